What follows belongs to an exercise in optimizing a design on an open flow for small area; a production flow would make more cautious choices. RTL that was checked went through simulation tests only; none was proved equivalent to the original. The runs stand in the order in which they began. Some may have run side by side, so a run need not build on the results above it, and the first need not be the original design. Not every run is shown, and edits may drop behaviour that the tests do not exercise. Only the layout flow was run in runs 3 to 6 and 14 to 16; the RTL was not checked for function there.

==> flow/design.v <==
module CC(
    clk,
    rst_n,
	in_valid,
	mode,
    xi,
    yi,
    out_valid,
	xo,
	yo
    );
input               clk, rst_n, in_valid;
input       [1:0]   mode;
input       [7:0]   xi, yi;  
output reg          out_valid;
output reg  [7:0]   xo, yo;
parameter IDLE  = 3'd0; 
parameter INPUT = 3'd1;
parameter MODE0 = 3'd2;
parameter CAL0 = 3'd3;
parameter MODE1 = 3'd4;
parameter MODE2 = 3'd5;
parameter OUTPUT = 3'd6;
parameter CAL2 = 3'd7;
integer i;
reg [2:0] current_state, next_state;
reg signed [7:0] in_x [0:3] ;
reg signed [7:0] in_y [0:3] ;
reg [1:0] cnt;
reg o_flag;  
reg signed [7:0] xcnt, ycnt;
reg signed [7:0] cur_lb, cur_rb, next_lb, next_rb;
wire signed [7:0] next_lb_c, next_rb_c;  
wire signed [31:0] c1, c2;
wire signed [7:0] t_lb, t_rb;
wire signed [6:0] circle_a, circle_b;  
wire signed [12:0] circle_c;
wire signed [24:0] distance;
wire signed [24:0] radius;
wire signed [6:0] new_ax, new_ay;
wire signed [6:0] new_bx, new_by;
wire signed [6:0] new_cx, new_cy;
wire signed [6:0] new_dx, new_dy;
wire signed [15:0] area0, area1, area2, area3;
wire signed [16:0] tmp_add1, tmp_add2;
wire signed [16:0] total;
wire signed [15:0] total_area;
always @(posedge clk, negedge rst_n) begin
    if(!rst_n)
        current_state <= IDLE;
    else
        current_state <= next_state;
end
always @(*)begin
    case(current_state)
    IDLE: if(in_valid) next_state = INPUT;
            else next_state = IDLE;
    INPUT: if(cnt == 3'd3 && mode == 2'd0) next_state = MODE0;
            else if(cnt == 3'd3 && mode == 2'd1) next_state = MODE1;
            else if(cnt == 3'd3 && mode == 2'd2) next_state = MODE2;
            else next_state = current_state;
    MODE0: next_state = CAL0;
    CAL0: if (o_flag) next_state = IDLE;
            else next_state = current_state;
    MODE1: next_state = OUTPUT;
    OUTPUT: if (!out_valid) next_state = IDLE;
        else next_state = current_state;
    MODE2: next_state = CAL2;
    CAL2: if (!out_valid) next_state = IDLE;
        else next_state = current_state;
    default next_state = current_state;
    endcase
end
always @(posedge clk, negedge rst_n) begin
    if(!rst_n) cnt <= 0;
    else begin
        case(current_state)
        IDLE: if(in_valid) cnt <= cnt + 1;
            else cnt <= cnt;
        INPUT: if(in_valid) cnt <= cnt + 1;
            else cnt <= cnt;
        default: cnt <= 0;
        endcase
    end
end
always @(posedge clk, negedge rst_n) begin
    if(!rst_n)
        for (i=0;i<4;i=i+1)begin
            in_x[i] <= 8'd0;
        end
    else
        case(current_state)
        IDLE: if(in_valid) in_x[cnt] <= xi;
            else in_x[cnt] <= in_x[cnt];
        INPUT: if(in_valid) in_x[cnt] <= xi;
            else in_x[cnt] <= in_x[cnt];
        default: in_x[cnt] <= in_x[cnt];
        endcase
end
always @(posedge clk, negedge rst_n) begin
    if(!rst_n)
        for (i=0;i<4;i=i+1)begin
            in_y[i] <= 8'd0;
        end
    else
        case(current_state)
        IDLE: if(in_valid) in_y[cnt] <= yi;
            else in_y[cnt] <= in_y[cnt];
        INPUT: if(in_valid) in_y[cnt] <= yi;
            else in_y[cnt] <= in_y[cnt];
        default: in_y[cnt] <= in_y[cnt];
        endcase
end
always @(posedge clk, negedge rst_n)begin
    if (!rst_n) begin
        cur_lb<=0;
        cur_rb<=0;
    end
    else begin
        case(current_state)
        IDLE:begin
            cur_lb<=0;
            cur_rb<=0;
        end
        INPUT:
            if(cnt == 3) begin
                cur_lb <= in_x[2];
                cur_rb <= xi;
            end
            else begin
                cur_lb <= cur_lb;
                cur_rb <= cur_rb;
            end
        MODE0:begin 
            cur_lb <= in_x[2];
            cur_rb <= in_x[3];
        end
        CAL0: begin
           if(xcnt == cur_rb)begin
                cur_lb <= next_lb_c;
                cur_rb <= next_rb_c;
           end
           else begin
                cur_lb <= cur_lb;
                cur_rb <= cur_rb;
           end
        end
        default: begin
            cur_lb <= cur_lb;
            cur_rb <= cur_rb;
            end
        endcase
    end
end
wire signed [8:0] delta_y;
assign delta_y = in_y[0]-in_y[2];
assign c1 = delta_y*in_x[2]-(in_x[0]-in_x[2])*in_y[2];
assign c2 = delta_y*in_x[3]+(in_x[3]-in_x[1])*in_y[2];
assign t_lb = ((delta_y*in_x[2]-(in_x[0]-in_x[2])*in_y[2]) + (in_x[0]-in_x[2])*(ycnt+1))/delta_y;
assign t_rb = ((delta_y*in_x[3]+(in_x[3]-in_x[1])*in_y[2]) - (in_x[3]-in_x[1])*(ycnt+1))/delta_y;
always @(posedge clk, negedge rst_n)begin
    if (!rst_n) begin
        next_lb<=0;
        next_rb<=0;
    end
    else begin
        case(current_state)
        IDLE:begin
            next_lb<=0;
            next_rb<=0;
        end
        MODE0: begin
            if ( (in_y[0]-in_y[2])*(t_lb-1)-(in_x[0]-in_x[2])*(ycnt+1) < c1 && (in_y[0]-in_y[2])*(t_lb)-(in_x[0]-in_x[2])*(ycnt+1) > c1  ) begin
                next_lb <= (t_lb-1);
            end
            else begin
                next_lb <= t_lb;
            end
            if ( (in_y[0]-in_y[2])*(t_rb-1)+(in_x[3]-in_x[1])*(ycnt+1) < c2 && (in_y[0]-in_y[2])*(t_rb)+(in_x[3]-in_x[1])*(ycnt+1) > c2 )begin
                next_rb <= t_rb-1;
            end
            else begin
                next_rb <= t_rb;
            end
        end
        CAL0: begin
            if ( (in_y[0]-in_y[2])*(t_lb-1)-(in_x[0]-in_x[2])*(ycnt+1) < c1 && (in_y[0]-in_y[2])*(t_lb)-(in_x[0]-in_x[2])*(ycnt+1) > c1  ) begin
                next_lb <= (t_lb-1);
            end
            else begin
                next_lb <= t_lb;
            end
            if ( (in_y[0]-in_y[2])*(t_rb-1)+(in_x[3]-in_x[1])*(ycnt+1) < c2 && (in_y[0]-in_y[2])*(t_rb)+(in_x[3]-in_x[1])*(ycnt+1) > c2 )begin
                next_rb <= t_rb-1;
            end
            else begin
                next_rb <= t_rb;
            end
        end
        default: begin
            next_lb <= next_lb;
            next_rb <= next_rb;
            end
        endcase
    end
end
assign next_lb_c = ( (in_y[0]-in_y[2])*(t_lb-1)-(in_x[0]-in_x[2])*(ycnt+1) < c1 && (in_y[0]-in_y[2])*(t_lb)-(in_x[0]-in_x[2])*(ycnt+1) > c1 ) ? (t_lb-1) : t_lb;
assign next_rb_c = ( (in_y[0]-in_y[2])*(t_rb-1)+(in_x[3]-in_x[1])*(ycnt+1) < c2 && (in_y[0]-in_y[2])*(t_rb)+(in_x[3]-in_x[1])*(ycnt+1) > c2 ) ? (t_rb-1) : t_rb;
always @(posedge clk, negedge rst_n)begin
    if(!rst_n) xcnt <= 0;
    else begin
        case(current_state)
        IDLE: xcnt<=0;
        INPUT: xcnt <= in_x[2];
        MODE0: xcnt <= xcnt+1;
        CAL0: begin
            if(xcnt < cur_rb) xcnt <= xcnt +1;
            else if (xcnt == cur_rb) xcnt <= next_lb_c;
            else xcnt <= xcnt;
        end
        endcase
    end
end
always @(posedge clk, negedge rst_n)begin
    if(!rst_n) ycnt <= 0;
    else begin
        case(current_state)
        IDLE:ycnt<=0;
        INPUT: ycnt <= in_y[2];
        MODE0: ycnt <= in_y[2];
        CAL0: begin
            if (xcnt == cur_rb) ycnt <= ycnt + 1;
            else ycnt <= ycnt;
        end
        endcase
    end
end
always @(posedge clk , negedge rst_n)begin
    if(!rst_n) o_flag<=1'b0;
    else begin
        case(current_state)
        IDLE: o_flag <=0;
        CAL0: if(xcnt == in_x[1] && ycnt == in_y[1]) o_flag <= 1'b1;
            else o_flag <= o_flag;
        default: o_flag <= o_flag;
        endcase
    end
end
assign new_ax = in_x[0]-in_x[2];
assign new_ay = in_y[0]-in_y[2];
assign new_bx = in_x[1]-in_x[2];
assign new_by = in_y[1]-in_y[2];
assign new_cx = 0;
assign new_cy = 0;
assign new_dx = in_x[3]-in_x[2];
assign new_dy = in_y[3]-in_y[2];
assign circle_a = new_ay-new_by;
assign circle_b = new_bx-new_ax;
assign circle_c = (new_ax-new_bx)*new_by+(new_by-new_ay)*new_bx;
assign distance = circle_c*circle_c;
assign radius = ((new_dx*new_dx)+(new_dy*new_dy))*(circle_a*circle_a+circle_b*circle_b);
assign area0 = in_x[0]*in_y[1] - in_x[1]*in_y[0];
assign area1 = in_x[1]*in_y[2] - in_x[2]*in_y[1];
assign area2 = in_x[2]*in_y[3] - in_x[3]*in_y[2];
assign area3 = in_x[3]*in_y[0] - in_x[0]*in_y[3];
assign tmp_add1 = area0 + area1;
assign tmp_add2 = area2 + area3;
assign total = ((tmp_add1+tmp_add2) > 0)?(tmp_add1+tmp_add2):(tmp_add1+tmp_add2)*(-1);
assign total_area = total/2;
always @(posedge clk , negedge rst_n)begin
    if(!rst_n)begin
        xo<=8'd0;
    end
    else begin
        case(current_state)
        IDLE: xo<=0;
        MODE0: xo <= in_x[2];
        CAL0: begin
            xo <= xcnt;
        end
        MODE2: xo <= total_area[15:8];
        default: xo<=xo;
        endcase
    end
end
always @(posedge clk , negedge rst_n)begin
    if(!rst_n)begin
        yo<=8'd0;
    end
    else begin
       case(current_state)
       IDLE: yo<=0;
        MODE0: yo<=in_y[2];
        CAL0:  yo <= ycnt;
        MODE1: if(distance > radius) yo <= 0;
            else if (distance == radius) yo <= 2;
            else yo <= 1; 
        MODE2: yo <= total_area[7:0];    
        default: yo <= yo;
        endcase
    end
end
always @(posedge clk , negedge rst_n)begin
    if(!rst_n) out_valid<=1'b0;
    else begin
        case(current_state)
        MODE0: out_valid<=1;
        CAL0: begin
                if(xo == in_x[1] && yo == in_y[1]) out_valid <=1'b0;
                else if(o_flag ==1 && ycnt != in_y[1]) out_valid <= 1'b0;
                else out_valid <= 1;
            end
        MODE2: out_valid <= 1'b1;
        MODE1: out_valid<=1'b1;
        OUTPUT: out_valid<=1'b0;
        CAL2: out_valid <= 1'b0;
        default: out_valid <= 0;
        endcase
    end
end
endmodule 
==> flow/run.sh <==
#!/bin/bash
# synth_recipe.tcl (not shown) runs the flow's synth.tcl, then flattens the netlist and writes it again
# the make line also repeats each setting of config.mk as NAME=value (left out here)
make -C /OpenROAD-flow-scripts/flow DESIGN_CONFIG=/design/flow/config.mk WORK_HOME=/design/flow/orfs CLKGATE_MAP_FILE= SYNTH_SCRIPT=/design/flow/synth_recipe.tcl finish
==> flow/config.mk <==
export PLATFORM = sky130hd
export DESIGN_NAME = CC
export DESIGN_NICKNAME = CC
export VERILOG_FILES = /design/flow/design.v
export SDC_FILE = /design/flow/constraint.sdc
export NUM_CORES = 8
export LEC_CHECK = 0
export CAP_MARGIN = 20
export CORE_MARGIN = 2
export CORE_UTILIZATION = 50
export SLEW_MARGIN = 20
==> flow/constraint.sdc <==
create_clock -name core_clock -period 100.0 [get_ports {clk}]
set_input_delay 20.0000 -clock core_clock [delete_from_list [all_inputs] [get_ports {clk}]]
set_output_delay 20.0000 -clock core_clock [all_outputs]
set_load 0.01 [all_outputs]
==> run notes, run 1 <==
yosys warns 3; maximum buffer depth of the clock tree 2; initial antenna violation count 11; met1 usage 41.7%; synth unique cells 122; kind of critical path flop to flop; Main synth FF type dfrtp_1; Total Routed Length 458,000 microns; Critical Path Start in_x[2][2]; worst reg-to-reg setup slack 6.62 ns; drt first pass iters 9; Top Ports 38; worst-path maximum fanout 31; post-synthesis xor/xnor area fraction between 7 and 8%; Worst Reg-to-Reg Cells 386; register area share after synthesis 1.90%; CP most frequent cell ha_1; Final Critical Period 93.38 ns; GR peak layer met2; outcome no timing/DRC/antenna violations; syn_area_per_cell about 8 sq um; Crit path max-delay family compound AO/OA/AOI/OAI gates; Final Hold Vio Count 0; CTS Hold Bufs 0; CTS sink count 111; met3 Track Usage GR 3.40%; pin count of the biggest net entering global routing 67; Area growth syn-to-layout 6.11%; period utilisation layout 93.4%; FF+latch area approximately 2800 sq um; IO Port Bufs 37; CTS buffer count 9; unrepaired setup endpoints after global routing false; source of the worst hold timing path cur_rb[3]; Post-synth EDFFs 0; final setup fails 0; max-slew violations 0; Remaining Overflow, GRT 0; die height 545 microns; achievable clock frequency 0.0107 GHz; setup TNS 0 ns; most numerous cell in the Yosys netlist inv_1; Least-Margin Pin Slew between 1 and 1.5 ns; multi-input logic area 134,000 sq um; Final nets ~23,000; starting density of the core 50.2%; adder-cell share of the synthesized area 45.1%; mux share of post-synthesis cell area between 1.5 and 2%; hold slack 0.492 ns; H-Tree Depth 3; share of layout cells above drive strength 1 4.62%; slowest CP cell or4_1; worst hold path type flop to flop; Core Util, Final 53.3%; first-pass GRT wire length 727,000 microns; global-route met2 utilization 52.5%; Synth Area in Simple Gates about 18%; die area ~300,000 sq um; skew final 0.0212 ns; Post-Syn Area roughly 150,000 sq um; post-DR wirelength/cell just over 20 microns; Synth top area share 26.2%; CORE AREA just under 300,000 sq um; WP buf/inv 37; Crit. End Element flop; Critical R2R Launch in_x[2][2]; vias post-DR 128,317; Worst Path Arrival 93.65 ns; total global-route track usage 31.0%; #FFs+latches synth approximately 110; Startpoint Class flop; max incr delay on CP 0.60 ns; compound-gate portion of the synthesized area 17.3%; DP HPWL 378,000 microns; Crit path depth just under 400; Max-Slew Margin vs Limit 20.2%; largest area contributor in the netlist fa_1; Root Buffer clkbuf_16; Setup crit end xcnt[6]; gpl congestion ~0.99; cells after synthesis 18,401; FP Rows about 200; drt drc 0; Filler cells 28,555; top cells by area, synth fa_1 26%, ha_1 19%, inv_1 6.8%; vias per cell 5.66; vias in the first global route 127,725; Clock Latency Late Sink 0.40 ns; RR Endpoint xcnt[6]; Critical Path RT between 100 and 150 ns; most common library cells after synthesis 2,645 x inv_1, 2,200 x ha_1, 1,912 x fa_1; Max Cap Viol 0; largest family of logic cells by synthesized area adder cells; Routed Antenna Nets 0; CTS clock-pin slew for the worst setup and hold paths roughly 0.090 ns; Die Wd approximately 540 microns; DRT iter0 DRCs approximately 9,400; CTS tree built; Async SR Flop Fraction 100%
## how the worst min path moves through the flow
stage                      endpoint  slack, ns  cells after the start
after detailed placement  cur_rb[1]       0.47                      2
after CTS                 cur_rb[3]       0.49                      2
after global routing      cur_rb[1]       0.53                      2
after floorplan           cur_rb[1]       0.45                      2
final                     cur_rb[3]       0.49                      2
after global placement    cur_rb[3]       0.47                      2
## registers in the layout (all words and copies together), names as in the netlist
name           cells
cur_rb             8
in_x              32
out_valid          1
xo                 8
cnt                2
current_state      3
in_y              32
o_flag             1
yo                 8
xcnt               8
ycnt               8
## stage by stage
| step | instances | setup slack [ns] | instance area (sq um) |
|---|---|---|---|
| finish | 22687 | 6.62 | 155000 |
| global placement | 22641 | 3.51 | 154000 |
| global route | 22682 | 0.000298 | 155000 |
| detailed placement | 22641 | 2.36 | 154000 |
| floorplan | 18971 | 10.96 | 148000 |
| CTS | 22657 | 1.96 | 154000 |
## cell usage in the layout, fill, tap and decap left out, types with 247 or more instances in the layout
master    netlist  routed
nor2_1       1640    1628
xor2_1        437     429
o21ai_0       653     645
nand2b_1      249     247
fa_1         1912    1911
nor3_1        359     353
inv_1        2645    2643
xnor2_1       873     846
a21oi_1      1028    1021
nand2_1      1727    1723
buf_4           2     323
a21o_1        488     484
and2_1        470     467
ha_1         2200    2198
conb_1          2     572
nand3_1       252     252
o21a_1        328     327
## area by class of cell
class                           count  area share (%)
Clock buffer                        9           0.145
Sequential cell                   111            1.79
Multi-Input combinational cell  15627            86.6
Tap cell                         3900            3.15
Inverter                         2666            6.46
Clock inverter                      7          0.0557
Antenna cell                        6         0.00968
Timing Repair Buffer              361            1.82
## worst register-to-register path: cells and delay by family (launching register included)
kind            cells  cell delay (ns)
simple gates       94            18.99
fa+ha+maj          49            17.47
mux                 5             1.60
compound gates    195            45.65
xor+xnor            6             1.63
buf+inv            37             7.60
flops               1             0.33
## per-layer routing
metal | wire length (microns) | share of wire, %
met2 | 213000 | 47
met5 | 183 | 0.040
met3 | 29300 | 6.4
met4 | 16000 | 3.5
met1 | 199000 | 44
## kinds of logic after synthesis
family / after synthesis
simple gates: 5597
fa+ha+maj: 4122
compound gates: 3807
buf+inv: 3235
xor+xnor: 1312
mux: 215
flops: 111
other cells: 2
## repair_timing
item / CTS / global route
gates resized for setup: 0 / 85
buffers inserted: 0 / 22
endpoints found under the setup margin: 0 / 16
Power of run 1 is not shown: default switching activity piles up to over one toggle a cycle in this logic, so the estimate is an artifact.
==> run 2: changes to the inputs <==
==> flow/design.v (replaced) <==
module CC(
    clk,
    rst_n,
    in_valid,
    mode,
    xi,
    yi,
    out_valid,
    xo,
    yo
);
input               clk, rst_n, in_valid;
input       [1:0]   mode;
input       [7:0]   xi, yi;
output reg          out_valid;
output      [7:0]   xo, yo;
function [9:0] add10;
    input [9:0] a, b;
    input ci;
    integer k;
    reg c;
    begin
        c = ci;
        for (k = 0; k < 10; k = k + 1) begin
            add10[k] = a[k] ^ b[k] ^ c;
            c = (a[k] & b[k]) | (a[k] & c) | (b[k] & c);
        end
    end
endfunction
function [25:0] add26;
    input [25:0] a, b;
    input ci;
    integer k;
    reg c;
    begin
        c = ci;
        for (k = 0; k < 26; k = k + 1) begin
            add26[k] = a[k] ^ b[k] ^ c;
            c = (a[k] & b[k]) | (a[k] & c) | (b[k] & c);
        end
    end
endfunction
function [15:0] udiv8;
    input [7:0] n;
    input [7:0] d1;
    integer k;
    reg [8:0] pr;
    reg [9:0] t;
    reg [7:0] q;
    begin
        pr = 9'd0;
        for (k = 7; k >= 0; k = k - 1) begin
            pr = {pr[7:0], n[k]};
            t  = add10({1'b0, pr}, {2'b11, ~d1}, 1'b0);    
            q[k] = ~t[9];
            if (~t[9]) pr = t[8:0];
        end
        udiv8 = {pr[7:0], q};
    end
endfunction
function [14:0] sp7;
    input [6:0] a1, b1, a2, b2;
    integer i, j;
    reg [14:0] s, c, pp, ns;
    reg cy;
    begin
        s = 15'h4100; c = 15'd0;    
        for (i = 0; i < 14; i = i + 1) begin
            pp = 15'd0;
            for (j = 0; j < 7; j = j + 1) begin
                if (i < 7)
                    pp[i+j] = ((i == 6) ^ (j == 6)) ? ~(a1[j] & b1[i]) : (a1[j] & b1[i]);
                else
                    pp[i-7+j] = ((i == 13) ^ (j == 6)) ? ~(a2[j] & b2[i-7]) : (a2[j] & b2[i-7]);
            end
            ns = s ^ c ^ pp;
            c  = ((s & c) | (s & pp) | (c & pp)) << 1;
            s  = ns;
        end
        cy = 1'b0;
        for (i = 0; i < 15; i = i + 1) begin
            sp7[i] = s[i] ^ c[i] ^ cy;
            cy = (s[i] & c[i]) | (s[i] & cy) | (c[i] & cy);
        end
    end
endfunction
function [24:0] mul14x12;
    input [13:0] a;
    input [11:0] b;
    integer i, j;
    reg [24:0] s, c, pp, ns;
    reg cy;
    begin
        s = 25'h0002800; c = 25'd0;    
        for (i = 0; i < 12; i = i + 1) begin
            pp = 25'd0;
            for (j = 0; j < 14; j = j + 1)
                pp[i+j] = ((i == 11) ^ (j == 13)) ? ~(a[j] & b[i]) : (a[j] & b[i]);
            ns = s ^ c ^ pp;
            c  = ((s & c) | (s & pp) | (c & pp)) << 1;
            s  = ns;
        end
        cy = 1'b0;
        for (i = 0; i < 25; i = i + 1) begin
            mul14x12[i] = s[i] ^ c[i] ^ cy;
            cy = (s[i] & c[i]) | (s[i] & cy) | (c[i] & cy);
        end
    end
endfunction
reg  [1:0] cnt;      
reg        t1;       
reg  [1:0] md;       
wire       last;     
wire in0 = in_valid & (cnt == 2'd0);
wire in1 = in_valid & (cnt == 2'd1);
wire in2 = in_valid & (cnt == 2'd2);
wire in3 = in_valid & (cnt == 2'd3);
wire m0  = (md == 2'd0);
wire m1  = (md == 2'd1);
wire m2  = (md == 2'd2);
wire run = out_valid & m0;           
always @(posedge clk or negedge rst_n) begin
    if (!rst_n) begin
        cnt       <= 2'd0;
        t1        <= 1'b0;
        out_valid <= 1'b0;
    end
    else begin
        if (in_valid) cnt <= cnt + 2'd1;
        t1        <= in3;
        out_valid <= t1 | (run & ~last);
    end
end
always @(posedge clk) if (in0) md <= mode;
reg  [7:0]  RX0, RY0, RX1, RY1;      
reg  [7:0]  RL, RR;                  
reg  [7:0]  X, Y;                    
reg  [8:0]  QL, QR;                  
reg  [7:0]  RQL, RQR;                
reg  [7:0]  EL, ER;                  
reg  [7:0]  D1R;                     
reg  [12:0] SREG;                    
reg  [24:0] AREG;                    
assign xo = X;
assign yo = Y;
wire [7:0] dA = t1 ? RX1 : RX0;
wire [7:0] dB = t1 ? RR  : RL;
wire [9:0] dlt = add10({dA[7], dA[7], dA}, ~{dB[7], dB[7], dB}, 1'b1);
wire       sg  = dlt[8];
wire [9:0] d1w = add10({RY0[7], RY0[7], RY0}, ~{Y[7], Y[7], Y}, 1'b0);    
wire [7:0] D1  = d1w[7:0];
wire [15:0] dv = udiv8(dlt[7:0] ^ {8{sg}}, D1);
wire [7:0] sx  = in3 ? RL : RX0;
wire [7:0] sy  = in3 ? Y  : RY0;
wire [9:0] s1w = add10({2'b00, xi}, ~{2'b00, sx}, 1'b1);
wire [9:0] s2w = add10({2'b00, yi}, ~{2'b00, sy}, 1'b1);
wire [9:0] wxw = add10({2'b00, RX1}, ~{2'b00, RX0}, 1'b1);
wire [9:0] nyw = add10({2'b00, RY0}, ~{2'b00, RY1}, 1'b1);
wire [6:0] s1 = s1w[6:0];
wire [6:0] s2 = s2w[6:0];
wire [14:0] spo = sp7(in2 ? nyw[6:0] : s1, s1, in2 ? wxw[6:0] : s2, s2);
wire [9:0]  zw = add10({yi[7], yi[7], yi}, ~{RY1[7], RY1[7], RY1}, 1'b1);   
wire [13:0] ma = in2 ? spo[13:0] : ((in3 & m1) ? {1'b0, SREG} : {{5{dlt[8]}}, dlt[8:0]});
wire [11:0] mb = (in2 | (in3 & m1)) ? spo[11:0] : (in3 ? {{3{zw[8]}}, zw[8:0]} : {{3{~d1w[8]}}, ~d1w[8:0]});
wire [24:0] mp = mul14x12(ma, mb);
wire [25:0] dfw = add26({1'b0, mp}, ~{1'b0, AREG}, 1'b1);
wire [24:0] df  = dfw[24:0];         
wire [1:0] res = (df == 25'd0) ? 2'd2 : (df[24] ? 2'd0 : 2'd1);
wire        ns = df[24];
wire [15:0] ha = df[16:1] ^ {16{ns}};
wire [25:0] arw = add26({10'd0, ha}, 26'd0, ns & ~df[0]);
wire [15:0] area = arw[15:0];
wire       sgL = QL[8];
wire       sgR = QR[8];
wire [9:0] tL  = add10({2'b00, EL}, {2'b00, RQL}, sgL);
wire [9:0] uL  = add10(tL, {2'b11, ~D1R}, 1'b0);
wire       wL  = ~uL[9];
wire [9:0] tR  = add10({2'b00, ER}, {2'b00, RQR}, sgR);
wire [9:0] uR  = add10(tR, {2'b11, ~D1R}, 1'b0);
wire       wR  = ~uR[9];
wire [9:0] nLw = add10({2'b00, RL}, {2'b00, QL[7:0] ^ {8{sgL}}}, wL ^ sgL);
wire [9:0] nRw = add10({2'b00, RR}, {2'b00, QR[7:0] ^ {8{sgR}}}, wR ^ sgR);
wire [9:0] xiw = add10({2'b00, X}, 10'd0, 1'b1);
wire [9:0] yiw = add10({2'b00, Y}, 10'd0, 1'b1);
wire       rowend = (X == RR);
assign     last   = rowend & (Y == RY0);
wire       step   = run & rowend;
always @(posedge clk) begin
    if (in0) begin
        RX0 <= xi;
        RY0 <= yi;
    end
    if (in1) begin
        RX1 <= xi;
        RY1 <= yi;
    end
    if (in1 & m1) SREG <= spo[12:0];
    AREG <= mp;
    if (in2)       RL <= xi;
    else if (step) RL <= nLw[7:0];
    if (in3)       RR <= xi;
    else if (step) RR <= nRw[7:0];
    if (in3 & m0) begin
        QL  <= {sg, dv[7:0]};
        RQL <= dv[15:8];
    end
    if (t1 & m0) begin
        QR  <= {sg, dv[7:0]};
        RQR <= dv[15:8];
        D1R <= D1;
        EL  <= QL[8] ? D1 : 8'd0;
        ER  <= sg    ? D1 : 8'd0;
    end
    else if (step) begin
        EL <= wL ? uL[7:0] : tL[7:0];
        ER <= wR ? uR[7:0] : tR[7:0];
    end
    if (in3 & m1)       X <= 8'd0;
    else if (t1 & m0)   X <= RL;
    else if (t1 & m2)   X <= area[15:8];
    else if (step)      X <= nLw[7:0];
    else if (run)       X <= xiw[7:0];
    if (in2)            Y <= yi;
    else if (in3 & m1)  Y <= {6'd0, res};
    else if (t1 & m2)   Y <= area[7:0];
    else if (step)      Y <= yiw[7:0];
end
endmodule
==> run 2 against run 1 <==
Compared with the run above:
- wire length fell by 90%
- die area fell by 86%
- non-clock buffer count fell by 299
- first-iteration DRC count fell by 92%
- clock skew fell by 0.0053 ns
- via count fell by 90%
- critical endpoint is now X[6]
- highest routed layer is now met4
==> run notes, run 2 <==
CP most frequent cell fa_1; Max Cap Viol 0 (unchanged); register area share after synthesis 22.6% (+21 points); FF+latch area 4630 sq um (+67%); WP buf/inv 12 (-68%); met1 usage 33.1% (-8.6 points); worst hold path type flop to flop; largest family of logic cells by synthesized area adder cells; number of cells on the worst hold path 1 (-1); max-slew violations 0 (unchanged); Final Hold Vio Count 0 (unchanged); CTS Hold Bufs 0 (unchanged); compound-gate portion of the synthesized area 6.21% (-11 points); global-route met2 utilization 40.0% (-12 points); die height 206 microns (-62%); most frequent cells in the layout 377 x fa_1, 339 x inv_1, 230 x nand2_1; gpl congestion 0.899 (-8.9%); largest registers AREG (25), SREG (13); RR Endpoint RQR[0]; Post-Syn Area 20,500 sq um (-86%); Die Wd 206 microns (-62%); skew final 0.0160 ns (-0.00526 ns); worst hold endpoint cnt[0]; Least-Margin Pin Slew 0.960 ns (-0.236 ns); Final Critical Period 49.81 ns (-43.57 ns); initial antenna violation count 0 (-11); vias in the first global route 13,678 (-89%); filler-free cell count of the finished design 2,493 (-89%); kind of critical path input port to flop; Top Ports 38 (unchanged); Main synth FF type edfxtp_1; Clock Latency Late Sink 0.47 ns (+0.07 ns); slowest CP cell xnor2_1; post-DR wirelength/cell 19.1 microns (-5.2%); adder-cell share of the synthesized area 44.5% (-0.63 points); CTS clock-pin slew for the worst setup and hold paths 0.08 ns (about the same); syn_area_per_cell 10.5 sq um (+33%); max incr delay on CP 0.77 ns (+0.17 ns); Remaining Overflow, GRT 0 (unchanged); DP HPWL 39,500 microns (-90%); unrepaired setup endpoints after global routing false; CTS buffer count 17 (+8); slack of the critical path 50.19 ns (+43.57 ns); post-synthesis xor/xnor area fraction 3.45% (-4.4 points); postcts setup bufs 0 (unchanged); Placement Setup Slack 49.77 ns (+47.40 ns); Critical Path RT 100.38 ns (+0.11 ns); H-Tree Depth 4 (+1); Area growth syn-to-layout 7.53%; CORE AREA 40,600 sq um (-86%); Max-Slew Margin vs Limit 35.8% (+16 points); Synth top area share 36.9% (+11 points); DRT iter0 DRCs 761 (-92%); achievable clock frequency 0.0201 GHz (+87%); commonest non-fill, non-tap cell in the layout fa_1; cells after synthesis 1,942 (-89%); multi-input logic area 14,200 sq um (-89%); Ant. Diodes 0 (-6); worst reg-to-reg setup slack 67.27 ns (+60.65 ns); worst-path maximum fanout 32 (+3.2%); drt first pass iters 6 (-3); Root Buffer clkbuf_16; most common library cells after synthesis 377 x fa_1, 339 x inv_1, 231 x nand2_1; Crit path max-delay family adder cells; Final nets 2,470 (-89%); die area 42,600 sq um (-86%); Startpoint Class input port; final setup fails 0 (unchanged); first-pass GRT wire length 76,600 microns (-89%); GR peak layer met2; Worst Path Arrival 50.19 ns (-43.46 ns); Crit. End Element flop; vias post-DR 13,157 (-90%); vias per cell 5.28 (-6.7%); total global-route track usage 24.1% (-6.9 points); met3 Track Usage GR 3.42% (+0.023 points); CTS tree built; share of layout cells above drive strength 1 5.51% (+0.89 points); most numerous cell in the Yosys netlist fa_1; Synth Area in Simple Gates 11.3% (-6.6 points); drt drc 0 (unchanged); Async SR Flop Fraction 2.41% (-98 points); pin count of the biggest net entering global routing 64 (-4.5%); starting density of the core 50.3% (+0.10 points); synth unique cells 77 (-37%); DP Cell Count 2,461 (-89%); Critical R2R Launch t1; Post-synth EDFFs 129 (+129); maximum buffer depth of the clock tree 2 (unchanged); register bank with the most flops AREG; outcome no timing/DRC/antenna violations; Routed Antenna Nets 0 (unchanged); Worst Reg-to-Reg Cells 103 (-73%); Crit path depth 91 (-76%); Filler cells 3,609 (-87%); post-cts resize count 0 (unchanged); setup TNS 0 ns (unchanged); yosys warns 1 (-2); CTS sink count 166 (+50%); FP Rows 74 (-63%); Total Routed Length 47,700 microns (-90%); mux share of post-synthesis cell area 4.05% (+2.5 points); #FFs+latches synth 166 (+50%); IO Port Bufs 37 (unchanged); source of the worst hold timing path cnt[0]; top cells by area, synth fa_1 37%, edfxtp_1 19%, ha_1 7.6%; Largest register FFs 25; period utilisation layout 49.8% (-44 points); largest area contributor in the netlist fa_1
[run 2: worst reg2reg max path: cells and delay by family, from the launching register on]
family | cells | cell delay, ns
multiplexers | 8 | 2.37
XOR/XNOR | 1 | 0.30
AND/OR/NAND/NOR | 5 | 1.75
flip-flops | 1 | 0.47
adder cells (fa/ha/maj) | 65 | 24.09
buffers and inverters | 14 | 1.20
AO/OA/AOI/OAI | 10 | 2.37
[run 2: worst max-delay path by stage]
stage	slack (ns)	start	to
2_1_floorplan	52.59	in_valid	X[6]
3_3_place_gp	50.28	in_valid	X[6]
3_5_place_dp	49.77	in_valid	X[6]
4_1_cts	50.22	in_valid	X[6]
5_1_grt	48.69	in_valid	X[6]
6_report	50.19	in_valid	X[6]
[run 2: stage by stage]
| stage | utilization, % | hold slack (ns) | area (sq um) |
|---|---|---|---|
| floorplan | - | 0.494 | 20500 |
| global placement | 52.6 | 0.523 | 21400 |
| detailed placement | 52.6 | 0.531 | 21400 |
| CTS | 54.1 | 0.546 | 22000 |
| global route | 54.1 | 0.572 | 22000 |
| finish | 54.1 | 0.541 | 22000 |
[run 2: cell families (layout without fill, tap and decap cells)]
group	Yosys count	count (layout)
xor+xnor	79	79
mux	79	79
flops	166	166
fa+ha+maj	501	501
simple gates	499	499
compound gates	199	199
buf+inv	419	438
[run 2: layout make-up]
type | count | share of cell area (%)
multi-input combinational | 1357 | 64.7
sequential | 166 | 21.1
inverter | 344 | 5.87
tap | 532 | 3.02
timing repair buffer | 62 | 2.54
clock buffer | 17 | 1.93
clock inverter | 15 | 0.904
[run 2: routing by layer]
metal | vias to the layer above | share of wire, %
met4 | 0 | 2.3
met5 | - | 0
li1 | 6112 | -
met2 | 227 | 50
met3 | 50 | 4.0
met1 | 6768 | 44
Power of run 2 is left out for the same reason.
==> run 3: changes to the inputs <==
==> flow/design.v (replaced) <==
module CC(
    clk,
    rst_n,
    in_valid,
    mode,
    xi,
    yi,
    out_valid,
    xo,
    yo
);
input               clk, rst_n, in_valid;
input       [1:0]   mode;
input       [7:0]   xi, yi;
output reg          out_valid;
output      [7:0]   xo, yo;
reg  [1:0] cnt;      
reg        t1;       
reg  [1:0] md;       
wire       last;     
wire in0 = in_valid & (cnt == 2'd0);
wire in1 = in_valid & (cnt == 2'd1);
wire in2 = in_valid & (cnt == 2'd2);
wire in3 = in_valid & (cnt == 2'd3);
wire m0  = (md == 2'd0);
wire m1  = (md == 2'd1);
wire m2  = (md == 2'd2);
wire run = out_valid & m0;           
always @(posedge clk or negedge rst_n) begin
    if (!rst_n) begin
        cnt       <= 2'd0;
        t1        <= 1'b0;
        out_valid <= 1'b0;
    end
    else begin
        if (in_valid) cnt <= cnt + 2'd1;
        t1        <= in3;
        out_valid <= t1 | (run & ~last);
    end
end
always @(posedge clk) if (in0) md <= mode;
reg  [7:0]  RX0, RY0;        
reg  [7:0]  RX1, RY1;        
reg  [7:0]  RL, RR;          
reg  [7:0]  X, Y;            
reg  [16:0] QA, QB;          
reg  [21:0] AREG;            
assign xo = X;
assign yo = Y;
wire n0, n1, n2, n3, n4, n5, n6, n7, n8, n9, n10, n11;
wire n12, n13, n14, n15, n16, n17, n18, n19, n20, n21, n22, n23;
wire n24, n25, n26, n27, n28, n29, n30, n31, n32, n33, n34, n35;
wire n36, n37, n38, n39, n40, n41, n42, n43, n44, n45, n46, n47;
wire n48, n49, n50, n51, n52, n53, n54, n55, n56, n57, n58, n59;
wire n60, n61, n62, n63, n64, n65, n66, n67, n68, n69, n70, n71;
wire n72, n73, n74, n75, n76, n77, n78, n79, n80, n81, n82, n83;
wire n84, n85, n86, n87, n88, n89, n90, n91, n92, n93, n94, n95;
wire n96, n97, n98, n99, n100, n101, n102, n103, n104, n105, n106, n107;
wire n108, n109, n110, n111, n112, n113, n114, n115, n116, n117, n118, n119;
wire n120, n121, n122, n123, n124, n125, n126, n127, n128, n129, n130, n131;
wire n132, n133, n134, n135, n136, n137, n138, n139, n140, n141, n142, n143;
wire n144, n145, n146, n147, n148, n149, n150, n151, n152, n153, n154, n155;
wire n156, n157, n158, n159, n160, n161, n162, n163, n164, n165, n166, n167;
wire n168, n169, n170, n171, n172, n173, n174, n175, n176, n177, n178, n179;
wire n180, n181, n182, n183, n184, n185, n186, n187, n188, n189, n190, n191;
wire n192, n193, n194, n195, n196, n197, n198, n199, n200, n201, n202, n203;
wire n204, n205, n206, n207, n208, n209, n210, n211, n212, n213, n214, n215;
wire n216, n217, n218, n219, n220, n221, n222, n223, n224, n225, n226, n227;
wire n228, n229, n230, n231, n232, n233, n234, n235, n236, n237, n238, n239;
wire n240, n241, n242, n243, n244, n245, n246, n247, n248, n249, n250, n251;
wire n252, n253, n254, n255, n256, n257, n258, n259, n260, n261, n262, n263;
wire n264, n265, n266, n267, n268, n269, n270, n271, n272, n273, n274, n275;
wire n276, n277, n278, n279, n280, n281, n282, n283, n284, n285, n286, n287;
wire n288, n289, n290, n291, n292, n293, n294, n295, n296, n297, n298, n299;
wire n300, n301, n302, n303, n304, n305, n306, n307, n308, n309, n310, n311;
wire n312, n313, n314, n315, n316, n317, n318, n319, n320, n321, n322, n323;
wire n324, n325, n326, n327, n328, n329, n330, n331, n332, n333, n334, n335;
wire n336, n337, n338, n339, n340, n341, n342, n343, n344, n345, n346, n347;
wire n348, n349, n350, n351, n352, n353, n354, n355, n356, n357, n358, n359;
wire n360, n361, n362, n363, n364, n365, n366, n367, n368, n369, n370, n371;
wire n372, n373, n374, n375, n376, n377, n378, n379, n380, n381, n382, n383;
wire n384, n385, n386, n387, n388, n389, n390, n391, n392, n393, n394, n395;
wire n396, n397, n398, n399, n400, n401, n402, n403, n404, n405, n406, n407;
wire n408, n409, n410, n411, n412, n413, n414, n415, n416, n417, n418, n419;
wire n420, n421, n422, n423, n424, n425, n426, n427, n428, n429, n430, n431;
wire n432, n433, n434, n435, n436, n437, n438, n439, n440, n441, n442, n443;
wire n444, n445, n446, n447, n448, n449, n450, n451, n452, n453, n454, n455;
wire n456, n457, n458, n459, n460, n461, n462, n463, n464, n465, n466, n467;
wire n468, n469, n470, n471, n472, n473, n474, n475, n476, n477, n478, n479;
wire n480, n481, n482, n483, n484, n485, n486, n487, n488, n489, n490, n491;
wire n492, n493, n494, n495, n496, n497, n498, n499, n500, n501, n502, n503;
wire n504, n505, n506, n507, n508, n509, n510, n511, n512, n513, n514, n515;
wire n516, n517, n518, n519, n520, n521, n522, n523, n524, n525, n526, n527;
wire n528, n529, n530, n531, n532, n533, n534, n535, n536, n537, n538, n539;
wire n540, n541, n542, n543, n544, n545, n546, n547, n548, n549, n550, n551;
wire n552, n553, n554, n555, n556, n557, n558, n559, n560, n561, n562, n563;
wire n564, n565, n566, n567, n568, n569, n570, n571, n572, n573, n574, n575;
wire n576, n577, n578, n579, n580, n581, n582, n583, n584, n585, n586, n587;
wire n588, n589, n590, n591, n592, n593, n594, n595, n596, n597, n598, n599;
wire n600, n601, n602, n603, n604, n605, n606, n607, n608, n609, n610, n611;
wire n612, n613, n614, n615, n616, n617, n618, n619, n620, n621, n622, n623;
wire n624, n625, n626, n627, n628, n629, n630, n631, n632, n633, n634, n635;
wire n636, n637, n638, n639, n640, n641, n642, n643, n644, n645, n646, n647;
wire n648, n649, n650, n651, n652, n653, n654, n655, n656, n657, n658, n659;
wire n660, n661, n662, n663, n664, n665, n666, n667, n668, n669, n670, n671;
wire n672, n673, n674, n675, n676, n677, n678, n679, n680, n681, n682, n683;
wire n684, n685, n686, n687, n688, n689, n690, n691, n692, n693, n694, n695;
wire n696, n697, n698, n699, n700, n701, n702, n703, n704, n705, n706, n707;
wire n708, n709, n710, n711, n712, n713, n714, n715, n716, n717, n718, n719;
wire n720, n721, n722, n723, n724, n725, n726, n727, n728, n729, n730, n731;
wire n732, n733, n734, n735, n736, n737, n738, n739, n740, n741, n742, n743;
wire n744, n745, n746, n747, n748, n749, n750, n751, n752, n753, n754, n755;
wire n756, n757, n758, n759, n760, n761, n762, n763, n764, n765, n766, n767;
wire n768, n769, n770, n771, n772, n773, n774, n775, n776, n777, n778, n779;
wire n780, n781, n782, n783, n784, n785, n786, n787, n788, n789, n790, n791;
wire n792, n793, n794, n795, n796, n797, n798, n799, n800, n801, n802, n803;
wire n804, n805, n806, n807, n808, n809, n810, n811, n812, n813, n814, n815;
wire n816, n817, n818, n819, n820, n821, n822, n823, n824, n825, n826, n827;
wire n828, n829, n830, n831, n832, n833, n834, n835, n836, n837, n838, n839;
wire n840, n841, n842, n843, n844, n845, n846, n847, n848, n849, n850, n851;
wire n852, n853, n854, n855, n856, n857, n858, n859, n860, n861, n862, n863;
wire n864, n865, n866, n867, n868, n869, n870, n871, n872, n873, n874, n875;
wire n876, n877, n878, n879, n880, n881, n882, n883, n884, n885, n886, n887;
wire n888, n889, n890, n891, n892, n893, n894, n895, n896, n897, n898, n899;
wire n900, n901, n902, n903, n904, n905, n906, n907, n908, n909, n910, n911;
wire n912, n913, n914, n915, n916, n917, n918, n919, n920, n921, n922, n923;
wire n924, n925, n926, n927, n928, n929, n930, n931, n932, n933, n934, n935;
wire n936, n937, n938, n939, n940, n941, n942, n943, n944, n945, n946, n947;
wire n948, n949, n950, n951, n952, n953, n954, n955, n956, n957, n958, n959;
wire n960, n961, n962, n963, n964, n965, n966, n967, n968, n969, n970, n971;
wire n972, n973, n974, n975, n976, n977, n978, n979, n980, n981, n982, n983;
wire n984, n985, n986, n987, n988, n989, n990, n991, n992, n993, n994, n995;
wire n996, n997, n998, n999, n1000, n1001, n1002, n1003, n1004, n1005, n1006, n1007;
wire n1008, n1009, n1010, n1011, n1012, n1013, n1014, n1015, n1016, n1017, n1018, n1019;
wire n1020, n1021, n1022, n1023, n1024, n1025, n1026, n1027, n1028, n1029, n1030, n1031;
wire n1032, n1033, n1034, n1035, n1036, n1037, n1038, n1039, n1040, n1041, n1042, n1043;
wire n1044, n1045, n1046, n1047, n1048, n1049, n1050, n1051, n1052, n1053, n1054, n1055;
wire n1056, n1057, n1058, n1059, n1060, n1061, n1062, n1063, n1064, n1065, n1066, n1067;
wire n1068, n1069, n1070, n1071, n1072, n1073, n1074, n1075, n1076, n1077, n1078, n1079;
wire n1080, n1081, n1082, n1083, n1084, n1085, n1086, n1087, n1088, n1089, n1090, n1091;
wire n1092, n1093, n1094, n1095, n1096, n1097, n1098, n1099, n1100, n1101, n1102, n1103;
wire n1104, n1105, n1106, n1107, n1108, n1109, n1110, n1111, n1112, n1113, n1114, n1115;
wire n1116, n1117, n1118, n1119, n1120, n1121, n1122, n1123, n1124, n1125, n1126, n1127;
wire n1128, n1129, n1130, n1131, n1132, n1133, n1134, n1135, n1136, n1137, n1138, n1139;
wire n1140, n1141, n1142, n1143, n1144, n1145, n1146, n1147, n1148, n1149, n1150, n1151;
wire n1152, n1153, n1154, n1155, n1156, n1157, n1158, n1159, n1160, n1161, n1162, n1163;
wire n1164, n1165, n1166, n1167, n1168, n1169, n1170, n1171, n1172, n1173, n1174, n1175;
wire n1176, n1177, n1178, n1179, n1180, n1181, n1182, n1183, n1184, n1185, n1186, n1187;
wire n1188, n1189, n1190, n1191, n1192, n1193, n1194, n1195, n1196, n1197, n1198, n1199;
wire n1200, n1201, n1202, n1203, n1204, n1205, n1206, n1207, n1208, n1209, n1210, n1211;
wire n1212, n1213, n1214, n1215, n1216, n1217, n1218, n1219, n1220, n1221, n1222, n1223;
wire n1224, n1225, n1226, n1227, n1228, n1229, n1230, n1231, n1232, n1233, n1234, n1235;
wire n1236, n1237, n1238, n1239, n1240, n1241, n1242, n1243, n1244, n1245, n1246, n1247;
wire n1248, n1249, n1250, n1251, n1252, n1253, n1254, n1255, n1256, n1257, n1258, n1259;
wire n1260, n1261, n1262, n1263, n1264, n1265, n1266, n1267, n1268, n1269, n1270, n1271;
wire n1272, n1273, n1274, n1275, n1276, n1277, n1278, n1279, n1280, n1281, n1282, n1283;
wire n1284, n1285, n1286, n1287, n1288, n1289, n1290, n1291, n1292, n1293, n1294, n1295;
wire n1296, n1297, n1298, n1299, n1300, n1301, n1302, n1303, n1304, n1305, n1306, n1307;
wire n1308, n1309, n1310, n1311, n1312, n1313, n1314, n1315, n1316, n1317, n1318, n1319;
wire n1320, n1321, n1322, n1323, n1324, n1325, n1326, n1327, n1328, n1329, n1330, n1331;
wire n1332, n1333, n1334, n1335, n1336, n1337, n1338, n1339, n1340, n1341, n1342, n1343;
wire n1344, n1345, n1346, n1347, n1348, n1349, n1350, n1351, n1352, n1353, n1354, n1355;
wire n1356, n1357, n1358, n1359, n1360, n1361, n1362, n1363, n1364, n1365, n1366, n1367;
wire n1368, n1369, n1370, n1371, n1372, n1373, n1374, n1375, n1376, n1377, n1378, n1379;
wire n1380, n1381, n1382, n1383, n1384, n1385, n1386, n1387, n1388, n1389, n1390, n1391;
wire n1392, n1393, n1394, n1395, n1396, n1397, n1398, n1399, n1400, n1401, n1402, n1403;
wire n1404, n1405, n1406, n1407, n1408, n1409, n1410, n1411, n1412, n1413, n1414, n1415;
wire n1416, n1417, n1418, n1419, n1420, n1421, n1422, n1423, n1424, n1425, n1426, n1427;
wire n1428, n1429, n1430, n1431, n1432, n1433, n1434, n1435, n1436, n1437, n1438, n1439;
wire n1440, n1441, n1442, n1443, n1444, n1445, n1446, n1447, n1448, n1449, n1450, n1451;
wire n1452, n1453, n1454, n1455, n1456, n1457, n1458, n1459, n1460, n1461, n1462, n1463;
wire n1464, n1465, n1466, n1467, n1468, n1469, n1470, n1471, n1472, n1473, n1474, n1475;
wire n1476, n1477, n1478, n1479, n1480, n1481, n1482, n1483, n1484, n1485, n1486, n1487;
wire n1488, n1489, n1490, n1491, n1492, n1493, n1494, n1495, n1496, n1497, n1498, n1499;
wire n1500, n1501, n1502, n1503, n1504, n1505, n1506, n1507, n1508, n1509, n1510, n1511;
wire n1512, n1513, n1514, n1515, n1516, n1517, n1518, n1519, n1520, n1521, n1522, n1523;
wire n1524, n1525, n1526, n1527, n1528, n1529, n1530, n1531, n1532, n1533, n1534, n1535;
wire n1536, n1537, n1538, n1539, n1540, n1541, n1542, n1543, n1544, n1545, n1546, n1547;
wire n1548, n1549, n1550, n1551, n1552, n1553, n1554, n1555, n1556, n1557, n1558, n1559;
wire n1560, n1561, n1562, n1563, n1564, n1565, n1566, n1567, n1568, n1569, n1570, n1571;
wire n1572, n1573, n1574, n1575, n1576, n1577, n1578, n1579, n1580, n1581, n1582, n1583;
wire n1584, n1585, n1586, n1587, n1588, n1589, n1590, n1591, n1592, n1593, n1594, n1595;
wire n1596, n1597, n1598, n1599, n1600, n1601, n1602, n1603, n1604, n1605, n1606, n1607;
wire n1608, n1609, n1610, n1611, n1612, n1613, n1614, n1615, n1616, n1617, n1618, n1619;
wire n1620, n1621, n1622, n1623, n1624, n1625;
assign n0 = t1 ? RX1[0] : RX0[0];
assign n1 = t1 ? RX1[1] : RX0[1];
assign n2 = t1 ? RX1[2] : RX0[2];
assign n3 = t1 ? RX1[3] : RX0[3];
assign n4 = t1 ? RX1[4] : RX0[4];
assign n5 = t1 ? RX1[5] : RX0[5];
assign n6 = t1 ? RX1[6] : RX0[6];
assign n7 = t1 ? RX1[7] : RX0[7];
assign n8 = t1 ? RR[0] : RL[0];
assign n9 = t1 ? RR[1] : RL[1];
assign n10 = t1 ? RR[2] : RL[2];
assign n11 = t1 ? RR[3] : RL[3];
assign n12 = t1 ? RR[4] : RL[4];
assign n13 = t1 ? RR[5] : RL[5];
assign n14 = t1 ? RR[6] : RL[6];
assign n15 = t1 ? RR[7] : RL[7];
assign n16 = n1 ^ n9;
assign n17 = n1 & ~n9;
assign n18 = n2 ^ n10;
assign n19 = n2 & ~n10;
assign n20 = n3 ^ n11;
assign n21 = n3 & ~n11;
assign n22 = n4 ^ n12;
assign n23 = n4 & ~n12;
assign n24 = n5 ^ n13;
assign n25 = n5 & ~n13;
assign n26 = n6 ^ n14;
assign n27 = n6 & ~n14;
assign n28 = n7 ^ n15;
assign n29 = n7 & ~n15;
assign n30 = n7 ^ n15;
assign n31 = ~n7 & n15;
assign n32 = n8 ^ n0;
assign n33 = ~(n8 | n0);
assign n34 = ~n16;
cc_fa u_n35 (.a(n34), .b(n0), .c(n33), .s(n35), .co(n36));
assign n37 = ~n18;
cc_fa u_n38 (.a(n37), .b(n17), .c(n36), .s(n38), .co(n39));
assign n40 = ~n20;
cc_fa u_n41 (.a(n40), .b(n19), .c(n39), .s(n41), .co(n42));
assign n43 = ~n22;
cc_fa u_n44 (.a(n43), .b(n21), .c(n42), .s(n44), .co(n45));
assign n46 = ~n24;
cc_fa u_n47 (.a(n46), .b(n23), .c(n45), .s(n47), .co(n48));
assign n49 = ~n26;
cc_fa u_n50 (.a(n49), .b(n25), .c(n48), .s(n50), .co(n51));
assign n52 = ~n28;
cc_fa u_n53 (.a(n52), .b(n27), .c(n51), .s(n53), .co(n54));
assign n55 = n30 ^ n29;
assign n56 = n55 ^ n54;
assign n57 = Y[1] ^ RY0[1];
assign n58 = Y[1] & ~RY0[1];
assign n59 = Y[2] ^ RY0[2];
assign n60 = Y[2] & ~RY0[2];
assign n61 = Y[3] ^ RY0[3];
assign n62 = Y[3] & ~RY0[3];
assign n63 = Y[4] ^ RY0[4];
assign n64 = Y[4] & ~RY0[4];
assign n65 = Y[5] ^ RY0[5];
assign n66 = Y[5] & ~RY0[5];
assign n67 = Y[6] ^ RY0[6];
assign n68 = Y[6] & ~RY0[6];
assign n69 = Y[7] ^ RY0[7];
assign n70 = Y[7] & ~RY0[7];
assign n71 = Y[7] ^ RY0[7];
assign n72 = ~Y[7] & RY0[7];
assign n73 = RY0[0] ^ Y[0];
assign n74 = ~(RY0[0] | Y[0]);
assign n75 = ~n57;
cc_fa u_n76 (.a(n75), .b(Y[0]), .c(n74), .s(n76), .co(n77));
assign n78 = ~n59;
cc_fa u_n79 (.a(n78), .b(n58), .c(n77), .s(n79), .co(n80));
assign n81 = ~n61;
cc_fa u_n82 (.a(n81), .b(n60), .c(n80), .s(n82), .co(n83));
assign n84 = ~n63;
cc_fa u_n85 (.a(n84), .b(n62), .c(n83), .s(n85), .co(n86));
assign n87 = ~n65;
cc_fa u_n88 (.a(n87), .b(n64), .c(n86), .s(n88), .co(n89));
assign n90 = ~n67;
cc_fa u_n91 (.a(n90), .b(n66), .c(n89), .s(n91), .co(n92));
assign n93 = ~n69;
cc_fa u_n94 (.a(n93), .b(n68), .c(n92), .s(n94), .co(n95));
assign n96 = n71 ^ n70;
assign n97 = n96 ^ n95;
assign n98 = n32 ^ n56;
assign n99 = n35 ^ n56;
assign n100 = n38 ^ n56;
assign n101 = n41 ^ n56;
assign n102 = n44 ^ n56;
assign n103 = n47 ^ n56;
assign n104 = n50 ^ n56;
assign n105 = n53 ^ n56;
assign n106 = n105 ^ n73;
assign n107 = ~n105 & n73;
assign n108 = n76 & n79 & n82 & n85 & n88 & n91 & n94;
assign n109 = n107 & n108;
assign n110 = n109 ? ~n106 : ~n105;
assign n111 = n104 ^ n73;
assign n112 = ~n104 & n73;
cc_fa u_n113 (.a(n110), .b(n76), .c(n112), .s(n113), .co(n114));
assign n115 = n79 & n82 & n85 & n88 & n91 & n94;
assign n116 = n114 & n115;
assign n117 = n116 ? ~n111 : ~n104;
assign n118 = n116 ? n113 : n110;
assign n119 = n103 ^ n73;
assign n120 = ~n103 & n73;
cc_fa u_n121 (.a(n117), .b(n76), .c(n120), .s(n121), .co(n122));
cc_fa u_n123 (.a(n118), .b(n79), .c(n122), .s(n123), .co(n124));
assign n125 = n82 & n85 & n88 & n91 & n94;
assign n126 = n124 & n125;
assign n127 = n126 ? ~n119 : ~n103;
assign n128 = n126 ? n121 : n117;
assign n129 = n126 ? n123 : n118;
assign n130 = n102 ^ n73;
assign n131 = ~n102 & n73;
cc_fa u_n132 (.a(n127), .b(n76), .c(n131), .s(n132), .co(n133));
cc_fa u_n134 (.a(n128), .b(n79), .c(n133), .s(n134), .co(n135));
cc_fa u_n136 (.a(n129), .b(n82), .c(n135), .s(n136), .co(n137));
assign n138 = n85 & n88 & n91 & n94;
assign n139 = n137 & n138;
assign n140 = n139 ? ~n130 : ~n102;
assign n141 = n139 ? n132 : n127;
assign n142 = n139 ? n134 : n128;
assign n143 = n139 ? n136 : n129;
assign n144 = n101 ^ n73;
assign n145 = ~n101 & n73;
cc_fa u_n146 (.a(n140), .b(n76), .c(n145), .s(n146), .co(n147));
cc_fa u_n148 (.a(n141), .b(n79), .c(n147), .s(n148), .co(n149));
cc_fa u_n150 (.a(n142), .b(n82), .c(n149), .s(n150), .co(n151));
cc_fa u_n152 (.a(n143), .b(n85), .c(n151), .s(n152), .co(n153));
assign n154 = n88 & n91 & n94;
assign n155 = n153 & n154;
assign n156 = n155 ? ~n144 : ~n101;
assign n157 = n155 ? n146 : n140;
assign n158 = n155 ? n148 : n141;
assign n159 = n155 ? n150 : n142;
assign n160 = n155 ? n152 : n143;
assign n161 = n100 ^ n73;
assign n162 = ~n100 & n73;
cc_fa u_n163 (.a(n156), .b(n76), .c(n162), .s(n163), .co(n164));
cc_fa u_n165 (.a(n157), .b(n79), .c(n164), .s(n165), .co(n166));
cc_fa u_n167 (.a(n158), .b(n82), .c(n166), .s(n167), .co(n168));
cc_fa u_n169 (.a(n159), .b(n85), .c(n168), .s(n169), .co(n170));
cc_fa u_n171 (.a(n160), .b(n88), .c(n170), .s(n171), .co(n172));
assign n173 = n91 & n94;
assign n174 = n172 & n173;
assign n175 = n174 ? ~n161 : ~n100;
assign n176 = n174 ? n163 : n156;
assign n177 = n174 ? n165 : n157;
assign n178 = n174 ? n167 : n158;
assign n179 = n174 ? n169 : n159;
assign n180 = n174 ? n171 : n160;
assign n181 = n99 ^ n73;
assign n182 = ~n99 & n73;
cc_fa u_n183 (.a(n175), .b(n76), .c(n182), .s(n183), .co(n184));
cc_fa u_n185 (.a(n176), .b(n79), .c(n184), .s(n185), .co(n186));
cc_fa u_n187 (.a(n177), .b(n82), .c(n186), .s(n187), .co(n188));
cc_fa u_n189 (.a(n178), .b(n85), .c(n188), .s(n189), .co(n190));
cc_fa u_n191 (.a(n179), .b(n88), .c(n190), .s(n191), .co(n192));
cc_fa u_n193 (.a(n180), .b(n91), .c(n192), .s(n193), .co(n194));
assign n195 = n94;
assign n196 = n194 & n195;
assign n197 = n196 ? ~n181 : ~n99;
assign n198 = n196 ? n183 : n175;
assign n199 = n196 ? n185 : n176;
assign n200 = n196 ? n187 : n177;
assign n201 = n196 ? n189 : n178;
assign n202 = n196 ? n191 : n179;
assign n203 = n196 ? n193 : n180;
assign n204 = n98 ^ n73;
assign n205 = ~n98 & n73;
cc_fa u_n206 (.a(n197), .b(n76), .c(n205), .s(n206), .co(n207));
cc_fa u_n208 (.a(n198), .b(n79), .c(n207), .s(n208), .co(n209));
cc_fa u_n210 (.a(n199), .b(n82), .c(n209), .s(n210), .co(n211));
cc_fa u_n212 (.a(n200), .b(n85), .c(n211), .s(n212), .co(n213));
cc_fa u_n214 (.a(n201), .b(n88), .c(n213), .s(n214), .co(n215));
cc_fa u_n216 (.a(n202), .b(n91), .c(n215), .s(n216), .co(n217));
cc_fa u_n218 (.a(n203), .b(n94), .c(n217), .s(n218), .co(n219));
assign n220 = n219 ? ~n204 : ~n98;
assign n221 = n219 ? n206 : n197;
assign n222 = n219 ? n208 : n198;
assign n223 = n219 ? n210 : n199;
assign n224 = n219 ? n212 : n200;
assign n225 = n219 ? n214 : n201;
assign n226 = n219 ? n216 : n202;
assign n227 = n219 ? n218 : n203;
assign n228 = n219 ^ n56;
assign n229 = n196 ^ n56;
assign n230 = n174 ^ n56;
assign n231 = n155 ^ n56;
assign n232 = n139 ^ n56;
assign n233 = n126 ^ n56;
assign n234 = n116 ^ n56;
assign n235 = n109 ^ n56;
cc_ha u_n236 (.a(RY1[0]), .b(QA[0]), .s(n236), .co(n237));
cc_ha u_n238 (.a(RY1[1]), .b(QA[1]), .s(n238), .co(n239));
cc_ha u_n240 (.a(RY1[2]), .b(QA[2]), .s(n240), .co(n241));
cc_ha u_n242 (.a(RY1[3]), .b(QA[3]), .s(n242), .co(n243));
cc_ha u_n244 (.a(RY1[4]), .b(QA[4]), .s(n244), .co(n245));
cc_ha u_n246 (.a(RY1[5]), .b(QA[5]), .s(n246), .co(n247));
cc_ha u_n248 (.a(RY1[6]), .b(QA[6]), .s(n248), .co(n249));
cc_ha u_n250 (.a(RY1[7]), .b(QA[7]), .s(n250), .co(n251));
cc_ha u_n252 (.a(QA[16]), .b(n236), .s(n252), .co(n253));
cc_fa u_n254 (.a(n238), .b(n237), .c(n253), .s(n254), .co(n255));
cc_fa u_n256 (.a(n240), .b(n239), .c(n255), .s(n256), .co(n257));
cc_fa u_n258 (.a(n242), .b(n241), .c(n257), .s(n258), .co(n259));
cc_fa u_n260 (.a(n244), .b(n243), .c(n259), .s(n260), .co(n261));
cc_fa u_n262 (.a(n246), .b(n245), .c(n261), .s(n262), .co(n263));
cc_fa u_n264 (.a(n248), .b(n247), .c(n263), .s(n264), .co(n265));
cc_fa u_n266 (.a(n250), .b(n249), .c(n265), .s(n266), .co(n267));
assign n268 = n251 ^ n267;
cc_ha u_n269 (.a(n252), .b(RX0[0]), .s(n269), .co(n270));
cc_fa u_n271 (.a(n254), .b(RX0[1]), .c(n270), .s(n271), .co(n272));
cc_fa u_n273 (.a(n256), .b(RX0[2]), .c(n272), .s(n273), .co(n274));
cc_fa u_n275 (.a(n258), .b(RX0[3]), .c(n274), .s(n275), .co(n276));
cc_fa u_n277 (.a(n260), .b(RX0[4]), .c(n276), .s(n277), .co(n278));
cc_fa u_n279 (.a(n262), .b(RX0[5]), .c(n278), .s(n279), .co(n280));
cc_fa u_n281 (.a(n264), .b(RX0[6]), .c(n280), .s(n281), .co(n282));
cc_fa u_n283 (.a(n266), .b(RX0[7]), .c(n282), .s(n283), .co(n284));
assign n285 = n268 ^ n284;
assign n286 = n268 | n284;
assign n287 = n286 ? n269 : n252;
assign n288 = n286 ? n271 : n254;
assign n289 = n286 ? n273 : n256;
assign n290 = n286 ? n275 : n258;
assign n291 = n286 ? n277 : n260;
assign n292 = n286 ? n279 : n262;
assign n293 = n286 ? n281 : n264;
assign n294 = n286 ? n283 : n266;
assign n295 = n286 ^ QA[16];
cc_ha u_n296 (.a(RL[0]), .b(QA[8]), .s(n296), .co(n297));
cc_ha u_n298 (.a(RL[1]), .b(QA[9]), .s(n298), .co(n299));
cc_ha u_n300 (.a(RL[2]), .b(QA[10]), .s(n300), .co(n301));
cc_ha u_n302 (.a(RL[3]), .b(QA[11]), .s(n302), .co(n303));
cc_ha u_n304 (.a(RL[4]), .b(QA[12]), .s(n304), .co(n305));
cc_ha u_n306 (.a(RL[5]), .b(QA[13]), .s(n306), .co(n307));
cc_ha u_n308 (.a(RL[6]), .b(QA[14]), .s(n308), .co(n309));
cc_ha u_n310 (.a(RL[7]), .b(QA[15]), .s(n310), .co(n311));
cc_ha u_n312 (.a(n295), .b(n296), .s(n312), .co(n313));
cc_fa u_n314 (.a(n298), .b(n297), .c(n313), .s(n314), .co(n315));
cc_fa u_n316 (.a(n300), .b(n299), .c(n315), .s(n316), .co(n317));
cc_fa u_n318 (.a(n302), .b(n301), .c(n317), .s(n318), .co(n319));
cc_fa u_n320 (.a(n304), .b(n303), .c(n319), .s(n320), .co(n321));
cc_fa u_n322 (.a(n306), .b(n305), .c(n321), .s(n322), .co(n323));
cc_fa u_n324 (.a(n308), .b(n307), .c(n323), .s(n324), .co(n325));
assign n326 = n310 ^ n309;
assign n327 = n326 ^ n325;
cc_ha u_n328 (.a(RX1[0]), .b(QB[0]), .s(n328), .co(n329));
cc_ha u_n330 (.a(RX1[1]), .b(QB[1]), .s(n330), .co(n331));
cc_ha u_n332 (.a(RX1[2]), .b(QB[2]), .s(n332), .co(n333));
cc_ha u_n334 (.a(RX1[3]), .b(QB[3]), .s(n334), .co(n335));
cc_ha u_n336 (.a(RX1[4]), .b(QB[4]), .s(n336), .co(n337));
cc_ha u_n338 (.a(RX1[5]), .b(QB[5]), .s(n338), .co(n339));
cc_ha u_n340 (.a(RX1[6]), .b(QB[6]), .s(n340), .co(n341));
cc_ha u_n342 (.a(RX1[7]), .b(QB[7]), .s(n342), .co(n343));
cc_ha u_n344 (.a(QB[16]), .b(n328), .s(n344), .co(n345));
cc_fa u_n346 (.a(n330), .b(n329), .c(n345), .s(n346), .co(n347));
cc_fa u_n348 (.a(n332), .b(n331), .c(n347), .s(n348), .co(n349));
cc_fa u_n350 (.a(n334), .b(n333), .c(n349), .s(n350), .co(n351));
cc_fa u_n352 (.a(n336), .b(n335), .c(n351), .s(n352), .co(n353));
cc_fa u_n354 (.a(n338), .b(n337), .c(n353), .s(n354), .co(n355));
cc_fa u_n356 (.a(n340), .b(n339), .c(n355), .s(n356), .co(n357));
cc_fa u_n358 (.a(n342), .b(n341), .c(n357), .s(n358), .co(n359));
assign n360 = n343 ^ n359;
cc_ha u_n361 (.a(n344), .b(RX0[0]), .s(n361), .co(n362));
cc_fa u_n363 (.a(n346), .b(RX0[1]), .c(n362), .s(n363), .co(n364));
cc_fa u_n365 (.a(n348), .b(RX0[2]), .c(n364), .s(n365), .co(n366));
cc_fa u_n367 (.a(n350), .b(RX0[3]), .c(n366), .s(n367), .co(n368));
cc_fa u_n369 (.a(n352), .b(RX0[4]), .c(n368), .s(n369), .co(n370));
cc_fa u_n371 (.a(n354), .b(RX0[5]), .c(n370), .s(n371), .co(n372));
cc_fa u_n373 (.a(n356), .b(RX0[6]), .c(n372), .s(n373), .co(n374));
cc_fa u_n375 (.a(n358), .b(RX0[7]), .c(n374), .s(n375), .co(n376));
assign n377 = n360 ^ n376;
assign n378 = n360 | n376;
assign n379 = n378 ? n361 : n344;
assign n380 = n378 ? n363 : n346;
assign n381 = n378 ? n365 : n348;
assign n382 = n378 ? n367 : n350;
assign n383 = n378 ? n369 : n352;
assign n384 = n378 ? n371 : n354;
assign n385 = n378 ? n373 : n356;
assign n386 = n378 ? n375 : n358;
assign n387 = n378 ^ QB[16];
cc_ha u_n388 (.a(RR[0]), .b(QB[8]), .s(n388), .co(n389));
cc_ha u_n390 (.a(RR[1]), .b(QB[9]), .s(n390), .co(n391));
cc_ha u_n392 (.a(RR[2]), .b(QB[10]), .s(n392), .co(n393));
cc_ha u_n394 (.a(RR[3]), .b(QB[11]), .s(n394), .co(n395));
cc_ha u_n396 (.a(RR[4]), .b(QB[12]), .s(n396), .co(n397));
cc_ha u_n398 (.a(RR[5]), .b(QB[13]), .s(n398), .co(n399));
cc_ha u_n400 (.a(RR[6]), .b(QB[14]), .s(n400), .co(n401));
cc_ha u_n402 (.a(RR[7]), .b(QB[15]), .s(n402), .co(n403));
cc_ha u_n404 (.a(n387), .b(n388), .s(n404), .co(n405));
cc_fa u_n406 (.a(n390), .b(n389), .c(n405), .s(n406), .co(n407));
cc_fa u_n408 (.a(n392), .b(n391), .c(n407), .s(n408), .co(n409));
cc_fa u_n410 (.a(n394), .b(n393), .c(n409), .s(n410), .co(n411));
cc_fa u_n412 (.a(n396), .b(n395), .c(n411), .s(n412), .co(n413));
cc_fa u_n414 (.a(n398), .b(n397), .c(n413), .s(n414), .co(n415));
cc_fa u_n416 (.a(n400), .b(n399), .c(n415), .s(n416), .co(n417));
assign n418 = n402 ^ n401;
assign n419 = n418 ^ n417;
cc_ha u_n420 (.a(X[1]), .b(X[0]), .s(n420), .co(n421));
cc_ha u_n422 (.a(X[2]), .b(n421), .s(n422), .co(n423));
cc_ha u_n424 (.a(X[3]), .b(n423), .s(n424), .co(n425));
cc_ha u_n426 (.a(X[4]), .b(n425), .s(n426), .co(n427));
cc_ha u_n428 (.a(X[5]), .b(n427), .s(n428), .co(n429));
cc_ha u_n430 (.a(X[6]), .b(n429), .s(n430), .co(n431));
assign n432 = X[7] ^ n431;
cc_ha u_n433 (.a(Y[1]), .b(Y[0]), .s(n433), .co(n434));
cc_ha u_n435 (.a(Y[2]), .b(n434), .s(n435), .co(n436));
cc_ha u_n437 (.a(Y[3]), .b(n436), .s(n437), .co(n438));
cc_ha u_n439 (.a(Y[4]), .b(n438), .s(n439), .co(n440));
cc_ha u_n441 (.a(Y[5]), .b(n440), .s(n441), .co(n442));
cc_ha u_n443 (.a(Y[6]), .b(n442), .s(n443), .co(n444));
assign n445 = Y[7] ^ n444;
assign n446 = in3 ? RL[0] : RX0[0];
assign n447 = in3 ? RL[1] : RX0[1];
assign n448 = in3 ? RL[2] : RX0[2];
assign n449 = in3 ? RL[3] : RX0[3];
assign n450 = in3 ? RL[4] : RX0[4];
assign n451 = in3 ? RL[5] : RX0[5];
assign n452 = in3 ? RL[6] : RX0[6];
assign n453 = in3 ? RL[7] : RX0[7];
assign n454 = in3 ? Y[0] : RY0[0];
assign n455 = in3 ? Y[1] : RY0[1];
assign n456 = in3 ? Y[2] : RY0[2];
assign n457 = in3 ? Y[3] : RY0[3];
assign n458 = in3 ? Y[4] : RY0[4];
assign n459 = in3 ? Y[5] : RY0[5];
assign n460 = in3 ? Y[6] : RY0[6];
assign n461 = in3 ? Y[7] : RY0[7];
assign n462 = xi[1] ^ n447;
assign n463 = xi[1] & ~n447;
assign n464 = xi[2] ^ n448;
assign n465 = xi[2] & ~n448;
assign n466 = xi[3] ^ n449;
assign n467 = xi[3] & ~n449;
assign n468 = xi[4] ^ n450;
assign n469 = xi[4] & ~n450;
assign n470 = xi[5] ^ n451;
assign n471 = xi[5] & ~n451;
assign n472 = xi[6] ^ n452;
assign n473 = xi[6] & ~n452;
assign n474 = n446 ^ xi[0];
assign n475 = ~(n446 | xi[0]);
assign n476 = ~n462;
cc_fa u_n477 (.a(n476), .b(xi[0]), .c(n475), .s(n477), .co(n478));
assign n479 = ~n464;
cc_fa u_n480 (.a(n479), .b(n463), .c(n478), .s(n480), .co(n481));
assign n482 = ~n466;
cc_fa u_n483 (.a(n482), .b(n465), .c(n481), .s(n483), .co(n484));
assign n485 = ~n468;
cc_fa u_n486 (.a(n485), .b(n467), .c(n484), .s(n486), .co(n487));
assign n488 = ~n470;
cc_fa u_n489 (.a(n488), .b(n469), .c(n487), .s(n489), .co(n490));
assign n491 = n472 ^ n471;
assign n492 = n491 ^ n490;
assign n493 = yi[1] ^ n455;
assign n494 = yi[1] & ~n455;
assign n495 = yi[2] ^ n456;
assign n496 = yi[2] & ~n456;
assign n497 = yi[3] ^ n457;
assign n498 = yi[3] & ~n457;
assign n499 = yi[4] ^ n458;
assign n500 = yi[4] & ~n458;
assign n501 = yi[5] ^ n459;
assign n502 = yi[5] & ~n459;
assign n503 = yi[6] ^ n460;
assign n504 = yi[6] & ~n460;
assign n505 = n454 ^ yi[0];
assign n506 = ~(n454 | yi[0]);
assign n507 = ~n493;
cc_fa u_n508 (.a(n507), .b(yi[0]), .c(n506), .s(n508), .co(n509));
assign n510 = ~n495;
cc_fa u_n511 (.a(n510), .b(n494), .c(n509), .s(n511), .co(n512));
assign n513 = ~n497;
cc_fa u_n514 (.a(n513), .b(n496), .c(n512), .s(n514), .co(n515));
assign n516 = ~n499;
cc_fa u_n517 (.a(n516), .b(n498), .c(n515), .s(n517), .co(n518));
assign n519 = ~n501;
cc_fa u_n520 (.a(n519), .b(n500), .c(n518), .s(n520), .co(n521));
assign n522 = n503 ^ n502;
assign n523 = n522 ^ n521;
assign n524 = RX1[1] ^ RX0[1];
assign n525 = RX1[1] & ~RX0[1];
assign n526 = RX1[2] ^ RX0[2];
assign n527 = RX1[2] & ~RX0[2];
assign n528 = RX1[3] ^ RX0[3];
assign n529 = RX1[3] & ~RX0[3];
assign n530 = RX1[4] ^ RX0[4];
assign n531 = RX1[4] & ~RX0[4];
assign n532 = RX1[5] ^ RX0[5];
assign n533 = RX1[5] & ~RX0[5];
assign n534 = RX1[6] ^ RX0[6];
assign n535 = RX1[6] & ~RX0[6];
assign n536 = RX0[0] ^ RX1[0];
assign n537 = ~(RX0[0] | RX1[0]);
assign n538 = ~n524;
cc_fa u_n539 (.a(n538), .b(RX1[0]), .c(n537), .s(n539), .co(n540));
assign n541 = ~n526;
cc_fa u_n542 (.a(n541), .b(n525), .c(n540), .s(n542), .co(n543));
assign n544 = ~n528;
cc_fa u_n545 (.a(n544), .b(n527), .c(n543), .s(n545), .co(n546));
assign n547 = ~n530;
cc_fa u_n548 (.a(n547), .b(n529), .c(n546), .s(n548), .co(n549));
assign n550 = ~n532;
cc_fa u_n551 (.a(n550), .b(n531), .c(n549), .s(n551), .co(n552));
assign n553 = n534 ^ n533;
assign n554 = n553 ^ n552;
assign n555 = RY0[1] ^ RY1[1];
assign n556 = RY0[1] & ~RY1[1];
assign n557 = RY0[2] ^ RY1[2];
assign n558 = RY0[2] & ~RY1[2];
assign n559 = RY0[3] ^ RY1[3];
assign n560 = RY0[3] & ~RY1[3];
assign n561 = RY0[4] ^ RY1[4];
assign n562 = RY0[4] & ~RY1[4];
assign n563 = RY0[5] ^ RY1[5];
assign n564 = RY0[5] & ~RY1[5];
assign n565 = RY0[6] ^ RY1[6];
assign n566 = RY0[6] & ~RY1[6];
assign n567 = RY1[0] ^ RY0[0];
assign n568 = ~(RY1[0] | RY0[0]);
assign n569 = ~n555;
cc_fa u_n570 (.a(n569), .b(RY0[0]), .c(n568), .s(n570), .co(n571));
assign n572 = ~n557;
cc_fa u_n573 (.a(n572), .b(n556), .c(n571), .s(n573), .co(n574));
assign n575 = ~n559;
cc_fa u_n576 (.a(n575), .b(n558), .c(n574), .s(n576), .co(n577));
assign n578 = ~n561;
cc_fa u_n579 (.a(n578), .b(n560), .c(n577), .s(n579), .co(n580));
assign n581 = ~n563;
cc_fa u_n582 (.a(n581), .b(n562), .c(n580), .s(n582), .co(n583));
assign n584 = n565 ^ n564;
assign n585 = n584 ^ n583;
assign n586 = in2 ? n567 : n474;
assign n587 = in2 ? n570 : n477;
assign n588 = in2 ? n573 : n480;
assign n589 = in2 ? n576 : n483;
assign n590 = in2 ? n579 : n486;
assign n591 = in2 ? n582 : n489;
assign n592 = in2 ? ~n585 : ~n492;
assign n593 = in2 ? n536 : n505;
assign n594 = in2 ? n539 : n508;
assign n595 = in2 ? n542 : n511;
assign n596 = in2 ? n545 : n514;
assign n597 = in2 ? n548 : n517;
assign n598 = in2 ? n551 : n520;
assign n599 = in2 ? ~n554 : ~n523;
assign n600 = ~(n586 & n474);
assign n601 = ~(n587 & n474);
assign n602 = ~(n588 & n474);
assign n603 = ~(n589 & n474);
assign n604 = ~(n590 & n474);
assign n605 = ~(n591 & n474);
assign n606 = n592 & n474;
assign n607 = ~(n586 & n477);
assign n608 = ~(n587 & n477);
assign n609 = ~(n588 & n477);
assign n610 = ~(n589 & n477);
assign n611 = ~(n590 & n477);
assign n612 = ~(n591 & n477);
assign n613 = n592 & n477;
assign n614 = ~(n586 & n480);
assign n615 = ~(n587 & n480);
assign n616 = ~(n588 & n480);
assign n617 = ~(n589 & n480);
assign n618 = ~(n590 & n480);
assign n619 = ~(n591 & n480);
assign n620 = n592 & n480;
assign n621 = ~(n586 & n483);
assign n622 = ~(n587 & n483);
assign n623 = ~(n588 & n483);
assign n624 = ~(n589 & n483);
assign n625 = ~(n590 & n483);
assign n626 = ~(n591 & n483);
assign n627 = n592 & n483;
assign n628 = ~(n586 & n486);
assign n629 = ~(n587 & n486);
assign n630 = ~(n588 & n486);
assign n631 = ~(n589 & n486);
assign n632 = ~(n590 & n486);
assign n633 = ~(n591 & n486);
assign n634 = n592 & n486;
assign n635 = ~(n586 & n489);
assign n636 = ~(n587 & n489);
assign n637 = ~(n588 & n489);
assign n638 = ~(n589 & n489);
assign n639 = ~(n590 & n489);
assign n640 = ~(n591 & n489);
assign n641 = n592 & n489;
assign n642 = n586 & ~n492;
assign n643 = n587 & ~n492;
assign n644 = n588 & ~n492;
assign n645 = n589 & ~n492;
assign n646 = n590 & ~n492;
assign n647 = n591 & ~n492;
assign n648 = ~(n592 & ~n492);
assign n649 = ~(n593 & n505);
assign n650 = ~(n594 & n505);
assign n651 = ~(n595 & n505);
assign n652 = ~(n596 & n505);
assign n653 = ~(n597 & n505);
assign n654 = ~(n598 & n505);
assign n655 = n599 & n505;
assign n656 = ~(n593 & n508);
assign n657 = ~(n594 & n508);
assign n658 = ~(n595 & n508);
assign n659 = ~(n596 & n508);
assign n660 = ~(n597 & n508);
assign n661 = ~(n598 & n508);
assign n662 = n599 & n508;
assign n663 = ~(n593 & n511);
assign n664 = ~(n594 & n511);
assign n665 = ~(n595 & n511);
assign n666 = ~(n596 & n511);
assign n667 = ~(n597 & n511);
assign n668 = ~(n598 & n511);
assign n669 = n599 & n511;
assign n670 = ~(n593 & n514);
assign n671 = ~(n594 & n514);
assign n672 = ~(n595 & n514);
assign n673 = ~(n596 & n514);
assign n674 = ~(n597 & n514);
assign n675 = ~(n598 & n514);
assign n676 = n599 & n514;
assign n677 = ~(n593 & n517);
assign n678 = ~(n594 & n517);
assign n679 = ~(n595 & n517);
assign n680 = ~(n596 & n517);
assign n681 = ~(n597 & n517);
assign n682 = ~(n598 & n517);
assign n683 = n599 & n517;
assign n684 = ~(n593 & n520);
assign n685 = ~(n594 & n520);
assign n686 = ~(n595 & n520);
assign n687 = ~(n596 & n520);
assign n688 = ~(n597 & n520);
assign n689 = ~(n598 & n520);
assign n690 = n599 & n520;
assign n691 = n593 & ~n523;
assign n692 = n594 & ~n523;
assign n693 = n595 & ~n523;
assign n694 = n596 & ~n523;
assign n695 = n597 & ~n523;
assign n696 = n598 & ~n523;
assign n697 = ~(n599 & ~n523);
assign n698 = n606 ^ n612;
assign n699 = ~(n606 | n612);
assign n700 = n604 ^ n610;
assign n701 = ~(n604 | n610);
cc_fa u_n702 (.a(n605), .b(n611), .c(n617), .s(n702), .co(n703));
cc_fa u_n704 (.a(n623), .b(n629), .c(n635), .s(n704), .co(n705));
cc_fa u_n706 (.a(n618), .b(n624), .c(n630), .s(n706), .co(n707));
cc_fa u_n708 (.a(n636), .b(n642), .c(n655), .s(n708), .co(n709));
cc_fa u_n710 (.a(n661), .b(n667), .c(n673), .s(n710), .co(n711));
cc_fa u_n712 (.a(n613), .b(n619), .c(n625), .s(n712), .co(n713));
cc_fa u_n714 (.a(n631), .b(n637), .c(n643), .s(n714), .co(n715));
cc_fa u_n716 (.a(n662), .b(n668), .c(n674), .s(n716), .co(n717));
assign n718 = n680 ^ n686;
assign n719 = ~(n680 | n686);
cc_fa u_n720 (.a(n620), .b(n626), .c(n632), .s(n720), .co(n721));
cc_fa u_n722 (.a(n638), .b(n644), .c(n669), .s(n722), .co(n723));
cc_fa u_n724 (.a(n675), .b(n681), .c(n687), .s(n724), .co(n725));
cc_fa u_n726 (.a(n627), .b(n633), .c(n639), .s(n726), .co(n727));
cc_fa u_n728 (.a(n603), .b(n609), .c(n615), .s(n728), .co(n729));
cc_fa u_n730 (.a(n616), .b(n622), .c(n628), .s(n730), .co(n731));
cc_fa u_n732 (.a(n653), .b(n659), .c(n665), .s(n732), .co(n733));
cc_fa u_n734 (.a(n702), .b(n704), .c(n654), .s(n734), .co(n735));
cc_fa u_n736 (.a(n660), .b(n666), .c(n672), .s(n736), .co(n737));
assign n738 = n678 ^ n684;
assign n739 = ~(n678 | n684);
cc_fa u_n740 (.a(n706), .b(n708), .c(n710), .s(n740), .co(n741));
cc_fa u_n742 (.a(n703), .b(n705), .c(n679), .s(n742), .co(n743));
assign n744 = ~n698;
cc_fa u_n745 (.a(n685), .b(n691), .c(n744), .s(n745), .co(n746));
cc_fa u_n747 (.a(n712), .b(n714), .c(n716), .s(n747), .co(n748));
cc_fa u_n749 (.a(n707), .b(n709), .c(n711), .s(n749), .co(n750));
assign n751 = ~n692;
cc_fa u_n752 (.a(n699), .b(n718), .c(n751), .s(n752), .co(n753));
cc_fa u_n754 (.a(n720), .b(n722), .c(n724), .s(n754), .co(n755));
cc_fa u_n756 (.a(n713), .b(n715), .c(n717), .s(n756), .co(n757));
assign n758 = n719 ^ n693;
assign n759 = n719 | ~n693;
cc_fa u_n760 (.a(n726), .b(n721), .c(n723), .s(n760), .co(n761));
cc_fa u_n762 (.a(n725), .b(n645), .c(n676), .s(n762), .co(n763));
cc_fa u_n764 (.a(n682), .b(n688), .c(n694), .s(n764), .co(n765));
cc_fa u_n766 (.a(n727), .b(n634), .c(n640), .s(n766), .co(n767));
cc_fa u_n768 (.a(n646), .b(n683), .c(n689), .s(n768), .co(n769));
cc_fa u_n770 (.a(n602), .b(n608), .c(n614), .s(n770), .co(n771));
cc_fa u_n772 (.a(n728), .b(n621), .c(n652), .s(n772), .co(n773));
assign n774 = n658 ^ n664;
assign n775 = ~(n658 | n664);
cc_fa u_n776 (.a(n730), .b(n732), .c(n729), .s(n776), .co(n777));
assign n778 = ~n700;
cc_fa u_n779 (.a(n671), .b(n677), .c(n778), .s(n779), .co(n780));
cc_fa u_n781 (.a(n734), .b(n736), .c(n731), .s(n781), .co(n782));
assign n783 = ~n733;
cc_fa u_n784 (.a(n701), .b(n738), .c(n783), .s(n784), .co(n785));
cc_fa u_n786 (.a(n740), .b(n742), .c(n745), .s(n786), .co(n787));
assign n788 = ~n739;
cc_fa u_n789 (.a(n735), .b(n737), .c(n788), .s(n789), .co(n790));
cc_fa u_n791 (.a(n747), .b(n749), .c(n741), .s(n791), .co(n792));
assign n793 = ~n752;
cc_fa u_n794 (.a(n793), .b(n743), .c(n746), .s(n794), .co(n795));
cc_fa u_n796 (.a(n754), .b(n756), .c(n748), .s(n796), .co(n797));
assign n798 = ~n750;
cc_fa u_n799 (.a(n758), .b(n798), .c(n753), .s(n799), .co(n800));
cc_fa u_n801 (.a(n760), .b(n762), .c(n764), .s(n801), .co(n802));
assign n803 = ~n759;
cc_fa u_n804 (.a(n755), .b(n757), .c(n803), .s(n804), .co(n805));
cc_fa u_n806 (.a(n766), .b(n768), .c(n761), .s(n806), .co(n807));
cc_fa u_n808 (.a(n763), .b(n765), .c(n695), .s(n808), .co(n809));
cc_fa u_n810 (.a(n767), .b(n769), .c(n641), .s(n810), .co(n811));
cc_fa u_n812 (.a(n647), .b(n690), .c(n696), .s(n812), .co(n813));
assign n814 = n601 ^ n607;
assign n815 = ~(n601 | n607);
cc_fa u_n816 (.a(n770), .b(n651), .c(n657), .s(n816), .co(n817));
cc_fa u_n818 (.a(n772), .b(n771), .c(n670), .s(n818), .co(n819));
cc_fa u_n820 (.a(n776), .b(n779), .c(n773), .s(n820), .co(n821));
cc_fa u_n822 (.a(n781), .b(n777), .c(n780), .s(n822), .co(n823));
cc_fa u_n824 (.a(n786), .b(n789), .c(n782), .s(n824), .co(n825));
cc_fa u_n826 (.a(n791), .b(n794), .c(n787), .s(n826), .co(n827));
cc_fa u_n828 (.a(n796), .b(n792), .c(n795), .s(n828), .co(n829));
cc_fa u_n830 (.a(n801), .b(n804), .c(n797), .s(n830), .co(n831));
cc_fa u_n832 (.a(n806), .b(n808), .c(n802), .s(n832), .co(n833));
cc_fa u_n834 (.a(n810), .b(n812), .c(n807), .s(n834), .co(n835));
cc_fa u_n836 (.a(n811), .b(n813), .c(n648), .s(n836), .co(n837));
assign n838 = n650 ^ n656;
assign n839 = ~(n650 | n656);
assign n840 = ~n815;
cc_fa u_n841 (.a(n663), .b(n816), .c(n840), .s(n841), .co(n842));
assign n843 = ~n774;
cc_fa u_n844 (.a(n818), .b(n817), .c(n843), .s(n844), .co(n845));
assign n846 = ~n775;
cc_fa u_n847 (.a(n820), .b(n819), .c(n846), .s(n847), .co(n848));
assign n849 = ~n784;
cc_fa u_n850 (.a(n849), .b(n822), .c(n821), .s(n850), .co(n851));
assign n852 = ~n785;
cc_fa u_n853 (.a(n852), .b(n824), .c(n823), .s(n853), .co(n854));
cc_fa u_n855 (.a(n790), .b(n826), .c(n825), .s(n855), .co(n856));
assign n857 = ~n799;
cc_fa u_n858 (.a(n857), .b(n828), .c(n827), .s(n858), .co(n859));
assign n860 = ~n800;
cc_fa u_n861 (.a(n860), .b(n830), .c(n829), .s(n861), .co(n862));
cc_fa u_n863 (.a(n805), .b(n832), .c(n831), .s(n863), .co(n864));
cc_fa u_n865 (.a(n809), .b(n834), .c(n833), .s(n865), .co(n866));
cc_fa u_n867 (.a(n836), .b(n835), .c(n697), .s(n867), .co(n868));
assign n869 = n600 ^ n649;
assign n870 = ~(n600 | n649);
cc_fa u_n871 (.a(n814), .b(n838), .c(n870), .s(n871), .co(n872));
assign n873 = ~n841;
cc_fa u_n874 (.a(n873), .b(n839), .c(n872), .s(n874), .co(n875));
assign n876 = ~n875;
cc_fa u_n877 (.a(n844), .b(n842), .c(n876), .s(n877), .co(n878));
cc_fa u_n879 (.a(n847), .b(n845), .c(n878), .s(n879), .co(n880));
cc_fa u_n881 (.a(n850), .b(n848), .c(n880), .s(n881), .co(n882));
cc_fa u_n883 (.a(n853), .b(n851), .c(n882), .s(n883), .co(n884));
cc_fa u_n885 (.a(n855), .b(n854), .c(n884), .s(n885), .co(n886));
cc_fa u_n887 (.a(n858), .b(n856), .c(n886), .s(n887), .co(n888));
cc_fa u_n889 (.a(n861), .b(n859), .c(n888), .s(n889), .co(n890));
cc_fa u_n891 (.a(n863), .b(n862), .c(n890), .s(n891), .co(n892));
cc_fa u_n893 (.a(n865), .b(n864), .c(n892), .s(n893), .co(n894));
cc_fa u_n895 (.a(n867), .b(n866), .c(n894), .s(n895), .co(n896));
cc_fa u_n897 (.a(n837), .b(n868), .c(n896), .s(n897), .co(n898));
assign n899 = yi[1] ^ RY1[1];
assign n900 = yi[1] & ~RY1[1];
assign n901 = yi[2] ^ RY1[2];
assign n902 = yi[2] & ~RY1[2];
assign n903 = yi[3] ^ RY1[3];
assign n904 = yi[3] & ~RY1[3];
assign n905 = yi[4] ^ RY1[4];
assign n906 = yi[4] & ~RY1[4];
assign n907 = yi[5] ^ RY1[5];
assign n908 = yi[5] & ~RY1[5];
assign n909 = yi[6] ^ RY1[6];
assign n910 = yi[6] & ~RY1[6];
assign n911 = yi[7] ^ RY1[7];
assign n912 = yi[7] & ~RY1[7];
assign n913 = yi[7] ^ RY1[7];
assign n914 = ~yi[7] & RY1[7];
assign n915 = RY1[0] ^ yi[0];
assign n916 = ~(RY1[0] | yi[0]);
assign n917 = ~n899;
cc_fa u_n918 (.a(n917), .b(yi[0]), .c(n916), .s(n918), .co(n919));
assign n920 = ~n901;
cc_fa u_n921 (.a(n920), .b(n900), .c(n919), .s(n921), .co(n922));
assign n923 = ~n903;
cc_fa u_n924 (.a(n923), .b(n902), .c(n922), .s(n924), .co(n925));
assign n926 = ~n905;
cc_fa u_n927 (.a(n926), .b(n904), .c(n925), .s(n927), .co(n928));
assign n929 = ~n907;
cc_fa u_n930 (.a(n929), .b(n906), .c(n928), .s(n930), .co(n931));
assign n932 = ~n909;
cc_fa u_n933 (.a(n932), .b(n908), .c(n931), .s(n933), .co(n934));
assign n935 = ~n911;
cc_fa u_n936 (.a(n935), .b(n910), .c(n934), .s(n936), .co(n937));
assign n938 = n913 ^ n912;
assign n939 = n938 ^ n937;
assign n940 = in2 ? n869 : ((in3 & m1) ? QA[0] : n32);
assign n941 = in2 ? n871 : ((in3 & m1) ? QA[1] : n35);
assign n942 = in2 ? n874 : ((in3 & m1) ? QA[2] : n38);
assign n943 = in2 ? ~n877 : ((in3 & m1) ? QA[3] : n41);
assign n944 = in2 ? ~n879 : ((in3 & m1) ? QA[4] : n44);
assign n945 = in2 ? ~n881 : ((in3 & m1) ? QA[5] : n47);
assign n946 = in2 ? ~n883 : ((in3 & m1) ? QA[6] : n50);
assign n947 = in2 ? ~n885 : ((in3 & m1) ? QA[7] : n53);
assign n948 = in2 ? ~n887 : ((in3 & m1) ? QA[8] : ~n56);
assign n949 = in2 ? ~n889 : ((in3 & m1) ? QA[9] : ~n56);
assign n950 = in2 ? ~n891 : ((in3 & m1) ? QA[10] : ~n56);
assign n951 = in2 ? ~n893 : ((in3 & m1) ? QA[11] : ~n56);
assign n952 = in2 ? ~n893 : ((in3 & m1) ? QA[12] : ~n56);
assign n953 = in2 ? ~n893 : ((in3 & m1) ? 1'b0 : ~n56);
assign n954 = (in2 | (in3 & m1)) ? n869 : (in3 ? n915 : n73);
assign n955 = (in2 | (in3 & m1)) ? n871 : (in3 ? n918 : n76);
assign n956 = (in2 | (in3 & m1)) ? n874 : (in3 ? n921 : n79);
assign n957 = (in2 | (in3 & m1)) ? ~n877 : (in3 ? n924 : n82);
assign n958 = (in2 | (in3 & m1)) ? ~n879 : (in3 ? n927 : n85);
assign n959 = (in2 | (in3 & m1)) ? ~n881 : (in3 ? n930 : n88);
assign n960 = (in2 | (in3 & m1)) ? ~n883 : (in3 ? n933 : n91);
assign n961 = (in2 | (in3 & m1)) ? ~n885 : (in3 ? n936 : n94);
assign n962 = (in2 | (in3 & m1)) ? ~n887 : (in3 ? ~n939 : ~n97);
assign n963 = (in2 | (in3 & m1)) ? ~n889 : (in3 ? ~n939 : ~n97);
assign n964 = (in2 | (in3 & m1)) ? ~n891 : (in3 ? ~n939 : ~n97);
assign n965 = (in2 | (in3 & m1)) ? ~n893 : (in3 ? ~n939 : ~n97);
assign n966 = ~(n940 & n954);
assign n967 = ~(n941 & n954);
assign n968 = ~(n942 & n954);
assign n969 = ~(n943 & n954);
assign n970 = ~(n944 & n954);
assign n971 = ~(n945 & n954);
assign n972 = ~(n946 & n954);
assign n973 = ~(n947 & n954);
assign n974 = ~(n948 & n954);
assign n975 = ~(n949 & n954);
assign n976 = ~(n950 & n954);
assign n977 = ~(n951 & n954);
assign n978 = ~(n952 & n954);
assign n979 = n953 & n954;
assign n980 = ~(n940 & n955);
assign n981 = ~(n941 & n955);
assign n982 = ~(n942 & n955);
assign n983 = ~(n943 & n955);
assign n984 = ~(n944 & n955);
assign n985 = ~(n945 & n955);
assign n986 = ~(n946 & n955);
assign n987 = ~(n947 & n955);
assign n988 = ~(n948 & n955);
assign n989 = ~(n949 & n955);
assign n990 = ~(n950 & n955);
assign n991 = ~(n951 & n955);
assign n992 = ~(n952 & n955);
assign n993 = n953 & n955;
assign n994 = ~(n940 & n956);
assign n995 = ~(n941 & n956);
assign n996 = ~(n942 & n956);
assign n997 = ~(n943 & n956);
assign n998 = ~(n944 & n956);
assign n999 = ~(n945 & n956);
assign n1000 = ~(n946 & n956);
assign n1001 = ~(n947 & n956);
assign n1002 = ~(n948 & n956);
assign n1003 = ~(n949 & n956);
assign n1004 = ~(n950 & n956);
assign n1005 = ~(n951 & n956);
assign n1006 = ~(n952 & n956);
assign n1007 = n953 & n956;
assign n1008 = ~(n940 & n957);
assign n1009 = ~(n941 & n957);
assign n1010 = ~(n942 & n957);
assign n1011 = ~(n943 & n957);
assign n1012 = ~(n944 & n957);
assign n1013 = ~(n945 & n957);
assign n1014 = ~(n946 & n957);
assign n1015 = ~(n947 & n957);
assign n1016 = ~(n948 & n957);
assign n1017 = ~(n949 & n957);
assign n1018 = ~(n950 & n957);
assign n1019 = ~(n951 & n957);
assign n1020 = ~(n952 & n957);
assign n1021 = n953 & n957;
assign n1022 = ~(n940 & n958);
assign n1023 = ~(n941 & n958);
assign n1024 = ~(n942 & n958);
assign n1025 = ~(n943 & n958);
assign n1026 = ~(n944 & n958);
assign n1027 = ~(n945 & n958);
assign n1028 = ~(n946 & n958);
assign n1029 = ~(n947 & n958);
assign n1030 = ~(n948 & n958);
assign n1031 = ~(n949 & n958);
assign n1032 = ~(n950 & n958);
assign n1033 = ~(n951 & n958);
assign n1034 = ~(n952 & n958);
assign n1035 = n953 & n958;
assign n1036 = ~(n940 & n959);
assign n1037 = ~(n941 & n959);
assign n1038 = ~(n942 & n959);
assign n1039 = ~(n943 & n959);
assign n1040 = ~(n944 & n959);
assign n1041 = ~(n945 & n959);
assign n1042 = ~(n946 & n959);
assign n1043 = ~(n947 & n959);
assign n1044 = ~(n948 & n959);
assign n1045 = ~(n949 & n959);
assign n1046 = ~(n950 & n959);
assign n1047 = ~(n951 & n959);
assign n1048 = ~(n952 & n959);
assign n1049 = n953 & n959;
assign n1050 = ~(n940 & n960);
assign n1051 = ~(n941 & n960);
assign n1052 = ~(n942 & n960);
assign n1053 = ~(n943 & n960);
assign n1054 = ~(n944 & n960);
assign n1055 = ~(n945 & n960);
assign n1056 = ~(n946 & n960);
assign n1057 = ~(n947 & n960);
assign n1058 = ~(n948 & n960);
assign n1059 = ~(n949 & n960);
assign n1060 = ~(n950 & n960);
assign n1061 = ~(n951 & n960);
assign n1062 = ~(n952 & n960);
assign n1063 = n953 & n960;
assign n1064 = ~(n940 & n961);
assign n1065 = ~(n941 & n961);
assign n1066 = ~(n942 & n961);
assign n1067 = ~(n943 & n961);
assign n1068 = ~(n944 & n961);
assign n1069 = ~(n945 & n961);
assign n1070 = ~(n946 & n961);
assign n1071 = ~(n947 & n961);
assign n1072 = ~(n948 & n961);
assign n1073 = ~(n949 & n961);
assign n1074 = ~(n950 & n961);
assign n1075 = ~(n951 & n961);
assign n1076 = ~(n952 & n961);
assign n1077 = n953 & n961;
assign n1078 = ~(n940 & n962);
assign n1079 = ~(n941 & n962);
assign n1080 = ~(n942 & n962);
assign n1081 = ~(n943 & n962);
assign n1082 = ~(n944 & n962);
assign n1083 = ~(n945 & n962);
assign n1084 = ~(n946 & n962);
assign n1085 = ~(n947 & n962);
assign n1086 = ~(n948 & n962);
assign n1087 = ~(n949 & n962);
assign n1088 = ~(n950 & n962);
assign n1089 = ~(n951 & n962);
assign n1090 = ~(n952 & n962);
assign n1091 = n953 & n962;
assign n1092 = ~(n940 & n963);
assign n1093 = ~(n941 & n963);
assign n1094 = ~(n942 & n963);
assign n1095 = ~(n943 & n963);
assign n1096 = ~(n944 & n963);
assign n1097 = ~(n945 & n963);
assign n1098 = ~(n946 & n963);
assign n1099 = ~(n947 & n963);
assign n1100 = ~(n948 & n963);
assign n1101 = ~(n949 & n963);
assign n1102 = ~(n950 & n963);
assign n1103 = ~(n951 & n963);
assign n1104 = ~(n952 & n963);
assign n1105 = n953 & n963;
assign n1106 = ~(n940 & n964);
assign n1107 = ~(n941 & n964);
assign n1108 = ~(n942 & n964);
assign n1109 = ~(n943 & n964);
assign n1110 = ~(n944 & n964);
assign n1111 = ~(n945 & n964);
assign n1112 = ~(n946 & n964);
assign n1113 = ~(n947 & n964);
assign n1114 = ~(n948 & n964);
assign n1115 = ~(n949 & n964);
assign n1116 = ~(n950 & n964);
assign n1117 = ~(n951 & n964);
assign n1118 = ~(n952 & n964);
assign n1119 = n953 & n964;
assign n1120 = n940 & n965;
assign n1121 = n941 & n965;
assign n1122 = n942 & n965;
assign n1123 = n943 & n965;
assign n1124 = n944 & n965;
assign n1125 = n945 & n965;
assign n1126 = n946 & n965;
assign n1127 = n947 & n965;
assign n1128 = n948 & n965;
assign n1129 = n949 & n965;
assign n1130 = n950 & n965;
assign n1131 = n951 & n965;
assign n1132 = n952 & n965;
assign n1133 = ~(n953 & n965);
assign n1134 = n975 ^ n988;
assign n1135 = ~(n975 | n988);
cc_fa u_n1136 (.a(n976), .b(n989), .c(n1002), .s(n1136), .co(n1137));
assign n1138 = n1015 ^ n1028;
assign n1139 = ~(n1015 | n1028);
cc_fa u_n1140 (.a(n977), .b(n990), .c(n1003), .s(n1140), .co(n1141));
cc_fa u_n1142 (.a(n1016), .b(n1029), .c(n1042), .s(n1142), .co(n1143));
cc_fa u_n1144 (.a(n1055), .b(n1068), .c(n1081), .s(n1144), .co(n1145));
cc_fa u_n1146 (.a(n978), .b(n991), .c(n1004), .s(n1146), .co(n1147));
cc_fa u_n1148 (.a(n1017), .b(n1030), .c(n1043), .s(n1148), .co(n1149));
cc_fa u_n1150 (.a(n1056), .b(n1069), .c(n1082), .s(n1150), .co(n1151));
cc_fa u_n1152 (.a(n979), .b(n992), .c(n1005), .s(n1152), .co(n1153));
cc_fa u_n1154 (.a(n1018), .b(n1031), .c(n1044), .s(n1154), .co(n1155));
cc_fa u_n1156 (.a(n1057), .b(n1070), .c(n1083), .s(n1156), .co(n1157));
assign n1158 = n1096 ^ n1109;
assign n1159 = ~(n1096 | n1109);
cc_fa u_n1160 (.a(n993), .b(n1006), .c(n1019), .s(n1160), .co(n1161));
cc_fa u_n1162 (.a(n1032), .b(n1045), .c(n1058), .s(n1162), .co(n1163));
cc_fa u_n1164 (.a(n1071), .b(n1084), .c(n1097), .s(n1164), .co(n1165));
cc_fa u_n1166 (.a(n1007), .b(n1020), .c(n1033), .s(n1166), .co(n1167));
cc_fa u_n1168 (.a(n1046), .b(n1059), .c(n1072), .s(n1168), .co(n1169));
cc_fa u_n1170 (.a(n1021), .b(n1034), .c(n1047), .s(n1170), .co(n1171));
assign n1172 = n972 ^ n985;
assign n1173 = ~(n972 | n985);
cc_fa u_n1174 (.a(n973), .b(n986), .c(n999), .s(n1174), .co(n1175));
assign n1176 = n1012 ^ n1025;
assign n1177 = ~(n1012 | n1025);
cc_fa u_n1178 (.a(n974), .b(n987), .c(n1000), .s(n1178), .co(n1179));
cc_fa u_n1180 (.a(n1013), .b(n1026), .c(n1039), .s(n1180), .co(n1181));
assign n1182 = n1052 ^ n1065;
assign n1183 = ~(n1052 | n1065);
cc_fa u_n1184 (.a(n1001), .b(n1014), .c(n1027), .s(n1184), .co(n1185));
cc_fa u_n1186 (.a(n1040), .b(n1053), .c(n1066), .s(n1186), .co(n1187));
assign n1188 = ~n1134;
cc_fa u_n1189 (.a(n1079), .b(n1092), .c(n1188), .s(n1189), .co(n1190));
cc_fa u_n1191 (.a(n1136), .b(n1041), .c(n1054), .s(n1191), .co(n1192));
cc_fa u_n1193 (.a(n1067), .b(n1080), .c(n1093), .s(n1193), .co(n1194));
assign n1195 = ~n1106;
cc_fa u_n1196 (.a(n1138), .b(n1135), .c(n1195), .s(n1196), .co(n1197));
cc_fa u_n1198 (.a(n1140), .b(n1142), .c(n1144), .s(n1198), .co(n1199));
cc_fa u_n1200 (.a(n1137), .b(n1094), .c(n1107), .s(n1200), .co(n1201));
assign n1202 = n1139 ^ n1120;
assign n1203 = n1139 | ~n1120;
cc_fa u_n1204 (.a(n1146), .b(n1148), .c(n1150), .s(n1204), .co(n1205));
cc_fa u_n1206 (.a(n1141), .b(n1143), .c(n1145), .s(n1206), .co(n1207));
cc_fa u_n1208 (.a(n1095), .b(n1108), .c(n1121), .s(n1208), .co(n1209));
cc_fa u_n1210 (.a(n1152), .b(n1154), .c(n1156), .s(n1210), .co(n1211));
cc_fa u_n1212 (.a(n1147), .b(n1149), .c(n1151), .s(n1212), .co(n1213));
assign n1214 = n1158 ^ n1122;
assign n1215 = n1158 | ~n1122;
cc_fa u_n1216 (.a(n1160), .b(n1162), .c(n1164), .s(n1216), .co(n1217));
cc_fa u_n1218 (.a(n1153), .b(n1155), .c(n1157), .s(n1218), .co(n1219));
assign n1220 = ~n1159;
cc_fa u_n1221 (.a(n1110), .b(n1123), .c(n1220), .s(n1221), .co(n1222));
cc_fa u_n1223 (.a(n1166), .b(n1168), .c(n1161), .s(n1223), .co(n1224));
cc_fa u_n1225 (.a(n1163), .b(n1165), .c(n1085), .s(n1225), .co(n1226));
cc_fa u_n1227 (.a(n1098), .b(n1111), .c(n1124), .s(n1227), .co(n1228));
cc_fa u_n1229 (.a(n1170), .b(n1167), .c(n1169), .s(n1229), .co(n1230));
cc_fa u_n1231 (.a(n1060), .b(n1073), .c(n1086), .s(n1231), .co(n1232));
cc_fa u_n1233 (.a(n1099), .b(n1112), .c(n1125), .s(n1233), .co(n1234));
cc_fa u_n1235 (.a(n1171), .b(n1035), .c(n1048), .s(n1235), .co(n1236));
cc_fa u_n1237 (.a(n1061), .b(n1074), .c(n1087), .s(n1237), .co(n1238));
cc_fa u_n1239 (.a(n1100), .b(n1113), .c(n1126), .s(n1239), .co(n1240));
cc_fa u_n1241 (.a(n1049), .b(n1062), .c(n1075), .s(n1241), .co(n1242));
cc_fa u_n1243 (.a(n1088), .b(n1101), .c(n1114), .s(n1243), .co(n1244));
cc_fa u_n1245 (.a(n1063), .b(n1076), .c(n1089), .s(n1245), .co(n1246));
assign n1247 = n970 ^ n983;
assign n1248 = ~(n970 | n983);
cc_fa u_n1249 (.a(n971), .b(n984), .c(n997), .s(n1249), .co(n1250));
assign n1251 = n1010 ^ n1023;
assign n1252 = ~(n1010 | n1023);
cc_fa u_n1253 (.a(n998), .b(n1011), .c(n1024), .s(n1253), .co(n1254));
assign n1255 = ~n1172;
cc_fa u_n1256 (.a(n1037), .b(n1050), .c(n1255), .s(n1256), .co(n1257));
cc_fa u_n1258 (.a(n1174), .b(n1038), .c(n1051), .s(n1258), .co(n1259));
assign n1260 = ~n1064;
cc_fa u_n1261 (.a(n1176), .b(n1173), .c(n1260), .s(n1261), .co(n1262));
cc_fa u_n1263 (.a(n1178), .b(n1180), .c(n1175), .s(n1263), .co(n1264));
assign n1265 = ~n1078;
cc_fa u_n1266 (.a(n1182), .b(n1177), .c(n1265), .s(n1266), .co(n1267));
cc_fa u_n1268 (.a(n1184), .b(n1186), .c(n1189), .s(n1268), .co(n1269));
assign n1270 = ~n1183;
cc_fa u_n1271 (.a(n1179), .b(n1181), .c(n1270), .s(n1271), .co(n1272));
cc_fa u_n1273 (.a(n1191), .b(n1193), .c(n1185), .s(n1273), .co(n1274));
assign n1275 = ~n1196;
cc_fa u_n1276 (.a(n1275), .b(n1187), .c(n1190), .s(n1276), .co(n1277));
cc_fa u_n1278 (.a(n1198), .b(n1200), .c(n1192), .s(n1278), .co(n1279));
assign n1280 = ~n1194;
cc_fa u_n1281 (.a(n1202), .b(n1280), .c(n1197), .s(n1281), .co(n1282));
cc_fa u_n1283 (.a(n1204), .b(n1206), .c(n1208), .s(n1283), .co(n1284));
assign n1285 = ~n1203;
cc_fa u_n1286 (.a(n1199), .b(n1201), .c(n1285), .s(n1286), .co(n1287));
cc_fa u_n1288 (.a(n1210), .b(n1212), .c(n1205), .s(n1288), .co(n1289));
assign n1290 = ~n1214;
cc_fa u_n1291 (.a(n1207), .b(n1209), .c(n1290), .s(n1291), .co(n1292));
cc_fa u_n1293 (.a(n1216), .b(n1218), .c(n1221), .s(n1293), .co(n1294));
assign n1295 = ~n1215;
cc_fa u_n1296 (.a(n1211), .b(n1213), .c(n1295), .s(n1296), .co(n1297));
cc_fa u_n1298 (.a(n1223), .b(n1225), .c(n1227), .s(n1298), .co(n1299));
cc_fa u_n1300 (.a(n1217), .b(n1219), .c(n1222), .s(n1300), .co(n1301));
cc_fa u_n1302 (.a(n1229), .b(n1231), .c(n1233), .s(n1302), .co(n1303));
cc_fa u_n1304 (.a(n1224), .b(n1226), .c(n1228), .s(n1304), .co(n1305));
cc_fa u_n1306 (.a(n1235), .b(n1237), .c(n1239), .s(n1306), .co(n1307));
cc_fa u_n1308 (.a(n1230), .b(n1232), .c(n1234), .s(n1308), .co(n1309));
cc_fa u_n1310 (.a(n1241), .b(n1243), .c(n1236), .s(n1310), .co(n1311));
cc_fa u_n1312 (.a(n1238), .b(n1240), .c(n1127), .s(n1312), .co(n1313));
cc_fa u_n1314 (.a(n1245), .b(n1242), .c(n1244), .s(n1314), .co(n1315));
cc_fa u_n1316 (.a(n1102), .b(n1115), .c(n1128), .s(n1316), .co(n1317));
cc_fa u_n1318 (.a(n1246), .b(n1077), .c(n1090), .s(n1318), .co(n1319));
cc_fa u_n1320 (.a(n1103), .b(n1116), .c(n1129), .s(n1320), .co(n1321));
cc_fa u_n1322 (.a(n1091), .b(n1104), .c(n1117), .s(n1322), .co(n1323));
assign n1324 = n969 ^ n982;
assign n1325 = ~(n969 | n982);
cc_fa u_n1326 (.a(n996), .b(n1009), .c(n1022), .s(n1326), .co(n1327));
assign n1328 = ~n1251;
cc_fa u_n1329 (.a(n1036), .b(n1249), .c(n1328), .s(n1329), .co(n1330));
cc_fa u_n1331 (.a(n1253), .b(n1256), .c(n1250), .s(n1331), .co(n1332));
cc_fa u_n1333 (.a(n1258), .b(n1254), .c(n1257), .s(n1333), .co(n1334));
assign n1335 = ~n1266;
cc_fa u_n1336 (.a(n1263), .b(n1335), .c(n1259), .s(n1336), .co(n1337));
cc_fa u_n1338 (.a(n1268), .b(n1271), .c(n1264), .s(n1338), .co(n1339));
cc_fa u_n1340 (.a(n1273), .b(n1276), .c(n1269), .s(n1340), .co(n1341));
cc_fa u_n1342 (.a(n1278), .b(n1274), .c(n1277), .s(n1342), .co(n1343));
cc_fa u_n1344 (.a(n1283), .b(n1286), .c(n1279), .s(n1344), .co(n1345));
cc_fa u_n1346 (.a(n1288), .b(n1291), .c(n1284), .s(n1346), .co(n1347));
cc_fa u_n1348 (.a(n1293), .b(n1296), .c(n1289), .s(n1348), .co(n1349));
cc_fa u_n1350 (.a(n1298), .b(n1300), .c(n1294), .s(n1350), .co(n1351));
cc_fa u_n1352 (.a(n1302), .b(n1304), .c(n1299), .s(n1352), .co(n1353));
cc_fa u_n1354 (.a(n1306), .b(n1308), .c(n1303), .s(n1354), .co(n1355));
cc_fa u_n1356 (.a(n1310), .b(n1312), .c(n1307), .s(n1356), .co(n1357));
cc_fa u_n1358 (.a(n1314), .b(n1316), .c(n1311), .s(n1358), .co(n1359));
cc_fa u_n1360 (.a(n1318), .b(n1320), .c(n1315), .s(n1360), .co(n1361));
cc_fa u_n1362 (.a(n1322), .b(n1319), .c(n1321), .s(n1362), .co(n1363));
cc_fa u_n1364 (.a(n1323), .b(n1105), .c(n1118), .s(n1364), .co(n1365));
assign n1366 = n968 ^ n981;
assign n1367 = ~(n968 | n981);
assign n1368 = ~n1324;
cc_fa u_n1369 (.a(n995), .b(n1008), .c(n1368), .s(n1369), .co(n1370));
assign n1371 = ~n1326;
cc_fa u_n1372 (.a(n1247), .b(n1371), .c(n1325), .s(n1372), .co(n1373));
assign n1374 = ~n1248;
cc_fa u_n1375 (.a(n1329), .b(n1327), .c(n1374), .s(n1375), .co(n1376));
assign n1377 = ~n1252;
cc_fa u_n1378 (.a(n1331), .b(n1330), .c(n1377), .s(n1378), .co(n1379));
assign n1380 = ~n1261;
cc_fa u_n1381 (.a(n1380), .b(n1333), .c(n1332), .s(n1381), .co(n1382));
assign n1383 = ~n1262;
cc_fa u_n1384 (.a(n1383), .b(n1336), .c(n1334), .s(n1384), .co(n1385));
assign n1386 = ~n1267;
cc_fa u_n1387 (.a(n1386), .b(n1338), .c(n1337), .s(n1387), .co(n1388));
cc_fa u_n1389 (.a(n1272), .b(n1340), .c(n1339), .s(n1389), .co(n1390));
assign n1391 = ~n1281;
cc_fa u_n1392 (.a(n1391), .b(n1342), .c(n1341), .s(n1392), .co(n1393));
assign n1394 = ~n1282;
cc_fa u_n1395 (.a(n1394), .b(n1344), .c(n1343), .s(n1395), .co(n1396));
cc_fa u_n1397 (.a(n1287), .b(n1346), .c(n1345), .s(n1397), .co(n1398));
cc_fa u_n1399 (.a(n1292), .b(n1348), .c(n1347), .s(n1399), .co(n1400));
cc_fa u_n1401 (.a(n1297), .b(n1350), .c(n1349), .s(n1401), .co(n1402));
cc_fa u_n1403 (.a(n1301), .b(n1352), .c(n1351), .s(n1403), .co(n1404));
cc_fa u_n1405 (.a(n1305), .b(n1354), .c(n1353), .s(n1405), .co(n1406));
cc_fa u_n1407 (.a(n1309), .b(n1356), .c(n1355), .s(n1407), .co(n1408));
cc_fa u_n1409 (.a(n1313), .b(n1358), .c(n1357), .s(n1409), .co(n1410));
cc_fa u_n1411 (.a(n1317), .b(n1360), .c(n1359), .s(n1411), .co(n1412));
cc_fa u_n1413 (.a(n1362), .b(n1361), .c(n1130), .s(n1413), .co(n1414));
cc_fa u_n1415 (.a(n1364), .b(n1363), .c(n1131), .s(n1415), .co(n1416));
cc_fa u_n1417 (.a(n1365), .b(n1119), .c(n1132), .s(n1417), .co(n1418));
assign n1419 = n967 ^ n980;
assign n1420 = ~(n967 | n980);
assign n1421 = ~n994;
cc_fa u_n1422 (.a(n1421), .b(n1366), .c(n1420), .s(n1422), .co(n1423));
assign n1424 = ~n1369;
cc_fa u_n1425 (.a(n1424), .b(n1367), .c(n1423), .s(n1425), .co(n1426));
assign n1427 = ~n1370;
cc_fa u_n1428 (.a(n1372), .b(n1427), .c(n1426), .s(n1428), .co(n1429));
assign n1430 = ~n1375;
cc_fa u_n1431 (.a(n1430), .b(n1373), .c(n1429), .s(n1431), .co(n1432));
assign n1433 = ~n1432;
cc_fa u_n1434 (.a(n1378), .b(n1376), .c(n1433), .s(n1434), .co(n1435));
cc_fa u_n1436 (.a(n1381), .b(n1379), .c(n1435), .s(n1436), .co(n1437));
cc_fa u_n1438 (.a(n1384), .b(n1382), .c(n1437), .s(n1438), .co(n1439));
cc_fa u_n1440 (.a(n1387), .b(n1385), .c(n1439), .s(n1440), .co(n1441));
cc_fa u_n1442 (.a(n1389), .b(n1388), .c(n1441), .s(n1442), .co(n1443));
cc_fa u_n1444 (.a(n1392), .b(n1390), .c(n1443), .s(n1444), .co(n1445));
cc_fa u_n1446 (.a(n1395), .b(n1393), .c(n1445), .s(n1446), .co(n1447));
cc_fa u_n1448 (.a(n1397), .b(n1396), .c(n1447), .s(n1448), .co(n1449));
cc_fa u_n1450 (.a(n1399), .b(n1398), .c(n1449), .s(n1450), .co(n1451));
cc_fa u_n1452 (.a(n1401), .b(n1400), .c(n1451), .s(n1452), .co(n1453));
cc_fa u_n1454 (.a(n1403), .b(n1402), .c(n1453), .s(n1454), .co(n1455));
cc_fa u_n1456 (.a(n1405), .b(n1404), .c(n1455), .s(n1456), .co(n1457));
cc_fa u_n1458 (.a(n1407), .b(n1406), .c(n1457), .s(n1458), .co(n1459));
cc_fa u_n1460 (.a(n1409), .b(n1408), .c(n1459), .s(n1460), .co(n1461));
cc_fa u_n1462 (.a(n1411), .b(n1410), .c(n1461), .s(n1462), .co(n1463));
cc_fa u_n1464 (.a(n1413), .b(n1412), .c(n1463), .s(n1464), .co(n1465));
cc_fa u_n1466 (.a(n1415), .b(n1414), .c(n1465), .s(n1466), .co(n1467));
cc_fa u_n1468 (.a(n1417), .b(n1416), .c(n1467), .s(n1468), .co(n1469));
assign n1470 = n1133 ^ n1418;
assign n1471 = n1470 ^ n1469;
assign n1472 = m2 & AREG[21];
assign n1473 = n966 ^ AREG[0];
assign n1474 = ~(n966 | AREG[0]);
assign n1475 = n1419 ^ AREG[1];
assign n1476 = n1419 & ~AREG[1];
assign n1477 = n1422 ^ AREG[2];
assign n1478 = n1422 & ~AREG[2];
assign n1479 = n1425 ^ AREG[3];
assign n1480 = n1425 & ~AREG[3];
assign n1481 = n1428 ^ AREG[4];
assign n1482 = n1428 & ~AREG[4];
assign n1483 = n1431 ^ AREG[5];
assign n1484 = n1431 & ~AREG[5];
assign n1485 = n1434 ^ AREG[6];
assign n1486 = ~(n1434 | AREG[6]);
assign n1487 = n1436 ^ AREG[7];
assign n1488 = ~(n1436 | AREG[7]);
assign n1489 = n1438 ^ AREG[8];
assign n1490 = ~(n1438 | AREG[8]);
assign n1491 = n1440 ^ AREG[9];
assign n1492 = ~(n1440 | AREG[9]);
assign n1493 = n1442 ^ AREG[10];
assign n1494 = ~(n1442 | AREG[10]);
assign n1495 = n1444 ^ AREG[11];
assign n1496 = ~(n1444 | AREG[11]);
assign n1497 = n1446 ^ AREG[12];
assign n1498 = ~(n1446 | AREG[12]);
assign n1499 = n1448 ^ AREG[13];
assign n1500 = ~(n1448 | AREG[13]);
assign n1501 = n1450 ^ AREG[14];
assign n1502 = ~(n1450 | AREG[14]);
assign n1503 = n1452 ^ AREG[15];
assign n1504 = ~(n1452 | AREG[15]);
assign n1505 = n1454 ^ AREG[16];
assign n1506 = ~(n1454 | AREG[16]);
assign n1507 = n1456 ^ AREG[17];
assign n1508 = ~(n1456 | AREG[17]);
assign n1509 = n1458 ^ AREG[18];
assign n1510 = ~(n1458 | AREG[18]);
assign n1511 = n1460 ^ AREG[19];
assign n1512 = ~(n1460 | AREG[19]);
assign n1513 = n1462 ^ AREG[20];
assign n1514 = ~(n1462 | AREG[20]);
assign n1515 = n1464 ^ AREG[21];
assign n1516 = ~(n1464 | AREG[21]);
assign n1517 = n1466 ^ n1472;
assign n1518 = ~(n1466 | n1472);
assign n1519 = n1468 ^ n1472;
assign n1520 = ~(n1468 | n1472);
assign n1521 = n1471 ^ n1472;
assign n1522 = ~(n1471 | n1472);
assign n1523 = ~n1475;
cc_fa u_n1524 (.a(n1523), .b(n1474), .c(n1473), .s(n1524), .co(n1525));
assign n1526 = ~n1477;
cc_fa u_n1527 (.a(n1526), .b(n1476), .c(n1525), .s(n1527), .co(n1528));
assign n1529 = ~n1479;
cc_fa u_n1530 (.a(n1529), .b(n1478), .c(n1528), .s(n1530), .co(n1531));
assign n1532 = ~n1481;
cc_fa u_n1533 (.a(n1532), .b(n1480), .c(n1531), .s(n1533), .co(n1534));
assign n1535 = ~n1483;
cc_fa u_n1536 (.a(n1535), .b(n1482), .c(n1534), .s(n1536), .co(n1537));
cc_fa u_n1538 (.a(n1485), .b(n1484), .c(n1537), .s(n1538), .co(n1539));
cc_fa u_n1540 (.a(n1487), .b(n1486), .c(n1539), .s(n1540), .co(n1541));
cc_fa u_n1542 (.a(n1489), .b(n1488), .c(n1541), .s(n1542), .co(n1543));
cc_fa u_n1544 (.a(n1491), .b(n1490), .c(n1543), .s(n1544), .co(n1545));
cc_fa u_n1546 (.a(n1493), .b(n1492), .c(n1545), .s(n1546), .co(n1547));
cc_fa u_n1548 (.a(n1495), .b(n1494), .c(n1547), .s(n1548), .co(n1549));
cc_fa u_n1550 (.a(n1497), .b(n1496), .c(n1549), .s(n1550), .co(n1551));
cc_fa u_n1552 (.a(n1499), .b(n1498), .c(n1551), .s(n1552), .co(n1553));
cc_fa u_n1554 (.a(n1501), .b(n1500), .c(n1553), .s(n1554), .co(n1555));
cc_fa u_n1556 (.a(n1503), .b(n1502), .c(n1555), .s(n1556), .co(n1557));
cc_fa u_n1558 (.a(n1505), .b(n1504), .c(n1557), .s(n1558), .co(n1559));
cc_fa u_n1560 (.a(n1507), .b(n1506), .c(n1559), .s(n1560), .co(n1561));
cc_fa u_n1562 (.a(n1509), .b(n1508), .c(n1561), .s(n1562), .co(n1563));
cc_fa u_n1564 (.a(n1511), .b(n1510), .c(n1563), .s(n1564), .co(n1565));
cc_fa u_n1566 (.a(n1513), .b(n1512), .c(n1565), .s(n1566), .co(n1567));
cc_fa u_n1568 (.a(n1515), .b(n1514), .c(n1567), .s(n1568), .co(n1569));
cc_fa u_n1570 (.a(n1517), .b(n1516), .c(n1569), .s(n1570), .co(n1571));
cc_fa u_n1572 (.a(n1519), .b(n1518), .c(n1571), .s(n1572), .co(n1573));
assign n1574 = n1521 ^ n1520;
assign n1575 = n1574 ^ n1573;
assign n1576 = ~(~n1473 | n1524 | n1527 | n1530 | n1533 | n1536 | n1538 | n1540 | n1542 | n1544 | n1546 | n1548 | n1550 | n1552 | n1554 | n1556 | n1558 | n1560 | n1562 | n1564 | n1566 | n1568 | n1570 | n1572 | n1575);
assign n1577 = ~n1576 & ~n1575;
assign n1578 = n1524 ^ n1575;
assign n1579 = n1527 ^ n1575;
assign n1580 = n1530 ^ n1575;
assign n1581 = n1533 ^ n1575;
assign n1582 = n1536 ^ n1575;
assign n1583 = n1538 ^ n1575;
assign n1584 = n1540 ^ n1575;
assign n1585 = n1542 ^ n1575;
assign n1586 = n1544 ^ n1575;
assign n1587 = n1546 ^ n1575;
assign n1588 = n1548 ^ n1575;
assign n1589 = n1550 ^ n1575;
assign n1590 = n1552 ^ n1575;
assign n1591 = n1554 ^ n1575;
assign n1592 = n1556 ^ n1575;
assign n1593 = n1558 ^ n1575;
assign n1594 = n1575 & n1473;
cc_ha u_n1595 (.a(n1578), .b(n1594), .s(n1595), .co(n1596));
cc_ha u_n1597 (.a(n1579), .b(n1596), .s(n1597), .co(n1598));
cc_ha u_n1599 (.a(n1580), .b(n1598), .s(n1599), .co(n1600));
cc_ha u_n1601 (.a(n1581), .b(n1600), .s(n1601), .co(n1602));
cc_ha u_n1603 (.a(n1582), .b(n1602), .s(n1603), .co(n1604));
cc_ha u_n1605 (.a(n1583), .b(n1604), .s(n1605), .co(n1606));
cc_ha u_n1607 (.a(n1584), .b(n1606), .s(n1607), .co(n1608));
cc_ha u_n1609 (.a(n1585), .b(n1608), .s(n1609), .co(n1610));
cc_ha u_n1611 (.a(n1586), .b(n1610), .s(n1611), .co(n1612));
cc_ha u_n1613 (.a(n1587), .b(n1612), .s(n1613), .co(n1614));
cc_ha u_n1615 (.a(n1588), .b(n1614), .s(n1615), .co(n1616));
cc_ha u_n1617 (.a(n1589), .b(n1616), .s(n1617), .co(n1618));
cc_ha u_n1619 (.a(n1590), .b(n1618), .s(n1619), .co(n1620));
cc_ha u_n1621 (.a(n1591), .b(n1620), .s(n1621), .co(n1622));
cc_ha u_n1623 (.a(n1592), .b(n1622), .s(n1623), .co(n1624));
assign n1625 = n1593 ^ n1624;
wire       rowend = (X == RR);
assign     last   = rowend & (Y == RY0);
wire       step   = run & rowend;
always @(posedge clk) begin
    if (in0) begin
        RX0 <= xi;
        RY0 <= yi;
    end
    else if (t1 & m0)
        RX0 <= {n94, n91, n88, n85, n82, n79, n76, n73};
    if (in1) begin
        RX1 <= xi;
        RY1 <= yi;
    end
    else if (t1 & m0) begin
        RY1 <= QA[16] ? {~n94, ~n91, ~n88, ~n85, ~n82, ~n79, ~n76, ~n73} : 8'd0;
        RX1 <= {~n56} ? {~n94, ~n91, ~n88, ~n85, ~n82, ~n79, ~n76, ~n73} : 8'd0;
    end
    else if (step) begin
        RY1 <= {n294, n293, n292, n291, n290, n289, n288, n287};
        RX1 <= {n386, n385, n384, n383, n382, n381, n380, n379};
    end
    if (in1 & m1)      QA[12:0] <= {~n895, ~n893, ~n891, ~n889, ~n887, ~n885, ~n883, ~n881, ~n879, ~n877, n874, n871, n869};
    else if (in3 & m0) QA[12:0] <= {{~n232, ~n231, ~n230, ~n229, ~n228}, {n227, n226, n225, n224, n223, n222, n221, n220}};
    if (in3 & m0)      QA[16:13] <= {{~n56}, {~n235, ~n234, ~n233}};
    if (t1 & m0)       QB <= {{~n56}, {~n235, ~n234, ~n233, ~n232, ~n231, ~n230, ~n229, ~n228}, {n227, n226, n225, n224, n223, n222, n221, n220}};
    AREG <= {~n1464, ~n1462, ~n1460, ~n1458, ~n1456, ~n1454, ~n1452, ~n1450, ~n1448, ~n1446, ~n1444, ~n1442, ~n1440, ~n1438, ~n1436, ~n1434, n1431, n1428, n1425, n1422, n1419, ~n966};
    if (in2)       RL <= xi;
    else if (step) RL <= {n327, n324, n322, n320, n318, n316, n314, n312};
    if (in3)       RR <= xi;
    else if (step) RR <= {n419, n416, n414, n412, n410, n408, n406, n404};
    if (in3 & m1)       X <= 8'd0;
    else if (t1 & m0)   X <= RL;
    else if (t1 & m2)   X <= {n1625, n1623, n1621, n1619, n1617, n1615, n1613, n1611};
    else if (step)      X <= {n327, n324, n322, n320, n318, n316, n314, n312};
    else if (run)       X <= {n432, n430, n428, n426, n424, n422, n420, ~X[0]};
    if (in2)            Y <= yi;
    else if (in3 & m1)  Y <= {6'd0, {n1576}, {n1577}};
    else if (t1 & m2)   Y <= {n1609, n1607, n1605, n1603, n1601, n1599, n1597, n1595};
    else if (step)      Y <= {n445, n443, n441, n439, n437, n435, n433, ~Y[0]};
end
endmodule
module cc_fa(a, b, c, s, co);
input a, b, c;
output s, co;
assign s  = a ^ b ^ c;
assign co = (a & b) | (a & c) | (b & c);
endmodule
module cc_ha(a, b, s, co);
input a, b;
output s, co;
assign s  = a ^ b;
assign co = a & b;
endmodule
--- a/flow/config.mk
+++ b/flow/config.mk
@@ -10,2 +10,4 @@
 export CORE_UTILIZATION = 50
 export SLEW_MARGIN = 20
+export SYNTH_HIERARCHICAL = 1
+export SYNTH_MINIMUM_KEEP_SIZE = 0
==> run 3 against run 2 <==
Compared with the run above:
- critical endpoint unchanged
- wire length is 11% higher
- area after synthesis fell by 9.4%
- critical path depth is 19 lower
- utilization increased by 0.96 points
==> run notes, run 3 <==
die area 38,600 sq um (-9.3%); worst reg-to-reg setup slack 74.77 ns (+7.50 ns); #FFs+latches synth 126 (-24%); unrepaired setup endpoints after global routing false; worst hold path type flop to flop; Top Ports 38 (unchanged); gpl congestion 0.902 (+0.26%); Remaining Overflow, GRT 0 (unchanged); Final Hold Vio Count 0 (unchanged); Max-Slew Margin vs Limit 24.4% (-11 points); Worst Reg-to-Reg Cells 72 (-30%); CTS Hold Bufs 0 (unchanged); Final Critical Period 44.88 ns (-4.93 ns); Worst Path Arrival 45.26 ns (-4.93 ns); vias per cell 5.88 (+11%); vias in the first global route 13,971 (+2.1%); CTS clock-pin slew for the worst setup and hold paths 0.07 ns (about the same); synth unique cells 63 (-18%); largest registers AREG (22), QA (17), QB (17); initial antenna violation count 1 (+1); starting density of the core 50.7% (+0.40 points); skew final 0.0160 ns (+0.00000770 ns); CTS sink count 126 (-24%); CP most frequent cell fa_1; max incr delay on CP 0.88 ns (+0.11 ns); register bank with the most flops AREG; Post-synth EDFFs 92 (-29%); kind of critical path input port to flop; Area growth syn-to-layout 8.58%; yosys warns 7 (+6); commonest non-fill, non-tap cell in the layout fa_1; Main synth FF type edfxtp_1; die height 197 microns (-4.7%); Root Buffer clkbuf_16; most frequent cells in the layout 355 x fa_1, 293 x nand2_1, 171 x ha_1; most numerous cell in the Yosys netlist fa_1; drt drc 0 (unchanged); postcts setup bufs 0 (unchanged); CTS tree built; achievable clock frequency 0.0223 GHz (+11%); first-pass GRT wire length 82,900 microns (+8.2%); H-Tree Depth 4 (unchanged); total global-route track usage 29.4% (+5.4 points); post-cts resize count 0 (unchanged); Clock Latency Late Sink 0.45 ns (-0.02 ns); final setup fails 0 (unchanged); Crit path depth 72 (-21%); largest area contributor in the netlist fa_1; Post-Syn Area 18,500 sq um (-9.4%); post-DR wirelength/cell 24.1 microns (+26%); top cells by area, synth fa_1 38%, edfxtp_1 15%, ha_1 12%; most common library cells after synthesis 355 x fa_1, 293 x nand2_1, 171 x ha_1; Least-Margin Pin Slew 1.12 ns (+0.162 ns); Crit path max-delay family adder cells; worst hold endpoint cnt[0]; Synth top area share 38.3% (+1.5 points); Async SR Flop Fraction 3.17% (+0.76 points); IO Port Bufs 37 (unchanged); source of the worst hold timing path cnt[0]; FP Rows 70 (-5.4%); worst-path maximum fanout 16 (-50%); Routed Antenna Nets 0 (unchanged); Critical Path RT 100.38 ns (about the same); max-slew violations 0 (unchanged); Final nets 2,269 (-8.1%); RR Endpoint X[6]; DRT iter0 DRCs 858 (+13%); drt first pass iters 5 (-1); Total Routed Length 53,200 microns (+11%); DP HPWL 43,400 microns (+9.7%); register area share after synthesis 18.7% (-4.0 points); pin count of the biggest net entering global routing 41 (-36%); CTS buffer count 17 (unchanged); share of layout cells above drive strength 1 6.63% (+1.1 points); slowest CP cell a21oi_1; Largest register FFs 22 (-12%); Die Wd 197 microns (-4.7%); WP buf/inv 3 (-9); number of cells on the worst hold path 1 (unchanged); cells after synthesis 1,698 (-13%); CORE AREA 36,500 sq um (-10%); period utilisation layout 44.9% (-4.9 points); hold slack 0.536 ns (-0.00475 ns); Max Cap Viol 0 (unchanged); setup TNS 0 ns (unchanged); vias post-DR 12,961 (-1.5%); Critical R2R Launch cnt[0]; Startpoint Class input port; Crit. End Element flop; maximum buffer depth of the clock tree 2 (unchanged); syn_area_per_cell 10.9 sq um (+3.6%); outcome no timing/DRC/antenna violations
[run 3: per-layer routing]
layer	wire [microns]	global-route usage, %	vias up
met1	22700	41.2	6701
met5	0	0	-
met4	1700	8.75	0
met3	4250	6.57	98
met2	24500	46.2	502
li1	-	-	5660
[run 3: Yosys stat by module, one instance, submodules excluded]
module	copies in the design	flops+latches	cells inside	area [sq um]
cc_ha	65	0	1	12.5
cc_fa	355	0	1	20.0
CC	1	126	1278	10600
[run 3: kinds of logic (layout without fill, tap and decap cells)]
| family | Yosys count | after routing | share of synthesized area [%] |
|---|---|---|---|
| buffers and inverters | 200 | 237 | 4.12 |
| xor gates and xnor gates | 73 | 73 | 3.76 |
| and+or+nand+nor | 500 | 500 | 12.2 |
| adders and majority gates | 526 | 526 | 49.9 |
| other | 0 | 1 | 0 |
| DFF | 126 | 126 | 18.7 |
| AOI/OAI and AO/OA | 178 | 178 | 5.97 |
| muxes | 95 | 95 | 5.34 |
[run 3: area by class of cell]
cell class | count | area, sq um
antenna | 1 | 2.50
clock buffer | 17 | 425
clock inverter | 15 | 195
fill | 3183 | 16400
inverter | 131 | 492
multi-input combinational | 1372 | 14300
sequential | 126 | 3460
tap | 468 | 586
timing repair buffer | 74 | 648
[run 3: how the worst max path moves through the flow]
stage / from / to / slack, ns
finish: in_valid / X[6] / 55.12
global placement: in_valid / X[6] / 55.30
detailed placement: in_valid / X[6] / 54.65
CTS: in_valid / X[6] / 55.15
floorplan: in_valid / X[6] / 57.62
global route: in_valid / X[6] / 53.89
[run 3: metrics by stage]
stage	std cells	worst slack, ns	utilization (%)	instance area (sq um)
global placement	2171	55.30	53.4	19500
floorplan	1698	57.62	-	18500
CTS	2203	55.15	55.1	20100
global route	2204	53.89	55.1	20100
detailed placement	2171	54.65	53.4	19500
finish	2204	55.12	55.1	20100
Power of run 3 is left out for the same reason.
## Run 4: large edit since run 3, in outline
flow/design.v: 1444 -> 1284 lines; modules unchanged: 2
  CC: edited, 1432 -> 1272 lines, shown in part
==> module CC as of run 4, first 58 of 1272 lines <==
module CC(
    clk,
    rst_n,
    in_valid,
    mode,
    xi,
    yi,
    out_valid,
    xo,
    yo
);
input               clk, rst_n, in_valid;
input       [1:0]   mode;
input       [7:0]   xi, yi;
output reg          out_valid;
output      [7:0]   xo, yo;
reg  [1:0] cnt;      
reg        t1;       
reg  [1:0] md;       
wire       last;     
wire in0 = in_valid & (cnt == 2'd0);
wire in1 = in_valid & (cnt == 2'd1);
wire in2 = in_valid & (cnt == 2'd2);
wire in3 = in_valid & (cnt == 2'd3);
wire m0  = (md == 2'd0);
wire m1  = (md == 2'd1);
wire m2  = (md == 2'd2);
wire run = out_valid & m0;           
always @(posedge clk or negedge rst_n) begin
    if (!rst_n) begin
        cnt       <= 2'd0;
        t1        <= 1'b0;
        out_valid <= 1'b0;
    end
    else begin
        if (in_valid) cnt <= cnt + 2'd1;
        t1        <= in3;
        out_valid <= t1 | (run & ~last);
    end
end
always @(posedge clk) if (in0) md <= mode;
reg  [7:0]  RX0, RY0;        
reg  [7:0]  RX1, RY1;        
reg  [7:0]  RL, RR;          
reg  [7:0]  X, Y;            
reg  [16:0] QA, QB;          
reg  [21:0] AREG;            
assign xo = X;
assign yo = Y;
wire n0, n1, n2, n3, n4, n5, n6, n7, n8, n9, n10, n11;
wire n12, n13, n14, n15, n16, n17, n18, n19, n20, n21, n22, n23;
wire n24, n25, n26, n27, n28, n29, n30, n31, n32, n33, n34, n35;
wire n36, n37, n38, n39, n40, n41, n42, n43, n44, n45, n46, n47;
wire n48, n49, n50, n51, n52, n53, n54, n55, n56, n57, n58, n59;
wire n60, n61, n62, n63, n64, n65, n66, n67, n68, n69, n70, n71;
wire n72, n73, n74, n75, n76, n77, n78, n79, n80, n81, n82, n83;
wire n84, n85, n86, n87, n88, n89, n90, n91, n92, n93, n94, n95;
wire n96, n97, n98, n99, n100, n101, n102, n103, n104, n105, n106, n107;
--- a/flow/config.mk
+++ b/flow/config.mk
@@ -8,5 +8,6 @@
 export CAP_MARGIN = 20
 export CORE_MARGIN = 2
-export CORE_UTILIZATION = 50
+export CORE_UTILIZATION = 80
+export CTS_BUF_LIST = sky130_fd_sc_hd__clkbuf_4 sky130_fd_sc_hd__clkbuf_8
 export SLEW_MARGIN = 20
 export SYNTH_HIERARCHICAL = 1
==> run 4 against run 3 <==
Compared with the run above:
- synthesized cell count is 1.5% lower
- non-clock buffer count is 5 lower
- count of clock-buffer cells in the layout is 1 higher
- clock skew is 0.0015 ns higher
- final area is 7.0% lower
- critical path depth is 1 higher
- utilization is 31 points higher
- wire length is 0.62% lower
- largest cell class unchanged
- highest routed layer is now met5
==> run notes, run 4 <==
yosys warns 7 (unchanged); CTS Hold Bufs 0 (unchanged); FP Rows 54 (-23%); drt first pass iters 7 (+2); Final Critical Period 43.96 ns (-0.924 ns); Synth top area share 40.6% (+2.3 points); Final Hold Vio Count 0 (unchanged); Total Routed Length 52,900 microns (-0.62%); vias post-DR 13,669 (+5.5%); post-DR wirelength/cell 26.8 microns (+11%); worst reg-to-reg setup slack 75.52 ns (+0.75 ns); Critical Path RT 100.38 ns (about the same); share of layout cells above drive strength 1 5.91% (-0.72 points); period utilisation layout 44.0% (-0.92 points); Main synth FF type edfxtp_1; worst hold path type flop to flop; postcts setup bufs 0 (unchanged); setup TNS 0 ns (unchanged); CTS clock-pin slew for the worst setup and hold paths 0.09 ns (+0.02 ns); initial antenna violation count 0 (-1); most common library cells after synthesis 359 x fa_1, 303 x nand2_1, 121 x inv_1; Routed Antenna Nets 0 (unchanged); H-Tree Depth 4 (unchanged); Die Wd 153 microns (-22%); total global-route track usage 47.7% (+18 points); filler-free cell count of the finished design 1,974 (-10%); Max-Slew Margin vs Limit 29.2% (+4.8 points); post-cts resize count 0 (unchanged); die height 153 microns (-22%); outcome no timing/DRC/antenna violations; largest registers AREG (22), QA (17), QB (17); Worst Reg-to-Reg Cells 72 (unchanged); worst hold endpoint cnt[0]; first-pass GRT wire length 82,900 microns (about the same); achievable clock frequency 0.0227 GHz (+2.1%); max-slew violations 0 (unchanged); largest area contributor in the netlist fa_1; DP Cell Count 1,941 (-11%); drt drc 0 (unchanged); skew final 0.0175 ns (+0.00153 ns); RR Endpoint X[7]; DP HPWL 41,300 microns (-4.6%); Final nets 2,131 (-6.1%); Root Buffer clkbuf_8; Largest register FFs 22 (unchanged); maximum buffer depth of the clock tree 2 (unchanged); Area growth syn-to-layout 5.77%; top cells by area, synth fa_1 41%, edfxtp_1 16%, nand2_1 6.4%; final setup fails 0 (unchanged); register area share after synthesis 19.6% (+0.88 points); CTS sink count 126 (unchanged); syn_area_per_cell 10.6 sq um (-3.1%); vias per cell 6.92 (+18%); vias in the first global route 14,621 (+4.7%); Crit. End Element flop; Max Cap Viol 0 (unchanged); unrepaired setup endpoints after global routing false; DRT iter0 DRCs 1,865 (+120%); CTS buffer count 17 (unchanged); gpl congestion 1.05 (+16%); worst-path maximum fanout 22 (+6); most numerous cell in the Yosys netlist fa_1; register bank with the most flops AREG; CP most frequent cell fa_1; Async SR Flop Fraction 3.17% (unchanged); die area 23,300 sq um (-40%); cells after synthesis 1,673 (-1.5%); max incr delay on CP 0.71 ns (-0.17 ns); Post-Syn Area 17,700 sq um (-4.5%); most frequent cells in the layout 359 x fa_1, 303 x nand2_1, 121 x inv_1; #FFs+latches synth 126 (unchanged); source of the worst hold timing path cnt[0]; starting density of the core 81.4% (+31 points); Critical R2R Launch cnt[0]; Remaining Overflow, GRT 0 (unchanged); CORE AREA 21,800 sq um (-40%); Least-Margin Pin Slew 1.06 ns (-0.0614 ns); Post-synth EDFFs 92 (unchanged); Startpoint Class input port; commonest non-fill, non-tap cell in the layout fa_1; pin count of the biggest net entering global routing 58 (+41%); slowest CP cell xnor2_1; kind of critical path input port to flop; number of cells on the worst hold path 1 (unchanged); synth unique cells 71 (+13%); Clock Latency Late Sink 0.47 ns (+0.02 ns); IO Port Bufs 37 (unchanged); Worst Path Arrival 44.33 ns (-0.93 ns); CTS tree built; Top Ports 38 (unchanged)
run 4: cell types whose count changed after synthesis, moves of 10 or more:
cell,delta
xor2_1,+11
xnor2_1,-18
ha_1,-100
nor2_1,+15
o21ai_0,+36
mux2_2,-10
nand2b_1,+15
a21oi_1,+23
nand2_1,+10
a31oi_1,+17
o21ai_1,-17
clkbuf_1,+11
mux2i_1,-10
run 4: critical path: cells and delay by family:
family | cells | cell delay (ns)
AOI/OAI and AO/OA | 4 | 0.78
buffers and inverters | 5 | 1.61
adders and majority gates | 51 | 18.54
and+or+nand+nor | 4 | 0.52
xor gates and xnor gates | 9 | 2.83
run 4: cell families after synthesis:
family                     Yosys count  share of synthesized area [%]
AOI/OAI and AO/OA                  229                           7.68
xor gates and xnor gates            73                           4.50
adders and majority gates          430                           45.6
buffers and inverters              206                           4.59
DFF                                126                           19.6
muxes                               75                           4.39
and+or+nand+nor                    534                           13.7
run 4: cell type report:
cell class	instances	area, sq um
Multi-Input combinational cell	1341	13400
Sequential cell	126	3460
Fill cell	1177	3030
Timing Repair Buffer	69	611
Inverter	125	472
Tap cell	280	350
Clock buffer	18	241
Clock inverter	14	156
Antenna cell	1	2.50
run 4: stage by stage:
step	util, %	hold WS (ns)	worst slack, ns	instance area (sq um)
4_1_cts	86.0	0.549	56.33	18700
3_5_place_dp	84.2	0.536	55.86	18300
5_1_grt	86.0	0.568	55.37	18700
3_3_place_gp	84.2	0.516	56.56	18300
2_1_floorplan	-	0.491	57.99	17700
6_report	86.1	0.550	56.04	18700
run 4: per-module statistics from Yosys, one instance, submodules excluded:
module / cell area, sq um / times used / cells / flops+latches
CC: 9810 / 1 / 1258 / 126
cc_ha: 12.5 / 56 / 1 / 0
cc_fa: 20.0 / 359 / 1 / 0
run 4: worst max path at each step:
| stage | start | end | slack, ns |
|---|---|---|---|
| after global routing | in_valid | X[7] | 55.37 |
| after global placement | in_valid | X[7] | 56.56 |
| after CTS | in_valid | X[7] | 56.33 |
| final | in_valid | X[7] | 56.04 |
| after detailed placement | in_valid | X[7] | 55.86 |
| after floorplan | in_valid | X[6] | 57.99 |
run 4: layer usage:
metal  part of all wire (%)  global-route usage (%)  wire length [microns]  vias up
met5                   0.11                    2.28                     58        -
met4                    6.9                    24.6                   3640        2
met3                     14                    15.6                   7530      317
met2                     46                    72.2                  24200     1156
met1                     33                    62.7                  17400     6702
li1                       -                       -                      -     5492
Power of run 4 is left out for the same reason.
==> run 5: changes to the inputs <==
--- a/flow/config.mk
+++ b/flow/config.mk
@@ -6,9 +6,9 @@
 export NUM_CORES = 8
 export LEC_CHECK = 0
-export CAP_MARGIN = 20
+export CAP_MARGIN = 0
 export CORE_MARGIN = 2
 export CORE_UTILIZATION = 80
 export CTS_BUF_LIST = sky130_fd_sc_hd__clkbuf_4 sky130_fd_sc_hd__clkbuf_8
-export SLEW_MARGIN = 20
+export SLEW_MARGIN = 0
 export SYNTH_HIERARCHICAL = 1
 export SYNTH_MINIMUM_KEEP_SIZE = 0
==> run 5 against run 4 <==
Compared with the run above:
- final area unchanged
- clock skew unchanged
- hold slack unchanged
- still clean on timing, DRC and antenna
- die area unchanged
- critical path type unchanged
- wire length unchanged
- area after synthesis unchanged
==> run notes, run 5 <==
Startpoint Class input port; DRT iter0 DRCs 1,865 (unchanged); worst hold path type flop to flop; vias per cell 6.92 (unchanged); cells after synthesis 1,673 (unchanged); Critical Path RT 100.38 ns (about the same); Post-Syn Area 17,700 sq um (unchanged); CP most frequent cell fa_1; drt first pass iters 7 (unchanged); most common library cells after synthesis 359 x fa_1, 303 x nand2_1, 121 x inv_1; drt drc 0 (unchanged); kind of critical path input port to flop; outcome no timing/DRC/antenna violations; Synth top area share 40.6% (unchanged); CTS sink count 126 (unchanged); die area 23,300 sq um (unchanged); FP Rows 54 (unchanged); slowest CP cell xnor2_1; Filler cells 1,177 (unchanged); pin count of the biggest net entering global routing 58 (unchanged); initial antenna violation count 0 (unchanged); Async SR Flop Fraction 3.17% (unchanged); CTS Hold Bufs 0 (unchanged); CTS buffer count 17 (unchanged); Die Wd 153 microns (unchanged); largest registers AREG (22), QA (17), QB (17); Post-synth EDFFs 92 (unchanged); DP HPWL 41,300 microns (unchanged); die height 153 microns (unchanged); Final Hold Vio Count 0 (unchanged); Routed Antenna Nets 0 (unchanged); most numerous cell in the Yosys netlist fa_1; CTS tree built; Top Ports 38 (unchanged); #FFs+latches synth 126 (unchanged); setup TNS 0 ns (unchanged); starting density of the core 81.4% (unchanged); largest area contributor in the netlist fa_1; Area growth syn-to-layout 5.77% (unchanged); Largest register FFs 22 (unchanged); max incr delay on CP 0.71 ns (about the same); Least-Margin Pin Slew 1.06 ns (unchanged); hold slack 0.550 ns (unchanged); unrepaired setup endpoints after global routing false; multi-input logic area 13,400 sq um (unchanged); gpl congestion 1.05 (unchanged); Final nets 2,131 (unchanged); commonest non-fill, non-tap cell in the layout fa_1; Root Buffer clkbuf_8; FF+latch area 3460 sq um (unchanged); vias post-DR 13,669 (unchanged); maximum buffer depth of the clock tree 2 (unchanged); IO Port Bufs 37 (unchanged); Crit. End Element flop; syn_area_per_cell 10.6 sq um (unchanged); share of layout cells above drive strength 1 5.91% (unchanged); most frequent cells in the layout 359 x fa_1, 303 x nand2_1, 121 x inv_1; Final Critical Period 43.96 ns (unchanged); achievable clock frequency 0.0227 GHz (unchanged); post-DR wirelength/cell 26.8 microns (unchanged); Max-Slew Margin vs Limit 29.2% (unchanged); first-pass GRT wire length 82,900 microns (unchanged); yosys warns 7 (unchanged); H-Tree Depth 4 (unchanged); worst reg-to-reg setup slack 75.52 ns (about the same); total global-route track usage 47.7% (unchanged); synth unique cells 71 (unchanged); top cells by area, synth fa_1 41%, edfxtp_1 16%, nand2_1 6.4%; worst-path maximum fanout 22 (unchanged); CTS clock-pin slew for the worst setup and hold paths 0.09 ns (about the same); Remaining Overflow, GRT 0 (unchanged); Clock Latency Late Sink 0.47 ns (about the same); skew final 0.0175 ns (unchanged); Total Routed Length 52,900 microns (unchanged); CORE AREA 21,800 sq um (unchanged); Worst Path Arrival 44.33 ns (about the same); period utilisation layout 44.0% (unchanged); register bank with the most flops AREG; max-slew violations 0 (unchanged); Main synth FF type edfxtp_1; register area share after synthesis 19.6% (unchanged); post-cts resize count 0 (unchanged); Max Cap Viol 0 (unchanged); final setup fails 0 (unchanged); postcts setup bufs 0 (unchanged); vias in the first global route 14,621 (unchanged)
run 5: cell counts after synthesis:
No cell type changed its count.
run 5: critical path, delay by kind of cell:
family / cells / cell delay, ns
fa+ha+maj: 51 / 18.54
xor+xnor: 9 / 2.83
buf+inv: 5 / 1.61
compound gates: 4 / 0.78
simple gates: 4 / 0.52
run 5: cells by family (layout without fill, tap and decap cells):
| kind of cell | count (synthesis) | after routing | share of synthesized area [%] |
|---|---|---|---|
| and+or+nand+nor | 534 | 534 | 13.7 |
| buffers and inverters | 206 | 226 | 4.59 |
| xor gates and xnor gates | 73 | 73 | 4.50 |
| DFF | 126 | 126 | 19.6 |
| AOI/OAI and AO/OA | 229 | 229 | 7.68 |
| muxes | 75 | 75 | 4.39 |
| other | 0 | 1 | 0 |
| adders and majority gates | 430 | 430 | 45.6 |
run 5: Yosys stat by module, one instance, submodules excluded:
module / times used / cell area (sq um) / cells inside / flip-flops and latches
cc_fa: 359 / 20.0 / 1 / 0
CC: 1 / 9810 / 1258 / 126
cc_ha: 56 / 12.5 / 1 / 0
run 5: final cells by class:
class / instances / area share (%)
diodes: 1 / 0.0134
clock buffers: 18 / 1.29
clock inverters: 14 / 0.835
inverters: 125 / 2.52
multi-input cells: 1341 / 71.7
flip-flops and latches: 126 / 18.5
well taps: 280 / 1.87
repair buffers: 69 / 3.26
run 5: per-layer routing:
layer  GRT usage, %  wire length, microns  up-vias
met4           24.6                  3640        2
li1               -                     -     5492
met2           72.2                 24200     1156
met5           2.28                    58        -
met1           62.7                 17400     6702
met3           15.6                  7530      317
run 5: worst paths after layout:
kind,start,end,depth (start not counted)
max in group asynchronous,rst_n,cnt[0],1
setup / recovery,in_valid,X[7],73
setup reg to reg,cnt[0],X[7],72
min in group asynchronous,rst_n,out_valid,1
hold / removal,cnt[0],cnt[0],1
hold reg to reg,cnt[0],cnt[0],1
run 5: metrics by stage:
step / util, % / setup WS, ns / std cells / cell area [sq um]
floorplan: - / 57.99 / 1673 / 17700
global placement: 84.2 / 56.56 / 1941 / 18300
detailed placement: 84.2 / 55.86 / 1941 / 18300
CTS: 86.0 / 56.33 / 1973 / 18700
global route: 86.0 / 55.37 / 1973 / 18700
finish: 86.1 / 56.04 / 1974 / 18700
Power of run 5 is left out for the same reason.
## Run 6: large edit since run 5, in outline
flow/design.v: 1284 -> 1238 lines; modules unchanged: 2
  CC: edited, 1272 -> 1221 lines, shown in part
  cc_bth: new, 5 lines
==> module CC, changes in run 6, first 33 of 2102 lines <==
@@ -165,26 +165,21 @@
 wire n1380, n1381, n1382, n1383, n1384, n1385, n1386, n1387, n1388, n1389, n1390, n1391;
 wire n1392, n1393, n1394, n1395, n1396, n1397, n1398, n1399, n1400, n1401, n1402, n1403;
-wire n1404, n1405, n1406, n1407, n1408, n1409, n1410, n1411, n1412, n1413, n1414, n1415;
-wire n1416, n1417, n1418, n1419, n1420, n1421, n1422, n1423, n1424, n1425, n1426, n1427;
-wire n1428, n1429, n1430, n1431, n1432, n1433, n1434, n1435, n1436, n1437, n1438, n1439;
-wire n1440, n1441, n1442, n1443, n1444, n1445, n1446, n1447, n1448, n1449, n1450, n1451;
-wire n1452, n1453, n1454, n1455, n1456, n1457, n1458, n1459, n1460, n1461, n1462, n1463;
-wire n1464, n1465, n1466, n1467, n1468, n1469, n1470, n1471, n1472, n1473;
-assign n0 = t1 ? RX1[0] : RX0[0];
-assign n1 = t1 ? RX1[1] : RX0[1];
-assign n2 = t1 ? RX1[2] : RX0[2];
-assign n3 = t1 ? RX1[3] : RX0[3];
-assign n4 = t1 ? RX1[4] : RX0[4];
-assign n5 = t1 ? RX1[5] : RX0[5];
-assign n6 = t1 ? RX1[6] : RX0[6];
-assign n7 = t1 ? RX1[7] : RX0[7];
-assign n8 = t1 ? RR[0] : RL[0];
-assign n9 = t1 ? RR[1] : RL[1];
-assign n10 = t1 ? RR[2] : RL[2];
-assign n11 = t1 ? RR[3] : RL[3];
-assign n12 = t1 ? RR[4] : RL[4];
-assign n13 = t1 ? RR[5] : RL[5];
-assign n14 = t1 ? RR[6] : RL[6];
-assign n15 = t1 ? RR[7] : RL[7];
+wire n1404, n1405, n1406, n1407, n1408, n1409, n1410;
+assign n0 = t1 ? RX1[0] : ((in3 & ~m1) ? RX0[0] : xi[0]);
+assign n1 = t1 ? RX1[1] : ((in3 & ~m1) ? RX0[1] : xi[1]);
+assign n2 = t1 ? RX1[2] : ((in3 & ~m1) ? RX0[2] : xi[2]);
+assign n3 = t1 ? RX1[3] : ((in3 & ~m1) ? RX0[3] : xi[3]);
+assign n4 = t1 ? RX1[4] : ((in3 & ~m1) ? RX0[4] : xi[4]);
+assign n5 = t1 ? RX1[5] : ((in3 & ~m1) ? RX0[5] : xi[5]);
+assign n6 = t1 ? RX1[6] : ((in3 & ~m1) ? RX0[6] : xi[6]);
==> module cc_bth as of run 6 <==
module cc_bth(one, two, neg, a, am, p);
input one, two, neg, a, am;
output p;
assign p = ((one & a) | (two & am)) ^ neg;
endmodule
removed: flow/run.sh
==> flow/flow/run.sh (new file) <==
#!/bin/bash
# Own layout flow: the standard synthesis and layout, with port buffers of the smallest
# buffer and power recovery (downsizing of cells off the critical paths) after global routing.
set -euo pipefail
bash standard.sh synth > synth.log 2>&1
bash standard.sh RECOVER_POWER=100 "BUFFER_PORTS_ARGS=-buffer_cell sky130_fd_sc_hd__buf_1" finish > finish.log 2>&1
==> flow/standard.sh (new file) <==
#!/bin/bash
# synth_recipe.tcl (not shown) runs the flow's synth.tcl, then flattens the netlist and writes it again
# the make line also repeats each setting of config.mk as NAME=value (left out here)
make -C /OpenROAD-flow-scripts/flow DESIGN_CONFIG=/design/flow/config.mk WORK_HOME=/design/flow/orfs CLKGATE_MAP_FILE= SYNTH_SCRIPT=/design/flow/synth_recipe.tcl "${@:-finish}"
--- a/flow/config.mk
+++ b/flow/config.mk
@@ -6,9 +6,9 @@
 export NUM_CORES = 8
 export LEC_CHECK = 0
-export CAP_MARGIN = 0
+export CAP_MARGIN = 20
 export CORE_MARGIN = 2
 export CORE_UTILIZATION = 80
 export CTS_BUF_LIST = sky130_fd_sc_hd__clkbuf_4 sky130_fd_sc_hd__clkbuf_8
-export SLEW_MARGIN = 0
+export SLEW_MARGIN = 20
 export SYNTH_HIERARCHICAL = 1
 export SYNTH_MINIMUM_KEEP_SIZE = 0
==> run 6 against run 5 <==
Compared with the run above:
- the layout now fails its checks (max-capacitance violations, max-slew violations)
- critical path type unchanged
- first-iteration DRC count down 1.0%
- wire length down 0.88%
- global-route usage down 0.091 points
- register-to-register slack worse by 3.4 ns
- critical endpoint is now X[6]
- synthesized cell count up 4.2%
- die area down 1.1%
- largest cell class unchanged
- fmax down 6.6%
- utilization down 2.1 points
- count of clock-buffer cells in the layout down 1
- clock skew up 0.0030 ns
- cell count up 2.6%
- critical path depth down 1
==> run notes, run 6 <==
Final Hold Vio Count 0 (unchanged); multi-input logic area 13,200 sq um (-1.9%); #FFs+latches synth 126 (unchanged); Root Buffer clkbuf_8; Area growth syn-to-layout 3.78%; initial antenna violation count 0 (unchanged); register bank with the most flops AREG; CTS sink count 126 (unchanged); register area share after synthesis 19.8% (+0.23 points); CTS Hold Bufs 0 (unchanged); synth unique cells 66 (-7.0%); vias in the first global route 14,888 (+1.8%); Top Ports 38 (unchanged); Final nets 2,163 (+1.5%); slowest CP cell xnor2_1; commonest non-fill, non-tap cell in the layout nand2_1; Post-synth EDFFs 92 (unchanged); yosys warns 7 (unchanged); CTS buffer count 17 (unchanged); postcts setup bufs 0 (unchanged); SO Faults max-capacitance violations, max-slew violations; Filler cells 1,257 (+6.8%); Least-Margin Pin Slew 2.41 ns (+1.35 ns); Routed Antenna Nets 0 (unchanged); worst-path maximum fanout 32 (+45%); Ant. Diodes 0 (-1); share of layout cells above drive strength 1 4.64% (-1.3 points); syn_area_per_cell 10.0 sq um (-5.1%); maximum buffer depth of the clock tree 2 (unchanged); max-slew violations 131 (+131); Max Cap Viol 3 (+3); drt first pass iters 9 (+2); gpl congestion 1.01 (-3.2%); Post-Syn Area 17,500 sq um (-1.2%); setup TNS 0 ns (unchanged); largest area contributor in the netlist fa_1; Crit path max-delay family adder cells; unrepaired setup endpoints after global routing false; H-Tree Depth 4 (unchanged); hold slack 0.572 ns (+0.0219 ns); vias per cell 6.99 (+0.95%); most numerous cell in the Yosys netlist nand2_1; IO Port Bufs 37 (unchanged); Worst Path Arrival 47.38 ns (+3.05 ns); total global-route track usage 47.6% (-0.091 points); CP most frequent cell fa_1; most common library cells after synthesis 350 x nand2_1, 342 x fa_1, 106 x inv_1; DRT iter0 DRCs 1,846 (-1.0%); outcome failed layout checks; Remaining Overflow, GRT 0 (unchanged); DP HPWL 40,800 microns (-1.3%); first-pass GRT wire length 82,900 microns (-0.11%); top cells by area, synth fa_1 39%, edfxtp_1 16%, nand2_1 7.5%; max incr delay on CP 1.51 ns (+0.80 ns); Die Wd 152 microns (-0.56%); Critical Path RT 100.32 ns (-0.06 ns); Startpoint Class input port; Largest register FFs 22 (unchanged); FP Rows 54 (unchanged); largest registers AREG (22), QA (17), QB (17); WP buf/inv 4 (-1); final setup fails 0 (unchanged); period utilisation layout 47.1% (+3.1 points); Crit. End Element flop; starting density of the core 80.9% (-0.43 points); post-cts resize count 0 (unchanged); achievable clock frequency 0.0212 GHz (-6.6%); cells after synthesis 1,743 (+4.2%); worst hold path type flop to flop; kind of critical path input port to flop; die height 152 microns (-0.56%); Async SR Flop Fraction 3.17% (unchanged); most frequent cells in the layout 351 x nand2_1, 342 x fa_1, 105 x inv_1; Total Routed Length 52,400 microns (-0.88%); Main synth FF type edfxtp_1; skew final 0.0206 ns (+0.00303 ns); drt drc 0 (unchanged); Clock Latency Late Sink 0.48 ns (about the same); post-DR wirelength/cell 25.9 microns (-3.4%); die area 23,100 sq um (-1.1%); vias post-DR 14,155 (+3.6%); CTS clock-pin slew for the worst setup and hold paths 0.10 ns (about the same); Max-Slew Margin vs Limit -61.7% (-91 points); CORE AREA 21,600 sq um (-0.62%); Final Critical Period 47.07 ns (+3.11 ns); CTS tree built; pin count of the biggest net entering global routing 66 (+14%); Synth top area share 39.1% (-1.5 points); FF+latch area 3460 sq um (unchanged)
## run 6: Yosys stat by module, one instance, submodules excluded
module,flops+latches,copies in the design,cells
CC,126,1,1345
cc_fa,0,342,1
cc_ha,0,56,1
## run 6: worst paths after layout
path / start / end / slack [ns] / cells past startpoint
max: in_valid / X[6] / 52.94 / 72
min: cnt[0] / cnt[0] / 0.57 / 1
max reg2reg: cnt[0] / X[6] / 72.10 / 72
min reg2reg: cnt[0] / cnt[0] / 0.57 / 1
max in group asynchronous: rst_n / cnt[1] / 80.33 / 1
min in group asynchronous: rst_n / cnt[0] / 19.40 / 1
## run 6: cell type report
cell class              count  area share, %
clock buffers              17           1.29
clock inverters            15           1.07
inverters                 109           2.27
multi-input cells        1411           72.5
flip-flops and latches    126           19.1
well taps                 280           1.93
repair buffers             67           1.82
## run 6: per-stage QoR
| stage | utilization (%) | instance area (sq um) | instances | setup slack (ns) |
|---|---|---|---|---|
| after floorplan | - | 17500 | 1743 | 57.42 |
| after global placement | 82.4 | 17800 | 1993 | 55.98 |
| after detailed placement | 82.4 | 17800 | 1993 | 55.27 |
| after CTS | 84.4 | 18200 | 2025 | 55.76 |
| after global routing | 84.0 | 18200 | 2025 | 51.77 |
| final | 84.0 | 18200 | 2025 | 52.94 |
## run 6: cells by family after synthesis
group	share of synthesized area [%]
AND/OR/NAND/NOR	15.1
adder cells (fa/ha/maj)	44.0
AO/OA/AOI/OAI	9.08
buffers and inverters	4.67
flip-flops	19.8
XOR/XNOR	4.23
multiplexers	3.17
## run 6: layer usage
metal / global-route usage, % / part of all wire (%) / up-vias
met1: 63.1 / 33 / 6843
met4: 30.0 / 8.0 / 0
li1: - / - / 5691
met2: 69.7 / 43 / 1273
met3: 14.7 / 15 / 348
met5: 0 / 0 / -
Power of run 6 is left out for the same reason.
--- run 7: outline of the changes from run 6 ---
flow/design.v: 1238 -> 1126 lines; modules unchanged: 3
  CC: edited, 1221 -> 1104 lines, shown in part
  cc_s3: new, 5 lines
==> module CC as of run 7, first 58 of 1104 lines <==
module CC(
    clk,
    rst_n,
    in_valid,
    mode,
    xi,
    yi,
    out_valid,
    xo,
    yo
);
input               clk, rst_n, in_valid;
input       [1:0]   mode;
input       [7:0]   xi, yi;
output reg          out_valid;
output      [7:0]   xo, yo;
reg  [1:0] cnt;      
reg        t1;       
reg  [1:0] md;       
wire       last;     
wire in0 = in_valid & (cnt == 2'd0);
wire in1 = in_valid & (cnt == 2'd1);
wire in2 = in_valid & (cnt == 2'd2);
wire in3 = in_valid & (cnt == 2'd3);
wire m0  = (md == 2'd0);
wire m1  = (md == 2'd1);
wire m2  = (md == 2'd2);
wire run = out_valid & m0;           
always @(posedge clk or negedge rst_n) begin
    if (!rst_n) begin
        cnt       <= 2'd0;
        t1        <= 1'b0;
        out_valid <= 1'b0;
    end
    else begin
        if (in_valid) cnt <= cnt + 2'd1;
        t1        <= in3;
        out_valid <= t1 | (run & ~last);
    end
end
always @(posedge clk) if (in0) md <= mode;
reg  [7:0]  RX0, RY0;        
reg  [7:0]  RX1, RY1;        
reg  [7:0]  RL, RR;          
reg  [7:0]  X, Y;            
reg  [16:0] QA, QB;          
reg  [21:0] AREG;            
assign xo = X;
assign yo = Y;
wire n0, n1, n2, n3, n4, n5, n6, n7, n8, n9, n10, n11;
wire n12, n13, n14, n15, n16, n17, n18, n19, n20, n21, n22, n23;
wire n24, n25, n26, n27, n28, n29, n30, n31, n32, n33, n34, n35;
wire n36, n37, n38, n39, n40, n41, n42, n43, n44, n45, n46, n47;
wire n48, n49, n50, n51, n52, n53, n54, n55, n56, n57, n58, n59;
wire n60, n61, n62, n63, n64, n65, n66, n67, n68, n69, n70, n71;
wire n72, n73, n74, n75, n76, n77, n78, n79, n80, n81, n82, n83;
wire n84, n85, n86, n87, n88, n89, n90, n91, n92, n93, n94, n95;
wire n96, n97, n98, n99, n100, n101, n102, n103, n104, n105, n106, n107;
==> module cc_s3 as of run 7 <==
module cc_s3(a, b, c, s1, s2, s3, y);
input a, b, c, s1, s2, s3;
output y;
assign y = ~((a & s1) | (b & s2) | (c & s3));
endmodule
removed: flow/flow/run.sh
removed: flow/standard.sh
==> flow/run.sh (new file) <==
#!/bin/bash
# synth_recipe.tcl (not shown) runs the flow's synth.tcl, then flattens the netlist and writes it again
# the make line also repeats each setting of config.mk as NAME=value (left out here)
make -C /OpenROAD-flow-scripts/flow DESIGN_CONFIG=/design/flow/config.mk WORK_HOME=/design/flow/orfs CLKGATE_MAP_FILE= SYNTH_SCRIPT=/design/flow/synth_recipe.tcl finish
==> run 7 against run 6 <==
Compared with the run above:
- the run now finishes clean
- utilization rose by 2.4 points
- critical path depth rose by 1
- first-iteration DRC count rose by 67%
- die area fell by 2.3%
- wire length rose by 3.6%
- count of clock-buffer cells in the layout rose by 1
- critical endpoint is now X[7]
- largest cell class unchanged
==> run notes, run 7 <==
outcome no timing/DRC/antenna violations; max incr delay on CP 0.90 ns (-0.61 ns); Final Hold Vio Count 0 (unchanged); post-DR wirelength/cell 28.5 microns (+10%); register area share after synthesis 20.3% (+0.48 points); metal3 WL 8910 microns (+13%); Metal-1 WL 16,900 microns (-3.6%); Synth Area in Simple Gates 13.2% (-1.9 points); Critical Path RT 100.36 ns (+0.04 ns); most frequent cells in the layout 297 x fa_1, 236 x nand2_1, 92 x edfxtp_1; Startpoint Class input port; CTS buffer count 17 (unchanged); max-slew violations 0 (-100%); Clock Latency Late Sink 0.49 ns (about the same); Total Routed Length 54,300 microns (+3.6%); DRT iter0 DRCs 3,078 (+67%); CP most frequent cell fa_1; vias in the first global route 15,038 (+1.0%); mux share of post-synthesis cell area 4.31% (+1.1 points); Root Buffer clkbuf_8; yosys warns 7 (unchanged); worst-path maximum fanout 33 (+3.1%); Post-synth EDFFs 92 (unchanged); Max Cap Viol 0 (-3); syn_area_per_cell 10.7 sq um (+6.8%); commonest non-fill, non-tap cell in the layout fa_1; drt drc 0 (unchanged); most numerous cell in the Yosys netlist fa_1; H-Tree Depth 4 (unchanged); total global-route track usage 51.0% (+3.4 points); postcts setup bufs 0 (unchanged); Async SR Flop Fraction 3.17% (unchanged); vias per cell 7.67 (+9.7%); CTS Hold Bufs 0 (unchanged); period utilisation layout 45.0% (-2.1 points); highest metal used met5; pin count of the biggest net entering global routing 49 (-26%); starting density of the core 81.3% (+0.33 points); Main synth FF type edfxtp_1; Routed Antenna Nets 0 (unchanged); cells after synthesis 1,593 (-8.6%); post-cts resize count 0 (unchanged); worst reg-to-reg setup slack 74.60 ns (+2.50 ns); CTS tree built; Die Wd 150 microns (-1.2%); CORE AREA 21,000 sq um (-2.8%); most common library cells after synthesis 297 x fa_1, 236 x nand2_1, 92 x edfxtp_1; compound-gate portion of the synthesized area 13.6% (+4.5 points); Final Critical Period 45.01 ns (-2.06 ns); initial antenna violation count 6 (+6); Crit. End Element flop; IO Port Bufs 37 (unchanged); final setup fails 0 (unchanged); DP HPWL 39,600 microns (-3.0%); share of layout cells above drive strength 1 9.30% (+4.7 points); gpl congestion 0.995 (-1.8%); skew final 0.0244 ns (+0.00388 ns); CTS clock-pin slew for the worst setup and hold paths 0.09 ns (about the same); adder-cell share of the synthesized area 39.8% (-4.2 points); largest area contributor in the netlist fa_1; worst hold path type flop to flop; DR WL met2 24,000 microns (+5.3%); slowest CP cell fa_1; first-pass GRT wire length 84,300 microns (+1.7%); synth unique cells 86 (+30%); top cells by area, synth fa_1 35%, edfxtp_1 16%, nand2_1 5.2%; kind of critical path input port to flop; Final nets 1,997 (-7.7%); Remaining Overflow, GRT 0 (unchanged); post-synthesis xor/xnor area fraction 4.73% (+0.50 points); Largest register FFs 22 (unchanged); die area 22,500 sq um (-2.3%); Top Ports 38 (unchanged); #FFs+latches synth 126 (unchanged); drt first pass iters 28 (+19); CTS sink count 126 (unchanged); achievable clock frequency 0.0222 GHz (+4.6%); setup TNS 0 ns (unchanged); Post-Syn Area 17,100 sq um (-2.4%); FP Rows 53 (-1.9%); largest registers AREG (22), QA (17), QB (17); Worst Path Arrival 45.37 ns (-2.01 ns); Least-Margin Pin Slew 1.31 ns (-1.10 ns); Synth top area share 34.8% (-4.3 points); register bank with the most flops AREG; Area growth syn-to-layout 6.35%; vias post-DR 14,587 (+3.1%); unrepaired setup endpoints after global routing false; die height 150 microns (-1.2%); maximum buffer depth of the clock tree 2 (unchanged); Max-Slew Margin vs Limit 12.1% (+74 points); largest family of logic cells by synthesized area adder cells
## run 7: cell count changes in the layout (fill, tap and decap cells not counted), moves of 14 or more
cell / before / now
o21ai_0: 103 / 63
inv_1: 105 / 88
nor2b_1: 31 / 16
mux2_2: 15 / 34
nand3b_1: 0 / 14
fa_1: 342 / 297
clkbuf_1: 19 / 0
buf_1: 27 / 0
nor2_1: 93 / 61
nand2_1: 351 / 236
a31oi_1: 31 / 12
a222oi_1: 0 / 80
clkdlybuf4s50_1: 0 / 37
a21oi_1: 90 / 62
## run 7: kinds of logic (layout without fill, tap and decap cells)
group                    after synthesis  count (layout)
other                                  1               8
XOR/XNOR                              79              79
AO/OA/AOI/OAI                        312             312
buffers and inverters                168             195
multiplexers                          68              68
adder cells (fa/ha/maj)              365             365
AND/OR/NAND/NOR                      474             474
flip-flops                           126             126
## run 7: cell type report
| cell class | count | area [sq um] |
|---|---|---|
| clock inverter | 14 | 153 |
| sequential | 126 | 3460 |
| timing repair buffer | 71 | 626 |
| tap | 275 | 344 |
| multi-input combinational | 1303 | 13000 |
| clock buffer | 18 | 241 |
| inverter | 92 | 353 |
| antenna | 3 | 7.51 |
| fill | 1083 | 2860 |
## run 7: critical path, delay by kind of cell
| kind | cells | cell delay, ns |
|---|---|---|
| simple gates | 6 | 1.51 |
| buf+inv | 3 | 1.41 |
| fa+ha+maj | 51 | 19.50 |
| xor+xnor | 6 | 1.02 |
| compound gates | 6 | 1.56 |
| mux | 1 | 0.32 |
## run 7: path summary, 6_finish.rpt
path,to,start,depth (start not counted)
worst min register to register,cnt[0],cnt[0],1
worst min-delay path,cnt[0],cnt[0],1
worst max register to register,X[7],cnt[0],73
min in group asynchronous,out_valid,rst_n,1
max in group asynchronous,cnt[1],rst_n,1
worst max-delay path,X[7],in_valid,73
## run 7: metal layers
layer | global-route usage, % | vias up
met5 | 0 | -
met4 | 31.0 | 2
met3 | 22.5 | 446
met2 | 76.3 | 1496
met1 | 61.4 | 6971
li1 | - | 5672
## run 7: metrics by stage
stage | worst slack (ns) | hold WS (ns) | instance area [sq um] | util [%] | std cells
final | 54.99 | 0.585 | 18200 | 86.4 | 1902
after global routing | 54.25 | 0.608 | 18200 | 86.4 | 1899
after global placement | 56.06 | 0.519 | 17700 | 84.4 | 1867
after CTS | 55.24 | 0.576 | 18100 | 86.3 | 1899
after floorplan | 56.76 | 0.491 | 17100 | - | 1597
after detailed placement | 54.91 | 0.558 | 17700 | 84.4 | 1867
## run 7: per-module statistics from Yosys (local to each module, per instance)
module / flops+latches / times used
cc_ha: 0 / 54
cc_fa: 0 / 297
cc_s3: 0 / 80
CC: 126 / 1
Power of run 7 is left out for the same reason.
==> run 8: changes to the inputs <==
==> flow/flow/run.sh (new file) <==
#!/bin/bash
# Own layout flow: the standard synthesis and layout, with port buffers of the smallest buffer.
set -euo pipefail
bash standard.sh synth > synth.log 2>&1
bash standard.sh "BUFFER_PORTS_ARGS=-buffer_cell sky130_fd_sc_hd__buf_1" finish > finish.log 2>&1
==> flow/standard.sh (new file) <==
#!/bin/bash
# synth_recipe.tcl (not shown) runs the flow's synth.tcl, then flattens the netlist and writes it again
# the make line also repeats each setting of config.mk as NAME=value (left out here)
make -C /OpenROAD-flow-scripts/flow DESIGN_CONFIG=/design/flow/config.mk WORK_HOME=/design/flow/orfs CLKGATE_MAP_FILE= SYNTH_SCRIPT=/design/flow/synth_recipe.tcl "${@:-finish}"
removed: flow/run.sh
==> run 8 against run 7 <==
Compared with the run above:
- hold slack got worse by 0.021 ns
- count of clock-buffer cells in the layout did not move
- area after synthesis did not move
- sequential cell count did not move
- fmax rose by 1.9%
- first-iteration DRC count rose by 0.84%
- register-to-register slack improved by 0.58 ns
- utilization fell by 0.85 points
- wire length fell by 2.1%
- highest routed layer unchanged
==> run notes, run 8 <==
outcome no timing/DRC/antenna violations; total global-route track usage 50.5% (-0.56 points); final setup fails 0 (unchanged); postcts setup bufs 0 (unchanged); unrepaired setup endpoints after global routing false; Final Critical Period 44.16 ns (-0.845 ns); top cells by area, synth fa_1 35%, edfxtp_1 16%, nand2_1 5.2%; worst-path maximum fanout 33 (unchanged); post-cts resize count 0 (unchanged); CORE AREA 21,000 sq um (unchanged); DP HPWL 38,900 microns (-1.6%); Root Buffer clkbuf_8; Die Wd 150 microns (unchanged); CTS tree built; initial antenna violation count 1 (-5); starting density of the core 81.3% (unchanged); Largest register FFs 22 (unchanged); Total Routed Length 53,200 microns (-2.1%); largest area contributor in the netlist fa_1; Main synth FF type edfxtp_1; vias post-DR 14,403 (-1.3%); Max Cap Viol 0 (unchanged); #FFs+latches synth 126 (unchanged); Max-Slew Margin vs Limit 24.4% (+12 points); die area 22,500 sq um (unchanged); maximum buffer depth of the clock tree 2 (unchanged); register area share after synthesis 20.3% (unchanged); Final nets 2,000 (+0.15%); vias in the first global route 15,003 (-0.23%); period utilisation layout 44.2% (-0.85 points); most common library cells after synthesis 297 x fa_1, 236 x nand2_1, 92 x edfxtp_1; hold slack 0.564 ns (-0.0214 ns); Async SR Flop Fraction 3.17% (unchanged); drt drc 0 (unchanged); most frequent cells in the layout 297 x fa_1, 236 x nand2_1, 92 x edfxtp_1; Startpoint Class input port; achievable clock frequency 0.0226 GHz (+1.9%); drt first pass iters 22 (-21%); setup TNS 0 ns (unchanged); FP Rows 53 (unchanged); Area growth syn-to-layout 5.30%; slowest CP cell fa_1; Routed Antenna Nets 0 (unchanged); IO Port Bufs 37 (unchanged); CTS clock-pin slew for the worst setup and hold paths 0.10 ns (about the same); Post-Syn Area 17,100 sq um (unchanged); Cell Area, Placed 17,500 sq um (-1.2%); Metal-1 WL 16,600 microns (-1.8%); highest metal used met5; max incr delay on CP 0.89 ns (about the same); Top Ports 38 (unchanged); CTS sink count 126 (unchanged); CTS buffer count 17 (unchanged); share of layout cells above drive strength 1 9.34% (+0.044 points); CTS Hold Bufs 0 (unchanged); Post-synth EDFFs 92 (unchanged); first-pass GRT wire length 83,400 microns (-1.0%); Remaining Overflow, GRT 0 (unchanged); DR WL met2 23,500 microns (-2.1%); register bank with the most flops AREG; fin area 18,000 sq um (-0.98%); Final Hold Vio Count 0 (unchanged); die height 150 microns (unchanged); commonest non-fill, non-tap cell in the layout fa_1; DRT iter0 DRCs 3,104 (+0.84%); vias per cell 7.57 (-1.3%); Synth top area share 34.8% (unchanged); Worst Path Arrival 44.52 ns (-0.85 ns); Crit. End Element flop; gpl congestion 0.989 (-0.65%); largest registers AREG (22), QA (17), QB (17); post-DR wirelength/cell 27.9 microns (-2.1%); Least-Margin Pin Slew 1.13 ns (-0.183 ns); CP most frequent cell fa_1; yosys warns 7 (unchanged); Clock Latency Late Sink 0.48 ns (about the same); cells after synthesis 1,593 (unchanged); worst hold path type flop to flop; pin count of the biggest net entering global routing 49 (unchanged); Filler cells 1,136 (+4.9%); skew final 0.0282 ns (+0.00377 ns); syn_area_per_cell 10.7 sq um (unchanged); kind of critical path input port to flop; metal3 WL 8750 microns (-1.8%); synth unique cells 86 (unchanged); max-slew violations 0 (unchanged); H-Tree Depth 4 (unchanged); Critical Path RT 100.36 ns (about the same); most numerous cell in the Yosys netlist fa_1
==> run 8: worst paths after layout <==
kind | from | endpoint | slack, ns | cells past startpoint
min in group asynchronous | rst_n | cnt[1] | 19.36 | 1
max reg2reg | md[0] | X[7] | 75.18 | 72
max | in_valid | X[7] | 55.84 | 73
min reg2reg | cnt[0] | cnt[0] | 0.56 | 1
min | cnt[0] | cnt[0] | 0.56 | 1
max in group asynchronous | rst_n | t1 | 80.42 | 1
==> run 8: per-module statistics from Yosys (local to each module, per instance) <==
| module | copies in the design | cells inside |
|---|---|---|
| cc_fa | 297 | 1 |
| cc_ha | 54 | 1 |
| CC | 1 | 1162 |
| cc_s3 | 80 | 1 |
==> run 8: metrics by stage <==
stage          utilization (%)  instances  worst slack, ns
2_1_floorplan                -       1597            56.76
3_3_place_gp              83.4       1870            56.38
3_5_place_dp              83.4       1870            55.49
4_1_cts                   85.5       1902            55.95
5_1_grt                   85.6       1903            54.88
6_report                  85.6       1903            55.84
==> run 8: cell type report <==
type                       count  area [sq um]  area share (%)
clock inverter                14           204            1.13
timing repair buffer          74           417            2.32
clock buffer                  18           241            1.34
multi-input combinational   1303         13000            72.1
tap                          275           344            1.91
sequential                   126          3460            19.3
inverter                      92           353            1.96
antenna                        1          2.50          0.0139
==> run 8: critical path, delay by kind of cell <==
family                   cells  cell delay (ns)
adder cells (fa/ha/maj)     51            19.10
AND/OR/NAND/NOR              6             1.56
AO/OA/AOI/OAI                6             1.45
buffers and inverters        3             1.07
XOR/XNOR                     6             1.00
multiplexers                 1             0.28
==> run 8: cell families (layout without fill, tap and decap cells) <==
group	after synthesis	in the layout	synth area share (%)
adder cells (fa/ha/maj)	365	365	39.8
XOR/XNOR	79	79	4.73
multiplexers	68	68	4.31
buffers and inverters	168	198	4.13
AND/OR/NAND/NOR	474	474	13.2
flip-flops	126	126	20.3
other	1	6	0.0220
AO/OA/AOI/OAI	312	312	13.6
==> run 8: layer usage <==
layer	track usage, %	vias to the layer above
li1	-	5689
met1	61.3	6854
met2	74.0	1427
met3	22.6	429
met4	30.5	4
met5	6.36	-
Power of run 8 is left out for the same reason.
==> run 9: changes to the inputs <==
--- a/flow/design.v
+++ b/flow/design.v
@@ -45,5 +45,4 @@
 reg  [7:0]  X, Y;            
 reg  [16:0] QA, QB;          
-reg  [21:0] AREG;            
 assign xo = X;
 assign yo = Y;
@@ -153,4 +152,5 @@
 wire n1236, n1237, n1238, n1239, n1240, n1241, n1242, n1243, n1244, n1245, n1246, n1247;
 wire n1248, n1249, n1250, n1251, n1252, n1253, n1254, n1255, n1256, n1257, n1258, n1259;
+wire n1260, n1261, n1262, n1263, n1264;
 assign n0 = t1 ? RX1[0] : ((in3 & ~m1) ? RX0[0] : xi[0]);
 assign n1 = t1 ? RX1[1] : ((in3 & ~m1) ? RX0[1] : xi[1]);
@@ -981,84 +981,89 @@
 assign n1140 = n1089 ^ n1088;
 assign n1141 = n1140 ^ n1139;
-assign n1142 = m2 & AREG[21];
-assign n1143 = n796 ^ AREG[0];
-assign n1144 = ~n796 | ~AREG[0];
-assign n1145 = ~n1144;
-cc_fa u_n1146 (.a(n797), .b(AREG[1]), .c(n1145), .s(n1146), .co(n1147));
-assign n1148 = ~n1091;
-cc_fa u_n1149 (.a(n1148), .b(AREG[2]), .c(n1147), .s(n1149), .co(n1150));
-cc_fa u_n1151 (.a(n1095), .b(AREG[3]), .c(n1150), .s(n1151), .co(n1152));
-cc_fa u_n1153 (.a(n1098), .b(AREG[4]), .c(n1152), .s(n1153), .co(n1154));
-cc_fa u_n1155 (.a(n1101), .b(AREG[5]), .c(n1154), .s(n1155), .co(n1156));
-cc_fa u_n1157 (.a(n1103), .b(AREG[6]), .c(n1156), .s(n1157), .co(n1158));
-cc_fa u_n1159 (.a(n1105), .b(AREG[7]), .c(n1158), .s(n1159), .co(n1160));
-cc_fa u_n1161 (.a(n1107), .b(AREG[8]), .c(n1160), .s(n1161), .co(n1162));
-cc_fa u_n1163 (.a(n1109), .b(AREG[9]), .c(n1162), .s(n1163), .co(n1164));
-cc_fa u_n1165 (.a(n1111), .b(AREG[10]), .c(n1164), .s(n1165), .co(n1166));
-cc_fa u_n1167 (.a(n1113), .b(AREG[11]), .c(n1166), .s(n1167), .co(n1168));
-cc_fa u_n1169 (.a(n1115), .b(AREG[12]), .c(n1168), .s(n1169), .co(n1170));
-cc_fa u_n1171 (.a(n1117), .b(AREG[13]), .c(n1170), .s(n1171), .co(n1172));
-cc_fa u_n1173 (.a(n1119), .b(AREG[14]), .c(n1172), .s(n1173), .co(n1174));
-cc_fa u_n1175 (.a(n1121), .b(AREG[15]), .c(n1174), .s(n1175), .co(n1176));
-cc_fa u_n1177 (.a(n1123), .b(AREG[16]), .c(n1176), .s(n1177), .co(n1178));
-cc_fa u_n1179 (.a(n1125), .b(AREG[17]), .c(n1178), .s(n1179), .co(n1180));
-cc_fa u_n1181 (.a(n1127), .b(AREG[18]), .c(n1180), .s(n1181), .co(n1182));
-cc_fa u_n1183 (.a(n1129), .b(AREG[19]), .c(n1182), .s(n1183), .co(n1184));
-cc_fa u_n1185 (.a(n1131), .b(AREG[20]), .c(n1184), .s(n1185), .co(n1186));
-cc_fa u_n1187 (.a(n1133), .b(AREG[21]), .c(n1186), .s(n1187), .co(n1188));
-cc_fa u_n1189 (.a(n1135), .b(n1142), .c(n1188), .s(n1189), .co(n1190));
-cc_fa u_n1191 (.a(n1138), .b(n1142), .c(n1190), .s(n1191), .co(n1192));
-assign n1193 = n1141 ^ n1142;
-assign n1194 = n1193 ^ n1192;
-assign n1195 = ~(~n1143 | ~n1146 | ~n1149 | ~n1151 | ~n1153 | ~n1155 | ~n1157 | ~n1159 | ~n1161 | ~n1163 | ~n1165 | ~n1167 | ~n1169 | ~n1171 | ~n1173 | ~n1175 | ~n1177 | ~n1179 | ~n1181 | ~n1183 | ~n1185 | ~n1187 | ~n1189 | ~n1191 | n1194);
-assign n1196 = ~n1195 & ~n1194;
-assign n1197 = n1146 ^ n1194;
-assign n1198 = n1149 ^ n1194;
-assign n1199 = n1151 ^ n1194;
-assign n1200 = n1153 ^ n1194;
-assign n1201 = n1155 ^ n1194;
-assign n1202 = n1157 ^ n1194;
-assign n1203 = n1159 ^ n1194;
-assign n1204 = n1161 ^ n1194;
-assign n1205 = n1163 ^ n1194;
-assign n1206 = n1165 ^ n1194;
-assign n1207 = n1167 ^ n1194;
-assign n1208 = n1169 ^ n1194;
-assign n1209 = n1171 ^ n1194;
-assign n1210 = n1173 ^ n1194;
-assign n1211 = n1175 ^ n1194;
-assign n1212 = n1177 ^ n1194;
-assign n1213 = n1194 & n1143;
-assign n1214 = ~n1197;
-cc_ha u_n1215 (.a(n1214), .b(n1213), .s(n1215), .co(n1216));
-assign n1217 = ~n1198;
-cc_ha u_n1218 (.a(n1217), .b(n1216), .s(n1218), .co(n1219));
-assign n1220 = ~n1199;
-cc_ha u_n1221 (.a(n1220), .b(n1219), .s(n1221), .co(n1222));
-assign n1223 = ~n1200;
-cc_ha u_n1224 (.a(n1223), .b(n1222), .s(n1224), .co(n1225));
-assign n1226 = ~n1201;
-cc_ha u_n1227 (.a(n1226), .b(n1225), .s(n1227), .co(n1228));
-assign n1229 = ~n1202;
-cc_ha u_n1230 (.a(n1229), .b(n1228), .s(n1230), .co(n1231));
-assign n1232 = ~n1203;
-cc_ha u_n1233 (.a(n1232), .b(n1231), .s(n1233), .co(n1234));
-assign n1235 = ~n1204;
-cc_ha u_n1236 (.a(n1235), .b(n1234), .s(n1236), .co(n1237));
-assign n1238 = ~n1205;
-cc_ha u_n1239 (.a(n1238), .b(n1237), .s(n1239), .co(n1240));
-assign n1241 = ~n1206;
-cc_ha u_n1242 (.a(n1241), .b(n1240), .s(n1242), .co(n1243));
-assign n1244 = ~n1207;
-cc_ha u_n1245 (.a(n1244), .b(n1243), .s(n1245), .co(n1246));
-assign n1247 = ~n1208;
-cc_ha u_n1248 (.a(n1247), .b(n1246), .s(n1248), .co(n1249));
-assign n1250 = ~n1209;
-cc_ha u_n1251 (.a(n1250), .b(n1249), .s(n1251), .co(n1252));
-assign n1253 = ~n1210;
-cc_ha u_n1254 (.a(n1253), .b(n1252), .s(n1254), .co(n1255));
-assign n1256 = ~n1211;
-cc_ha u_n1257 (.a(n1256), .b(n1255), .s(n1257), .co(n1258));
-assign n1259 = n1212 ^ n1258;
+assign n1142 = m2 & QB[16];
+assign n1143 = m1 ? X[0] : n1142;
+assign n1144 = m1 ? X[1] : n1142;
+assign n1145 = m1 ? X[2] : n1142;
+assign n1146 = m1 ? X[3] : n1142;
+assign n1147 = m1 ? X[4] : n1142;
+assign n1148 = n796 ^ QB[0];
+assign n1149 = ~n796 | ~QB[0];
+assign n1150 = ~n1149;
+cc_fa u_n1151 (.a(n797), .b(QB[1]), .c(n1150), .s(n1151), .co(n1152));
+assign n1153 = ~n1091;
+cc_fa u_n1154 (.a(n1153), .b(QB[2]), .c(n1152), .s(n1154), .co(n1155));
+cc_fa u_n1156 (.a(n1095), .b(QB[3]), .c(n1155), .s(n1156), .co(n1157));
+cc_fa u_n1158 (.a(n1098), .b(QB[4]), .c(n1157), .s(n1158), .co(n1159));
+cc_fa u_n1160 (.a(n1101), .b(QB[5]), .c(n1159), .s(n1160), .co(n1161));
+cc_fa u_n1162 (.a(n1103), .b(QB[6]), .c(n1161), .s(n1162), .co(n1163));
+cc_fa u_n1164 (.a(n1105), .b(QB[7]), .c(n1163), .s(n1164), .co(n1165));
+cc_fa u_n1166 (.a(n1107), .b(QB[8]), .c(n1165), .s(n1166), .co(n1167));
+cc_fa u_n1168 (.a(n1109), .b(QB[9]), .c(n1167), .s(n1168), .co(n1169));
+cc_fa u_n1170 (.a(n1111), .b(QB[10]), .c(n1169), .s(n1170), .co(n1171));
+cc_fa u_n1172 (.a(n1113), .b(QB[11]), .c(n1171), .s(n1172), .co(n1173));
+cc_fa u_n1174 (.a(n1115), .b(QB[12]), .c(n1173), .s(n1174), .co(n1175));
+cc_fa u_n1176 (.a(n1117), .b(QB[13]), .c(n1175), .s(n1176), .co(n1177));
+cc_fa u_n1178 (.a(n1119), .b(QB[14]), .c(n1177), .s(n1178), .co(n1179));
+cc_fa u_n1180 (.a(n1121), .b(QB[15]), .c(n1179), .s(n1180), .co(n1181));
+cc_fa u_n1182 (.a(n1123), .b(QB[16]), .c(n1181), .s(n1182), .co(n1183));
+cc_fa u_n1184 (.a(n1125), .b(n1143), .c(n1183), .s(n1184), .co(n1185));
+cc_fa u_n1186 (.a(n1127), .b(n1144), .c(n1185), .s(n1186), .co(n1187));
+cc_fa u_n1188 (.a(n1129), .b(n1145), .c(n1187), .s(n1188), .co(n1189));
+cc_fa u_n1190 (.a(n1131), .b(n1146), .c(n1189), .s(n1190), .co(n1191));
+cc_fa u_n1192 (.a(n1133), .b(n1147), .c(n1191), .s(n1192), .co(n1193));
+cc_fa u_n1194 (.a(n1135), .b(n1142), .c(n1193), .s(n1194), .co(n1195));
+cc_fa u_n1196 (.a(n1138), .b(n1142), .c(n1195), .s(n1196), .co(n1197));
+assign n1198 = n1141 ^ n1142;
+assign n1199 = n1198 ^ n1197;
+assign n1200 = ~(~n1148 | ~n1151 | ~n1154 | ~n1156 | ~n1158 | ~n1160 | ~n1162 | ~n1164 | ~n1166 | ~n1168 | ~n1170 | ~n1172 | ~n1174 | ~n1176 | ~n1178 | ~n1180 | ~n1182 | ~n1184 | ~n1186 | ~n1188 | ~n1190 | ~n1192 | ~n1194 | ~n1196 | n1199);
+assign n1201 = ~n1200 & ~n1199;
+assign n1202 = n1151 ^ n1199;
+assign n1203 = n1154 ^ n1199;
+assign n1204 = n1156 ^ n1199;
+assign n1205 = n1158 ^ n1199;
+assign n1206 = n1160 ^ n1199;
+assign n1207 = n1162 ^ n1199;
+assign n1208 = n1164 ^ n1199;
+assign n1209 = n1166 ^ n1199;
+assign n1210 = n1168 ^ n1199;
+assign n1211 = n1170 ^ n1199;
+assign n1212 = n1172 ^ n1199;
+assign n1213 = n1174 ^ n1199;
+assign n1214 = n1176 ^ n1199;
+assign n1215 = n1178 ^ n1199;
+assign n1216 = n1180 ^ n1199;
+assign n1217 = n1182 ^ n1199;
+assign n1218 = n1199 & n1148;
+assign n1219 = ~n1202;
+cc_ha u_n1220 (.a(n1219), .b(n1218), .s(n1220), .co(n1221));
+assign n1222 = ~n1203;
+cc_ha u_n1223 (.a(n1222), .b(n1221), .s(n1223), .co(n1224));
+assign n1225 = ~n1204;
+cc_ha u_n1226 (.a(n1225), .b(n1224), .s(n1226), .co(n1227));
+assign n1228 = ~n1205;
+cc_ha u_n1229 (.a(n1228), .b(n1227), .s(n1229), .co(n1230));
+assign n1231 = ~n1206;
+cc_ha u_n1232 (.a(n1231), .b(n1230), .s(n1232), .co(n1233));
+assign n1234 = ~n1207;
+cc_ha u_n1235 (.a(n1234), .b(n1233), .s(n1235), .co(n1236));
+assign n1237 = ~n1208;
+cc_ha u_n1238 (.a(n1237), .b(n1236), .s(n1238), .co(n1239));
+assign n1240 = ~n1209;
+cc_ha u_n1241 (.a(n1240), .b(n1239), .s(n1241), .co(n1242));
+assign n1243 = ~n1210;
+cc_ha u_n1244 (.a(n1243), .b(n1242), .s(n1244), .co(n1245));
+assign n1246 = ~n1211;
+cc_ha u_n1247 (.a(n1246), .b(n1245), .s(n1247), .co(n1248));
+assign n1249 = ~n1212;
+cc_ha u_n1250 (.a(n1249), .b(n1248), .s(n1250), .co(n1251));
+assign n1252 = ~n1213;
+cc_ha u_n1253 (.a(n1252), .b(n1251), .s(n1253), .co(n1254));
+assign n1255 = ~n1214;
+cc_ha u_n1256 (.a(n1255), .b(n1254), .s(n1256), .co(n1257));
+assign n1258 = ~n1215;
+cc_ha u_n1259 (.a(n1258), .b(n1257), .s(n1259), .co(n1260));
+assign n1261 = ~n1216;
+cc_ha u_n1262 (.a(n1261), .b(n1260), .s(n1262), .co(n1263));
+assign n1264 = n1217 ^ n1263;
 wire       rowend = (X == RR);
 assign     last   = rowend & (Y == RY0);
@@ -1087,17 +1092,18 @@
     if (in3 & m0)      QA[16:13] <= {{~n40}, {~n227, ~n226, ~n225}};
     if (t1 & m0)       QB <= {{~n40}, {~n227, ~n226, ~n225, ~n224, ~n223, ~n222, ~n221, ~n220}, {n219, n218, n217, n216, n215, n214, n213, n212}};
-    AREG <= {~n1133, ~n1131, ~n1129, ~n1127, ~n1125, ~n1123, ~n1121, ~n1119, ~n1117, ~n1115, ~n1113, ~n1111, ~n1109, ~n1107, ~n1105, ~n1103, ~n1101, ~n1098, ~n1095, n1091, ~n797, ~n796};
+    else if ((in2 & m1) | (in3 & m2)) QB <= {~n1123, ~n1121, ~n1119, ~n1117, ~n1115, ~n1113, ~n1111, ~n1109, ~n1107, ~n1105, ~n1103, ~n1101, ~n1098, ~n1095, n1091, ~n797, ~n796};
     if (in2)       RL <= xi;
     else if (step) RL <= {n285, n282, n280, n278, n276, n274, n272, n270};
     if (in3)       RR <= xi;
     else if (step) RR <= {n343, n340, n338, n336, n334, n332, n330, n328};
-    if (in3 & m1)       X <= 8'd0;
+    if (in2 & m1)       X <= {n1141, ~n1138, ~n1135, ~n1133, ~n1131, ~n1129, ~n1127, ~n1125};
+    else if (t1 & m1)   X <= 8'd0;
     else if (t1 & m0)   X <= RL;
-    else if (t1 & m2)   X <= {~n1259, n1257, n1254, n1251, n1248, n1245, n1242, n1239};
+    else if (t1 & m2)   X <= {~n1264, n1262, n1259, n1256, n1253, n1250, n1247, n1244};
     else if (step)      X <= {n285, n282, n280, n278, n276, n274, n272, n270};
-    else if (run)       X <= {n356, n354, n352, n350, n348, n346, n344, ~X[0]};
+    else                X <= {n356, n354, n352, n350, n348, n346, n344, ~X[0]};
     if (in2)            Y <= yi;
-    else if (in3 & m1)  Y <= {6'd0, {n1195}, {n1196}};
-    else if (t1 & m2)   Y <= {n1236, n1233, n1230, n1227, n1224, n1221, n1218, n1215};
+    else if (in3 & m1)  Y <= {6'd0, {n1200}, {n1201}};
+    else if (t1 & m2)   Y <= {n1241, n1238, n1235, n1232, n1229, n1226, n1223, n1220};
     else if (step)      Y <= {n369, n367, n365, n363, n361, n359, n357, ~Y[0]};
 end
==> flow/run.sh (new file) <==
#!/bin/bash
# synth_recipe.tcl (not shown) runs the flow's synth.tcl, then flattens the netlist and writes it again
# the make line also repeats each setting of config.mk as NAME=value (left out here)
make -C /OpenROAD-flow-scripts/flow DESIGN_CONFIG=/design/flow/config.mk WORK_HOME=/design/flow/orfs CLKGATE_MAP_FILE= SYNTH_SCRIPT=/design/flow/synth_recipe.tcl finish
--- a/flow/config.mk
+++ b/flow/config.mk
@@ -8,5 +8,5 @@
 export CAP_MARGIN = 20
 export CORE_MARGIN = 2
-export CORE_UTILIZATION = 80
+export CORE_UTILIZATION = 65
 export CTS_BUF_LIST = sky130_fd_sc_hd__clkbuf_4 sky130_fd_sc_hd__clkbuf_8
 export SLEW_MARGIN = 20
removed: flow/flow/run.sh
removed: flow/standard.sh
==> run 9 against run 8 <==
Compared with the run above:
- first-iteration DRC count fell by 20%
- critical path depth rose by 2
- die area rose by 18%
- wire length fell by 0.24%
- count of clock-buffer cells in the layout fell by 9
- hold slack got worse by 0.0080 ns
- final area fell by 2.7%
- utilization fell by 16 points
- register-to-register slack improved by 0.07 ns
- fmax fell by 0.58%
- clock skew fell by 0.0043 ns
- area after synthesis fell by 3.6%
==> run notes, run 9 <==
outcome no timing/DRC/antenna violations; number of cells on the worst hold path 1 (unchanged); source of the worst hold timing path cnt[0]; largest registers QA (17), QB (17); Die Wd 163 microns (+8.7%); Final Hold Vio Count 0 (unchanged); synth unique cells 69 (-20%); post-cts resize count 0 (unchanged); maximum buffer depth of the clock tree 2 (unchanged); Post-synth EDFFs 92 (unchanged); CTS clock-pin slew for the worst setup and hold paths 0.11 ns (about the same); cells after synthesis 1,589 (-0.25%); commonest non-fill, non-tap cell in the layout fa_1; filler-free cell count of the finished design 1,934 (+1.6%); top cells by area, synth fa_1 36%, edfxtp_1 17%, nand2_1 5.7%; share of layout cells above drive strength 1 7.04% (-2.3 points); Critical Path Start in_valid; CTS tree built; Max-Slew Margin vs Limit 26.8% (+2.4 points); unrepaired setup endpoints after global routing false; post-DR wirelength/cell 27.4 microns (-1.8%); final setup fails 0 (unchanged); Critical R2R Launch cnt[0]; postcts setup bufs 0 (unchanged); Remaining Overflow, GRT 0 (unchanged); H-Tree Depth 3 (-1); DRT iter0 DRCs 2,489 (-20%); Area growth syn-to-layout 6.28%; most frequent cells in the layout 297 x fa_1, 248 x nand2_1, 92 x edfxtp_1; max-slew violations 0 (unchanged); yosys warns 7 (unchanged); slowest CP cell nor3_1; initial antenna violation count 1 (unchanged); period utilisation layout 44.4% (+0.26 points); achievable clock frequency 0.0225 GHz (-0.58%); vias per cell 7.04 (-7.0%); die area 26,600 sq um (+18%); Post-Syn Area 16,500 sq um (-3.6%); CTS buffer count 9 (-8); Critical Path RT 100.33 ns (-0.03 ns); Clock Latency Late Sink 0.41 ns (-0.07 ns); Ant. Diodes 0 (-1); drt first pass iters 19 (-14%); Main synth FF type edfxtp_1; starting density of the core 65.8% (-15 points); register area share after synthesis 18.4% (-1.9 points); most common library cells after synthesis 297 x fa_1, 249 x nand2_1, 92 x edfxtp_1; Worst Path Arrival 44.75 ns (+0.23 ns); Synth top area share 36.1% (+1.3 points); max incr delay on CP 0.82 ns (-0.07 ns); Placement Setup Slack 55.29 ns (-0.203 ns); Routed Antenna Nets 0 (unchanged); worst-path maximum fanout 37 (+12%); pin count of the biggest net entering global routing 50 (+2.0%); CTS Hold Bufs 0 (unchanged); largest area contributor in the netlist fa_1; die height 163 microns (+8.7%); CP most frequent cell fa_1; kind of critical path input port to flop; DP HPWL 40,600 microns (+4.2%); Startpoint Class input port; Worst Reg-to-Reg Cells 75 (+4.2%); CORE AREA 25,000 sq um (+19%); Total Routed Length 53,000 microns (-0.24%); Async SR Flop Fraction 3.85% (+0.67 points); gpl congestion 0.949 (-4.0%); FP Rows 58 (+9.4%); skew final 0.0239 ns (-0.00433 ns); Crit path depth 75 (+2.7%); IO Port Bufs 37 (unchanged); Crit path max-delay family adder cells; Final Critical Period 44.42 ns (+0.256 ns); setup TNS 0 ns (unchanged); slack of the critical path 55.58 ns (-0.256 ns); #FFs+latches synth 104 (-17%); Max Cap Viol 0 (unchanged); Top Ports 38 (unchanged); worst hold path type flop to flop; WP buf/inv 5 (+2); CTS sink count 104 (-17%); total global-route track usage 41.9% (-8.6 points); vias post-DR 13,614 (-5.5%); drt drc 0 (unchanged); most numerous cell in the Yosys netlist fa_1; DP Cell Count 1,918 (+2.6%); Root Buffer clkbuf_8; vias in the first global route 13,767 (-8.2%); first-pass GRT wire length 82,800 microns (-0.80%); Crit. End Element flop; Least-Margin Pin Slew 1.10 ns (-0.0310 ns); syn_area_per_cell 10.4 sq um (-3.4%); Final nets 1,985 (-0.75%)
run 9: modules after synthesis, one instance, submodules excluded:
module / times used / flip-flops and latches / area (sq um)
CC: 1 / 104 / 9040
cc_fa: 297 / 0 / 20.0
cc_ha: 54 / 0 / 12.5
cc_s3: 80 / 0 / 10.0
run 9: worst paths after layout:
path,to,slack [ns]
min,cnt[0],0.56
max reg2reg,X[7],75.25
max,X[7],55.58
min in group asynchronous,cnt[0],19.80
max in group asynchronous,t1,80.03
min reg2reg,cnt[0],0.56
run 9: stage by stage:
stage                     cell area, sq um  utilization, %  hold slack [ns]
after CTS                            17500            69.9            0.557
after detailed placement             17300            69.0            0.539
after floorplan                      16500               -            0.491
after global placement               17300            69.0            0.525
after global routing                 17500            69.9            0.594
final                                17500            69.9            0.556
run 9: metal layers:
| layer | wire, microns | up-vias | track usage (%) |
|---|---|---|---|
| met5 | 0 | - | 0 |
| met4 | 2380 | 0 | 15.4 |
| met3 | 7410 | 162 | 8.56 |
| met2 | 22600 | 1084 | 61.4 |
| met1 | 20600 | 6690 | 62.3 |
| li1 | - | 5678 | - |
run 9: layout make-up:
type,count,area (sq um)
fill,1936,7540
multi-input combinational,1341,12900
clock buffer,9,124
tap,330,413
timing repair buffer,77,671
sequential,104,3020
inverter,66,248
clock inverter,7,103
run 9: cells by family (layout without fill, tap and decap cells):
family	Yosys count	in the layout	synth area share, %
simple gates	522	522	14.8
fa+ha+maj	365	365	41.3
compound gates	302	302	13.3
buf+inv	148	159	3.47
flops	104	104	18.4
mux	78	78	4.95
xor+xnor	69	69	3.81
other cells	1	5	0.0228
Power of run 9 is left out for the same reason.
==> run 10: changes to the inputs <==
--- a/flow/config.mk
+++ b/flow/config.mk
@@ -10,4 +10,5 @@
 export CORE_UTILIZATION = 65
 export CTS_BUF_LIST = sky130_fd_sc_hd__clkbuf_4 sky130_fd_sc_hd__clkbuf_8
+export GPL_TIMING_DRIVEN = 0
 export SLEW_MARGIN = 20
 export SYNTH_HIERARCHICAL = 1
==> run 10 against run 9 <==
Compared with the run above:
- still clean on timing, DRC and antenna
- synthesized cell count is the same
- register-to-register slack lost 1.5 ns
- sequential share of layout area shrank 0.16 points
- critical path type unchanged
- largest cell class unchanged
==> run notes, run 10 <==
skew final 0.0161 ns (-0.00776 ns); Die Wd 163 microns (unchanged); worst hold path type flop to flop; kind of critical path input port to flop; unrepaired setup endpoints after global routing false; top cells by area, synth fa_1 36%, edfxtp_1 17%, nand2_1 5.7%; most frequent cells in the layout 297 x fa_1, 249 x nand2_1, 92 x edfxtp_1; syn_area_per_cell 10.4 sq um (unchanged); period utilisation layout 45.6% (+1.2 points); Max Cap Viol 0 (unchanged); Main synth FF type edfxtp_1; IO Port Bufs 37 (unchanged); setup TNS 0 ns (unchanged); Metal-1 WL 21,000 microns (+1.9%); postcts setup bufs 0 (unchanged); Placement Setup Slack 54.32 ns (-0.970 ns); Startpoint Class input port; pin count of the biggest net entering global routing 33 (-34%); Top Ports 38 (unchanged); yosys warns 7 (unchanged); Post-Syn Area 16,500 sq um (unchanged); FP Rows 58 (unchanged); drt first pass iters 14 (-5); largest registers QA (17), QB (17); max incr delay on CP 0.78 ns (-0.04 ns); vias per cell 7.04 (about the same); FF+latch area 3020 sq um (unchanged); most common library cells after synthesis 297 x fa_1, 249 x nand2_1, 92 x edfxtp_1; largest area contributor in the netlist fa_1; WP buf/inv 8 (+3); post-cts resize count 0 (unchanged); commonest non-fill, non-tap cell in the layout fa_1; CTS sink count 104 (unchanged); Filler cells 1,890 (-2.4%); achievable clock frequency 0.0219 GHz (-2.6%); CTS Hold Bufs 0 (unchanged); number of cells on the worst hold path 1 (unchanged); die area 26,600 sq um (unchanged); Routed Antenna Nets 0 (unchanged); Area growth syn-to-layout 7.25%; Worst Path Arrival 45.95 ns (+1.20 ns); vias post-DR 13,968 (+2.6%); metal3 WL 7410 microns (unchanged); most numerous cell in the Yosys netlist fa_1; cells after synthesis 1,589 (unchanged); Final nets 2,033 (+2.4%); Total Routed Length 55,900 microns (+5.3%); Root Buffer clkbuf_8; register area share after synthesis 18.4% (unchanged); DR WL met2 24,300 microns (+7.7%); worst-path maximum fanout 32 (-14%); Remaining Overflow, GRT 0 (unchanged); highest metal used met5; slowest CP cell fa_1; starting density of the core 65.8% (unchanged); H-Tree Depth 3 (unchanged); slack of the critical path 54.37 ns (-1.21 ns); Crit. End Element flop; die height 163 microns (unchanged); Max-Slew Margin vs Limit 22.7% (-4.1 points); maximum buffer depth of the clock tree 2 (unchanged); Critical Path RT 100.32 ns (about the same); outcome no timing/DRC/antenna violations; DRT iter0 DRCs 2,333 (-6.3%); Post-synth EDFFs 92 (unchanged); multi-input logic area 13,000 sq um (+0.76%); CTS buffer count 9 (unchanged); final setup fails 0 (unchanged); vias in the first global route 13,963 (+1.4%); DP HPWL 43,900 microns (+8.2%); #FFs+latches synth 104 (unchanged); CTS clock-pin slew for the worst setup and hold paths 0.11 ns (about the same); Crit path max-delay family adder cells; synth unique cells 69 (unchanged); CP most frequent cell fa_1; CORE AREA 25,000 sq um (unchanged); total global-route track usage 43.9% (+2.0 points); Clock Latency Late Sink 0.40 ns (about the same); share of layout cells above drive strength 1 6.17% (-0.87 points); Synth top area share 36.1% (unchanged); post-DR wirelength/cell 28.2 microns (+2.7%); Least-Margin Pin Slew 1.16 ns (+0.0638 ns); CTS tree built; first-pass GRT wire length 85,400 microns (+3.2%); Async SR Flop Fraction 3.85% (unchanged); Final Critical Period 45.63 ns (+1.21 ns); Crit path depth 76 (+1.3%); Final Hold Vio Count 0 (unchanged); max-slew violations 0 (unchanged); drt drc 0 (unchanged); Worst Reg-to-Reg Cells 76 (+1.3%); initial antenna violation count 3 (+2); gpl congestion 1.05 (+11%)
-- run 10: cell counts after synthesis --
No cell type changed its count.
-- run 10: cells by family after synthesis --
logic type | after synthesis | synth area share [%]
buffers and inverters | 148 | 3.47
adder cells (fa/ha/maj) | 365 | 41.3
XOR/XNOR | 69 | 3.81
multiplexers | 78 | 4.95
AO/OA/AOI/OAI | 302 | 13.3
AND/OR/NAND/NOR | 522 | 14.8
other | 1 | 0.0228
flip-flops | 104 | 18.4
-- run 10: area by class of cell --
cell class,instances,area share [%]
Multi-Input combinational cell,1341,73.7
Timing Repair Buffer,43,2.51
Antenna cell,2,0.0283
Inverter,66,1.40
Clock buffer,10,0.779
Clock inverter,6,0.283
Buffer,82,1.84
Tap cell,330,2.34
Sequential cell,104,17.1
-- run 10: per-module statistics from Yosys, one instance, submodules excluded --
| module | flip-flops and latches | copies in the design | cell area (sq um) | cells |
|---|---|---|---|---|
| CC | 104 | 1 | 9040 | 1158 |
| cc_fa | 0 | 297 | 20.0 | 1 |
| cc_ha | 0 | 54 | 12.5 | 1 |
| cc_s3 | 0 | 80 | 10.0 | 1 |
-- run 10: worst paths after layout --
kind                       startpoint   endpoint  slack (ns)
hold / removal                 cnt[0]     cnt[0]        0.57
setup / recovery             in_valid       X[7]       54.37
setup reg to reg                md[0]       X[7]       73.73
min in group asynchronous       rst_n     cnt[0]       19.80
hold reg to reg                cnt[0]     cnt[0]        0.57
max in group asynchronous       rst_n  out_valid       80.02
-- run 10: through the flow --
step / instance area (sq um) / hold slack [ns] / instances / util, %
after floorplan: 16500 / 0.491 / 1593 / -
after global routing: 17700 / 0.592 / 1982 / 70.5
final: 17700 / 0.570 / 1984 / 70.5
after global placement: 17300 / 0.516 / 1960 / 69.0
after detailed placement: 17500 / 0.554 / 1966 / 69.7
after CTS: 17600 / 0.568 / 1982 / 70.5
-- run 10: per-layer routing --
layer / track usage (%) / vias up
li1: - / 5763
met1: 62.3 / 6856
met2: 65.1 / 1130
met3: 10.0 / 217
met4: 19.7 / 2
met5: 0 / -
Power of run 10 is left out for the same reason.
==> run 11: changes to the inputs <==
--- a/flow/config.mk
+++ b/flow/config.mk
@@ -8,7 +8,6 @@
 export CAP_MARGIN = 20
 export CORE_MARGIN = 2
-export CORE_UTILIZATION = 65
+export CORE_UTILIZATION = 50
 export CTS_BUF_LIST = sky130_fd_sc_hd__clkbuf_4 sky130_fd_sc_hd__clkbuf_8
-export GPL_TIMING_DRIVEN = 0
 export SLEW_MARGIN = 20
 export SYNTH_HIERARCHICAL = 1
==> run 11 against run 10 <==
Compared with the run above:
- register-to-register slack improved by 1.4 ns
- cell count increased by 3.3%
- first-iteration DRC count decreased by 7.5%
- worst setup slack improved by 1.2 ns
- clock skew increased by 0.0018 ns
- die area increased by 29%
- sequential share of layout area about the same
- global-route usage decreased by 10 points
==> run notes, run 11 <==
CTS Hold Bufs 0 (unchanged); drt first pass iters 13 (-1); Main synth FF type edfxtp_1; H-Tree Depth 3 (unchanged); worst hold path type flop to flop; initial antenna violation count 0 (-3); kind of critical path input port to flop; Startpoint Class input port; Post-synth EDFFs 92 (unchanged); Total Routed Length 55,100 microns (-1.3%); period utilisation layout 44.5% (-1.2 points); post-cts resize count 0 (unchanged); Post-Syn Area 16,500 sq um (unchanged); hold slack 0.550 ns (-0.0204 ns); top cells by area, synth fa_1 36%, edfxtp_1 17%, nand2_1 5.7%; most frequent cells in the layout 297 x fa_1, 248 x nand2_1, 92 x edfxtp_1; Final Hold Vio Count 0 (unchanged); Crit. End Element flop; Filler cells 2,895 (+53%); largest registers QA (17), QB (17); Async SR Flop Fraction 3.85% (unchanged); number of cells on the worst hold path 1 (unchanged); outcome no timing/DRC/antenna violations; Synth top area share 36.1% (unchanged); DRT iter0 DRCs 2,158 (-7.5%); pin count of the biggest net entering global routing 50 (+52%); syn_area_per_cell 10.4 sq um (unchanged); Area growth syn-to-layout 7.07%; synth unique cells 69 (unchanged); Critical Path RT 100.27 ns (-0.05 ns); most numerous cell in the Yosys netlist fa_1; CTS sink count 104 (unchanged); starting density of the core 50.7% (-15 points); Remaining Overflow, GRT 0 (unchanged); Core Util, Final 54.3% (-16 points); yosys warns 7 (unchanged); Final nets 1,987 (-2.3%); total global-route track usage 33.5% (-10 points); Die Wd 185 microns (+14%); setup TNS 0 ns (unchanged); Least-Margin Pin Slew 1.04 ns (-0.116 ns); cells after synthesis 1,589 (unchanged); vias post-DR 13,317 (-4.7%); Top Ports 38 (unchanged); maximum buffer depth of the clock tree 2 (unchanged); CTS tree built; CP most frequent cell fa_1; CTS buffer count 9 (unchanged); Worst Reg-to-Reg Cells 75 (-1.3%); worst-path maximum fanout 37 (+16%); commonest non-fill, non-tap cell in the layout fa_1; Max Cap Viol 0 (unchanged); FP Rows 66 (+14%); post-DR wirelength/cell 26.9 microns (-4.4%); Max-Slew Margin vs Limit 30.3% (+7.6 points); slowest CP cell nor3_1; IO Port Bufs 37 (unchanged); DP HPWL 42,300 microns (-3.7%); Routed Antenna Nets 0 (unchanged); Clock Latency Late Sink 0.42 ns (+0.02 ns); Worst Path Arrival 44.74 ns (-1.21 ns); final setup fails 0 (unchanged); Final Critical Period 44.47 ns (-1.16 ns); vias in the first global route 13,165 (-5.7%); CTS clock-pin slew for the worst setup and hold paths 0.11 ns (about the same); unrepaired setup endpoints after global routing false; skew final 0.0179 ns (+0.00175 ns); max incr delay on CP 0.82 ns (+0.04 ns); die height 185 microns (+14%); max-slew violations 0 (unchanged); Root Buffer clkbuf_8; postcts setup bufs 0 (unchanged); drt drc 0 (unchanged); first-pass GRT wire length 84,400 microns (-1.3%); vias per cell 6.50 (-7.7%); die area 34,400 sq um (+29%); largest area contributor in the netlist fa_1; CORE AREA 32,500 sq um (+30%); gpl congestion 0.925 (-12%); register area share after synthesis 18.4% (unchanged); share of layout cells above drive strength 1 7.16% (+0.99 points); #FFs+latches synth 104 (unchanged); achievable clock frequency 0.0225 GHz (+2.6%); most common library cells after synthesis 297 x fa_1, 249 x nand2_1, 92 x edfxtp_1
==> run 11: worst paths after layout <==
check / startpoint / end / slack, ns
max: in_valid / X[7] / 55.53
min: cnt[0] / cnt[0] / 0.55
max reg2reg: cnt[0] / X[7] / 75.17
min reg2reg: cnt[0] / cnt[0] / 0.55
max in group asynchronous: rst_n / out_valid / 80.06
min in group asynchronous: rst_n / t1 / 19.77
==> run 11: kinds of logic (layout without fill, tap and decap cells) <==
family | after synthesis | in the layout | synth area share, %
other | 1 | 6 | 0.0228
adders and majority gates | 365 | 365 | 41.3
DFF | 104 | 104 | 18.4
muxes | 78 | 78 | 4.95
xor gates and xnor gates | 69 | 69 | 3.81
AOI/OAI and AO/OA | 302 | 302 | 13.3
buffers and inverters | 148 | 161 | 3.47
and+or+nand+nor | 522 | 522 | 14.8
==> run 11: modules after synthesis (local to each module, per instance) <==
module | cell area, sq um | cells inside
cc_s3 | 10.0 | 1
CC | 9040 | 1158
cc_ha | 12.5 | 1
cc_fa | 20.0 | 1
==> run 11: cell type report <==
class / instances / area (sq um) / share of cell area, %
clock inverters: 6 / 68.8 / 0.390
multi-input cells: 1341 / 12900 / 73.3
well taps: 442 / 553 / 3.14
diodes: 1 / 2.50 / 0.0142
repair buffers: 79 / 686 / 3.89
inverters: 66 / 248 / 1.41
clock buffers: 10 / 131 / 0.745
flip-flops and latches: 104 / 3020 / 17.1
==> run 11: per-layer routing <==
layer  global-route usage (%)  up-vias  wire [microns]
met5                        0        -               0
met4                     10.1        0            1570
met3                     5.36       88            5320
met2                     51.5      806           24800
met1                     49.0     6754           23400
li1                         -     5669               -
==> run 11: critical path: cells and delay by family <==
family | cells | cell delay (ns)
buf+inv | 5 | 1.66
xor+xnor | 7 | 1.25
compound gates | 7 | 1.57
fa+ha+maj | 51 | 18.29
simple gates | 4 | 1.65
mux | 1 | 0.25
==> run 11: stage by stage <==
stage	cell area (sq um)	cells	worst slack, ns
6_report	17600	2049	55.53
5_1_grt	17600	2048	54.61
2_1_floorplan	16500	1593	55.73
3_5_place_dp	17400	2032	55.35
3_3_place_gp	17400	2032	55.68
4_1_cts	17600	2048	55.71
Power of run 11 is left out for the same reason.
==> run 12: changes to the inputs <==
--- a/flow/design.v
+++ b/flow/design.v
@@ -1098,7 +1098,6 @@
     else if (step) RR <= {n343, n340, n338, n336, n334, n332, n330, n328};
     if (in2 & m1)       X <= {n1141, ~n1138, ~n1135, ~n1133, ~n1131, ~n1129, ~n1127, ~n1125};
-    else if (t1 & m1)   X <= 8'd0;
     else if (t1 & m0)   X <= RL;
-    else if (t1 & m2)   X <= {~n1264, n1262, n1259, n1256, n1253, n1250, n1247, n1244};
+    else if (t1)        X <= {~n1264, n1262, n1259, n1256, n1253, n1250, n1247, n1244} & {8{m2}};
     else if (step)      X <= {n285, n282, n280, n278, n276, n274, n272, n270};
     else                X <= {n356, n354, n352, n350, n348, n346, n344, ~X[0]};
==> run 12 against run 11 <==
Compared with the run above:
- still clean on timing, DRC and antenna
- die area hardly changed
- synthesized cell count up 0.25%
- sequential share of layout area barely moved
==> run notes, run 12 <==
vias per cell 6.43 (-1.1%); achievable clock frequency 0.0226 GHz (+0.50%); final setup fails 0 (unchanged); register area share after synthesis 18.4% (about the same); yosys warns 7 (unchanged); Crit path max-delay family adder cells; Post-synth EDFFs 92 (unchanged); cells after synthesis 1,593 (+0.25%); total global-route track usage 33.6% (+0.093 points); initial antenna violation count 0 (unchanged); RR Endpoint X[7]; Main synth FF type edfxtp_1; slowest CP cell nor3_1; postcts setup bufs 0 (unchanged); first-pass GRT wire length 84,800 microns (+0.47%); FP Rows 66 (unchanged); share of layout cells above drive strength 1 7.07% (-0.089 points); CORE AREA 32,500 sq um (unchanged); most common library cells after synthesis 297 x fa_1, 251 x nand2_1, 92 x edfxtp_1; syn_area_per_cell 10.3 sq um (-0.28%); Post-Syn Area 16,500 sq um (about the same); period utilisation layout 44.2% (-0.22 points); commonest non-fill, non-tap cell in the layout fa_1; Max Cap Viol 0 (unchanged); Crit. End Element flop; Worst Reg-to-Reg Cells 73 (-2.7%); H-Tree Depth 3 (unchanged); Max-Slew Margin vs Limit 31.2% (+0.93 points); largest registers QA (17), QB (17); Least-Margin Pin Slew 1.03 ns (-0.0148 ns); fin area 17,600 sq um (about the same); setup TNS 0 ns (unchanged); Area growth syn-to-layout 7.15% (about the same); CTS buffer count 9 (unchanged); DP Cell Count 2,038 (+0.30%); drt drc 0 (unchanged); Final Hold Vio Count 0 (unchanged); most frequent cells in the layout 297 x fa_1, 251 x nand2_1, 92 x edfxtp_1; Critical Path RT 100.25 ns (-0.02 ns); Root Buffer clkbuf_8; Remaining Overflow, GRT 0 (unchanged); outcome no timing/DRC/antenna violations; Top Ports 38 (unchanged); Critical R2R Launch cnt[0]; CTS sink count 104 (unchanged); gpl congestion 0.926 (about the same); hold slack 0.571 ns (+0.0218 ns); worst reg-to-reg setup slack 75.43 ns (+0.26 ns); post-cts resize count 0 (unchanged); WP buf/inv 5 (unchanged); post-DR wirelength/cell 26.7 microns (-0.61%); Final Critical Period 44.25 ns (-0.221 ns); Ant. Diodes 0 (-1); kind of critical path input port to flop; #FFs+latches synth 104 (unchanged); largest area contributor in the netlist fa_1; CTS tree built; worst hold endpoint cnt[0]; Async SR Flop Fraction 3.85% (unchanged); max incr delay on CP 0.84 ns (+0.02 ns); synth unique cells 69 (unchanged); most numerous cell in the Yosys netlist fa_1; unrepaired setup endpoints after global routing false; source of the worst hold timing path cnt[0]; drt first pass iters 9 (-4); pin count of the biggest net entering global routing 54 (+8.0%); vias post-DR 13,199 (-0.89%); Synth top area share 36.1% (about the same); Final nets 1,993 (+0.30%); CTS clock-pin slew for the worst setup and hold paths 0.11 ns (about the same); Startpoint Class input port; DP HPWL 42,400 microns (+0.29%); Cell Area, Placed 17,400 sq um (about the same); CP most frequent cell fa_1; worst-path maximum fanout 37 (unchanged); top cells by area, synth fa_1 36%, edfxtp_1 17%, nand2_1 5.7%; die height 185 microns (about the same); Routed Antenna Nets 0 (unchanged); Clock Latency Late Sink 0.41 ns (about the same); die area 34,400 sq um (about the same); vias in the first global route 13,386 (+1.7%); worst hold path type flop to flop; skew final 0.0250 ns (+0.00716 ns); number of cells on the worst hold path 1 (unchanged); maximum buffer depth of the clock tree 2 (unchanged); max-slew violations 0 (unchanged); IO Port Bufs 37 (unchanged); filler-free cell count of the finished design 2,054 (+0.24%); Total Routed Length 54,900 microns (-0.37%); Worst Path Arrival 44.49 ns (-0.25 ns); DRT iter0 DRCs 1,916 (-11%); starting density of the core 50.7% (about the same); CTS Hold Bufs 0 (unchanged); Die Wd 185 microns (about the same)
run 12: per-stage QoR:
step	setup WS, ns	utilization [%]
floorplan	56.66	-
global placement	55.61	53.7
detailed placement	55.40	53.7
CTS	55.84	54.3
global route	54.65	54.3
finish	55.75	54.3
run 12: cell families after synthesis:
group           count (synthesis)  share of synthesized area [%]
simple gates                  527                           15.0
fa+ha+maj                     365                           41.3
compound gates                302                           13.2
buf+inv                       149                           3.51
flops                         104                           18.4
mux                            76                           4.83
xor+xnor                       69                           3.81
other cells                     1                         0.0228
run 12: layout make-up:
type,instances,area [sq um]
fillers,2930,14800
multi-input cells,1344,12900
flip-flops and latches,104,3020
repair buffers,82,708
well taps,442,553
inverters,66,248
clock buffers,13,160
clock inverters,3,42.5
run 12: metal layers:
metal  track usage (%)  wire length [microns]
met5                 0                      0
met4              10.1                   1640
met3              4.86                   4950
met2              52.0                  24900
met1              49.1                  23500
run 12: worst max-delay path by stage:
stage	endpoint	slack (ns)	startpoint	cells after the start
after global routing	X[7]	54.65	in_valid	73
final	X[7]	55.75	in_valid	73
after global placement	X[7]	55.61	in_valid	73
after CTS	X[7]	55.84	in_valid	73
after floorplan	X[7]	56.66	in_valid	70
after detailed placement	X[7]	55.40	in_valid	73
run 12: per-module statistics from Yosys (local to each module, per instance):
module	times used	cells	area (sq um)
CC	1	1162	9040
cc_fa	297	1	20.0
cc_ha	54	1	12.5
cc_s3	80	1	10.0
Power of run 12 is left out for the same reason.
==> run 13: changes to the inputs <==
==> flow/flow/run.sh (new file) <==
#!/bin/bash
# Own layout flow: the standard synthesis and layout, with port buffers of the smallest buffer.
set -euo pipefail
bash standard.sh synth > synth.log 2>&1
bash standard.sh "BUFFER_PORTS_ARGS=-buffer_cell sky130_fd_sc_hd__buf_1" finish > finish.log 2>&1
==> flow/standard.sh (new file) <==
#!/bin/bash
# synth_recipe.tcl (not shown) runs the flow's synth.tcl, then flattens the netlist and writes it again
# the make line also repeats each setting of config.mk as NAME=value (left out here)
make -C /OpenROAD-flow-scripts/flow DESIGN_CONFIG=/design/flow/config.mk WORK_HOME=/design/flow/orfs CLKGATE_MAP_FILE= SYNTH_SCRIPT=/design/flow/synth_recipe.tcl "${@:-finish}"
removed: flow/run.sh
==> run 13 against run 12 <==
Compared with the run above:
- still clean on timing, DRC and antenna
- area after synthesis unchanged
- non-clock buffer count decreased by 1
- count of clock-buffer cells in the layout unchanged
- utilization decreased by 0.71 points
- sequential cell count unchanged
- critical path depth decreased by 2
- worst setup slack improved by 0.27 ns
- global-route usage decreased by 0.38 points
- register-to-register slack got worse by 0.06 ns
- die area unchanged
- first-iteration DRC count increased by 18%
- critical endpoint unchanged
==> run notes, run 13 <==
Crit. End Element flop; Synth top area share 36.1% (unchanged); Total Routed Length 54,500 microns (-0.72%); CTS Hold Bufs 0 (unchanged); die area 34,400 sq um (unchanged); vias post-DR 13,266 (+0.51%); most numerous cell in the Yosys netlist fa_1; register area share after synthesis 18.4% (unchanged); synth unique cells 69 (unchanged); drt drc 0 (unchanged); Worst Path Arrival 44.25 ns (-0.24 ns); Max-Slew Margin vs Limit 31.4% (+0.20 points); CTS tree built; commonest non-fill, non-tap cell in the layout fa_1; largest registers QA (17), QB (17); CTS buffer count 9 (unchanged); postcts setup bufs 0 (unchanged); worst hold path type flop to flop; pin count of the biggest net entering global routing 54 (unchanged); setup TNS 0 ns (unchanged); multi-input logic area 12,900 sq um (about the same); period utilisation layout 44.0% (-0.27 points); worst-path maximum fanout 37 (unchanged); outcome no timing/DRC/antenna violations; Ant. Diodes 0 (unchanged); maximum buffer depth of the clock tree 2 (unchanged); vias per cell 6.46 (+0.56%); post-cts resize count 0 (unchanged); most common library cells after synthesis 297 x fa_1, 251 x nand2_1, 92 x edfxtp_1; Root Buffer clkbuf_8; Final Critical Period 43.98 ns (-0.265 ns); unrepaired setup endpoints after global routing false; Final nets 1,992 (-0.050%); CORE AREA 32,500 sq um (unchanged); max incr delay on CP 0.86 ns (+0.02 ns); post-DR wirelength/cell 26.6 microns (-0.68%); vias in the first global route 13,210 (-1.3%); CTS clock-pin slew for the worst setup and hold paths 0.10 ns (about the same); Clock Latency Late Sink 0.41 ns (about the same); achievable clock frequency 0.0227 GHz (+0.60%); most frequent cells in the layout 297 x fa_1, 251 x nand2_1, 92 x edfxtp_1; Filler cells 2,939 (+0.31%); IO Port Bufs 37 (unchanged); total global-route track usage 33.2% (-0.38 points); Routed Antenna Nets 0 (unchanged); FP Rows 66 (unchanged); Async SR Flop Fraction 3.85% (unchanged); syn_area_per_cell 10.3 sq um (unchanged); die height 185 microns (unchanged); kind of critical path input port to flop; yosys warns 7 (unchanged); Remaining Overflow, GRT 0 (unchanged); CTS sink count 104 (unchanged); cells after synthesis 1,593 (unchanged); skew final 0.0217 ns (-0.00336 ns); Final Hold Vio Count 0 (unchanged); drt first pass iters 17 (+8); Post-Syn Area 16,500 sq um (unchanged); top cells by area, synth fa_1 36%, edfxtp_1 17%, nand2_1 5.7%; gpl congestion 0.921 (-0.52%); Main synth FF type edfxtp_1; first-pass GRT wire length 83,700 microns (-1.2%); FF+latch area 3020 sq um (unchanged); Max Cap Viol 0 (unchanged); DRT iter0 DRCs 2,255 (+18%); Top Ports 38 (unchanged); Die Wd 185 microns (unchanged); #FFs+latches synth 104 (unchanged); final setup fails 0 (unchanged); Startpoint Class input port; Area growth syn-to-layout 5.75%; Least-Margin Pin Slew 1.03 ns (-0.00205 ns); Post-synth EDFFs 92 (unchanged); DP HPWL 42,000 microns (-1.1%); share of layout cells above drive strength 1 7.08% (about the same); starting density of the core 50.7% (unchanged); largest area contributor in the netlist fa_1; initial antenna violation count 1 (+1); CP most frequent cell fa_1; Critical Path RT 100.27 ns (+0.02 ns); slowest CP cell nor3_1; H-Tree Depth 3 (unchanged); max-slew violations 0 (unchanged)
## run 13: layer usage
layer	GRT usage (%)	wire, microns	part of all wire (%)
met4	10.9	1840	3.4
met2	49.7	24100	44
met1	49.0	23200	42
met3	5.84	5440	10
met5	0	0	0
## run 13: cells by family after synthesis
kind of cell / Yosys count / share of synthesized area [%]
AO/OA/AOI/OAI: 302 / 13.2
XOR/XNOR: 69 / 3.81
adder cells (fa/ha/maj): 365 / 41.3
buffers and inverters: 149 / 3.51
flip-flops: 104 / 18.4
multiplexers: 76 / 4.83
other: 1 / 0.0228
AND/OR/NAND/NOR: 527 / 15.0
## run 13: critical path, delay by kind of cell
family | cells | cell delay (ns)
xor+xnor | 4 | 0.60
buf+inv | 4 | 1.19
simple gates | 4 | 1.72
fa+ha+maj | 51 | 18.86
compound gates | 7 | 1.49
mux | 1 | 0.37
## run 13: layout make-up
cell class	instances	share of cell area, %
well taps	442	3.18
clock inverters	3	0.244
flip-flops and latches	104	17.4
inverters	66	1.42
multi-input cells	1344	74.1
clock buffers	13	0.956
repair buffers	81	2.70
## run 13: worst paths after layout
kind                       slack [ns]  cells past startpoint      from     end
hold / removal                   0.54                      1    cnt[0]  cnt[0]
hold reg to reg                  0.54                      1    cnt[0]  cnt[0]
setup / recovery                56.02                     71  in_valid    X[7]
min in group asynchronous       19.41                      1     rst_n      t1
max in group asynchronous       80.41                      1     rst_n  cnt[1]
setup reg to reg                75.37                     71    cnt[0]    X[7]
## run 13: modules after synthesis, one instance, submodules excluded
module / flip-flops and latches / cells inside
CC: 104 / 1162
cc_fa: 0 / 1
cc_ha: 0 / 1
cc_s3: 0 / 1
## run 13: per-stage QoR
step	instances	utilization, %	hold slack [ns]	setup WS (ns)	instance area [sq um]
floorplan	1597	-	0.491	56.66	16500
global placement	2037	53.0	0.538	56.00	17200
detailed placement	2037	53.0	0.527	55.70	17200
CTS	2053	53.6	0.541	56.16	17400
global route	2053	53.6	0.558	54.82	17400
finish	2053	53.6	0.541	56.02	17400
Power of run 13 is left out for the same reason.
==> run 14: changes to the inputs <==
==> flow/design.v (replaced) <==
module CC(
    clk,
    rst_n,
    in_valid,
    mode,
    xi,
    yi,
    out_valid,
    xo,
    yo
);
input               clk, rst_n, in_valid;
input       [1:0]   mode;
input       [7:0]   xi, yi;
output reg          out_valid;
output      [7:0]   xo, yo;
reg  [1:0] cnt;      
reg        t1;       
reg  [1:0] md;       
wire       last;     
wire in0 = in_valid & (cnt == 2'd0);
wire in1 = in_valid & (cnt == 2'd1);
wire in2 = in_valid & (cnt == 2'd2);
wire in3 = in_valid & (cnt == 2'd3);
wire m0  = (md == 2'd0);
wire m1  = (md == 2'd1);
wire m2  = (md == 2'd2);
wire run = out_valid & m0;           
always @(posedge clk or negedge rst_n) begin
    if (!rst_n) begin
        cnt       <= 2'd0;
        t1        <= 1'b0;
        out_valid <= 1'b0;
    end
    else begin
        if (in_valid) cnt <= cnt + 2'd1;
        t1        <= in3;
        out_valid <= t1 | (run & ~last);
    end
end
always @(posedge clk) if (in0) md <= mode;
reg  [7:0]  RX0, RY0;        
reg  [7:0]  RX1, RY1;        
reg  [7:0]  RL, RR;          
reg  [7:0]  X, Y;            
reg  [16:0] QA, QB;          
assign xo = X;
assign yo = Y;
wire n0, n1, n2, n3, n4, n5, n6, n7, n8, n9, n10, n11;
wire n12, n13, n14, n15, n16, n17, n18, n19, n20, n21, n22, n23;
wire n24, n25, n26, n27, n28, n29, n30, n31, n32, n33, n34, n35;
wire n36, n37, n38, n39, n40, n41, n42, n43, n44, n45, n46, n47;
wire n48, n49, n50, n51, n52, n53, n54, n55, n56, n57, n58, n59;
wire n60, n61, n62, n63, n64, n65, n66, n67, n68, n69, n70, n71;
wire n72, n73, n74, n75, n76, n77, n78, n79, n80, n81, n82, n83;
wire n84, n85, n86, n87, n88, n89, n90, n91, n92, n93, n94, n95;
wire n96, n97, n98, n99, n100, n101, n102, n103, n104, n105, n106, n107;
wire n108, n109, n110, n111, n112, n113, n114, n115, n116, n117, n118, n119;
wire n120, n121, n122, n123, n124, n125, n126, n127, n128, n129, n130, n131;
wire n132, n133, n134, n135, n136, n137, n138, n139, n140, n141, n142, n143;
wire n144, n145, n146, n147, n148, n149, n150, n151, n152, n153, n154, n155;
wire n156, n157, n158, n159, n160, n161, n162, n163, n164, n165, n166, n167;
wire n168, n169, n170, n171, n172, n173, n174, n175, n176, n177, n178, n179;
wire n180, n181, n182, n183, n184, n185, n186, n187, n188, n189, n190, n191;
wire n192, n193, n194, n195, n196, n197, n198, n199, n200, n201, n202, n203;
wire n204, n205, n206, n207, n208, n209, n210, n211, n212, n213, n214, n215;
wire n216, n217, n218, n219, n220, n221, n222, n223, n224, n225, n226, n227;
wire n228, n229, n230, n231, n232, n233, n234, n235, n236, n237, n238, n239;
wire n240, n241, n242, n243, n244, n245, n246, n247, n248, n249, n250, n251;
wire n252, n253, n254, n255, n256, n257, n258, n259, n260, n261, n262, n263;
wire n264, n265, n266, n267, n268, n269, n270, n271, n272, n273, n274, n275;
wire n276, n277, n278, n279, n280, n281, n282, n283, n284, n285, n286, n287;
wire n288, n289, n290, n291, n292, n293, n294, n295, n296, n297, n298, n299;
wire n300, n301, n302, n303, n304, n305, n306, n307, n308, n309, n310, n311;
wire n312, n313, n314, n315, n316, n317, n318, n319, n320, n321, n322, n323;
wire n324, n325, n326, n327, n328, n329, n330, n331, n332, n333, n334, n335;
wire n336, n337, n338, n339, n340, n341, n342, n343, n344, n345, n346, n347;
wire n348, n349, n350, n351, n352, n353, n354, n355, n356, n357, n358, n359;
wire n360, n361, n362, n363, n364, n365, n366, n367, n368, n369, n370, n371;
wire n372, n373, n374, n375, n376, n377, n378, n379, n380, n381, n382, n383;
wire n384, n385, n386, n387, n388, n389, n390, n391, n392, n393, n394, n395;
wire n396, n397, n398, n399, n400, n401, n402, n403, n404, n405, n406, n407;
wire n408, n409, n410, n411, n412, n413, n414, n415, n416, n417, n418, n419;
wire n420, n421, n422, n423, n424, n425, n426, n427, n428, n429, n430, n431;
wire n432, n433, n434, n435, n436, n437, n438, n439, n440, n441, n442, n443;
wire n444, n445, n446, n447, n448, n449, n450, n451, n452, n453, n454, n455;
wire n456, n457, n458, n459, n460, n461, n462, n463, n464, n465, n466, n467;
wire n468, n469, n470, n471, n472, n473, n474, n475, n476, n477, n478, n479;
wire n480, n481, n482, n483, n484, n485, n486, n487, n488, n489, n490, n491;
wire n492, n493, n494, n495, n496, n497, n498, n499, n500, n501, n502, n503;
wire n504, n505, n506, n507, n508, n509, n510, n511, n512, n513, n514, n515;
wire n516, n517, n518, n519, n520, n521, n522, n523, n524, n525, n526, n527;
wire n528, n529, n530, n531, n532, n533, n534, n535, n536, n537, n538, n539;
wire n540, n541, n542, n543, n544, n545, n546, n547, n548, n549, n550, n551;
wire n552, n553, n554, n555, n556, n557, n558, n559, n560, n561, n562, n563;
wire n564, n565, n566, n567, n568, n569, n570, n571, n572, n573, n574, n575;
wire n576, n577, n578, n579, n580, n581, n582, n583, n584, n585, n586, n587;
wire n588, n589, n590, n591, n592, n593, n594, n595, n596, n597, n598, n599;
wire n600, n601, n602, n603, n604, n605, n606, n607, n608, n609, n610, n611;
wire n612, n613, n614, n615, n616, n617, n618, n619, n620, n621, n622, n623;
wire n624, n625, n626, n627, n628, n629, n630, n631, n632, n633, n634, n635;
wire n636, n637, n638, n639, n640, n641, n642, n643, n644, n645, n646, n647;
wire n648, n649, n650, n651, n652, n653, n654, n655, n656, n657, n658, n659;
wire n660, n661, n662, n663, n664, n665, n666, n667, n668, n669, n670, n671;
wire n672, n673, n674, n675, n676, n677, n678, n679, n680, n681, n682, n683;
wire n684, n685, n686, n687, n688, n689, n690, n691, n692, n693, n694, n695;
wire n696, n697, n698, n699, n700, n701, n702, n703, n704, n705, n706, n707;
wire n708, n709, n710, n711, n712, n713, n714, n715, n716, n717, n718, n719;
wire n720, n721, n722, n723, n724, n725, n726, n727, n728, n729, n730, n731;
wire n732, n733, n734, n735, n736, n737, n738, n739, n740, n741, n742, n743;
wire n744, n745, n746, n747, n748, n749, n750, n751, n752, n753, n754, n755;
wire n756, n757, n758, n759, n760, n761, n762, n763, n764, n765, n766, n767;
wire n768, n769, n770, n771, n772, n773, n774, n775, n776, n777, n778, n779;
wire n780, n781, n782, n783, n784, n785, n786, n787, n788, n789, n790, n791;
wire n792, n793, n794, n795, n796, n797, n798, n799, n800, n801, n802, n803;
wire n804, n805, n806, n807, n808, n809, n810, n811, n812, n813, n814, n815;
wire n816, n817, n818, n819, n820, n821, n822, n823, n824, n825, n826, n827;
wire n828, n829, n830, n831, n832, n833, n834, n835, n836, n837, n838, n839;
wire n840, n841, n842, n843, n844, n845, n846, n847, n848, n849, n850, n851;
wire n852, n853, n854, n855, n856, n857, n858, n859, n860, n861, n862, n863;
wire n864, n865, n866, n867, n868, n869, n870, n871, n872, n873, n874, n875;
wire n876, n877, n878, n879, n880, n881, n882, n883, n884, n885, n886, n887;
wire n888, n889, n890, n891, n892, n893, n894, n895, n896, n897, n898, n899;
wire n900, n901, n902, n903, n904, n905, n906, n907, n908, n909, n910, n911;
wire n912, n913, n914, n915, n916, n917, n918, n919, n920, n921, n922, n923;
wire n924, n925, n926, n927, n928, n929, n930, n931, n932, n933, n934, n935;
wire n936, n937, n938, n939, n940, n941, n942, n943, n944, n945, n946, n947;
wire n948, n949, n950, n951, n952, n953, n954, n955, n956, n957, n958, n959;
wire n960, n961, n962, n963, n964, n965, n966, n967, n968, n969, n970, n971;
wire n972, n973, n974, n975, n976, n977, n978, n979, n980, n981, n982, n983;
wire n984, n985, n986, n987, n988, n989, n990, n991, n992, n993, n994, n995;
wire n996, n997, n998, n999, n1000, n1001, n1002, n1003, n1004, n1005, n1006, n1007;
wire n1008, n1009, n1010, n1011, n1012, n1013, n1014, n1015, n1016, n1017, n1018, n1019;
wire n1020, n1021, n1022, n1023, n1024, n1025, n1026, n1027, n1028, n1029, n1030, n1031;
wire n1032, n1033, n1034, n1035, n1036, n1037, n1038, n1039, n1040, n1041, n1042, n1043;
wire n1044, n1045, n1046, n1047, n1048, n1049, n1050, n1051, n1052, n1053, n1054, n1055;
wire n1056, n1057, n1058, n1059, n1060, n1061, n1062, n1063, n1064, n1065, n1066, n1067;
wire n1068, n1069, n1070, n1071, n1072, n1073, n1074, n1075, n1076, n1077, n1078, n1079;
wire n1080, n1081, n1082, n1083, n1084, n1085, n1086, n1087, n1088, n1089, n1090, n1091;
wire n1092, n1093, n1094, n1095, n1096, n1097, n1098, n1099, n1100, n1101, n1102, n1103;
wire n1104, n1105, n1106, n1107, n1108, n1109, n1110, n1111, n1112, n1113, n1114, n1115;
wire n1116, n1117, n1118, n1119, n1120, n1121, n1122, n1123, n1124, n1125, n1126, n1127;
wire n1128, n1129, n1130, n1131, n1132, n1133, n1134, n1135, n1136, n1137, n1138, n1139;
wire n1140, n1141, n1142, n1143, n1144, n1145, n1146, n1147, n1148, n1149, n1150, n1151;
wire n1152, n1153, n1154, n1155, n1156, n1157, n1158, n1159, n1160, n1161, n1162, n1163;
wire n1164, n1165, n1166, n1167, n1168, n1169, n1170, n1171, n1172, n1173, n1174, n1175;
wire n1176, n1177, n1178, n1179, n1180, n1181, n1182, n1183, n1184, n1185, n1186, n1187;
wire n1188, n1189, n1190, n1191, n1192, n1193, n1194, n1195, n1196, n1197, n1198, n1199;
wire n1200, n1201, n1202, n1203, n1204, n1205, n1206, n1207, n1208, n1209, n1210, n1211;
wire n1212, n1213, n1214, n1215, n1216, n1217, n1218, n1219, n1220, n1221, n1222;
assign n0 = t1 ? RX1[0] : ((in3 & ~m1) ? ~RX0[0] : xi[0]);
assign n1 = t1 ? RX1[1] : ((in3 & ~m1) ? ~RX0[1] : xi[1]);
assign n2 = t1 ? RX1[2] : ((in3 & ~m1) ? ~RX0[2] : xi[2]);
assign n3 = t1 ? RX1[3] : ((in3 & ~m1) ? ~RX0[3] : xi[3]);
assign n4 = t1 ? RX1[4] : ((in3 & ~m1) ? ~RX0[4] : xi[4]);
assign n5 = t1 ? RX1[5] : ((in3 & ~m1) ? ~RX0[5] : xi[5]);
assign n6 = t1 ? RX1[6] : ((in3 & ~m1) ? ~RX0[6] : xi[6]);
assign n7 = t1 ? RX1[7] : ((in3 & ~m1) ? ~RX0[7] : xi[7]);
assign n8 = t1 ? RR[0] : (in3 ? RL[0] : ~RX0[0]);
assign n9 = t1 ? RR[1] : (in3 ? RL[1] : ~RX0[1]);
assign n10 = t1 ? RR[2] : (in3 ? RL[2] : ~RX0[2]);
assign n11 = t1 ? RR[3] : (in3 ? RL[3] : ~RX0[3]);
assign n12 = t1 ? RR[4] : (in3 ? RL[4] : ~RX0[4]);
assign n13 = t1 ? RR[5] : (in3 ? RL[5] : ~RX0[5]);
assign n14 = t1 ? RR[6] : (in3 ? RL[6] : ~RX0[6]);
assign n15 = t1 ? RR[7] : (in3 ? RL[7] : ~RX0[7]);
assign n16 = n0 ^ n8;
assign n17 = n0 | ~n8;
assign n18 = ~n9;
cc_fa u_n19 (.a(n1), .b(n18), .c(n17), .s(n19), .co(n20));
assign n21 = ~n10;
cc_fa u_n22 (.a(n2), .b(n21), .c(n20), .s(n22), .co(n23));
assign n24 = ~n11;
cc_fa u_n25 (.a(n3), .b(n24), .c(n23), .s(n25), .co(n26));
assign n27 = ~n12;
cc_fa u_n28 (.a(n4), .b(n27), .c(n26), .s(n28), .co(n29));
assign n30 = ~n13;
cc_fa u_n31 (.a(n5), .b(n30), .c(n29), .s(n31), .co(n32));
assign n33 = ~n14;
cc_fa u_n34 (.a(n6), .b(n33), .c(n32), .s(n34), .co(n35));
assign n36 = ~n15;
cc_fa u_n37 (.a(n7), .b(n36), .c(n35), .s(n37), .co(n38));
assign n39 = n7 ^ n15;
assign n40 = n39 ^ n38;
assign n41 = (t1 | (in3 & m0)) ? Y[0] : yi[0];
assign n42 = (t1 | (in3 & m0)) ? Y[1] : yi[1];
assign n43 = (t1 | (in3 & m0)) ? Y[2] : yi[2];
assign n44 = (t1 | (in3 & m0)) ? Y[3] : yi[3];
assign n45 = (t1 | (in3 & m0)) ? Y[4] : yi[4];
assign n46 = (t1 | (in3 & m0)) ? Y[5] : yi[5];
assign n47 = (t1 | (in3 & m0)) ? Y[6] : yi[6];
assign n48 = (t1 | (in3 & m0)) ? Y[7] : yi[7];
assign n49 = in3 ? (m1 ? Y[0] : (m2 ? ~RY1[0] : RY0[0])) : RY0[0];
assign n50 = in3 ? (m1 ? Y[1] : (m2 ? ~RY1[1] : RY0[1])) : RY0[1];
assign n51 = in3 ? (m1 ? Y[2] : (m2 ? ~RY1[2] : RY0[2])) : RY0[2];
assign n52 = in3 ? (m1 ? Y[3] : (m2 ? ~RY1[3] : RY0[3])) : RY0[3];
assign n53 = in3 ? (m1 ? Y[4] : (m2 ? ~RY1[4] : RY0[4])) : RY0[4];
assign n54 = in3 ? (m1 ? Y[5] : (m2 ? ~RY1[5] : RY0[5])) : RY0[5];
assign n55 = in3 ? (m1 ? Y[6] : (m2 ? ~RY1[6] : RY0[6])) : RY0[6];
assign n56 = in3 ? (m1 ? Y[7] : (m2 ? ~RY1[7] : RY0[7])) : RY0[7];
assign n57 = n41 ^ n49;
assign n58 = n41 | ~n49;
assign n59 = ~n50;
cc_fa u_n60 (.a(n42), .b(n59), .c(n58), .s(n60), .co(n61));
assign n62 = ~n51;
cc_fa u_n63 (.a(n43), .b(n62), .c(n61), .s(n63), .co(n64));
assign n65 = ~n52;
cc_fa u_n66 (.a(n44), .b(n65), .c(n64), .s(n66), .co(n67));
assign n68 = ~n53;
cc_fa u_n69 (.a(n45), .b(n68), .c(n67), .s(n69), .co(n70));
assign n71 = ~n54;
cc_fa u_n72 (.a(n46), .b(n71), .c(n70), .s(n72), .co(n73));
assign n74 = ~n55;
cc_fa u_n75 (.a(n47), .b(n74), .c(n73), .s(n75), .co(n76));
assign n77 = ~n56;
cc_fa u_n78 (.a(n48), .b(n77), .c(n76), .s(n78), .co(n79));
assign n80 = n48 ^ n56;
assign n81 = n80 ^ n79;
assign n82 = n16 ^ n40;
assign n83 = n19 ^ n40;
assign n84 = n22 ^ n40;
assign n85 = n25 ^ n40;
assign n86 = n28 ^ n40;
assign n87 = n31 ^ n40;
assign n88 = n34 ^ n40;
assign n89 = n37 ^ n40;
assign n90 = ~n89;
cc_ha u_n91 (.a(n90), .b(n57), .s(n91), .co(n92));
assign n93 = n60 & n63 & n66 & n69 & n72 & n75 & n78;
assign n94 = n92 & n93;
assign n95 = n94 ? n91 : ~n89;
assign n96 = ~n88;
cc_ha u_n97 (.a(n96), .b(n57), .s(n97), .co(n98));
cc_fa u_n99 (.a(n95), .b(n60), .c(n98), .s(n99), .co(n100));
assign n101 = n63 & n66 & n69 & n72 & n75 & n78;
assign n102 = n100 & n101;
assign n103 = n102 ? n97 : ~n88;
assign n104 = n102 ? n99 : n95;
assign n105 = ~n87;
cc_ha u_n106 (.a(n105), .b(n57), .s(n106), .co(n107));
cc_fa u_n108 (.a(n103), .b(n60), .c(n107), .s(n108), .co(n109));
cc_fa u_n110 (.a(n104), .b(n63), .c(n109), .s(n110), .co(n111));
assign n112 = n66 & n69 & n72 & n75 & n78;
assign n113 = n111 & n112;
assign n114 = n113 ? n106 : ~n87;
assign n115 = n113 ? n108 : n103;
assign n116 = n113 ? n110 : n104;
assign n117 = ~n86;
cc_ha u_n118 (.a(n117), .b(n57), .s(n118), .co(n119));
cc_fa u_n120 (.a(n114), .b(n60), .c(n119), .s(n120), .co(n121));
cc_fa u_n122 (.a(n115), .b(n63), .c(n121), .s(n122), .co(n123));
cc_fa u_n124 (.a(n116), .b(n66), .c(n123), .s(n124), .co(n125));
assign n126 = n69 & n72 & n75 & n78;
assign n127 = n125 & n126;
assign n128 = n127 ? n118 : ~n86;
assign n129 = n127 ? n120 : n114;
assign n130 = n127 ? n122 : n115;
assign n131 = n127 ? n124 : n116;
assign n132 = ~n85;
cc_ha u_n133 (.a(n132), .b(n57), .s(n133), .co(n134));
cc_fa u_n135 (.a(n128), .b(n60), .c(n134), .s(n135), .co(n136));
cc_fa u_n137 (.a(n129), .b(n63), .c(n136), .s(n137), .co(n138));
cc_fa u_n139 (.a(n130), .b(n66), .c(n138), .s(n139), .co(n140));
cc_fa u_n141 (.a(n131), .b(n69), .c(n140), .s(n141), .co(n142));
assign n143 = n72 & n75 & n78;
assign n144 = n142 & n143;
assign n145 = n144 ? n133 : ~n85;
assign n146 = n144 ? n135 : n128;
assign n147 = n144 ? n137 : n129;
assign n148 = n144 ? n139 : n130;
assign n149 = n144 ? n141 : n131;
assign n150 = ~n84;
cc_ha u_n151 (.a(n150), .b(n57), .s(n151), .co(n152));
cc_fa u_n153 (.a(n145), .b(n60), .c(n152), .s(n153), .co(n154));
cc_fa u_n155 (.a(n146), .b(n63), .c(n154), .s(n155), .co(n156));
cc_fa u_n157 (.a(n147), .b(n66), .c(n156), .s(n157), .co(n158));
cc_fa u_n159 (.a(n148), .b(n69), .c(n158), .s(n159), .co(n160));
cc_fa u_n161 (.a(n149), .b(n72), .c(n160), .s(n161), .co(n162));
assign n163 = n75 & n78;
assign n164 = n162 & n163;
assign n165 = n164 ? n151 : ~n84;
assign n166 = n164 ? n153 : n145;
assign n167 = n164 ? n155 : n146;
assign n168 = n164 ? n157 : n147;
assign n169 = n164 ? n159 : n148;
assign n170 = n164 ? n161 : n149;
assign n171 = ~n83;
cc_ha u_n172 (.a(n171), .b(n57), .s(n172), .co(n173));
cc_fa u_n174 (.a(n165), .b(n60), .c(n173), .s(n174), .co(n175));
cc_fa u_n176 (.a(n166), .b(n63), .c(n175), .s(n176), .co(n177));
cc_fa u_n178 (.a(n167), .b(n66), .c(n177), .s(n178), .co(n179));
cc_fa u_n180 (.a(n168), .b(n69), .c(n179), .s(n180), .co(n181));
cc_fa u_n182 (.a(n169), .b(n72), .c(n181), .s(n182), .co(n183));
cc_fa u_n184 (.a(n170), .b(n75), .c(n183), .s(n184), .co(n185));
assign n186 = n78;
assign n187 = n185 & n186;
assign n188 = n187 ? n172 : ~n83;
assign n189 = n187 ? n174 : n165;
assign n190 = n187 ? n176 : n166;
assign n191 = n187 ? n178 : n167;
assign n192 = n187 ? n180 : n168;
assign n193 = n187 ? n182 : n169;
assign n194 = n187 ? n184 : n170;
assign n195 = ~n82;
cc_ha u_n196 (.a(n195), .b(n57), .s(n196), .co(n197));
cc_fa u_n198 (.a(n188), .b(n60), .c(n197), .s(n198), .co(n199));
cc_fa u_n200 (.a(n189), .b(n63), .c(n199), .s(n200), .co(n201));
cc_fa u_n202 (.a(n190), .b(n66), .c(n201), .s(n202), .co(n203));
cc_fa u_n204 (.a(n191), .b(n69), .c(n203), .s(n204), .co(n205));
cc_fa u_n206 (.a(n192), .b(n72), .c(n205), .s(n206), .co(n207));
cc_fa u_n208 (.a(n193), .b(n75), .c(n207), .s(n208), .co(n209));
cc_fa u_n210 (.a(n194), .b(n78), .c(n209), .s(n210), .co(n211));
assign n212 = n211 ? n196 : ~n82;
assign n213 = n211 ? n198 : n188;
assign n214 = n211 ? n200 : n189;
assign n215 = n211 ? n202 : n190;
assign n216 = n211 ? n204 : n191;
assign n217 = n211 ? n206 : n192;
assign n218 = n211 ? n208 : n193;
assign n219 = n211 ? n210 : n194;
assign n220 = n211 ^ n40;
assign n221 = n187 ^ n40;
assign n222 = n164 ^ n40;
assign n223 = n144 ^ n40;
assign n224 = n127 ^ n40;
assign n225 = n113 ^ n40;
assign n226 = n102 ^ n40;
assign n227 = n94 ^ n40;
cc_fa u_n228 (.a(RY1[0]), .b(QA[0]), .c(QA[16]), .s(n228), .co(n229));
cc_fa u_n230 (.a(RY1[1]), .b(QA[1]), .c(n229), .s(n230), .co(n231));
cc_fa u_n232 (.a(RY1[2]), .b(QA[2]), .c(n231), .s(n232), .co(n233));
cc_fa u_n234 (.a(RY1[3]), .b(QA[3]), .c(n233), .s(n234), .co(n235));
cc_fa u_n236 (.a(RY1[4]), .b(QA[4]), .c(n235), .s(n236), .co(n237));
cc_fa u_n238 (.a(RY1[5]), .b(QA[5]), .c(n237), .s(n238), .co(n239));
cc_fa u_n240 (.a(RY1[6]), .b(QA[6]), .c(n239), .s(n240), .co(n241));
cc_fa u_n242 (.a(RY1[7]), .b(QA[7]), .c(n241), .s(n242), .co(n243));
cc_ha u_n244 (.a(n228), .b(RX0[0]), .s(n244), .co(n245));
cc_fa u_n246 (.a(n230), .b(RX0[1]), .c(n245), .s(n246), .co(n247));
cc_fa u_n248 (.a(n232), .b(RX0[2]), .c(n247), .s(n248), .co(n249));
cc_fa u_n250 (.a(n234), .b(RX0[3]), .c(n249), .s(n250), .co(n251));
cc_fa u_n252 (.a(n236), .b(RX0[4]), .c(n251), .s(n252), .co(n253));
cc_fa u_n254 (.a(n238), .b(RX0[5]), .c(n253), .s(n254), .co(n255));
cc_fa u_n256 (.a(n240), .b(RX0[6]), .c(n255), .s(n256), .co(n257));
cc_fa u_n258 (.a(n242), .b(RX0[7]), .c(n257), .s(n258), .co(n259));
assign n260 = n243 ^ n259;
assign n261 = n260 ? n244 : n228;
assign n262 = n260 ? n246 : n230;
assign n263 = n260 ? n248 : n232;
assign n264 = n260 ? n250 : n234;
assign n265 = n260 ? n252 : n236;
assign n266 = n260 ? n254 : n238;
assign n267 = n260 ? n256 : n240;
assign n268 = n260 ? n258 : n242;
assign n269 = n260 ^ QA[16];
cc_fa u_n270 (.a(RL[0]), .b(QA[8]), .c(n269), .s(n270), .co(n271));
cc_fa u_n272 (.a(RL[1]), .b(QA[9]), .c(n271), .s(n272), .co(n273));
cc_fa u_n274 (.a(RL[2]), .b(QA[10]), .c(n273), .s(n274), .co(n275));
cc_fa u_n276 (.a(RL[3]), .b(QA[11]), .c(n275), .s(n276), .co(n277));
cc_fa u_n278 (.a(RL[4]), .b(QA[12]), .c(n277), .s(n278), .co(n279));
cc_fa u_n280 (.a(RL[5]), .b(QA[13]), .c(n279), .s(n280), .co(n281));
cc_fa u_n282 (.a(RL[6]), .b(QA[14]), .c(n281), .s(n282), .co(n283));
assign n284 = RL[7] ^ QA[15];
assign n285 = n284 ^ n283;
cc_fa u_n286 (.a(RX1[0]), .b(QB[0]), .c(QB[16]), .s(n286), .co(n287));
cc_fa u_n288 (.a(RX1[1]), .b(QB[1]), .c(n287), .s(n288), .co(n289));
cc_fa u_n290 (.a(RX1[2]), .b(QB[2]), .c(n289), .s(n290), .co(n291));
cc_fa u_n292 (.a(RX1[3]), .b(QB[3]), .c(n291), .s(n292), .co(n293));
cc_fa u_n294 (.a(RX1[4]), .b(QB[4]), .c(n293), .s(n294), .co(n295));
cc_fa u_n296 (.a(RX1[5]), .b(QB[5]), .c(n295), .s(n296), .co(n297));
cc_fa u_n298 (.a(RX1[6]), .b(QB[6]), .c(n297), .s(n298), .co(n299));
cc_fa u_n300 (.a(RX1[7]), .b(QB[7]), .c(n299), .s(n300), .co(n301));
cc_ha u_n302 (.a(n286), .b(RX0[0]), .s(n302), .co(n303));
cc_fa u_n304 (.a(n288), .b(RX0[1]), .c(n303), .s(n304), .co(n305));
cc_fa u_n306 (.a(n290), .b(RX0[2]), .c(n305), .s(n306), .co(n307));
cc_fa u_n308 (.a(n292), .b(RX0[3]), .c(n307), .s(n308), .co(n309));
cc_fa u_n310 (.a(n294), .b(RX0[4]), .c(n309), .s(n310), .co(n311));
cc_fa u_n312 (.a(n296), .b(RX0[5]), .c(n311), .s(n312), .co(n313));
cc_fa u_n314 (.a(n298), .b(RX0[6]), .c(n313), .s(n314), .co(n315));
cc_fa u_n316 (.a(n300), .b(RX0[7]), .c(n315), .s(n316), .co(n317));
assign n318 = n301 ^ n317;
assign n319 = n318 ? n302 : n286;
assign n320 = n318 ? n304 : n288;
assign n321 = n318 ? n306 : n290;
assign n322 = n318 ? n308 : n292;
assign n323 = n318 ? n310 : n294;
assign n324 = n318 ? n312 : n296;
assign n325 = n318 ? n314 : n298;
assign n326 = n318 ? n316 : n300;
assign n327 = n318 ^ QB[16];
cc_fa u_n328 (.a(RR[0]), .b(QB[8]), .c(n327), .s(n328), .co(n329));
cc_fa u_n330 (.a(RR[1]), .b(QB[9]), .c(n329), .s(n330), .co(n331));
cc_fa u_n332 (.a(RR[2]), .b(QB[10]), .c(n331), .s(n332), .co(n333));
cc_fa u_n334 (.a(RR[3]), .b(QB[11]), .c(n333), .s(n334), .co(n335));
cc_fa u_n336 (.a(RR[4]), .b(QB[12]), .c(n335), .s(n336), .co(n337));
cc_fa u_n338 (.a(RR[5]), .b(QB[13]), .c(n337), .s(n338), .co(n339));
cc_fa u_n340 (.a(RR[6]), .b(QB[14]), .c(n339), .s(n340), .co(n341));
assign n342 = RR[7] ^ QB[15];
assign n343 = n342 ^ n341;
cc_ha u_n344 (.a(X[1]), .b(X[0]), .s(n344), .co(n345));
cc_ha u_n346 (.a(X[2]), .b(n345), .s(n346), .co(n347));
cc_ha u_n348 (.a(X[3]), .b(n347), .s(n348), .co(n349));
cc_ha u_n350 (.a(X[4]), .b(n349), .s(n350), .co(n351));
cc_ha u_n352 (.a(X[5]), .b(n351), .s(n352), .co(n353));
cc_ha u_n354 (.a(X[6]), .b(n353), .s(n354), .co(n355));
assign n356 = X[7] ^ n355;
cc_ha u_n357 (.a(Y[1]), .b(Y[0]), .s(n357), .co(n358));
cc_ha u_n359 (.a(Y[2]), .b(n358), .s(n359), .co(n360));
cc_ha u_n361 (.a(Y[3]), .b(n360), .s(n361), .co(n362));
cc_ha u_n363 (.a(Y[4]), .b(n362), .s(n363), .co(n364));
cc_ha u_n365 (.a(Y[5]), .b(n364), .s(n365), .co(n366));
cc_ha u_n367 (.a(Y[6]), .b(n366), .s(n367), .co(n368));
assign n369 = Y[7] ^ n368;
assign n370 = RX1[0] ^ RX0[0];
assign n371 = RX1[0] | RX0[0];
cc_fa u_n372 (.a(RX1[1]), .b(RX0[1]), .c(n371), .s(n372), .co(n373));
cc_fa u_n374 (.a(RX1[2]), .b(RX0[2]), .c(n373), .s(n374), .co(n375));
cc_fa u_n376 (.a(RX1[3]), .b(RX0[3]), .c(n375), .s(n376), .co(n377));
cc_fa u_n378 (.a(RX1[4]), .b(RX0[4]), .c(n377), .s(n378), .co(n379));
cc_fa u_n380 (.a(RX1[5]), .b(RX0[5]), .c(n379), .s(n380), .co(n381));
assign n382 = RX1[6] ^ RX0[6];
assign n383 = n382 ^ n381;
assign n384 = RY0[0] ^ RY1[0];
assign n385 = RY0[0] | RY1[0];
cc_fa u_n386 (.a(RY0[1]), .b(RY1[1]), .c(n385), .s(n386), .co(n387));
cc_fa u_n388 (.a(RY0[2]), .b(RY1[2]), .c(n387), .s(n388), .co(n389));
cc_fa u_n390 (.a(RY0[3]), .b(RY1[3]), .c(n389), .s(n390), .co(n391));
cc_fa u_n392 (.a(RY0[4]), .b(RY1[4]), .c(n391), .s(n392), .co(n393));
cc_fa u_n394 (.a(RY0[5]), .b(RY1[5]), .c(n393), .s(n394), .co(n395));
assign n396 = RY0[6] ^ RY1[6];
assign n397 = n396 ^ n395;
assign n398 = in2 ? ~n384 : n16;
assign n399 = in2 ? n386 : n19;
assign n400 = in2 ? n388 : n22;
assign n401 = in2 ? n390 : n25;
assign n402 = in2 ? n392 : n28;
assign n403 = in2 ? n394 : n31;
assign n404 = in2 ? n397 : n34;
assign n405 = in2 ? ~n370 : n57;
assign n406 = in2 ? n372 : n60;
assign n407 = in2 ? n374 : n63;
assign n408 = in2 ? n376 : n66;
assign n409 = in2 ? n378 : n69;
assign n410 = in2 ? n380 : n72;
assign n411 = in2 ? n383 : n75;
assign n412 = n398 & n16;
assign n413 = n399 & n16;
assign n414 = n400 & n16;
assign n415 = n401 & n16;
assign n416 = n402 & n16;
assign n417 = n403 & n16;
assign n418 = ~(n404 & n16);
assign n419 = n398 & n19;
assign n420 = n399 & n19;
assign n421 = n400 & n19;
assign n422 = n401 & n19;
assign n423 = n402 & n19;
assign n424 = n403 & n19;
assign n425 = ~(n404 & n19);
assign n426 = n398 & n22;
assign n427 = n399 & n22;
assign n428 = n400 & n22;
assign n429 = n401 & n22;
assign n430 = n402 & n22;
assign n431 = n403 & n22;
assign n432 = ~(n404 & n22);
assign n433 = n398 & n25;
assign n434 = n399 & n25;
assign n435 = n400 & n25;
assign n436 = n401 & n25;
assign n437 = n402 & n25;
assign n438 = n403 & n25;
assign n439 = ~(n404 & n25);
assign n440 = n398 & n28;
assign n441 = n399 & n28;
assign n442 = n400 & n28;
assign n443 = n401 & n28;
assign n444 = n402 & n28;
assign n445 = n403 & n28;
assign n446 = ~(n404 & n28);
assign n447 = n398 & n31;
assign n448 = n399 & n31;
assign n449 = n400 & n31;
assign n450 = n401 & n31;
assign n451 = n402 & n31;
assign n452 = n403 & n31;
assign n453 = ~(n404 & n31);
assign n454 = ~(n398 & n34);
assign n455 = ~(n399 & n34);
assign n456 = ~(n400 & n34);
assign n457 = ~(n401 & n34);
assign n458 = ~(n402 & n34);
assign n459 = ~(n403 & n34);
assign n460 = n404 & n34;
assign n461 = n405 & n57;
assign n462 = n406 & n57;
assign n463 = n407 & n57;
assign n464 = n408 & n57;
assign n465 = n409 & n57;
assign n466 = n410 & n57;
assign n467 = ~(n411 & n57);
assign n468 = n405 & n60;
assign n469 = n406 & n60;
assign n470 = n407 & n60;
assign n471 = n408 & n60;
assign n472 = n409 & n60;
assign n473 = n410 & n60;
assign n474 = ~(n411 & n60);
assign n475 = n405 & n63;
assign n476 = n406 & n63;
assign n477 = n407 & n63;
assign n478 = n408 & n63;
assign n479 = n409 & n63;
assign n480 = n410 & n63;
assign n481 = ~(n411 & n63);
assign n482 = n405 & n66;
assign n483 = n406 & n66;
assign n484 = n407 & n66;
assign n485 = n408 & n66;
assign n486 = n409 & n66;
assign n487 = n410 & n66;
assign n488 = ~(n411 & n66);
assign n489 = n405 & n69;
assign n490 = n406 & n69;
assign n491 = n407 & n69;
assign n492 = n408 & n69;
assign n493 = n409 & n69;
assign n494 = n410 & n69;
assign n495 = ~(n411 & n69);
assign n496 = n405 & n72;
assign n497 = n406 & n72;
assign n498 = n407 & n72;
assign n499 = n408 & n72;
assign n500 = n409 & n72;
assign n501 = n410 & n72;
assign n502 = ~(n411 & n72);
assign n503 = ~(n405 & n75);
assign n504 = ~(n406 & n75);
assign n505 = ~(n407 & n75);
assign n506 = ~(n408 & n75);
assign n507 = ~(n409 & n75);
assign n508 = ~(n410 & n75);
assign n509 = n411 & n75;
cc_ha u_n510 (.a(n418), .b(n424), .s(n510), .co(n511));
cc_ha u_n512 (.a(n416), .b(n422), .s(n512), .co(n513));
cc_fa u_n514 (.a(n417), .b(n423), .c(n429), .s(n514), .co(n515));
cc_fa u_n516 (.a(n435), .b(n441), .c(n447), .s(n516), .co(n517));
cc_fa u_n518 (.a(n510), .b(n430), .c(n436), .s(n518), .co(n519));
cc_fa u_n520 (.a(n442), .b(n448), .c(n454), .s(n520), .co(n521));
cc_fa u_n522 (.a(n467), .b(n473), .c(n479), .s(n522), .co(n523));
cc_fa u_n524 (.a(n511), .b(n425), .c(n431), .s(n524), .co(n525));
cc_fa u_n526 (.a(n437), .b(n443), .c(n449), .s(n526), .co(n527));
cc_fa u_n528 (.a(n455), .b(n474), .c(n480), .s(n528), .co(n529));
cc_ha u_n530 (.a(n486), .b(n492), .s(n530), .co(n531));
cc_fa u_n532 (.a(n432), .b(n438), .c(n444), .s(n532), .co(n533));
cc_fa u_n534 (.a(n450), .b(n456), .c(n481), .s(n534), .co(n535));
cc_fa u_n536 (.a(n487), .b(n493), .c(n499), .s(n536), .co(n537));
cc_fa u_n538 (.a(n439), .b(n445), .c(n451), .s(n538), .co(n539));
cc_fa u_n540 (.a(n415), .b(n421), .c(n427), .s(n540), .co(n541));
cc_fa u_n542 (.a(n512), .b(n428), .c(n434), .s(n542), .co(n543));
cc_fa u_n544 (.a(n440), .b(n465), .c(n471), .s(n544), .co(n545));
cc_fa u_n546 (.a(n514), .b(n516), .c(n513), .s(n546), .co(n547));
cc_fa u_n548 (.a(n466), .b(n472), .c(n478), .s(n548), .co(n549));
cc_ha u_n550 (.a(n484), .b(n490), .s(n550), .co(n551));
cc_fa u_n552 (.a(n518), .b(n520), .c(n522), .s(n552), .co(n553));
cc_fa u_n554 (.a(n515), .b(n517), .c(n485), .s(n554), .co(n555));
cc_fa u_n556 (.a(n491), .b(n497), .c(n503), .s(n556), .co(n557));
cc_fa u_n558 (.a(n524), .b(n526), .c(n528), .s(n558), .co(n559));
cc_fa u_n560 (.a(n530), .b(n519), .c(n521), .s(n560), .co(n561));
cc_fa u_n562 (.a(n523), .b(n498), .c(n504), .s(n562), .co(n563));
cc_fa u_n564 (.a(n532), .b(n534), .c(n536), .s(n564), .co(n565));
cc_fa u_n566 (.a(n525), .b(n527), .c(n529), .s(n566), .co(n567));
assign n568 = n531 ^ n505;
assign n569 = n531 | n505;
cc_fa u_n570 (.a(n538), .b(n533), .c(n535), .s(n570), .co(n571));
cc_fa u_n572 (.a(n537), .b(n457), .c(n488), .s(n572), .co(n573));
cc_fa u_n574 (.a(n494), .b(n500), .c(n506), .s(n574), .co(n575));
cc_fa u_n576 (.a(n539), .b(n446), .c(n452), .s(n576), .co(n577));
cc_fa u_n578 (.a(n458), .b(n495), .c(n501), .s(n578), .co(n579));
cc_fa u_n580 (.a(n414), .b(n420), .c(n426), .s(n580), .co(n581));
cc_fa u_n582 (.a(n540), .b(n433), .c(n464), .s(n582), .co(n583));
cc_ha u_n584 (.a(n470), .b(n476), .s(n584), .co(n585));
cc_fa u_n586 (.a(n542), .b(n544), .c(n541), .s(n586), .co(n587));
cc_fa u_n588 (.a(n477), .b(n483), .c(n489), .s(n588), .co(n589));
cc_fa u_n590 (.a(n546), .b(n548), .c(n550), .s(n590), .co(n591));
cc_fa u_n592 (.a(n543), .b(n545), .c(n496), .s(n592), .co(n593));
cc_fa u_n594 (.a(n552), .b(n554), .c(n556), .s(n594), .co(n595));
cc_fa u_n596 (.a(n547), .b(n549), .c(n551), .s(n596), .co(n597));
cc_fa u_n598 (.a(n558), .b(n560), .c(n562), .s(n598), .co(n599));
cc_fa u_n600 (.a(n553), .b(n555), .c(n557), .s(n600), .co(n601));
cc_fa u_n602 (.a(n564), .b(n566), .c(n559), .s(n602), .co(n603));
assign n604 = ~n568;
cc_fa u_n605 (.a(n561), .b(n563), .c(n604), .s(n605), .co(n606));
cc_fa u_n607 (.a(n570), .b(n572), .c(n574), .s(n607), .co(n608));
cc_fa u_n609 (.a(n565), .b(n567), .c(n569), .s(n609), .co(n610));
cc_fa u_n611 (.a(n576), .b(n578), .c(n571), .s(n611), .co(n612));
cc_fa u_n613 (.a(n573), .b(n575), .c(n507), .s(n613), .co(n614));
cc_fa u_n615 (.a(n577), .b(n579), .c(n453), .s(n615), .co(n616));
cc_fa u_n617 (.a(n459), .b(n502), .c(n508), .s(n617), .co(n618));
cc_ha u_n619 (.a(n413), .b(n419), .s(n619), .co(n620));
cc_fa u_n621 (.a(n580), .b(n463), .c(n469), .s(n621), .co(n622));
cc_fa u_n623 (.a(n582), .b(n584), .c(n581), .s(n623), .co(n624));
cc_fa u_n625 (.a(n586), .b(n588), .c(n583), .s(n625), .co(n626));
cc_fa u_n627 (.a(n590), .b(n592), .c(n587), .s(n627), .co(n628));
cc_fa u_n629 (.a(n594), .b(n596), .c(n591), .s(n629), .co(n630));
cc_fa u_n631 (.a(n598), .b(n600), .c(n595), .s(n631), .co(n632));
cc_fa u_n633 (.a(n602), .b(n605), .c(n599), .s(n633), .co(n634));
cc_fa u_n635 (.a(n607), .b(n609), .c(n603), .s(n635), .co(n636));
cc_fa u_n637 (.a(n611), .b(n613), .c(n608), .s(n637), .co(n638));
cc_fa u_n639 (.a(n615), .b(n617), .c(n612), .s(n639), .co(n640));
cc_fa u_n641 (.a(n616), .b(n618), .c(n460), .s(n641), .co(n642));
cc_ha u_n643 (.a(n462), .b(n468), .s(n643), .co(n644));
cc_fa u_n645 (.a(n621), .b(n620), .c(n475), .s(n645), .co(n646));
cc_fa u_n647 (.a(n623), .b(n622), .c(n482), .s(n647), .co(n648));
cc_fa u_n649 (.a(n585), .b(n625), .c(n624), .s(n649), .co(n650));
cc_fa u_n651 (.a(n589), .b(n627), .c(n626), .s(n651), .co(n652));
cc_fa u_n653 (.a(n593), .b(n629), .c(n628), .s(n653), .co(n654));
cc_fa u_n655 (.a(n597), .b(n631), .c(n630), .s(n655), .co(n656));
cc_fa u_n657 (.a(n601), .b(n633), .c(n632), .s(n657), .co(n658));
cc_fa u_n659 (.a(n606), .b(n635), .c(n634), .s(n659), .co(n660));
cc_fa u_n661 (.a(n610), .b(n637), .c(n636), .s(n661), .co(n662));
cc_fa u_n663 (.a(n614), .b(n639), .c(n638), .s(n663), .co(n664));
cc_fa u_n665 (.a(n641), .b(n640), .c(n509), .s(n665), .co(n666));
cc_ha u_n667 (.a(n412), .b(n461), .s(n667), .co(n668));
cc_fa u_n669 (.a(n619), .b(n643), .c(n668), .s(n669), .co(n670));
cc_fa u_n671 (.a(n645), .b(n644), .c(n670), .s(n671), .co(n672));
cc_fa u_n673 (.a(n647), .b(n646), .c(n672), .s(n673), .co(n674));
cc_fa u_n675 (.a(n649), .b(n648), .c(n674), .s(n675), .co(n676));
cc_fa u_n677 (.a(n651), .b(n650), .c(n676), .s(n677), .co(n678));
cc_fa u_n679 (.a(n653), .b(n652), .c(n678), .s(n679), .co(n680));
cc_fa u_n681 (.a(n655), .b(n654), .c(n680), .s(n681), .co(n682));
cc_fa u_n683 (.a(n657), .b(n656), .c(n682), .s(n683), .co(n684));
cc_fa u_n685 (.a(n659), .b(n658), .c(n684), .s(n685), .co(n686));
cc_fa u_n687 (.a(n661), .b(n660), .c(n686), .s(n687), .co(n688));
cc_fa u_n689 (.a(n663), .b(n662), .c(n688), .s(n689), .co(n690));
cc_fa u_n691 (.a(n665), .b(n664), .c(n690), .s(n691), .co(n692));
cc_fa u_n693 (.a(n642), .b(n666), .c(n692), .s(n693), .co(n694));
assign n695 = in2 ? n667 : ((in3 & m1) ? QA[0] : n16);
assign n696 = in2 ? n669 : ((in3 & m1) ? QA[1] : n19);
assign n697 = in2 ? n671 : ((in3 & m1) ? QA[2] : n22);
assign n698 = in2 ? n673 : ((in3 & m1) ? QA[3] : n25);
assign n699 = in2 ? n675 : ((in3 & m1) ? QA[4] : n28);
assign n700 = in2 ? n677 : ((in3 & m1) ? QA[5] : n31);
assign n701 = in2 ? n679 : ((in3 & m1) ? QA[6] : n34);
assign n702 = in2 ? n681 : ((in3 & m1) ? QA[7] : n37);
assign n703 = in2 ? n683 : ((in3 & m1) ? QA[8] : ~n40);
assign n704 = in2 ? n685 : ((in3 & m1) ? QA[9] : ~n40);
assign n705 = in2 ? n687 : ((in3 & m1) ? QA[10] : ~n40);
assign n706 = in2 ? n689 : ((in3 & m1) ? QA[11] : ~n40);
assign n707 = in2 ? n689 : ((in3 & m1) ? QA[12] : ~n40);
assign n708 = in2 ? n689 : ((in3 & m1) ? 1'b0 : ~n40);
assign n709 = (in2 | (in3 & m1)) ? n667 : n57;
assign n710 = (in2 | (in3 & m1)) ? n669 : n60;
assign n711 = (in2 | (in3 & m1)) ? n671 : n63;
assign n712 = (in2 | (in3 & m1)) ? n673 : n66;
assign n713 = (in2 | (in3 & m1)) ? n675 : n69;
assign n714 = (in2 | (in3 & m1)) ? n677 : n72;
assign n715 = (in2 | (in3 & m1)) ? n679 : n75;
assign n716 = (in2 | (in3 & m1)) ? n681 : n78;
assign n717 = (in2 | (in3 & m1)) ? n683 : ~n81;
assign n718 = (in2 | (in3 & m1)) ? n685 : ~n81;
assign n719 = (in2 | (in3 & m1)) ? n687 : ~n81;
assign n720 = (in2 | (in3 & m1)) ? n689 : ~n81;
cc_ha u_n721 (.a(n696), .b(n695), .s(n721), .co(n722));
cc_fa u_n723 (.a(n697), .b(n696), .c(n722), .s(n723), .co(n724));
cc_fa u_n725 (.a(n698), .b(n697), .c(n724), .s(n725), .co(n726));
cc_fa u_n727 (.a(n699), .b(n698), .c(n726), .s(n727), .co(n728));
cc_fa u_n729 (.a(n700), .b(n699), .c(n728), .s(n729), .co(n730));
cc_fa u_n731 (.a(n701), .b(n700), .c(n730), .s(n731), .co(n732));
cc_fa u_n733 (.a(n702), .b(n701), .c(n732), .s(n733), .co(n734));
cc_fa u_n735 (.a(n703), .b(n702), .c(n734), .s(n735), .co(n736));
cc_fa u_n737 (.a(n704), .b(n703), .c(n736), .s(n737), .co(n738));
cc_fa u_n739 (.a(n705), .b(n704), .c(n738), .s(n739), .co(n740));
cc_fa u_n741 (.a(n706), .b(n705), .c(n740), .s(n741), .co(n742));
cc_fa u_n743 (.a(n707), .b(n706), .c(n742), .s(n743), .co(n744));
cc_fa u_n745 (.a(n708), .b(n707), .c(n744), .s(n745), .co(n746));
cc_fa u_n747 (.a(n708), .b(n708), .c(n746), .s(n747), .co(n748));
assign n749 = n708 ^ n708;
assign n750 = n749 ^ n748;
assign n751 = n709 & ~n710;
assign n752 = ~n709 & n710;
assign n753 = n709 & n710;
cc_s3 u_n754 (.a(n695), .b(1'b0), .c(n695), .s1(n751), .s2(n752), .s3(n753), .y(n754));
cc_s3 u_n755 (.a(n696), .b(n695), .c(n721), .s1(n751), .s2(n752), .s3(n753), .y(n755));
cc_s3 u_n756 (.a(n697), .b(n696), .c(n723), .s1(n751), .s2(n752), .s3(n753), .y(n756));
cc_s3 u_n757 (.a(n698), .b(n697), .c(n725), .s1(n751), .s2(n752), .s3(n753), .y(n757));
cc_s3 u_n758 (.a(n699), .b(n698), .c(n727), .s1(n751), .s2(n752), .s3(n753), .y(n758));
cc_s3 u_n759 (.a(n700), .b(n699), .c(n729), .s1(n751), .s2(n752), .s3(n753), .y(n759));
cc_s3 u_n760 (.a(n701), .b(n700), .c(n731), .s1(n751), .s2(n752), .s3(n753), .y(n760));
cc_s3 u_n761 (.a(n702), .b(n701), .c(n733), .s1(n751), .s2(n752), .s3(n753), .y(n761));
cc_s3 u_n762 (.a(n703), .b(n702), .c(n735), .s1(n751), .s2(n752), .s3(n753), .y(n762));
cc_s3 u_n763 (.a(n704), .b(n703), .c(n737), .s1(n751), .s2(n752), .s3(n753), .y(n763));
cc_s3 u_n764 (.a(n705), .b(n704), .c(n739), .s1(n751), .s2(n752), .s3(n753), .y(n764));
cc_s3 u_n765 (.a(n706), .b(n705), .c(n741), .s1(n751), .s2(n752), .s3(n753), .y(n765));
cc_s3 u_n766 (.a(n707), .b(n706), .c(n743), .s1(n751), .s2(n752), .s3(n753), .y(n766));
cc_s3 u_n767 (.a(n708), .b(n707), .c(n745), .s1(n751), .s2(n752), .s3(n753), .y(n767));
cc_s3 u_n768 (.a(n708), .b(n708), .c(n747), .s1(n751), .s2(n752), .s3(n753), .y(n768));
cc_s3 u_n769 (.a(n708), .b(n708), .c(n750), .s1(n751), .s2(n752), .s3(n753), .y(n769));
assign n770 = n711 & ~n712;
assign n771 = ~n711 & n712;
assign n772 = n711 & n712;
cc_s3 u_n773 (.a(n695), .b(1'b0), .c(n695), .s1(n770), .s2(n771), .s3(n772), .y(n773));
cc_s3 u_n774 (.a(n696), .b(n695), .c(n721), .s1(n770), .s2(n771), .s3(n772), .y(n774));
cc_s3 u_n775 (.a(n697), .b(n696), .c(n723), .s1(n770), .s2(n771), .s3(n772), .y(n775));
cc_s3 u_n776 (.a(n698), .b(n697), .c(n725), .s1(n770), .s2(n771), .s3(n772), .y(n776));
cc_s3 u_n777 (.a(n699), .b(n698), .c(n727), .s1(n770), .s2(n771), .s3(n772), .y(n777));
cc_s3 u_n778 (.a(n700), .b(n699), .c(n729), .s1(n770), .s2(n771), .s3(n772), .y(n778));
cc_s3 u_n779 (.a(n701), .b(n700), .c(n731), .s1(n770), .s2(n771), .s3(n772), .y(n779));
cc_s3 u_n780 (.a(n702), .b(n701), .c(n733), .s1(n770), .s2(n771), .s3(n772), .y(n780));
cc_s3 u_n781 (.a(n703), .b(n702), .c(n735), .s1(n770), .s2(n771), .s3(n772), .y(n781));
cc_s3 u_n782 (.a(n704), .b(n703), .c(n737), .s1(n770), .s2(n771), .s3(n772), .y(n782));
cc_s3 u_n783 (.a(n705), .b(n704), .c(n739), .s1(n770), .s2(n771), .s3(n772), .y(n783));
cc_s3 u_n784 (.a(n706), .b(n705), .c(n741), .s1(n770), .s2(n771), .s3(n772), .y(n784));
cc_s3 u_n785 (.a(n707), .b(n706), .c(n743), .s1(n770), .s2(n771), .s3(n772), .y(n785));
cc_s3 u_n786 (.a(n708), .b(n707), .c(n745), .s1(n770), .s2(n771), .s3(n772), .y(n786));
cc_s3 u_n787 (.a(n708), .b(n708), .c(n747), .s1(n770), .s2(n771), .s3(n772), .y(n787));
cc_s3 u_n788 (.a(n708), .b(n708), .c(n750), .s1(n770), .s2(n771), .s3(n772), .y(n788));
assign n789 = n713 & ~n714;
assign n790 = ~n713 & n714;
assign n791 = n713 & n714;
cc_s3 u_n792 (.a(n695), .b(1'b0), .c(n695), .s1(n789), .s2(n790), .s3(n791), .y(n792));
cc_s3 u_n793 (.a(n696), .b(n695), .c(n721), .s1(n789), .s2(n790), .s3(n791), .y(n793));
cc_s3 u_n794 (.a(n697), .b(n696), .c(n723), .s1(n789), .s2(n790), .s3(n791), .y(n794));
cc_s3 u_n795 (.a(n698), .b(n697), .c(n725), .s1(n789), .s2(n790), .s3(n791), .y(n795));
cc_s3 u_n796 (.a(n699), .b(n698), .c(n727), .s1(n789), .s2(n790), .s3(n791), .y(n796));
cc_s3 u_n797 (.a(n700), .b(n699), .c(n729), .s1(n789), .s2(n790), .s3(n791), .y(n797));
cc_s3 u_n798 (.a(n701), .b(n700), .c(n731), .s1(n789), .s2(n790), .s3(n791), .y(n798));
cc_s3 u_n799 (.a(n702), .b(n701), .c(n733), .s1(n789), .s2(n790), .s3(n791), .y(n799));
cc_s3 u_n800 (.a(n703), .b(n702), .c(n735), .s1(n789), .s2(n790), .s3(n791), .y(n800));
cc_s3 u_n801 (.a(n704), .b(n703), .c(n737), .s1(n789), .s2(n790), .s3(n791), .y(n801));
cc_s3 u_n802 (.a(n705), .b(n704), .c(n739), .s1(n789), .s2(n790), .s3(n791), .y(n802));
cc_s3 u_n803 (.a(n706), .b(n705), .c(n741), .s1(n789), .s2(n790), .s3(n791), .y(n803));
cc_s3 u_n804 (.a(n707), .b(n706), .c(n743), .s1(n789), .s2(n790), .s3(n791), .y(n804));
cc_s3 u_n805 (.a(n708), .b(n707), .c(n745), .s1(n789), .s2(n790), .s3(n791), .y(n805));
cc_s3 u_n806 (.a(n708), .b(n708), .c(n747), .s1(n789), .s2(n790), .s3(n791), .y(n806));
cc_s3 u_n807 (.a(n708), .b(n708), .c(n750), .s1(n789), .s2(n790), .s3(n791), .y(n807));
assign n808 = n715 & ~n716;
assign n809 = ~n715 & n716;
assign n810 = n715 & n716;
cc_s3 u_n811 (.a(n695), .b(1'b0), .c(n695), .s1(n808), .s2(n809), .s3(n810), .y(n811));
cc_s3 u_n812 (.a(n696), .b(n695), .c(n721), .s1(n808), .s2(n809), .s3(n810), .y(n812));
cc_s3 u_n813 (.a(n697), .b(n696), .c(n723), .s1(n808), .s2(n809), .s3(n810), .y(n813));
cc_s3 u_n814 (.a(n698), .b(n697), .c(n725), .s1(n808), .s2(n809), .s3(n810), .y(n814));
cc_s3 u_n815 (.a(n699), .b(n698), .c(n727), .s1(n808), .s2(n809), .s3(n810), .y(n815));
cc_s3 u_n816 (.a(n700), .b(n699), .c(n729), .s1(n808), .s2(n809), .s3(n810), .y(n816));
cc_s3 u_n817 (.a(n701), .b(n700), .c(n731), .s1(n808), .s2(n809), .s3(n810), .y(n817));
cc_s3 u_n818 (.a(n702), .b(n701), .c(n733), .s1(n808), .s2(n809), .s3(n810), .y(n818));
cc_s3 u_n819 (.a(n703), .b(n702), .c(n735), .s1(n808), .s2(n809), .s3(n810), .y(n819));
cc_s3 u_n820 (.a(n704), .b(n703), .c(n737), .s1(n808), .s2(n809), .s3(n810), .y(n820));
cc_s3 u_n821 (.a(n705), .b(n704), .c(n739), .s1(n808), .s2(n809), .s3(n810), .y(n821));
cc_s3 u_n822 (.a(n706), .b(n705), .c(n741), .s1(n808), .s2(n809), .s3(n810), .y(n822));
cc_s3 u_n823 (.a(n707), .b(n706), .c(n743), .s1(n808), .s2(n809), .s3(n810), .y(n823));
cc_s3 u_n824 (.a(n708), .b(n707), .c(n745), .s1(n808), .s2(n809), .s3(n810), .y(n824));
cc_s3 u_n825 (.a(n708), .b(n708), .c(n747), .s1(n808), .s2(n809), .s3(n810), .y(n825));
cc_s3 u_n826 (.a(n708), .b(n708), .c(n750), .s1(n808), .s2(n809), .s3(n810), .y(n826));
assign n827 = n717 & ~n718;
assign n828 = ~n717 & n718;
assign n829 = n717 & n718;
cc_s3 u_n830 (.a(n695), .b(1'b0), .c(n695), .s1(n827), .s2(n828), .s3(n829), .y(n830));
cc_s3 u_n831 (.a(n696), .b(n695), .c(n721), .s1(n827), .s2(n828), .s3(n829), .y(n831));
cc_s3 u_n832 (.a(n697), .b(n696), .c(n723), .s1(n827), .s2(n828), .s3(n829), .y(n832));
cc_s3 u_n833 (.a(n698), .b(n697), .c(n725), .s1(n827), .s2(n828), .s3(n829), .y(n833));
cc_s3 u_n834 (.a(n699), .b(n698), .c(n727), .s1(n827), .s2(n828), .s3(n829), .y(n834));
cc_s3 u_n835 (.a(n700), .b(n699), .c(n729), .s1(n827), .s2(n828), .s3(n829), .y(n835));
cc_s3 u_n836 (.a(n701), .b(n700), .c(n731), .s1(n827), .s2(n828), .s3(n829), .y(n836));
cc_s3 u_n837 (.a(n702), .b(n701), .c(n733), .s1(n827), .s2(n828), .s3(n829), .y(n837));
cc_s3 u_n838 (.a(n703), .b(n702), .c(n735), .s1(n827), .s2(n828), .s3(n829), .y(n838));
cc_s3 u_n839 (.a(n704), .b(n703), .c(n737), .s1(n827), .s2(n828), .s3(n829), .y(n839));
cc_s3 u_n840 (.a(n705), .b(n704), .c(n739), .s1(n827), .s2(n828), .s3(n829), .y(n840));
cc_s3 u_n841 (.a(n706), .b(n705), .c(n741), .s1(n827), .s2(n828), .s3(n829), .y(n841));
cc_s3 u_n842 (.a(n707), .b(n706), .c(n743), .s1(n827), .s2(n828), .s3(n829), .y(n842));
cc_s3 u_n843 (.a(n708), .b(n707), .c(n745), .s1(n827), .s2(n828), .s3(n829), .y(n843));
cc_s3 u_n844 (.a(n708), .b(n708), .c(n747), .s1(n827), .s2(n828), .s3(n829), .y(n844));
cc_s3 u_n845 (.a(n708), .b(n708), .c(n750), .s1(n827), .s2(n828), .s3(n829), .y(n845));
assign n846 = ~(n695 & n719);
assign n847 = ~(n696 & n719);
assign n848 = ~(n697 & n719);
assign n849 = ~(n698 & n719);
assign n850 = ~(n699 & n719);
assign n851 = ~(n700 & n719);
assign n852 = ~(n701 & n719);
assign n853 = ~(n702 & n719);
assign n854 = ~(n703 & n719);
assign n855 = ~(n704 & n719);
assign n856 = ~(n705 & n719);
assign n857 = ~(n706 & n719);
assign n858 = ~(n707 & n719);
assign n859 = n708 & n719;
assign n860 = n695 & n720;
assign n861 = n696 & n720;
assign n862 = n697 & n720;
assign n863 = n698 & n720;
assign n864 = n699 & n720;
assign n865 = n700 & n720;
assign n866 = n701 & n720;
assign n867 = n702 & n720;
assign n868 = n703 & n720;
assign n869 = n704 & n720;
assign n870 = n705 & n720;
assign n871 = n706 & n720;
assign n872 = n707 & n720;
assign n873 = ~(n708 & n720);
cc_fa u_n874 (.a(n765), .b(n782), .c(n799), .s(n874), .co(n875));
cc_fa u_n876 (.a(n766), .b(n783), .c(n800), .s(n876), .co(n877));
cc_fa u_n878 (.a(n767), .b(n784), .c(n801), .s(n878), .co(n879));
cc_fa u_n880 (.a(n768), .b(n785), .c(n802), .s(n880), .co(n881));
cc_fa u_n882 (.a(n786), .b(n803), .c(n820), .s(n882), .co(n883));
cc_fa u_n884 (.a(n787), .b(n804), .c(n821), .s(n884), .co(n885));
assign n886 = ~n852;
assign n887 = ~n838;
cc_ha u_n888 (.a(n887), .b(n886), .s(n888), .co(n889));
cc_fa u_n890 (.a(n805), .b(n822), .c(n839), .s(n890), .co(n891));
cc_ha u_n892 (.a(n806), .b(n823), .s(n892), .co(n893));
assign n894 = ~(n892 | n893);
cc_ha u_n895 (.a(n762), .b(n779), .s(n895), .co(n896));
assign n897 = ~(n895 | n896);
cc_fa u_n898 (.a(n763), .b(n780), .c(n797), .s(n898), .co(n899));
cc_fa u_n900 (.a(n764), .b(n781), .c(n798), .s(n900), .co(n901));
cc_ha u_n902 (.a(n815), .b(n832), .s(n902), .co(n903));
assign n904 = ~(n902 | n903);
cc_fa u_n905 (.a(n816), .b(n833), .c(n874), .s(n905), .co(n906));
assign n907 = n847 ^ n860;
assign n908 = ~n847 | ~n860;
cc_fa u_n909 (.a(n817), .b(n834), .c(n876), .s(n909), .co(n910));
cc_fa u_n911 (.a(n875), .b(n848), .c(n861), .s(n911), .co(n912));
cc_fa u_n913 (.a(n818), .b(n835), .c(n878), .s(n913), .co(n914));
cc_fa u_n915 (.a(n877), .b(n849), .c(n862), .s(n915), .co(n916));
cc_fa u_n917 (.a(n819), .b(n836), .c(n880), .s(n917), .co(n918));
cc_fa u_n919 (.a(n879), .b(n850), .c(n863), .s(n919), .co(n920));
cc_fa u_n921 (.a(n837), .b(n882), .c(n769), .s(n921), .co(n922));
cc_fa u_n923 (.a(n881), .b(n851), .c(n864), .s(n923), .co(n924));
cc_fa u_n925 (.a(n884), .b(n883), .c(n865), .s(n925), .co(n926));
assign n927 = n888 ^ n769;
assign n928 = n888 | n769;
cc_fa u_n929 (.a(n890), .b(n885), .c(n853), .s(n929), .co(n930));
assign n931 = ~n866;
cc_fa u_n932 (.a(n788), .b(n889), .c(n931), .s(n932), .co(n933));
cc_fa u_n934 (.a(n840), .b(n891), .c(n854), .s(n934), .co(n935));
assign n936 = n892 ^ n867;
assign n937 = n892 | ~n867;
cc_fa u_n938 (.a(n824), .b(n841), .c(n855), .s(n938), .co(n939));
assign n940 = ~n868;
cc_fa u_n941 (.a(n807), .b(n894), .c(n940), .s(n941), .co(n942));
cc_fa u_n943 (.a(n825), .b(n842), .c(n856), .s(n943), .co(n944));
cc_fa u_n945 (.a(n843), .b(n857), .c(n870), .s(n945), .co(n946));
assign n947 = ~n858;
assign n948 = ~n844;
cc_ha u_n949 (.a(n948), .b(n947), .s(n949), .co(n950));
cc_ha u_n951 (.a(n760), .b(n777), .s(n951), .co(n952));
assign n953 = ~(n951 | n952);
cc_fa u_n954 (.a(n761), .b(n778), .c(n795), .s(n954), .co(n955));
cc_fa u_n956 (.a(n796), .b(n813), .c(n830), .s(n956), .co(n957));
cc_fa u_n958 (.a(n814), .b(n831), .c(n898), .s(n958), .co(n959));
cc_fa u_n960 (.a(n900), .b(n899), .c(n846), .s(n960), .co(n961));
cc_fa u_n962 (.a(n905), .b(n901), .c(n907), .s(n962), .co(n963));
cc_fa u_n964 (.a(n909), .b(n911), .c(n906), .s(n964), .co(n965));
cc_fa u_n966 (.a(n913), .b(n915), .c(n910), .s(n966), .co(n967));
cc_fa u_n968 (.a(n917), .b(n919), .c(n914), .s(n968), .co(n969));
cc_fa u_n970 (.a(n921), .b(n923), .c(n918), .s(n970), .co(n971));
cc_fa u_n972 (.a(n925), .b(n922), .c(n924), .s(n972), .co(n973));
assign n974 = ~n928;
cc_fa u_n975 (.a(n929), .b(n926), .c(n974), .s(n975), .co(n976));
assign n977 = ~n936;
cc_fa u_n978 (.a(n934), .b(n930), .c(n977), .s(n978), .co(n979));
assign n980 = ~n937;
cc_fa u_n981 (.a(n938), .b(n935), .c(n980), .s(n981), .co(n982));
assign n983 = ~n869;
cc_fa u_n984 (.a(n943), .b(n939), .c(n983), .s(n984), .co(n985));
cc_fa u_n986 (.a(n945), .b(n944), .c(n869), .s(n986), .co(n987));
assign n988 = n871 ^ n946;
assign n989 = ~n871 | ~n946;
cc_fa u_n990 (.a(n845), .b(n859), .c(n872), .s(n990), .co(n991));
cc_ha u_n992 (.a(n758), .b(n775), .s(n992), .co(n993));
assign n994 = ~(n992 | n993);
cc_fa u_n995 (.a(n759), .b(n776), .c(n793), .s(n995), .co(n996));
assign n997 = ~n951;
cc_fa u_n998 (.a(n794), .b(n811), .c(n997), .s(n998), .co(n999));
assign n1000 = ~n953;
cc_fa u_n1001 (.a(n812), .b(n954), .c(n1000), .s(n1001), .co(n1002));
assign n1003 = ~n895;
cc_fa u_n1004 (.a(n1003), .b(n956), .c(n955), .s(n1004), .co(n1005));
assign n1006 = ~n897;
cc_fa u_n1007 (.a(n958), .b(n957), .c(n1006), .s(n1007), .co(n1008));
assign n1009 = ~n902;
cc_fa u_n1010 (.a(n1009), .b(n960), .c(n959), .s(n1010), .co(n1011));
assign n1012 = ~n904;
cc_fa u_n1013 (.a(n962), .b(n961), .c(n1012), .s(n1013), .co(n1014));
assign n1015 = ~n908;
cc_fa u_n1016 (.a(n964), .b(n963), .c(n1015), .s(n1016), .co(n1017));
cc_fa u_n1018 (.a(n912), .b(n966), .c(n965), .s(n1018), .co(n1019));
cc_fa u_n1020 (.a(n916), .b(n968), .c(n967), .s(n1020), .co(n1021));
cc_fa u_n1022 (.a(n920), .b(n970), .c(n969), .s(n1022), .co(n1023));
cc_fa u_n1024 (.a(n972), .b(n971), .c(n927), .s(n1024), .co(n1025));
assign n1026 = ~n932;
cc_fa u_n1027 (.a(n1026), .b(n975), .c(n973), .s(n1027), .co(n1028));
assign n1029 = ~n933;
cc_fa u_n1030 (.a(n1029), .b(n978), .c(n976), .s(n1030), .co(n1031));
assign n1032 = ~n941;
cc_fa u_n1033 (.a(n1032), .b(n981), .c(n979), .s(n1033), .co(n1034));
assign n1035 = ~n942;
cc_fa u_n1036 (.a(n1035), .b(n984), .c(n982), .s(n1036), .co(n1037));
assign n1038 = ~n826;
cc_fa u_n1039 (.a(n1038), .b(n986), .c(n985), .s(n1039), .co(n1040));
assign n1041 = ~n949;
cc_fa u_n1042 (.a(n1041), .b(n988), .c(n987), .s(n1042), .co(n1043));
assign n1044 = ~n990;
cc_fa u_n1045 (.a(n950), .b(n1044), .c(n989), .s(n1045), .co(n1046));
cc_fa u_n1047 (.a(n845), .b(n991), .c(n873), .s(n1047), .co(n1048));
cc_ha u_n1049 (.a(n756), .b(n773), .s(n1049), .co(n1050));
assign n1051 = ~(n1049 | n1050);
assign n1052 = ~n1051;
cc_fa u_n1053 (.a(n757), .b(n774), .c(n1052), .s(n1053), .co(n1054));
assign n1055 = ~n992;
cc_fa u_n1056 (.a(n792), .b(n1055), .c(n1054), .s(n1056), .co(n1057));
assign n1058 = ~n994;
cc_fa u_n1059 (.a(n995), .b(n1058), .c(n1057), .s(n1059), .co(n1060));
cc_fa u_n1061 (.a(n998), .b(n996), .c(n1060), .s(n1061), .co(n1062));
cc_fa u_n1063 (.a(n1001), .b(n999), .c(n1062), .s(n1063), .co(n1064));
cc_fa u_n1065 (.a(n1004), .b(n1002), .c(n1064), .s(n1065), .co(n1066));
cc_fa u_n1067 (.a(n1007), .b(n1005), .c(n1066), .s(n1067), .co(n1068));
cc_fa u_n1069 (.a(n1010), .b(n1008), .c(n1068), .s(n1069), .co(n1070));
cc_fa u_n1071 (.a(n1013), .b(n1011), .c(n1070), .s(n1071), .co(n1072));
cc_fa u_n1073 (.a(n1016), .b(n1014), .c(n1072), .s(n1073), .co(n1074));
cc_fa u_n1075 (.a(n1018), .b(n1017), .c(n1074), .s(n1075), .co(n1076));
cc_fa u_n1077 (.a(n1020), .b(n1019), .c(n1076), .s(n1077), .co(n1078));
cc_fa u_n1079 (.a(n1022), .b(n1021), .c(n1078), .s(n1079), .co(n1080));
cc_fa u_n1081 (.a(n1024), .b(n1023), .c(n1080), .s(n1081), .co(n1082));
cc_fa u_n1083 (.a(n1027), .b(n1025), .c(n1082), .s(n1083), .co(n1084));
cc_fa u_n1085 (.a(n1030), .b(n1028), .c(n1084), .s(n1085), .co(n1086));
cc_fa u_n1087 (.a(n1033), .b(n1031), .c(n1086), .s(n1087), .co(n1088));
cc_fa u_n1089 (.a(n1036), .b(n1034), .c(n1088), .s(n1089), .co(n1090));
cc_fa u_n1091 (.a(n1039), .b(n1037), .c(n1090), .s(n1091), .co(n1092));
cc_fa u_n1093 (.a(n1042), .b(n1040), .c(n1092), .s(n1093), .co(n1094));
assign n1095 = ~n1045;
cc_fa u_n1096 (.a(n1095), .b(n1043), .c(n1094), .s(n1096), .co(n1097));
assign n1098 = n1047 ^ n1046;
assign n1099 = n1098 ^ n1097;
assign n1100 = m2 & QB[16];
assign n1101 = m1 ? X[0] : n1100;
assign n1102 = m1 ? X[1] : n1100;
assign n1103 = m1 ? X[2] : n1100;
assign n1104 = m1 ? X[3] : n1100;
assign n1105 = m1 ? X[4] : n1100;
assign n1106 = n754 ^ QB[0];
assign n1107 = ~n754 | ~QB[0];
assign n1108 = ~n1107;
cc_fa u_n1109 (.a(n755), .b(QB[1]), .c(n1108), .s(n1109), .co(n1110));
assign n1111 = ~n1049;
cc_fa u_n1112 (.a(n1111), .b(QB[2]), .c(n1110), .s(n1112), .co(n1113));
cc_fa u_n1114 (.a(n1053), .b(QB[3]), .c(n1113), .s(n1114), .co(n1115));
cc_fa u_n1116 (.a(n1056), .b(QB[4]), .c(n1115), .s(n1116), .co(n1117));
cc_fa u_n1118 (.a(n1059), .b(QB[5]), .c(n1117), .s(n1118), .co(n1119));
cc_fa u_n1120 (.a(n1061), .b(QB[6]), .c(n1119), .s(n1120), .co(n1121));
cc_fa u_n1122 (.a(n1063), .b(QB[7]), .c(n1121), .s(n1122), .co(n1123));
cc_fa u_n1124 (.a(n1065), .b(QB[8]), .c(n1123), .s(n1124), .co(n1125));
cc_fa u_n1126 (.a(n1067), .b(QB[9]), .c(n1125), .s(n1126), .co(n1127));
cc_fa u_n1128 (.a(n1069), .b(QB[10]), .c(n1127), .s(n1128), .co(n1129));
cc_fa u_n1130 (.a(n1071), .b(QB[11]), .c(n1129), .s(n1130), .co(n1131));
cc_fa u_n1132 (.a(n1073), .b(QB[12]), .c(n1131), .s(n1132), .co(n1133));
cc_fa u_n1134 (.a(n1075), .b(QB[13]), .c(n1133), .s(n1134), .co(n1135));
cc_fa u_n1136 (.a(n1077), .b(QB[14]), .c(n1135), .s(n1136), .co(n1137));
cc_fa u_n1138 (.a(n1079), .b(QB[15]), .c(n1137), .s(n1138), .co(n1139));
cc_fa u_n1140 (.a(n1081), .b(QB[16]), .c(n1139), .s(n1140), .co(n1141));
cc_fa u_n1142 (.a(n1083), .b(n1101), .c(n1141), .s(n1142), .co(n1143));
cc_fa u_n1144 (.a(n1085), .b(n1102), .c(n1143), .s(n1144), .co(n1145));
cc_fa u_n1146 (.a(n1087), .b(n1103), .c(n1145), .s(n1146), .co(n1147));
cc_fa u_n1148 (.a(n1089), .b(n1104), .c(n1147), .s(n1148), .co(n1149));
cc_fa u_n1150 (.a(n1091), .b(n1105), .c(n1149), .s(n1150), .co(n1151));
cc_fa u_n1152 (.a(n1093), .b(n1100), .c(n1151), .s(n1152), .co(n1153));
cc_fa u_n1154 (.a(n1096), .b(n1100), .c(n1153), .s(n1154), .co(n1155));
assign n1156 = n1099 ^ n1100;
assign n1157 = n1156 ^ n1155;
assign n1158 = ~(~n1106 | ~n1109 | ~n1112 | ~n1114 | ~n1116 | ~n1118 | ~n1120 | ~n1122 | ~n1124 | ~n1126 | ~n1128 | ~n1130 | ~n1132 | ~n1134 | ~n1136 | ~n1138 | ~n1140 | ~n1142 | ~n1144 | ~n1146 | ~n1148 | ~n1150 | ~n1152 | ~n1154 | n1157);
assign n1159 = ~n1158 & ~n1157;
assign n1160 = n1109 ^ n1157;
assign n1161 = n1112 ^ n1157;
assign n1162 = n1114 ^ n1157;
assign n1163 = n1116 ^ n1157;
assign n1164 = n1118 ^ n1157;
assign n1165 = n1120 ^ n1157;
assign n1166 = n1122 ^ n1157;
assign n1167 = n1124 ^ n1157;
assign n1168 = n1126 ^ n1157;
assign n1169 = n1128 ^ n1157;
assign n1170 = n1130 ^ n1157;
assign n1171 = n1132 ^ n1157;
assign n1172 = n1134 ^ n1157;
assign n1173 = n1136 ^ n1157;
assign n1174 = n1138 ^ n1157;
assign n1175 = n1140 ^ n1157;
assign n1176 = n1157 & n1106;
assign n1177 = ~n1160;
cc_ha u_n1178 (.a(n1177), .b(n1176), .s(n1178), .co(n1179));
assign n1180 = ~n1161;
cc_ha u_n1181 (.a(n1180), .b(n1179), .s(n1181), .co(n1182));
assign n1183 = ~n1162;
cc_ha u_n1184 (.a(n1183), .b(n1182), .s(n1184), .co(n1185));
assign n1186 = ~n1163;
cc_ha u_n1187 (.a(n1186), .b(n1185), .s(n1187), .co(n1188));
assign n1189 = ~n1164;
cc_ha u_n1190 (.a(n1189), .b(n1188), .s(n1190), .co(n1191));
assign n1192 = ~n1165;
cc_ha u_n1193 (.a(n1192), .b(n1191), .s(n1193), .co(n1194));
assign n1195 = ~n1166;
cc_ha u_n1196 (.a(n1195), .b(n1194), .s(n1196), .co(n1197));
assign n1198 = ~n1167;
cc_ha u_n1199 (.a(n1198), .b(n1197), .s(n1199), .co(n1200));
assign n1201 = ~n1168;
cc_ha u_n1202 (.a(n1201), .b(n1200), .s(n1202), .co(n1203));
assign n1204 = ~n1169;
cc_ha u_n1205 (.a(n1204), .b(n1203), .s(n1205), .co(n1206));
assign n1207 = ~n1170;
cc_ha u_n1208 (.a(n1207), .b(n1206), .s(n1208), .co(n1209));
assign n1210 = ~n1171;
cc_ha u_n1211 (.a(n1210), .b(n1209), .s(n1211), .co(n1212));
assign n1213 = ~n1172;
cc_ha u_n1214 (.a(n1213), .b(n1212), .s(n1214), .co(n1215));
assign n1216 = ~n1173;
cc_ha u_n1217 (.a(n1216), .b(n1215), .s(n1217), .co(n1218));
assign n1219 = ~n1174;
cc_ha u_n1220 (.a(n1219), .b(n1218), .s(n1220), .co(n1221));
assign n1222 = n1175 ^ n1221;
wire       rowend = (X == RR);
assign     last   = rowend & (Y == RY0);
wire       step   = run & rowend;
always @(posedge clk) begin
    if (in0) begin
        RX0 <= ~xi;
        RY0 <= yi;
    end
    else if (t1 & m0)
        RX0 <= {n78, n75, n72, n69, n66, n63, n60, n57};
    if (in1) begin
        RX1 <= xi;
        RY1 <= ~yi;
    end
    else if (t1 & m0) begin
        RY1 <= QA[16] ? {~n78, ~n75, ~n72, ~n69, ~n66, ~n63, ~n60, ~n57} : 8'd0;
        RX1 <= {~n40} ? {~n78, ~n75, ~n72, ~n69, ~n66, ~n63, ~n60, ~n57} : 8'd0;
    end
    else if (step) begin
        RY1 <= {n268, n267, n266, n265, n264, n263, n262, n261};
        RX1 <= {n326, n325, n324, n323, n322, n321, n320, n319};
    end
    if (in1 & m1)      QA[12:0] <= {n691, n689, n687, n685, n683, n681, n679, n677, n675, n673, n671, n669, n667};
    else if (in3 & m0) QA[12:0] <= {{~n224, ~n223, ~n222, ~n221, ~n220}, {n219, n218, n217, n216, n215, n214, n213, n212}};
    if (in3 & m0)      QA[16:13] <= {{~n40}, {~n227, ~n226, ~n225}};
    if (t1 & m0)       QB <= {{~n40}, {~n227, ~n226, ~n225, ~n224, ~n223, ~n222, ~n221, ~n220}, {n219, n218, n217, n216, n215, n214, n213, n212}};
    else if ((in2 & m1) | (in3 & m2)) QB <= {~n1081, ~n1079, ~n1077, ~n1075, ~n1073, ~n1071, ~n1069, ~n1067, ~n1065, ~n1063, ~n1061, ~n1059, ~n1056, ~n1053, n1049, ~n755, ~n754};
    if (in2)       RL <= xi;
    else if (step) RL <= {n285, n282, n280, n278, n276, n274, n272, n270};
    if (in3)       RR <= xi;
    else if (step) RR <= {n343, n340, n338, n336, n334, n332, n330, n328};
    if (in2 & m1)       X <= {n1099, ~n1096, ~n1093, ~n1091, ~n1089, ~n1087, ~n1085, ~n1083};
    else if (t1 & m0)   X <= RL;
    else if (t1)        X <= {~n1222, n1220, n1217, n1214, n1211, n1208, n1205, n1202} & {8{m2}};
    else if (step)      X <= {n285, n282, n280, n278, n276, n274, n272, n270};
    else                X <= {n356, n354, n352, n350, n348, n346, n344, ~X[0]};
    if (in2)            Y <= yi;
    else if (in3 & m1)  Y <= {6'd0, {n1158}, {n1159}};
    else if (t1 & m2)   Y <= {n1199, n1196, n1193, n1190, n1187, n1184, n1181, n1178};
    else if (step)      Y <= {n369, n367, n365, n363, n361, n359, n357, ~Y[0]};
end
endmodule
module cc_fa(a, b, c, s, co);
input a, b, c;
output s, co;
assign s  = a ^ b ^ c;
assign co = (a & b) | (a & c) | (b & c);
endmodule
module cc_bth(one, two, neg, a, am, p);
input one, two, neg, a, am;
output p;
assign p = ((one & a) | (two & am)) ^ neg;
endmodule
module cc_s3(a, b, c, s1, s2, s3, y);
input a, b, c, s1, s2, s3;
output y;
assign y = ~((a & s1) | (b & s2) | (c & s3));
endmodule
module cc_ha(a, b, s, co);
input a, b;
output s, co;
assign s  = a ^ b;
assign co = a & b;
endmodule
--- a/flow/config.mk
+++ b/flow/config.mk
@@ -10,4 +10,5 @@
 export CORE_UTILIZATION = 50
 export CTS_BUF_LIST = sky130_fd_sc_hd__clkbuf_4 sky130_fd_sc_hd__clkbuf_8
+export PLACE_DENSITY = 0.45
 export SLEW_MARGIN = 20
 export SYNTH_HIERARCHICAL = 1
==> run 14 against run 13 <==
Compared with the run above:
- first-iteration DRC count is 3.3% lower
- non-clock buffer count down 1
- global-route usage up 0.82 points
- register-to-register slack got worse by 0.54 ns
- via count down 1.5%
- sequential cell count did not move
- critical path depth grew 8
- utilization fell by 0.21 points
- largest cell class unchanged
- clock skew hardly changed
- count of clock-buffer cells in the layout rose by 1
- die area decreased by 0.39%
==> run notes, run 14 <==
Max Cap Viol 0 (unchanged); achievable clock frequency 0.0225 GHz (-1.1%); hold slack 0.564 ns (+0.0231 ns); vias in the first global route 12,962 (-1.9%); CTS tree built; CTS buffer count 9 (unchanged); Total Routed Length 55,800 microns (+2.3%); Metal-1 WL 24,400 microns (+5.3%); total global-route track usage 34.0% (+0.82 points); register area share after synthesis 18.4% (+0.073 points); FP Rows 66 (unchanged); Final nets 1,980 (-0.60%); CTS clock-pin slew for the worst setup and hold paths 0.11 ns (about the same); DRT iter0 DRCs 2,180 (-3.3%); Post-synth EDFFs 92 (unchanged); Crit. End Element flop; highest metal used met4; commonest non-fill, non-tap cell in the layout fa_1; initial antenna violation count 0 (-1); metal3 WL 5560 microns (+2.2%); Synth top area share 36.3% (+0.14 points); Least-Margin Pin Slew 1.04 ns (+0.0160 ns); syn_area_per_cell 10.4 sq um (+0.42%); most numerous cell in the Yosys netlist fa_1; Area growth syn-to-layout 5.49%; H-Tree Depth 3 (unchanged); die height 185 microns (-0.19%); vias per cell 6.40 (-0.89%); worst hold path type flop to flop; starting density of the core 50.6% (-0.072 points); most frequent cells in the layout 297 x fa_1, 195 x nand2_1, 123 x nor2_1; gpl congestion 0.930 (+1.0%); Critical Path RT 100.27 ns (about the same); postcts setup bufs 0 (unchanged); drt drc 0 (unchanged); filler-free cell count of the finished design 2,041 (-0.58%); die area 34,300 sq um (-0.39%); Remaining Overflow, GRT 0 (unchanged); WP buf/inv 7 (+3); Worst Path Arrival 44.74 ns (+0.49 ns); Top Ports 38 (unchanged); fin area 17,300 sq um (-0.65%); cells after synthesis 1,580 (-0.82%); Cell Area, Placed 17,100 sq um (-0.49%); DP Cell Count 2,025 (-0.59%); first-pass GRT wire length 84,500 microns (+0.90%); skew final 0.0221 ns (+0.000422 ns); pin count of the biggest net entering global routing 54 (unchanged); Final Hold Vio Count 0 (unchanged); Final Critical Period 44.47 ns (+0.484 ns); largest registers QA (17), QB (17); Root Buffer clkbuf_8; CORE AREA 32,400 sq um (-0.25%); DR WL met2 24,700 microns (+2.6%); CTS sink count 104 (unchanged); post-cts resize count 0 (unchanged); Die Wd 185 microns (-0.19%); DP HPWL 43,300 microns (+3.3%); setup TNS 0 ns (unchanged); share of layout cells above drive strength 1 6.50% (-0.57 points); Clock Latency Late Sink 0.42 ns (about the same); CTS Hold Bufs 0 (unchanged); IO Port Bufs 37 (unchanged); unrepaired setup endpoints after global routing false; vias post-DR 13,071 (-1.5%); drt first pass iters 17 (unchanged); Max-Slew Margin vs Limit 30.3% (-1.1 points); max-slew violations 0 (unchanged); synth unique cells 69 (unchanged); max incr delay on CP 0.65 ns (-0.21 ns); post-DR wirelength/cell 27.3 microns (+2.9%); largest area contributor in the netlist fa_1; slowest CP cell inv_1; maximum buffer depth of the clock tree 2 (unchanged); Async SR Flop Fraction 3.85% (unchanged); Ant. Diodes 0 (unchanged); worst-path maximum fanout 41 (+11%); yosys warns 7 (unchanged); top cells by area, synth fa_1 36%, edfxtp_1 17%, ha_1 5.2%; most common library cells after synthesis 297 x fa_1, 196 x nand2_1, 124 x nor2_1; outcome no timing/DRC/antenna violations; period utilisation layout 44.5% (+0.48 points); final setup fails 0 (unchanged); Startpoint Class input port; Crit path max-delay family adder cells; CP most frequent cell fa_1; Routed Antenna Nets 0 (unchanged); Post-Syn Area 16,400 sq um (-0.40%); #FFs+latches synth 104 (unchanged); kind of critical path input port to flop; Main synth FF type edfxtp_1
## run 14: per-module statistics from Yosys (local to each module, per instance)
| module | flip-flops and latches | copies in the design | cells inside | cell area [sq um] |
|---|---|---|---|---|
| CC | 104 | 1 | 1149 | 8970 |
| cc_fa | 0 | 297 | 1 | 20.0 |
| cc_ha | 0 | 54 | 1 | 12.5 |
| cc_s3 | 0 | 80 | 1 | 10.0 |
## run 14: layer usage
| metal | global-route usage [%] | vias to the layer above |
|---|---|---|
| met2 | 51.2 | 730 |
| li1 | - | 5637 |
| met4 | 7.84 | 0 |
| met5 | 0 | - |
| met3 | 6.19 | 71 |
| met1 | 51.3 | 6633 |
## run 14: stage by stage
stage / utilization [%] / worst slack, ns
after global routing: 53.4 / 54.39
after floorplan: - / 56.86
after CTS: 53.4 / 55.64
final: 53.4 / 55.53
after detailed placement: 52.9 / 55.13
after global placement: 52.9 / 55.56
## run 14: area by class of cell
class | instances | area [sq um]
fillers | 2989 | 15100
multi-input cells | 1354 | 12900
flip-flops and latches | 104 | 3020
well taps | 442 | 553
repair buffers | 80 | 462
inverters | 45 | 171
clock buffers | 14 | 168
clock inverters | 2 | 12.5
## run 14: final timing paths
check,slack [ns],startpoint,cells after the start,endpoint
min in group asynchronous,19.41,rst_n,1,cnt[0]
max in group asynchronous,80.40,rst_n,1,out_valid
setup / recovery,55.53,in_valid,79,X[7]
hold / removal,0.56,cnt[0],1,cnt[0]
setup reg to reg,74.83,cnt[0],79,X[7]
hold reg to reg,0.56,cnt[0],1,cnt[0]
## run 14: cells by family after synthesis
family	Yosys count	share of synthesized area, %
adders and majority gates	365	41.5
DFF	104	18.4
buffers and inverters	126	3.08
other	1	0.0229
AOI/OAI and AO/OA	324	13.9
muxes	61	3.85
and+or+nand+nor	528	15.4
xor gates and xnor gates	71	3.88
Power of run 14 is left out for the same reason.
==> run 15: too many edits to list; what changed since run 14 <==
flow/design.v: 1085 -> 1108 lines; modules unchanged: 4
  CC: edited, 1063 -> 1086 lines, shown in part
==> module CC, changes in run 15, first 31 of 1473 lines <==
@@ -47,4 +47,7 @@
 assign xo = X;
 assign yo = Y;
+wire       rowend = (X == RR);
+assign     last   = rowend & (Y == RY0);
+wire       step   = run & rowend;        
 wire n0, n1, n2, n3, n4, n5, n6, n7, n8, n9, n10, n11;
 wire n12, n13, n14, n15, n16, n17, n18, n19, n20, n21, n22, n23;
@@ -148,5 +151,7 @@
 wire n1188, n1189, n1190, n1191, n1192, n1193, n1194, n1195, n1196, n1197, n1198, n1199;
 wire n1200, n1201, n1202, n1203, n1204, n1205, n1206, n1207, n1208, n1209, n1210, n1211;
-wire n1212, n1213, n1214, n1215, n1216, n1217, n1218, n1219, n1220, n1221, n1222;
+wire n1212, n1213, n1214, n1215, n1216, n1217, n1218, n1219, n1220, n1221, n1222, n1223;
+wire n1224, n1225, n1226, n1227, n1228, n1229, n1230, n1231, n1232, n1233, n1234, n1235;
+wire n1236, n1237, n1238, n1239, n1240, n1241, n1242, n1243, n1244;
 assign n0 = t1 ? RX1[0] : ((in3 & ~m1) ? ~RX0[0] : xi[0]);
 assign n1 = t1 ? RX1[1] : ((in3 & ~m1) ? ~RX0[1] : xi[1]);
@@ -327,700 +332,718 @@
 assign n226 = n102 ^ n40;
 assign n227 = n94 ^ n40;
-cc_fa u_n228 (.a(RY1[0]), .b(QA[0]), .c(QA[16]), .s(n228), .co(n229));
-cc_fa u_n230 (.a(RY1[1]), .b(QA[1]), .c(n229), .s(n230), .co(n231));
-cc_fa u_n232 (.a(RY1[2]), .b(QA[2]), .c(n231), .s(n232), .co(n233));
-cc_fa u_n234 (.a(RY1[3]), .b(QA[3]), .c(n233), .s(n234), .co(n235));
-cc_fa u_n236 (.a(RY1[4]), .b(QA[4]), .c(n235), .s(n236), .co(n237));
-cc_fa u_n238 (.a(RY1[5]), .b(QA[5]), .c(n237), .s(n238), .co(n239));
-cc_fa u_n240 (.a(RY1[6]), .b(QA[6]), .c(n239), .s(n240), .co(n241));
-cc_fa u_n242 (.a(RY1[7]), .b(QA[7]), .c(n241), .s(n242), .co(n243));
-cc_ha u_n244 (.a(n228), .b(RX0[0]), .s(n244), .co(n245));
-cc_fa u_n246 (.a(n230), .b(RX0[1]), .c(n245), .s(n246), .co(n247));
-cc_fa u_n248 (.a(n232), .b(RX0[2]), .c(n247), .s(n248), .co(n249));
--- a/flow/config.mk
+++ b/flow/config.mk
@@ -9,6 +9,5 @@
 export CORE_MARGIN = 2
 export CORE_UTILIZATION = 50
-export CTS_BUF_LIST = sky130_fd_sc_hd__clkbuf_4 sky130_fd_sc_hd__clkbuf_8
-export PLACE_DENSITY = 0.45
+export CTS_BUF_LIST = sky130_fd_sc_hd__clkbuf_16
 export SLEW_MARGIN = 20
 export SYNTH_HIERARCHICAL = 1
==> run 15 against run 14 <==
Compared with the run above:
- still clean on timing, DRC and antenna
- cell count is 0.98% higher
- synthesized cell count grew 2.1%
- utilization increased by 0.067 points
- sequential cell count did not move
- hold slack got worse by 0.028 ns
- non-clock buffer count is 5 lower
- worst setup slack better by 0.32 ns
- die area decreased by 0.63%
- final area down 0.13%
- wire length is 2.3% lower
- first-iteration DRC count decreased by 5.2%
- count of clock-buffer cells in the layout down 5
- largest cell class unchanged
==> run notes, run 15 <==
H-Tree Depth 3 (unchanged); source of the worst hold timing path out_valid; unrepaired setup endpoints after global routing false; die height 184 microns (-0.32%); Max Cap Viol 0 (unchanged); largest area contributor in the netlist fa_1; skew final 0.0213 ns (-0.000798 ns); Main synth FF type edfxtp_1; total global-route track usage 33.8% (-0.22 points); Worst Path Arrival 44.35 ns (-0.39 ns); Max-Slew Margin vs Limit 34.2% (+3.8 points); DP Cell Count 2,045 (+0.99%); FP Rows 66 (unchanged); most common library cells after synthesis 297 x fa_1, 206 x nand2_1, 113 x nor2_1; drt drc 0 (unchanged); largest registers QA (17), QB (17); CTS clock-pin slew for the worst setup and hold paths 0.08 ns (-0.03 ns); Core Util, Final 53.5% (+0.067 points); max incr delay on CP 0.64 ns (about the same); Final nets 2,001 (+1.1%); first-pass GRT wire length 84,700 microns (+0.25%); Post-Syn Area 16,300 sq um (-0.65%); Routed Antenna Nets 0 (unchanged); kind of critical path input port to flop; mux share of post-synthesis cell area 3.68% (-0.17 points); CTS Hold Bufs 0 (unchanged); Metal-1 WL 22,900 microns (-6.2%); DRT iter0 DRCs 2,067 (-5.2%); Crit path max-delay family adder cells; highest metal used met5; worst-path maximum fanout 40 (-2.4%); slowest CP cell nor3_1; DR WL met2 23,700 microns (-4.0%); worst hold path type flop to flop; initial antenna violation count 1 (+1); largest family of logic cells by synthesized area adder cells; #FFs+latches synth 104 (unchanged); post-synthesis xor/xnor area fraction 3.92% (+0.033 points); FF+latch area 2780 sq um (-7.9%); Final Critical Period 44.14 ns (-0.322 ns); Die Wd 184 microns (-0.32%); period utilisation layout 44.1% (-0.32 points); CP most frequent cell fa_1; gpl congestion 0.995 (+7.0%); Total Routed Length 54,500 microns (-2.3%); post-cts resize count 0 (unchanged); Synth top area share 36.5% (+0.24 points); Least-Margin Pin Slew 0.984 ns (-0.0584 ns); starting density of the core 50.4% (-0.20 points); Async SR Flop Fraction 3.85% (unchanged); most frequent cells in the layout 297 x fa_1, 206 x nand2_1, 113 x nor2_1; maximum buffer depth of the clock tree 2 (unchanged); Final Hold Vio Count 0 (unchanged); pin count of the biggest net entering global routing 50 (-7.4%); Root Buffer clkbuf_16; Critical Path RT 100.21 ns (-0.06 ns); final setup fails 0 (unchanged); yosys warns 7 (unchanged); cells after synthesis 1,613 (+2.1%); Area growth syn-to-layout 6.04%; share of layout cells above drive strength 1 5.87% (-0.64 points); metal3 WL 5460 microns (-1.8%); vias post-DR 13,297 (+1.7%); IO Port Bufs 37 (unchanged); most numerous cell in the Yosys netlist fa_1; Crit. End Element flop; hold slack 0.536 ns (-0.0279 ns); outcome no timing/DRC/antenna violations; Critical Path Start in_valid; setup TNS 0 ns (unchanged); Filler cells 2,913 (-2.5%); Post-synth EDFFs 68 (-26%); postcts setup bufs 0 (unchanged); vias per cell 6.45 (+0.74%); CTS tree built; adder-cell share of the synthesized area 41.8% (+0.35 points); achievable clock frequency 0.0227 GHz (+0.73%); DP HPWL 42,200 microns (-2.7%); max-slew violations 0 (unchanged); commonest non-fill, non-tap cell in the layout fa_1; die area 34,000 sq um (-0.63%); Synth Area in Simple Gates 16.2% (+0.84 points); synth unique cells 69 (unchanged); WP buf/inv 6 (-1); post-DR wirelength/cell 26.5 microns (-3.2%); vias in the first global route 13,500 (+4.2%); multi-input logic area 13,000 sq um (+0.86%); CORE AREA 32,300 sq um (-0.25%); CTS buffer count 9 (unchanged); top cells by area, synth fa_1 37%, edfxtp_1 13%, ha_1 5.3%; Clock Latency Late Sink 0.38 ns (-0.04 ns); filler-free cell count of the finished design 2,061 (+0.98%); Ant. Diodes 0 (unchanged); drt first pass iters 12 (-5); Critical R2R Launch md[1]; CTS sink count 104 (unchanged); syn_area_per_cell 10.1 sq um (-2.7%); Startpoint Class input port; register area share after synthesis 17.1% (-1.4 points); Remaining Overflow, GRT 0 (unchanged); Top Ports 38 (unchanged); compound-gate portion of the synthesized area 14.2% (+0.28 points)
## run 15: cell types whose count changed after synthesis, moves of 8 or more
cell / before / now
o22ai_1: 4 / 12
and2_1: 21 / 47
o21ai_0: 70 / 85
nor2b_1: 59 / 49
nand2_1: 196 / 206
nor2_1: 124 / 113
dfxtp_1: 8 / 32
a31oi_1: 21 / 10
edfxtp_1: 92 / 68
## run 15: cell type report
type / instances / area share [%]
sequential: 104 / 16.1
multi-input combinational: 1379 / 75.4
tap: 442 / 3.20
clock buffer: 9 / 1.30
clock inverter: 7 / 0.587
inverter: 45 / 0.978
timing repair buffer: 75 / 2.46
## run 15: Yosys stat by module (local to each module, per instance)
module | flip-flops and latches | cells inside | times used
CC | 104 | 1186 | 1
cc_fa | 0 | 1 | 297
cc_ha | 0 | 1 | 55
cc_s3 | 0 | 1 | 75
## run 15: path summary, 6_finish.rpt
check | to | slack (ns) | cells after the start
max in group asynchronous | t1 | 80.37 | 1
worst min register to register | out_valid | 0.54 | 1
worst max-delay path | X[7] | 55.86 | 76
worst min-delay path | out_valid | 0.54 | 1
min in group asynchronous | cnt[1] | 19.45 | 1
worst max register to register | X[7] | 75.01 | 75
## run 15: cell families (layout without fill, tap and decap cells)
kind of cell / count (synthesis) / count (layout)
xor gates and xnor gates: 72 / 72
AOI/OAI and AO/OA: 337 / 337
DFF: 104 / 104
buffers and inverters: 130 / 136
muxes: 58 / 58
adders and majority gates: 366 / 366
and+or+nand+nor: 546 / 546
## run 15: routing by layer
layer / vias up / global-route usage (%)
met2: 777 / 50.0
met1: 6685 / 48.5
met3: 135 / 6.54
met5: - / 0
met4: 2 / 14.6
li1: 5698 / -
## run 15: metrics by stage
stage / setup WS [ns] / instance area, sq um
finish: 55.86 / 17300
global placement: 56.02 / 16900
detailed placement: 55.59 / 16900
floorplan: 56.83 / 16300
CTS: 55.92 / 17300
global route: 54.58 / 17300
Power of run 15 is left out for the same reason.
==> run 16: changes to the inputs <==
--- a/flow/config.mk
+++ b/flow/config.mk
@@ -8,6 +8,6 @@
 export CAP_MARGIN = 20
 export CORE_MARGIN = 2
-export CORE_UTILIZATION = 50
-export CTS_BUF_LIST = sky130_fd_sc_hd__clkbuf_16
+export CORE_UTILIZATION = 65
+export CTS_BUF_LIST = sky130_fd_sc_hd__clkbuf_8
 export SLEW_MARGIN = 20
 export SYNTH_HIERARCHICAL = 1
==> run 16 against run 15 <==
Compared with the run above:
- still clean
- cell count is 5.9% lower
- worst setup slack worse by 0.68 ns
- register-to-register slack worse by 0.33 ns
- sequential share of layout area is 0.27 points higher
- final area is 1.7% lower
- first-iteration DRC count is 8.6% higher
==> run notes, run 16 <==
outcome no timing/DRC/antenna violations; DP HPWL 40,900 microns (-3.1%); post-cts resize count 0 (unchanged); CP most frequent cell fa_1; Clock Latency Late Sink 0.41 ns (+0.03 ns); Crit path max-delay family adder cells; worst hold endpoint cnt[0]; Root Buffer clkbuf_8; CTS buffer count 9 (unchanged); Routed Antenna Nets 0 (unchanged); vias per cell 6.99 (+8.3%); total global-route track usage 41.7% (+7.9 points); starting density of the core 66.6% (+16 points); period utilisation layout 44.8% (+0.68 points); max-slew violations 0 (unchanged); pin count of the biggest net entering global routing 50 (unchanged); worst-path maximum fanout 41 (+2.5%); source of the worst hold timing path cnt[0]; Synth Area in Simple Gates 16.2% (unchanged); drt first pass iters 13 (+1); gpl congestion 1.02 (+2.7%); Post-synth EDFFs 68 (unchanged); DRT iter0 DRCs 2,244 (+8.6%); mux share of post-synthesis cell area 3.68% (unchanged); synth unique cells 69 (unchanged); vias in the first global route 13,531 (+0.23%); die area 26,300 sq um (-23%); number of cells on the worst hold path 1 (unchanged); worst reg-to-reg setup slack 74.68 ns (-0.33 ns); CTS clock-pin slew for the worst setup and hold paths 0.11 ns (+0.03 ns); Placement Setup Slack 54.97 ns (-0.616 ns); most common library cells after synthesis 297 x fa_1, 206 x nand2_1, 113 x nor2_1; Async SR Flop Fraction 3.85% (unchanged); final setup fails 0 (unchanged); CTS tree built; Max Cap Viol 0 (unchanged); worst hold path type flop to flop; Critical Path Start in_valid; postcts setup bufs 0 (unchanged); cells after synthesis 1,613 (unchanged); Post-Syn Area 16,300 sq um (unchanged); initial antenna violation count 0 (-1); slowest CP cell nor3_1; skew final 0.0148 ns (-0.00645 ns); FP Rows 57 (-14%); Max-Slew Margin vs Limit 28.1% (-6.1 points); Total Routed Length 52,900 microns (-2.9%); largest registers QA (17), QB (17); Area growth syn-to-layout 4.27%; achievable clock frequency 0.0223 GHz (-1.5%); most frequent cells in the layout 297 x fa_1, 206 x nand2_1, 113 x nor2_1; #FFs+latches synth 104 (unchanged); drt drc 0 (unchanged); most numerous cell in the Yosys netlist fa_1; Final nets 1,997 (-0.20%); largest family of logic cells by synthesized area adder cells; Top Ports 38 (unchanged); Final Hold Vio Count 0 (unchanged); Main synth FF type edfxtp_1; maximum buffer depth of the clock tree 2 (unchanged); Remaining Overflow, GRT 0 (unchanged); Die Wd 162 microns (-12%); yosys warns 7 (unchanged); first-pass GRT wire length 81,500 microns (-3.7%); unrepaired setup endpoints after global routing false; RR Endpoint X[7]; compound-gate portion of the synthesized area 14.2% (unchanged); setup TNS 0 ns (unchanged); kind of critical path input port to flop; Startpoint Class input port; post-synthesis xor/xnor area fraction 3.92% (unchanged); Ant. Diodes 0 (unchanged); Critical R2R Launch cnt[0]; post-DR wirelength/cell 27.3 microns (+3.2%); IO Port Bufs 37 (unchanged); WP buf/inv 5 (-1); CTS sink count 104 (unchanged); Synth top area share 36.5% (unchanged); slack of the critical path 55.18 ns (-0.677 ns); Crit. End Element flop; Worst Reg-to-Reg Cells 75 (unchanged); Worst Path Arrival 45.08 ns (+0.73 ns); top cells by area, synth fa_1 37%, edfxtp_1 13%, ha_1 5.3%; CTS Hold Bufs 0 (unchanged); adder-cell share of the synthesized area 41.8% (unchanged); vias post-DR 13,549 (+1.9%); CORE AREA 24,500 sq um (-24%); Final Critical Period 44.82 ns (+0.677 ns); register area share after synthesis 17.1% (unchanged); share of layout cells above drive strength 1 5.57% (-0.30 points); Least-Margin Pin Slew 1.08 ns (+0.0913 ns); H-Tree Depth 3 (unchanged); die height 162 microns (-12%); syn_area_per_cell 10.1 sq um (unchanged); Critical Path RT 100.26 ns (+0.05 ns); max incr delay on CP 0.82 ns (+0.18 ns); largest area contributor in the netlist fa_1; commonest non-fill, non-tap cell in the layout fa_1
run 16: cell counts after synthesis:
No cell type changed its count.
run 16: worst max-delay path by stage:
stage	depth (start not counted)	to	slack (ns)
2_1_floorplan	75	X[7]	56.83
3_3_place_gp	73	X[7]	55.61
3_5_place_dp	75	X[7]	54.97
4_1_cts	75	X[7]	55.43
5_1_grt	77	X[7]	54.07
6_report	75	X[7]	55.18
run 16: cells by family (layout without fill, tap and decap cells):
family          Yosys count  in the layout
xor+xnor                 72             72
mux                      58             58
compound gates          337            337
simple gates            546            546
fa+ha+maj               366            366
flops                   104            104
buf+inv                 130            132
run 16: stage by stage:
| step | hold WS (ns) | cells | cell area, sq um | util, % |
|---|---|---|---|---|
| floorplan | 0.492 | 1613 | 16300 | - |
| global placement | 0.512 | 1922 | 16800 | 68.5 |
| detailed placement | 0.530 | 1922 | 16800 | 68.5 |
| CTS | 0.553 | 1938 | 17000 | 69.4 |
| global route | 0.576 | 1939 | 17000 | 69.4 |
| finish | 0.549 | 1939 | 17000 | 69.4 |
run 16: routing by layer:
| metal | track usage, % | wire length [microns] | share of wire (%) |
|---|---|---|---|
| met3 | 11.4 | 7090 | 13 |
| met4 | 15.7 | 2360 | 4.4 |
| met2 | 60.3 | 22600 | 43 |
| met5 | 0 | 0 | 0 |
| met1 | 60.8 | 20900 | 40 |
run 16: layout make-up:
cell class	count	area, sq um
clock buffer	10	138
clock inverter	6	76.3
multi-input combinational	1379	13000
timing repair buffer	71	402
tap	324	405
fill	1941	7480
inverter	45	169
sequential	104	2780
run 16: per-module statistics from Yosys (local to each module, per instance):
module	times used	cells
CC	1	1186
cc_fa	297	1
cc_ha	55	1
cc_s3	75	1
Power of run 16 is left out for the same reason.
==> run 17: changes to the inputs <==
--- a/flow/design.v
+++ b/flow/design.v
@@ -153,5 +153,6 @@
 wire n1212, n1213, n1214, n1215, n1216, n1217, n1218, n1219, n1220, n1221, n1222, n1223;
 wire n1224, n1225, n1226, n1227, n1228, n1229, n1230, n1231, n1232, n1233, n1234, n1235;
-wire n1236, n1237, n1238, n1239, n1240, n1241, n1242, n1243, n1244;
+wire n1236, n1237, n1238, n1239, n1240, n1241, n1242, n1243, n1244, n1245, n1246, n1247;
+wire n1248, n1249;
 assign n0 = t1 ? RX1[0] : ((in3 & ~m1) ? ~RX0[0] : xi[0]);
 assign n1 = t1 ? RX1[1] : ((in3 & ~m1) ? ~RX0[1] : xi[1]);
@@ -798,252 +799,265 @@
 cc_s3 u_n866 (.a(n730), .b(n730), .c(n769), .s1(n849), .s2(n850), .s3(n851), .y(n866));
 cc_s3 u_n867 (.a(n730), .b(n730), .c(n772), .s1(n849), .s2(n850), .s3(n851), .y(n867));
-assign n868 = ~(n717 & n741);
-assign n869 = ~(n718 & n741);
-assign n870 = ~(n719 & n741);
-assign n871 = ~(n720 & n741);
-assign n872 = ~(n721 & n741);
-assign n873 = ~(n722 & n741);
-assign n874 = ~(n723 & n741);
-assign n875 = ~(n724 & n741);
-assign n876 = ~(n725 & n741);
-assign n877 = ~(n726 & n741);
-assign n878 = ~(n727 & n741);
-assign n879 = ~(n728 & n741);
-assign n880 = ~(n729 & n741);
-assign n881 = n730 & n741;
-assign n882 = n717 & n742;
-assign n883 = n718 & n742;
-assign n884 = n719 & n742;
-assign n885 = n720 & n742;
-assign n886 = n721 & n742;
-assign n887 = n722 & n742;
-assign n888 = n723 & n742;
-assign n889 = n724 & n742;
-assign n890 = n725 & n742;
-assign n891 = n726 & n742;
-assign n892 = n727 & n742;
-assign n893 = n728 & n742;
-assign n894 = n729 & n742;
-assign n895 = ~(n730 & n742);
-cc_fa u_n896 (.a(n787), .b(n804), .c(n821), .s(n896), .co(n897));
-cc_fa u_n898 (.a(n788), .b(n805), .c(n822), .s(n898), .co(n899));
-cc_fa u_n900 (.a(n789), .b(n806), .c(n823), .s(n900), .co(n901));
-cc_fa u_n902 (.a(n790), .b(n807), .c(n824), .s(n902), .co(n903));
-cc_fa u_n904 (.a(n808), .b(n825), .c(n842), .s(n904), .co(n905));
-cc_fa u_n906 (.a(n809), .b(n826), .c(n843), .s(n906), .co(n907));
-assign n908 = ~n874;
-assign n909 = ~n860;
-cc_ha u_n910 (.a(n909), .b(n908), .s(n910), .co(n911));
-cc_fa u_n912 (.a(n827), .b(n844), .c(n861), .s(n912), .co(n913));
-cc_ha u_n914 (.a(n828), .b(n845), .s(n914), .co(n915));
+assign n868 = n741 & ~n742;
+assign n869 = n741 & n742;
+assign n870 = ~n741 & n742;
+assign n871 = ~n717;
+assign n872 = ~n718;
+assign n873 = ~n719;
+assign n874 = ~n720;
+assign n875 = ~n721;
+assign n876 = ~n722;
+assign n877 = ~n723;
+assign n878 = ~n724;
+assign n879 = ~n725;
+assign n880 = ~n726;
+assign n881 = ~n727;
+assign n882 = ~n728;
+assign n883 = ~n729;
+assign n884 = ~n730;
+assign n885 = ~n730;
+assign n886 = ~n730;
+assign n887 = ~((n717 & n868) | (n871 & n869) | n870);
+cc_s3 u_n888 (.a(n718), .b(n872), .c(n871), .s1(n868), .s2(n869), .s3(n870), .y(n888));
+cc_s3 u_n889 (.a(n719), .b(n873), .c(n872), .s1(n868), .s2(n869), .s3(n870), .y(n889));
+cc_s3 u_n890 (.a(n720), .b(n874), .c(n873), .s1(n868), .s2(n869), .s3(n870), .y(n890));
+cc_s3 u_n891 (.a(n721), .b(n875), .c(n874), .s1(n868), .s2(n869), .s3(n870), .y(n891));
+cc_s3 u_n892 (.a(n722), .b(n876), .c(n875), .s1(n868), .s2(n869), .s3(n870), .y(n892));
+cc_s3 u_n893 (.a(n723), .b(n877), .c(n876), .s1(n868), .s2(n869), .s3(n870), .y(n893));
+cc_s3 u_n894 (.a(n724), .b(n878), .c(n877), .s1(n868), .s2(n869), .s3(n870), .y(n894));
+cc_s3 u_n895 (.a(n725), .b(n879), .c(n878), .s1(n868), .s2(n869), .s3(n870), .y(n895));
+cc_s3 u_n896 (.a(n726), .b(n880), .c(n879), .s1(n868), .s2(n869), .s3(n870), .y(n896));
+cc_s3 u_n897 (.a(n727), .b(n881), .c(n880), .s1(n868), .s2(n869), .s3(n870), .y(n897));
+cc_s3 u_n898 (.a(n728), .b(n882), .c(n881), .s1(n868), .s2(n869), .s3(n870), .y(n898));
+cc_s3 u_n899 (.a(n729), .b(n883), .c(n882), .s1(n868), .s2(n869), .s3(n870), .y(n899));
+cc_s3 u_n900 (.a(n730), .b(n884), .c(n883), .s1(n868), .s2(n869), .s3(n870), .y(n900));
+cc_s3 u_n901 (.a(n730), .b(n885), .c(n884), .s1(n868), .s2(n869), .s3(n870), .y(n901));
+cc_ha u_n902 (.a(n786), .b(n803), .s(n902), .co(n903));
+assign n904 = ~(n902 | n903);
+cc_ha u_n905 (.a(n787), .b(n804), .s(n905), .co(n906));
+assign n907 = ~(n905 | n906);
+cc_ha u_n908 (.a(n788), .b(n805), .s(n908), .co(n909));
+assign n910 = ~(n908 | n909);
+cc_ha u_n911 (.a(n789), .b(n806), .s(n911), .co(n912));
+assign n913 = ~(n911 | n912);
+cc_ha u_n914 (.a(n790), .b(n807), .s(n914), .co(n915));
 assign n916 = ~(n914 | n915);
-cc_ha u_n917 (.a(n784), .b(n801), .s(n917), .co(n918));
-assign n919 = ~(n917 | n918);
-cc_fa u_n920 (.a(n785), .b(n802), .c(n819), .s(n920), .co(n921));
-cc_fa u_n922 (.a(n786), .b(n803), .c(n820), .s(n922), .co(n923));
-cc_ha u_n924 (.a(n837), .b(n854), .s(n924), .co(n925));
-assign n926 = ~(n924 | n925);
-cc_fa u_n927 (.a(n838), .b(n855), .c(n896), .s(n927), .co(n928));
-assign n929 = n869 ^ n882;
-assign n930 = ~n869 | ~n882;
-cc_fa u_n931 (.a(n839), .b(n856), .c(n898), .s(n931), .co(n932));
-cc_fa u_n933 (.a(n897), .b(n870), .c(n883), .s(n933), .co(n934));
-cc_fa u_n935 (.a(n840), .b(n857), .c(n900), .s(n935), .co(n936));
-cc_fa u_n937 (.a(n899), .b(n871), .c(n884), .s(n937), .co(n938));
-cc_fa u_n939 (.a(n841), .b(n858), .c(n902), .s(n939), .co(n940));
-cc_fa u_n941 (.a(n901), .b(n872), .c(n885), .s(n941), .co(n942));
-cc_fa u_n943 (.a(n859), .b(n904), .c(n791), .s(n943), .co(n944));
-cc_fa u_n945 (.a(n903), .b(n873), .c(n886), .s(n945), .co(n946));
-cc_fa u_n947 (.a(n906), .b(n905), .c(n887), .s(n947), .co(n948));
-assign n949 = n910 ^ n791;
-assign n950 = n910 | n791;
-cc_fa u_n951 (.a(n912), .b(n907), .c(n875), .s(n951), .co(n952));
-assign n953 = ~n888;
-cc_fa u_n954 (.a(n810), .b(n911), .c(n953), .s(n954), .co(n955));
-cc_fa u_n956 (.a(n862), .b(n913), .c(n876), .s(n956), .co(n957));
-assign n958 = n914 ^ n889;
-assign n959 = n914 | ~n889;
-cc_fa u_n960 (.a(n846), .b(n863), .c(n877), .s(n960), .co(n961));
-assign n962 = ~n890;
-cc_fa u_n963 (.a(n829), .b(n916), .c(n962), .s(n963), .co(n964));
-cc_fa u_n965 (.a(n847), .b(n864), .c(n878), .s(n965), .co(n966));
-cc_fa u_n967 (.a(n865), .b(n879), .c(n892), .s(n967), .co(n968));
-assign n969 = ~n880;
-assign n970 = ~n866;
-cc_ha u_n971 (.a(n970), .b(n969), .s(n971), .co(n972));
-cc_ha u_n973 (.a(n782), .b(n799), .s(n973), .co(n974));
-assign n975 = ~(n973 | n974);
-cc_fa u_n976 (.a(n783), .b(n800), .c(n817), .s(n976), .co(n977));
-cc_fa u_n978 (.a(n818), .b(n835), .c(n852), .s(n978), .co(n979));
-cc_fa u_n980 (.a(n836), .b(n853), .c(n920), .s(n980), .co(n981));
-cc_fa u_n982 (.a(n922), .b(n921), .c(n868), .s(n982), .co(n983));
-cc_fa u_n984 (.a(n927), .b(n923), .c(n929), .s(n984), .co(n985));
-cc_fa u_n986 (.a(n931), .b(n933), .c(n928), .s(n986), .co(n987));
-cc_fa u_n988 (.a(n935), .b(n937), .c(n932), .s(n988), .co(n989));
-cc_fa u_n990 (.a(n939), .b(n941), .c(n936), .s(n990), .co(n991));
-cc_fa u_n992 (.a(n943), .b(n945), .c(n940), .s(n992), .co(n993));
-cc_fa u_n994 (.a(n947), .b(n944), .c(n946), .s(n994), .co(n995));
-assign n996 = ~n950;
-cc_fa u_n997 (.a(n951), .b(n948), .c(n996), .s(n997), .co(n998));
+cc_fa u_n917 (.a(n808), .b(n825), .c(n842), .s(n917), .co(n918));
+cc_ha u_n919 (.a(n809), .b(n826), .s(n919), .co(n920));
+assign n921 = ~(n919 | n920);
+cc_ha u_n922 (.a(n784), .b(n801), .s(n922), .co(n923));
+assign n924 = ~(n922 | n923);
+cc_fa u_n925 (.a(n785), .b(n802), .c(n819), .s(n925), .co(n926));
+cc_fa u_n927 (.a(n820), .b(n837), .c(n854), .s(n927), .co(n928));
+cc_ha u_n929 (.a(n742), .b(n902), .s(n929), .co(n930));
+cc_fa u_n931 (.a(n821), .b(n838), .c(n855), .s(n931), .co(n932));
+assign n933 = ~n888;
+cc_fa u_n934 (.a(n933), .b(n905), .c(n904), .s(n934), .co(n935));
+cc_fa u_n936 (.a(n822), .b(n839), .c(n856), .s(n936), .co(n937));
+assign n938 = ~n889;
+cc_fa u_n939 (.a(n938), .b(n908), .c(n907), .s(n939), .co(n940));
+cc_fa u_n941 (.a(n823), .b(n840), .c(n857), .s(n941), .co(n942));
+assign n943 = ~n890;
+cc_fa u_n944 (.a(n943), .b(n911), .c(n910), .s(n944), .co(n945));
+cc_fa u_n946 (.a(n824), .b(n841), .c(n858), .s(n946), .co(n947));
+assign n948 = ~n891;
+cc_fa u_n949 (.a(n948), .b(n914), .c(n913), .s(n949), .co(n950));
+cc_fa u_n951 (.a(n859), .b(n892), .c(n917), .s(n951), .co(n952));
+assign n953 = n791 ^ n916;
+assign n954 = n791 | n916;
+cc_fa u_n955 (.a(n843), .b(n860), .c(n893), .s(n955), .co(n956));
+assign n957 = n919 ^ n918;
+assign n958 = n919 | ~n918;
+cc_fa u_n959 (.a(n827), .b(n844), .c(n861), .s(n959), .co(n960));
+assign n961 = ~n894;
+cc_fa u_n962 (.a(n810), .b(n961), .c(n921), .s(n962), .co(n963));
+cc_fa u_n964 (.a(n828), .b(n845), .c(n862), .s(n964), .co(n965));
+cc_fa u_n966 (.a(n846), .b(n863), .c(n896), .s(n966), .co(n967));
+cc_ha u_n968 (.a(n847), .b(n864), .s(n968), .co(n969));
+assign n970 = ~(n968 | n969);
+cc_ha u_n971 (.a(n782), .b(n799), .s(n971), .co(n972));
+assign n973 = ~(n971 | n972);
+cc_fa u_n974 (.a(n783), .b(n800), .c(n817), .s(n974), .co(n975));
+cc_fa u_n976 (.a(n818), .b(n835), .c(n852), .s(n976), .co(n977));
+cc_fa u_n978 (.a(n836), .b(n853), .c(n925), .s(n978), .co(n979));
+cc_fa u_n980 (.a(n887), .b(n927), .c(n926), .s(n980), .co(n981));
+assign n982 = ~n934;
+cc_fa u_n983 (.a(n931), .b(n982), .c(n928), .s(n983), .co(n984));
+assign n985 = ~n939;
+cc_fa u_n986 (.a(n936), .b(n985), .c(n932), .s(n986), .co(n987));
+assign n988 = ~n944;
+cc_fa u_n989 (.a(n941), .b(n988), .c(n937), .s(n989), .co(n990));
+assign n991 = ~n949;
+cc_fa u_n992 (.a(n946), .b(n991), .c(n942), .s(n992), .co(n993));
+cc_fa u_n994 (.a(n951), .b(n947), .c(n953), .s(n994), .co(n995));
+assign n996 = ~n957;
+cc_fa u_n997 (.a(n955), .b(n952), .c(n996), .s(n997), .co(n998));
 assign n999 = ~n958;
-cc_fa u_n1000 (.a(n956), .b(n952), .c(n999), .s(n1000), .co(n1001));
-assign n1002 = ~n959;
-cc_fa u_n1003 (.a(n960), .b(n957), .c(n1002), .s(n1003), .co(n1004));
-assign n1005 = ~n891;
-cc_fa u_n1006 (.a(n965), .b(n961), .c(n1005), .s(n1006), .co(n1007));
-cc_fa u_n1008 (.a(n967), .b(n966), .c(n891), .s(n1008), .co(n1009));
-assign n1010 = n893 ^ n968;
-assign n1011 = ~n893 | ~n968;
-cc_fa u_n1012 (.a(n867), .b(n881), .c(n894), .s(n1012), .co(n1013));
-cc_ha u_n1014 (.a(n780), .b(n797), .s(n1014), .co(n1015));
-assign n1016 = ~(n1014 | n1015);
-cc_fa u_n1017 (.a(n781), .b(n798), .c(n815), .s(n1017), .co(n1018));
-assign n1019 = ~n973;
-cc_fa u_n1020 (.a(n816), .b(n833), .c(n1019), .s(n1020), .co(n1021));
-assign n1022 = ~n975;
-cc_fa u_n1023 (.a(n834), .b(n976), .c(n1022), .s(n1023), .co(n1024));
-assign n1025 = ~n917;
-cc_fa u_n1026 (.a(n1025), .b(n978), .c(n977), .s(n1026), .co(n1027));
-assign n1028 = ~n919;
-cc_fa u_n1029 (.a(n980), .b(n979), .c(n1028), .s(n1029), .co(n1030));
-assign n1031 = ~n924;
-cc_fa u_n1032 (.a(n1031), .b(n982), .c(n981), .s(n1032), .co(n1033));
-assign n1034 = ~n926;
-cc_fa u_n1035 (.a(n984), .b(n983), .c(n1034), .s(n1035), .co(n1036));
-assign n1037 = ~n930;
-cc_fa u_n1038 (.a(n986), .b(n985), .c(n1037), .s(n1038), .co(n1039));
-cc_fa u_n1040 (.a(n934), .b(n988), .c(n987), .s(n1040), .co(n1041));
-cc_fa u_n1042 (.a(n938), .b(n990), .c(n989), .s(n1042), .co(n1043));
-cc_fa u_n1044 (.a(n942), .b(n992), .c(n991), .s(n1044), .co(n1045));
-cc_fa u_n1046 (.a(n994), .b(n993), .c(n949), .s(n1046), .co(n1047));
-assign n1048 = ~n954;
-cc_fa u_n1049 (.a(n1048), .b(n997), .c(n995), .s(n1049), .co(n1050));
-assign n1051 = ~n955;
-cc_fa u_n1052 (.a(n1051), .b(n1000), .c(n998), .s(n1052), .co(n1053));
-assign n1054 = ~n963;
-cc_fa u_n1055 (.a(n1054), .b(n1003), .c(n1001), .s(n1055), .co(n1056));
-assign n1057 = ~n964;
-cc_fa u_n1058 (.a(n1057), .b(n1006), .c(n1004), .s(n1058), .co(n1059));
-assign n1060 = ~n848;
-cc_fa u_n1061 (.a(n1060), .b(n1008), .c(n1007), .s(n1061), .co(n1062));
-assign n1063 = ~n971;
-cc_fa u_n1064 (.a(n1063), .b(n1010), .c(n1009), .s(n1064), .co(n1065));
-assign n1066 = ~n1012;
-cc_fa u_n1067 (.a(n972), .b(n1066), .c(n1011), .s(n1067), .co(n1068));
-cc_fa u_n1069 (.a(n867), .b(n1013), .c(n895), .s(n1069), .co(n1070));
-cc_ha u_n1071 (.a(n778), .b(n795), .s(n1071), .co(n1072));
-assign n1073 = ~(n1071 | n1072);
-assign n1074 = ~n1073;
-cc_fa u_n1075 (.a(n779), .b(n796), .c(n1074), .s(n1075), .co(n1076));
-assign n1077 = ~n1014;
-cc_fa u_n1078 (.a(n814), .b(n1077), .c(n1076), .s(n1078), .co(n1079));
-assign n1080 = ~n1016;
-cc_fa u_n1081 (.a(n1017), .b(n1080), .c(n1079), .s(n1081), .co(n1082));
-cc_fa u_n1083 (.a(n1020), .b(n1018), .c(n1082), .s(n1083), .co(n1084));
-cc_fa u_n1085 (.a(n1023), .b(n1021), .c(n1084), .s(n1085), .co(n1086));
-cc_fa u_n1087 (.a(n1026), .b(n1024), .c(n1086), .s(n1087), .co(n1088));
-cc_fa u_n1089 (.a(n1029), .b(n1027), .c(n1088), .s(n1089), .co(n1090));
-cc_fa u_n1091 (.a(n1032), .b(n1030), .c(n1090), .s(n1091), .co(n1092));
-cc_fa u_n1093 (.a(n1035), .b(n1033), .c(n1092), .s(n1093), .co(n1094));
-cc_fa u_n1095 (.a(n1038), .b(n1036), .c(n1094), .s(n1095), .co(n1096));
-cc_fa u_n1097 (.a(n1040), .b(n1039), .c(n1096), .s(n1097), .co(n1098));
-cc_fa u_n1099 (.a(n1042), .b(n1041), .c(n1098), .s(n1099), .co(n1100));
-cc_fa u_n1101 (.a(n1044), .b(n1043), .c(n1100), .s(n1101), .co(n1102));
-cc_fa u_n1103 (.a(n1046), .b(n1045), .c(n1102), .s(n1103), .co(n1104));
-cc_fa u_n1105 (.a(n1049), .b(n1047), .c(n1104), .s(n1105), .co(n1106));
-cc_fa u_n1107 (.a(n1052), .b(n1050), .c(n1106), .s(n1107), .co(n1108));
-cc_fa u_n1109 (.a(n1055), .b(n1053), .c(n1108), .s(n1109), .co(n1110));
-cc_fa u_n1111 (.a(n1058), .b(n1056), .c(n1110), .s(n1111), .co(n1112));
-cc_fa u_n1113 (.a(n1061), .b(n1059), .c(n1112), .s(n1113), .co(n1114));
-cc_fa u_n1115 (.a(n1064), .b(n1062), .c(n1114), .s(n1115), .co(n1116));
-assign n1117 = ~n1067;
-cc_fa u_n1118 (.a(n1117), .b(n1065), .c(n1116), .s(n1118), .co(n1119));
-assign n1120 = n1069 ^ n1068;
-assign n1121 = n1120 ^ n1119;
-assign n1122 = m2 & QB[16];
-assign n1123 = m1 ? X[0] : n1122;
-assign n1124 = m1 ? X[1] : n1122;
-assign n1125 = m1 ? X[2] : n1122;
-assign n1126 = m1 ? X[3] : n1122;
-assign n1127 = m1 ? X[4] : n1122;
-assign n1128 = n776 ^ QB[0];
-assign n1129 = ~n776 | ~QB[0];
-assign n1130 = ~n1129;
-cc_fa u_n1131 (.a(n777), .b(QB[1]), .c(n1130), .s(n1131), .co(n1132));
-assign n1133 = ~n1071;
-cc_fa u_n1134 (.a(n1133), .b(QB[2]), .c(n1132), .s(n1134), .co(n1135));
-cc_fa u_n1136 (.a(n1075), .b(QB[3]), .c(n1135), .s(n1136), .co(n1137));
-cc_fa u_n1138 (.a(n1078), .b(QB[4]), .c(n1137), .s(n1138), .co(n1139));
-cc_fa u_n1140 (.a(n1081), .b(QB[5]), .c(n1139), .s(n1140), .co(n1141));
-cc_fa u_n1142 (.a(n1083), .b(QB[6]), .c(n1141), .s(n1142), .co(n1143));
-cc_fa u_n1144 (.a(n1085), .b(QB[7]), .c(n1143), .s(n1144), .co(n1145));
-cc_fa u_n1146 (.a(n1087), .b(QB[8]), .c(n1145), .s(n1146), .co(n1147));
-cc_fa u_n1148 (.a(n1089), .b(QB[9]), .c(n1147), .s(n1148), .co(n1149));
-cc_fa u_n1150 (.a(n1091), .b(QB[10]), .c(n1149), .s(n1150), .co(n1151));
-cc_fa u_n1152 (.a(n1093), .b(QB[11]), .c(n1151), .s(n1152), .co(n1153));
-cc_fa u_n1154 (.a(n1095), .b(QB[12]), .c(n1153), .s(n1154), .co(n1155));
-cc_fa u_n1156 (.a(n1097), .b(QB[13]), .c(n1155), .s(n1156), .co(n1157));
-cc_fa u_n1158 (.a(n1099), .b(QB[14]), .c(n1157), .s(n1158), .co(n1159));
-cc_fa u_n1160 (.a(n1101), .b(QB[15]), .c(n1159), .s(n1160), .co(n1161));
-cc_fa u_n1162 (.a(n1103), .b(QB[16]), .c(n1161), .s(n1162), .co(n1163));
-cc_fa u_n1164 (.a(n1105), .b(n1123), .c(n1163), .s(n1164), .co(n1165));
-cc_fa u_n1166 (.a(n1107), .b(n1124), .c(n1165), .s(n1166), .co(n1167));
-cc_fa u_n1168 (.a(n1109), .b(n1125), .c(n1167), .s(n1168), .co(n1169));
-cc_fa u_n1170 (.a(n1111), .b(n1126), .c(n1169), .s(n1170), .co(n1171));
-cc_fa u_n1172 (.a(n1113), .b(n1127), .c(n1171), .s(n1172), .co(n1173));
-cc_fa u_n1174 (.a(n1115), .b(n1122), .c(n1173), .s(n1174), .co(n1175));
-cc_fa u_n1176 (.a(n1118), .b(n1122), .c(n1175), .s(n1176), .co(n1177));
-assign n1178 = n1121 ^ n1122;
-assign n1179 = n1178 ^ n1177;
-assign n1180 = ~(~n1128 | ~n1131 | ~n1134 | ~n1136 | ~n1138 | ~n1140 | ~n1142 | ~n1144 | ~n1146 | ~n1148 | ~n1150 | ~n1152 | ~n1154 | ~n1156 | ~n1158 | ~n1160 | ~n1162 | ~n1164 | ~n1166 | ~n1168 | ~n1170 | ~n1172 | ~n1174 | ~n1176 | n1179);
-assign n1181 = ~n1180 & ~n1179;
-assign n1182 = n1131 ^ n1179;
-assign n1183 = n1134 ^ n1179;
-assign n1184 = n1136 ^ n1179;
-assign n1185 = n1138 ^ n1179;
-assign n1186 = n1140 ^ n1179;
-assign n1187 = n1142 ^ n1179;
-assign n1188 = n1144 ^ n1179;
-assign n1189 = n1146 ^ n1179;
-assign n1190 = n1148 ^ n1179;
-assign n1191 = n1150 ^ n1179;
-assign n1192 = n1152 ^ n1179;
-assign n1193 = n1154 ^ n1179;
-assign n1194 = n1156 ^ n1179;
-assign n1195 = n1158 ^ n1179;
-assign n1196 = n1160 ^ n1179;
-assign n1197 = n1162 ^ n1179;
-assign n1198 = n1179 & n1128;
-assign n1199 = ~n1182;
-cc_ha u_n1200 (.a(n1199), .b(n1198), .s(n1200), .co(n1201));
-assign n1202 = ~n1183;
-cc_ha u_n1203 (.a(n1202), .b(n1201), .s(n1203), .co(n1204));
-assign n1205 = ~n1184;
-cc_ha u_n1206 (.a(n1205), .b(n1204), .s(n1206), .co(n1207));
-assign n1208 = ~n1185;
-cc_ha u_n1209 (.a(n1208), .b(n1207), .s(n1209), .co(n1210));
-assign n1211 = ~n1186;
-cc_ha u_n1212 (.a(n1211), .b(n1210), .s(n1212), .co(n1213));
-assign n1214 = ~n1187;
-cc_ha u_n1215 (.a(n1214), .b(n1213), .s(n1215), .co(n1216));
-assign n1217 = ~n1188;
-cc_ha u_n1218 (.a(n1217), .b(n1216), .s(n1218), .co(n1219));
-assign n1220 = ~n1189;
-cc_ha u_n1221 (.a(n1220), .b(n1219), .s(n1221), .co(n1222));
-assign n1223 = ~n1190;
-cc_ha u_n1224 (.a(n1223), .b(n1222), .s(n1224), .co(n1225));
-assign n1226 = ~n1191;
-cc_ha u_n1227 (.a(n1226), .b(n1225), .s(n1227), .co(n1228));
-assign n1229 = ~n1192;
-cc_ha u_n1230 (.a(n1229), .b(n1228), .s(n1230), .co(n1231));
-assign n1232 = ~n1193;
-cc_ha u_n1233 (.a(n1232), .b(n1231), .s(n1233), .co(n1234));
-assign n1235 = ~n1194;
-cc_ha u_n1236 (.a(n1235), .b(n1234), .s(n1236), .co(n1237));
-assign n1238 = ~n1195;
-cc_ha u_n1239 (.a(n1238), .b(n1237), .s(n1239), .co(n1240));
-assign n1241 = ~n1196;
-cc_ha u_n1242 (.a(n1241), .b(n1240), .s(n1242), .co(n1243));
-assign n1244 = n1197 ^ n1243;
+cc_fa u_n1000 (.a(n959), .b(n956), .c(n999), .s(n1000), .co(n1001));
+assign n1002 = ~n895;
+cc_fa u_n1003 (.a(n964), .b(n1002), .c(n960), .s(n1003), .co(n1004));
+cc_fa u_n1005 (.a(n966), .b(n965), .c(n895), .s(n1005), .co(n1006));
+assign n1007 = n897 ^ n967;
+assign n1008 = ~n897 | ~n967;
+assign n1009 = ~n970;
+cc_fa u_n1010 (.a(n865), .b(n898), .c(n1009), .s(n1010), .co(n1011));
+cc_ha u_n1012 (.a(n866), .b(n899), .s(n1012), .co(n1013));
+assign n1014 = ~(n1012 | n1013);
+cc_ha u_n1015 (.a(n780), .b(n797), .s(n1015), .co(n1016));
+assign n1017 = ~(n1015 | n1016);
+cc_fa u_n1018 (.a(n781), .b(n798), .c(n815), .s(n1018), .co(n1019));
+assign n1020 = ~n971;
+cc_fa u_n1021 (.a(n816), .b(n833), .c(n1020), .s(n1021), .co(n1022));
+assign n1023 = ~n973;
+cc_fa u_n1024 (.a(n834), .b(n974), .c(n1023), .s(n1024), .co(n1025));
+assign n1026 = ~n922;
+cc_fa u_n1027 (.a(n1026), .b(n976), .c(n975), .s(n1027), .co(n1028));
+assign n1029 = ~n924;
+cc_fa u_n1030 (.a(n978), .b(n977), .c(n1029), .s(n1030), .co(n1031));
+assign n1032 = ~n929;
+cc_fa u_n1033 (.a(n1032), .b(n980), .c(n979), .s(n1033), .co(n1034));
+assign n1035 = ~n930;
+cc_fa u_n1036 (.a(n1035), .b(n983), .c(n981), .s(n1036), .co(n1037));
+assign n1038 = ~n935;
+cc_fa u_n1039 (.a(n1038), .b(n986), .c(n984), .s(n1039), .co(n1040));
+assign n1041 = ~n940;
+cc_fa u_n1042 (.a(n1041), .b(n989), .c(n987), .s(n1042), .co(n1043));
+assign n1044 = ~n945;
+cc_fa u_n1045 (.a(n1044), .b(n992), .c(n990), .s(n1045), .co(n1046));
+assign n1047 = ~n950;
+cc_fa u_n1048 (.a(n1047), .b(n994), .c(n993), .s(n1048), .co(n1049));
+assign n1050 = ~n954;
+cc_fa u_n1051 (.a(n997), .b(n995), .c(n1050), .s(n1051), .co(n1052));
+assign n1053 = ~n962;
+cc_fa u_n1054 (.a(n1053), .b(n1000), .c(n998), .s(n1054), .co(n1055));
+assign n1056 = ~n963;
+cc_fa u_n1057 (.a(n1056), .b(n1003), .c(n1001), .s(n1057), .co(n1058));
+assign n1059 = ~n829;
+cc_fa u_n1060 (.a(n1059), .b(n1005), .c(n1004), .s(n1060), .co(n1061));
+assign n1062 = ~n968;
+cc_fa u_n1063 (.a(n1062), .b(n1007), .c(n1006), .s(n1063), .co(n1064));
+assign n1065 = ~n1010;
+cc_fa u_n1066 (.a(n848), .b(n1065), .c(n1008), .s(n1066), .co(n1067));
+assign n1068 = n1012 ^ n1011;
+assign n1069 = n1012 | ~n1011;
+assign n1070 = ~n900;
+cc_fa u_n1071 (.a(n867), .b(n1070), .c(n1014), .s(n1071), .co(n1072));
+cc_ha u_n1073 (.a(n778), .b(n795), .s(n1073), .co(n1074));
+assign n1075 = ~(n1073 | n1074);
+assign n1076 = ~n1075;
+cc_fa u_n1077 (.a(n779), .b(n796), .c(n1076), .s(n1077), .co(n1078));
+assign n1079 = ~n1015;
+cc_fa u_n1080 (.a(n814), .b(n1079), .c(n1078), .s(n1080), .co(n1081));
+assign n1082 = ~n1017;
+cc_fa u_n1083 (.a(n1018), .b(n1082), .c(n1081), .s(n1083), .co(n1084));
+cc_fa u_n1085 (.a(n1021), .b(n1019), .c(n1084), .s(n1085), .co(n1086));
+cc_fa u_n1087 (.a(n1024), .b(n1022), .c(n1086), .s(n1087), .co(n1088));
+cc_fa u_n1089 (.a(n1027), .b(n1025), .c(n1088), .s(n1089), .co(n1090));
+cc_fa u_n1091 (.a(n1030), .b(n1028), .c(n1090), .s(n1091), .co(n1092));
+cc_fa u_n1093 (.a(n1033), .b(n1031), .c(n1092), .s(n1093), .co(n1094));
+cc_fa u_n1095 (.a(n1036), .b(n1034), .c(n1094), .s(n1095), .co(n1096));
+cc_fa u_n1097 (.a(n1039), .b(n1037), .c(n1096), .s(n1097), .co(n1098));
+cc_fa u_n1099 (.a(n1042), .b(n1040), .c(n1098), .s(n1099), .co(n1100));
+cc_fa u_n1101 (.a(n1045), .b(n1043), .c(n1100), .s(n1101), .co(n1102));
+cc_fa u_n1103 (.a(n1048), .b(n1046), .c(n1102), .s(n1103), .co(n1104));
+cc_fa u_n1105 (.a(n1051), .b(n1049), .c(n1104), .s(n1105), .co(n1106));
+cc_fa u_n1107 (.a(n1054), .b(n1052), .c(n1106), .s(n1107), .co(n1108));
+cc_fa u_n1109 (.a(n1057), .b(n1055), .c(n1108), .s(n1109), .co(n1110));
+cc_fa u_n1111 (.a(n1060), .b(n1058), .c(n1110), .s(n1111), .co(n1112));
+cc_fa u_n1113 (.a(n1063), .b(n1061), .c(n1112), .s(n1113), .co(n1114));
+assign n1115 = ~n1066;
+cc_fa u_n1116 (.a(n1115), .b(n1064), .c(n1114), .s(n1116), .co(n1117));
+assign n1118 = ~n1117;
+cc_fa u_n1119 (.a(n1068), .b(n1067), .c(n1118), .s(n1119), .co(n1120));
+cc_fa u_n1121 (.a(n1071), .b(n1069), .c(n1120), .s(n1121), .co(n1122));
+assign n1123 = n901 ^ n1072;
+assign n1124 = n1123 ^ n1122;
+assign n1125 = m2 & QB[16];
+assign n1126 = m1 ? X[0] : n1125;
+assign n1127 = m1 ? X[1] : n1125;
+assign n1128 = m1 ? X[2] : n1125;
+assign n1129 = m1 ? X[3] : n1125;
+assign n1130 = m1 ? X[4] : n1125;
+assign n1131 = n776 ^ QB[0];
+assign n1132 = ~n776 | ~QB[0];
+assign n1133 = ~n1132;
+cc_fa u_n1134 (.a(n777), .b(QB[1]), .c(n1133), .s(n1134), .co(n1135));
+assign n1136 = ~n1073;
+cc_fa u_n1137 (.a(n1136), .b(QB[2]), .c(n1135), .s(n1137), .co(n1138));
+cc_fa u_n1139 (.a(n1077), .b(QB[3]), .c(n1138), .s(n1139), .co(n1140));
+cc_fa u_n1141 (.a(n1080), .b(QB[4]), .c(n1140), .s(n1141), .co(n1142));
+cc_fa u_n1143 (.a(n1083), .b(QB[5]), .c(n1142), .s(n1143), .co(n1144));
+cc_fa u_n1145 (.a(n1085), .b(QB[6]), .c(n1144), .s(n1145), .co(n1146));
+cc_fa u_n1147 (.a(n1087), .b(QB[7]), .c(n1146), .s(n1147), .co(n1148));
+cc_fa u_n1149 (.a(n1089), .b(QB[8]), .c(n1148), .s(n1149), .co(n1150));
+cc_fa u_n1151 (.a(n1091), .b(QB[9]), .c(n1150), .s(n1151), .co(n1152));
+cc_fa u_n1153 (.a(n1093), .b(QB[10]), .c(n1152), .s(n1153), .co(n1154));
+cc_fa u_n1155 (.a(n1095), .b(QB[11]), .c(n1154), .s(n1155), .co(n1156));
+cc_fa u_n1157 (.a(n1097), .b(QB[12]), .c(n1156), .s(n1157), .co(n1158));
+cc_fa u_n1159 (.a(n1099), .b(QB[13]), .c(n1158), .s(n1159), .co(n1160));
+cc_fa u_n1161 (.a(n1101), .b(QB[14]), .c(n1160), .s(n1161), .co(n1162));
+cc_fa u_n1163 (.a(n1103), .b(QB[15]), .c(n1162), .s(n1163), .co(n1164));
+cc_fa u_n1165 (.a(n1105), .b(QB[16]), .c(n1164), .s(n1165), .co(n1166));
+cc_fa u_n1167 (.a(n1107), .b(n1126), .c(n1166), .s(n1167), .co(n1168));
+cc_fa u_n1169 (.a(n1109), .b(n1127), .c(n1168), .s(n1169), .co(n1170));
+cc_fa u_n1171 (.a(n1111), .b(n1128), .c(n1170), .s(n1171), .co(n1172));
+cc_fa u_n1173 (.a(n1113), .b(n1129), .c(n1172), .s(n1173), .co(n1174));
+cc_fa u_n1175 (.a(n1116), .b(n1130), .c(n1174), .s(n1175), .co(n1176));
+assign n1177 = ~n1119;
+cc_fa u_n1178 (.a(n1177), .b(n1125), .c(n1176), .s(n1178), .co(n1179));
+assign n1180 = ~n1121;
+cc_fa u_n1181 (.a(n1180), .b(n1125), .c(n1179), .s(n1181), .co(n1182));
+assign n1183 = n1124 ^ n1125;
+assign n1184 = n1183 ^ n1182;
+assign n1185 = ~(~n1131 | ~n1134 | ~n1137 | ~n1139 | ~n1141 | ~n1143 | ~n1145 | ~n1147 | ~n1149 | ~n1151 | ~n1153 | ~n1155 | ~n1157 | ~n1159 | ~n1161 | ~n1163 | ~n1165 | ~n1167 | ~n1169 | ~n1171 | ~n1173 | ~n1175 | ~n1178 | ~n1181 | n1184);
+assign n1186 = ~n1185 & ~n1184;
+assign n1187 = n1134 ^ n1184;
+assign n1188 = n1137 ^ n1184;
+assign n1189 = n1139 ^ n1184;
+assign n1190 = n1141 ^ n1184;
+assign n1191 = n1143 ^ n1184;
+assign n1192 = n1145 ^ n1184;
+assign n1193 = n1147 ^ n1184;
+assign n1194 = n1149 ^ n1184;
+assign n1195 = n1151 ^ n1184;
+assign n1196 = n1153 ^ n1184;
+assign n1197 = n1155 ^ n1184;
+assign n1198 = n1157 ^ n1184;
+assign n1199 = n1159 ^ n1184;
+assign n1200 = n1161 ^ n1184;
+assign n1201 = n1163 ^ n1184;
+assign n1202 = n1165 ^ n1184;
+assign n1203 = n1184 & n1131;
+assign n1204 = ~n1187;
+cc_ha u_n1205 (.a(n1204), .b(n1203), .s(n1205), .co(n1206));
+assign n1207 = ~n1188;
+cc_ha u_n1208 (.a(n1207), .b(n1206), .s(n1208), .co(n1209));
+assign n1210 = ~n1189;
+cc_ha u_n1211 (.a(n1210), .b(n1209), .s(n1211), .co(n1212));
+assign n1213 = ~n1190;
+cc_ha u_n1214 (.a(n1213), .b(n1212), .s(n1214), .co(n1215));
+assign n1216 = ~n1191;
+cc_ha u_n1217 (.a(n1216), .b(n1215), .s(n1217), .co(n1218));
+assign n1219 = ~n1192;
+cc_ha u_n1220 (.a(n1219), .b(n1218), .s(n1220), .co(n1221));
+assign n1222 = ~n1193;
+cc_ha u_n1223 (.a(n1222), .b(n1221), .s(n1223), .co(n1224));
+assign n1225 = ~n1194;
+cc_ha u_n1226 (.a(n1225), .b(n1224), .s(n1226), .co(n1227));
+assign n1228 = ~n1195;
+cc_ha u_n1229 (.a(n1228), .b(n1227), .s(n1229), .co(n1230));
+assign n1231 = ~n1196;
+cc_ha u_n1232 (.a(n1231), .b(n1230), .s(n1232), .co(n1233));
+assign n1234 = ~n1197;
+cc_ha u_n1235 (.a(n1234), .b(n1233), .s(n1235), .co(n1236));
+assign n1237 = ~n1198;
+cc_ha u_n1238 (.a(n1237), .b(n1236), .s(n1238), .co(n1239));
+assign n1240 = ~n1199;
+cc_ha u_n1241 (.a(n1240), .b(n1239), .s(n1241), .co(n1242));
+assign n1243 = ~n1200;
+cc_ha u_n1244 (.a(n1243), .b(n1242), .s(n1244), .co(n1245));
+assign n1246 = ~n1201;
+cc_ha u_n1247 (.a(n1246), .b(n1245), .s(n1247), .co(n1248));
+assign n1249 = n1202 ^ n1248;
 always @(posedge clk) begin
     if (in0) begin
@@ -1069,17 +1083,17 @@
     if (in3 & m0)      QA[16:13] <= {{~n40}, {~n227, ~n226, ~n225}};
     if (t1 & m0)       QB <= {{~n40}, {~n227, ~n226, ~n225, ~n224, ~n223, ~n222, ~n221, ~n220}, {n219, n218, n217, n216, n215, n214, n213, n212}};
-    else if ((in2 & m1) | (in3 & m2)) QB <= {~n1103, ~n1101, ~n1099, ~n1097, ~n1095, ~n1093, ~n1091, ~n1089, ~n1087, ~n1085, ~n1083, ~n1081, ~n1078, ~n1075, n1071, ~n777, ~n776};
+    else if ((in2 & m1) | (in3 & m2)) QB <= {~n1105, ~n1103, ~n1101, ~n1099, ~n1097, ~n1095, ~n1093, ~n1091, ~n1089, ~n1087, ~n1085, ~n1083, ~n1080, ~n1077, n1073, ~n777, ~n776};
     if (in2)       RL <= xi;
     else if (step) RL <= {n295, n292, n290, n288, n286, n284, n282, n280};
     if (in3)       RR <= xi;
     else if (step) RR <= {n363, n360, n358, n356, n354, n352, n350, n348};
-    if (in2 & m1)       X <= {n1121, ~n1118, ~n1115, ~n1113, ~n1111, ~n1109, ~n1107, ~n1105};
+    if (in2 & m1)       X <= {n1124, n1121, n1119, ~n1116, ~n1113, ~n1111, ~n1109, ~n1107};
     else if (t1 & m0)   X <= RL;
-    else if (t1)        X <= {~n1244, n1242, n1239, n1236, n1233, n1230, n1227, n1224} & {8{m2}};
+    else if (t1)        X <= {~n1249, n1247, n1244, n1241, n1238, n1235, n1232, n1229} & {8{m2}};
     else if (step)      X <= {n295, n292, n290, n288, n286, n284, n282, n280};
     else                X <= {n376, n374, n372, n370, n368, n366, n364, ~X[0]};
     if (in2)            Y <= yi;
-    else if (in3 & m1)  Y <= {6'd0, {n1180}, {n1181}};
-    else if (t1 & m2)   Y <= {n1221, n1218, n1215, n1212, n1209, n1206, n1203, n1200};
+    else if (in3 & m1)  Y <= {6'd0, {n1185}, {n1186}};
+    else if (t1 & m2)   Y <= {n1226, n1223, n1220, n1217, n1214, n1211, n1208, n1205};
     else                Y <= {n391, n389, n387, n385, n383, n381, n379, n377};
 end
--- a/flow/config.mk
+++ b/flow/config.mk
@@ -8,6 +8,6 @@
 export CAP_MARGIN = 20
 export CORE_MARGIN = 2
-export CORE_UTILIZATION = 65
-export CTS_BUF_LIST = sky130_fd_sc_hd__clkbuf_8
+export CORE_UTILIZATION = 50
+export CTS_BUF_LIST = sky130_fd_sc_hd__clkbuf_16
 export SLEW_MARGIN = 20
 export SYNTH_HIERARCHICAL = 1
==> run 17 against run 16 <==
Compared with the run above:
- highest routed layer unchanged
- cell count rose by 5.8%
- via count fell by 2.0%
- wire length rose by 1.8%
- first-iteration DRC count rose by 4.4%
- clock skew fell by 0.0045 ns
- global-route usage fell by 9.0 points
- die area rose by 29%
- synthesized cell count fell by 0.62%
- critical endpoint unchanged
==> run notes, run 17 <==
share of layout cells above drive strength 1 5.84% (+0.27 points); cells after synthesis 1,603 (-0.62%); synth unique cells 70 (+1.4%); postcts setup bufs 0 (unchanged); total global-route track usage 32.7% (-9.0 points); CTS clock-pin slew for the worst setup and hold paths 0.08 ns (-0.03 ns); starting density of the core 50.3% (-16 points); Routed Antenna Nets 0 (unchanged); H-Tree Depth 3 (unchanged); drt first pass iters 14 (+1); Root Buffer clkbuf_16; CORE AREA 32,300 sq um (+32%); worst hold endpoint cnt[0]; Max-Slew Margin vs Limit 30.3% (+2.2 points); multi-input logic area 12,900 sq um (-1.2%); worst-path maximum fanout 42 (+2.4%); Die Wd 184 microns (+14%); worst reg-to-reg setup slack 74.28 ns (-0.40 ns); die height 184 microns (+14%); Max Cap Viol 0 (unchanged); slowest CP cell inv_1; max incr delay on CP 0.85 ns (+0.03 ns); vias post-DR 13,278 (-2.0%); Final Critical Period 45.16 ns (+0.342 ns); Ant. Diodes 0 (unchanged); Final Hold Vio Count 0 (unchanged); initial antenna violation count 0 (unchanged); skew final 0.0103 ns (-0.00453 ns); die area 34,000 sq um (+29%); Final nets 1,983 (-0.70%); yosys warns 7 (unchanged); CTS buffer count 9 (unchanged); CTS sink count 104 (unchanged); most frequent cells in the layout 284 x fa_1, 183 x nand2_1, 112 x nor2_1; Total Routed Length 53,900 microns (+1.8%); Post-Syn Area 16,300 sq um (-0.20%); CP most frequent cell fa_1; number of cells on the worst hold path 1 (unchanged); source of the worst hold timing path cnt[0]; largest registers QA (17), QB (17); outcome no timing/DRC/antenna violations; Worst Path Arrival 45.38 ns (+0.30 ns); Remaining Overflow, GRT 0 (unchanged); Synth top area share 35.0% (-1.5 points); RR Endpoint X[7]; first-pass GRT wire length 82,000 microns (+0.61%); kind of critical path input port to flop; drt drc 0 (unchanged); commonest non-fill, non-tap cell in the layout fa_1; pin count of the biggest net entering global routing 47 (-6.0%); vias in the first global route 13,091 (-3.3%); FF+latch area 2780 sq um (unchanged); CTS Hold Bufs 0 (unchanged); Startpoint Class input port; #FFs+latches synth 104 (unchanged); vias per cell 6.47 (-7.4%); Clock Latency Late Sink 0.37 ns (-0.04 ns); setup TNS 0 ns (unchanged); unrepaired setup endpoints after global routing false; Post-synth EDFFs 68 (unchanged); register area share after synthesis 17.1% (+0.034 points); syn_area_per_cell 10.1 sq um (+0.42%); Critical R2R Launch cnt[0]; Least-Margin Pin Slew 1.04 ns (-0.0318 ns); Crit. End Element flop; largest area contributor in the netlist fa_1; worst hold path type flop to flop; Filler cells 2,922 (+51%); most common library cells after synthesis 284 x fa_1, 184 x nand2_1, 112 x nor2_1; most numerous cell in the Yosys netlist fa_1; maximum buffer depth of the clock tree 2 (unchanged); CTS tree built; Main synth FF type edfxtp_1; IO Port Bufs 37 (unchanged); final setup fails 0 (unchanged); max-slew violations 0 (unchanged); Worst Reg-to-Reg Cells 78 (+4.0%); Area growth syn-to-layout 5.81%; Critical Path RT 100.22 ns (-0.04 ns); post-DR wirelength/cell 26.3 microns (-3.8%); DRT iter0 DRCs 2,343 (+4.4%); Async SR Flop Fraction 3.85% (unchanged); Top Ports 38 (unchanged); DP HPWL 41,800 microns (+2.3%); gpl congestion 0.927 (-9.3%); FP Rows 66 (+16%); post-cts resize count 0 (unchanged); top cells by area, synth fa_1 35%, edfxtp_1 13%, ha_1 5.7%; period utilisation layout 45.2% (+0.34 points); achievable clock frequency 0.0221 GHz (-0.76%)
==> run 17: modules after synthesis, one instance, submodules excluded <==
module	cells	flip-flops and latches
CC	1170	104
cc_fa	1	0
cc_ha	1	0
cc_s3	1	0
==> run 17: logic make-up (layout without fill, tap and decap cells) <==
logic type | after synthesis | count (layout) | share of synthesized area (%)
XOR/XNOR | 75 | 75 | 4.39
adder cells (fa/ha/maj) | 358 | 358 | 40.7
buffers and inverters | 160 | 166 | 3.87
flip-flops | 104 | 104 | 17.1
AO/OA/AOI/OAI | 349 | 349 | 15.3
multiplexers | 68 | 68 | 4.31
AND/OR/NAND/NOR | 489 | 489 | 14.3
==> run 17: worst max-delay path by stage <==
stage	slack [ns]	from	end
2_1_floorplan	56.96	in_valid	X[7]
3_3_place_gp	55.18	in_valid	X[7]
3_5_place_dp	54.64	in_valid	X[7]
4_1_cts	55.05	in_valid	X[7]
5_1_grt	53.68	in_valid	X[7]
6_report	54.84	in_valid	X[7]
==> run 17: stage by stage <==
step           hold WS (ns)  cell area [sq um]  utilization, %  std cells  worst slack, ns
2_1_floorplan         0.491              16300               -       1603            56.96
3_3_place_gp          0.529              16900            52.3       2034            55.18
3_5_place_dp          0.525              16900            52.3       2034            54.64
4_1_cts               0.532              17200            53.2       2050            55.05
5_1_grt               0.582              17200            53.3       2051            53.68
6_report              0.531              17200            53.3       2051            54.84
==> run 17: layout make-up <==
class / instances / area share, %
well taps: 442 / 3.22
clock inverters: 6 / 0.342
clock buffers: 10 / 1.45
repair buffers: 72 / 2.34
flip-flops and latches: 104 / 16.2
multi-input cells: 1339 / 74.8
inverters: 78 / 1.70
==> run 17: worst max-delay path, delay by kind of cell <==
kind / cells / cell delay (ns)
adder cells (fa/ha/maj): 53 / 19.36
buffers and inverters: 7 / 2.13
AO/OA/AOI/OAI: 8 / 1.85
AND/OR/NAND/NOR: 6 / 1.45
XOR/XNOR: 4 / 0.55
==> run 17: routing by layer <==
metal  vias to the layer above  part of all wire, %  track usage, %
met2                       812                   44            50.2
met5                         -                    0               0
met1                      6638                   43            47.1
li1                       5697                    -               -
met3                       131                  8.9            4.96
met4                         0                  3.9            12.0
Power of run 17 is left out for the same reason.
==> run 18: changes to the inputs <==
--- a/flow/design.v
+++ b/flow/design.v
@@ -974,9 +974,9 @@
 assign n1124 = n1123 ^ n1122;
 assign n1125 = m2 & QB[16];
-assign n1126 = m1 ? X[0] : n1125;
-assign n1127 = m1 ? X[1] : n1125;
-assign n1128 = m1 ? X[2] : n1125;
-assign n1129 = m1 ? X[3] : n1125;
-assign n1130 = m1 ? X[4] : n1125;
+assign n1126 = m1 ? RR[0] : n1125;
+assign n1127 = m1 ? RR[1] : n1125;
+assign n1128 = m1 ? RR[2] : n1125;
+assign n1129 = m1 ? RR[3] : n1125;
+assign n1130 = m1 ? RR[4] : n1125;
 assign n1131 = n776 ^ QB[0];
 assign n1132 = ~n776 | ~QB[0];
@@ -1087,7 +1087,7 @@
     else if (step) RL <= {n295, n292, n290, n288, n286, n284, n282, n280};
     if (in3)       RR <= xi;
+    else if (in2 & m1) RR <= {n1124, n1121, n1119, ~n1116, ~n1113, ~n1111, ~n1109, ~n1107};
     else if (step) RR <= {n363, n360, n358, n356, n354, n352, n350, n348};
-    if (in2 & m1)       X <= {n1124, n1121, n1119, ~n1116, ~n1113, ~n1111, ~n1109, ~n1107};
-    else if (t1 & m0)   X <= RL;
+    if (t1 & m0)        X <= RL;
     else if (t1)        X <= {~n1249, n1247, n1244, n1241, n1238, n1235, n1232, n1229} & {8{m2}};
     else if (step)      X <= {n295, n292, n290, n288, n286, n284, n282, n280};
--- a/flow/config.mk
+++ b/flow/config.mk
@@ -8,6 +8,6 @@
 export CAP_MARGIN = 20
 export CORE_MARGIN = 2
-export CORE_UTILIZATION = 50
-export CTS_BUF_LIST = sky130_fd_sc_hd__clkbuf_16
+export CORE_UTILIZATION = 65
+export CTS_BUF_LIST = sky130_fd_sc_hd__clkbuf_8
 export SLEW_MARGIN = 20
 export SYNTH_HIERARCHICAL = 1
==> run 18 against run 17 <==
Compared with the run above:
- wire length shrank 5.2%
- area after synthesis shrank 0.23%
- die area shrank 23%
- worst setup slack gained 0.64 ns
- clock skew grew 0.0029 ns
- still clean
==> run notes, run 18 <==
initial antenna violation count 0 (unchanged); Critical Path RT 100.27 ns (+0.05 ns); die height 162 microns (-12%); vias post-DR 13,355 (+0.58%); die area 26,200 sq um (-23%); adder-cell share of the synthesized area 40.8% (+0.094 points); IO Port Bufs 37 (unchanged); most frequent cells in the layout 284 x fa_1, 167 x nand2_1, 117 x nor2_1; DP HPWL 39,300 microns (-5.9%); CTS buffer count 9 (unchanged); achievable clock frequency 0.0225 GHz (+1.4%); Final Hold Vio Count 0 (unchanged); worst-path maximum fanout 37 (-12%); Routed Antenna Nets 0 (unchanged); setup TNS 0 ns (unchanged); first-pass GRT wire length 79,900 microns (-2.6%); pin count of the biggest net entering global routing 55 (+17%); max-slew violations 0 (unchanged); RR Endpoint X[7]; H-Tree Depth 3 (unchanged); Filler cells 1,942 (-34%); CORE AREA 24,400 sq um (-24%); yosys warns 7 (unchanged); starting density of the core 66.5% (+16 points); Post-Syn Area 16,200 sq um (-0.23%); Top Ports 38 (unchanged); kind of critical path input port to flop; outcome no timing/DRC/antenna violations; synth unique cells 69 (-1.4%); Async SR Flop Fraction 3.85% (unchanged); skew final 0.0132 ns (+0.00288 ns); #FFs+latches synth 104 (unchanged); Synth Area in Simple Gates 14.0% (-0.30 points); Worst Reg-to-Reg Cells 79 (+1.3%); Die Wd 162 microns (-12%); number of cells on the worst hold path 1 (unchanged); post-cts resize count 0 (unchanged); slowest CP cell fa_1; Clock Latency Late Sink 0.39 ns (+0.02 ns); final setup fails 0 (unchanged); share of layout cells above drive strength 1 5.66% (-0.18 points); drt first pass iters 15 (+1); gpl congestion 0.964 (+4.0%); register area share after synthesis 17.2% (+0.040 points); Area growth syn-to-layout 4.17%; Final Critical Period 44.52 ns (-0.642 ns); cells after synthesis 1,601 (-0.12%); Total Routed Length 51,100 microns (-5.2%); Startpoint Class input port; maximum buffer depth of the clock tree 2 (unchanged); Crit. End Element flop; Synth top area share 35.1% (+0.081 points); most numerous cell in the Yosys netlist fa_1; drt drc 0 (unchanged); Post-synth EDFFs 68 (unchanged); compound-gate portion of the synthesized area 15.6% (+0.25 points); CTS tree built; most common library cells after synthesis 284 x fa_1, 168 x nand2_1, 117 x nor2_1; Remaining Overflow, GRT 0 (unchanged); Max-Slew Margin vs Limit 21.6% (-8.7 points); largest family of logic cells by synthesized area adder cells; total global-route track usage 40.5% (+7.8 points); syn_area_per_cell 10.1 sq um (-0.11%); vias per cell 6.91 (+6.8%); Ant. Diodes 0 (unchanged); Worst Path Arrival 44.79 ns (-0.59 ns); FP Rows 57 (-14%); CTS Hold Bufs 0 (unchanged); unrepaired setup endpoints after global routing false; Final nets 1,982 (-0.050%); CP most frequent cell fa_1; postcts setup bufs 0 (unchanged); source of the worst hold timing path cnt[0]; DRT iter0 DRCs 2,338 (-0.21%); Cell Area, Placed 16,700 sq um (-0.97%); top cells by area, synth fa_1 35%, edfxtp_1 13%, ha_1 5.7%; post-synthesis xor/xnor area fraction 4.35% (-0.036 points); worst hold endpoint cnt[0]; post-DR wirelength/cell 26.4 microns (+0.67%); Least-Margin Pin Slew 1.17 ns (+0.128 ns); CTS clock-pin slew for the worst setup and hold paths 0.11 ns (+0.03 ns); fin area 16,900 sq um (-1.8%); largest registers QA (17), QB (17); Max Cap Viol 0 (unchanged); largest area contributor in the netlist fa_1; max incr delay on CP 0.80 ns (-0.05 ns); CTS sink count 104 (unchanged); vias in the first global route 13,275 (+1.4%); Main synth FF type edfxtp_1; Root Buffer clkbuf_8; mux share of post-synthesis cell area 4.32% (+0.010 points); worst hold path type flop to flop; commonest non-fill, non-tap cell in the layout fa_1; worst reg-to-reg setup slack 74.89 ns (+0.61 ns); period utilisation layout 44.5% (-0.64 points); Critical R2R Launch cnt[0]
-- run 18: cell types whose count changed after synthesis, sizes merged, moves of 2 or more --
cell and change:
nand2 -16, a211oi -2, o21ai +8, nor2 +5
a21oi +4
-- run 18: critical path: cells and delay by family --
family | cells | cell delay [ns]
compound gates | 8 | 1.60
xor+xnor | 4 | 0.58
fa+ha+maj | 53 | 19.44
buf+inv | 7 | 1.81
simple gates | 7 | 1.28
-- run 18: metrics by stage --
stage / hold slack [ns] / setup slack, ns / utilization [%] / instances
after floorplan: 0.491 / 57.16 / - / 1601
after global placement: 0.522 / 55.87 / 68.5 / 1916
after CTS: 0.549 / 55.59 / 69.3 / 1932
after global routing: 0.584 / 54.22 / 69.3 / 1932
final: 0.555 / 55.48 / 69.3 / 1932
after detailed placement: 0.532 / 55.17 / 68.5 / 1916
-- run 18: Yosys stat by module, one instance, submodules excluded --
module,cell area (sq um),copies in the design
cc_s3,10.0,89
cc_ha,12.5,60
cc_fa,20.0,284
CC,8890,1
-- run 18: cells by family after synthesis --
kind of cell	Yosys count
DFF	104
muxes	68
and+or+nand+nor	476
AOI/OAI and AO/OA	360
buffers and inverters	160
adders and majority gates	358
xor gates and xnor gates	75
-- run 18: cell type report --
| cell class | instances | area [sq um] | area share [%] |
|---|---|---|---|
| multi-input combinational | 1337 | 12800 | 75.9 |
| clock inverter | 7 | 51.3 | 0.304 |
| inverter | 78 | 293 | 1.73 |
| tap | 324 | 405 | 2.40 |
| clock buffer | 9 | 124 | 0.733 |
| timing repair buffer | 73 | 409 | 2.42 |
| sequential | 104 | 2780 | 16.5 |
-- run 18: how the worst max path moves through the flow --
stage / start / to / slack [ns] / cells past startpoint
CTS: in_valid / X[7] / 55.59 / 79
global route: in_valid / X[7] / 54.22 / 79
global placement: in_valid / X[7] / 55.87 / 79
detailed placement: in_valid / X[7] / 55.17 / 79
floorplan: in_valid / X[7] / 57.16 / 80
finish: in_valid / X[7] / 55.48 / 79
-- run 18: routing by layer --
metal / up-vias / GRT usage, % / wire length, microns
met4: 0 / 15.2 / 2110
li1: 5691 / - / -
met5: - / 0 / 0
met3: 145 / 7.00 / 5700
met2: 915 / 60.1 / 22500
met1: 6604 / 60.5 / 20800
Power of run 18 is left out for the same reason.
==> run 19: changes to the inputs <==
--- a/flow/config.mk
+++ b/flow/config.mk
@@ -8,6 +8,6 @@
 export CAP_MARGIN = 20
 export CORE_MARGIN = 2
-export CORE_UTILIZATION = 65
-export CTS_BUF_LIST = sky130_fd_sc_hd__clkbuf_8
+export CORE_UTILIZATION = 50
+export CTS_BUF_LIST = sky130_fd_sc_hd__clkbuf_16
 export SLEW_MARGIN = 20
 export SYNTH_HIERARCHICAL = 1
==> run 19 against run 18 <==
Compared with the run above:
- critical endpoint unchanged
- via count shrank 2.0%
- fmax about the same
- hold slack got worse by 0.0085 ns
- critical path type unchanged
==> run notes, run 19 <==
outcome no timing/DRC/antenna violations; Worst Path Arrival 44.80 ns (about the same); Routed Antenna Nets 0 (unchanged); worst hold path type flop to flop; cells after synthesis 1,601 (unchanged); Worst Reg-to-Reg Cells 79 (unchanged); drt first pass iters 16 (+1); share of layout cells above drive strength 1 5.90% (+0.24 points); most numerous cell in the Yosys netlist fa_1; vias per cell 6.50 (-5.9%); yosys warns 7 (unchanged); Root Buffer clkbuf_16; period utilisation layout 44.6% (about the same); Die Wd 184 microns (+14%); pin count of the biggest net entering global routing 55 (unchanged); register area share after synthesis 17.2% (unchanged); maximum buffer depth of the clock tree 2 (unchanged); Top Ports 38 (unchanged); Async SR Flop Fraction 3.85% (unchanged); setup TNS 0 ns (unchanged); Max Cap Viol 0 (unchanged); Filler cells 2,882 (+48%); post-DR wirelength/cell 26.5 microns (+0.13%); kind of critical path input port to flop; vias in the first global route 13,095 (-1.4%); global-route met2 utilization 50.3% (-9.8 points); skew final 0.0163 ns (+0.00308 ns); commonest non-fill, non-tap cell in the layout fa_1; Crit path max-delay family adder cells; Total Routed Length 53,300 microns (+4.3%); IO Port Bufs 37 (unchanged); most common library cells after synthesis 284 x fa_1, 168 x nand2_1, 117 x nor2_1; Post-synth EDFFs 68 (unchanged); Critical R2R Launch cnt[0]; initial antenna violation count 0 (unchanged); Clock Latency Late Sink 0.37 ns (-0.02 ns); postcts setup bufs 0 (unchanged); syn_area_per_cell 10.1 sq um (unchanged); Max-Slew Margin vs Limit 34.0% (+12 points); Crit. End Element flop; Crit path depth 79 (unchanged); CTS buffer count 9 (unchanged); post-cts resize count 0 (unchanged); Main synth FF type edfxtp_1; Critical Path Start in_valid; CORE AREA 31,700 sq um (+30%); most frequent cells in the layout 284 x fa_1, 167 x nand2_1, 117 x nor2_1; H-Tree Depth 3 (unchanged); Final nets 1,985 (+0.15%); gpl congestion 0.951 (-1.4%); Final Hold Vio Count 0 (unchanged); Least-Margin Pin Slew 0.991 ns (-0.181 ns); CP most frequent cell fa_1; Setup crit end X[7]; Synth top area share 35.1% (unchanged); total global-route track usage 32.8% (-7.7 points); achievable clock frequency 0.0224 GHz (about the same); Placement Setup Slack 55.18 ns (+0.00690 ns); slack of the critical path 55.45 ns (-0.0320 ns); met3 Track Usage GR 5.73% (-1.3 points); starting density of the core 51.1% (-15 points); Post-Syn Area 16,200 sq um (unchanged); synth unique cells 69 (unchanged); Remaining Overflow, GRT 0 (unchanged); unrepaired setup endpoints after global routing false; CTS clock-pin slew for the worst setup and hold paths 0.09 ns (-0.02 ns); Final Critical Period 44.55 ns (+0.0320 ns); top cells by area, synth fa_1 35%, edfxtp_1 13%, ha_1 5.7%; worst reg-to-reg setup slack 74.91 ns (+0.02 ns); max incr delay on CP 0.75 ns (-0.05 ns); #FFs+latches synth 104 (unchanged); WP buf/inv 7 (unchanged); met1 usage 47.5% (-13 points); CTS tree built; Ant. Diodes 0 (unchanged); drt drc 0 (unchanged); CTS sink count 104 (unchanged); first-pass GRT wire length 82,500 microns (+3.3%); slowest CP cell fa_1; worst-path maximum fanout 37 (unchanged); vias post-DR 13,093 (-2.0%); Critical Path RT 100.24 ns (-0.03 ns); FP Rows 65 (+14%); die area 33,900 sq um (+29%); CTS Hold Bufs 0 (unchanged); DRT iter0 DRCs 2,099 (-10%); hold slack 0.547 ns (-0.00849 ns); Area growth syn-to-layout 5.66%; DP HPWL 41,300 microns (+5.1%); Startpoint Class input port; max-slew violations 0 (unchanged); largest area contributor in the netlist fa_1; die height 184 microns (+14%); final setup fails 0 (unchanged); GR peak layer met2; largest registers QA (17), QB (17); RR Endpoint X[7]
==> run 19: cell count changes in the layout (fill, tap and decap cells not counted) <==
cell	previous run	this run
clkinv_1	1	0
o31ai_1	11	10
inv_6	3	1
buf_4	36	39
clkbuf_8	9	0
inv_1	76	77
inv_8	0	2
clkinv_8	0	1
o31ai_2	0	1
clkinvlp_4	1	0
clkbuf_16	0	9
==> run 19: per-module statistics from Yosys (local to each module, per instance) <==
module | flip-flops and latches | area [sq um] | copies in the design
cc_fa | 0 | 20.0 | 284
cc_s3 | 0 | 10.0 | 89
cc_ha | 0 | 12.5 | 60
CC | 104 | 8890 | 1
==> run 19: layer usage <==
| layer | vias up | routed length (microns) |
|---|---|---|
| met5 | - | 0 |
| met4 | 0 | 1870 |
| met3 | 107 | 4930 |
| met2 | 739 | 23600 |
| met1 | 6548 | 22900 |
| li1 | 5699 | - |
==> run 19: layout make-up <==
class | count | area [sq um] | area share (%)
Clock buffer | 9 | 225 | 1.31
Clock inverter | 7 | 65.1 | 0.380
Inverter | 78 | 293 | 1.71
Multi-Input combinational cell | 1337 | 12800 | 74.9
Sequential cell | 104 | 2780 | 16.2
Tap cell | 402 | 503 | 2.94
Timing Repair Buffer | 76 | 432 | 2.52
==> run 19: kinds of logic (layout without fill, tap and decap cells) <==
logic type / after synthesis / in the layout / synth area share (%)
AO/OA/AOI/OAI: 360 / 360 / 15.6
XOR/XNOR: 75 / 75 / 4.35
adder cells (fa/ha/maj): 358 / 358 / 40.8
buffers and inverters: 160 / 170 / 3.81
flip-flops: 104 / 104 / 17.2
multiplexers: 68 / 68 / 4.32
AND/OR/NAND/NOR: 476 / 476 / 14.0
==> run 19: worst min-delay path by stage <==
stage	start	end	depth (start not counted)
2_1_floorplan	cnt[0]	cnt[0]	1
3_3_place_gp	cnt[0]	cnt[0]	1
3_5_place_dp	cnt[0]	cnt[0]	1
4_1_cts	cnt[0]	cnt[0]	1
5_1_grt	cnt[0]	cnt[0]	1
6_report	cnt[0]	cnt[0]	1
==> run 19: per-stage QoR <==
| stage | instances | cell area [sq um] | util, % |
|---|---|---|---|
| 6_report | 2013 | 17100 | 54.0 |
| 5_1_grt | 2013 | 17100 | 54.0 |
| 4_1_cts | 2012 | 17100 | 54.0 |
| 3_5_place_dp | 1996 | 16800 | 53.1 |
| 3_3_place_gp | 1996 | 16800 | 53.1 |
| 2_1_floorplan | 1601 | 16200 | - |
Power of run 19 is left out for the same reason.
==> run 20: changes to the inputs <==
--- a/flow/config.mk
+++ b/flow/config.mk
@@ -8,6 +8,6 @@
 export CAP_MARGIN = 20
 export CORE_MARGIN = 2
-export CORE_UTILIZATION = 50
-export CTS_BUF_LIST = sky130_fd_sc_hd__clkbuf_16
+export CORE_UTILIZATION = 72
+export CTS_BUF_LIST = sky130_fd_sc_hd__clkbuf_8
 export SLEW_MARGIN = 20
 export SYNTH_HIERARCHICAL = 1
==> run 20 against run 19 <==
Compared with the run above:
- sequential cell count unchanged
- cell count decreased by 6.3%
- worst setup slack got worse by 0.15 ns
- hold slack improved by 0.00087 ns
- count of clock-buffer cells in the layout unchanged
- fmax decreased by 0.34%
- non-clock buffer count decreased by 4
- highest routed layer unchanged
==> run notes, run 20 <==
slowest CP cell fa_1; syn_area_per_cell 10.1 sq um (unchanged); total global-route track usage 44.4% (+12 points); Synth top area share 35.1% (unchanged); DP HPWL 38,700 microns (-6.3%); RR Endpoint X[7]; Area growth syn-to-layout 3.85%; CTS clock-pin slew for the worst setup and hold paths 0.12 ns (+0.03 ns); FP Rows 54 (-17%); skew final 0.0203 ns (+0.00405 ns); CTS sink count 104 (unchanged); CTS buffer count 9 (unchanged); DRT iter0 DRCs 2,502 (+19%); maximum buffer depth of the clock tree 2 (unchanged); Async SR Flop Fraction 3.85% (unchanged); Final Critical Period 44.70 ns (+0.150 ns); largest registers QA (17), QB (17); worst hold path type flop to flop; Worst Path Arrival 45.00 ns (+0.20 ns); WP buf/inv 7 (unchanged); worst reg-to-reg setup slack 74.73 ns (-0.18 ns); drt first pass iters 16 (unchanged); Total Routed Length 50,700 microns (-4.9%); number of cells on the worst hold path 1 (unchanged); gpl congestion 0.974 (+2.4%); Core Util, Final 76.7% (+23 points); cells after synthesis 1,601 (unchanged); Final Hold Vio Count 0 (unchanged); CORE AREA 22,000 sq um (-31%); period utilisation layout 44.7% (+0.15 points); postcts setup bufs 0 (unchanged); Post-synth EDFFs 68 (unchanged); first-pass GRT wire length 79,600 microns (-3.5%); top cells by area, synth fa_1 35%, edfxtp_1 13%, ha_1 5.7%; register area share after synthesis 17.2% (unchanged); most common library cells after synthesis 284 x fa_1, 168 x nand2_1, 117 x nor2_1; Ant. Diodes 0 (unchanged); initial antenna violation count 0 (unchanged); Post-Syn Area 16,200 sq um (unchanged); Critical R2R Launch cnt[0]; Main synth FF type edfxtp_1; pin count of the biggest net entering global routing 55 (unchanged); Remaining Overflow, GRT 0 (unchanged); Least-Margin Pin Slew 1.12 ns (+0.131 ns); starting density of the core 73.9% (+23 points); unrepaired setup endpoints after global routing false; Root Buffer clkbuf_8; setup TNS 0 ns (unchanged); Clock Latency Late Sink 0.41 ns (+0.04 ns); Placement Setup Slack 55.15 ns (-0.0332 ns); CTS Hold Bufs 0 (unchanged); post-DR wirelength/cell 26.9 microns (+1.4%); max-slew violations 0 (unchanged); die area 23,700 sq um (-30%); Final nets 1,981 (-0.20%); H-Tree Depth 3 (unchanged); Crit. End Element flop; Max Cap Viol 0 (unchanged); outcome no timing/DRC/antenna violations; achievable clock frequency 0.0224 GHz (-0.34%); max incr delay on CP 0.81 ns (+0.06 ns); source of the worst hold timing path cnt[0]; drt drc 0 (unchanged); worst-path maximum fanout 37 (unchanged); most numerous cell in the Yosys netlist fa_1; final setup fails 0 (unchanged); die height 154 microns (-16%); Routed Antenna Nets 0 (unchanged); commonest non-fill, non-tap cell in the layout fa_1; vias post-DR 13,684 (+4.5%); Die Wd 154 microns (-16%); Startpoint Class input port; Max-Slew Margin vs Limit 25.0% (-9.0 points); synth unique cells 69 (unchanged); Top Ports 38 (unchanged); #FFs+latches synth 104 (unchanged); Crit path max-delay family adder cells; largest area contributor in the netlist fa_1; kind of critical path input port to flop; Critical Path RT 100.29 ns (+0.05 ns); slack of the critical path 55.30 ns (-0.150 ns); post-cts resize count 0 (unchanged); IO Port Bufs 37 (unchanged); vias per cell 7.25 (+11%); share of layout cells above drive strength 1 5.66% (-0.23 points); CP most frequent cell fa_1; yosys warns 7 (unchanged); Worst Reg-to-Reg Cells 79 (unchanged); CTS tree built; vias in the first global route 13,677 (+4.4%); Filler cells 1,551 (-46%); worst hold endpoint cnt[0]; most frequent cells in the layout 284 x fa_1, 167 x nand2_1, 117 x nor2_1
## run 20: cells by family after synthesis
group,after synthesis,share of synthesized area [%]
multiplexers,68,4.32
buffers and inverters,160,3.81
flip-flops,104,17.2
AND/OR/NAND/NOR,476,14.0
adder cells (fa/ha/maj),358,40.8
AO/OA/AOI/OAI,360,15.6
XOR/XNOR,75,4.35
## run 20: worst max path at each step
stage | cells after the start | slack, ns | from | end
3_3_place_gp | 79 | 55.89 | in_valid | X[7]
2_1_floorplan | 80 | 57.16 | in_valid | X[7]
6_report | 79 | 55.30 | in_valid | X[7]
3_5_place_dp | 79 | 55.15 | in_valid | X[7]
5_1_grt | 79 | 54.35 | in_valid | X[7]
4_1_cts | 79 | 55.61 | in_valid | X[7]
## run 20: routing by layer
metal | share of wire (%) | vias up | wire length [microns] | track usage, %
li1 | - | 5681 | - | -
met1 | 37 | 6599 | 18600 | 62.9
met2 | 43 | 1201 | 22000 | 66.0
met3 | 15 | 203 | 7520 | 11.3
met4 | 5.0 | 0 | 2560 | 18.8
met5 | 0 | - | 0 | 0.207
## run 20: final cells by class
type	instances	area [sq um]	share of cell area, %
Clock buffer	9	124	0.735
Multi-Input combinational cell	1337	12800	76.2
Tap cell	280	350	2.08
Sequential cell	104	2780	16.5
Timing Repair Buffer	72	402	2.38
Clock inverter	7	61.3	0.364
Inverter	78	293	1.74
## run 20: per-module statistics from Yosys, one instance, submodules excluded
module	area [sq um]	times used	cells inside	flops+latches
cc_s3	10.0	89	1	0
cc_ha	12.5	60	1	0
CC	8890	1	1168	104
cc_fa	20.0	284	1	0
## run 20: stage by stage
stage	cells	hold slack (ns)	area, sq um
finish	1887	0.548	16800
CTS	1886	0.544	16800
global placement	1870	0.528	16600
floorplan	1601	0.491	16200
detailed placement	1870	0.532	16600
global route	1887	0.558	16800
Power of run 20 is left out for the same reason.

what the ideal ports hide:
No port has a modelled driver above. Below, the same layouts with a new extraction and two added sets of constraints. Step 1, drivers: a clkbuf_16 drives clk and a buf_2 each remaining input, both assumed. Step 2 also shifts input and output timing later by t, the mid clock arrival at the registers, as if the neighbouring blocks saw the same clock. Three values: ideal ports, drivers, drivers and shift; two values: the first two.
run	t, ns	slack for setup (ns)	worst setup path at the end	slew at the worst register clock pin (ns)	worst data-port slew with drivers (ns)
run 1	0.449	6.621 / 6.621 / 6.621	register to register	0.10 / 0.10	0.07
run 2	0.506	50.190 / 50.215 / 49.709	input to register	0.08 / 0.08	0.04
run 3	0.500	55.116 / 55.082 / 54.582	input to register	0.08 / 0.08	0.08
run 4	0.510	56.040 / 56.062 / 55.551	input to register	0.09 / 0.09	0.05
run 5	0.510	56.040 / 56.062 / 55.551	input to register	0.09 / 0.09	0.05
run 6	0.514	52.935 / 52.931 / 52.417	input to register	0.11 / 0.11	0.06
run 7	0.526	54.991 / 55.011 / 54.485	input to register	0.10 / 0.10	0.04
run 8	0.514	55.836 / 55.858 / 55.344	input to register	0.11 / 0.11	0.04
run 9	0.437	55.580 / 55.597 / 55.160	input to register	0.12 / 0.12	0.04
run 10	0.439	54.371 / 54.389 / 53.950	input to register	0.11 / 0.11	0.03
run 11	0.453	55.532 / 55.541 / 55.088	input to register	0.12 / 0.12	0.06
run 12	0.439	55.753 / 55.769 / 55.330	input to register	0.12 / 0.12	0.04
run 13	0.445	56.018 / 56.036 / 55.591	input to register	0.11 / 0.11	0.04
run 14	0.449	55.534 / 55.550 / 55.101	input to register	0.12 / 0.12	0.03
run 15	0.416	55.856 / 55.879 / 55.463	input to register	0.09 / 0.09	0.03
run 16	0.450	55.179 / 55.196 / 54.746	input to register	0.12 / 0.12	0.04
run 17	0.408	54.837 / 54.859 / 54.450	input to register	0.08 / 0.08	0.04
run 18	0.429	55.479 / 55.500 / 55.070	input to register	0.11 / 0.11	0.04
run 19	0.413	55.447 / 55.466 / 55.053	input to register	0.09 / 0.09	0.04
run 20	0.437	55.296 / 55.311 / 54.874	input to register	0.12 / 0.12	0.04
The setup slack of run 3, which loses most, moves by -0.034 ns with the drivers and by -0.534 ns with both steps.
